Context: an optimization exercise on an open-source flow, tuned for small area, a short achievable clock period and few clock cycles. The choices shown serve that exercise and are no tape-out recipe.
RTL that was checked went through simulation tests only; none was proved equivalent to the original.
Order is by start time. A run may have started before the one above it ended, and the first run may already hold edits.
Not every run is shown, and edits may drop behaviour that the tests do not exercise.
No functional check of the RTL was part of runs 3 to 12 and 19.
Power and IR drop assume default switching activity.

[config.mk]
export PLATFORM = sky130hd
export DESIGN_NAME = potato_cpu
export DESIGN_NICKNAME = potato_cpu
export VERILOG_FILES = /design/flow/design.v
export SDC_FILE = /design/flow/constraint.sdc
export NUM_CORES = 4
export LEC_CHECK = 0
export CAP_MARGIN = 20
export CORE_MARGIN = 2
export CORE_UTILIZATION = 40
export SLEW_MARGIN = 20
[constraint.sdc]
create_clock -name core_clock -period 5.5 [get_ports {clk}]
set_input_delay 1.1000 -clock core_clock [delete_from_list [all_inputs] [get_ports {clk}]]
set_output_delay 1.1000 -clock core_clock [all_outputs]
set_load 0.01 [all_outputs]
[design.v]
module potato_cpu(input clk, input rst_n, input [7:0] start_pc,
      input [15:0] mem_rdata,
      output [7:0] mem_addr, output mem_we, output [15:0] mem_wdata,
      output halted, output[15:0] out);
wire [15:0] ram_r_data, ir_out, sximm5, sximm8, datapath_out;
wire [7:0] pc_out, pc_in, DARout, ram_addr;
wire [2:0] opcode, r_addr, w_addr ;
wire [1:0] reg_sel, ALU_op, shift_op, wb_sel  ;
wire load_ir, w_en, en_A, en_B, en_C, sel_A, 
sel_B, en_status, Z, N, V, load_pc, load_addr, sel_addr, ram_w_en, clear_pc ;
sixteen_bit_reg InstructionReg(.clk(clk), .in(ram_r_data),
.en(load_ir), .out(ir_out));
idecoder Idecoder(.ir(ir_out), .reg_sel(reg_sel), .opcode(opcode),
 .ALU_op(ALU_op), .shift_op(shift_op), .sximm5(sximm5), .sximm8(sximm8),
  .r_addr(r_addr), .w_addr(w_addr));
datapath Datapath(.clk(clk), .mdata(ram_r_data), .pc(pc_out), .wb_sel(wb_sel),
.w_addr(w_addr), .w_en(w_en), .r_addr(r_addr), .en_A(en_A),
.en_B(en_B), .shift_op(shift_op), .sel_A(sel_A), .sel_B(sel_B),
.ALU_op(ALU_op), .en_C(en_C), .en_status(en_status), .sximm8(sximm8),
.sximm5(sximm5),.datapath_out(datapath_out), .Z_out(Z), 
.N_out(N), .V_out(V));
controller Controller(         
.clk(clk), .rst_n(rst_n), .opcode(opcode),
.ALU_op(ALU_op), .shift_op(shift_op), .Z(Z),   .N(N),   .V(V), 
.reg_sel(reg_sel), .wb_sel(wb_sel), .w_en(w_en), .en_A(en_A), 
.en_B(en_B), .en_C(en_C), .en_status(en_status), .sel_A(sel_A), .sel_B(sel_B),
.load_ir(load_ir), .load_pc(load_pc), .load_addr(load_addr), .clear_pc(clear_pc),
.sel_addr(sel_addr), .ram_w_en(ram_w_en), .halted(halted)
          );
assign  pc_in = (clear_pc)? start_pc  : pc_out + 1'd1; 
eight_bit_reg ProgramCounter(.clk(clk), .in(pc_in), .en(load_pc),
 .out(pc_out));
eight_bit_reg DataAddressRegister(.clk(clk), .in(rst_n ? datapath_out[7:0] : 8'd0), 
.en(load_addr | ~rst_n), .out(DARout));
assign  ram_addr = (sel_addr)? pc_out : DARout; 
assign mem_addr = ram_addr;
assign mem_we = ram_w_en;
assign mem_wdata = datapath_out;
assign ram_r_data = mem_rdata;
assign out = datapath_out;
endmodule
module ALU(input [15:0] val_A, input [15:0] val_B,
 input [1:0] ALU_op, output [15:0] ALU_out, output [2:0] znv);
reg [15:0] ALU_ot;
assign ALU_out = ALU_ot;
always_comb begin 
case(ALU_op)
2'b00: ALU_ot = val_A+val_B;
2'b01: ALU_ot = val_A-val_B;
2'b10: ALU_ot = val_A & val_B;
2'b11: ALU_ot =~val_B;
default ALU_ot = 16'd0;
endcase
end
reg overFlow;
assign znv[2] = (ALU_out)? 1'b0:1'b1;
assign znv[1] = (ALU_out[15])? 1'b1: 1'b0;
assign znv[0] = (overFlow);
always_comb begin 
case({val_A[15], val_B[15], ALU_op, znv[1]})
5'b1_0_01_0: overFlow = 1'b1;  
5'b0_1_01_1: overFlow = 1'b1; 
5'b1_1_00_0: overFlow = 1'b1;  
5'b0_0_00_1: overFlow = 1'b1;  
default:  overFlow = 1'b0;
endcase
end
endmodule
module controller(input clk, input rst_n, 
input [2:0] opcode, input [1:0] ALU_op, input [1:0] shift_op,
input Z, input N, input V,
output [1:0] reg_sel, output [1:0] wb_sel, output w_en,
output en_A, output en_B, output en_C, output en_status,
output sel_A, output sel_B,
output load_ir, output load_pc, output load_addr, output clear_pc,
output sel_addr, output ram_w_en, output halted);
reg [10:0] outDD;  
reg [5:0] outMM;  
assign {reg_sel, wb_sel, w_en, en_A, 
en_B, en_C, en_status, sel_A, sel_B} = outDD;
assign {load_ir, load_pc, load_addr, 
clear_pc, sel_addr, ram_w_en} = outMM;
enum reg[5:0]{
HALT = 6'd0,
FETCH1 = 6'd1,  
FETCH2 = 6'd2,  
FETCH3 = 6'd3,  
FETCH4 = 6'd26,
MOVIM = 6'd4, 
MOV1 = 6'd5, 
MOV2 = 6'd6, 
MOV3 = 6'd7, 
ANDD1 = 6'd8,
ANDD2 = 6'd9, 
ANDD3 = 6'd10,
ANDD4 = 6'd11, 
CMP1 = 6'd12, 
CMP2 = 6'd13,
CMP3 = 6'd14,
MVN1 = 6'd15,
MVN2 = 6'd16,
MVN3 = 6'd17,
CMPTAD1 = 6'd18,  
CMPTAD2 = 6'd19,   
CMPTAD3 = 6'd20,  
STR1 = 6'd21,   
STR2 = 6'd22,   
STR3 = 6'd23,  
LDR1 = 6'd24,   
LDR2 = 6'd25,   
LDR3 = 6'd27
} state;
assign halted = (state == HALT);
always_ff @(posedge clk) begin
if (~rst_n) begin
state <= FETCH1;
end else begin
casex ({state, opcode, ALU_op })
{HALT, 3'bx, 2'bx } : state <= HALT;
{FETCH4, 3'b111, 2'bx } : state <= HALT;
{FETCH1, 3'bx, 2'bx } : state <= FETCH2;
{FETCH2, 3'bx, 2'bx } : state <= FETCH3;
{FETCH3, 3'bx, 2'bx } : state <= FETCH4;
{FETCH4, 3'b110, 2'b10} : state <= MOVIM;
{FETCH4, 3'b110, 2'b00} : state <= MOV1;
{FETCH4, 3'b101, 2'bx0} : state <=ANDD1;
{FETCH4, 3'b101, 2'b01} : state <= CMP1;
{FETCH4, 3'b101, 2'b11} : state <= MVN1;
{FETCH4, 3'b011, 2'bxx} : state <= CMPTAD1;
{FETCH4, 3'b100, 2'bxx} : state <= CMPTAD1;
{CMPTAD1, 3'bxxx, 2'bxx} : state <= CMPTAD2;
{CMPTAD2, 3'bxxx, 2'bxx} : state <= CMPTAD3;
{CMPTAD3, 3'b011, 2'bxx} : state <= LDR1;
{CMPTAD3, 3'b100, 2'bxx} : state <= STR1;
{MOVIM, 3'bxxx, 2'bxx} : state <= FETCH2;
{MOV1, 3'bxxx, 2'bxx} : state <= MOV2;
{MOV2, 3'bxxx, 2'bxx} : state <= MOV3;
{MOV3, 3'bxxx, 2'bxx} : state <= FETCH2;
{ANDD1, 3'bxxx, 2'bxx} : state <= ANDD2;
{ANDD2, 3'bxxx, 2'bxx} : state <= ANDD3;
{ANDD3, 3'bxxx, 2'bxx} : state <= ANDD4;
{ANDD4, 3'bxxx, 2'bxx} : state <= FETCH2;
{CMP1, 3'bxxx, 2'bxx} : state <= CMP2;
{CMP2, 3'bxxx, 2'bxx} : state <= CMP3;
{CMP3, 3'bxxx, 2'bxx} : state <= FETCH2;
{MVN1, 3'bxxx, 2'bxx} : state <= MVN2;
{MVN2, 3'bxxx, 2'bxx} : state <= MVN3;
{MVN3, 3'bxxx, 2'bxx} : state <= FETCH2;
{STR1, 3'bxxx, 2'bxx} : state <= STR2;
{STR2, 3'bxxx, 2'bxx} : state <= STR3;
{STR3, 3'bxxx, 2'bxx} : state <= FETCH2;
{LDR1, 3'bxxx, 2'bxx} : state <= LDR2;
{LDR2, 3'bxxx, 2'bxx} : state <= LDR3;
{LDR3, 3'bxxx, 2'bxx} : state <= FETCH2;
endcase
end
end
always_comb begin
case (state)
FETCH1 : outDD = 11'b00_00_0_0_0_0_0_0_0; 
FETCH2 : outDD = 11'b00_00_0_0_0_0_0_0_0; 
FETCH3 : outDD = 11'b00_00_0_0_0_0_0_0_0; 
FETCH4 : outDD = 11'b00_00_0_0_0_0_0_0_0; 
HALT : outDD = 11'b00_00_0_0_0_0_0_0_0; 
MOVIM : outDD =  11'b10_10_1_0_0_0_0_1_1;
MOV1 : outDD =  11'b00_00_0_0_1_0_0_1_0;
MOV2 : outDD =  11'b00_00_0_0_0_1_0_1_0;
MOV3 : outDD =  11'b01_00_1_0_0_0_0_1_0;
ANDD1 : outDD =  11'b10_00_0_1_0_0_0_0_0;
ANDD2 : outDD =  11'b00_00_0_0_1_0_0_0_0;
ANDD3 : outDD =  11'b01_00_0_0_0_1_0_0_0;
ANDD4 : outDD =  11'b01_00_1_0_0_0_0_0_0;
CMP1 : outDD =  11'b10_00_0_1_0_0_0_0_0;
CMP2 : outDD =  11'b00_00_0_0_1_0_0_0_0;
CMP3 : outDD =  11'b01_00_0_0_0_0_1_0_0;
MVN1 : outDD =  11'b00_00_0_0_1_0_0_1_0;
MVN2 : outDD =  11'b00_00_0_0_0_1_0_1_0;
MVN3 : outDD =  11'b01_00_1_0_0_0_0_1_0;
CMPTAD1 : outDD =  11'b10_00_0_1_0_0_0_0_1;
CMPTAD2 : outDD =  11'b10_00_0_0_0_1_0_0_1;
CMPTAD3 : outDD =  11'b10_00_0_0_0_0_0_0_1;
STR1 : outDD =  11'b01_00_0_0_1_0_0_1_0;
STR2 : outDD =  11'b10_00_0_0_0_1_0_1_0;
STR3 : outDD =  11'b10_00_0_0_0_0_0_1_0;
LDR1 : outDD =  11'b01_11_0_0_0_0_0_1_0;
LDR2 : outDD =  11'b01_11_0_0_0_0_0_1_0;
LDR3 : outDD =  11'b01_11_1_0_0_0_0_1_0;
default : outDD = 11'b00_00_0_0_0_0_0_0_0;
endcase
end
always_comb begin
case (state)
FETCH1 : outMM = 6'b0_1_0_1_1_0; 
FETCH2 : outMM = 6'b0_0_0_0_1_0; 
FETCH3 : outMM = 6'b1_0_0_0_1_0; 
FETCH4 : outMM = 6'b0_1_0_0_1_0; 
HALT : outMM = 6'b0_0_0_0_1_0; 
MOVIM : outMM =  6'b0_0_0_0_1_0;
MOV1 : outMM =  6'b0_0_0_0_1_0;
MOV2 : outMM =  6'b0_0_0_0_1_0;
MOV3 : outMM =  6'b0_0_0_0_1_0;
ANDD1 : outMM =  6'b0_0_0_0_1_0;
ANDD2 : outMM =  6'b0_0_0_0_1_0;
ANDD3 : outMM =  6'b0_0_0_0_1_0;
ANDD4 : outMM =  6'b0_0_0_0_1_0;
CMP1 : outMM =  6'b0_0_0_0_1_0;
CMP2 : outMM =  6'b0_0_0_0_1_0;
CMP3 : outMM =  6'b0_0_0_0_1_0;
MVN1 : outMM =  6'b0_0_0_0_1_0;
MVN2 : outMM =  6'b0_0_0_0_1_0;
MVN3 : outMM =  6'b0_0_0_0_1_0;
CMPTAD1 : outMM =  6'b0_0_0_0_0_0;
CMPTAD2 : outMM =  6'b0_0_0_0_0_0;
CMPTAD3 : outMM =  6'b0_0_1_0_0_0;
STR1 : outMM =  6'b0_0_0_0_0_0;
STR2 : outMM =  6'b0_0_0_0_0_0;
STR3 : outMM =  6'b0_0_0_0_0_1;
LDR1 : outMM =  6'b0_0_0_0_0_0;
LDR2 : outMM =  6'b0_0_0_0_0_0;
LDR3 : outMM =  6'b0_0_0_0_0_0;
default : outMM = 6'b0_0_0_0_1_0;
endcase
end
endmodule
module datapath(input clk, input [15:0] mdata, input [7:0] pc, input [1:0] wb_sel,
                input [2:0] w_addr, input w_en, input [2:0] r_addr, input en_A,
                input en_B, input [1:0] shift_op, input sel_A, input sel_B,
                input [1:0] ALU_op, input en_C, input en_status,
		input [15:0] sximm8, input [15:0] sximm5,
                output [15:0] datapath_out, output Z_out, output N_out, output V_out);
  reg [15:0] r_data, w_data, val_A, val_B, ALU_out,
shift_in, shift_out, reg_A_out; 
wire [2:0] znv;
regfile regfile1 (.w_data(w_data), .w_addr(w_addr), .w_en(w_en),
.r_addr(r_addr),.clk(clk), .r_data(r_data) );
ALU ALU1(.val_A(val_A), .val_B(val_B), .ALU_op(ALU_op),
.ALU_out(ALU_out), .znv(znv));
sixteen_bit_reg regA(.clk(clk), .in(r_data), .en(en_A), .out(reg_A_out) );
sixteen_bit_reg regB(.clk(clk), .in(r_data), .en(en_B), .out(shift_in) );
sixteen_bit_reg regC(.clk(clk), .in(ALU_out), .en(en_C), .out(datapath_out) );
always_comb begin
val_A = (sel_A) ? 16'b0 : reg_A_out;
val_B = (sel_B) ? sximm5: shift_out;
end
shifter shifter1(.shift_in(shift_in), .shift_op(shift_op), .shift_out(shift_out));
always_comb begin
case (wb_sel)
2'b00: w_data = datapath_out;
2'b01: w_data = {8'b0, pc};
2'b10: w_data = sximm8;
2'b11: w_data = mdata;
endcase
end
three_bit_reg status(.clk(clk), .in(znv), .en(en_status), .out({Z_out, N_out, V_out}));
endmodule
module idecoder(input [15:0] ir, input [1:0] reg_sel,
                output [2:0] opcode, output [1:0] ALU_op, output [1:0] shift_op,
		output [15:0] sximm5, output [15:0] sximm8,
                output [2:0] r_addr, output [2:0] w_addr);
        reg [2:0] r_add, w_add;
        reg [1:0] shift;
        assign opcode = ir[15:13];
        assign ALU_op = ir[12:11];
        assign sximm5 = {ir[4],ir[4],ir[4],ir[4],ir[4],ir[4],ir[4]
        ,ir[4],ir[4],ir[4], ir[4] ,ir[4:0]} ;
        assign sximm8 = {ir[7],ir[7],ir[7],ir[7],ir[7],
        ir[7],ir[7], ir[7], ir[7:0]};
        always_comb begin
          case(opcode)
          3'b110: shift = ir[4:3];
          3'b101: shift = ir[4:3];
          default: shift = 2'b00;
          endcase
        end
        assign shift_op = shift;
        always_comb begin 
        case(reg_sel) 
        2'b00: w_add = ir[2:0];
        2'b01: w_add = ir[7:5];
        2'b10: w_add = ir[10:8];
        default: w_add =  3'b000;
        endcase
        end 
        always_comb begin 
        case(reg_sel) 
        2'b00: r_add = ir[2:0];
        2'b01: r_add = ir[7:5];
        2'b10: r_add = ir[10:8];
        default: r_add =  3'b000;
        endcase
        end 
        assign r_addr = r_add;
        assign w_addr = w_add;
endmodule
module eight_bit_reg(input clk, input [7:0] in, input en, output reg [7:0] out);
always_ff @(posedge clk) if(en) out <= in;
endmodule
module sixteen_bit_reg(input clk, input [15:0]in, input en, output reg [15:0]out);
always_ff @(posedge clk) if (en) out <= in;
endmodule
module three_bit_reg(input clk, input [2:0]in, input en, output reg [2:0] out);
always_ff @(posedge clk) if (en) out <= in;
endmodule 
module regfile(input logic clk, input logic [15:0] w_data,
 input logic [2:0] w_addr, input logic w_en,
  input logic [2:0] r_addr, output logic [15:0] r_data);
    logic [15:0] m[0:7];
    assign r_data = m[r_addr];
    always_ff @(posedge clk) if (w_en) m[w_addr] <= w_data;
endmodule
module shifter(input [15:0] shift_in, 
input [1:0] shift_op, output reg [15:0] shift_out);
always_comb begin 
    case(shift_op)
    2'b00 : shift_out = shift_in;
    2'b01 : shift_out = {shift_in[14:0], 1'b0};
    2'b10 : shift_out = {1'b0, shift_in[15:1]};
    2'b11 : shift_out ={shift_in[15], shift_in[15:1]};
    default: shift_out = shift_in;
    endcase
end
endmodule
[run.sh]
#!/bin/bash
# synth_recipe.tcl (not shown) runs the flow's synth.tcl, then flattens the netlist and writes it again
# the make line also repeats each setting of config.mk as NAME=value (left out here)
make -C /OpenROAD-flow-scripts/flow DESIGN_CONFIG=/design/flow/config.mk WORK_HOME=/design/flow/orfs CLKGATE_MAP_FILE= SYNTH_SCRIPT=/design/flow/synth_recipe.tcl finish
==> flow_summary.yaml, run 1 <==
timing:
  tightest_slew_ps: 927.7
  hold_viol_final: 0
  tns_ps: 0
  finClkSkew_ps: 24.50
  layout_min_cycle_time_ps: 5095
  rsz0062_at_grt: "false"
  fmax_mhz: 196.3
  setup_viol: 0
  max_slew_margin: 0.3792
  slew_violations: 0
  fin_crit_sh: 0.9263
grt:
  antenna_found_initial: 0
  grt_use_total: 0.1915
  grt_start_max_net_pins: 40
  grt_pass1_vias: 7955
  grt_pass1_wl_mm: 45.58
  grt.overflow.total: 0
setup_path:
  slowest_stage: "a2111oi_0"
  crit_chain: "xor2_4 -> a21oi_1 -> a221oi_1 -> buf_4 -> nor2b_1 -> a21oi_1 -> xor2_1 -> ha_1 -> a21oi_1 -> o21bai_1 -> a2111oi_0 -> o31ai_1 -> or4_1 -> a31oi_1 -> xor2_1 -> o21ai_0"
  end_kind: "register"
  cp_slowest_stage_delay_ps: 570
  arrival_ps: 5360
  cp-start-kind: "register"
  cpMostUsedCell: "a21oi_1"
  crit_type: "reg2reg"
  path_max_fanout: 14
  cp.required_ps: 5770
finish:
  nets: 1167
  syn_to_final_growth_pct: 15.44
  layout-drive-gt1-share: 0.09929
  n_antenna_cell: 0
  fin_util: 0.4703
yosys:
  synth_area_sq_mm: 0.01176
  syn_nets: 1126
  synth-seq-cells: 229
  avgSynthCellArea_sq_um: 10.93
  yosysWarnings: 9
  synthArstFlopShare: 0
  synth_cell_types: 76
  synth_edf_count: 208
  seq_area_frac_synth: 0.5671
  ys.flop_type: "edfxtp_1"
  synthCells: 1075
routing:
  first_pass_iters: 5
  vias_per_cell: 5.503
  antenna_left: 0
  drt-initial-drc-count: 664
  drc: 0
  routed_wl_mm: 29.71
  num_vias: 8321
  post_drt_wl_per_cell_microns: 19.65
clock_network:
  cts.htree.levels: 1
  cts_tree: "built"
  clk_latency_ps: 540
  cts-root-buf: "clkbuf_16"
  postCtsSetupBuffers: 0
  numClockSinks: 229
  cts.reportedPaths.clkPinSlew_ps: 60
  numCtsBuffers: 26
  cts.path.max_buffers: 3
place:
  place_congestion: 0.8784
  placement.io_buffers: 67
  dp_hpwl_mm: 20.43
floorplan:
  die_h_microns: 175.4
  std_cell_rows: 62
  core_sq_mm: 0.02886
  io_pins: 68
  initial_core_util: 0.4073
  design.die.area_sq_mm: 0.03078
  die_w_microns: 175.4
power_and_ir_drop:
  power_density_mw_per_mm2: 443.5
  p_leak_uw: 0.004877
  vdd_drop_max_mv: 0.2547
min_path:
  hp-class: "reg2reg"
flow_run:
  drv_cap: 0
outcome:
  status: "finished clean"
[cells in the mapped netlist, types with 11 or more instances]
cell / number / share of area
edfxtp_1: 208 / 0.53
nand2_1: 203 / 0.065
nand3_1: 95 / 0.040
nor2_1: 48 / 0.015
clkbuf_1: 47 / 0.015
o21ai_0: 46 / 0.020
a21oi_1: 33 / 0.014
nor2b_1: 32 / 0.017
ha_1: 24 / 0.026
dfxtp_1: 21 / 0.036
inv_1: 20 / 0.0064
nor3_1: 20 / 0.0085
xnor2_1: 18 / 0.013
buf_4: 17 / 0.011
mux2_2: 16 / 0.015
mux2i_1: 15 / 0.013
and2_1: 14 / 0.0075
xor2_1: 14 / 0.010
nand2b_1: 13 / 0.0069
a221o_1: 11 / 0.0094
[through the flow]
step,std cells,hold WS (ps),setup WS (ps),total power [uW],instance area (sq um)
3_5_place_dp,1472,638.4,431.2,4412,12770
5_1_grt,1512,664.9,15.52,6356,13570
6_report,1512,629.1,405.2,6019,13570
2_1_floorplan,1075,559.8,1071,3771,11760
4_1_cts,1512,637.2,420.5,6046,13560
3_3_place_gp,1472,632.2,506.6,4389,12770
[critical path: cells and delay by family (launching register included)]
family	cells	cell delay [ps]
AND/OR/NAND/NOR	2	730
AO/OA/AOI/OAI	9	2270
flip-flops	1	560
buffers and inverters	1	200
XOR/XNOR	3	760
adder cells (fa/ha/maj)	1	330
[cell families (layout without fill, tap and decap cells)]
family | after synthesis | after routing | synth area share
AOI/OAI and AO/OA | 176 | 176 | 0.1041
xor gates and xnor gates | 33 | 33 | 0.02618
adders and majority gates | 25 | 25 | 0.02725
buffers and inverters | 101 | 154 | 0.04023
DFF | 229 | 229 | 0.5671
muxes | 39 | 39 | 0.04343
and+or+nand+nor | 472 | 472 | 0.1917
[layout by cell type (no fill, tap or decap), drive strengths merged, types with 6 or more instances in the layout]
| cell type | Yosys | routed |
|---|---|---|
| nand2b | 13 | 13 |
| and3 | 8 | 8 |
| edfxtp | 208 | 208 |
| o21ai | 48 | 48 |
| clkinv | 0 | 7 |
| nand2 | 203 | 203 |
| nor3 | 20 | 20 |
| clkdlybuf4s50 | 0 | 67 |
| o21a | 9 | 9 |
| mux4 | 8 | 8 |
| nor2b | 32 | 32 |
| nor4 | 6 | 6 |
| a22oi | 6 | 6 |
| mux2i | 15 | 15 |
| nand3 | 95 | 95 |
| mux2 | 16 | 16 |
| a41o | 8 | 8 |
| xor2 | 15 | 15 |
| buf | 31 | 26 |
| dfxtp | 21 | 21 |
| clkbuf | 49 | 30 |
| a21oi | 33 | 33 |
| a22o | 9 | 9 |
| and2 | 16 | 16 |
| inv | 21 | 21 |
| a31oi | 7 | 7 |
| a221o | 11 | 11 |
| nor2 | 48 | 48 |
| ha | 24 | 24 |
| xnor2 | 18 | 18 |
[state kept, by name, summed over array words and instances, names as in the netlist]
register                 cells
InstructionReg.out          16
Controller.state             5
Datapath.regC.out           16
Controller.outDD            10
Datapath.regA.out           16
Controller.load_addr         1
Controller.load_pc           1
Controller.clear_pc          1
mem_we                       1
Controller.load_ir           1
Controller.sel_addr          1
DataAddressRegister.out      8
Datapath.regB.out           16
ProgramCounter.out           8
Datapath.regfile1.m        128
[area by class of cell]
type                            count  area, sq um
Timing Repair Buffer               93        865.8
Multi-Input combinational cell    745         4688
Sequential cell                   229         6666
Inverter                           21        78.83
Clock buffer                       30        665.6
Fill cell                        2672        15290
Tap cell                          384        480.5
Clock inverter                     10        125.1
[report_power, final]
group,total (uW),switching [uW],internal (uW),leakage [uW]
combinational,2010,1220,787,0.00243
clock,1620,670,953,0.000384
sequential,2390,197,2190,0.00207
[layer usage]
metal,up-vias,wire length (microns),track usage
met5,-,0,0
met1,4075,13440,0.2716
met4,0,750,0.04855
met2,212,14210,0.3151
met3,49,1311,0.02165
li1,3985,-,-
[timing repair]
item | CTS | global route
hold buffers | 0 | 0
endpoints found under the setup margin | 0 | 1
resized for setup | 0 | 2
[path summary, 6_finish.rpt]
kind	startpoint	to	slack [ps]	cells past startpoint
worst max-delay path	InstructionReg.out[13]$_DFFE_PP_	Datapath.regC.out[14]$_DFFE_PP_	410	16
worst min-delay path	Controller.load_pc$_DFF_P_	ProgramCounter.out[7]$_DFFE_PP_	630	0
worst max register to register	InstructionReg.out[13]$_DFFE_PP_	Datapath.regC.out[14]$_DFFE_PP_	410	16
worst min register to register	Controller.load_pc$_DFF_P_	ProgramCounter.out[7]$_DFFE_PP_	630	0
Testbench counts, summed over its fixed seeds: cycles 90,884.
==> run 2: changes to the inputs <==
==> design.v (replaced) <==
module potato_cpu(input clk, input rst_n, input [7:0] start_pc,
      input [15:0] mem_rdata,
      output [7:0] mem_addr, output mem_we, output [15:0] mem_wdata,
      output halted, output [15:0] out);
  reg [15:0] R [0:7];    
  reg [15:0] ir;         
  reg        iv;         
  reg        fv;         
  reg [7:0]  pc;         
  reg        rf;         
  reg        ldp;        
  reg [2:0]  ldr;        
  reg [15:0] outr;       
  wire is_halt  = ir[15] & ir[14] & ir[13];           
  wire is_ldr   = ~ir[15];                            
  wire is_str   = ir[15] & ~ir[14] & ~ir[13];         
  wire is_alu   = ir[15] & ~ir[14] & ir[13];          
  wire is_mov   = ir[15] & ir[14] & ~ir[13];          
  wire is_movim = is_mov & ir[12];
  wire is_cmp   = is_alu & ~ir[12] & ir[11];
  wire halt  = iv & is_halt;
  wire exec  = iv & ~ldp;
  wire memop = exec & (is_ldr | is_str);
  wire [15:0] a  = R[ir[10:8]];
  wire [15:0] b  = R[is_str ? ir[7:5] : ir[2:0]];
  reg  [15:0] bs;
  always @* begin
    case (ir[4:3])
      2'b00: bs = b;
      2'b01: bs = {b[14:0], 1'b0};
      2'b10: bs = {1'b0, b[15:1]};
      default: bs = {b[15], b[15:1]};
    endcase
  end
  wire [15:0] sximm5 = {{11{ir[4]}}, ir[4:0]};
  wire [15:0] sximm8 = {{8{ir[7]}}, ir[7:0]};
  wire [15:0] sum = a + (is_ldr ? sximm5 : bs);
  wire [7:0]  ea  = a[7:0] + sximm5[7:0];
  reg [15:0] res;
  always @* begin
    if (is_ldr) res = sum;
    else if (is_str) res = b;
    else if (~ir[13]) res = bs;             
    else case (ir[12:11])
      2'b00: res = sum;                     
      2'b10: res = a & bs;                  
      default: res = ~bs;                   
    endcase
  end
  wire        wr_ex = exec & ((is_alu & ~is_cmp) | is_mov);
  wire        wen   = ldp | wr_ex;
  wire [2:0]  wa    = ldp ? ldr : (is_movim ? ir[10:8] : ir[7:5]);
  wire [15:0] wd    = ldp ? mem_rdata : (is_movim ? sximm8 : res);
  always @(posedge clk) if (wen) R[wa] <= wd;
  wire out_en = exec & ((is_alu & ~is_cmp) | (is_mov & ~ir[12]) | is_ldr | is_str);
  always @(posedge clk) if (out_en) outr <= res;
  wire [7:0] fa = pc + {7'd0, ~rf};
  assign mem_addr  = ~rst_n ? start_pc : (memop ? ea : fa);
  assign mem_we    = exec & is_str;
  assign mem_wdata = b;
  wire hazard = exec & is_str & fv & (ea == pc);
  always @(posedge clk) begin
    if (~rst_n) begin
      pc  <= start_pc;
      rf  <= 1'b0;
      fv  <= 1'b1;
      iv  <= 1'b0;
      ldp <= 1'b0;
    end else begin
      if (~memop) begin
        pc <= fa;
        rf <= 1'b0;
      end else if (hazard) begin
        rf <= 1'b1;
      end
      fv  <= ~memop;
      ldp <= exec & is_ldr;
      if (~ldp & ~halt) iv <= fv & ~hazard;
    end
    ldr <= ir[7:5];
    if (~ldp & ~halt) ir <= mem_rdata;
  end
  assign halted = halt;
  assign out = outr;
endmodule
==> run 2 against run 1 <==
Net effect: still clean; die area fell by 8.0%; register-to-register slack got worse by 310 ps; via count fell by 1.5%; utilization rose by 3.1 points.
==> flow_summary.yaml, run 2 <==
setup_path:
  critPathBufInv: 3
  cpLargestDelayFamily: "compound AO/OA/AOI/OAI gates"
  cp_slowest_stage_delay_ps: 440
  crit_chain: "or3b_4 -> a21oi_4 -> buf_12 -> buf_12 -> mux2i_1 -> mux2i_4 -> mux2i_4 -> o22ai_2 -> mux2_2 -> ha_1 -> a211oi_2 -> o21bai_2 -> or4_4 -> a221o_1 -> buf_4 -> a31oi_4 -> o21ai_1 -> o2111a_1 -> a311o_1 -> a221o_2"
  arrival_ps: 5560
  path_max_fanout: 10
  end_kind: "register"
  cp.required_ps: 5660
  crit_type: "reg2reg"
  slowest_stage: "a221o_2"
  cp-start-kind: "register"
timing:
  fin_crit_sh: 0.9825
  max_slew_margin: 0.3057
  rsz0062_at_grt: "true"
  fmax_mhz: 185.1
  tns_ps: 0
  tightest_slew_ps: 1041
  finClkSkew_ps: 21.12
  layout_min_cycle_time_ps: 5404
  slew_violations: 0
  hold_viol_final: 0
  setup_viol: 0
yosys:
  ys.flop_type: "edfxtp_1"
  synth_common_cells: "168 x edfxtp_1, 85 x nand2_1, 76 x mux2i_1, 49 x nor2_1, 46 x mux4_2"
  synth.most_common_cell: "edfxtp_1"
  synth_top_area_share: 0.4675
  yosysTopAreaCell: "edfxtp_1"
  synth-seq-cells: 178
  yosysWarnings: 1
  synth_edf_count: 168
  synth_area_sq_mm: 0.01079
  syn_nets: 945
  seq_area_frac_synth: 0.4860
  synth_area_leaders: "edfxtp_1 47%, mux4_2 9.6%, mux2i_1 7.0%"
  synth_cell_types: 68
  avgSynthCellArea_sq_um: 12.14
  synthCells: 889
  synthArstFlopShare: 0
grt:
  grt_pass1_wl_mm: 48.21
  grt_start_max_net_pins: 43
  grt.overflow.total: 0
  grt_pass1_vias: 7996
  grt_use_total: 0.2266
  antenna_found_initial: 0
min_path:
  hp-class: "reg2reg"
routing:
  drt-initial-drc-count: 1057
  vias_per_cell: 5.932
  antenna_left: 0
  drc: 0
  wl_met2_mm: 15.57
  routed_wl_mm: 32.30
  wl_met1_mm: 13.92
  topRoutingLayerUsed: "met4"
  num_vias: 8198
  post_drt_wl_per_cell_microns: 23.37
  wl_met3_mm: 2.188
  first_pass_iters: 5
place:
  dp_hpwl_mm: 23.06
  placedCellCount: 1339
  place_congestion: 0.9371
  placement.io_buffers: 67
finish:
  nFillCells: 2301
  nets: 1084
  syn_to_final_growth_pct: 24.19
  layout_common_cells: "168 x edfxtp_1, 98 x buf_4, 84 x nand2_1, 67 x clkdlybuf4s50_1, 63 x mux2i_1"
  top_register: "R"
  n_antenna_cell: 0
  largest_register_ff_count: 128
  layout-drive-gt1-share: 0.2594
  fin_util: 0.5015
  stdcell_count: 1382
  top_regs: "R: 128 flops, ir: 16 flops, outr: 16 flops"
  layout_commonest_cell: "edfxtp_1"
floorplan:
  initial_core_util: 0.4038
  std_cell_rows: 60
  core_sq_mm: 0.02673
  die_w_microns: 168.3
  io_pins: 68
  design.die.area_sq_mm: 0.02831
  die_h_microns: 168.3
clock_network:
  cts_tree: "built"
  numClockSinks: 178
  hold_buffers: 0
  cts.path.max_buffers: 2
  cts.htree.levels: 4
  clk_latency_ps: 440
  cts-root-buf: "clkbuf_16"
  cts.reportedPaths.clkPinSlew_ps: 90
  numCtsBuffers: 17
power_and_ir_drop:
  p_leak_uw: 0.005010
  vdd_drop_max_mv: 0.2319
  power_density_mw_per_mm2: 366.7
flow_run:
  drv_cap: 0
outcome:
  status: "finished clean"
[run 2: changes by cell type after synthesis, moves of 17 or more]
cell      change
nor2b_1      -26
nand3_1      -86
nand2_1     -118
clkbuf_1     -17
mux4_2       +38
buf_4        -17
mux2i_1      +61
edfxtp_1     -40
[run 2: area by class of cell]
type	count	area, sq um	share of cell area
inverter	36	135.1	0.01008
timing repair buffer	173	1539	0.1148
sequential	178	5249	0.3917
tap	341	426.7	0.03184
clock inverter	15	201.4	0.01503
clock buffer	17	425.4	0.03174
multi-input combinational	622	5425	0.4048
[run 2: path summary, 6_finish.rpt]
| kind | to | slack, ps | depth (start not counted) | start |
|---|---|---|---|---|
| min reg2reg | rf$_SDFFE_PN0P_ | 480 | 1 | rf$_SDFFE_PN0P_ |
| min | rf$_SDFFE_PN0P_ | 480 | 1 | rf$_SDFFE_PN0P_ |
| max | R[7][15]$_DFFE_PP_ | 100 | 20 | ir[14]$_DFFE_PP_ |
| max reg2reg | R[7][15]$_DFFE_PP_ | 100 | 20 | ir[14]$_DFFE_PP_ |
[run 2: routing by layer]
metal / vias up / GRT usage
met1: 4072 / 0.3111
met2: 350 / 0.3806
met4: 0 / 0.05585
li1: 3722 / -
met5: - / 0
met3: 54 / 0.03244
[run 2: logic make-up after synthesis]
| logic type | after synthesis | synth area share |
|---|---|---|
| xor+xnor | 33 | 0.02678 |
| fa+ha+maj | 30 | 0.03617 |
| flops | 178 | 0.4860 |
| mux | 155 | 0.2013 |
| compound gates | 190 | 0.1217 |
| simple gates | 214 | 0.09287 |
| buf+inv | 89 | 0.03513 |
[run 2: what timing repair did]
item	CTS	global route
resized for setup	6	42
endpoints found under the setup margin	32	75
buffers inserted	1	9
hold endpoints to repair	0	0
cloned	1	0
pin swaps	2	21
[run 2: worst register-to-register path: cells and delay by family (launching register included)]
| family | cells | cell delay (ps) |
|---|---|---|
| AND/OR/NAND/NOR | 2 | 860 |
| flip-flops | 1 | 400 |
| adder cells (fa/ha/maj) | 1 | 230 |
| buffers and inverters | 3 | 460 |
| AO/OA/AOI/OAI | 10 | 2260 |
| multiplexers | 4 | 920 |
[run 2: power breakdown]
group | internal [uW] | total (uW) | switching [uW]
Combinational | 848 | 1870 | 1020
Clock | 628 | 1280 | 648
Sequential | 1720 | 1770 | 52.8
[run 2: metrics by stage]
stage / power (uW) / area [sq um] / hold slack [ps] / setup slack (ps)
2_1_floorplan: 2843 / 10800 / 342.7 / 19.92
3_3_place_gp: 3519 / 12430 / 449.5 / -23.00
3_5_place_dp: 3529 / 12430 / 458.4 / -153.5
4_1_cts: 4816 / 13130 / 479.4 / 4.868
5_1_grt: 5131 / 13400 / 504.4 / -104.5
6_report: 4914 / 13400 / 476.4 / 96.38
Testbench counts for the RTL of run 2, summed over its fixed seeds: cycles 17,718.
==> run 3: changes to the inputs <==
==> design.v (replaced) <==
module pfx_add #(parameter W = 16) (input [W-1:0] a, input [W-1:0] b, output [W-1:0] s);
  reg [W-1:0] g, p;
  integer l, i, k;
  always @* begin
    g = a & b;
    p = a ^ b;
    for (l = 1; l < W; l = l * 2)
      for (i = 0; i < W; i = i + 1)
        if (i & l) begin
          k = (i & ~(l - 1)) - 1;
          g[i] = g[i] | (p[i] & g[k]);
          p[i] = p[i] & p[k];
        end
  end
  assign s = (a ^ b) ^ {g[W-2:0], 1'b0};
endmodule
module potato_cpu(input clk, input rst_n, input [7:0] start_pc,
      input [15:0] mem_rdata,
      output [7:0] mem_addr, output mem_we, output [15:0] mem_wdata,
      output halted, output [15:0] out);
  reg [15:0] R [0:7];    
  reg [15:0] ir;         
  reg [2:0]  rb;         
  reg        iv;         
  reg        fv;         
  reg [7:0]  nf;         
  reg [7:0]  lf;         
  reg        rf;         
  reg        ldp;        
  reg [2:0]  ldr;        
  reg [7:0]  ea;         
  reg        eok;        
  reg [15:0] outr;       
  wire is_halt  = ir[15] & ir[14] & ir[13];           
  wire is_ldr   = ~ir[15];                            
  wire is_str   = ir[15] & ~ir[14] & ~ir[13];         
  wire is_mem   = ~ir[15] | (~ir[14] & ~ir[13]);
  wire is_alu   = ir[15] & ~ir[14] & ir[13];          
  wire is_mov   = ir[15] & ir[14] & ~ir[13];          
  wire is_movim = is_mov & ir[12];
  wire is_cmp   = is_alu & ~ir[12] & ir[11];
  wire halt    = iv & is_halt;
  wire ready   = iv & ~ldp;
  wire stall   = ready & is_mem & ~eok;
  wire exec    = ready & ~stall;
  wire use_ea  = exec & is_mem;
  wire load_ir = ~ldp & ~halt & ~stall;
  wire [15:0] a = R[ir[10:8]];
  wire [15:0] b = R[rb];
  reg  [15:0] bs;
  always @* begin
    case (ir[4:3] & {2{~is_mem}})
      2'b00: bs = b;
      2'b01: bs = {b[14:0], 1'b0};
      2'b10: bs = {1'b0, b[15:1]};
      default: bs = {b[15], b[15:1]};
    endcase
  end
  wire [15:0] sximm5 = {{11{ir[4]}}, ir[4:0]};
  wire [15:0] sximm8 = {{8{ir[7]}}, ir[7:0]};
  wire [15:0] sum;
  pfx_add #(16) add16(.a(a), .b(is_ldr ? sximm5 : bs), .s(sum));
  reg [15:0] res;
  always @* begin
    if (is_ldr) res = sum;
    else if (~ir[13] | is_str) res = bs;    
    else case (ir[12:11])
      2'b00: res = sum;                     
      2'b10: res = a & bs;                  
      default: res = ~bs;                   
    endcase
  end
  wire        wr_ex = exec & ((is_alu & ~is_cmp) | is_mov);
  wire        wen   = ldp | wr_ex;
  wire [2:0]  wa    = ldp ? ldr : (is_movim ? ir[10:8] : ir[7:5]);
  wire [15:0] wd    = ldp ? mem_rdata : (is_movim ? sximm8 : res);
  always @(posedge clk) if (wen) R[wa] <= wd;
  wire out_en = exec & ((is_alu & ~is_cmp) | (is_mov & ~ir[12]) | is_mem);
  always @(posedge clk) if (out_en) outr <= res;
  wire [15:0] nir = load_ir ? mem_rdata : ir;
  wire [15:0] c   = R[nir[10:8]];
  wire [7:0]  ea_n;
  pfx_add #(8) add8(.a(c[7:0]), .b({{3{nir[4]}}, nir[4:0]}), .s(ea_n));
  wire hazard  = use_ea & is_str & fv & (ea == lf);
  wire refetch = rf | (stall & fv);
  assign mem_addr  = ~rst_n ? start_pc : (use_ea ? ea : (refetch ? lf : nf));
  assign mem_we    = use_ea & is_str;
  assign mem_wdata = b;
  always @(posedge clk) begin
    if (~rst_n) begin
      nf  <= start_pc + 8'd1;
      lf  <= start_pc;
      rf  <= 1'b0;
      fv  <= 1'b1;
      iv  <= 1'b0;
      ldp <= 1'b0;
    end else begin
      if (~use_ea & ~refetch) begin
        lf <= nf;
        nf <= nf + 8'd1;
      end
      rf  <= hazard;
      fv  <= ~use_ea;
      ldp <= use_ea & is_ldr;
      if (load_ir) iv <= fv & ~hazard;
    end
    ldr <= ir[7:5];
    if (load_ir) begin
      ir <= mem_rdata;
      rb <= (mem_rdata[15:13] == 3'b100) ? mem_rdata[7:5] : mem_rdata[2:0];
    end
    ea  <= ea_n;
    eok <= ~(wen & (wa == nir[10:8]));
  end
  assign halted = halt;
  assign out = outr;
endmodule
--- a/config.mk
+++ b/config.mk
@@ -9,3 +9,4 @@
 export CORE_MARGIN = 2
-export CORE_UTILIZATION = 40
+export CORE_UTILIZATION = 55
+export SETUP_SLACK_MARGIN = 2.5
 export SLEW_MARGIN = 20
==> run 3 against run 2 <==
Net effect: still clean; utilization is 25 points higher; sequential power grew 15%; clock power barely moved; worst setup slack gained 980 ps; sequential share of layout area is 1.7 points lower; total power up 17%; count of clock-buffer cells in the layout did not move; clock skew hardly changed; hold slack worse by 72 ps; register-to-register slack gained 980 ps; critical path type unchanged; critical endpoint is now R[4][13]$_DFFE_PP_; largest cell class unchanged.
==> flow_summary.yaml, run 3 <==
power_and_ir_drop:
  power_density_mw_per_mm2: 379.5
  intPower_uw: 3798
  clockPowerShare: 0.219
  p_seq_frac: 0.352
  p_sw_uw: 1969
  swShare: 0.3414
  p_leak_uw: 0.005900
  power_frac_comb: 0.429
  vdd_drop_max_mv: 0.2916
clock_network:
  cts_tree: "built"
  cts.reportedPaths.clkPinSlew_ps: 80
  cts-root-buf: "clkbuf_16"
  hold_buffers: 0
  clk_latency_ps: 450
  cts.htree.levels: 4
  cts.path.max_buffers: 2
  numCtsBuffers: 17
  numClockSinks: 198
finish:
  layout_common_cells: "171 x edfxtp_1, 118 x buf_4, 73 x mux4_2, 68 x nand2_1, 67 x buf_6"
  layout_commonest_cell: "edfxtp_1"
  layout-drive-gt1-share: 0.4653
  syn_to_final_growth_pct: 34.97
  top_regs: "R: 128 flops, ir: 16 flops, outr: 16 flops"
  top_register: "R"
  fin_util: 0.7535
  final_area_sq_mm: 0.01520
  nets: 1107
  largest_register_ff_count: 128
  n_antenna_cell: 0
  nFillCells: 1255
yosys:
  yosysWarnings: 3
  syn_nets: 881
  synth.most_common_cell: "edfxtp_1"
  synth_area_leaders: "edfxtp_1 46%, mux4_2 13%, mux2i_1 5.0%"
  synth_top_area_share: 0.4561
  synth_cell_types: 63
  synth-seq-cells: 198
  synthCells: 827
  synth_common_cells: "171 x edfxtp_1, 77 x nand2_1, 63 x mux4_2, 56 x mux2i_1, 42 x a21oi_1"
  ys.flop_type: "edfxtp_1"
  synthArstFlopShare: 0
  synth_area_sq_mm: 0.01126
  synth_edf_count: 171
  seq_area_frac_synth: 0.5041
  yosysTopAreaCell: "edfxtp_1"
  avgSynthCellArea_sq_um: 13.61
grt:
  grt_pass1_wl_mm: 49.99
  grt_start_max_net_pins: 28
  antenna_found_initial: 1
  grt_use_total: 0.3136
  grt.overflow.total: 0
  grt_pass1_vias: 8377
setup_path:
  crit_type: "reg2reg"
  r2r_setup_slack_ps: 1080
  cp.required_ps: 5660
  cp-start-kind: "register"
  path_max_fanout: 8
  end_kind: "register"
  arrival_ps: 4580
timing:
  tightest_slew_ps: 1001
  rsz0062_at_grt: "true"
  setup_ws_ps: 1076
  hold_ws_ps: 404.8
  max_slew_margin: 0.3303
  hold_viol_final: 0
  setup_viol: 0
  fin_crit_sh: 0.8044
  slew_violations: 0
  finClkSkew_ps: 21.32
  layout_min_cycle_time_ps: 4424
  tns_ps: 0
  fmax_mhz: 226.0
floorplan:
  die_h_microns: 147.1
  core_sq_mm: 0.02017
  std_cell_rows: 52
  io_pins: 68
  die_w_microns: 147.1
  initial_core_util: 0.5583
  design.die.area_sq_mm: 0.02163
routing:
  num_vias: 8474
  post_drt_wl_per_cell_microns: 25.57
  antenna_left: 0
  first_pass_iters: 5
  vias_per_cell: 6.343
  drc: 0
  routed_wl_mm: 34.16
  drt-initial-drc-count: 981
place:
  placement.io_buffers: 67
  place_congestion: 0.9108
  placed_cell_area_sq_mm: 0.01244
  dp_slack_ps: 795.6
  dp_hpwl_mm: 21.67
outcome:
  status: "finished clean"
flow_run:
  drv_cap: 0
min_path:
  hp-class: "reg2reg"
run 3: cell types whose count changed in the layout (fill, tap and decap cells not counted), moves of 12 or more:
| cell | previous run | this run |
|---|---|---|
| a211oi_1 | 14 | 0 |
| a21oi_1 | 38 | 22 |
| a21oi_2 | 4 | 21 |
| buf_2 | 0 | 12 |
| buf_4 | 98 | 118 |
| buf_6 | 4 | 67 |
| clkdlybuf4s50_1 | 67 | 41 |
| dfxtp_1 | 9 | 21 |
| mux2i_1 | 63 | 42 |
| mux4_2 | 46 | 73 |
| nand2_1 | 84 | 68 |
| nor2_1 | 48 | 23 |
| o21ai_0 | 32 | 7 |
| o21ai_2 | 1 | 15 |
run 3: per-stage QoR:
stage                     total power [uW]  std cells
after floorplan                       3140        827
after detailed placement              3673       1146
after CTS                             5481       1305
after global placement                3623       1146
after global routing                  5961       1336
final                                 5767       1336
run 3: critical path: stages (launching register included):
cell	delay, ps
dfxtp_4	440
buf_6	170
mux4_2	530
mux2i_4	280
nor2_1	130
a221oi_2	260
a21oi_1	130
ha_1	370
o21a_1	120
o211ai_1	240
buf_4	190
a211oi_4	40
buf_4	150
o31a_1	290
nor2_2	130
xor2_1	180
o22ai_2	90
o31a_1	400
run 3: worst paths after layout:
check                   from            endpoint  depth (start not counted)
min          ir[7]$_DFFE_PP_      ldr[2]$_DFF_P_                          0
max reg2reg         register  R[4][13]$_DFFE_PP_                         17
max                 register  R[4][13]$_DFFE_PP_                         17
min reg2reg  ir[7]$_DFFE_PP_      ldr[2]$_DFF_P_                          0
run 3: area by class of cell:
class                      count  area, sq um  area share
clock inverter                15        180.2     0.01186
clock buffer                  17        425.4     0.02799
tap                          270        337.8     0.02223
multi-input combinational    536         5987      0.3940
timing repair buffer         256         2407      0.1584
inverter                      44        166.4     0.01095
sequential                   198         5693      0.3746
run 3: routing by layer:
metal	vias to the layer above	global-route usage	share of wire
li1	3626	-	-
met2	480	0.5243	0.49
met3	72	0.05466	0.088
met4	0	0.08413	0.025
met1	4296	0.4307	0.39
met5	-	0	0
run 3: power by group through the flow:
| stage | registers [uW] | clock network, uW | logic (uW) |
|---|---|---|---|
| floorplan | 2030 | 0 | 1110 |
| global placement | 2060 | 0 | 1560 |
| detailed placement | 2070 | 0 | 1600 |
| CTS | 2030 | 1270 | 2180 |
| global route | 2050 | 1320 | 2590 |
| finish | 2030 | 1260 | 2480 |
run 3: logic make-up (layout without fill, tap and decap cells):
logic type,count (synthesis),in the layout,share of synthesized area
buffers and inverters,93,332,0.03756
AND/OR/NAND/NOR,164,164,0.06667
XOR/XNOR,31,31,0.02534
AO/OA/AOI/OAI,149,149,0.08690
multiplexers,164,164,0.2437
adder cells (fa/ha/maj),28,28,0.03578
flip-flops,198,198,0.5041
run 3: what timing repair did:
item                       CTS  global route
buffers inserted           127            31
resized for setup          287            54
setup endpoints to repair  307           290
pin swaps                   63            42
==> run 4: changes to the inputs <==
--- a/config.mk
+++ b/config.mk
@@ -9,4 +9,4 @@
 export CORE_MARGIN = 2
-export CORE_UTILIZATION = 55
-export SETUP_SLACK_MARGIN = 2.5
+export CORE_UTILIZATION = 40
+export SETUP_SLACK_MARGIN = 1.5
 export SLEW_MARGIN = 20
==> run 4 against run 3 <==
Net effect: area after synthesis stayed put; utilization is 24 points lower; cell count is 2.8% higher; sequential share of layout area is 2.3 points higher; via count is 7.4% lower; critical path type unchanged; largest cell class is now flip-flops and latches; highest routed layer unchanged.
==> flow_summary.yaml, run 4 <==
outcome:
  status: "finished clean"
setup_path:
  critPathBufInv: 3
  crit_type: "reg2reg"
  cp-start-kind: "register"
  cpLargestDelayFamily: "compound AO/OA/AOI/OAI gates"
  path_max_fanout: 8
  crit_chain: "buf_12 -> buf_8 -> mux4_2 -> mux2_4 -> mux2i_1 -> a21oi_2 -> o21ba_4 -> ha_4 -> o211ai_1 -> a21o_1 -> nand2_2 -> a21o_1 -> a21oi_2 -> fa_2 -> o22ai_2 -> o31a_1 -> buf_12"
  cp.required_ps: 5710
  slowest_stage: "fa_2"
  arrival_ps: 4440
  end_kind: "register"
  cp_slowest_stage_delay_ps: 570
timing:
  rsz0062_at_grt: "true"
  setup_viol: 0
  layout_min_cycle_time_ps: 4226
  hold_viol_final: 0
  hold_ws_ps: 414.4
  max_slew_margin: 0.2615
  tns_ps: 0
  finClkSkew_ps: 17.78
  fmax_mhz: 236.6
  fin_crit_sh: 0.7685
  slew_violations: 0
  tightest_slew_ps: 1104
yosys:
  seq_area_frac_synth: 0.5041
  synth_edf_count: 171
  yosysWarnings: 3
  ys.flop_type: "edfxtp_1"
  syn_nets: 881
  avgSynthCellArea_sq_um: 13.61
  synth_cell_types: 63
  synth.most_common_cell: "edfxtp_1"
  yosysTopAreaCell: "edfxtp_1"
  synth_top_area_share: 0.4561
  synthCells: 827
  synth_common_cells: "171 x edfxtp_1, 77 x nand2_1, 63 x mux4_2, 56 x mux2i_1, 42 x a21oi_1"
  synth_area_leaders: "edfxtp_1 46%, mux4_2 13%, mux2i_1 5.0%"
  synthArstFlopShare: 0
  synth_area_sq_mm: 0.01126
  synth-seq-cells: 198
finish:
  final_area_sq_mm: 0.01429
  top_regs: "R: 128 flops, ir: 16 flops, outr: 16 flops"
  layout_common_cells: "171 x edfxtp_1, 86 x buf_4, 72 x mux4_2, 68 x nand2_1, 66 x clkdlybuf4s50_1"
  nets: 1037
  largest_register_ff_count: 128
  nFillCells: 2364
  syn_to_final_growth_pct: 26.95
  layout_commonest_cell: "edfxtp_1"
  n_antenna_cell: 0
  stdcell_count: 1374
  layout-drive-gt1-share: 0.3474
  top_register: "R"
place:
  placement.io_buffers: 67
  placedCellCount: 1266
  placed_cell_area_sq_mm: 0.01251
  dp_hpwl_mm: 21.38
  place_congestion: 0.8591
floorplan:
  initial_core_util: 0.4053
  core_sq_mm: 0.02778
  die_w_microns: 171.8
  io_pins: 68
  std_cell_rows: 61
  design.die.area_sq_mm: 0.02951
  die_h_microns: 171.8
min_path:
  hp-class: "reg2reg"
routing:
  post_drt_wl_per_cell_microns: 22.72
  vias_per_cell: 5.713
  drt-initial-drc-count: 720
  first_pass_iters: 5
  drc: 0
  num_vias: 7849
  routed_wl_mm: 31.21
  antenna_left: 0
grt:
  grt.overflow.total: 0
  grt_pass1_wl_mm: 45.20
  grt_pass1_vias: 7579
  antenna_found_initial: 0
  grt_start_max_net_pins: 44
  grt_use_total: 0.2109
clock_network:
  numClockSinks: 198
  clk_latency_ps: 450
  cts.reportedPaths.clkPinSlew_ps: 80
  cts-root-buf: "clkbuf_16"
  numCtsBuffers: 17
  cts_tree: "built"
  hold_buffers: 0
  cts.htree.levels: 4
  cts.path.max_buffers: 2
power_and_ir_drop:
  p_leak_uw: 0.005419
  vdd_drop_max_mv: 0.2251
  power_uw: 5393
  power_density_mw_per_mm2: 377.3
flow_run:
  drv_cap: 0
[run 4: cell counts after synthesis]
Identical to the previous run, type by type.
[run 4: logic make-up (layout without fill, tap and decap cells)]
family | Yosys count | count (layout) | share of synthesized area
AO/OA/AOI/OAI | 149 | 149 | 0.08690
XOR/XNOR | 31 | 31 | 0.02534
adder cells (fa/ha/maj) | 28 | 28 | 0.03578
buffers and inverters | 93 | 262 | 0.03756
flip-flops | 198 | 198 | 0.5041
multiplexers | 164 | 164 | 0.2437
AND/OR/NAND/NOR | 164 | 164 | 0.06667
[run 4: timing repair]
action / 4_1_cts / 5_1_grt
endpoints found under the setup margin: 130 / 117
pin swaps: 40 / 42
gates resized for setup: 88 / 53
gates cloned: 1 / 1
setup buffers: 49 / 25
[run 4: per-stage QoR]
step | worst slack, ps | utilization
after floorplan | 1470 | -
after global placement | 649.5 | 0.4502
after detailed placement | 617.2 | 0.4502
after CTS | 1377 | 0.5006
after global routing | 1123 | 0.5145
final | 1274 | 0.5145
[run 4: final timing paths]
| check | from | end | slack (ps) | cells past startpoint |
|---|---|---|---|---|
| max | register | R[6][8]$_DFFE_PP_ | 1270 | 17 |
| min reg2reg | ir[5]$_DFFE_PP_ | ldr[0]$_DFF_P_ | 410 | 0 |
| max reg2reg | register | R[6][8]$_DFFE_PP_ | 1270 | 17 |
| min | ir[5]$_DFFE_PP_ | ldr[0]$_DFF_P_ | 410 | 0 |
[run 4: power breakdown]
| part | internal, uW | switching, uW |
|---|---|---|
| Combinational | 1010 | 1050 |
| Sequential | 1930 | 93.5 |
| Clock | 664 | 648 |
[run 4: cell type report]
| type | instances | area, sq um | area share |
|---|---|---|---|
| Sequential cell | 198 | 5688 | 0.3979 |
| Timing Repair Buffer | 186 | 1758 | 0.1230 |
| Inverter | 44 | 166.4 | 0.01164 |
| Multi-Input combinational cell | 536 | 5579 | 0.3903 |
| Clock inverter | 15 | 203.9 | 0.01427 |
| Tap cell | 378 | 473.0 | 0.03309 |
| Clock buffer | 17 | 425.4 | 0.02976 |
[run 4: routing by layer]
layer | vias to the layer above | track usage | routed length, microns
li1 | 3491 | - | -
met1 | 4008 | 0.2815 | 13010
met4 | 0 | 0.06540 | 707
met3 | 42 | 0.02715 | 2208
met2 | 308 | 0.3597 | 15290
met5 | - | 0 | 0
==> run 5: changes to the inputs <==
--- a/design.v
+++ b/design.v
@@ -22,3 +22,4 @@
   reg [15:0] ir;         
-  reg [2:0]  rb;         
+  reg [7:0]  sa;         
+  reg [7:0]  sb;         
   reg        iv;         
@@ -47,17 +48,22 @@
   wire load_ir = ~ldp & ~halt & ~stall;
-  wire [15:0] a = R[ir[10:8]];
-  wire [15:0] b = R[rb];
-  reg  [15:0] bs;
+  reg [15:0] a, b;
+  integer j;
   always @* begin
-    case (ir[4:3] & {2{~is_mem}})
-      2'b00: bs = b;
-      2'b01: bs = {b[14:0], 1'b0};
-      2'b10: bs = {1'b0, b[15:1]};
-      default: bs = {b[15], b[15:1]};
-    endcase
+    a = 16'd0;
+    b = 16'd0;
+    for (j = 0; j < 8; j = j + 1) begin
+      a = a | ({16{sa[j]}} & R[j]);
+      b = b | ({16{sb[j]}} & R[j]);
+    end
   end
+  wire sh_n = ~ir[4] & ~ir[3] | is_mem;                  
+  wire sh_l = ~ir[4] &  ir[3] & ~is_mem;                 
+  wire sh_r =  ir[4] & ~is_mem;                          
+  wire [15:0] bs = ({16{sh_n}} & b) | ({16{sh_l}} & {b[14:0], 1'b0})
+                 | ({16{sh_r}} & {ir[3] & b[15], b[15:1]});
   wire [15:0] sximm5 = {{11{ir[4]}}, ir[4:0]};
   wire [15:0] sximm8 = {{8{ir[7]}}, ir[7:0]};
+  wire [15:0] bb = is_ldr ? sximm5 : bs;
   wire [15:0] sum;
-  pfx_add #(16) add16(.a(a), .b(is_ldr ? sximm5 : bs), .s(sum));
+  pfx_add #(16) add16(.a(a), .b(bb), .s(sum));
   reg [15:0] res;
@@ -109,3 +115,4 @@
       ir <= mem_rdata;
-      rb <= (mem_rdata[15:13] == 3'b100) ? mem_rdata[7:5] : mem_rdata[2:0];
+      sa <= 8'd1 << mem_rdata[10:8];
+      sb <= 8'd1 << ((mem_rdata[15:13] == 3'b100) ? mem_rdata[7:5] : mem_rdata[2:0]);
     end
--- a/config.mk
+++ b/config.mk
@@ -9,4 +9,4 @@
 export CORE_MARGIN = 2
-export CORE_UTILIZATION = 40
-export SETUP_SLACK_MARGIN = 1.5
+export CORE_UTILIZATION = 55
+export SETUP_SLACK_MARGIN = 1.2
 export SLEW_MARGIN = 20
==> run 5 against run 4 <==
Net effect: cell count grew 3.0%; clock power up 24%; via count is 18% higher; hold slack better by 64 ps; highest routed layer unchanged.
==> flow_summary.yaml, run 5 <==
finish:
  syn_to_final_growth_pct: 19.74
  stdcell_count: 1415
  fin_util: 0.6671
  largest_register_ff_count: 128
  n_antenna_cell: 0
  nets: 1183
  top_register: "R"
  final_area_sq_mm: 0.01346
  layout_commonest_cell: "edfxtp_1"
  layout_common_cells: "184 x edfxtp_1, 132 x nand2_1, 129 x a22oi_1, 81 x buf_4, 67 x clkdlybuf4s50_1"
  nFillCells: 1584
  multi_input_area_sq_mm: 0.004848
  ff_latch_area_sq_mm: 0.006008
  layout-drive-gt1-share: 0.1380
  top_regs: "R: 128 flops, ir: 16 flops, outr: 16 flops"
grt:
  grt_pass1_wl_mm: 52.40
  grt_start_max_net_pins: 53
  grt_use_total: 0.3209
  grt_pass1_vias: 8716
  antenna_found_initial: 0
  grt.overflow.total: 0
clock_network:
  cts_tree: "built"
  cts.path.max_buffers: 3
  hold_buffers: 0
  cts-root-buf: "clkbuf_16"
  numCtsBuffers: 23
  clk_latency_ps: 530
  numClockSinks: 208
  cts.htree.levels: 1
  cts.reportedPaths.clkPinSlew_ps: 70
place:
  placement.io_buffers: 67
  place_congestion: 0.9040
  dp_hpwl_mm: 24.02
  placed_cell_area_sq_mm: 0.01217
  placedCellCount: 1324
yosys:
  synth_edf_count: 184
  synth-seq-cells: 208
  synth_area_sq_mm: 0.01124
  synthXorXnorAreaFrac: 0.02650
  muxShareOfSynthArea: 0.03953
  synth_cell_types: 73
  yosysWarnings: 3
  avgSynthCellArea_sq_um: 10.96
  seq_area_frac_synth: 0.5345
  synth_common_cells: "184 x edfxtp_1, 134 x nand2_1, 129 x a22oi_1, 45 x o21ai_0"
  synthCells: 1025
  ys.flop_type: "edfxtp_1"
  synthSimpleGateAreaFrac: 0.1220
  synth_top_family_by_area: "compound AO/OA/AOI/OAI gates"
  syn_nets: 1079
  synth_compound_area_frac: 0.1996
  synthArstFlopShare: 0
  synth.most_common_cell: "edfxtp_1"
  synth_area_leaders: "edfxtp_1 49%, a22oi_1 8.6%, nand2_1 4.5%"
  synth_top_area_share: 0.4917
  synth_fa_ha_area_frac: 0.03585
  yosysTopAreaCell: "edfxtp_1"
routing:
  num_vias: 9276
  routed_wl_mm: 35.51
  drc: 0
  antenna_left: 0
  post_drt_wl_per_cell_microns: 25.10
  drt-initial-drc-count: 1404
  first_pass_iters: 6
  vias_per_cell: 6.555
min_path:
  hp-class: "reg2reg"
  min-delay-start: "ir[6]$_DFFE_PP_"
timing:
  tightest_slew_ps: 1034
  tns_ps: 0
  slew_violations: 0
  finClkSkew_ps: 13.76
  hold_viol_final: 0
  setup_viol: 0
  layout_min_cycle_time_ps: 4213
  max_slew_margin: 0.3033
  fin_crit_sh: 0.7660
  fmax_mhz: 237.4
  rsz0062_at_grt: "true"
setup_path:
  cp.required_ps: 5740
  critPathBufInv: 1
  cp_slowest_stage_delay_ps: 940
  crit_start: "sa[1]$_SDFFCE_PP0P_"
  crit_type: "reg2reg"
  arrival_ps: 4460
  path_max_fanout: 16
  crit_chain: "a22oi_1 -> nand4_1 -> ha_1 -> inv_1 -> fa_1 -> nand2b_1 -> a21oi_2 -> a41oi_1 -> fa_1 -> xnor2_1 -> a22oi_1 -> o221ai_1 -> o21ai_2 -> nand2_2"
  rr_startpoint: "sa[1]$_SDFFCE_PP0P_"
  end_kind: "register"
  slowest_stage: "edfxtp_1"
  cp-start-kind: "register"
  cpLargestDelayFamily: "compound AO/OA/AOI/OAI gates"
power_and_ir_drop:
  power_density_mw_per_mm2: 422.3
  p_leak_uw: 0.005169
  vdd_drop_max_mv: 0.3443
floorplan:
  std_cell_rows: 52
  die_h_microns: 146.9
  core_sq_mm: 0.02017
  design.die.area_sq_mm: 0.02159
  die_w_microns: 146.9
  initial_core_util: 0.5571
  io_pins: 68
outcome:
  status: "finished clean"
flow_run:
  drv_cap: 0
## run 5: changes by cell type after synthesis, moves of 10 or more
cell and delta:
o21ai_1 -10, a22oi_1 +127, clkbuf_1 +12, o21ai_0 +22, mux4_2 -63, mux4_1 -17, mux2_2 -21, mux2i_1 -22
a21o_1 +10, edfxtp_1 +13, nand3_1 +26, inv_1 -10, nand2_1 +57, nand4_1 +31
## run 5: worst reg2reg max path, delay by kind of cell (launching register included)
kind	cells	cell delay (ps)
AO/OA/AOI/OAI	6	1120
AND/OR/NAND/NOR	3	560
buffers and inverters	1	50
XOR/XNOR	1	150
adder cells (fa/ha/maj)	3	1090
flip-flops	1	940
## run 5: worst paths after layout
path / slack [ps] / depth (start not counted) / to
worst min register to register: 480 / 0 / ldr[1]$_DFF_P_
worst max-delay path: 1290 / 14 / R[1][9]$_DFFE_PP_
worst max register to register: 1290 / 14 / R[1][9]$_DFFE_PP_
worst min-delay path: 480 / 0 / ldr[1]$_DFF_P_
## run 5: final cells by class
| type | instances | area share |
|---|---|---|
| flip-flops and latches | 208 | 0.4465 |
| multi-input cells | 712 | 0.3603 |
| repair buffers | 151 | 0.09913 |
| clock buffers | 30 | 0.04622 |
| well taps | 270 | 0.02511 |
| clock inverters | 11 | 0.01311 |
| inverters | 33 | 0.009578 |
## run 5: repair_timing
item / CTS / global route
cloned: 0 / 1
setup endpoints to repair: 78 / 85
setup buffers: 30 / 19
pin swaps: 3 / 9
resized for setup: 11 / 16
## run 5: cells by family after synthesis
group,Yosys count
XOR/XNOR,34
AO/OA/AOI/OAI,317
AND/OR/NAND/NOR,290
buffers and inverters,106
multiplexers,42
flip-flops,208
adder cells (fa/ha/maj),28
## run 5: metrics by stage
step | power, uW | hold WS (ps) | setup slack (ps)
after floorplan | 3257 | 361.0 | 1422
after global placement | 3898 | 428.3 | 865.0
after detailed placement | 3907 | 439.0 | 847.4
after CTS | 5583 | 460.1 | 1200
after global routing | 5922 | 486.3 | 1153
final | 5682 | 478.8 | 1287
## run 5: power by group
| part | switching [uW] | leakage, uW | internal (uW) |
|---|---|---|---|
| sequential | 137 | 0.00195 | 2060 |
| combinational | 1100 | 0.00283 | 760 |
| clock | 637 | 0.000392 | 991 |
| total | 1870 | 0.00517 | 3810 |
## run 5: routing by layer
metal  track usage  vias up  routed length, microns  part of all wire
met5             0        -                       0                 0
met4        0.1168        0                    1623             0.046
met3       0.08540      142                    4247              0.12
met2        0.4915      623                   15450              0.43
met1        0.4448     4372                   14200              0.40
li1              -     4139                       -                 -
==> run 6: changes to the inputs <==
--- a/config.mk
+++ b/config.mk
@@ -10,3 +10,2 @@
 export CORE_UTILIZATION = 55
-export SETUP_SLACK_MARGIN = 1.2
 export SLEW_MARGIN = 20
==> run 6 against run 5 <==
Net effect: critical path depth increased by 2; cell area decreased by 3.6%; area after synthesis unchanged; sequential share of layout area increased by 1.6 points; register-to-register slack got worse by 620 ps; sequential power increased by 2%; cell count decreased by 3.5%; via count decreased by 2.8%; flip-flop and latch count unchanged; total power decreased by 2.2%; critical endpoint is now R[2][9]$_DFFE_PP_.
==> flow_summary.yaml, run 6 <==
outcome:
  status: "finished clean"
grt:
  grt_pass1_wl_mm: 51.79
  grt.overflow.total: 0
  grt_pass1_vias: 8518
  grt_use_total: 0.3169
  grt_start_max_net_pins: 53
  antenna_found_initial: 1
yosys:
  synth_edf_count: 184
  synth_fa_ha_area_frac: 0.03585
  synthArstFlopShare: 0
  synthXorXnorAreaFrac: 0.02650
  synth_common_cells: "184 x edfxtp_1, 134 x nand2_1, 129 x a22oi_1, 45 x o21ai_0"
  synth-seq-cells: 208
  synth_top_area_share: 0.4917
  muxShareOfSynthArea: 0.03953
  synth_cell_types: 73
  yosysWarnings: 3
  syn_nets: 1079
  synth_area_leaders: "edfxtp_1 49%, a22oi_1 8.6%, nand2_1 4.5%"
  synthCells: 1025
  synth_compound_area_frac: 0.1996
  synth_area_sq_mm: 0.01124
  synth.most_common_cell: "edfxtp_1"
  synthSimpleGateAreaFrac: 0.1220
  synth_top_family_by_area: "compound AO/OA/AOI/OAI gates"
  avgSynthCellArea_sq_um: 10.96
  seq_area_frac_synth: 0.5345
  ys.flop_type: "edfxtp_1"
  yosysTopAreaCell: "edfxtp_1"
finish:
  top_register: "R"
  nets: 1133
  multi_input_area_sq_mm: 0.004773
  syn_to_final_growth_pct: 15.47
  layout_commonest_cell: "edfxtp_1"
  ff_latch_area_sq_mm: 0.006006
  nFillCells: 1607
  top_regs: "R: 128 flops, ir: 16 flops, outr: 16 flops"
  largest_register_ff_count: 128
  layout-drive-gt1-share: 0.08493
  layout_common_cells: "184 x edfxtp_1, 134 x nand2_1, 129 x a22oi_1, 67 x clkdlybuf4s50_1, 44 x o21ai_0"
power_and_ir_drop:
  p_seq_frac: 0.402
  p_leak_uw: 0.004898
  swShare: 0.3298
  clockPowerShare: 0.293
  power_density_mw_per_mm2: 428.5
  intPower_uw: 3726
  power_frac_comb: 0.305
  p_sw_uw: 1833
  vdd_drop_max_mv: 0.3443
setup_path:
  end_kind: "register"
  cp-start-kind: "register"
  arrival_ps: 5040
  cp_slowest_stage_delay_ps: 860
  crit_type: "reg2reg"
  r2r_setup_slack_ps: 670
  cp.required_ps: 5710
  path_max_fanout: 16
  crit_chain: "a22oi_1 -> nand4_1 -> a32oi_1 -> a21oi_1 -> ha_1 -> inv_1 -> fa_1 -> nand2b_1 -> a21oi_1 -> a41oi_1 -> fa_1 -> xnor2_1 -> a22oi_1 -> o221ai_1 -> o21ai_0 -> nand2_1"
  slowest_stage: "edfxtp_1"
clock_network:
  postCtsSetupBuffers: 0
  cts-root-buf: "clkbuf_16"
  cts_tree: "built"
  numClockSinks: 208
  cts.path.max_buffers: 3
  cts-resized-gates: 0
  cts.htree.levels: 1
  numCtsBuffers: 23
  hold_buffers: 0
  clk_latency_ps: 530
  cts.reportedPaths.clkPinSlew_ps: 70
timing:
  max_slew_margin: 0.3271
  fin_crit_sh: 0.8782
  hold_viol_final: 0
  tns_ps: 0
  layout_min_cycle_time_ps: 4830
  fmax_mhz: 207.0
  setup_viol: 0
  rsz0062_at_grt: "false"
  slew_violations: 0
  setup_ws_ps: 670.1
  finClkSkew_ps: 15.34
  tightest_slew_ps: 998.7
routing:
  post_drt_wl_per_cell_microns: 25.32
  antenna_left: 0
  vias_per_cell: 6.602
  drt-initial-drc-count: 1260
  routed_wl_mm: 34.59
  num_vias: 9019
  first_pass_iters: 6
  drc: 0
min_path:
  hp-class: "reg2reg"
floorplan:
  std_cell_rows: 52
  die_h_microns: 146.9
  initial_core_util: 0.5571
  io_pins: 68
  design.die.area_sq_mm: 0.02159
  core_sq_mm: 0.02017
  die_w_microns: 146.9
place:
  dp_hpwl_mm: 24.02
  place_congestion: 0.9040
  dp_slack_ps: 847.4
  placement.io_buffers: 67
flow_run:
  drv_cap: 0
-- run 6: cell counts after synthesis --
Identical to the previous run, type by type.
-- run 6: routing by layer --
metal	GRT usage	routed length [microns]	up-vias
li1	-	-	4036
met1	0.4407	13830	4305
met2	0.4819	15210	586
met3	0.08882	4317	92
met4	0.1115	1237	0
met5	0	0	-
-- run 6: metrics by stage --
step / util / area [sq um] / hold WS [ps] / cells / total power [uW]
6_report: 0.6433 / 12970 / 473.3 / 1366 / 5559
5_1_grt: 0.6432 / 12970 / 486.1 / 1365 / 5799
4_1_cts: 0.6429 / 12970 / 460.1 / 1365 / 5527
3_5_place_dp: 0.6033 / 12170 / 439.0 / 1324 / 3907
3_3_place_gp: 0.6033 / 12170 / 428.3 / 1324 / 3898
2_1_floorplan: - / 11240 / 361.0 / 1025 / 3257
-- run 6: kinds of logic after synthesis --
| logic type | Yosys count |
|---|---|
| AOI/OAI and AO/OA | 317 |
| buffers and inverters | 106 |
| DFF | 208 |
| muxes | 42 |
| xor gates and xnor gates | 34 |
| adders and majority gates | 28 |
| and+or+nand+nor | 290 |
-- run 6: final timing paths --
check,start,to,cells after the start
setup / recovery,sb[4]$_SDFFCE_PN0P_,R[2][9]$_DFFE_PP_,16
hold / removal,ir[6]$_DFFE_PP_,ldr[1]$_DFF_P_,0
setup reg to reg,sb[4]$_SDFFCE_PN0P_,R[2][9]$_DFFE_PP_,16
hold reg to reg,ir[6]$_DFFE_PP_,ldr[1]$_DFF_P_,0
-- run 6: cell type report --
class | count | share of cell area
flip-flops and latches | 208 | 0.4629
multi-input cells | 711 | 0.3679
repair buffers | 102 | 0.07194
clock buffers | 30 | 0.04793
well taps | 270 | 0.02604
clock inverters | 11 | 0.01360
inverters | 33 | 0.009547
diodes | 1 | 0.0001929
-- run 6: power groups by stage --
| stage | combinational [uW] | clock [uW] | sequential, uW |
|---|---|---|---|
| floorplan | 1100 | 0 | 2160 |
| global placement | 1640 | 0 | 2260 |
| detailed placement | 1650 | 0 | 2250 |
| CTS | 1660 | 1640 | 2220 |
| global route | 1850 | 1710 | 2240 |
| finish | 1700 | 1630 | 2240 |
-- run 6: critical path, delay by kind of cell (launching register included) --
family	cells	cell delay (ps)
XOR/XNOR	1	150
AO/OA/AOI/OAI	8	1620
AND/OR/NAND/NOR	3	740
buffers and inverters	1	50
flip-flops	1	860
adder cells (fa/ha/maj)	3	1100
==> run 7: changes to the inputs <==
--- a/design.v
+++ b/design.v
@@ -20,6 +20,8 @@
       output halted, output [15:0] out);
-  reg [15:0] R [0:7];    
+  reg [127:0] R;         
   reg [15:0] ir;         
-  reg [7:0]  sa;         
-  reg [7:0]  sb;         
+  reg [15:0] opa;        
+  reg [15:0] opb;        
+  reg [7:0]  ea;         
+  reg        eok;        
   reg        iv;         
@@ -31,4 +33,2 @@
   reg [2:0]  ldr;        
-  reg [7:0]  ea;         
-  reg        eok;        
   reg [15:0] outr;       
@@ -48,12 +48,2 @@
   wire load_ir = ~ldp & ~halt & ~stall;
-  reg [15:0] a, b;
-  integer j;
-  always @* begin
-    a = 16'd0;
-    b = 16'd0;
-    for (j = 0; j < 8; j = j + 1) begin
-      a = a | ({16{sa[j]}} & R[j]);
-      b = b | ({16{sb[j]}} & R[j]);
-    end
-  end
   wire sh_n = ~ir[4] & ~ir[3] | is_mem;                  
@@ -61,9 +51,8 @@
   wire sh_r =  ir[4] & ~is_mem;                          
-  wire [15:0] bs = ({16{sh_n}} & b) | ({16{sh_l}} & {b[14:0], 1'b0})
-                 | ({16{sh_r}} & {ir[3] & b[15], b[15:1]});
+  wire [15:0] bs = ({16{sh_n}} & opb) | ({16{sh_l}} & {opb[14:0], 1'b0})
+                 | ({16{sh_r}} & {ir[3] & opb[15], opb[15:1]});
   wire [15:0] sximm5 = {{11{ir[4]}}, ir[4:0]};
   wire [15:0] sximm8 = {{8{ir[7]}}, ir[7:0]};
-  wire [15:0] bb = is_ldr ? sximm5 : bs;
   wire [15:0] sum;
-  pfx_add #(16) add16(.a(a), .b(bb), .s(sum));
+  pfx_add #(16) add16(.a(opa), .b(is_ldr ? sximm5 : bs), .s(sum));
   reg [15:0] res;
@@ -74,3 +63,3 @@
       2'b00: res = sum;                     
-      2'b10: res = a & bs;                  
+      2'b10: res = opa & bs;                
       default: res = ~bs;                   
@@ -78,7 +67,12 @@
   end
-  wire        wr_ex = exec & ((is_alu & ~is_cmp) | is_mov);
-  wire        wen   = ldp | wr_ex;
-  wire [2:0]  wa    = ldp ? ldr : (is_movim ? ir[10:8] : ir[7:5]);
-  wire [15:0] wd    = ldp ? mem_rdata : (is_movim ? sximm8 : res);
-  always @(posedge clk) if (wen) R[wa] <= wd;
+  wire        wr_alu = exec & ((is_alu & ~is_cmp) | (is_mov & ~ir[12]));
+  wire        wr_erl = ldp | (exec & is_movim);       
+  wire        wen    = wr_alu | wr_erl;
+  wire [2:0]  wa     = ldp ? ldr : (is_movim ? ir[10:8] : ir[7:5]);
+  wire [15:0] wde    = ldp ? mem_rdata : sximm8;
+  wire [15:0] wd     = wr_alu ? res : wde;
+  genvar gi;
+  generate for (gi = 0; gi < 8; gi = gi + 1) begin : rfw
+    always @(posedge clk) if (wen && wa == gi) R[16*gi +: 16] <= wd;
+  end endgenerate
   wire out_en = exec & ((is_alu & ~is_cmp) | (is_mov & ~ir[12]) | is_mem);
@@ -86,5 +80,24 @@
   wire [15:0] nir = load_ir ? mem_rdata : ir;
-  wire [15:0] c   = R[nir[10:8]];
+  wire [2:0]  nra = nir[10:8];
+  wire [2:0]  nrb = (nir[15:13] == 3'b100) ? nir[7:5] : nir[2:0];
+  reg  [15:0] ra, rb;
+  always @* begin
+    case (nra)
+      3'd0: ra = R[15:0];     3'd1: ra = R[31:16];
+      3'd2: ra = R[47:32];    3'd3: ra = R[63:48];
+      3'd4: ra = R[79:64];    3'd5: ra = R[95:80];
+      3'd6: ra = R[111:96];   default: ra = R[127:112];
+    endcase
+    case (nrb)
+      3'd0: rb = R[15:0];     3'd1: rb = R[31:16];
+      3'd2: rb = R[47:32];    3'd3: rb = R[63:48];
+      3'd4: rb = R[79:64];    3'd5: rb = R[95:80];
+      3'd6: rb = R[111:96];   default: rb = R[127:112];
+    endcase
+  end
+  wire        fwa = wen & (wa == nra);
+  wire        fwb = wen & (wa == nrb);
+  wire [7:0]  eab = (wr_erl & (wa == nra)) ? wde[7:0] : ra[7:0];
   wire [7:0]  ea_n;
-  pfx_add #(8) add8(.a(c[7:0]), .b({{3{nir[4]}}, nir[4:0]}), .s(ea_n));
+  pfx_add #(8) add8(.a(eab), .b({{3{nir[4]}}, nir[4:0]}), .s(ea_n));
   wire hazard  = use_ea & is_str & fv & (ea == lf);
@@ -93,3 +106,3 @@
   assign mem_we    = use_ea & is_str;
-  assign mem_wdata = b;
+  assign mem_wdata = opb;
   always @(posedge clk) begin
@@ -113,9 +126,7 @@
     ldr <= ir[7:5];
-    if (load_ir) begin
-      ir <= mem_rdata;
-      sa <= 8'd1 << mem_rdata[10:8];
-      sb <= 8'd1 << ((mem_rdata[15:13] == 3'b100) ? mem_rdata[7:5] : mem_rdata[2:0]);
-    end
+    if (load_ir) ir <= mem_rdata;
+    opa <= fwa ? wd : ra;
+    opb <= fwb ? wd : rb;
     ea  <= ea_n;
-    eok <= ~(wen & (wa == nir[10:8]));
+    eok <= ~(wr_alu & (wa == nra));
   end
==> run 7 against run 6 <==
Net effect: still clean; global-route usage fell by 2.0 points; first-iteration DRC count fell by 19%; cell count rose by 11%; area after synthesis rose by 7.0%; clock skew rose by 15 ps; cell area rose by 7.5%; wire length rose by 1.2%; total power rose by 0.30%; combinational power barely moved.
==> flow_summary.yaml, run 7 <==
power_and_ir_drop:
  p_leak_uw: 0.005312
  vdd_drop_max_mv: 0.2658
  power_density_mw_per_mm2: 399.8
floorplan:
  initial_core_util: 0.5559
  die_w_microns: 151.8
  std_cell_rows: 54
  io_pins: 68
  core_sq_mm: 0.02162
  die_h_microns: 151.8
  design.die.area_sq_mm: 0.02305
yosys:
  muxShareOfSynthArea: 0.09681
  synth-seq-cells: 224
  synth_area_sq_mm: 0.01202
  synthArstFlopShare: 0
  synthXorXnorAreaFrac: 0.02478
  synth_cell_types: 68
  synth_top_area_share: 0.4047
  synth_fa_ha_area_frac: 0.03352
  synth_area_leaders: "edfxtp_1 40%, dfxtp_1 10%, mux2i_1 5.2%"
  avgSynthCellArea_sq_um: 10.48
  ys.flop_type: "edfxtp_1"
  synth_compound_area_frac: 0.1913
  synth_edf_count: 162
  synthCells: 1147
  yosysWarnings: 3
  synth.most_common_cell: "edfxtp_1"
  yosysTopAreaCell: "edfxtp_1"
  syn_nets: 1201
  synth_top_family_by_area: "compound AO/OA/AOI/OAI gates"
  synthSimpleGateAreaFrac: 0.1080
  synth_common_cells: "162 x edfxtp_1, 141 x nand2_1, 82 x o21ai_0, 78 x nor2_1, 71 x a21oi_1"
  seq_area_frac_synth: 0.5080
place:
  place_congestion: 0.9141
  placement.io_buffers: 67
  dp_hpwl_mm: 25.03
  placed_cell_area_sq_mm: 0.01314
setup_path:
  reg2reg_depth: 12
  cp-start-kind: "register"
  arrival_ps: 5090
  crit_type: "reg2reg"
  r2r_setup_slack_ps: 620
  r2r-end: "R[63]$_DFFE_PP_"
  path_max_fanout: 10
  rr_startpoint: "ir[14]$_DFF_P_"
  end_kind: "register"
  cp.required_ps: 5710
min_path:
  hold_path_end: "ldr[1]$_DFF_P_"
  min-delay-start: "ir[6]$_DFF_P_"
  hp-class: "reg2reg"
  whs_path_depth: 0
finish:
  top_register: "R"
  n_antenna_cell: 0
  layout_common_cells: "162 x edfxtp_1, 141 x nand2_1, 81 x o21ai_0, 78 x nor2_1, 71 x a21oi_1"
  layout-drive-gt1-share: 0.1078
  nets: 1272
  final_area_sq_mm: 0.01395
  syn_to_final_growth_pct: 16.04
  largest_register_ff_count: 128
  layout_commonest_cell: "edfxtp_1"
routing:
  post_drt_wl_per_cell_microns: 23.12
  topRoutingLayerUsed: "met4"
  first_pass_iters: 7
  drt-initial-drc-count: 1015
  wl_met1_mm: 15.14
  wl_met2_mm: 16.03
  num_vias: 9447
  antenna_left: 0
  drc: 0
  vias_per_cell: 6.240
  routed_wl_mm: 35.00
  wl_met3_mm: 2.558
clock_network:
  cts-resized-gates: 0
  clk_latency_ps: 540
  cts-root-buf: "clkbuf_16"
  cts.path.max_buffers: 3
  postCtsSetupBuffers: 0
  numCtsBuffers: 24
  cts.reportedPaths.clkPinSlew_ps: 60
  cts.htree.levels: 1
  numClockSinks: 224
  cts_tree: "built"
  hold_buffers: 0
timing:
  setup_viol: 0
  fmax_mhz: 205.0
  tns_ps: 0
  hold_viol_final: 0
  fin_crit_sh: 0.8868
  slew_violations: 0
  tightest_slew_ps: 1129
  finClkSkew_ps: 30.70
  layout_min_cycle_time_ps: 4878
  max_slew_margin: 0.2459
  rsz0062_at_grt: "false"
grt:
  grt.overflow.total: 0
  antenna_found_initial: 0
  grt_pass1_vias: 9016
  grt_start_max_net_pins: 36
  grt_pass1_wl_mm: 53.31
  grt_use_total: 0.2973
outcome:
  status: "finished clean"
flow_run:
  drv_cap: 0
run 7: worst max path at each step:
stage                         startpoint          endpoint
after global placement     mem_rdata[10]     ea[7]$_DFF_P_
after global routing      ir[14]$_DFF_P_   R[63]$_DFFE_PP_
final                     ir[14]$_DFF_P_   R[63]$_DFFE_PP_
after detailed placement   mem_rdata[10]     ea[7]$_DFF_P_
after floorplan           ir[15]$_DFF_P_  R[105]$_DFFE_PP_
after CTS                 ir[15]$_DFF_P_     ea[7]$_DFF_P_
run 7: area by class of cell:
cell class                 count  area [sq um]
sequential                   224          6106
clock inverter                12         148.9
multi-input combinational    811          5492
fill                        1776          7674
clock buffer                  30         654.4
tap                          280         350.3
inverter                      40         150.1
timing repair buffer         117          1046
run 7: metrics by stage:
step | worst slack (ps) | total power (uW) | util | hold WS [ps] | std cells
floorplan | 1071 | 3315 | - | 367.9 | 1147
global placement | 466.9 | 3929 | 0.6079 | 405.6 | 1472
detailed placement | 368.1 | 3946 | 0.6079 | 411.1 | 1472
CTS | 706.5 | 5575 | 0.6451 | 393.0 | 1514
global route | 176.6 | 5832 | 0.6451 | 411.3 | 1514
finish | 622.5 | 5576 | 0.6451 | 400.4 | 1514
run 7: kinds of logic (layout without fill, tap and decap cells):
| family | after synthesis | count (layout) |
|---|---|---|
| compound gates | 351 | 351 |
| simple gates | 296 | 296 |
| flops | 224 | 224 |
| buf+inv | 112 | 199 |
| mux | 102 | 102 |
| xor+xnor | 34 | 34 |
| fa+ha+maj | 28 | 28 |
run 7: report_power, final:
group          switching [uW]  internal (uW)  leakage [uW]
Clock                     649            983      0.000387
Combinational             991            717       0.00291
Sequential                162           2070       0.00202
Total                    1800           3770       0.00531
run 7: worst max-delay path: stages, from the launching register on:
cell       delay (ps)
dfxtp_1           400
o211ai_1          770
a2bb2oi_1         180
o21ai_0           140
o21ai_0           340
ha_1              240
a211oi_1           50
o21ai_0           600
o311a_1           300
o21ai_0           180
a2111oi_0         460
o32ai_1           170
a21oi_1           730
run 7: routing by layer:
layer  up-vias  global-route usage
met2       433              0.4725
li1       4423                   -
met3        79             0.04107
met5         -                   0
met1      4512              0.4210
met4         0              0.1077
==> run 8: changes to the inputs <==
--- a/config.mk
+++ b/config.mk
@@ -10,2 +10,3 @@
 export CORE_UTILIZATION = 55
+export SETUP_SLACK_MARGIN = 1.0
 export SLEW_MARGIN = 20
==> run 8 against run 7 <==
Net effect: die area unchanged; non-clock buffer count grew 19; cell count up 1.3%; wire length grew 1.1%; largest cell class unchanged; area after synthesis did not move; synthesized cell count unchanged; utilization rose by 1.3 points; hold slack worse by 3.6 ps; register-to-register slack better by 500 ps; global-route usage about the same; fmax is 11% higher; sequential share of layout area shrank 0.80 points.
==> flow_summary.yaml, run 8 <==
yosys:
  synth_cell_types: 68
  synthSimpleGateAreaFrac: 0.1080
  ys.flop_type: "edfxtp_1"
  synth_compound_area_frac: 0.1913
  synth_fa_ha_area_frac: 0.03352
  syn_nets: 1201
  synth.most_common_cell: "edfxtp_1"
  seq_area_frac_synth: 0.5080
  synthCells: 1147
  synth_common_cells: "162 x edfxtp_1, 141 x nand2_1, 82 x o21ai_0, 78 x nor2_1, 71 x a21oi_1"
  synth_edf_count: 162
  synth_area_leaders: "edfxtp_1 40%, dfxtp_1 10%, mux2i_1 5.2%"
  muxShareOfSynthArea: 0.09681
  synth_top_family_by_area: "compound AO/OA/AOI/OAI gates"
  synth_area_sq_mm: 0.01202
  avgSynthCellArea_sq_um: 10.48
  synth-seq-cells: 224
  synthArstFlopShare: 0
  synthXorXnorAreaFrac: 0.02478
  yosysTopAreaCell: "edfxtp_1"
  yosysWarnings: 3
  synth_top_area_share: 0.4047
timing:
  slew_violations: 0
  max_slew_margin: 0.2410
  fin_crit_sh: 0.7962
  layout_min_cycle_time_ps: 4379
  hold_viol_final: 0
  setup_ws_ps: 1121
  finClkSkew_ps: 31.19
  fmax_mhz: 228.4
  tns_ps: 0
  tightest_slew_ps: 1136
  rsz0062_at_grt: "true"
  setup_viol: 0
place:
  place_congestion: 0.9141
  dp_hpwl_mm: 25.03
  placement.io_buffers: 67
  dp_slack_ps: 368.1
power_and_ir_drop:
  power_frac_comb: 0.314
  p_leak_uw: 0.005435
  clockPowerShare: 0.290
  intPower_uw: 3815
  swShare: 0.3237
  p_seq_frac: 0.396
  vdd_drop_max_mv: 0.2673
  power_density_mw_per_mm2: 396.6
  p_sw_uw: 1826
floorplan:
  design.die.area_sq_mm: 0.02305
  io_pins: 68
  core_sq_mm: 0.02162
  initial_core_util: 0.5559
  std_cell_rows: 54
  die_h_microns: 151.8
  die_w_microns: 151.8
grt:
  groute.layer.met2.usage: 0.4725
  antenna_found_initial: 0
  grt_pass1_wl_mm: 53.34
  grt_start_max_net_pins: 36
  met3_usage: 0.04079
  grt.overflow.total: 0
  grt.busiest_layer: "met2"
  grt_pass1_vias: 9021
  gr-usage-met1: 0.4214
  grt_use_total: 0.2974
finish:
  largest_register_ff_count: 128
  layout_common_cells: "162 x edfxtp_1, 141 x nand2_1, 78 x nor2_1, 76 x o21ai_0, 68 x a21oi_1"
  nets: 1291
  n_antenna_cell: 0
  layout_commonest_cell: "edfxtp_1"
  layout-drive-gt1-share: 0.1333
  syn_to_final_growth_pct: 18.34
  top_register: "R"
  nFillCells: 1745
clock_network:
  cts_tree: "built"
  numClockSinks: 224
  clk_latency_ps: 540
  cts-root-buf: "clkbuf_16"
  numCtsBuffers: 24
  cts.reportedPaths.clkPinSlew_ps: 70
  cts.path.max_buffers: 3
  cts.htree.levels: 1
setup_path:
  cp.required_ps: 5950
  end_kind: "register"
  path_max_fanout: 11
  arrival_ps: 4830
  crit_type: "reg2reg"
  cp-start-kind: "register"
routing:
  post_drt_wl_per_cell_microns: 23.09
  routed_wl_mm: 35.40
  num_vias: 9603
  vias_per_cell: 6.264
  antenna_left: 0
  first_pass_iters: 5
  drt-initial-drc-count: 983
  drc: 0
min_path:
  hp-class: "reg2reg"
flow_run:
  drv_cap: 0
outcome:
  status: "finished clean"
-- run 8: cell counts after synthesis --
No cell type changed its count.
-- run 8: cell type report --
type	count	area, sq um	area share
inverter	40	150.1	0.01056
sequential	224	6113	0.4298
timing repair buffer	136	1259	0.08849
clock buffer	30	654.4	0.04601
tap	280	350.3	0.02463
multi-input combinational	811	5548	0.3900
clock inverter	12	148.9	0.01047
-- run 8: power groups by stage --
stage / clock network [uW] / logic [uW] / registers [uW]
after CTS: 1650 / 1690 / 2230
final: 1640 / 1770 / 2240
after floorplan: 0 / 1080 / 2230
after global routing: 1720 / 1920 / 2250
after detailed placement: 0 / 1680 / 2270
after global placement: 0 / 1660 / 2270
-- run 8: critical path: stages, from the launching register on --
cell	delay, ps
dfxtp_4	380
and4_1	220
a311o_2	440
buf_12	180
mux2i_4	220
inv_1	230
o21ai_0	170
o221ai_1	150
o22a_1	220
mux2_2	280
ha_1	220
fa_2	400
a21o_1	160
a21o_1	180
a21o_1	190
a21oi_2	150
nor2b_1	60
nor2_1	130
xor2_1	190
xnor2_1	140
-- run 8: through the flow --
step / area, sq um / std cells / power [uW] / hold slack, ps / util
after floorplan: 12020 / 1147 / 3315 / 367.9 / -
after global placement: 13140 / 1472 / 3929 / 405.6 / 0.6079
after detailed placement: 13140 / 1472 / 3946 / 411.1 / 0.6079
after CTS: 13980 / 1516 / 5581 / 393.0 / 0.6464
after global routing: 14220 / 1533 / 5898 / 411.1 / 0.6579
final: 14220 / 1533 / 5641 / 396.8 / 0.6579
-- run 8: cells by family (layout without fill, tap and decap cells) --
group / Yosys count / in the layout
AOI/OAI and AO/OA: 351 / 351
and+or+nand+nor: 296 / 296
DFF: 224 / 224
xor gates and xnor gates: 34 / 34
muxes: 102 / 102
adders and majority gates: 28 / 28
buffers and inverters: 112 / 218
-- run 8: final timing paths --
kind / cells after the start / from / slack, ps / endpoint
max: 19 / ir[14]$_DFF_P_ / 1120 / ea[7]$_DFF_P_
min: 0 / ir[6]$_DFF_P_ / 400 / ldr[1]$_DFF_P_
max reg2reg: 19 / ir[14]$_DFF_P_ / 1120 / ea[7]$_DFF_P_
min reg2reg: 0 / ir[6]$_DFF_P_ / 400 / ldr[1]$_DFF_P_
-- run 8: per-layer routing --
layer  wire length [microns]  vias up
li1                        -     4475
met1                   15110     4601
met2                   16240      443
met3                    2775       84
met4                    1271        0
met5                       0        -
-- run 8: what timing repair did --
item	CTS	global route
buffers inserted	2	16
pin swaps	1	6
setup endpoints to repair	24	67
endpoints found under the hold margin	0	0
hold buffers	0	0
gates cloned	0	1
resized for setup	6	28
==> run 9: changes to the inputs <==
--- a/design.v
+++ b/design.v
@@ -22,2 +22,3 @@
   reg [15:0] ir;         
+  reg        im;         
   reg [15:0] opa;        
@@ -37,3 +38,2 @@
   wire is_str   = ir[15] & ~ir[14] & ~ir[13];         
-  wire is_mem   = ~ir[15] | (~ir[14] & ~ir[13]);
   wire is_alu   = ir[15] & ~ir[14] & ir[13];          
@@ -42,27 +42,16 @@
   wire is_cmp   = is_alu & ~ir[12] & ir[11];
+  wire is_add   = is_alu & ~ir[12] & ~ir[11];
+  wire is_and   = is_alu & ir[12] & ~ir[11];
+  wire is_mvn   = is_alu & ir[12] & ir[11];
   wire halt    = iv & is_halt;
   wire ready   = iv & ~ldp;
-  wire stall   = ready & is_mem & ~eok;
+  wire stall   = ready & im & ~eok;
   wire exec    = ready & ~stall;
-  wire use_ea  = exec & is_mem;
+  wire use_ea  = ready & im & eok;
   wire load_ir = ~ldp & ~halt & ~stall;
-  wire sh_n = ~ir[4] & ~ir[3] | is_mem;                  
-  wire sh_l = ~ir[4] &  ir[3] & ~is_mem;                 
-  wire sh_r =  ir[4] & ~is_mem;                          
-  wire [15:0] bs = ({16{sh_n}} & opb) | ({16{sh_l}} & {opb[14:0], 1'b0})
-                 | ({16{sh_r}} & {ir[3] & opb[15], opb[15:1]});
-  wire [15:0] sximm5 = {{11{ir[4]}}, ir[4:0]};
-  wire [15:0] sximm8 = {{8{ir[7]}}, ir[7:0]};
   wire [15:0] sum;
-  pfx_add #(16) add16(.a(opa), .b(is_ldr ? sximm5 : bs), .s(sum));
-  reg [15:0] res;
-  always @* begin
-    if (is_ldr) res = sum;
-    else if (~ir[13] | is_str) res = bs;    
-    else case (ir[12:11])
-      2'b00: res = sum;                     
-      2'b10: res = opa & bs;                
-      default: res = ~bs;                   
-    endcase
-  end
+  pfx_add #(16) add16(.a(opa), .b(opb), .s(sum));
+  wire [15:0] lres = is_and ? (opa & opb) : (is_mvn ? ~opb : opb);
+  wire        rsum = is_add | is_ldr;                 
+  wire [15:0] res  = rsum ? sum : lres;
   wire        wr_alu = exec & ((is_alu & ~is_cmp) | (is_mov & ~ir[12]));
@@ -71,4 +60,6 @@
   wire [2:0]  wa     = ldp ? ldr : (is_movim ? ir[10:8] : ir[7:5]);
-  wire [15:0] wde    = ldp ? mem_rdata : sximm8;
-  wire [15:0] wd     = wr_alu ? res : wde;
+  wire [15:0] wde    = ldp ? mem_rdata : {{8{ir[7]}}, ir[7:0]};
+  wire        wsum   = wr_alu & is_add;               
+  wire [15:0] wdo    = wr_alu ? lres : wde;           
+  wire [15:0] wd     = wsum ? sum : wdo;
   genvar gi;
@@ -77,7 +68,10 @@
   end endgenerate
-  wire out_en = exec & ((is_alu & ~is_cmp) | (is_mov & ~ir[12]) | is_mem);
+  wire out_en = exec & ((is_alu & ~is_cmp) | (is_mov & ~ir[12]) | im);
   always @(posedge clk) if (out_en) outr <= res;
-  wire [15:0] nir = load_ir ? mem_rdata : ir;
-  wire [2:0]  nra = nir[10:8];
-  wire [2:0]  nrb = (nir[15:13] == 3'b100) ? nir[7:5] : nir[2:0];
+  wire [15:0] d   = mem_rdata;
+  wire        d_ldr = ~d[15];
+  wire        d_str = d[15] & ~d[14] & ~d[13];
+  wire        d_sh  = d[15] & (d[14] ^ d[13]);        
+  wire [2:0]  nra = d[10:8];
+  wire [2:0]  nrb = d_str ? d[7:5] : d[2:0];
   reg  [15:0] ra, rb;
@@ -97,7 +91,28 @@
   end
-  wire        fwa = wen & (wa == nra);
-  wire        fwb = wen & (wa == nrb);
+  wire fwa = wen & (wa == nra);
+  wire fwb = wen & (wa == nrb);
+  wire [2:0]  irb  = is_str ? ir[7:5] : ir[2:0];
+  wire        kla  = ldp & (ldr == ir[10:8]);
+  wire        klb  = ldp & (ldr == irb) & ~is_ldr;
+  wire [1:0]  amt  = load_ir ? (d[4:3] & {2{d_sh}}) : (ir[4:3] & {2{is_mov | is_alu}});
+  wire        s_n  = amt == 2'b00;
+  wire        s_l  = amt == 2'b01;
+  wire        s_r  = amt[1];
+  wire        s_a  = amt[0];
+  function [15:0] shf(input [15:0] x, input n, input l, input r, input ar);
+    shf = ({16{n}} & x) | ({16{l}} & {x[14:0], 1'b0}) | ({16{r}} & {ar & x[15], x[15:1]});
+  endfunction
+  wire        bsum = load_ir & fwb & wsum & ~d_ldr;   
+  wire [15:0] bx   = load_ir ? (fwb ? wdo : rb) : d;
+  wire [15:0] opb_o = (load_ir & d_ldr) ? {{11{d[4]}}, d[4:0]} :
+                      (load_ir | klb) ? shf(bx, s_n, s_l, s_r, s_a) : opb;
+  wire [15:0] opb_n = bsum ? shf(sum, s_n, s_l, s_r, s_a) : opb_o;
+  wire        asum = load_ir & fwa & wsum;
+  wire [15:0] ka   = kla ? d : opa;
+  wire [15:0] opa_o = load_ir ? (fwa ? wdo : ra) : ka;
+  wire [15:0] opa_n = asum ? sum : opa_o;
   wire [7:0]  eab = (wr_erl & (wa == nra)) ? wde[7:0] : ra[7:0];
-  wire [7:0]  ea_n;
-  pfx_add #(8) add8(.a(eab), .b({{3{nir[4]}}, nir[4:0]}), .s(ea_n));
+  wire [7:0]  ea_l, ea_k;
+  pfx_add #(8) add8l(.a(eab), .b({{3{d[4]}}, d[4:0]}), .s(ea_l));
+  pfx_add #(8) add8k(.a(ka[7:0]), .b({{3{ir[4]}}, ir[4:0]}), .s(ea_k));
   wire hazard  = use_ea & is_str & fv & (ea == lf);
@@ -126,7 +141,10 @@
     ldr <= ir[7:5];
-    if (load_ir) ir <= mem_rdata;
-    opa <= fwa ? wd : ra;
-    opb <= fwb ? wd : rb;
-    ea  <= ea_n;
-    eok <= ~(wr_alu & (wa == nra));
+    if (load_ir) begin
+      ir <= d;
+      im <= d_ldr | d_str;
+    end
+    opa <= opa_n;
+    opb <= opb_n;
+    ea  <= load_ir ? ea_l : ea_k;
+    eok <= ~(load_ir & wr_alu & (wa == nra));
   end
--- a/config.mk
+++ b/config.mk
@@ -10,3 +10,3 @@
 export CORE_UTILIZATION = 55
-export SETUP_SLACK_MARGIN = 1.0
+export SETUP_SLACK_MARGIN = 2.2
 export SLEW_MARGIN = 20
==> run 9 against run 8 <==
Net effect: count of clock-buffer cells in the layout shrank 4; hold slack improved by 4.4 ps; flip-flop and latch count grew 1; sequential share of layout area is 7.3 points lower; utilization up 4.7 points; critical path type unchanged.
==> flow_summary.yaml, run 9 <==
floorplan:
  io_pins: 68
  design.die.area_sq_mm: 0.02755
  die_h_microns: 166.0
  initial_core_util: 0.5570
  core_sq_mm: 0.02591
  std_cell_rows: 59
  die_w_microns: 166.0
grt:
  grt_use_total: 0.3564
  antenna_found_initial: 0
  grt_pass1_vias: 12240
  grt.overflow.total: 0
  grt_start_max_net_pins: 67
  grt_pass1_wl_mm: 75.55
setup_path:
  cp-start-kind: "register"
  reg2reg_depth: 21
  cp.required_ps: 5910
  path_max_fanout: 5
  arrival_ps: 4280
  crit_type: "reg2reg"
  end_kind: "register"
  r2r_setup_slack_ps: 1620
yosys:
  avgSynthCellArea_sq_um: 10.11
  synth_top_area_share: 0.4182
  synth-seq-cells: 225
  synthCells: 1427
  seq_area_frac_synth: 0.4515
  synth.most_common_cell: "edfxtp_1"
  synth_area_leaders: "edfxtp_1 42%, mux2i_1 5.1%, nand2_1 4.0%"
  synth_area_sq_mm: 0.01443
  synth_edf_count: 201
  synthArstFlopShare: 0
  yosysWarnings: 3
  synth_cell_types: 80
  syn_nets: 1492
  synth_common_cells: "201 x edfxtp_1, 152 x nand2_1, 109 x nor2_1, 90 x o21ai_0, 89 x a21oi_1"
  ys.flop_type: "edfxtp_1"
  yosysTopAreaCell: "edfxtp_1"
timing:
  fin_crit_sh: 0.7050
  max_slew_margin: 0.2710
  layout_min_cycle_time_ps: 3877
  finClkSkew_ps: 18.04
  rsz0062_at_grt: "true"
  tns_ps: 0
  fmax_mhz: 257.9
  hold_viol_final: 0
  slew_violations: 0
  tightest_slew_ps: 1082
  hold_ws_ps: 401.2
  setup_viol: 0
routing:
  drt-initial-drc-count: 2018
  drc: 0
  post_drt_wl_per_cell_microns: 26.89
  antenna_left: 0
  first_pass_iters: 6
  vias_per_cell: 6.802
  num_vias: 13060
  routed_wl_mm: 51.62
place:
  placedCellCount: 1777
  placement.io_buffers: 67
  dp_hpwl_mm: 35.16
  place_congestion: 1.005
finish:
  layout_commonest_cell: "edfxtp_1"
  largest_register_ff_count: 128
  nFillCells: 1909
  stdcell_count: 1920
  layout_common_cells: "201 x edfxtp_1, 147 x nand2_1, 114 x buf_4, 104 x nor2_1, 78 x a21oi_1"
  n_antenna_cell: 0
  syn_to_final_growth_pct: 26.62
  layout-drive-gt1-share: 0.2549
  top_register: "R"
  nets: 1636
power_and_ir_drop:
  vdd_drop_max_mv: 0.2858
  intPower_uw: 3918
  swShare: 0.3418
  p_leak_uw: 0.006806
  power_density_mw_per_mm2: 325.7
  clockPowerShare: 0.283
  p_sw_uw: 2034
  power_frac_comb: 0.349
  p_seq_frac: 0.369
clock_network:
  cts.reportedPaths.clkPinSlew_ps: 60
  numCtsBuffers: 25
  cts.path.max_buffers: 3
  cts-root-buf: "clkbuf_16"
  clk_latency_ps: 530
  cts_tree: "built"
  numClockSinks: 225
  cts.htree.levels: 1
min_path:
  whs_path_depth: 0
  hp-class: "reg2reg"
outcome:
  status: "finished clean"
flow_run:
  drv_cap: 0
[run 9: cell type report]
type,count,area (sq um),area share
Multi-Input combinational cell,1070,8307,0.4545
Sequential cell,225,6521,0.3568
Clock buffer,26,629.4,0.03444
Timing Repair Buffer,222,2116,0.1158
Inverter,27,105.1,0.005751
Tap cell,335,419.2,0.02294
Clock inverter,15,177.7,0.009722
[run 9: final timing paths]
kind,to,start
setup / recovery,ea[7]$_DFF_P_,ir[13]$_DFFE_PP_
hold / removal,ldr[2]$_DFF_P_,ir[7]$_DFFE_PP_
hold reg to reg,ldr[2]$_DFF_P_,ir[7]$_DFFE_PP_
setup reg to reg,ea[7]$_DFF_P_,ir[13]$_DFFE_PP_
[run 9: stage by stage]
step | power (uW) | cell area, sq um | setup WS (ps) | util
floorplan | 3333 | 14770 | 1649 | -
detailed placement | 3940 | 15680 | 753.7 | 0.6053
global placement | 3921 | 15680 | 796.1 | 0.6053
CTS | 5739 | 17490 | 1740 | 0.6751
global route | 6178 | 18280 | 1542 | 0.7053
finish | 5953 | 18280 | 1623 | 0.7053
[run 9: repair_timing]
item,CTS,global route
hold buffers,0,0
cloned,6,4
endpoints found under the setup margin,139,117
buffers inserted,50,41
gates resized for setup,158,94
pin swaps,32,57
[run 9: cells by family after synthesis]
group / share of synthesized area
compound gates: 0.2029
simple gates: 0.1393
flops: 0.4515
buf+inv: 0.03832
mux: 0.1011
xor+xnor: 0.02792
fa+ha+maj: 0.03901
[run 9: layer usage]
metal | routed length [microns] | share of wire | vias up | track usage
li1 | - | - | 5743 | -
met1 | 20280 | 0.39 | 6311 | 0.4893
met2 | 23450 | 0.45 | 838 | 0.5584
met3 | 5158 | 0.10 | 168 | 0.06363
met4 | 2735 | 0.053 | 0 | 0.1577
met5 | 0 | 0 | - | 0
[run 9: power by group through the flow]
stage               clock (uW)  sequential [uW]  combinational (uW)
CTS                       1690             2190                1860
global route              1760             2210                2210
global placement             0             2230                1690
finish                    1680             2190                2080
detailed placement           0             2230                1710
floorplan                    0             2220                1120
[run 9: critical path: stages (launching register included)]
cell and delay (ps):
edfxtp_1 420, and4b_4 400, buf_4 140, mux2i_4 240, nand2_1 130, xor2_2 200, nor4_4 240, buf_6 180
nor2_4 50, a21oi_2 140, ha_2 200, inv_2 40, fa_2 330, inv_2 80, a21o_1 120, a21o_1 140
a21o_1 130, a21oi_2 60, o21bai_1 180, xnor2_1 150, xnor2_1 140, o21ai_1 70
==> run 10: changes to the inputs <==
--- a/config.mk
+++ b/config.mk
@@ -10,3 +10,3 @@
 export CORE_UTILIZATION = 55
-export SETUP_SLACK_MARGIN = 2.2
+export SETUP_SLACK_MARGIN = 1.5
 export SLEW_MARGIN = 20
==> run 10 against run 9 <==
Net effect: still clean; non-clock buffer count shrank 82; die area is the same; clock power shrank 7%; total power shrank 6.6%; register-to-register slack lost 50 ps; cell area shrank 8.4%; via count shrank 4.3%; area after synthesis is the same; first-iteration DRC count shrank 24%; critical endpoint is now opb[3]$_DFFE_PP_; highest routed layer unchanged.
==> flow_summary.yaml, run 10 <==
clock_network:
  numCtsBuffers: 25
  cts_tree: "built"
  cts.path.max_buffers: 3
  hold_buffers: 0
  cts.reportedPaths.clkPinSlew_ps: 70
  cts.htree.levels: 1
  numClockSinks: 225
  clk_latency_ps: 560
  cts-root-buf: "clkbuf_16"
setup_path:
  reg2reg_depth: 17
  cp_slowest_stage_delay_ps: 470
  end_kind: "register"
  cp-start-kind: "input port"
  rr_startpoint: "ir[13]$_DFFE_PP_"
  path_max_fanout: 12
  r2r-end: "ea[7]$_DFF_P_"
  endpoint: "opb[3]$_DFFE_PP_"
  cpMostUsedCell: "mux2_4"
  crit_type: "in2reg"
  slowest_stage: "clkdlybuf4s50_1"
  arrival_ps: 4300
  crit_chain: "clkdlybuf4s50_1 -> or3b_4 -> buf_12 -> mux2_4 -> a222oi_1 -> a31oi_2 -> mux2_4 -> mux4_2 -> a211oi_2 -> o22ai_1"
  r2r_setup_slack_ps: 1570
  cp.required_ps: 5800
  crit_start: "mem_rdata[15]"
routing:
  post_drt_wl_per_cell_microns: 26.33
  topRoutingLayerUsed: "met4"
  drt-initial-drc-count: 1531
  first_pass_iters: 6
  wl_met1_mm: 19.33
  vias_per_cell: 6.794
  num_vias: 12500
  wl_met3_mm: 4.829
  drc: 0
  routed_wl_mm: 48.46
  wl_met2_mm: 21.91
  antenna_left: 0
timing:
  setup_viol: 0
  max_slew_margin: 0.2429
  slew_violations: 0
  fmax_mhz: 249.9
  layout_min_cycle_time_ps: 4001
  tightest_slew_ps: 1124
  hold_viol_final: 0
  tns_ps: 0
  rsz0062_at_grt: "true"
  finClkSkew_ps: 31.78
  fin_crit_sh: 0.7275
place:
  placement.io_buffers: 67
  dp_hpwl_mm: 34.01
  place_congestion: 0.9578
finish:
  fin_util: 0.6458
  layout_commonest_cell: "edfxtp_1"
  nets: 1552
  layout-drive-gt1-share: 0.1488
  largest_register_ff_count: 128
  top_register: "R"
  layout_common_cells: "201 x edfxtp_1, 151 x nand2_1, 109 x nor2_1, 87 x a21oi_1, 84 x o21ai_0"
  n_antenna_cell: 0
  syn_to_final_growth_pct: 15.94
floorplan:
  design.die.area_sq_mm: 0.02755
  io_pins: 68
  die_w_microns: 166.0
  initial_core_util: 0.5570
  std_cell_rows: 59
  core_sq_mm: 0.02591
  die_h_microns: 166.0
yosys:
  synth_common_cells: "201 x edfxtp_1, 152 x nand2_1, 109 x nor2_1, 90 x o21ai_0, 89 x a21oi_1"
  ys.flop_type: "edfxtp_1"
  synth_cell_types: 80
  synthArstFlopShare: 0
  avgSynthCellArea_sq_um: 10.11
  syn_nets: 1492
  synth_area_sq_mm: 0.01443
  yosysWarnings: 3
  yosysTopAreaCell: "edfxtp_1"
  synthCells: 1427
  synth-seq-cells: 225
  synth_area_leaders: "edfxtp_1 42%, mux2i_1 5.1%, nand2_1 4.0%"
  seq_area_frac_synth: 0.4515
  synth_top_area_share: 0.4182
  synth.most_common_cell: "edfxtp_1"
  synth_edf_count: 201
grt:
  grt_use_total: 0.3429
  grt_pass1_wl_mm: 72.62
  grt.overflow.total: 0
  grt_pass1_vias: 11860
  antenna_found_initial: 0
  grt_start_max_net_pins: 43
flow_run:
  drv_cap: 0
outcome:
  status: "finished clean"
power_and_ir_drop:
  vdd_drop_max_mv: 0.3059
  p_leak_uw: 0.006130
  power_density_mw_per_mm2: 332.3
min_path:
  hp-class: "reg2reg"
==> run 10: cell count changes in the layout (fill, tap and decap cells not counted), moves of 6 or more <==
cell / delta
buf_6: -21
o21ai_1: -6
buf_2: -7
a21oi_1: +9
buf_4: -51
a21oi_2: -8
o21ai_0: +11
clkdlybuf4s50_1: +15
mux2i_1: +9
xnor2_1: +6
==> run 10: cell families (layout without fill, tap and decap cells) <==
group                    after synthesis  after routing  share of synthesized area
AO/OA/AOI/OAI                        435            435                     0.2029
XOR/XNOR                              46             46                    0.02792
adder cells (fa/ha/maj)               39             39                    0.03901
buffers and inverters                134            212                    0.03832
flip-flops                           225            225                     0.4515
multiplexers                         123            123                     0.1011
AND/OR/NAND/NOR                      425            425                     0.1393
==> run 10: layout make-up <==
class / count / area [sq um]
well taps: 335 / 419.2
inverters: 27 / 101.3
multi-input cells: 1068 / 7636
clock buffers: 26 / 629.4
repair buffers: 140 / 1309
flip-flops and latches: 225 / 6520
clock inverters: 19 / 118.9
fillers: 2074 / 9178
==> run 10: routing by layer <==
| layer | track usage | up-vias |
|---|---|---|
| li1 | - | 5554 |
| met1 | 0.4652 | 6032 |
| met2 | 0.5376 | 771 |
| met3 | 0.06363 | 144 |
| met4 | 0.1595 | 0 |
| met5 | 0 | - |
==> run 10: worst min path at each step <==
stage	start	cells after the start	end
global route	ir[7]$_DFFE_PP_	0	ldr[2]$_DFF_P_
floorplan	ir[7]$_DFFE_PP_	0	ldr[2]$_DFF_P_
CTS	ir[7]$_DFFE_PP_	0	ldr[2]$_DFF_P_
detailed placement	ir[7]$_DFFE_PP_	0	ldr[2]$_DFF_P_
finish	ir[7]$_DFFE_PP_	0	ldr[2]$_DFF_P_
global placement	ir[7]$_DFFE_PP_	0	ldr[2]$_DFF_P_
==> run 10: metrics by stage <==
step / hold slack [ps] / instance area, sq um / power, uW / worst slack (ps) / instances
3_5_place_dp: 385.6 / 15510 / 3923 / 744.3 / 1776
5_1_grt: 421.3 / 16730 / 5794 / 1432 / 1840
3_3_place_gp: 389.6 / 15510 / 3905 / 772.9 / 1776
2_1_floorplan: 361.9 / 14470 / 3300 / 1501 / 1427
6_report: 411.0 / 16730 / 5561 / 1499 / 1840
4_1_cts: 403.4 / 16370 / 5476 / 1438 / 1828
==> run 10: where the power goes <==
part	leakage (uW)	internal (uW)	switching, uW	total (uW)
Sequential	0.00211	2080	117	2200
Clock	0.000361	838	729	1570
Combinational	0.00366	696	1100	1800
Total	0.00613	3610	1950	5560
==> run 10: repair_timing <==
item,4_1_cts,5_1_grt
pin swaps,1,10
endpoints found under the setup margin,20,42
resized for setup,19,54
setup buffers,7,9
cloned,0,2
==> run 10: critical path, delay by kind of cell <==
kind | cells | cell delay, ps
buffers and inverters | 2 | 640
multiplexers | 3 | 1170
AO/OA/AOI/OAI | 4 | 950
AND/OR/NAND/NOR | 1 | 420
==> run 11: changes to the inputs <==
==> design.v: back to that of run 5 <==
==> flow/run.sh (new file) <==
#!/bin/bash
# Own layout flow: the standard ORFS flow, with the I/O port buffers made
# from plain buffers (sky130_fd_sc_hd__buf_2) instead of delay cells, and the
# resizer free to change a cell's footprint. Everything else is standard.
set -euo pipefail
cd "$(dirname "$0")/.."
bash standard.sh MATCH_CELL_FOOTPRINT=0 "BUFFER_PORTS_ARGS=-buffer_cell sky130_fd_sc_hd__buf_2" finish > flow_make.log 2>&1
==> standard.sh (new file) <==
#!/bin/bash
# synth_recipe.tcl (not shown) runs the flow's synth.tcl, then flattens the netlist and writes it again
# the make line also repeats each setting of config.mk as NAME=value (left out here)
make -C /OpenROAD-flow-scripts/flow DESIGN_CONFIG=/design/flow/config.mk WORK_HOME=/design/flow/orfs CLKGATE_MAP_FILE= SYNTH_SCRIPT=/design/flow/synth_recipe.tcl "${@:-finish}"
--- a/config.mk
+++ b/config.mk
@@ -10,3 +10,3 @@
 export CORE_UTILIZATION = 55
-export SETUP_SLACK_MARGIN = 1.5
+export SETUP_SLACK_MARGIN = 1.2
 export SLEW_MARGIN = 20
removed: run.sh
==> run 11 against run 10 <==
Net effect: highest routed layer unchanged; clock power shrank 3%; clock skew shrank 16 ps; fmax shrank 6.0%; critical path type is now reg2reg; cell area shrank 21%; area after synthesis shrank 22%; combinational power is essentially flat; non-clock buffer count grew 17; first-iteration DRC count shrank 27%; hold slack gained 5.8 ps; synthesized cell count shrank 28%; total power shrank 0.12%.
==> flow_summary.yaml, run 11 <==
outcome:
  status: "finished clean"
place:
  place_congestion: 0.9129
  placement.io_buffers: 67
  dp_hpwl_mm: 24.72
  dp_slack_ps: 803.9
  placed_cell_area_sq_mm: 0.01185
finish:
  nets: 1189
  largest_register_ff_count: 128
  fin_util: 0.6534
  top_register: "R"
  layout_commonest_cell: "edfxtp_1"
  syn_to_final_growth_pct: 17.28
  layout-drive-gt1-share: 0.2009
  layout_common_cells: "184 x edfxtp_1, 132 x nand2_1, 128 x a22oi_1, 85 x buf_4, 67 x buf_2"
  n_antenna_cell: 0
  top_regs: "R: 128 flops, ir: 16 flops, outr: 16 flops"
  final_area_sq_mm: 0.01318
yosys:
  ys.flop_type: "edfxtp_1"
  synth_edf_count: 184
  synth_top_area_share: 0.4917
  synth_area_sq_mm: 0.01124
  synth.most_common_cell: "edfxtp_1"
  avgSynthCellArea_sq_um: 10.96
  yosysWarnings: 3
  yosysTopAreaCell: "edfxtp_1"
  syn_nets: 1079
  seq_area_frac_synth: 0.5345
  synth_cell_types: 73
  synth-seq-cells: 208
  synth_area_leaders: "edfxtp_1 49%, a22oi_1 8.6%, nand2_1 4.5%"
  synthArstFlopShare: 0
  synthCells: 1025
  synth_common_cells: "184 x edfxtp_1, 134 x nand2_1, 129 x a22oi_1, 45 x o21ai_0"
setup_path:
  cp.required_ps: 5740
  end_kind: "register"
  crit_type: "reg2reg"
  cp-start-kind: "register"
  arrival_ps: 4500
  path_max_fanout: 8
routing:
  drt-initial-drc-count: 1123
  routed_wl_mm: 36.66
  vias_per_cell: 6.613
  antenna_left: 0
  first_pass_iters: 6
  drc: 0
  post_drt_wl_per_cell_microns: 25.82
  num_vias: 9391
power_and_ir_drop:
  p_sw_uw: 1881
  swShare: 0.3387
  vdd_drop_max_mv: 0.3474
  p_leak_uw: 0.005177
  p_seq_frac: 0.395
  clockPowerShare: 0.276
  power_frac_comb: 0.329
  intPower_uw: 3673
  power_density_mw_per_mm2: 421.5
grt:
  grt_pass1_wl_mm: 52.95
  antenna_found_initial: 0
  grt_start_max_net_pins: 53
  grt.overflow.total: 0
  grt_pass1_vias: 8626
  grt_use_total: 0.3278
timing:
  setup_ws_ps: 1242
  setup_viol: 0
  slew_violations: 0
  tightest_slew_ps: 980.1
  fin_crit_sh: 0.7741
  tns_ps: 0
  max_slew_margin: 0.3452
  fmax_mhz: 234.9
  rsz0062_at_grt: "true"
  hold_viol_final: 0
  layout_min_cycle_time_ps: 4258
  finClkSkew_ps: 15.86
floorplan:
  die_h_microns: 146.9
  std_cell_rows: 52
  initial_core_util: 0.5571
  core_sq_mm: 0.02017
  die_w_microns: 146.9
  design.die.area_sq_mm: 0.02159
  io_pins: 68
clock_network:
  hold_buffers: 0
  cts.reportedPaths.clkPinSlew_ps: 60
  numClockSinks: 208
  cts.htree.levels: 1
  cts-root-buf: "clkbuf_16"
  cts.path.max_buffers: 3
  numCtsBuffers: 23
  cts_tree: "built"
  clk_latency_ps: 530
flow_run:
  drv_cap: 0
min_path:
  hp-class: "reg2reg"
[run 11: changes by cell type in the layout (fill, tap and decap cells not counted), sizes merged, moves of 45 or more]
| cell | change |
|---|---|
| o21ai | -45 |
| a22oi | +109 |
| nor2 | -73 |
| clkdlybuf4s50 | -60 |
| a21oi | -52 |
| buf | +82 |
[run 11: cell families (layout without fill, tap and decap cells)]
group	count (synthesis)	count (layout)	share of synthesized area
AO/OA/AOI/OAI	317	318	0.1996
AND/OR/NAND/NOR	290	290	0.1220
flip-flops	208	208	0.5345
buffers and inverters	106	230	0.04198
multiplexers	42	42	0.03953
XOR/XNOR	34	34	0.02650
adder cells (fa/ha/maj)	28	28	0.03585
[run 11: per-layer routing]
metal | routed length [microns] | vias up | GRT usage | part of all wire
met5 | 0 | - | 0 | 0
met1 | 14960 | 4452 | 0.4694 | 0.41
li1 | - | 4153 | - | -
met2 | 16200 | 649 | 0.5063 | 0.44
met4 | 1503 | 0 | 0.1154 | 0.041
met3 | 4002 | 137 | 0.06180 | 0.11
[run 11: worst max-delay path, stage by stage (launching register included)]
cell and delay [ps]:
edfxtp_1 540, buf_4 230, a22oi_1 230, nand4_1 160, buf_4 200, a21oi_1 200, nor2_1 70, a21o_1 200
ha_1 270, o21ai_1 140, a21oi_2 160, a41oi_1 170, fa_1 460, xnor2_1 150, a22oi_1 170, o221ai_1 200
o21ai_2 240, nand2_2 150
[run 11: repair_timing]
item / CTS / global route
pin swaps: 0 / 10
hold endpoints to repair: 0 / 0
gates resized for setup: 7 / 30
buffers inserted: 23 / 29
gates cloned: 0 / 2
endpoints found under the setup margin: 33 / 92
[run 11: worst paths after layout]
path,startpoint,to,slack [ps],cells past startpoint
worst min register to register,ir[5]$_DFFE_PP_,ldr[0]$_DFF_P_,420,0
worst max register to register,sb[3]$_SDFFCE_PP0P_,R[4][9]$_DFFE_PP_,1240,17
worst min-delay path,ir[5]$_DFFE_PP_,ldr[0]$_DFF_P_,420,0
worst max-delay path,sb[3]$_SDFFCE_PP0P_,R[4][9]$_DFFE_PP_,1240,17
[run 11: through the flow]
step / instances / power (uW) / hold slack, ps
global route: 1420 / 5778 / 425.6
finish: 1420 / 5554 / 416.7
global placement: 1326 / 3821 / 401.7
floorplan: 1025 / 3257 / 361.0
detailed placement: 1326 / 3833 / 406.4
CTS: 1389 / 5394 / 412.6
[run 11: power by group through the flow]
stage / logic (uW) / clock network [uW] / registers (uW)
after detailed placement: 1590 / 0 / 2250
after global placement: 1580 / 0 / 2250
after global routing: 1970 / 1600 / 2210
after CTS: 1670 / 1540 / 2190
after floorplan: 1100 / 0 / 2160
final: 1830 / 1530 / 2200
[run 11: cell type report]
cell class              instances  area [sq um]
fillers                      1605          6990
clock inverters                10         140.1
inverters                      33         131.4
well taps                     270         337.8
repair buffers                157          1061
multi-input cells             712          4900
flip-flops and latches        208          6007
clock buffers                  30         601.8
==> run 12: changes to the inputs <==
==> design.v: back to that of run 9 <==
--- a/config.mk
+++ b/config.mk
@@ -10,3 +10,3 @@
 export CORE_UTILIZATION = 55
-export SETUP_SLACK_MARGIN = 1.2
+export SETUP_SLACK_MARGIN = 1.5
 export SLEW_MARGIN = 20
==> run 12 against run 11 <==
Net effect: critical endpoint is now opb[9]$_DFFE_PP_; global-route usage increased by 1.3 points; flip-flop and latch count increased by 17; sequential share of layout area down 5.3 points; non-clock buffer count decreased by 32; synthesized cell count is 39% higher; still clean on timing, DRC and antenna; critical path type is now in2reg.
==> flow_summary.yaml, run 12 <==
grt:
  grt_start_max_net_pins: 44
  grt.overflow.total: 0
  antenna_found_initial: 1
  grt_pass1_vias: 11520
  grt_use_total: 0.3404
  grt_pass1_wl_mm: 72.39
setup_path:
  rr_startpoint: "ir[13]$_DFFE_PP_"
  cp_slowest_stage_delay_ps: 580
  crit_chain: "buf_2 -> buf_4 -> nor3b_2 -> mux2_2 -> a221oi_1 -> nor3_1 -> nor3_1 -> mux2_2 -> mux2i_1 -> o21ai_0 -> a32oi_1"
  slowest_stage: "nor3b_2"
  cpLargestDelayFamily: "simple AND/OR/NAND/NOR gates"
  crit_type: "in2reg"
  critPathBufInv: 2
  r2r-end: "ea[7]$_DFF_P_"
  path_max_fanout: 18
  arrival_ps: 4190
  r2r_setup_slack_ps: 1560
  crit_start: "mem_rdata[15]"
  reg2reg_depth: 20
  cp-start-kind: "input port"
  end_kind: "register"
  cp.required_ps: 5740
min_path:
  min-delay-start: "ir[6]$_DFFE_PP_"
  hold_path_end: "ldr[1]$_DFF_P_"
  hp-class: "reg2reg"
  whs_path_depth: 0
yosys:
  yosysTopAreaCell: "edfxtp_1"
  syn_nets: 1492
  synth_common_cells: "201 x edfxtp_1, 152 x nand2_1, 109 x nor2_1, 90 x o21ai_0, 89 x a21oi_1"
  yosysWarnings: 3
  ys.flop_type: "edfxtp_1"
  synthArstFlopShare: 0
  synthCells: 1427
  synth_top_area_share: 0.4182
  synth_area_leaders: "edfxtp_1 42%, mux2i_1 5.1%, nand2_1 4.0%"
  synth_edf_count: 201
  synth_area_sq_mm: 0.01443
  seq_area_frac_synth: 0.4515
  synth-seq-cells: 225
  synth_cell_types: 80
  avgSynthCellArea_sq_um: 10.11
  synth.most_common_cell: "edfxtp_1"
power_and_ir_drop:
  p_seq_frac: 0.392
  power_density_mw_per_mm2: 344.9
  intPower_uw: 3684
  p_sw_uw: 1903
  p_leak_uw: 0.006027
  clockPowerShare: 0.302
  power_frac_comb: 0.305
  swShare: 0.3405
  vdd_drop_max_mv: 0.3235
finish:
  layout_commonest_cell: "edfxtp_1"
  n_antenna_cell: 0
  top_register: "R"
  largest_register_ff_count: 128
  layout_common_cells: "201 x edfxtp_1, 152 x nand2_1, 109 x nor2_1, 88 x a21oi_1, 87 x o21ai_0"
  fin_util: 0.6252
  nets: 1537
  syn_to_final_growth_pct: 12.24
  layout-drive-gt1-share: 0.1752
routing:
  drc: 0
  vias_per_cell: 6.757
  num_vias: 12330
  first_pass_iters: 6
  post_drt_wl_per_cell_microns: 26.29
  drt-initial-drc-count: 1911
  antenna_left: 0
  routed_wl_mm: 47.98
clock_network:
  cts-root-buf: "clkbuf_16"
  numClockSinks: 225
  numCtsBuffers: 25
  cts.path.max_buffers: 3
  cts.htree.levels: 1
  cts.reportedPaths.clkPinSlew_ps: 60
  clk_latency_ps: 540
  cts_tree: "built"
  hold_buffers: 0
floorplan:
  initial_core_util: 0.5570
  std_cell_rows: 59
  die_w_microns: 166.0
  design.die.area_sq_mm: 0.02755
  core_sq_mm: 0.02591
  die_h_microns: 166.0
  io_pins: 68
timing:
  max_slew_margin: 0.2330
  tns_ps: 0
  fmax_mhz: 253.2
  rsz0062_at_grt: "true"
  tightest_slew_ps: 1138
  finClkSkew_ps: 29.10
  setup_viol: 0
  hold_viol_final: 0
  fin_crit_sh: 0.7182
  slew_violations: 0
  layout_min_cycle_time_ps: 3950
place:
  placement.io_buffers: 67
  dp_hpwl_mm: 33.86
  place_congestion: 0.9802
outcome:
  status: "finished clean"
flow_run:
  drv_cap: 0
## run 12: changes by cell type after synthesis, sizes merged, moves of 16 or more
cell	delta
mux2i	+40
nand2	+18
mux2	+28
edfxtp	+17
a22oi	-109
nand4	-25
o21ai	+45
a211oi	+28
nor2	+73
o211ai	+16
a21oi	+52
clkbuf	+30
a221oi	+23
nor2b	+19
## run 12: worst max path at each step
stage          slack, ps           endpoint  cells after the start
6_report            1550   opb[9]$_DFFE_PP_                     11
5_1_grt             1350      ea[7]$_DFF_P_                     20
4_1_cts             1510      ea[7]$_DFF_P_                     21
3_5_place_dp         470  opb[13]$_DFFE_PP_                     12
3_3_place_gp         500  opb[13]$_DFFE_PP_                     12
2_1_floorplan       1500      ea[7]$_DFF_P_                     19
## run 12: cell type report
class	count	area [sq um]
clock buffer	27	633.1
timing repair buffer	125	787.0
multi-input combinational	1068	7546
sequential	225	6518
clock inverter	18	192.7
tap	335	419.2
inverter	27	103.9
fill	2120	9712
## run 12: kinds of logic after synthesis
group / after synthesis / synth area share
XOR/XNOR: 46 / 0.02792
buffers and inverters: 134 / 0.03832
AND/OR/NAND/NOR: 425 / 0.1393
AO/OA/AOI/OAI: 435 / 0.2029
adder cells (fa/ha/maj): 39 / 0.03901
flip-flops: 225 / 0.4515
multiplexers: 123 / 0.1011
## run 12: metal layers
| metal | share of wire | global-route usage | vias up |
|---|---|---|---|
| met1 | 0.42 | 0.4881 | 5955 |
| met5 | 0 | 0 | - |
| met3 | 0.088 | 0.04171 | 114 |
| met2 | 0.46 | 0.5443 | 724 |
| li1 | - | - | 5539 |
| met4 | 0.032 | 0.1070 | 0 |
## run 12: through the flow
stage          hold WS (ps)  std cells  instance area (sq um)  setup WS (ps)  total power, uW
2_1_floorplan         361.9       1427                  14460           1502             3299
3_3_place_gp          393.9       1767                  15120          497.0             3836
3_5_place_dp          387.2       1767                  15120          472.0             3846
4_1_cts               405.9       1819                  16020           1507             5541
5_1_grt               433.8       1825                  16200           1347             5841
6_report              412.8       1825                  16200           1550             5587
## run 12: timing repair
action | CTS | global route
pin swaps | 1 | 3
setup buffers | 7 | 4
resized for setup | 7 | 31
endpoints found under the setup margin | 14 | 30
## run 12: power groups by stage
stage	clock network, uW	registers (uW)	logic, uW
6_report	1690	2190	1710
5_1_grt	1780	2210	1850
4_1_cts	1710	2190	1640
3_5_place_dp	0	2230	1620
3_3_place_gp	0	2230	1610
2_1_floorplan	0	2220	1080
==> run 13: changes to the inputs <==
==> design.v (replaced) <==
module pfx_add #(parameter W = 16) (input [W-1:0] a, input [W-1:0] b, output [W-1:0] s);
  reg [W-1:0] g, p;
  integer l, i, k;
  always @* begin
    g = a & b;
    p = a ^ b;
    for (l = 1; l < W; l = l * 2)
      for (i = 0; i < W; i = i + 1)
        if (i & l) begin
          k = (i & ~(l - 1)) - 1;
          g[i] = g[i] | (p[i] & g[k]);
          p[i] = p[i] & p[k];
        end
  end
  assign s = (a ^ b) ^ {g[W-2:0], 1'b0};
endmodule
module potato_cpu(input clk, input rst_n, input [7:0] start_pc,
      input [15:0] mem_rdata,
      output [7:0] mem_addr, output mem_we, output [15:0] mem_wdata,
      output halted, output [15:0] out);
  reg [127:0] R;         
  reg [15:0] ir;         
  reg        iv;         
  reg        fv;         
  reg [7:0]  nf;         
  reg [7:0]  lf;         
  reg        rf;         
  reg        ldp;        
  reg [2:0]  ldr;        
  reg [7:0]  ea;         
  reg        eok;        
  reg [15:0] outr;       
  reg [7:0]  sa;         
  reg [7:0]  sb;         
  reg        s_n, s_l, s_r, s_a;    
  reg        f_mem;      
  reg        f_ldr;      
  reg        f_halt;     
  reg        f_add;      
  reg        f_sum;      
  wire is_alu   = ir[15] & ~ir[14] & ir[13];          
  wire is_mov   = ir[15] & ir[14] & ~ir[13];          
  wire is_movim = is_mov & ir[12];
  wire is_cmp   = is_alu & ~ir[12] & ir[11];
  wire is_and   = is_alu & ir[12] & ~ir[11];
  wire is_mvn   = is_alu & ir[12] & ir[11];
  wire halt    = iv & f_halt;
  wire ready   = iv & ~ldp;
  wire stall   = ready & f_mem & ~eok;
  wire exec    = ready & ~stall;
  wire use_ea  = ready & f_mem & eok;
  wire load_ir = ~ldp & ~halt & ~stall;
  reg [15:0] a, b;
  integer j;
  always @* begin
    a = 16'd0;
    b = 16'd0;
    for (j = 0; j < 8; j = j + 1) begin
      a = a | ({16{sa[j]}} & R[16*j +: 16]);
      b = b | ({16{sb[j]}} & R[16*j +: 16]);
    end
  end
  wire [15:0] bb = ({16{s_n}} & b) | ({16{s_l}} & {b[14:0], 1'b0})
                 | ({16{s_r}} & {s_a & b[15], b[15:1]})
                 | ({16{f_ldr}} & {{11{ir[4]}}, ir[4:0]});
  wire [15:0] sum;
  pfx_add #(16) add16(.a(a), .b(bb), .s(sum));
  wire [15:0] lres = is_and ? (a & bb) : (is_mvn ? ~bb : bb);    
  wire [15:0] res  = f_sum ? sum : lres;
  wire        wr_ex = exec & ((is_alu & ~is_cmp) | is_mov);
  wire        wen   = ldp | wr_ex;
  wire [2:0]  wa    = ldp ? ldr : (is_movim ? ir[10:8] : ir[7:5]);
  wire [15:0] wde   = ldp ? mem_rdata : {{8{ir[7]}}, ir[7:0]};
  wire        wsum  = ~ldp & f_add;
  wire [15:0] wd    = wsum ? sum : ((ldp | is_movim) ? wde : lres);
  genvar gi;
  generate for (gi = 0; gi < 8; gi = gi + 1) begin : rfw
    always @(posedge clk) if (wen && wa == gi) R[16*gi +: 16] <= wd;
  end endgenerate
  wire out_en = exec & ((is_alu & ~is_cmp) | (is_mov & ~ir[12]) | f_mem);
  always @(posedge clk) if (out_en) outr <= res;
  wire [15:0] nir = load_ir ? mem_rdata : ir;
  wire        n_ldr = ~nir[15];
  wire        n_str = nir[15] & ~nir[14] & ~nir[13];
  wire        n_sh  = nir[15] & (nir[14] ^ nir[13]);   
  wire [2:0]  n_rb  = n_str ? nir[7:5] : nir[2:0];
  wire [15:0] c;
  assign c = R[16*nir[10:8] +: 16];
  wire        wr_erl = ldp | (exec & is_movim);      
  wire [7:0]  eab = (wr_erl & (wa == nir[10:8])) ? wde[7:0] : c[7:0];
  wire [7:0]  ea_n;
  pfx_add #(8) add8(.a(eab), .b({{3{nir[4]}}, nir[4:0]}), .s(ea_n));
  wire hazard  = use_ea & ~f_ldr & fv & (ea == lf);
  wire refetch = rf | (stall & fv);
  assign mem_addr  = ~rst_n ? start_pc : (use_ea ? ea : (refetch ? lf : nf));
  assign mem_we    = use_ea & ~f_ldr;
  assign mem_wdata = b;
  always @(posedge clk) begin
    if (~rst_n) begin
      nf  <= start_pc + 8'd1;
      lf  <= start_pc;
      rf  <= 1'b0;
      fv  <= 1'b1;
      iv  <= 1'b0;
      ldp <= 1'b0;
    end else begin
      if (~use_ea & ~refetch) begin
        lf <= nf;
        nf <= nf + 8'd1;
      end
      rf  <= hazard;
      fv  <= ~use_ea;
      ldp <= use_ea & f_ldr;
      if (load_ir) iv <= fv & ~hazard;
    end
    ldr <= ir[7:5];
    if (load_ir) ir <= mem_rdata;
    sa     <= 8'd1 << nir[10:8];
    sb     <= 8'd1 << n_rb;
    s_n    <= ~n_ldr & ~(n_sh & (nir[4] | nir[3]));
    s_l    <= n_sh & ~nir[4] & nir[3];
    s_r    <= n_sh & nir[4];
    s_a    <= nir[3];
    f_mem  <= n_ldr | n_str;
    f_ldr  <= n_ldr;
    f_halt <= nir[15] & nir[14] & nir[13];
    f_add  <= nir[15] & ~nir[14] & nir[13] & ~nir[12] & ~nir[11];
    f_sum  <= n_ldr | (nir[15] & ~nir[14] & nir[13] & ~nir[12] & ~nir[11]);
    ea     <= ea_n;
    eok    <= ~(wen & ~wr_erl & (wa == nir[10:8]));
  end
  assign halted = halt;
  assign out = outr;
endmodule
--- a/config.mk
+++ b/config.mk
@@ -10,3 +10,3 @@
 export CORE_UTILIZATION = 55
-export SETUP_SLACK_MARGIN = 1.5
+export SETUP_SLACK_MARGIN = 2.0
 export SLEW_MARGIN = 20
==> run 13 against run 12 <==
Net effect: fmax rose by 2.4%; combinational power is 9% lower; register-to-register slack better by 80 ps; clock power down 9%; clock skew down 11 ps; cell count is 22% lower; synthesized cell count down 27%; worst setup slack better by 93 ps; critical path depth up 4; global-route usage increased by 0.40 points; via count down 21%.
==> flow_summary.yaml, run 13 <==
outcome:
  status: "finished clean"
yosys:
  seq_area_frac_synth: 0.5212
  synth_top_area_share: 0.4226
  synth_common_cells: "160 x edfxtp_1, 135 x a22oi_1, 97 x nand2_1, 62 x clkbuf_1, 56 x dfxtp_1"
  synthCells: 1048
  syn_nets: 1104
  synth_cell_types: 68
  avgSynthCellArea_sq_um: 10.85
  synth_area_sq_mm: 0.01137
  synth_area_leaders: "edfxtp_1 42%, dfxtp_1 9.9%, a22oi_1 8.9%"
  synthArstFlopShare: 0
  synth_edf_count: 160
  ys.flop_type: "edfxtp_1"
  synth.most_common_cell: "edfxtp_1"
  yosysTopAreaCell: "edfxtp_1"
  yosysWarnings: 3
  synth-seq-cells: 216
finish:
  layout-drive-gt1-share: 0.2506
  layout_common_cells: "160 x edfxtp_1, 128 x a22oi_1, 95 x nand2_1, 67 x buf_2, 58 x buf_4"
  stdcell_count: 1427
  layout_commonest_cell: "edfxtp_1"
  multi_input_area_sq_mm: 0.005473
  nets: 1195
  ff_latch_area_sq_mm: 0.005972
  top_regs: "R: 128 flops, ir: 16 flops, outr: 16 flops"
  top_register: "R"
  fin_util: 0.6718
  nFillCells: 1553
  syn_to_final_growth_pct: 19.56
  largest_register_ff_count: 128
  n_antenna_cell: 0
setup_path:
  cpMostUsedCell: "fa_2"
  cpLargestDelayFamily: "compound AO/OA/AOI/OAI gates"
  cp-start-kind: "register"
  path_max_fanout: 16
  slowest_stage: "dfxtp_4"
  end_kind: "register"
  cp.required_ps: 5760
  cp_slowest_stage_delay_ps: 450
  critPathBufInv: 1
  arrival_ps: 4120
  crit_chain: "a22oi_2 -> nand4_1 -> a222oi_1 -> inv_1 -> ha_2 -> fa_2 -> a211oi_2 -> o21bai_1 -> a21oi_2 -> nor2b_1 -> o21ai_1 -> nand2b_1 -> fa_2 -> xor2_2 -> o21a_4"
  crit_type: "reg2reg"
routing:
  antenna_left: 0
  drt-initial-drc-count: 1354
  vias_per_cell: 6.797
  post_drt_wl_per_cell_microns: 26.76
  first_pass_iters: 7
  routed_wl_mm: 38.19
  num_vias: 9699
  drc: 0
grt:
  antenna_found_initial: 1
  grt.busiest_layer: "met2"
  grt_pass1_vias: 8947
  groute.layer.met2.usage: 0.5037
  gr-usage-met1: 0.5001
  grt_pass1_wl_mm: 56.10
  grt.overflow.total: 0
  grt_start_max_net_pins: 40
  grt_use_total: 0.3444
  met3_usage: 0.08117
clock_network:
  cts.htree.levels: 1
  cts_tree: "built"
  cts-root-buf: "clkbuf_16"
  numCtsBuffers: 24
  clk_latency_ps: 530
  cts.reportedPaths.clkPinSlew_ps: 60
  numClockSinks: 216
  cts.path.max_buffers: 3
  hold_buffers: 0
timing:
  layout_min_cycle_time_ps: 3858
  slew_violations: 0
  rsz0062_at_grt: "true"
  max_slew_margin: 0.3343
  hold_viol_final: 0
  fin_crit_sh: 0.7014
  finClkSkew_ps: 17.71
  fmax_mhz: 259.2
  setup_viol: 0
  tns_ps: 0
  tightest_slew_ps: 997.2
floorplan:
  die_h_microns: 147.8
  core_sq_mm: 0.02023
  io_pins: 68
  die_w_microns: 147.8
  std_cell_rows: 52
  initial_core_util: 0.5619
  design.die.area_sq_mm: 0.02184
power_and_ir_drop:
  power_density_mw_per_mm2: 385.7
  vdd_drop_max_mv: 0.3569
  p_leak_uw: 0.005254
place:
  place_congestion: 0.9528
  dp_hpwl_mm: 25.56
  placedCellCount: 1332
  placement.io_buffers: 67
min_path:
  hp-class: "reg2reg"
flow_run:
  drv_cap: 0
[run 13: cell count changes after synthesis, moves of 21 or more]
cell	previous run	this run
mux2_2	31	6
nand2_1	152	97
a221oi_1	22	1
mux2i_1	73	35
edfxtp_1	201	160
nor2_1	109	41
a22oi_1	20	135
nand3_1	33	12
dfxtp_1	24	56
o21ai_0	90	43
nand4_1	9	42
a21oi_1	89	49
[run 13: repair_timing]
| item | 4_1_cts | 5_1_grt |
|---|---|---|
| endpoints found under the setup margin | 123 | 117 |
| pin swaps | 17 | 30 |
| gates cloned | 0 | 0 |
| buffers inserted | 36 | 15 |
| gates resized for setup | 69 | 48 |
[run 13: final cells by class]
class / count / share of cell area
inverter: 34 / 0.01031
timing repair buffer: 136 / 0.06775
clock buffer: 30 / 0.04740
multi-input combinational: 727 / 0.4026
clock inverter: 14 / 0.007732
sequential: 216 / 0.4393
tap: 270 / 0.02485
[run 13: cell families after synthesis]
group,count (synthesis),share of synthesized area
AOI/OAI and AO/OA,356,0.2172
xor gates and xnor gates,33,0.02542
adders and majority gates,30,0.03764
buffers and inverters,105,0.03708
DFF,216,0.5212
muxes,46,0.04589
and+or+nand+nor,262,0.1155
[run 13: path summary, 6_finish.rpt]
check                   startpoint         endpoint  slack, ps  depth (start not counted)
hold reg to reg      ir[5]$_DFF_P_   ldr[0]$_DFF_P_        390                          0
setup / recovery  sb[7]$_SDFF_PN0_  R[41]$_DFFE_PP_       1640                         15
hold / removal       ir[5]$_DFF_P_   ldr[0]$_DFF_P_        390                          0
setup reg to reg  sb[7]$_SDFF_PN0_  R[41]$_DFFE_PP_       1640                         15
[run 13: worst reg2reg max path: stages (launching register included)]
cell and delay [ps]:
dfxtp_4 450, a22oi_2 180, nand4_1 270, a222oi_1 460, inv_1 90, ha_2 200
fa_2 360, a211oi_2 270, o21bai_1 110, a21oi_2 160, nor2b_1 80, o21ai_1 120
nand2b_1 90, fa_2 360, xor2_2 160, o21a_4 250
[run 13: routing by layer]
metal  vias up  routed length, microns
li1       4254                       -
met1      4588                   15330
met2       682                   16210
met3       173                    4816
met4         2                    1819
met5         -                      12
[run 13: report_power, final]
group	switching [uW]	leakage (uW)	internal, uW
Sequential	168	0.00195	1980
Clock	655	0.000373	881
Combinational	923	0.00293	634
Total	1750	0.00525	3500
[run 13: metrics by stage]
stage                     total power (uW)  hold WS (ps)  setup WS, ps  area (sq um)
after floorplan                       3008         362.1          1783         11580
after global placement                3446         377.5          1081         11990
after detailed placement              3449         381.1         994.9         12000
after CTS                             5059         389.0          1764         13240
after global routing                  5442         412.2          1534         13590
final                                 5243         387.6          1642         13590
Testbench counts for the RTL of run 13, summed over its fixed seeds: cycles 17,907.
==> run 14: changes to the inputs <==
--- a/config.mk
+++ b/config.mk
@@ -10,3 +10,5 @@
 export CORE_UTILIZATION = 55
-export SETUP_SLACK_MARGIN = 2.0
+export CTS_BUF_LIST = sky130_fd_sc_hd__clkbuf_8
+export CTS_CLUSTER_SIZE = 30
+export SETUP_SLACK_MARGIN = 1.5
 export SLEW_MARGIN = 20
==> run 14 against run 13 <==
Net effect: still clean on timing, DRC and antenna; hold slack got worse by 12 ps; cell area decreased by 3.4%; clock skew increased by 18 ps; combinational power decreased by 9.6%; wire length increased by 0.60%; critical path type unchanged; largest cell class unchanged.
==> flow_summary.yaml, run 14 <==
yosys:
  synthCells: 1048
  yosysWarnings: 3
  yosysTopAreaCell: "edfxtp_1"
  synth.most_common_cell: "edfxtp_1"
  ys.flop_type: "edfxtp_1"
  synthArstFlopShare: 0
  seq_area_frac_synth: 0.5212
  synth_cell_types: 68
  synth_edf_count: 160
  synth_common_cells: "160 x edfxtp_1, 135 x a22oi_1, 97 x nand2_1, 62 x clkbuf_1, 56 x dfxtp_1"
  syn_nets: 1104
  avgSynthCellArea_sq_um: 10.85
  synth_top_area_share: 0.4226
  synth_area_sq_mm: 0.01137
  synth_area_leaders: "edfxtp_1 42%, dfxtp_1 9.9%, a22oi_1 8.9%"
  synth-seq-cells: 216
min_path:
  hp-class: "reg2reg"
  min-delay-start: "ir[6]$_DFF_P_"
  whs_path_depth: 0
floorplan:
  std_cell_rows: 52
  die_h_microns: 147.8
  core_sq_mm: 0.02023
  initial_core_util: 0.5619
  die_w_microns: 147.8
  design.die.area_sq_mm: 0.02184
  io_pins: 68
timing:
  hold_ws_ps: 375.5
  rsz0062_at_grt: "true"
  setup_viol: 0
  tns_ps: 0
  slew_violations: 0
  hold_viol_final: 0
  finClkSkew_ps: 35.33
  fin_crit_sh: 0.7164
  layout_min_cycle_time_ps: 3940
  tightest_slew_ps: 1025
  max_slew_margin: 0.3108
  fmax_mhz: 253.8
grt:
  grt_use_total: 0.3501
  antenna_found_initial: 1
  grt_pass1_wl_mm: 56.80
  grt_pass1_vias: 9225
  grt.overflow.total: 0
  grt_start_max_net_pins: 42
finish:
  largest_register_ff_count: 128
  layout_commonest_cell: "edfxtp_1"
  syn_to_final_growth_pct: 15.47
  fin_util: 0.6488
  layout-drive-gt1-share: 0.1940
  nFillCells: 1638
  ff_latch_area_sq_mm: 0.005957
  nets: 1191
  layout_common_cells: "160 x edfxtp_1, 135 x a22oi_1, 97 x nand2_1, 67 x buf_2"
  multi_input_area_sq_mm: 0.005140
  top_register: "R"
  top_regs: "R: 128 flops, ir: 16 flops, outr: 16 flops"
clock_network:
  cts-root-buf: "clkbuf_8"
  cts_tree: "built"
  cts.reportedPaths.clkPinSlew_ps: 60
  cts.path.max_buffers: 3
  hold_buffers: 0
  clk_latency_ps: 560
  numClockSinks: 216
  numCtsBuffers: 39
  cts.htree.levels: 2
power_and_ir_drop:
  power_uw: 5124
  p_leak_uw: 0.005151
  power_frac_comb: 0.276
  swShare: 0.3319
  p_sw_uw: 1701
  p_seq_frac: 0.418
  clockPowerShare: 0.306
  vdd_drop_max_mv: 0.2865
  power_density_mw_per_mm2: 390.3
  intPower_uw: 3423
place:
  placement.io_buffers: 67
  place_congestion: 1.019
  dp_hpwl_mm: 25.87
routing:
  post_drt_wl_per_cell_microns: 26.76
  vias_per_cell: 6.752
  num_vias: 9696
  drt-initial-drc-count: 1236
  antenna_left: 0
  drc: 0
  routed_wl_mm: 38.42
  first_pass_iters: 7
setup_path:
  reg2reg_depth: 19
  end_kind: "register"
  slowest_stage: "dfxtp_1"
  cp-start-kind: "register"
  path_max_fanout: 15
  crit_chain: "nor2_1 -> a21o_4 -> mux2i_4 -> buf_4 -> inv_1 -> o221ai_1 -> a31oi_1 -> nor3_1 -> a21oi_1 -> ha_1 -> inv_1 -> fa_1 -> inv_1 -> a21o_1 -> a21o_1 -> a21o_1 -> a31o_2 -> xnor2_1 -> xnor2_1"
  crit_type: "reg2reg"
  rr_startpoint: "ldp$_SDFF_PN0_"
  arrival_ps: 4360
  cp_slowest_stage_delay_ps: 330
  crit_start: "ldp$_SDFF_PN0_"
  cp.required_ps: 5920
flow_run:
  drv_cap: 0
outcome:
  status: "finished clean"
[run 14: cell families (layout without fill, tap and decap cells)]
logic type      count (synthesis)  in the layout  share of synthesized area
compound gates                356            356                     0.2172
flops                         216            216                     0.5212
xor+xnor                       33             33                    0.02542
other cells                     0              1                          0
mux                            46             46                    0.04589
buf+inv                       105            222                    0.03708
simple gates                  262            262                     0.1155
fa+ha+maj                      30             30                    0.03764
[run 14: area by class of cell]
type	instances	share of cell area
Antenna cell	1	0.0001906
Clock buffer	45	0.04717
Clock inverter	26	0.01544
Inverter	34	0.009911
Multi-Input combinational cell	727	0.3915
Sequential cell	216	0.4537
Tap cell	270	0.02573
Timing Repair Buffer	117	0.05632
[run 14: per-layer routing]
layer	global-route usage	wire length, microns	vias to the layer above
met5	0	0	-
met3	0.09383	4580	129
li1	-	-	4247
met4	0.1606	1776	0
met2	0.5156	16700	669
met1	0.4871	15370	4651
[run 14: metrics by stage]
| stage | cell area [sq um] | instances | worst slack [ps] |
|---|---|---|---|
| 2_1_floorplan | 11390 | 1048 | 1504 |
| 3_3_place_gp | 11960 | 1338 | 1098 |
| 3_5_place_dp | 11960 | 1338 | 1013 |
| 4_1_cts | 12950 | 1425 | 1506 |
| 5_1_grt | 13130 | 1435 | 1385 |
| 6_report | 13130 | 1436 | 1560 |
[run 14: worst max-delay path, delay by kind of cell, from the launching register on]
| kind | cells | cell delay, ps |
|---|---|---|
| compound gates | 8 | 1430 |
| buf+inv | 4 | 630 |
| simple gates | 2 | 560 |
| fa+ha+maj | 2 | 370 |
| flops | 1 | 330 |
| xor+xnor | 2 | 260 |
| mux | 1 | 230 |
[run 14: timing repair]
item | in CTS | in global routing
resized for setup | 23 | 19
buffers inserted | 16 | 10
setup endpoints to repair | 54 | 46
cloned | 0 | 0
pin swaps | 4 | 11
[run 14: final timing paths]
check | slack [ps] | to
min reg2reg | 380 | ldr[1]$_DFF_P_
min | 380 | ldr[1]$_DFF_P_
max reg2reg | 1560 | ea[7]$_DFF_P_
max | 1560 | ea[7]$_DFF_P_
[run 14: power groups by stage]
stage	clock (uW)	sequential, uW	combinational, uW
finish	1570	2140	1410
global route	1680	2150	1520
CTS	1580	2140	1330
detailed placement	0	2170	1270
global placement	0	2170	1270
floorplan	0	2080	897
==> run 15: changes to the inputs <==
--- a/config.mk
+++ b/config.mk
@@ -9,5 +9,5 @@
 export CORE_MARGIN = 2
-export CORE_UTILIZATION = 55
-export CTS_BUF_LIST = sky130_fd_sc_hd__clkbuf_8
-export CTS_CLUSTER_SIZE = 30
+export CORE_UTILIZATION = 65
+export CTS_BUF_LIST = sky130_fd_sc_hd__clkbuf_4 sky130_fd_sc_hd__clkbuf_8
+export CTS_CLUSTER_SIZE = 20
 export SETUP_SLACK_MARGIN = 1.5
==> run 15 against run 14 <==
Net effect: still clean on timing, DRC and antenna; synthesized cell count did not move; worst setup slack worse by 56 ps; cell area down 0.43%; clock skew fell by 4.4 ps; count of clock-buffer cells in the layout increased by 6; area after synthesis is the same; via count is 3.9% higher; critical path depth is the same; largest cell class unchanged.
==> flow_summary.yaml, run 15 <==
routing:
  num_vias: 10070
  drc: 0
  drt-initial-drc-count: 1482
  antenna_left: 0
  vias_per_cell: 7.219
  routed_wl_mm: 37.84
  post_drt_wl_per_cell_microns: 27.12
  first_pass_iters: 9
setup_path:
  rr_startpoint: "R[16]$_DFFE_PP_"
  end_kind: "register"
  r2r_setup_slack_ps: 1500
  arrival_ps: 4220
  path_max_fanout: 8
  crit_type: "reg2reg"
  cp.required_ps: 5720
  cp-start-kind: "register"
  crit_start: "R[16]$_DFFE_PP_"
clock_network:
  cts-root-buf: "clkbuf_8"
  cts_tree: "built"
  cts.path.max_buffers: 3
  cts.htree.levels: 2
  numClockSinks: 216
  hold_buffers: 0
  clk_latency_ps: 550
  cts.reportedPaths.clkPinSlew_ps: 70
  numCtsBuffers: 36
yosys:
  synthCells: 1048
  syn_nets: 1104
  synth.most_common_cell: "edfxtp_1"
  seq_area_frac_synth: 0.5212
  yosysWarnings: 3
  synth-seq-cells: 216
  synth_area_leaders: "edfxtp_1 42%, dfxtp_1 9.9%, a22oi_1 8.9%"
  synth_edf_count: 160
  synthArstFlopShare: 0
  synth_top_area_share: 0.4226
  synth_cell_types: 68
  avgSynthCellArea_sq_um: 10.85
  ys.flop_type: "edfxtp_1"
  synth_area_sq_mm: 0.01137
  synth_common_cells: "160 x edfxtp_1, 135 x a22oi_1, 97 x nand2_1, 62 x clkbuf_1, 56 x dfxtp_1"
  yosysTopAreaCell: "edfxtp_1"
grt:
  grt_pass1_wl_mm: 54.60
  grt.overflow.total: 0
  antenna_found_initial: 0
  grt_use_total: 0.3996
  grt_start_max_net_pins: 43
  grt_pass1_vias: 9376
finish:
  layout_commonest_cell: "edfxtp_1"
  top_register: "R"
  nets: 1198
  fin_util: 0.7611
  layout-drive-gt1-share: 0.2111
  nFillCells: 1211
  n_antenna_cell: 0
  layout_common_cells: "160 x edfxtp_1, 134 x a22oi_1, 97 x nand2_1, 67 x buf_2, 57 x buf_4"
  syn_to_final_growth_pct: 14.98
  top_regs: "R: 128 flops, ir: 16 flops, outr: 16 flops"
  largest_register_ff_count: 128
timing:
  tightest_slew_ps: 1042
  tns_ps: 0
  max_slew_margin: 0.3042
  fin_crit_sh: 0.7265
  rsz0062_at_grt: "true"
  layout_min_cycle_time_ps: 3996
  slew_violations: 0
  finClkSkew_ps: 30.94
  fmax_mhz: 250.3
  setup_viol: 0
  hold_viol_final: 0
floorplan:
  design.die.area_sq_mm: 0.01857
  initial_core_util: 0.6619
  io_pins: 68
  die_w_microns: 136.3
  die_h_microns: 136.3
  std_cell_rows: 48
  core_sq_mm: 0.01718
power_and_ir_drop:
  p_leak_uw: 0.005131
  intPower_uw: 3292
  p_seq_frac: 0.428
  p_sw_uw: 1705
  power_density_mw_per_mm2: 382.2
  power_frac_comb: 0.290
  vdd_drop_max_mv: 0.3393
  clockPowerShare: 0.282
  swShare: 0.3411
place:
  place_congestion: 1.052
  dp_hpwl_mm: 24.85
  placement.io_buffers: 67
flow_run:
  drv_cap: 0
outcome:
  status: "finished clean"
min_path:
  hp-class: "reg2reg"
  min-delay-start: "ir[6]$_DFF_P_"
run 15: cell count changes in the layout (fill, tap and decap cells not counted), moves of 2 or more:
| cell | before | now |
|---|---|---|
| xnor2_2 | 0 | 2 |
| clkbuf_8 | 45 | 40 |
| bufinv_16 | 3 | 0 |
| dfxtp_1 | 47 | 45 |
| o21ai_0 | 41 | 38 |
| o21ai_1 | 5 | 7 |
| dfxtp_2 | 1 | 3 |
| clkbuf_4 | 0 | 11 |
| xnor2_1 | 21 | 19 |
| nor2_2 | 0 | 2 |
| inv_1 | 43 | 32 |
| buf_4 | 47 | 57 |
run 15: metal layers:
layer,global-route usage,share of wire,up-vias
li1,-,-,4268
met1,0.5286,0.36,4756
met2,0.5935,0.42,832
met3,0.1245,0.15,215
met4,0.2078,0.066,0
met5,0,0,-
run 15: critical path, stage by stage (launching register included):
cell	delay [ps]
edfxtp_1	440
a22oi_1	270
nand4_1	240
a222oi_1	420
buf_4	180
buf_4	100
buf_4	90
buf_4	90
buf_4	90
buf_4	90
buf_4	90
buf_4	90
buf_4	100
buf_4	90
buf_4	100
buf_4	100
nand2_1	50
a22oi_1	220
mux2i_1	140
a21oi_1	660
run 15: through the flow:
stage / power, uW / area, sq um / hold slack (ps) / cells / setup slack [ps]
after floorplan: 2976 / 11390 / 362.1 / 1048 / 1504
after global placement: 3405 / 11880 / 384.7 / 1290 / 1070
after detailed placement: 3427 / 11880 / 386.4 / 1290 / 1011
after CTS: 4849 / 12750 / 374.3 / 1371 / 1536
after global routing: 5164 / 13070 / 390.1 / 1395 / 1361
final: 4997 / 13070 / 378.0 / 1395 / 1504
run 15: timing repair:
action                     CTS  global route
cloned                       0             1
pin swaps                    3            16
hold endpoints to repair     0             0
buffers inserted            15            23
resized for setup           23            31
setup endpoints to repair   61            62
run 15: power groups by stage:
| stage | clock (uW) | combinational (uW) | sequential (uW) |
|---|---|---|---|
| 2_1_floorplan | 0 | 897 | 2080 |
| 3_3_place_gp | 0 | 1240 | 2160 |
| 3_5_place_dp | 0 | 1260 | 2160 |
| 4_1_cts | 1410 | 1310 | 2130 |
| 5_1_grt | 1480 | 1540 | 2150 |
| 6_report | 1410 | 1450 | 2140 |
run 15: logic make-up (layout without fill, tap and decap cells):
group,count (synthesis),after routing,synth area share
DFF,216,216,0.5212
and+or+nand+nor,262,262,0.1155
buffers and inverters,105,226,0.03708
AOI/OAI and AO/OA,356,357,0.2172
adders and majority gates,30,30,0.03764
xor gates and xnor gates,33,33,0.02542
muxes,46,46,0.04589
run 15: final cells by class:
type | count | area (sq um) | area share
clock buffers | 51 | 633.1 | 0.04843
multi-input cells | 728 | 5185 | 0.3966
flip-flops and latches | 216 | 5959 | 0.4559
well taps | 225 | 281.5 | 0.02154
repair buffers | 126 | 794.5 | 0.06078
clock inverters | 15 | 88.84 | 0.006796
inverters | 34 | 130.1 | 0.009954
run 15: worst paths after layout:
kind	to	cells past startpoint
setup / recovery	R[96]$_DFFE_PP_	19
hold / removal	ldr[1]$_DFF_P_	0
setup reg to reg	R[96]$_DFFE_PP_	19
hold reg to reg	ldr[1]$_DFF_P_	0
==> run 16: changes to the inputs <==
--- a/config.mk
+++ b/config.mk
@@ -9,6 +9,4 @@
 export CORE_MARGIN = 2
-export CORE_UTILIZATION = 65
-export CTS_BUF_LIST = sky130_fd_sc_hd__clkbuf_4 sky130_fd_sc_hd__clkbuf_8
-export CTS_CLUSTER_SIZE = 20
-export SETUP_SLACK_MARGIN = 1.5
+export CORE_UTILIZATION = 55
+export SETUP_SLACK_MARGIN = 1.2
 export SLEW_MARGIN = 20
==> run 16 against run 15 <==
Net effect: wire length down 0.74%; utilization down 12 points; area after synthesis unchanged; synthesized cell count unchanged; highest routed layer is now met5; clock power up 16%.
==> flow_summary.yaml, run 16 <==
routing:
  antenna_left: 0
  routed_wl_mm: 37.56
  first_pass_iters: 9
  vias_per_cell: 6.918
  drc: 0
  drt-initial-drc-count: 1631
  post_drt_wl_per_cell_microns: 27.04
  num_vias: 9609
timing:
  finClkSkew_ps: 14.44
  layout_min_cycle_time_ps: 4138
  tns_ps: 0
  fmax_mhz: 241.7
  hold_viol_final: 0
  tightest_slew_ps: 952.3
  rsz0062_at_grt: "false"
  setup_viol: 0
  max_slew_margin: 0.3597
  slew_violations: 0
  fin_crit_sh: 0.7524
setup_path:
  cp.required_ps: 5750
  reg2reg_depth: 15
  crit_start: "R[65]$_DFFE_PP_"
  critPathBufInv: 1
  rr_startpoint: "R[65]$_DFFE_PP_"
  end_kind: "register"
  slowest_stage: "edfxtp_1"
  crit_type: "reg2reg"
  cp_slowest_stage_delay_ps: 430
  crit_chain: "a22oi_1 -> nand4_1 -> a222oi_1 -> inv_1 -> ha_1 -> fa_2 -> a211oi_2 -> o21bai_1 -> a21oi_2 -> nor2b_1 -> o21ai_0 -> nand2b_1 -> fa_1 -> xor2_1 -> o21a_2"
  r2r_setup_slack_ps: 1360
  cp-start-kind: "register"
  cpLargestDelayFamily: "compound AO/OA/AOI/OAI gates"
  path_max_fanout: 8
  r2r-end: "R[73]$_DFFE_PP_"
  arrival_ps: 4390
clock_network:
  numClockSinks: 216
  cts_tree: "built"
  cts.reportedPaths.clkPinSlew_ps: 70
  cts.htree.levels: 1
  numCtsBuffers: 23
  cts-root-buf: "clkbuf_16"
  clk_latency_ps: 530
  cts.path.max_buffers: 3
finish:
  nets: 1158
  syn_to_final_growth_pct: 13.46
  final_area_sq_mm: 0.01290
  top_regs: "R: 128 flops, ir: 16 flops, outr: 16 flops"
  largest_register_ff_count: 128
  n_antenna_cell: 0
  layout-drive-gt1-share: 0.1626
  nFillCells: 1638
  layout_commonest_cell: "edfxtp_1"
  top_register: "R"
  layout_common_cells: "160 x edfxtp_1, 135 x a22oi_1, 97 x nand2_1, 67 x buf_2, 48 x dfxtp_1"
outcome:
  status: "finished clean"
min_path:
  hold_path_end: "ldr[1]$_DFF_P_"
  whs_path_depth: 0
  hp-class: "reg2reg"
  min-delay-start: "ir[6]$_DFF_P_"
floorplan:
  design.die.area_sq_mm: 0.02184
  std_cell_rows: 52
  initial_core_util: 0.5619
  die_w_microns: 147.8
  io_pins: 68
  die_h_microns: 147.8
  core_sq_mm: 0.02023
yosys:
  yosysTopAreaCell: "edfxtp_1"
  synth_common_cells: "160 x edfxtp_1, 135 x a22oi_1, 97 x nand2_1, 62 x clkbuf_1, 56 x dfxtp_1"
  yosysWarnings: 3
  synthArstFlopShare: 0
  avgSynthCellArea_sq_um: 10.85
  synth_area_leaders: "edfxtp_1 42%, dfxtp_1 9.9%, a22oi_1 8.9%"
  synth_top_area_share: 0.4226
  syn_nets: 1104
  synthCells: 1048
  synth_cell_types: 68
  ys.flop_type: "edfxtp_1"
  synth-seq-cells: 216
  synth.most_common_cell: "edfxtp_1"
  seq_area_frac_synth: 0.5212
  synth_edf_count: 160
  synth_area_sq_mm: 0.01137
grt:
  grt_start_max_net_pins: 43
  antenna_found_initial: 1
  grt_pass1_wl_mm: 55.78
  grt.overflow.total: 0
  grt_pass1_vias: 9012
  grt_use_total: 0.3394
power_and_ir_drop:
  p_leak_uw: 0.004986
  vdd_drop_max_mv: 0.3012
  power_density_mw_per_mm2: 396.2
place:
  place_congestion: 1.012
  placement.io_buffers: 67
  placed_cell_area_sq_mm: 0.01198
  dp_hpwl_mm: 26.45
flow_run:
  drv_cap: 0
==> run 16: cell counts after synthesis <==
Identical to the previous run, type by type.
==> run 16: worst max-delay path by stage <==
stage,end,slack [ps],cells past startpoint
finish,R[73]$_DFFE_PP_,1360,15
global route,R[73]$_DFFE_PP_,1180,15
CTS,R[73]$_DFFE_PP_,1270,15
detailed placement,ea[7]$_DFF_P_,940,18
global placement,ea[7]$_DFF_P_,970,18
floorplan,R[105]$_DFFE_PP_,1320,17
==> run 16: logic make-up (layout without fill, tap and decap cells) <==
logic type | count (synthesis) | after routing | share of synthesized area
AO/OA/AOI/OAI | 356 | 356 | 0.2172
XOR/XNOR | 33 | 33 | 0.02542
adder cells (fa/ha/maj) | 30 | 30 | 0.03764
buffers and inverters | 105 | 176 | 0.03708
flip-flops | 216 | 216 | 0.5212
multiplexers | 46 | 46 | 0.04589
AND/OR/NAND/NOR | 262 | 262 | 0.1155
==> run 16: worst reg2reg max path, delay by kind of cell (launching register included) <==
kind            cells  cell delay, ps
flops               1             430
fa+ha+maj           3            1110
compound gates      7            1690
buf+inv             1             100
simple gates        3             360
xor+xnor            1             180
==> run 16: cell type report <==
| class | instances | area, sq um | share of cell area |
|---|---|---|---|
| Clock buffer | 30 | 643.1 | 0.04985 |
| Timing Repair Buffer | 100 | 583.1 | 0.04520 |
| Tap cell | 270 | 337.8 | 0.02619 |
| Inverter | 34 | 130.1 | 0.01009 |
| Clock inverter | 12 | 156.4 | 0.01212 |
| Sequential cell | 216 | 5953 | 0.4615 |
| Multi-Input combinational cell | 727 | 5096 | 0.3951 |
==> run 16: what timing repair did <==
item | CTS | global route
buffers inserted | 1 | 4
setup endpoints to repair | 35 | 38
resized for setup | 11 | 20
hold buffers | 0 | 0
pin swaps | 1 | 5
==> run 16: where the power goes <==
| group | internal [uW] | total [uW] | leakage, uW | switching [uW] |
|---|---|---|---|---|
| clock network | 973 | 1630 | 0.000386 | 657 |
| logic | 504 | 1350 | 0.00265 | 847 |
| registers | 1980 | 2130 | 0.00195 | 151 |
| total | 3460 | 5110 | 0.00499 | 1650 |
==> run 16: layer usage <==
| metal | GRT usage | part of all wire |
|---|---|---|
| met1 | 0.4791 | 0.39 |
| met2 | 0.5188 | 0.44 |
| met5 | 0 | 0.00045 |
| met3 | 0.07809 | 0.12 |
| met4 | 0.1197 | 0.043 |
==> run 16: through the flow <==
stage	hold WS (ps)	cells	total power (uW)	utilization	worst slack [ps]
2_1_floorplan	362.1	1048	2970	-	1325
3_3_place_gp	390.5	1342	3436	0.5920	974.4
3_5_place_dp	383.7	1342	3442	0.5923	936.3
4_1_cts	392.9	1385	5063	0.6334	1265
5_1_grt	401.0	1389	5302	0.6375	1177
6_report	391.4	1389	5111	0.6375	1362
==> run 17: changes to the inputs <==
--- a/config.mk
+++ b/config.mk
@@ -7,2 +7,3 @@
 export LEC_CHECK = 0
+export ABC_AREA = 1
 export CAP_MARGIN = 20
@@ -10,3 +11,3 @@
 export CORE_UTILIZATION = 55
-export SETUP_SLACK_MARGIN = 1.2
+export SETUP_SLACK_MARGIN = 1.5
 export SLEW_MARGIN = 20
==> run 17 against run 16 <==
Net effect: still clean on timing, DRC and antenna; die area rose by 6.8%; area after synthesis rose by 7.0%; cell area is 6.8% higher; via count is 18% higher; register-to-register slack improved by 350 ps; critical path depth shrank 1; worst setup slack improved by 350 ps; fmax rose by 9.2%; first-iteration DRC count shrank 6.0%; hold slack got worse by 16 ps; sequential power increased by 9.4%.
==> flow_summary.yaml, run 17 <==
outcome:
  status: "finished clean"
finish:
  top_register: "R"
  nets: 1644
  layout_common_cells: "515 x nand2_1, 160 x edfxtp_1, 142 x nor2_1, 140 x inv_1, 97 x nand3_1"
  n_antenna_cell: 0
  syn_to_final_growth_pct: 13.31
  largest_register_ff_count: 128
  fin_util: 0.6334
  layout-drive-gt1-share: 0.1344
  top_regs: "R: 128 flops, ir: 16 flops, outr: 16 flops"
  nFillCells: 1949
  stdcell_count: 1887
  layout_commonest_cell: "nand2_1"
grt:
  grt.overflow.total: 0
  grt_start_max_net_pins: 32
  grt_pass1_vias: 10220
  grt_use_total: 0.3416
  antenna_found_initial: 0
  grt_pass1_wl_mm: 61.30
yosys:
  synth_edf_count: 160
  synth.most_common_cell: "nand2_1"
  yosysWarnings: 3
  synth_area_sq_mm: 0.01216
  ys.flop_type: "edfxtp_1"
  yosysTopAreaCell: "edfxtp_1"
  synth-seq-cells: 216
  synth_cell_types: 54
  avgSynthCellArea_sq_um: 8.022
  seq_area_frac_synth: 0.4872
  synthCells: 1516
  synth_common_cells: "517 x nand2_1, 160 x edfxtp_1, 143 x inv_1, 143 x nor2_1, 100 x nand3_1"
  synthArstFlopShare: 0
  synth_area_leaders: "edfxtp_1 40%, nand2_1 16%, dfxtp_1 9.2%"
  synth_top_area_share: 0.3951
  syn_nets: 1572
routing:
  antenna_left: 0
  vias_per_cell: 5.986
  post_drt_wl_per_cell_microns: 21.68
  wl_met1_mm: 16.73
  topRoutingLayerUsed: "met4"
  num_vias: 11300
  wl_met3_mm: 4.727
  wl_met2_mm: 17.82
  first_pass_iters: 8
  routed_wl_mm: 40.91
  drc: 0
  drt-initial-drc-count: 1533
power_and_ir_drop:
  power_density_mw_per_mm2: 449.3
  swShare: 0.3906
  p_sw_uw: 2419
  p_leak_uw: 0.006177
  power_frac_comb: 0.361
  p_seq_frac: 0.376
  clockPowerShare: 0.262
  intPower_uw: 3774
  vdd_drop_max_mv: 0.3332
timing:
  tns_ps: 0
  finClkSkew_ps: 23.65
  max_slew_margin: 0.3279
  fin_crit_sh: 0.6891
  setup_viol: 0
  hold_ws_ps: 375.3
  layout_min_cycle_time_ps: 3790
  fmax_mhz: 263.9
  hold_viol_final: 0
  rsz0062_at_grt: "false"
  slew_violations: 0
  setup_ws_ps: 1710
  tightest_slew_ps: 999.6
floorplan:
  initial_core_util: 0.5590
  die_h_microns: 152.7
  std_cell_rows: 54
  design.die.area_sq_mm: 0.02332
  io_pins: 68
  core_sq_mm: 0.02176
  die_w_microns: 152.7
clock_network:
  numCtsBuffers: 25
  cts_tree: "built"
  cts.path.max_buffers: 3
  clk_latency_ps: 550
  cts-root-buf: "clkbuf_16"
  cts.htree.levels: 1
  hold_buffers: 0
  cts.reportedPaths.clkPinSlew_ps: 60
  numClockSinks: 216
setup_path:
  crit_chain: "inv_1 -> buf_4 -> o21ai_0 -> a221oi_1 -> nand2_1 -> ha_1 -> fa_1 -> nand3_1 -> nand2_1 -> nand4_1 -> nand3_4 -> fa_1 -> nor2_1 -> a21oi_2"
  endpoint: "R[104]$_DFFE_PP_"
  crit_type: "reg2reg"
  slowest_stage: "fa_1"
  cp_slowest_stage_delay_ps: 590
  r2r_setup_slack_ps: 1710
  path_max_fanout: 10
  cp-start-kind: "register"
  cp.required_ps: 5800
  r2r-end: "R[104]$_DFFE_PP_"
  end_kind: "register"
  reg2reg_depth: 14
  rr_startpoint: "sa[1]$_SDFF_PP0_"
  crit_start: "sa[1]$_SDFF_PP0_"
  arrival_ps: 4090
flow_run:
  drv_cap: 0
place:
  placedCellCount: 1822
  dp_hpwl_mm: 28.72
  placement.io_buffers: 67
  place_congestion: 0.9914
  dp_slack_ps: 833.7
min_path:
  hp-class: "reg2reg"
==> run 17: worst max-delay path, delay by kind of cell (launching register included) <==
kind	cells	cell delay (ps)
flops	1	490
fa+ha+maj	3	1290
compound gates	3	670
buf+inv	2	350
simple gates	6	750
==> run 17: how the worst min path moves through the flow <==
stage / from / to / slack, ps / cells after the start
2_1_floorplan: ir[7]$_DFF_P_ / ldr[2]$_DFF_P_ / 350 / 0
3_3_place_gp: ir[7]$_DFF_P_ / ldr[2]$_DFF_P_ / 370 / 0
3_5_place_dp: ir[7]$_DFF_P_ / ldr[2]$_DFF_P_ / 370 / 0
4_1_cts: ir[7]$_DFF_P_ / ldr[2]$_DFF_P_ / 380 / 0
5_1_grt: ir[7]$_DFF_P_ / ldr[2]$_DFF_P_ / 380 / 0
6_report: ir[7]$_DFF_P_ / ldr[2]$_DFF_P_ / 380 / 0
==> run 17: area by class of cell <==
cell class / count / area, sq um / share of cell area
clock buffers: 39 / 729.5 / 0.05293
repair buffers: 100 / 590.6 / 0.04285
clock inverters: 7 / 77.57 / 0.005629
multi-input cells: 1091 / 5512 / 0.3999
flip-flops and latches: 216 / 5937 / 0.4308
well taps: 280 / 350.3 / 0.02542
inverters: 154 / 584.3 / 0.04240
==> run 17: cells by family after synthesis <==
kind of cell / after synthesis / synth area share
xor gates and xnor gates: 17 / 0.01224
and+or+nand+nor: 839 / 0.2948
AOI/OAI and AO/OA: 204 / 0.1004
buffers and inverters: 210 / 0.07016
DFF: 216 / 0.4872
adders and majority gates: 30 / 0.03519
==> run 17: power groups by stage <==
stage / Sequential (uW) / Clock (uW) / Combinational (uW)
3_5_place_dp: 2350 / 0 / 2100
3_3_place_gp: 2350 / 0 / 2080
2_1_floorplan: 2230 / 0 / 1470
4_1_cts: 2320 / 1640 / 2130
6_report: 2330 / 1620 / 2240
5_1_grt: 2340 / 1710 / 2470
==> run 17: routing by layer <==
metal | up-vias | global-route usage
met2 | 697 | 0.5283
met3 | 135 | 0.05774
met4 | 0 | 0.1063
li1 | 5183 | -
met1 | 5281 | 0.4953
met5 | - | 0
==> run 17: per-stage QoR <==
stage	power [uW]	instance area [sq um]
2_1_floorplan	3704	12160
3_3_place_gp	4430	12680
3_5_place_dp	4455	12690
4_1_cts	6094	13540
5_1_grt	6522	13780
6_report	6192	13780
==> run 17: what timing repair did <==
item | in CTS | in global routing
resized for setup | 11 | 23
setup endpoints to repair | 78 | 69
setup buffers | 0 | 18
pin swaps | 0 | 5
cloned | 0 | 1
==> run 18: changes to the inputs <==
--- a/config.mk
+++ b/config.mk
@@ -7,3 +7,2 @@
 export LEC_CHECK = 0
-export ABC_AREA = 1
 export CAP_MARGIN = 20
==> run 18 against run 17 <==
Net effect: combinational power is 38% lower; critical path type unchanged; fmax is 3.6% lower; sequential share of layout area is 2.4 points higher; critical endpoint is now ea[7]$_DFF_P_; first-iteration DRC count is 15% lower; critical path depth is 5 higher; still clean on timing, DRC and antenna; global-route usage is 0.44 points higher.
==> flow_summary.yaml, run 18 <==
setup_path:
  rr_startpoint: "ldp$_SDFF_PN0_"
  arrival_ps: 4340
  end_kind: "register"
  cp-start-kind: "register"
  crit_start: "ldp$_SDFF_PN0_"
  cp.required_ps: 5910
  crit_type: "reg2reg"
  path_max_fanout: 15
timing:
  tns_ps: 0
  max_slew_margin: 0.3403
  finClkSkew_ps: 34.65
  layout_min_cycle_time_ps: 3933
  rsz0062_at_grt: "true"
  fin_crit_sh: 0.7150
  hold_viol_final: 0
  fmax_mhz: 254.3
  tightest_slew_ps: 988.1
  slew_violations: 0
  setup_viol: 0
power_and_ir_drop:
  power_uw: 5214
  intPower_uw: 3548
  vdd_drop_max_mv: 0.2518
  power_frac_comb: 0.267
  swShare: 0.3194
  clockPowerShare: 0.323
  power_density_mw_per_mm2: 398.4
  p_leak_uw: 0.005074
  p_seq_frac: 0.410
  p_sw_uw: 1665
grt:
  grt_pass1_vias: 9155
  grt_pass1_wl_mm: 56.60
  antenna_found_initial: 1
  grt_start_max_net_pins: 42
  grt.overflow.total: 0
  grt_use_total: 0.3460
min_path:
  hp-class: "reg2reg"
  min-delay-start: "ir[6]$_DFF_P_"
finish:
  top_regs: "R: 128 flops, ir: 16 flops, outr: 16 flops"
  syn_to_final_growth_pct: 15.09
  final_area_sq_mm: 0.01309
  top_register: "R"
  layout-drive-gt1-share: 0.1808
  layout_common_cells: "160 x edfxtp_1, 134 x a22oi_1, 97 x nand2_1, 67 x buf_2, 47 x dfxtp_1"
  layout_commonest_cell: "edfxtp_1"
  nets: 1172
  largest_register_ff_count: 128
  ff_latch_area_sq_mm: 0.005957
  multi_input_area_sq_mm: 0.005127
  nFillCells: 1634
  n_antenna_cell: 0
clock_network:
  cts_tree: "built"
  cts.path.max_buffers: 3
  cts-root-buf: "clkbuf_16"
  numCtsBuffers: 24
  hold_buffers: 0
  cts.htree.levels: 1
  clk_latency_ps: 550
  cts.reportedPaths.clkPinSlew_ps: 60
  numClockSinks: 216
floorplan:
  die_h_microns: 147.8
  io_pins: 68
  std_cell_rows: 52
  design.die.area_sq_mm: 0.02184
  initial_core_util: 0.5619
  core_sq_mm: 0.02023
  die_w_microns: 147.8
routing:
  drc: 0
  antenna_left: 0
  drt-initial-drc-count: 1302
  first_pass_iters: 6
  routed_wl_mm: 38.09
  vias_per_cell: 6.874
  post_drt_wl_per_cell_microns: 27.13
  num_vias: 9651
yosys:
  yosysTopAreaCell: "edfxtp_1"
  synth_area_leaders: "edfxtp_1 42%, dfxtp_1 9.9%, a22oi_1 8.9%"
  synthArstFlopShare: 0
  synth_edf_count: 160
  synth.most_common_cell: "edfxtp_1"
  synth_cell_types: 68
  synth_common_cells: "160 x edfxtp_1, 135 x a22oi_1, 97 x nand2_1, 62 x clkbuf_1, 56 x dfxtp_1"
  synth-seq-cells: 216
  synth_area_sq_mm: 0.01137
  synth_top_area_share: 0.4226
  synthCells: 1048
  avgSynthCellArea_sq_um: 10.85
  seq_area_frac_synth: 0.5212
  yosysWarnings: 3
  syn_nets: 1104
  ys.flop_type: "edfxtp_1"
place:
  place_congestion: 1.019
  placement.io_buffers: 67
  placed_cell_area_sq_mm: 0.01196
  dp_hpwl_mm: 25.87
outcome:
  status: "finished clean"
flow_run:
  drv_cap: 0
run 18: cell types whose count changed after synthesis, sizes merged, moves of 20 or more:
cell / delta
a221oi: -20
clkbuf: +26
a21o: +26
mux2i: +37
nand2: -439
inv: -119
o21ai: -48
nand3: -88
nor2: -107
a22oi: +135
run 18: final timing paths:
kind	end	slack, ps	cells after the start
max	ea[7]$_DFF_P_	1570	19
min	ldr[1]$_DFF_P_	370	0
max reg2reg	ea[7]$_DFF_P_	1570	19
min reg2reg	ldr[1]$_DFF_P_	370	0
run 18: layout make-up:
type / count / share of cell area
Clock buffer: 37 / 0.05422
Tap cell: 270 / 0.02582
Clock inverter: 7 / 0.01061
Sequential cell: 216 / 0.4553
Multi-Input combinational cell: 727 / 0.3919
Timing Repair Buffer: 113 / 0.05230
Inverter: 34 / 0.009945
run 18: repair_timing:
item,CTS,global route
resized for setup,22,19
pin swaps,4,11
setup endpoints to repair,54,46
setup buffers,15,7
run 18: metal layers:
| metal | part of all wire | global-route usage |
|---|---|---|
| met5 | 0 | 0 |
| met4 | 0.049 | 0.1476 |
| met3 | 0.12 | 0.06667 |
| met2 | 0.43 | 0.5205 |
| met1 | 0.40 | 0.4938 |
run 18: logic make-up after synthesis:
group	after synthesis	synth area share
flops	216	0.5212
mux	46	0.04589
compound gates	356	0.2172
fa+ha+maj	30	0.03764
buf+inv	105	0.03708
xor+xnor	33	0.02542
simple gates	262	0.1155
run 18: through the flow:
| stage | hold slack, ps | setup slack, ps | util | cells |
|---|---|---|---|---|
| after floorplan | 362.1 | 1504 | - | 1048 |
| after global placement | 385.9 | 1098 | 0.5909 | 1338 |
| after detailed placement | 386.6 | 1013 | 0.5911 | 1338 |
| after CTS | 377.6 | 1486 | 0.6412 | 1397 |
| after global routing | 398.3 | 1405 | 0.6467 | 1404 |
| final | 372.8 | 1567 | 0.6467 | 1404 |
run 18: critical path, stage by stage, from the launching register on:
cell and delay (ps):
dfxtp_1 330, nor2_1 280, a21o_4 280, mux2i_4 240
buf_4 240, inv_1 240, o221ai_1 140, a31oi_1 90
nor3_1 260, a21oi_1 70, ha_1 200, inv_1 70
fa_1 170, inv_1 70, a21o_1 190, a21o_1 210
a21o_1 200, a31o_2 250, xnor2_1 130, xnor2_1 130
run 18: power groups by stage:
stage	sequential (uW)	clock [uW]	combinational, uW
3_3_place_gp	2170	0	1270
6_report	2140	1680	1390
2_1_floorplan	2080	0	897
4_1_cts	2140	1690	1320
3_5_place_dp	2170	0	1270
5_1_grt	2150	1770	1500
==> run 19: changes to the inputs <==
--- a/design.v
+++ b/design.v
@@ -25,3 +25,2 @@
   reg [7:0]  nf;         
-  reg [7:0]  lf;         
   reg        rf;         
@@ -39,3 +38,2 @@
   reg        f_add;      
-  reg        f_sum;      
   wire is_alu   = ir[15] & ~ir[14] & ir[13];          
@@ -68,3 +66,3 @@
   wire [15:0] lres = is_and ? (a & bb) : (is_mvn ? ~bb : bb);    
-  wire [15:0] res  = f_sum ? sum : lres;
+  wire [15:0] res  = (f_ldr | f_add) ? sum : lres;
   wire        wr_ex = exec & ((is_alu & ~is_cmp) | is_mov);
@@ -92,2 +90,3 @@
   pfx_add #(8) add8(.a(eab), .b({{3{nir[4]}}, nir[4:0]}), .s(ea_n));
+  wire [7:0] lf = nf - 8'd1;                         
   wire hazard  = use_ea & ~f_ldr & fv & (ea == lf);
@@ -100,3 +99,2 @@
       nf  <= start_pc + 8'd1;
-      lf  <= start_pc;
       rf  <= 1'b0;
@@ -106,6 +104,3 @@
     end else begin
-      if (~use_ea & ~refetch) begin
-        lf <= nf;
-        nf <= nf + 8'd1;
-      end
+      if (~use_ea & ~refetch) nf <= nf + 8'd1;
       rf  <= hazard;
@@ -127,3 +122,2 @@
     f_add  <= nir[15] & ~nir[14] & nir[13] & ~nir[12] & ~nir[11];
-    f_sum  <= n_ldr | (nir[15] & ~nir[14] & nir[13] & ~nir[12] & ~nir[11]);
     ea     <= ea_n;
==> run 19 against run 18 <==
Net effect: cell count increased by 4.1%; area after synthesis decreased by 0.56%; largest cell class unchanged; clock skew decreased by 20 ps; total power increased by 2.9%; via count increased by 5.3%; global-route usage increased by 1.3 points; cell area increased by 2.6%; critical path type unchanged; first-iteration DRC count increased by 6.1%; count of clock-buffer cells in the layout decreased by 6.
==> flow_summary.yaml, run 19 <==
grt:
  grt_pass1_wl_mm: 58.31
  grt_use_total: 0.3589
  grt.overflow.total: 0
  grt_start_max_net_pins: 30
  antenna_found_initial: 1
  grt_pass1_vias: 9365
timing:
  setup_ws_ps: 1500
  finClkSkew_ps: 14.29
  tns_ps: 0
  layout_min_cycle_time_ps: 4000
  tightest_slew_ps: 1087
  max_slew_margin: 0.2698
  hold_viol_final: 0
  fin_crit_sh: 0.7273
  slew_violations: 0
  hold_ws_ps: 456.9
  fmax_mhz: 250.0
  setup_viol: 0
  rsz0062_at_grt: "true"
yosys:
  syn_nets: 1133
  synth_edf_count: 152
  synthCells: 1076
  seq_area_frac_synth: 0.5011
  synth_area_leaders: "edfxtp_1 40%, dfxtp_1 9.7%, a22oi_1 8.2%"
  synthArstFlopShare: 0
  synth_common_cells: "152 x edfxtp_1, 123 x a22oi_1, 95 x nand2_1, 67 x nor2_1, 63 x clkbuf_1"
  avgSynthCellArea_sq_um: 10.51
  synth.most_common_cell: "edfxtp_1"
  synth-seq-cells: 207
  synth_area_sq_mm: 0.01131
  yosysWarnings: 3
  synth_top_area_share: 0.4037
  ys.flop_type: "edfxtp_1"
  synth_cell_types: 72
  yosysTopAreaCell: "edfxtp_1"
power_and_ir_drop:
  p_sw_uw: 1838
  clockPowerShare: 0.291
  power_density_mw_per_mm2: 399.8
  swShare: 0.3426
  power_frac_comb: 0.322
  p_leak_uw: 0.005085
  p_seq_frac: 0.387
  intPower_uw: 3527
  vdd_drop_max_mv: 0.3155
finish:
  layout_commonest_cell: "edfxtp_1"
  nets: 1232
  fin_util: 0.6633
  nFillCells: 1613
  n_antenna_cell: 0
  ff_latch_area_sq_mm: 0.005683
  top_register: "R"
  syn_to_final_growth_pct: 18.71
  multi_input_area_sq_mm: 0.005517
  largest_register_ff_count: 128
  top_regs: "R: 128 flops, ir: 16 flops, outr: 16 flops"
  stdcell_count: 1461
  layout-drive-gt1-share: 0.2183
  layout_common_cells: "152 x edfxtp_1, 110 x a22oi_1, 95 x nand2_1, 71 x buf_4, 67 x buf_2"
outcome:
  status: "finished clean"
setup_path:
  cpLargestDelayFamily: "compound AO/OA/AOI/OAI gates"
  path_max_fanout: 15
  critPathBufInv: 3
  reg2reg_depth: 15
  endpoint: "R[30]$_DFFE_PP_"
  path_depth: 15
  cp_slowest_stage_delay_ps: 440
  cp-start-kind: "register"
  r2r_setup_slack_ps: 1500
  rr_startpoint: "sb[0]$_SDFF_PP0_"
  crit_start: "sb[0]$_SDFF_PP0_"
  arrival_ps: 4240
  slowest_stage: "fa_2"
  r2r-end: "R[30]$_DFFE_PP_"
  end_kind: "register"
  crit_chain: "buf_6 -> a22oi_1 -> nand4_1 -> a222oi_1 -> inv_1 -> ha_2 -> fa_2 -> a211oi_4 -> o21ai_2 -> a31oi_4 -> buf_6 -> o31ai_4 -> a21oi_2 -> xnor2_1 -> o221a_2"
  cpMostUsedCell: "buf_6"
  cp.required_ps: 5740
  crit_type: "reg2reg"
min_path:
  hp-class: "reg2reg"
  min-delay-start: "ir[6]$_DFF_P_"
  whs_path_depth: 0
clock_network:
  cts.htree.levels: 1
  cts.path.max_buffers: 3
  cts.reportedPaths.clkPinSlew_ps: 70
  hold_buffers: 0
  cts_tree: "built"
  numClockSinks: 207
  cts-root-buf: "clkbuf_16"
  numCtsBuffers: 22
  clk_latency_ps: 530
routing:
  post_drt_wl_per_cell_microns: 27.55
  num_vias: 10160
  drt-initial-drc-count: 1382
  first_pass_iters: 6
  routed_wl_mm: 40.26
  antenna_left: 0
  drc: 0
  vias_per_cell: 6.953
place:
  dp_slack_ps: 1004
  place_congestion: 1.003
  dp_hpwl_mm: 27.17
  placedCellCount: 1369
  placement.io_buffers: 67
floorplan:
  initial_core_util: 0.5587
  design.die.area_sq_mm: 0.02172
  io_pins: 68
  die_w_microns: 147.4
  die_h_microns: 147.4
  std_cell_rows: 52
  core_sq_mm: 0.02023
flow_run:
  drv_cap: 0
## run 19: cell count changes after synthesis, moves of 7 or more
cell | before | now
inv_1 | 32 | 40
xnor2_1 | 21 | 31
nor2_1 | 41 | 67
edfxtp_1 | 160 | 152
a22oi_1 | 135 | 123
nand4_1 | 42 | 33
a21o_1 | 29 | 20
a22o_1 | 3 | 13
a2111o_1 | 0 | 7
a21oi_1 | 49 | 41
## run 19: how the worst min path moves through the flow
stage                           to
floorplan           ldr[1]$_DFF_P_
global placement    ldr[1]$_DFF_P_
detailed placement  ldr[1]$_DFF_P_
CTS                 ldr[1]$_DFF_P_
global route        ldr[1]$_DFF_P_
finish              ldr[1]$_DFF_P_
## run 19: cell families (layout without fill, tap and decap cells)
| kind of cell | after synthesis | count (layout) | share of synthesized area |
|---|---|---|---|
| AO/OA/AOI/OAI | 378 | 379 | 0.2404 |
| XOR/XNOR | 43 | 43 | 0.03398 |
| adder cells (fa/ha/maj) | 31 | 31 | 0.03896 |
| buffers and inverters | 113 | 227 | 0.03873 |
| flip-flops | 207 | 207 | 0.5011 |
| multiplexers | 33 | 33 | 0.02988 |
| AND/OR/NAND/NOR | 271 | 271 | 0.1170 |
## run 19: layout make-up
type                    instances  area share
clock buffers                  31     0.04894
repair buffers                145     0.07085
inverters                      42     0.01203
well taps                     270     0.02517
multi-input cells             757      0.4110
flip-flops and latches        207      0.4234
clock inverters                 9    0.008576
## run 19: power groups by stage
| stage | sequential [uW] | combinational (uW) | clock [uW] |
|---|---|---|---|
| floorplan | 2020 | 1050 | 0 |
| global placement | 2110 | 1460 | 0 |
| detailed placement | 2110 | 1470 | 0 |
| CTS | 2070 | 1550 | 1560 |
| global route | 2080 | 1850 | 1630 |
| finish | 2070 | 1730 | 1560 |
## run 19: per-layer routing
layer | global-route usage | part of all wire | up-vias
li1 | - | - | 4386
met5 | 0 | 0.00032 | -
met3 | 0.07191 | 0.12 | 190
met4 | 0.1563 | 0.057 | 2
met2 | 0.5481 | 0.43 | 699
met1 | 0.5023 | 0.39 | 4882
## run 19: per-stage QoR
| stage | power (uW) | instance area [sq um] |
|---|---|---|
| 3_3_place_gp | 3569 | 11930 |
| 2_1_floorplan | 3065 | 11340 |
| 5_1_grt | 5559 | 13420 |
| 3_5_place_dp | 3577 | 11930 |
| 4_1_cts | 5184 | 12970 |
| 6_report | 5365 | 13420 |
## run 19: worst reg2reg max path, delay by kind of cell, from the launching register on
kind	cells	cell delay [ps]
AOI/OAI and AO/OA	8	1870
xor gates and xnor gates	1	120
adders and majority gates	2	670
buffers and inverters	3	470
DFF	1	350
and+or+nand+nor	1	230
## run 19: timing repair
item,in CTS,in global routing
buffers inserted,24,27
gates resized for setup,22,54
pin swaps,11,26
cloned,0,1
setup endpoints to repair,90,72
==> run 20: changes to the inputs <==
--- a/design.v
+++ b/design.v
@@ -25,2 +25,3 @@
   reg [7:0]  nf;         
+  reg [7:0]  lf;         
   reg        rf;         
@@ -38,2 +39,3 @@
   reg        f_add;      
+  reg        f_sum;      
   wire is_alu   = ir[15] & ~ir[14] & ir[13];          
@@ -66,3 +68,3 @@
   wire [15:0] lres = is_and ? (a & bb) : (is_mvn ? ~bb : bb);    
-  wire [15:0] res  = (f_ldr | f_add) ? sum : lres;
+  wire [15:0] res  = f_sum ? sum : lres;
   wire        wr_ex = exec & ((is_alu & ~is_cmp) | is_mov);
@@ -90,3 +92,2 @@
   pfx_add #(8) add8(.a(eab), .b({{3{nir[4]}}, nir[4:0]}), .s(ea_n));
-  wire [7:0] lf = nf - 8'd1;                         
   wire hazard  = use_ea & ~f_ldr & fv & (ea == lf);
@@ -99,2 +100,3 @@
       nf  <= start_pc + 8'd1;
+      lf  <= start_pc;
       rf  <= 1'b0;
@@ -104,3 +106,6 @@
     end else begin
-      if (~use_ea & ~refetch) nf <= nf + 8'd1;
+      if (~use_ea & ~refetch) begin
+        lf <= nf;
+        nf <= nf + 8'd1;
+      end
       rf  <= hazard;
@@ -122,2 +127,3 @@
     f_add  <= nir[15] & ~nir[14] & nir[13] & ~nir[12] & ~nir[11];
+    f_sum  <= n_ldr | (nir[15] & ~nir[14] & nir[13] & ~nir[12] & ~nir[11]);
     ea     <= ea_n;
--- a/config.mk
+++ b/config.mk
@@ -7,2 +7,3 @@
 export LEC_CHECK = 0
+export ABC_AREA = 1
 export CAP_MARGIN = 20
@@ -10,3 +11,3 @@
 export CORE_UTILIZATION = 55
-export SETUP_SLACK_MARGIN = 1.5
+export SETUP_SLACK_MARGIN = 1.0
 export SLEW_MARGIN = 20
==> run 20 against run 19 <==
Net effect: sequential power is 13% higher; count of clock-buffer cells in the layout is 8 higher; worst setup slack worse by 190 ps; synthesized cell count is 41% higher; first-iteration DRC count is 6.7% higher; wire length is 0.83% higher; cell area is 0.95% higher; total power is 15% higher; area after synthesis is 7.6% higher; critical path type unchanged.
==> flow_summary.yaml, run 20 <==
outcome:
  status: "finished clean"
timing:
  fmax_mhz: 238.7
  layout_min_cycle_time_ps: 4190
  tightest_slew_ps: 1050
  rsz0062_at_grt: "true"
  setup_viol: 0
  max_slew_margin: 0.2989
  hold_viol_final: 0
  finClkSkew_ps: 21.33
  fin_crit_sh: 0.7618
  hold_ws_ps: 373.8
  tns_ps: 0
  slew_violations: 0
yosys:
  synth_cell_types: 54
  yosysWarnings: 3
  synth.most_common_cell: "nand2_1"
  synth_top_family_by_area: "simple AND/OR/NAND/NOR gates"
  synth_area_leaders: "edfxtp_1 40%, nand2_1 16%, dfxtp_1 9.2%"
  synthCells: 1516
  synth_common_cells: "517 x nand2_1, 160 x edfxtp_1, 143 x inv_1, 143 x nor2_1, 100 x nand3_1"
  avgSynthCellArea_sq_um: 8.022
  synth_fa_ha_area_frac: 0.03519
  synth_area_sq_mm: 0.01216
  syn_nets: 1572
  synthXorXnorAreaFrac: 0.01224
  yosysTopAreaCell: "edfxtp_1"
  synth-seq-cells: 216
  synthSimpleGateAreaFrac: 0.2948
  ys.flop_type: "edfxtp_1"
  seq_area_frac_synth: 0.4872
  synth_top_area_share: 0.3951
  muxShareOfSynthArea: 0
  synthArstFlopShare: 0
  synth_edf_count: 160
  synth_compound_area_frac: 0.1004
routing:
  num_vias: 11160
  drc: 0
  vias_per_cell: 5.974
  post_drt_wl_per_cell_microns: 21.73
  first_pass_iters: 6
  routed_wl_mm: 40.59
  antenna_left: 0
  drt-initial-drc-count: 1474
clock_network:
  cts.reportedPaths.clkPinSlew_ps: 60
  cts-root-buf: "clkbuf_16"
  clk_latency_ps: 550
  hold_buffers: 0
  cts.htree.levels: 1
  cts.path.max_buffers: 3
  cts_tree: "built"
  numClockSinks: 216
  numCtsBuffers: 25
grt:
  grt_use_total: 0.3411
  grt_start_max_net_pins: 32
  antenna_found_initial: 0
  grt_pass1_wl_mm: 61.19
  grt_pass1_vias: 10210
  grt.overflow.total: 0
floorplan:
  initial_core_util: 0.5590
  die_w_microns: 152.7
  std_cell_rows: 54
  design.die.area_sq_mm: 0.02332
  io_pins: 68
  die_h_microns: 152.7
  core_sq_mm: 0.02176
finish:
  multi_input_area_sq_mm: 0.005426
  largest_register_ff_count: 128
  syn_to_final_growth_pct: 11.41
  n_antenna_cell: 0
  final_area_sq_mm: 0.01355
  stdcell_count: 1868
  top_register: "R"
  nets: 1625
  top_regs: "R: 128 flops, ir: 16 flops, outr: 16 flops"
  layout_common_cells: "516 x nand2_1, 160 x edfxtp_1, 143 x inv_1, 143 x nor2_1, 100 x nand3_1"
  layout-drive-gt1-share: 0.1146
  fin_util: 0.6228
  ff_latch_area_sq_mm: 0.005929
  layout_commonest_cell: "nand2_1"
  nFillCells: 1977
setup_path:
  cp.required_ps: 5930
  path_max_fanout: 31
  cp-start-kind: "register"
  crit_type: "reg2reg"
  arrival_ps: 4620
  r2r_setup_slack_ps: 1310
  end_kind: "register"
  r2r-end: "ea[7]$_DFF_P_"
  rr_startpoint: "ldp$_SDFF_PN0_"
  cp_slowest_stage_delay_ps: 570
  slowest_stage: "dfxtp_4"
  reg2reg_depth: 25
min_path:
  min-delay-start: "ir[7]$_DFF_P_"
  whs_path_depth: 0
  hp-class: "reg2reg"
  hold_path_end: "ldr[2]$_DFF_P_"
power_and_ir_drop:
  p_seq_frac: 0.379
  intPower_uw: 3746
  clockPowerShare: 0.264
  swShare: 0.3904
  p_leak_uw: 0.006057
  power_density_mw_per_mm2: 453.5
  vdd_drop_max_mv: 0.3333
  power_frac_comb: 0.356
  p_sw_uw: 2399
place:
  placement.io_buffers: 67
  place_congestion: 0.9914
  dp_hpwl_mm: 28.72
  placedCellCount: 1822
  placed_cell_area_sq_mm: 0.01269
flow_run:
  drv_cap: 0
[run 20: changes by cell type in the layout (fill, tap and decap cells not counted), moves of 18 or more]
cell      before  now
a221oi_1       1   21
a22oi_1      110    0
a31oi_1       19    1
buf_4         71   14
inv_1         38  143
mux2i_1       28    0
nand2_1       95  516
nand3_1        7  100
nor2_1        63  143
o21ai_0       41   79
xnor2_1       28    6
[run 20: layout make-up]
type,count,share of cell area
clock inverter,7,0.005725
multi-input combinational,1090,0.4005
timing repair buffer,82,0.03334
tap,280,0.02586
sequential,216,0.4376
inverter,154,0.04313
clock buffer,39,0.05384
[run 20: logic make-up after synthesis]
group / Yosys count
AND/OR/NAND/NOR: 839
flip-flops: 216
buffers and inverters: 210
AO/OA/AOI/OAI: 204
adder cells (fa/ha/maj): 30
XOR/XNOR: 17
[run 20: power groups by stage]
stage | combinational (uW) | sequential, uW | clock [uW]
3_3_place_gp | 2080 | 2350 | 0
5_1_grt | 2420 | 2340 | 1710
3_5_place_dp | 2100 | 2350 | 0
4_1_cts | 2120 | 2320 | 1640
2_1_floorplan | 1470 | 2230 | 0
6_report | 2190 | 2330 | 1620
[run 20: worst max path at each step]
stage | startpoint | endpoint | slack [ps] | cells after the start
3_3_place_gp | ldp$_SDFF_PN0_ | ea[7]$_DFF_P_ | 950 | 26
3_5_place_dp | ldp$_SDFF_PN0_ | ea[7]$_DFF_P_ | 830 | 25
4_1_cts | ldp$_SDFF_PN0_ | ea[7]$_DFF_P_ | 1180 | 26
2_1_floorplan | mem_rdata[8] | ea[7]$_DFF_P_ | 1930 | 25
5_1_grt | ldp$_SDFF_PN0_ | ea[7]$_DFF_P_ | 970 | 25
6_report | ldp$_SDFF_PN0_ | ea[7]$_DFF_P_ | 1310 | 25
[run 20: routing by layer]
layer / vias up / GRT usage / wire (microns)
li1: 5140 / - / -
met4: 0 / 0.1076 / 1399
met2: 696 / 0.5270 / 17930
met1: 5213 / 0.4942 / 16790
met5: - / 0 / 0
met3: 110 / 0.05774 / 4476
[run 20: critical path, delay by kind of cell (launching register included)]
family	cells	cell delay [ps]
simple gates	14	1930
xor+xnor	1	190
flops	1	570
buf+inv	6	570
fa+ha+maj	2	550
compound gates	2	260
[run 20: per-stage QoR]
stage	total power (uW)	setup WS (ps)
CTS	6081	1184
global route	6471	967.3
finish	6145	1310
global placement	4430	951.2
detailed placement	4455	833.7
floorplan	3704	1927
[run 20: repair_timing]
item                       CTS  global route
gates resized for setup      1            11
setup buffers                0             0
setup endpoints to repair    2            67
Testbench counts for the RTL of run 20, summed over its fixed seeds: cycles 17,907.
==> run 21: changes to the inputs <==
--- a/config.mk
+++ b/config.mk
@@ -7,3 +7,2 @@
 export LEC_CHECK = 0
-export ABC_AREA = 1
 export CAP_MARGIN = 20
@@ -11,3 +10,3 @@
 export CORE_UTILIZATION = 55
-export SETUP_SLACK_MARGIN = 1.0
+export SETUP_SLACK_MARGIN = 1.7
 export SLEW_MARGIN = 20
==> run 21 against run 20 <==
Net effect: clock power increased by 4%; total power decreased by 14%; fmax up 5.2%; clock skew shrank 5.0 ps; largest cell class unchanged; global-route usage is 0.59 points higher; still clean; area after synthesis is 6.5% lower; via count shrank 12%; first-iteration DRC count increased by 2.2%; combinational power decreased by 34%; sequential power fell by 8.6%; critical path type unchanged; cell count down 23%.
==> flow_summary.yaml, run 21 <==
outcome:
  status: "finished clean"
flow_run:
  drv_cap: 0
floorplan:
  die_h_microns: 147.8
  die_w_microns: 147.8
  design.die.area_sq_mm: 0.02184
  io_pins: 68
  initial_core_util: 0.5619
  std_cell_rows: 52
  core_sq_mm: 0.02023
yosys:
  synth_area_sq_mm: 0.01137
  synth-seq-cells: 216
  synth_edf_count: 160
  seq_area_frac_synth: 0.5212
  syn_nets: 1104
  synth_area_leaders: "edfxtp_1 42%, dfxtp_1 9.9%, a22oi_1 8.9%"
  synthCells: 1048
  synth_cell_types: 68
  ys.flop_type: "edfxtp_1"
  synthArstFlopShare: 0
  avgSynthCellArea_sq_um: 10.85
  yosysTopAreaCell: "edfxtp_1"
  synth_common_cells: "160 x edfxtp_1, 135 x a22oi_1, 97 x nand2_1, 62 x clkbuf_1, 56 x dfxtp_1"
  synth_top_area_share: 0.4226
  synth.most_common_cell: "edfxtp_1"
  yosysWarnings: 3
setup_path:
  crit_chain: "a22oi_1 -> nand4_1 -> a222oi_1 -> inv_1 -> ha_2 -> fa_2 -> a211oi_2 -> o21bai_1 -> a21oi_2 -> nor2b_1 -> o21ai_1 -> nand2b_1 -> fa_2 -> xor2_1 -> o21a_2"
  r2r_setup_slack_ps: 1520
  end_kind: "register"
  rr_startpoint: "R[96]$_DFFE_PP_"
  path_max_fanout: 8
  reg2reg_depth: 15
  r2r-end: "R[25]$_DFFE_PP_"
  cp.required_ps: 5750
  crit_type: "reg2reg"
  cp_slowest_stage_delay_ps: 470
  critPathBufInv: 1
  cpLargestDelayFamily: "compound AO/OA/AOI/OAI gates"
  cp-start-kind: "register"
  arrival_ps: 4230
  cpMostUsedCell: "fa_2"
  slowest_stage: "edfxtp_1"
power_and_ir_drop:
  power_density_mw_per_mm2: 392.6
  vdd_drop_max_mv: 0.3147
  p_leak_uw: 0.005244
min_path:
  whs_path_depth: 0
  min-delay-start: "ir[5]$_DFF_P_"
  hp-class: "reg2reg"
  hold_path_end: "ldr[0]$_DFF_P_"
place:
  dp_hpwl_mm: 26.06
  placed_cell_area_sq_mm: 0.01196
  placement.io_buffers: 67
  dp_slack_ps: 1225
  place_congestion: 0.9301
routing:
  antenna_left: 0
  vias_per_cell: 6.856
  num_vias: 9811
  post_drt_wl_per_cell_microns: 27.18
  wl_met3_mm: 4.834
  topRoutingLayerUsed: "met4"
  first_pass_iters: 6
  wl_met1_mm: 15.01
  routed_wl_mm: 38.90
  drc: 0
  wl_met2_mm: 16.96
  drt-initial-drc-count: 1507
timing:
  hold_ws_ps: 393.7
  tightest_slew_ps: 1218
  slew_violations: 0
  setup_ws_ps: 1518
  layout_min_cycle_time_ps: 3982
  max_slew_margin: 0.1809
  rsz0062_at_grt: "true"
  setup_viol: 0
  fin_crit_sh: 0.7240
  fmax_mhz: 251.1
  hold_viol_final: 0
  tns_ps: 0
  finClkSkew_ps: 16.30
finish:
  top_regs: "R: 128 flops, ir: 16 flops, outr: 16 flops"
  largest_register_ff_count: 128
  fin_util: 0.6631
  layout-drive-gt1-share: 0.2145
  final_area_sq_mm: 0.01342
  n_antenna_cell: 0
  top_register: "R"
  layout_common_cells: "160 x edfxtp_1, 134 x a22oi_1, 97 x nand2_1, 67 x buf_2, 66 x buf_4"
  nFillCells: 1593
  nets: 1199
  layout_commonest_cell: "edfxtp_1"
  syn_to_final_growth_pct: 18.00
grt:
  grt_pass1_vias: 9119
  grt_use_total: 0.3470
  grt.overflow.total: 0
  antenna_found_initial: 0
  grt_pass1_wl_mm: 56.55
  grt_start_max_net_pins: 27
clock_network:
  clk_latency_ps: 530
  numClockSinks: 216
  cts.path.max_buffers: 3
  cts.htree.levels: 1
  hold_buffers: 0
  cts_tree: "built"
  cts.reportedPaths.clkPinSlew_ps: 60
  numCtsBuffers: 24
  cts-root-buf: "clkbuf_16"
run 21: repair_timing:
action                     CTS  global route
buffers inserted            21            28
resized for setup           33            38
setup endpoints to repair   89            71
pin swaps                    4            12
run 21: power by group:
group | switching (uW) | total, uW | internal (uW)
Sequential | 152 | 2130 | 1980
Combinational | 882 | 1440 | 562
Clock | 664 | 1690 | 1030
Total | 1700 | 5270 | 3570
run 21: kinds of logic (layout without fill, tap and decap cells):
| logic type | count (synthesis) | after routing | synth area share |
|---|---|---|---|
| buffers and inverters | 105 | 218 | 0.03708 |
| multiplexers | 46 | 46 | 0.04589 |
| AO/OA/AOI/OAI | 356 | 356 | 0.2172 |
| AND/OR/NAND/NOR | 262 | 262 | 0.1155 |
| flip-flops | 216 | 216 | 0.5212 |
| adder cells (fa/ha/maj) | 30 | 30 | 0.03764 |
| XOR/XNOR | 33 | 33 | 0.02542 |
run 21: worst register-to-register path, delay by kind of cell (launching register included):
family | cells | cell delay [ps]
DFF | 1 | 470
adders and majority gates | 3 | 910
and+or+nand+nor | 3 | 430
AOI/OAI and AO/OA | 7 | 1600
xor gates and xnor gates | 1 | 190
buffers and inverters | 1 | 90
run 21: worst max path at each step:
stage	startpoint	slack, ps	cells past startpoint	end
3_3_place_gp	mem_rdata[10]	1270	16	ea[7]$_DFF_P_
2_1_floorplan	mem_rdata[8]	1700	16	ea[7]$_DFF_P_
6_report	R[96]$_DFFE_PP_	1520	15	R[25]$_DFFE_PP_
3_5_place_dp	mem_rdata[8]	1230	17	ea[7]$_DFF_P_
4_1_cts	ldp$_SDFF_PN0_	1610	19	ea[7]$_DFF_P_
5_1_grt	R[96]$_DFFE_PP_	1320	15	R[25]$_DFFE_PP_
run 21: area by class of cell:
cell class / count / area, sq um / area share
Sequential cell: 216 / 5958 / 0.4441
Multi-Input combinational cell: 727 / 5202 / 0.3878
Timing Repair Buffer: 140 / 944.7 / 0.07041
Clock buffer: 31 / 646.9 / 0.04821
Tap cell: 270 / 337.8 / 0.02518
Clock inverter: 13 / 190.2 / 0.01418
Inverter: 34 / 136.4 / 0.01017
run 21: per-layer routing:
| metal | track usage | vias up |
|---|---|---|
| li1 | - | 4264 |
| met1 | 0.4747 | 4698 |
| met2 | 0.5309 | 690 |
| met3 | 0.08395 | 159 |
| met4 | 0.1500 | 0 |
| met5 | 0 | - |
run 21: stage by stage:
stage	std cells	total power [uW]
final	1431	5268
after global routing	1431	5466
after CTS	1403	5162
after detailed placement	1338	3440
after global placement	1338	3440
after floorplan	1048	2987
==> run 22: changes to the inputs <==
--- a/config.mk
+++ b/config.mk
@@ -10,3 +10,4 @@
 export CORE_UTILIZATION = 55
-export SETUP_SLACK_MARGIN = 1.7
+export PLACE_DENSITY = 0.75
+export SETUP_SLACK_MARGIN = 1.5
 export SLEW_MARGIN = 20
==> run 22 against run 21 <==
Net effect: combinational power shrank 3%; die area unchanged; area after synthesis is the same; fmax down 1.3%; utilization decreased by 1.3 points; sequential share of layout area up 0.88 points; clock skew down 0.85 ps; hold slack about the same; cell count decreased by 1.0%; count of clock-buffer cells in the layout increased by 1; sequential power hardly changed; critical path type unchanged; largest power group unchanged; highest routed layer unchanged.
==> flow_summary.yaml, run 22 <==
yosys:
  synth_edf_count: 160
  avgSynthCellArea_sq_um: 10.85
  yosysTopAreaCell: "edfxtp_1"
  synth_top_family_by_area: "compound AO/OA/AOI/OAI gates"
  yosysWarnings: 3
  synth-seq-cells: 216
  synth_area_sq_mm: 0.01137
  synth_area_leaders: "edfxtp_1 42%, dfxtp_1 9.9%, a22oi_1 8.9%"
  syn_nets: 1104
  ys.flop_type: "edfxtp_1"
  synthXorXnorAreaFrac: 0.02542
  synthArstFlopShare: 0
  synth_cell_types: 68
  muxShareOfSynthArea: 0.04589
  synth_compound_area_frac: 0.2172
  synthSimpleGateAreaFrac: 0.1155
  synth_top_area_share: 0.4226
  synth_common_cells: "160 x edfxtp_1, 135 x a22oi_1, 97 x nand2_1, 62 x clkbuf_1, 56 x dfxtp_1"
  seq_area_frac_synth: 0.5212
  synthCells: 1048
  synth_fa_ha_area_frac: 0.03764
  synth.most_common_cell: "edfxtp_1"
floorplan:
  design.die.area_sq_mm: 0.02184
  die_w_microns: 147.8
  die_h_microns: 147.8
  initial_core_util: 0.5619
  std_cell_rows: 52
  core_sq_mm: 0.02023
  io_pins: 68
routing:
  vias_per_cell: 7.006
  drt-initial-drc-count: 1635
  post_drt_wl_per_cell_microns: 26.40
  num_vias: 9921
  antenna_left: 0
  first_pass_iters: 9
  drc: 0
  routed_wl_mm: 37.38
grt:
  grt_use_total: 0.3366
  grt_start_max_net_pins: 43
  antenna_found_initial: 2
  grt.overflow.total: 0
  grt_pass1_vias: 9415
  grt_pass1_wl_mm: 55.82
clock_network:
  numClockSinks: 216
  cts.reportedPaths.clkPinSlew_ps: 60
  cts_tree: "built"
  cts.htree.levels: 1
  clk_latency_ps: 540
  cts.path.max_buffers: 3
  cts-root-buf: "clkbuf_16"
  hold_buffers: 0
  numCtsBuffers: 24
setup_path:
  crit_type: "reg2reg"
  path_max_fanout: 16
  cpLargestDelayFamily: "compound AO/OA/AOI/OAI gates"
  cp.required_ps: 5760
  critPathBufInv: 0
  cp_slowest_stage_delay_ps: 430
  crit_chain: "a22oi_1 -> nand4_1 -> a22oi_1 -> nand3_1 -> ha_1 -> o21ai_0 -> o21bai_1 -> a21oi_2 -> nor2b_1 -> o21ai_1 -> nand2b_1 -> fa_2 -> xor2_1 -> o21a_2"
  arrival_ps: 4300
  end_kind: "register"
  cp-start-kind: "register"
  cpMostUsedCell: "a22oi_1"
  slowest_stage: "dfxtp_4"
place:
  placement.io_buffers: 67
  place_congestion: 1.018
  dp_hpwl_mm: 25.16
  placedCellCount: 1334
finish:
  syn_to_final_growth_pct: 15.73
  top_register: "R"
  layout_common_cells: "160 x edfxtp_1, 130 x a22oi_1, 97 x nand2_1, 67 x buf_2, 51 x buf_4"
  stdcell_count: 1416
  top_regs: "R: 128 flops, ir: 16 flops, outr: 16 flops"
  largest_register_ff_count: 128
  layout-drive-gt1-share: 0.1921
  nets: 1183
  layout_commonest_cell: "edfxtp_1"
power_and_ir_drop:
  p_leak_uw: 0.005117
  power_density_mw_per_mm2: 388.8
  vdd_drop_max_mv: 0.2751
timing:
  tns_ps: 0
  setup_viol: 0
  rsz0062_at_grt: "false"
  fin_crit_sh: 0.7338
  max_slew_margin: 0.3042
  layout_min_cycle_time_ps: 4036
  tightest_slew_ps: 1042
  finClkSkew_ps: 15.45
  fmax_mhz: 247.8
  hold_viol_final: 0
  slew_violations: 0
min_path:
  hp-class: "reg2reg"
outcome:
  status: "finished clean"
flow_run:
  drv_cap: 0
[run 22: worst paths after layout]
path | start | to | slack (ps) | cells after the start
max | sb[6]$_SDFF_PN0_ | R[25]$_DFFE_PP_ | 1460 | 14
min | ir[7]$_DFF_P_ | ldr[2]$_DFF_P_ | 390 | 0
max reg2reg | sb[6]$_SDFF_PN0_ | R[25]$_DFFE_PP_ | 1460 | 14
min reg2reg | ir[7]$_DFF_P_ | ldr[2]$_DFF_P_ | 390 | 0
[run 22: final cells by class]
class | count | area (sq um)
repair buffers | 124 | 807.0
diodes | 1 | 2.502
clock buffers | 32 | 650.6
fillers | 1603 | 7077
clock inverters | 12 | 125.1
well taps | 270 | 337.8
flip-flops and latches | 216 | 5959
multi-input cells | 727 | 5144
inverters | 34 | 131.4
[run 22: cells by family after synthesis]
family | count (synthesis)
compound gates | 356
simple gates | 262
flops | 216
buf+inv | 105
mux | 46
xor+xnor | 33
fa+ha+maj | 30
[run 22: routing by layer]
layer  GRT usage  up-vias  wire (microns)
met5           0        -               0
met4      0.1587        0            2082
met3     0.07747      179            5441
met2      0.5019      845           16010
met1      0.4692     4665           13850
li1            -     4232               -
[run 22: timing repair]
action                     in CTS  in global routing
setup endpoints to repair      54                 54
pin swaps                       3                 13
buffers inserted               14                 23
resized for setup              20                 29
hold endpoints to repair        0                  0
[run 22: per-stage QoR]
stage	total power, uW	area, sq um	setup slack [ps]	hold WS (ps)	util
after floorplan	2976	11390	1504	362.1	-
after global placement	3388	11920	1224	379.8	0.5893
after detailed placement	3414	11920	1125	384.7	0.5893
after CTS	5013	12850	1504	392.9	0.6353
after global routing	5305	13160	1430	407.3	0.6503
final	5115	13160	1464	393.4	0.6503
[run 22: power breakdown]
| part | leakage [uW] | switching (uW) | internal (uW) |
|---|---|---|---|
| Combinational | 0.00278 | 852 | 545 |
| Clock | 0.000388 | 645 | 928 |
| Sequential | 0.00195 | 163 | 1980 |
==> run 23: changes to the inputs <==
--- a/config.mk
+++ b/config.mk
@@ -10,3 +10,5 @@
 export CORE_UTILIZATION = 55
-export PLACE_DENSITY = 0.75
+export CTS_BUF_LIST = sky130_fd_sc_hd__clkbuf_16
+export CTS_CLUSTER_DIAMETER = 200
+export CTS_CLUSTER_SIZE = 24
 export SETUP_SLACK_MARGIN = 1.5
==> run 23 against run 22 <==
Net effect: total power decreased by 12%; clock power decreased by about 40%; non-clock buffer count decreased by 5; largest power group unchanged; count of clock-buffer cells in the layout decreased by 19; synthesized cell count unchanged; clock skew decreased by 0.60 ps; first-iteration DRC count decreased by 19%; utilization decreased by 2.5 points; hold slack improved by 8.0 ps; largest cell class unchanged; critical path depth increased by 2; highest routed layer is now met5; register-to-register slack improved by 90 ps.
==> flow_summary.yaml, run 23 <==
routing:
  vias_per_cell: 6.944
  drt-initial-drc-count: 1328
  antenna_left: 0
  post_drt_wl_per_cell_microns: 27.58
  num_vias: 9624
  first_pass_iters: 6
  drc: 0
  routed_wl_mm: 38.23
floorplan:
  core_sq_mm: 0.02023
  die_w_microns: 147.8
  io_pins: 68
  initial_core_util: 0.5619
  design.die.area_sq_mm: 0.02184
  std_cell_rows: 52
  die_h_microns: 147.8
setup_path:
  endpoint: "ea[7]$_DFF_P_"
  rr_startpoint: "ldp$_SDFF_PN0_"
  reg2reg_depth: 16
  r2r-end: "ea[7]$_DFF_P_"
  arrival_ps: 4330
  cp-start-kind: "register"
  crit_type: "reg2reg"
  crit_start: "ldp$_SDFF_PN0_"
  r2r_setup_slack_ps: 1550
  path_max_fanout: 10
  end_kind: "register"
  cp.required_ps: 5880
timing:
  fin_crit_sh: 0.7174
  hold_ws_ps: 401.5
  max_slew_margin: 0.2999
  hold_viol_final: 0
  slew_violations: 0
  finClkSkew_ps: 14.85
  setup_viol: 0
  tightest_slew_ps: 1049
  tns_ps: 0
  fmax_mhz: 253.4
  rsz0062_at_grt: "true"
  layout_min_cycle_time_ps: 3946
flow_run:
  drv_cap: 0
yosys:
  yosysTopAreaCell: "edfxtp_1"
  synth_area_sq_mm: 0.01137
  syn_nets: 1104
  muxShareOfSynthArea: 0.04589
  synth.most_common_cell: "edfxtp_1"
  yosysWarnings: 3
  avgSynthCellArea_sq_um: 10.85
  ys.flop_type: "edfxtp_1"
  synthCells: 1048
  synth-seq-cells: 216
  synthXorXnorAreaFrac: 0.02542
  synth_edf_count: 160
  synth_compound_area_frac: 0.2172
  synth_cell_types: 68
  synth_fa_ha_area_frac: 0.03764
  synth_common_cells: "160 x edfxtp_1, 135 x a22oi_1, 97 x nand2_1, 62 x clkbuf_1, 56 x dfxtp_1"
  synthArstFlopShare: 0
  synth_top_area_share: 0.4226
  seq_area_frac_synth: 0.5212
  synthSimpleGateAreaFrac: 0.1155
  synth_top_family_by_area: "compound AO/OA/AOI/OAI gates"
  synth_area_leaders: "edfxtp_1 42%, dfxtp_1 9.9%, a22oi_1 8.9%"
grt:
  groute.layer.met2.usage: 0.5174
  grt_pass1_wl_mm: 56.26
  antenna_found_initial: 2
  grt_use_total: 0.3450
  grt_start_max_net_pins: 42
  grt_pass1_vias: 9067
  grt.overflow.total: 0
  grt.busiest_layer: "met2"
  met3_usage: 0.06821
  gr-usage-met1: 0.4878
clock_network:
  hold_buffers: 0
  clk_latency_ps: 490
  cts.path.max_buffers: 3
  cts_tree: "built"
  cts.reportedPaths.clkPinSlew_ps: 100
  numClockSinks: 216
  cts-root-buf: "clkbuf_16"
  cts.htree.levels: 1
  numCtsBuffers: 12
place:
  placement.io_buffers: 67
  place_congestion: 1.019
  placed_cell_area_sq_mm: 0.01196
  dp_hpwl_mm: 25.87
finish:
  final_area_sq_mm: 0.01266
  n_antenna_cell: 0
  layout_commonest_cell: "edfxtp_1"
  top_regs: "R: 128 flops, ir: 16 flops, outr: 16 flops"
  layout_common_cells: "160 x edfxtp_1, 133 x a22oi_1, 97 x nand2_1, 67 x buf_2, 51 x buf_4"
  layout-drive-gt1-share: 0.1694
  nFillCells: 1695
  top_register: "R"
  fin_util: 0.6255
  syn_to_final_growth_pct: 11.32
  largest_register_ff_count: 128
  nets: 1166
power_and_ir_drop:
  power_density_mw_per_mm2: 355.2
  power_uw: 4496
  p_seq_frac: 0.475
  swShare: 0.3429
  vdd_drop_max_mv: 0.2846
  clockPowerShare: 0.210
  p_leak_uw: 0.004893
  power_frac_comb: 0.314
  p_sw_uw: 1541
  intPower_uw: 2954
outcome:
  status: "finished clean"
min_path:
  min-delay-start: "ir[6]$_DFF_P_"
  hp-class: "reg2reg"
[run 23: cell counts after synthesis]
No cell type changed its count.
[run 23: worst max-delay path, cell delays in order, from the launching register on]
cell and delay, ps:
dfxtp_1 350, nor2_1 280, a21o_4 280, mux2i_2 430, buf_4 250, clkinv_1 280, mux4_2 380, nand2_1 100
a22o_1 150, fa_1 170, inv_1 70, a21o_1 190, a21o_1 210, a21o_1 200, a31o_2 250, xnor2_1 130
xnor2_1 130
[run 23: what timing repair did]
item                                    4_1_cts  5_1_grt
endpoints found under the setup margin       54       46
buffers inserted                             17       11
gates resized for setup                      24       21
pin swaps                                     4       14
hold endpoints to repair                      0        0
[run 23: logic make-up after synthesis]
family,Yosys count
adders and majority gates,30
AOI/OAI and AO/OA,356
xor gates and xnor gates,33
and+or+nand+nor,262
DFF,216
buffers and inverters,105
muxes,46
[run 23: final cells by class]
type	count	area [sq um]	area share
Tap cell	270	337.8	0.02669
Clock inverter	7	26.28	0.002076
Timing Repair Buffer	119	729.5	0.05763
Clock buffer	13	325.3	0.02570
Inverter	34	130.1	0.01028
Sequential cell	216	5957	0.4706
Multi-Input combinational cell	727	5151	0.4070
[run 23: how the worst min path moves through the flow]
stage                           endpoint  slack, ps  cells after the start
after global routing      ldr[0]$_DFF_P_        420                      0
after CTS                 ldr[0]$_DFF_P_        410                      0
final                     ldr[1]$_DFF_P_        400                      0
after global placement    ldr[1]$_DFF_P_        390                      0
after floorplan           ldr[0]$_DFF_P_        360                      0
after detailed placement  ldr[0]$_DFF_P_        390                      0
[run 23: power groups by stage]
stage / clock (uW) / combinational (uW) / sequential, uW
3_3_place_gp: 0 / 1270 / 2170
6_report: 946 / 1410 / 2140
4_1_cts: 961 / 1330 / 2130
3_5_place_dp: 0 / 1270 / 2170
5_1_grt: 1020 / 1520 / 2150
2_1_floorplan: 0 / 897 / 2080
[run 23: routing by layer]
layer / up-vias / wire length (microns)
li1: 4184 / -
met1: 4639 / 15250
met2: 647 / 16580
met3: 152 / 4367
met4: 2 / 2023
met5: - / 13
[run 23: per-stage QoR]
stage               setup slack (ps)  instances
floorplan                       1504       1048
global placement                1098       1338
detailed placement              1013       1338
CTS                             1508       1375
global route                    1395       1386
finish                          1554       1386
==> run 24: changes to the inputs <==
--- a/config.mk
+++ b/config.mk
@@ -10,5 +10,5 @@
 export CORE_UTILIZATION = 55
-export CTS_BUF_LIST = sky130_fd_sc_hd__clkbuf_16
+export CTS_BUF_LIST = sky130_fd_sc_hd__clkbuf_8
 export CTS_CLUSTER_DIAMETER = 200
-export CTS_CLUSTER_SIZE = 24
+export CTS_CLUSTER_SIZE = 16
 export SETUP_SLACK_MARGIN = 1.5
==> run 24 against run 23 <==
Net effect: hold slack improved by 8.2 ps; sequential share of layout area about the same; highest routed layer is now met4; cell area about the same; global-route usage about the same; largest cell class unchanged; sequential power about the same.
==> flow_summary.yaml, run 24 <==
power_and_ir_drop:
  swShare: 0.3554
  power_density_mw_per_mm2: 346.2
  intPower_uw: 2827
  power_frac_comb: 0.325
  p_sw_uw: 1558
  clockPowerShare: 0.188
  power_uw: 4385
  vdd_drop_max_mv: 0.2620
  p_seq_frac: 0.487
  p_leak_uw: 0.004908
timing:
  rsz0062_at_grt: "false"
  hold_viol_final: 0
  fmax_mhz: 258.9
  tns_ps: 0
  setup_viol: 0
  slew_violations: 0
  hold_ws_ps: 409.7
  tightest_slew_ps: 1009
  finClkSkew_ps: 41.89
  max_slew_margin: 0.3263
  fin_crit_sh: 0.7022
  layout_min_cycle_time_ps: 3862
finish:
  nFillCells: 1702
  n_antenna_cell: 0
  syn_to_final_growth_pct: 11.39
  top_register: "R"
  largest_register_ff_count: 128
  layout-drive-gt1-share: 0.1814
  layout_commonest_cell: "edfxtp_1"
  layout_common_cells: "160 x edfxtp_1, 134 x a22oi_1, 97 x nand2_1, 67 x buf_2, 54 x buf_4"
  nets: 1176
  top_regs: "R: 128 flops, ir: 16 flops, outr: 16 flops"
floorplan:
  die_h_microns: 147.8
  std_cell_rows: 52
  die_w_microns: 147.8
  io_pins: 68
  initial_core_util: 0.5619
  design.die.area_sq_mm: 0.02184
  core_sq_mm: 0.02023
grt:
  antenna_found_initial: 1
  grt.busiest_layer: "met2"
  met3_usage: 0.06790
  grt_pass1_wl_mm: 56.37
  grt_use_total: 0.3447
  grt.overflow.total: 0
  grt_pass1_vias: 9049
  gr-usage-met1: 0.4956
  grt_start_max_net_pins: 42
  groute.layer.met2.usage: 0.5142
routing:
  routed_wl_mm: 38.28
  drt-initial-drc-count: 1273
  vias_per_cell: 6.896
  antenna_left: 0
  drc: 0
  first_pass_iters: 8
  post_drt_wl_per_cell_microns: 27.34
  num_vias: 9654
setup_path:
  cpLargestDelayFamily: "buffers and inverters"
  rr_startpoint: "sb[2]$_SDFF_PP0_"
  crit_chain: "a22oi_1 -> nand4_1 -> a222oi_1 -> buf_4 -> buf_4 -> buf_4 -> buf_4 -> buf_4 -> buf_4 -> buf_4 -> buf_4 -> buf_4 -> buf_4 -> buf_4 -> buf_4 -> a22oi_1 -> mux2i_1 -> a21oi_1"
  crit_start: "sb[2]$_SDFF_PP0_"
  cp.required_ps: 5710
  cpMostUsedCell: "buf_4"
  cp_slowest_stage_delay_ps: 690
  crit_type: "reg2reg"
  arrival_ps: 4070
  cp-start-kind: "register"
  path_max_fanout: 16
  end_kind: "register"
  critPathBufInv: 12
  slowest_stage: "a21oi_1"
yosys:
  synth_edf_count: 160
  synth_cell_types: 68
  yosysWarnings: 3
  yosysTopAreaCell: "edfxtp_1"
  synthCells: 1048
  synth_common_cells: "160 x edfxtp_1, 135 x a22oi_1, 97 x nand2_1, 62 x clkbuf_1, 56 x dfxtp_1"
  synth_top_area_share: 0.4226
  ys.flop_type: "edfxtp_1"
  synth_fa_ha_area_frac: 0.03764
  synth_top_family_by_area: "compound AO/OA/AOI/OAI gates"
  muxShareOfSynthArea: 0.04589
  synth.most_common_cell: "edfxtp_1"
  synthSimpleGateAreaFrac: 0.1155
  syn_nets: 1104
  synthXorXnorAreaFrac: 0.02542
  seq_area_frac_synth: 0.5212
  avgSynthCellArea_sq_um: 10.85
  synth_area_sq_mm: 0.01137
  synthArstFlopShare: 0
  synth_area_leaders: "edfxtp_1 42%, dfxtp_1 9.9%, a22oi_1 8.9%"
  synth_compound_area_frac: 0.2172
  synth-seq-cells: 216
clock_network:
  numCtsBuffers: 17
  numClockSinks: 216
  cts.reportedPaths.clkPinSlew_ps: 120
  cts.path.max_buffers: 3
  cts-root-buf: "clkbuf_8"
  cts.htree.levels: 1
  cts_tree: "built"
  clk_latency_ps: 540
  hold_buffers: 0
min_path:
  hp-class: "reg2reg"
  min-delay-start: "ir[7]$_DFF_P_"
flow_run:
  drv_cap: 0
place:
  placement.io_buffers: 67
  dp_hpwl_mm: 25.87
  place_congestion: 1.019
outcome:
  status: "finished clean"
run 24: cell counts after synthesis:
No cell type changed its count.
run 24: timing repair:
item                       in CTS  in global routing
pin swaps                       4                 15
resized for setup              23                 30
setup endpoints to repair      54                 46
setup buffers                  16                 17
run 24: power groups by stage:
stage | registers (uW) | logic [uW] | clock network (uW)
after floorplan | 2080 | 897 | 0
after global placement | 2170 | 1270 | 0
after detailed placement | 2170 | 1270 | 0
after CTS | 2130 | 1330 | 833
after global routing | 2150 | 1530 | 903
final | 2140 | 1420 | 825
run 24: worst paths after layout:
check                                      end  slack [ps]  depth (start not counted)
worst min register to register  ldr[2]$_DFF_P_         410                          0
worst max-delay path            R[0]$_DFFE_PP_        1640                         18
worst max register to register  R[0]$_DFFE_PP_        1640                         18
worst min-delay path            ldr[2]$_DFF_P_         410                          0
run 24: routing by layer:
metal / wire length, microns / vias up
met5: 0 / -
met2: 16610 / 667
met1: 15380 / 4638
li1: - / 4204
met4: 1834 / 0
met3: 4448 / 145
run 24: logic make-up (layout without fill, tap and decap cells):
kind of cell	after synthesis	count (layout)
simple gates	262	262
xor+xnor	33	33
compound gates	356	356
mux	46	46
flops	216	216
buf+inv	105	187
fa+ha+maj	30	30
run 24: final cells by class:
type,count,area [sq um],area share
clock buffers,17,234.0,0.01847
clock inverters,12,50.05,0.003952
inverters,34,133.9,0.01057
multi-input cells,727,5164,0.4077
flip-flops and latches,216,5962,0.4708
well taps,270,337.8,0.02667
repair buffers,124,783.3,0.06185
run 24: stage by stage:
stage	cell area, sq um	util	setup slack, ps	instances
after global routing	12660	0.6259	1476	1400
final	12660	0.6259	1638	1400
after floorplan	11390	-	1504	1048
after CTS	12420	0.6138	1521	1383
after detailed placement	11960	0.5911	1013	1338
after global placement	11960	0.5909	1098	1338
==> run 25: changes to the inputs <==
--- a/config.mk
+++ b/config.mk
@@ -10,6 +10,6 @@
 export CORE_UTILIZATION = 55
-export CTS_BUF_LIST = sky130_fd_sc_hd__clkbuf_8
+export CTS_BUF_LIST = sky130_fd_sc_hd__clkbuf_16
 export CTS_CLUSTER_DIAMETER = 200
-export CTS_CLUSTER_SIZE = 16
-export SETUP_SLACK_MARGIN = 1.5
+export CTS_CLUSTER_SIZE = 24
+export SETUP_SLACK_MARGIN = 1.7
 export SLEW_MARGIN = 20
==> run 25 against run 24 <==
Net effect: count of clock-buffer cells in the layout fell by 4; largest cell class unchanged; area after synthesis unchanged; cell area grew 2.8%.
==> flow_summary.yaml, run 25 <==
setup_path:
  end_kind: "register"
  rr_startpoint: "R[96]$_DFFE_PP_"
  cp-start-kind: "register"
  crit_type: "reg2reg"
  path_max_fanout: 8
  reg2reg_depth: 15
  r2r-end: "R[105]$_DFFE_PP_"
  cp.required_ps: 5730
  arrival_ps: 4270
  r2r_setup_slack_ps: 1460
power_and_ir_drop:
  intPower_uw: 2991
  p_sw_uw: 1560
  p_leak_uw: 0.005054
  clockPowerShare: 0.208
  p_seq_frac: 0.467
  power_frac_comb: 0.326
  swShare: 0.3428
  vdd_drop_max_mv: 0.3292
  power_density_mw_per_mm2: 349.5
yosys:
  synth.most_common_cell: "edfxtp_1"
  syn_nets: 1104
  ys.flop_type: "edfxtp_1"
  synth_top_area_share: 0.4226
  synth_edf_count: 160
  synth_common_cells: "160 x edfxtp_1, 135 x a22oi_1, 97 x nand2_1, 62 x clkbuf_1, 56 x dfxtp_1"
  avgSynthCellArea_sq_um: 10.85
  yosysTopAreaCell: "edfxtp_1"
  seq_area_frac_synth: 0.5212
  synth_area_sq_mm: 0.01137
  yosysWarnings: 3
  synthCells: 1048
  synth_area_leaders: "edfxtp_1 42%, dfxtp_1 9.9%, a22oi_1 8.9%"
  synthArstFlopShare: 0
  synth-seq-cells: 216
  synth_cell_types: 68
finish:
  syn_to_final_growth_pct: 14.53
  fin_util: 0.6435
  layout_common_cells: "160 x edfxtp_1, 134 x a22oi_1, 97 x nand2_1, 71 x buf_4, 67 x buf_2"
  nFillCells: 1639
  top_register: "R"
  layout-drive-gt1-share: 0.2095
  layout_commonest_cell: "edfxtp_1"
  largest_register_ff_count: 128
  n_antenna_cell: 0
  top_regs: "R: 128 flops, ir: 16 flops, outr: 16 flops"
  nets: 1192
timing:
  layout_min_cycle_time_ps: 4038
  slew_violations: 0
  rsz0062_at_grt: "true"
  tightest_slew_ps: 1226
  setup_viol: 0
  hold_ws_ps: 403.2
  finClkSkew_ps: 17.11
  max_slew_margin: 0.1760
  fin_crit_sh: 0.7343
  fmax_mhz: 247.6
  hold_viol_final: 0
  tns_ps: 0
min_path:
  min-delay-start: "ir[6]$_DFF_P_"
  whs_path_depth: 0
  hold_path_end: "ldr[1]$_DFF_P_"
  hp-class: "reg2reg"
clock_network:
  numClockSinks: 216
  cts.htree.levels: 1
  numCtsBuffers: 12
  cts.reportedPaths.clkPinSlew_ps: 100
  cts-root-buf: "clkbuf_16"
  cts_tree: "built"
  hold_buffers: 0
  cts.path.max_buffers: 3
  clk_latency_ps: 490
grt:
  grt.overflow.total: 0
  grt_pass1_wl_mm: 55.38
  grt_start_max_net_pins: 27
  antenna_found_initial: 1
  grt_pass1_vias: 8839
  grt_use_total: 0.3399
floorplan:
  design.die.area_sq_mm: 0.02184
  core_sq_mm: 0.02023
  io_pins: 68
  die_w_microns: 147.8
  std_cell_rows: 52
  initial_core_util: 0.5619
  die_h_microns: 147.8
routing:
  drt-initial-drc-count: 1583
  drc: 0
  antenna_left: 0
  num_vias: 9764
  vias_per_cell: 6.920
  routed_wl_mm: 38.26
  first_pass_iters: 7
  post_drt_wl_per_cell_microns: 27.11
place:
  placement.io_buffers: 67
  dp_hpwl_mm: 26.06
  place_congestion: 0.9301
flow_run:
  drv_cap: 0
outcome:
  status: "finished clean"
==> run 25: cell types whose count changed in the layout (fill, tap and decap cells not counted), moves of 3 or more <==
cell and delta:
buf_4 +17, clkbuf_16 +13, clkbuf_8 -17, inv_1 -7, o21ai_0 -4, o21ai_2 +3
==> run 25: through the flow <==
stage	worst slack [ps]	instances	area (sq um)	power [uW]
floorplan	1704	1048	11460	2987
global placement	1272	1338	11960	3440
detailed placement	1225	1338	11960	3440
CTS	1680	1375	12560	4409
global route	1315	1411	13020	4732
finish	1462	1411	13020	4551
==> run 25: power by group through the flow <==
stage / Sequential, uW / Clock (uW) / Combinational [uW]
after CTS: 2120 / 946 / 1340
after global placement: 2160 / 0 / 1280
after detailed placement: 2160 / 0 / 1280
after floorplan: 2080 / 0 / 907
after global routing: 2130 / 1010 / 1590
final: 2120 / 946 / 1480
==> run 25: worst max path at each step <==
stage / startpoint / endpoint / cells past startpoint
final: R[96]$_DFFE_PP_ / R[105]$_DFFE_PP_ / 15
after global routing: R[16]$_DFFE_PP_ / R[105]$_DFFE_PP_ / 15
after CTS: sb[5]$_SDFF_PN0_ / R[105]$_DFFE_PP_ / 15
after detailed placement: mem_rdata[8] / ea[7]$_DFF_P_ / 17
after global placement: mem_rdata[10] / ea[7]$_DFF_P_ / 16
after floorplan: mem_rdata[8] / ea[7]$_DFF_P_ / 16
==> run 25: cell type report <==
cell class,instances,area [sq um],share of cell area
Clock buffer,13,325.3,0.02498
Clock inverter,6,22.52,0.001730
Inverter,34,136.4,0.01047
Multi-Input combinational cell,727,5258,0.4038
Sequential cell,216,5964,0.4581
Tap cell,270,337.8,0.02594
Timing Repair Buffer,145,977.2,0.07505
==> run 25: per-layer routing <==
metal	wire length, microns	part of all wire	global-route usage	vias up
li1	-	-	-	4230
met1	15240	0.40	0.4763	4666
met2	16620	0.43	0.5216	697
met3	4521	0.12	0.07778	169
met4	1859	0.049	0.1245	2
met5	13	0.00034	0	-
==> run 25: worst max-delay path, cell delays in order, from the launching register on <==
cell and delay, ps:
edfxtp_1 470, a22oi_1 260, nand4_1 270, a222oi_1 500, inv_1 100, ha_2 210
fa_2 370, a211oi_2 240, o21bai_1 110, a21oi_2 160, nor2b_1 70, o21ai_1 140
nand2b_1 90, fa_2 360, xor2_2 200, o21a_4 240
==> run 25: kinds of logic after synthesis <==
logic type,synth area share
xor gates and xnor gates,0.02542
adders and majority gates,0.03764
AOI/OAI and AO/OA,0.2172
and+or+nand+nor,0.1155
DFF,0.5212
buffers and inverters,0.03708
muxes,0.04589
==> run 25: timing repair <==
item,4_1_cts,5_1_grt
setup buffers,18,36
resized for setup,41,45
pin swaps,4,15
endpoints found under the setup margin,88,95
==> run 26: changes to the inputs <==
--- a/config.mk
+++ b/config.mk
@@ -9,3 +9,3 @@
 export CORE_MARGIN = 2
-export CORE_UTILIZATION = 55
+export CORE_UTILIZATION = 45
 export CTS_BUF_LIST = sky130_fd_sc_hd__clkbuf_16
@@ -13,3 +13,3 @@
 export CTS_CLUSTER_SIZE = 24
-export SETUP_SLACK_MARGIN = 1.7
+export SETUP_SLACK_MARGIN = 1.5
 export SLEW_MARGIN = 20
==> run 26 against run 25 <==
Net effect: clock power grew 1%; sequential power is essentially flat; wire length grew 0.81%; hold slack lost 5.2 ps; critical path depth is the same; register-to-register slack gained 220 ps; critical endpoint is now R[89]$_DFFE_PP_.
==> flow_summary.yaml, run 26 <==
floorplan:
  die_h_microns: 163.0
  core_sq_mm: 0.02496
  io_pins: 68
  std_cell_rows: 58
  design.die.area_sq_mm: 0.02655
  die_w_microns: 163.0
  initial_core_util: 0.4554
min_path:
  min-delay-start: "ir[7]$_DFF_P_"
  whs_path_depth: 0
  hold_path_end: "ldr[2]$_DFF_P_"
  hp-class: "reg2reg"
place:
  placedCellCount: 1396
  placement.io_buffers: 67
  dp_hpwl_mm: 26.20
  place_congestion: 0.9729
setup_path:
  crit_start: "R[80]$_DFFE_PP_"
  r2r_setup_slack_ps: 1680
  cp-start-kind: "register"
  rr_startpoint: "R[80]$_DFFE_PP_"
  crit_type: "reg2reg"
  path_max_fanout: 8
  reg2reg_depth: 15
  end_kind: "register"
  r2r-end: "R[89]$_DFFE_PP_"
  arrival_ps: 4060
  cp.required_ps: 5740
routing:
  antenna_left: 0
  first_pass_iters: 8
  post_drt_wl_per_cell_microns: 26.36
  routed_wl_mm: 38.56
  drc: 0
  num_vias: 9687
  drt-initial-drc-count: 1418
  vias_per_cell: 6.621
grt:
  grt_start_max_net_pins: 28
  grt.overflow.total: 0
  grt_use_total: 0.2813
  grt_pass1_vias: 8868
  antenna_found_initial: 0
  grt_pass1_wl_mm: 55.86
finish:
  nFillCells: 2160
  layout_commonest_cell: "edfxtp_1"
  largest_register_ff_count: 128
  layout-drive-gt1-share: 0.1915
  top_regs: "R: 128 flops, ir: 16 flops, outr: 16 flops"
  n_antenna_cell: 0
  nets: 1184
  syn_to_final_growth_pct: 14.10
  stdcell_count: 1463
  layout_common_cells: "160 x edfxtp_1, 126 x a22oi_1, 97 x nand2_1, 67 x buf_2, 64 x buf_4"
  top_register: "R"
timing:
  hold_viol_final: 0
  fin_crit_sh: 0.6939
  slew_violations: 0
  max_slew_margin: 0.2765
  tightest_slew_ps: 1076
  setup_viol: 0
  rsz0062_at_grt: "false"
  fmax_mhz: 262.0
  layout_min_cycle_time_ps: 3817
  finClkSkew_ps: 27.08
  tns_ps: 0
  hold_ws_ps: 398.1
clock_network:
  cts.reportedPaths.clkPinSlew_ps: 100
  numClockSinks: 216
  cts_tree: "built"
  cts.htree.levels: 1
  hold_buffers: 0
  clk_latency_ps: 500
  cts-root-buf: "clkbuf_16"
  cts.path.max_buffers: 3
  numCtsBuffers: 12
yosys:
  ys.flop_type: "edfxtp_1"
  synth_area_leaders: "edfxtp_1 42%, dfxtp_1 9.9%, a22oi_1 8.9%"
  syn_nets: 1104
  synth-seq-cells: 216
  synth_common_cells: "160 x edfxtp_1, 135 x a22oi_1, 97 x nand2_1, 62 x clkbuf_1, 56 x dfxtp_1"
  synth_area_sq_mm: 0.01137
  yosysWarnings: 3
  yosysTopAreaCell: "edfxtp_1"
  synth_cell_types: 68
  avgSynthCellArea_sq_um: 10.85
  synth.most_common_cell: "edfxtp_1"
  synth_top_area_share: 0.4226
  synthArstFlopShare: 0
  seq_area_frac_synth: 0.5212
  synth_edf_count: 160
  synthCells: 1048
power_and_ir_drop:
  vdd_drop_max_mv: 0.2832
  power_density_mw_per_mm2: 349.5
  p_leak_uw: 0.004994
  power_uw: 4533
flow_run:
  drv_cap: 0
outcome:
  status: "finished clean"
==> run 26: cell counts after synthesis <==
No cell type changed its count.
==> run 26: where the power goes <==
group / switching [uW] / total [uW] / leakage [uW] / internal (uW)
combinational: 869 / 1440 / 0.00285 / 573
clock: 527 / 957 / 0.000192 / 430
sequential: 157 / 2130 / 0.00195 / 1980
==> run 26: cells by family (layout without fill, tap and decap cells) <==
logic type	after synthesis	count (layout)	share of synthesized area
xor gates and xnor gates	33	33	0.02542
muxes	46	46	0.04589
adders and majority gates	30	30	0.03764
and+or+nand+nor	262	262	0.1155
buffers and inverters	105	190	0.03708
AOI/OAI and AO/OA	356	356	0.2172
DFF	216	216	0.5212
==> run 26: stage by stage <==
step                cell area, sq um  utilization  worst slack (ps)
floorplan                      11390            -              1504
CTS                            12550       0.5029              1507
detailed placement             12010       0.4813              1115
global placement               12010       0.4813              1188
global route                   12970       0.5196              1501
finish                         12970       0.5196              1683
==> run 26: how the worst max path moves through the flow <==
| stage | endpoint | depth (start not counted) |
|---|---|---|
| 6_report | R[89]$_DFFE_PP_ | 15 |
| 2_1_floorplan | R[105]$_DFFE_PP_ | 17 |
| 5_1_grt | ea[7]$_DFF_P_ | 17 |
| 3_5_place_dp | R[46]$_DFFE_PP_ | 13 |
| 4_1_cts | R[73]$_DFFE_PP_ | 15 |
| 3_3_place_gp | R[94]$_DFFE_PP_ | 13 |
==> run 26: routing by layer <==
layer  vias to the layer above  part of all wire  GRT usage
li1                       4211                 -          -
met1                      4658              0.40     0.4020
met2                       678              0.44     0.4368
met3                       140              0.11    0.04584
met4                         0             0.042    0.09332
met5                         -                 0          0
==> run 26: final cells by class <==
class	instances	area, sq um	share of cell area
clock buffers	13	325.3	0.02508
repair buffers	137	918.4	0.07079
well taps	330	412.9	0.03183
clock inverters	6	22.52	0.001736
flip-flops and latches	216	5961	0.4595
multi-input cells	727	5201	0.4009
inverters	34	131.4	0.01013
==> run 26: worst max-delay path, stage by stage (launching register included) <==
cell and delay, ps:
edfxtp_1 460, a22oi_2 230, nand4_1 170, buf_4 190, a22o_1 180, nand3b_1 240, fa_2 460, a211oi_4 280
o21bai_1 110, a21oi_2 170, nor2b_1 70, o21ai_1 130, nand2b_1 100, fa_2 380, xor2_2 160, o21a_4 230
==> run 26: timing repair <==
| action | in CTS | in global routing |
|---|---|---|
| buffers inserted | 19 | 29 |
| pin swaps | 3 | 20 |
| setup endpoints to repair | 54 | 62 |
| resized for setup | 21 | 39 |
| endpoints found under the hold margin | 0 | 0 |
==> run 27: changes to the inputs <==
==> flow/run.sh (replaced) <==
#!/bin/bash
# Own layout flow: the standard ORFS flow, with the I/O port buffers made
# from plain buffers (sky130_fd_sc_hd__buf_1) instead of delay cells, and the
# resizer free to change a cell's footprint. Everything else is standard.
set -euo pipefail
cd "$(dirname "$0")/.."
bash standard.sh MATCH_CELL_FOOTPRINT=0 "BUFFER_PORTS_ARGS=-buffer_cell sky130_fd_sc_hd__buf_1" finish > flow_make.log 2>&1
--- a/config.mk
+++ b/config.mk
@@ -9,6 +9,6 @@
 export CORE_MARGIN = 2
-export CORE_UTILIZATION = 45
-export CTS_BUF_LIST = sky130_fd_sc_hd__clkbuf_16
+export CORE_UTILIZATION = 55
+export CTS_BUF_LIST = sky130_fd_sc_hd__clkbuf_8
 export CTS_CLUSTER_DIAMETER = 200
-export CTS_CLUSTER_SIZE = 24
+export CTS_CLUSTER_SIZE = 14
 export SETUP_SLACK_MARGIN = 1.5
==> run 27 against run 26 <==
Net effect: largest cell class unchanged; clock power down 11%; still clean; via count down 1.8%; flip-flop and latch count stayed put; hold slack gained 18 ps; sequential power about the same; sequential share of layout area increased by 1.4 points; total power down 3.8%.
==> flow_summary.yaml, run 27 <==
power_and_ir_drop:
  intPower_uw: 2821
  vdd_drop_max_mv: 0.2659
  clockPowerShare: 0.196
  p_sw_uw: 1539
  power_density_mw_per_mm2: 346.0
  p_leak_uw: 0.004740
  swShare: 0.3529
  power_frac_comb: 0.316
  p_seq_frac: 0.487
setup_path:
  reg2reg_depth: 16
  endpoint: "outr[9]$_DFFE_PP_"
  slowest_stage: "edfxtp_1"
  cp-start-kind: "register"
  crit_start: "R[33]$_DFFE_PP_"
  crit_type: "reg2reg"
  arrival_ps: 4200
  path_max_fanout: 3
  cpMostUsedCell: "o21ai_0"
  r2r-end: "outr[9]$_DFFE_PP_"
  crit_chain: "a22oi_2 -> nand4_1 -> a222oi_1 -> inv_1 -> ha_2 -> fa_2 -> a211oi_2 -> o21bai_1 -> a21oi_2 -> nor2b_1 -> o21ai_0 -> nand2b_1 -> fa_1 -> xor2_1 -> nand2_1 -> o21ai_0"
  r2r_setup_slack_ps: 1530
  rr_startpoint: "R[33]$_DFFE_PP_"
  cp_slowest_stage_delay_ps: 450
  cp.required_ps: 5730
  end_kind: "register"
yosys:
  synth_cell_types: 68
  ys.flop_type: "edfxtp_1"
  synth_common_cells: "160 x edfxtp_1, 135 x a22oi_1, 97 x nand2_1, 62 x clkbuf_1, 56 x dfxtp_1"
  synth_edf_count: 160
  avgSynthCellArea_sq_um: 10.85
  synth_area_sq_mm: 0.01137
  synth.most_common_cell: "edfxtp_1"
  syn_nets: 1104
  synthCells: 1048
  synth-seq-cells: 216
  synth_top_area_share: 0.4226
  yosysTopAreaCell: "edfxtp_1"
  seq_area_frac_synth: 0.5212
  synthArstFlopShare: 0
  yosysWarnings: 3
  synth_area_leaders: "edfxtp_1 42%, dfxtp_1 9.9%, a22oi_1 8.9%"
routing:
  first_pass_iters: 6
  vias_per_cell: 6.782
  num_vias: 9515
  post_drt_wl_per_cell_microns: 26.92
  drc: 0
  antenna_left: 0
  drt-initial-drc-count: 1383
  routed_wl_mm: 37.77
clock_network:
  numCtsBuffers: 19
  hold_buffers: 0
  clk_latency_ps: 540
  cts.reportedPaths.clkPinSlew_ps: 90
  cts-root-buf: "clkbuf_8"
  cts.path.max_buffers: 3
  numClockSinks: 216
  cts_tree: "built"
  cts.htree.levels: 1
finish:
  fin_util: 0.6228
  nets: 1177
  multi_input_area_sq_mm: 0.005142
  top_register: "R"
  nFillCells: 1721
  n_antenna_cell: 0
  layout_common_cells: "160 x edfxtp_1, 133 x a22oi_1, 97 x nand2_1, 67 x buf_1, 53 x buf_4"
  largest_register_ff_count: 128
  ff_latch_area_sq_mm: 0.005966
  syn_to_final_growth_pct: 10.84
  stdcell_count: 1403
  layout_commonest_cell: "edfxtp_1"
  layout-drive-gt1-share: 0.1200
  top_regs: "R: 128 flops, ir: 16 flops, outr: 16 flops"
grt:
  grt_use_total: 0.3438
  grt.overflow.total: 0
  grt_start_max_net_pins: 43
  antenna_found_initial: 1
  grt_pass1_wl_mm: 56.28
  grt_pass1_vias: 9047
floorplan:
  core_sq_mm: 0.02023
  std_cell_rows: 52
  design.die.area_sq_mm: 0.02184
  initial_core_util: 0.5619
  die_h_microns: 147.8
  die_w_microns: 147.8
  io_pins: 68
timing:
  tns_ps: 0
  layout_min_cycle_time_ps: 3969
  finClkSkew_ps: 35.04
  tightest_slew_ps: 1032
  fmax_mhz: 252.0
  max_slew_margin: 0.3064
  setup_viol: 0
  fin_crit_sh: 0.7216
  slew_violations: 0
  hold_viol_final: 0
  rsz0062_at_grt: "true"
place:
  place_congestion: 0.9761
  dp_hpwl_mm: 26.23
  placement.io_buffers: 67
  placedCellCount: 1340
min_path:
  hp-class: "reg2reg"
flow_run:
  drv_cap: 0
outcome:
  status: "finished clean"
run 27: worst min path at each step:
stage / from / to / slack [ps] / cells past startpoint
floorplan: ir[5]$_DFF_P_ / ldr[0]$_DFF_P_ / 360 / 0
global placement: ir[6]$_DFF_P_ / ldr[1]$_DFF_P_ / 390 / 0
finish: ir[5]$_DFF_P_ / ldr[0]$_DFF_P_ / 420 / 0
detailed placement: ir[6]$_DFF_P_ / ldr[1]$_DFF_P_ / 390 / 0
global route: ir[5]$_DFF_P_ / ldr[0]$_DFF_P_ / 420 / 0
CTS: ir[6]$_DFF_P_ / ldr[1]$_DFF_P_ / 410 / 0
run 27: final cells by class:
class / instances / share of cell area
clock buffers: 19 / 0.02075
clock inverters: 14 / 0.004567
inverters: 34 / 0.01082
multi-input cells: 727 / 0.4081
flip-flops and latches: 216 / 0.4734
well taps: 270 / 0.02681
repair buffers: 123 / 0.05560
run 27: critical path, delay by kind of cell, from the launching register on:
kind | cells | cell delay, ps
AND/OR/NAND/NOR | 4 | 430
adder cells (fa/ha/maj) | 3 | 1010
flip-flops | 1 | 450
buffers and inverters | 1 | 90
XOR/XNOR | 1 | 180
AO/OA/AOI/OAI | 7 | 1530
run 27: layer usage:
metal	vias up	GRT usage	part of all wire
met3	119	0.06728	0.11
met1	4565	0.4949	0.41
met5	-	0	0.00034
met2	617	0.5247	0.44
met4	2	0.1188	0.036
li1	4212	-	-
run 27: cells by family (layout without fill, tap and decap cells):
group | after synthesis | after routing | share of synthesized area
buffers and inverters | 105 | 190 | 0.03708
xor gates and xnor gates | 33 | 33 | 0.02542
muxes | 46 | 46 | 0.04589
AOI/OAI and AO/OA | 356 | 356 | 0.2172
adders and majority gates | 30 | 30 | 0.03764
and+or+nand+nor | 262 | 262 | 0.1155
DFF | 216 | 216 | 0.5212
run 27: what timing repair did:
action,4_1_cts,5_1_grt
pin swaps,2,10
setup buffers,18,12
cloned,0,0
endpoints found under the setup margin,46,61
resized for setup,26,27
run 27: power groups by stage:
stage / clock [uW] / sequential, uW / combinational (uW)
after floorplan: 0 / 2080 / 897
after global placement: 0 / 2160 / 1260
after detailed placement: 0 / 2160 / 1260
after CTS: 871 / 2120 / 1320
after global routing: 933 / 2140 / 1490
final: 856 / 2130 / 1380
run 27: stage by stage:
stage | power [uW] | setup slack (ps) | hold WS [ps] | area [sq um]
2_1_floorplan | 2976 | 1504 | 362.1 | 11390
3_3_place_gp | 3422 | 1025 | 391.3 | 11890
3_5_place_dp | 3426 | 945.2 | 387.0 | 11890
4_1_cts | 4305 | 1507 | 414.4 | 12400
5_1_grt | 4562 | 1283 | 423.3 | 12600
6_report | 4360 | 1531 | 415.7 | 12600
==> run 28: changes to the inputs <==
==> flow/run.sh (replaced) <==
#!/bin/bash
# Own layout flow: the standard ORFS flow, with the I/O port buffers made
# from plain buffers (sky130_fd_sc_hd__buf_2) instead of delay cells, and the
# resizer free to change a cell's footprint. Everything else is standard.
set -euo pipefail
cd "$(dirname "$0")/.."
bash standard.sh MATCH_CELL_FOOTPRINT=0 "BUFFER_PORTS_ARGS=-buffer_cell sky130_fd_sc_hd__buf_2" finish > flow_make.log 2>&1
--- a/config.mk
+++ b/config.mk
@@ -9,7 +9,7 @@
 export CORE_MARGIN = 2
-export CORE_UTILIZATION = 55
-export CTS_BUF_LIST = sky130_fd_sc_hd__clkbuf_8
+export CORE_UTILIZATION = 50
+export CTS_BUF_LIST = sky130_fd_sc_hd__clkbuf_16
 export CTS_CLUSTER_DIAMETER = 200
-export CTS_CLUSTER_SIZE = 14
-export SETUP_SLACK_MARGIN = 1.5
+export CTS_CLUSTER_SIZE = 24
+export SETUP_SLACK_MARGIN = 1.4
 export SLEW_MARGIN = 20
==> run 28 against run 27 <==
Net effect: synthesized cell count is the same; highest routed layer is now met4; still clean; largest cell class unchanged; critical endpoint is now R[14]$_DFFE_PP_; sequential share of layout area shrank 0.51 points; critical path depth shrank 1; hold slack lost 24 ps; cell count grew 0.57%.
==> flow_summary.yaml, run 28 <==
setup_path:
  cp.required_ps: 5720
  reg2reg_depth: 15
  end_kind: "register"
  path_max_fanout: 8
  arrival_ps: 4230
  cp-start-kind: "register"
  crit_type: "reg2reg"
clock_network:
  numClockSinks: 216
  cts_tree: "built"
  clk_latency_ps: 490
  cts-root-buf: "clkbuf_16"
  cts.path.max_buffers: 3
  numCtsBuffers: 12
  cts.reportedPaths.clkPinSlew_ps: 100
  cts.htree.levels: 1
yosys:
  ys.flop_type: "edfxtp_1"
  synth_common_cells: "160 x edfxtp_1, 135 x a22oi_1, 97 x nand2_1, 62 x clkbuf_1, 56 x dfxtp_1"
  synthArstFlopShare: 0
  synth_edf_count: 160
  yosysTopAreaCell: "edfxtp_1"
  synth_area_leaders: "edfxtp_1 42%, dfxtp_1 9.9%, a22oi_1 8.9%"
  synth.most_common_cell: "edfxtp_1"
  synth_top_area_share: 0.4226
  synthCells: 1048
  synth_cell_types: 68
  yosysWarnings: 3
  seq_area_frac_synth: 0.5212
  synth-seq-cells: 216
  synth_area_sq_mm: 0.01137
  avgSynthCellArea_sq_um: 10.85
  syn_nets: 1104
finish:
  layout_common_cells: "160 x edfxtp_1, 131 x a22oi_1, 97 x nand2_1, 67 x buf_2, 60 x buf_4"
  nets: 1175
  top_register: "R"
  largest_register_ff_count: 128
  top_regs: "R: 128 flops, ir: 16 flops, outr: 16 flops"
  fin_util: 0.5653
  syn_to_final_growth_pct: 11.89
  nFillCells: 1911
  layout_commonest_cell: "edfxtp_1"
  layout-drive-gt1-share: 0.1717
routing:
  post_drt_wl_per_cell_microns: 27.42
  num_vias: 9558
  antenna_left: 0
  first_pass_iters: 6
  vias_per_cell: 6.774
  routed_wl_mm: 38.69
  drt-initial-drc-count: 1395
  drc: 0
power_and_ir_drop:
  power_frac_comb: 0.318
  swShare: 0.3422
  intPower_uw: 2956
  p_seq_frac: 0.470
  power_density_mw_per_mm2: 353.3
  clockPowerShare: 0.212
  p_leak_uw: 0.004934
  vdd_drop_max_mv: 0.2995
  p_sw_uw: 1538
place:
  placement.io_buffers: 67
  place_congestion: 0.9369
  dp_hpwl_mm: 26.61
timing:
  setup_viol: 0
  fmax_mhz: 249.3
  rsz0062_at_grt: "true"
  slew_violations: 0
  hold_viol_final: 0
  tns_ps: 0
  fin_crit_sh: 0.7292
  finClkSkew_ps: 16.23
  tightest_slew_ps: 1005
  layout_min_cycle_time_ps: 4011
  max_slew_margin: 0.3301
grt:
  antenna_found_initial: 1
  grt_pass1_vias: 8916
  grt_start_max_net_pins: 43
  grt_use_total: 0.3167
  grt.overflow.total: 0
  grt_pass1_wl_mm: 56.70
floorplan:
  core_sq_mm: 0.02250
  std_cell_rows: 55
  die_h_microns: 154.8
  design.die.area_sq_mm: 0.02396
  initial_core_util: 0.5053
  die_w_microns: 154.8
  io_pins: 68
min_path:
  whs_path_depth: 0
  hp-class: "reg2reg"
flow_run:
  drv_cap: 0
outcome:
  status: "finished clean"
## run 28: cell counts after synthesis
No cell type changed its count.
## run 28: power groups by stage
stage / Sequential, uW / Clock [uW] / Combinational (uW)
6_report: 2110 / 953 / 1430
5_1_grt: 2120 / 1020 / 1540
4_1_cts: 2110 / 966 / 1330
3_5_place_dp: 2150 / 0 / 1290
3_3_place_gp: 2150 / 0 / 1290
2_1_floorplan: 2080 / 0 / 895
## run 28: final timing paths
kind                   startpoint              end  slack, ps
setup / recovery  R[32]$_DFFE_PP_  R[14]$_DFFE_PP_       1490
hold / removal      ir[5]$_DFF_P_   ldr[0]$_DFF_P_        390
setup reg to reg  R[32]$_DFFE_PP_  R[14]$_DFFE_PP_       1490
hold reg to reg     ir[5]$_DFF_P_   ldr[0]$_DFF_P_        390
## run 28: per-layer routing
layer / wire length [microns] / share of wire / GRT usage / vias up
met1: 15950 / 0.41 / 0.4422 / 4631
met5: 0 / 0 / 0 / -
met3: 4047 / 0.10 / 0.06108 / 104
met2: 17350 / 0.45 / 0.5023 / 621
met4: 1345 / 0.035 / 0.1001 / 0
li1: - / - / - / 4202
## run 28: through the flow
step	hold WS [ps]	instance area, sq um	power (uW)	cells	worst slack (ps)
6_report	391.7	12720	4494	1411	1489
3_5_place_dp	381.7	12000	3443	1357	1059
2_1_floorplan	362.1	11380	2974	1048	1402
4_1_cts	395.1	12480	4408	1388	1401
5_1_grt	410.4	12720	4681	1409	1335
3_3_place_gp	385.5	12000	3440	1357	1153
## run 28: layout make-up
type,count,area (sq um),area share
inverter,34,130.1,0.01023
clock buffer,13,325.3,0.02557
antenna,2,5.005,0.0003934
sequential,216,5957,0.4683
tap,285,356.6,0.02803
timing repair buffer,128,805.8,0.06334
multi-input combinational,727,5119,0.4024
clock inverter,6,22.52,0.001770
## run 28: cell families (layout without fill, tap and decap cells)
| kind of cell | after synthesis | after routing | share of synthesized area |
|---|---|---|---|
| other | 0 | 2 | 0 |
| adders and majority gates | 30 | 30 | 0.03764 |
| muxes | 46 | 46 | 0.04589 |
| AOI/OAI and AO/OA | 356 | 356 | 0.2172 |
| xor gates and xnor gates | 33 | 33 | 0.02542 |
| DFF | 216 | 216 | 0.5212 |
| and+or+nand+nor | 262 | 262 | 0.1155 |
| buffers and inverters | 105 | 181 | 0.03708 |
## run 28: critical path: stages (launching register included)
cell and delay (ps):
edfxtp_1 450, a22oi_2 210, nand4_1 240, a222oi_1 420, inv_1 90, ha_2 210
fa_2 370, a211oi_2 280, buf_4 150, buf_4 90, o21a_1 140, o21a_1 190
nor2b_1 110, a22o_1 200, nor2_1 160, a2bb2oi_2 440
## run 28: repair_timing
item | CTS | global route
hold buffers | 0 | 0
gates cloned | 0 | 0
resized for setup | 19 | 22
buffers inserted | 12 | 21
pin swaps | 2 | 11
setup endpoints to repair | 43 | 38
==> run 29: changes to the inputs <==
--- a/config.mk
+++ b/config.mk
@@ -13,3 +13,3 @@
 export CTS_CLUSTER_SIZE = 24
-export SETUP_SLACK_MARGIN = 1.4
+export SETUP_SLACK_MARGIN = 1.5
 export SLEW_MARGIN = 20
==> run 29 against run 28 <==
Net effect: hold slack about the same; total power down 0.86%; clock power about the same; area after synthesis unchanged; die area unchanged; sequential share of layout area up 0.61 points; critical path type unchanged; largest power group unchanged.
==> flow_summary.yaml, run 29 <==
routing:
  vias_per_cell: 6.752
  antenna_left: 0
  drt-initial-drc-count: 1256
  routed_wl_mm: 37.50
  num_vias: 9379
  post_drt_wl_per_cell_microns: 27.00
  drc: 0
  first_pass_iters: 6
power_and_ir_drop:
  p_leak_uw: 0.004827
  power_density_mw_per_mm2: 354.4
  p_sw_uw: 1526
  vdd_drop_max_mv: 0.2181
  power_frac_comb: 0.307
  clockPowerShare: 0.213
  intPower_uw: 2930
  p_seq_frac: 0.479
  swShare: 0.3424
  power_uw: 4455
yosys:
  syn_nets: 1104
  yosysWarnings: 3
  synth_edf_count: 160
  synthArstFlopShare: 0
  synthCells: 1048
  synth_cell_types: 68
  synth_area_leaders: "edfxtp_1 42%, dfxtp_1 9.9%, a22oi_1 8.9%"
  seq_area_frac_synth: 0.5212
  yosysTopAreaCell: "edfxtp_1"
  synth_common_cells: "160 x edfxtp_1, 135 x a22oi_1, 97 x nand2_1, 62 x clkbuf_1, 56 x dfxtp_1"
  ys.flop_type: "edfxtp_1"
  synth.most_common_cell: "edfxtp_1"
  avgSynthCellArea_sq_um: 10.85
  synth_area_sq_mm: 0.01137
  synth-seq-cells: 216
  synth_top_area_share: 0.4226
timing:
  fmax_mhz: 256.3
  hold_viol_final: 0
  setup_viol: 0
  max_slew_margin: 0.3753
  fin_crit_sh: 0.7094
  tns_ps: 0
  tightest_slew_ps: 929.1
  layout_min_cycle_time_ps: 3902
  slew_violations: 0
  finClkSkew_ps: 22.61
  rsz0062_at_grt: "true"
clock_network:
  numClockSinks: 216
  clk_latency_ps: 490
  cts.path.max_buffers: 3
  cts_tree: "built"
  cts-root-buf: "clkbuf_16"
  numCtsBuffers: 12
  cts.reportedPaths.clkPinSlew_ps: 100
  cts.htree.levels: 1
setup_path:
  crit_type: "reg2reg"
  arrival_ps: 4120
  rr_startpoint: "sb[1]$_SDFF_PP0_"
  cpLargestDelayFamily: "compound AO/OA/AOI/OAI gates"
  end_kind: "register"
  cp-start-kind: "register"
  critPathBufInv: 1
  reg2reg_depth: 15
  crit_chain: "a22oi_1 -> nand4_1 -> buf_4 -> a22o_1 -> nand3b_1 -> fa_2 -> a211oi_2 -> o21bai_1 -> a21oi_2 -> nor2b_1 -> o21ai_1 -> nand2b_1 -> fa_2 -> xor2_1 -> o21a_2"
  cpMostUsedCell: "fa_2"
  cp.required_ps: 5720
  r2r_setup_slack_ps: 1600
  path_max_fanout: 16
  cp_slowest_stage_delay_ps: 450
  r2r-end: "R[57]$_DFFE_PP_"
  slowest_stage: "dfxtp_4"
finish:
  n_antenna_cell: 0
  layout-drive-gt1-share: 0.1639
  top_register: "R"
  largest_register_ff_count: 128
  nets: 1154
  layout_common_cells: "160 x edfxtp_1, 132 x a22oi_1, 97 x nand2_1, 67 x buf_2, 46 x a21oi_1"
  top_regs: "R: 128 flops, ir: 16 flops, outr: 16 flops"
  nFillCells: 1935
  fin_util: 0.5586
  layout_commonest_cell: "edfxtp_1"
  syn_to_final_growth_pct: 10.56
place:
  place_congestion: 0.9257
  placement.io_buffers: 67
  dp_hpwl_mm: 25.95
min_path:
  hold_path_end: "ldr[1]$_DFF_P_"
  whs_path_depth: 0
  min-delay-start: "ir[6]$_DFF_P_"
  hp-class: "reg2reg"
grt:
  grt.busiest_layer: "met2"
  antenna_found_initial: 0
  grt_start_max_net_pins: 43
  grt_pass1_vias: 8718
  groute.layer.met2.usage: 0.4770
  grt.overflow.total: 0
  met3_usage: 0.05380
  gr-usage-met1: 0.4432
  grt_pass1_wl_mm: 55.49
  grt_use_total: 0.3081
flow_run:
  drv_cap: 0
floorplan:
  die_h_microns: 154.8
  std_cell_rows: 55
  io_pins: 68
  design.die.area_sq_mm: 0.02396
  die_w_microns: 154.8
  initial_core_util: 0.5053
  core_sq_mm: 0.02250
outcome:
  status: "finished clean"
[run 29: metrics by stage]
step | hold slack [ps] | instances | worst slack (ps) | area (sq um)
after floorplan | 362.1 | 1048 | 1504 | 11390
after global placement | 388.7 | 1352 | 1145 | 11970
after detailed placement | 378.5 | 1352 | 992.1 | 11970
after CTS | 396.3 | 1376 | 1506 | 12400
after global routing | 412.7 | 1389 | 1432 | 12570
final | 392.0 | 1389 | 1598 | 12570
[run 29: worst max path at each step]
| stage | cells after the start | from | end | slack, ps |
|---|---|---|---|---|
| after floorplan | 17 | sb[1]$_SDFF_PP0_ | R[105]$_DFFE_PP_ | 1500 |
| after global placement | 17 | mem_rdata[8] | ea[7]$_DFF_P_ | 1140 |
| after detailed placement | 17 | mem_rdata[8] | ea[7]$_DFF_P_ | 990 |
| after CTS | 14 | sb[6]$_SDFF_PN0_ | R[57]$_DFFE_PP_ | 1510 |
| after global routing | 15 | sb[1]$_SDFF_PP0_ | R[9]$_DFFE_PP_ | 1430 |
| final | 15 | sb[1]$_SDFF_PP0_ | R[57]$_DFFE_PP_ | 1600 |
[run 29: layout make-up]
class                   instances  area (sq um)  share of cell area
inverters                      34         130.1             0.01035
well taps                     285         356.6             0.02837
clock buffers                  13         325.3             0.02588
multi-input cells             727          5130              0.4081
flip-flops and latches        216          5963              0.4744
repair buffers                107         639.4             0.05086
clock inverters                 7         26.28            0.002090
[run 29: worst register-to-register path: stages (launching register included)]
cell and delay, ps:
dfxtp_4 450, a22oi_1 220, nand4_1 210, buf_4 210
a22o_1 180, nand3b_1 240, fa_2 430, a211oi_2 290
o21bai_1 120, a21oi_2 180, nor2b_1 80, o21ai_1 130
nand2b_1 110, fa_2 380, xor2_1 180, o21a_2 250
[run 29: timing repair]
action | in CTS | in global routing
resized for setup | 22 | 25
pin swaps | 2 | 16
buffers inserted | 4 | 13
setup endpoints to repair | 46 | 46
hold buffers | 0 | 0
[run 29: cells by family after synthesis]
| kind of cell | Yosys count | share of synthesized area |
|---|---|---|
| adder cells (fa/ha/maj) | 30 | 0.03764 |
| XOR/XNOR | 33 | 0.02542 |
| flip-flops | 216 | 0.5212 |
| multiplexers | 46 | 0.04589 |
| buffers and inverters | 105 | 0.03708 |
| AO/OA/AOI/OAI | 356 | 0.2172 |
| AND/OR/NAND/NOR | 262 | 0.1155 |
[run 29: power groups by stage]
stage               registers, uW  clock network [uW]  logic (uW)
detailed placement           2160                   0        1280
global route                 2150                1020        1480
finish                       2140                 950        1370
global placement             2160                   0        1270
CTS                          2130                 962        1310
floorplan                    2080                   0         897
[run 29: routing by layer]
metal / wire length [microns] / part of all wire
met1: 15660 / 0.42
met2: 16680 / 0.44
met3: 3834 / 0.10
met4: 1331 / 0.035
met5: 0 / 0
==> run 30: changes to the inputs <==
--- a/config.mk
+++ b/config.mk
@@ -10,5 +10,5 @@
 export CORE_UTILIZATION = 50
-export CTS_BUF_LIST = sky130_fd_sc_hd__clkbuf_16
+export CTS_BUF_LIST = sky130_fd_sc_hd__clkbuf_8
 export CTS_CLUSTER_DIAMETER = 200
-export CTS_CLUSTER_SIZE = 24
+export CTS_CLUSTER_SIZE = 14
 export SETUP_SLACK_MARGIN = 1.5
==> run 30 against run 29 <==
Net effect: worst setup slack better by 31 ps; global-route usage is 0.23 points higher; non-clock buffer count is 2 lower; sequential power hardly changed; cell count is 0.79% higher; largest power group unchanged; flip-flop and latch count stayed put; still clean.
==> flow_summary.yaml, run 30 <==
power_and_ir_drop:
  power_uw: 4373
  p_leak_uw: 0.004829
  vdd_drop_max_mv: 0.1887
  power_density_mw_per_mm2: 349.3
yosys:
  ys.flop_type: "edfxtp_1"
  synth_edf_count: 160
  seq_area_frac_synth: 0.5212
  synthCells: 1048
  synthArstFlopShare: 0
  avgSynthCellArea_sq_um: 10.85
  yosysTopAreaCell: "edfxtp_1"
  synth-seq-cells: 216
  synth_area_sq_mm: 0.01137
  synth.most_common_cell: "edfxtp_1"
  synth_cell_types: 68
  synth_area_leaders: "edfxtp_1 42%, dfxtp_1 9.9%, a22oi_1 8.9%"
  synth_common_cells: "160 x edfxtp_1, 135 x a22oi_1, 97 x nand2_1, 62 x clkbuf_1, 56 x dfxtp_1"
  synth_top_area_share: 0.4226
  yosysWarnings: 3
  syn_nets: 1104
finish:
  top_register: "R"
  largest_register_ff_count: 128
  multi_input_area_sq_mm: 0.005125
  layout-drive-gt1-share: 0.1659
  nFillCells: 1957
  nets: 1159
  top_regs: "R: 128 flops, ir: 16 flops, outr: 16 flops"
  layout_common_cells: "160 x edfxtp_1, 133 x a22oi_1, 97 x nand2_1, 67 x buf_2, 46 x a21oi_1"
  n_antenna_cell: 0
  ff_latch_area_sq_mm: 0.005963
  syn_to_final_growth_pct: 10.10
  layout_commonest_cell: "edfxtp_1"
timing:
  tns_ps: 0
  rsz0062_at_grt: "true"
  fin_crit_sh: 0.7038
  hold_viol_final: 0
  fmax_mhz: 258.3
  max_slew_margin: 0.3746
  finClkSkew_ps: 27.50
  setup_viol: 0
  layout_min_cycle_time_ps: 3871
  slew_violations: 0
  tightest_slew_ps: 936.9
  setup_ws_ps: 1629
clock_network:
  cts.reportedPaths.clkPinSlew_ps: 100
  cts.htree.levels: 1
  cts_tree: "built"
  numCtsBuffers: 19
  numClockSinks: 216
  clk_latency_ps: 550
  cts-root-buf: "clkbuf_8"
  cts.path.max_buffers: 3
grt:
  antenna_found_initial: 0
  grt_pass1_wl_mm: 55.79
  grt_start_max_net_pins: 43
  grt.overflow.total: 0
  grt_pass1_vias: 8749
  grt_use_total: 0.3104
floorplan:
  core_sq_mm: 0.02250
  std_cell_rows: 55
  design.die.area_sq_mm: 0.02396
  die_w_microns: 154.8
  io_pins: 68
  die_h_microns: 154.8
  initial_core_util: 0.5053
routing:
  drt-initial-drc-count: 1195
  post_drt_wl_per_cell_microns: 26.96
  first_pass_iters: 7
  routed_wl_mm: 37.74
  num_vias: 9443
  drc: 0
  antenna_left: 0
  vias_per_cell: 6.745
setup_path:
  end_kind: "register"
  crit_type: "reg2reg"
  cp-start-kind: "register"
  arrival_ps: 4150
  path_max_fanout: 16
  reg2reg_depth: 15
  cp.required_ps: 5780
min_path:
  whs_path_depth: 0
  hp-class: "reg2reg"
place:
  dp_slack_ps: 992.1
  placement.io_buffers: 67
  place_congestion: 0.9257
  dp_hpwl_mm: 25.95
flow_run:
  drv_cap: 0
outcome:
  status: "finished clean"
-- run 30: cells by family after synthesis --
family | after synthesis | share of synthesized area
flip-flops | 216 | 0.5212
XOR/XNOR | 33 | 0.02542
adder cells (fa/ha/maj) | 30 | 0.03764
multiplexers | 46 | 0.04589
AO/OA/AOI/OAI | 356 | 0.2172
AND/OR/NAND/NOR | 262 | 0.1155
buffers and inverters | 105 | 0.03708
-- run 30: power by group --
part,switching [uW],internal (uW)
Sequential,156,1980
Combinational,849,516
Clock,546,327
Total,1550,2820
-- run 30: metrics by stage --
| step | hold WS (ps) | utilization | instances | instance area, sq um |
|---|---|---|---|---|
| 6_report | 394.4 | 0.5563 | 1400 | 12520 |
| 5_1_grt | 412.2 | 0.5563 | 1400 | 12520 |
| 4_1_cts | 395.9 | 0.5502 | 1390 | 12380 |
| 3_5_place_dp | 378.5 | 0.5318 | 1352 | 11970 |
| 3_3_place_gp | 388.7 | 0.5318 | 1352 | 11970 |
| 2_1_floorplan | 362.1 | - | 1048 | 11390 |
-- run 30: worst max-delay path, cell delays in order, from the launching register on --
cell and delay [ps]:
dfxtp_4 450, a22oi_1 220, nand4_1 190, buf_4 200
a22o_1 180, nand3b_1 240, fa_2 430, a211oi_2 280
o21bai_1 120, a21oi_2 180, nor2b_1 80, o21ai_1 130
nand2b_1 110, fa_2 380, xor2_1 180, o21a_2 250
-- run 30: path summary, 6_finish.rpt --
| path | startpoint | to | slack, ps |
|---|---|---|---|
| worst min register to register | ir[6]$_DFF_P_ | ldr[1]$_DFF_P_ | 390 |
| worst max-delay path | sb[1]$_SDFF_PP0_ | R[41]$_DFFE_PP_ | 1630 |
| worst max register to register | sb[1]$_SDFF_PP0_ | R[41]$_DFFE_PP_ | 1630 |
| worst min-delay path | ir[6]$_DFF_P_ | ldr[1]$_DFF_P_ | 390 |
-- run 30: layout make-up --
cell class,instances,area share
timing repair buffer,105,0.04987
clock buffer,19,0.02089
multi-input combinational,727,0.4094
clock inverter,14,0.004598
sequential,216,0.4764
tap,285,0.02849
inverter,34,0.01039
-- run 30: what timing repair did --
item	in CTS	in global routing
resized for setup	22	24
pin swaps	3	14
hold endpoints to repair	0	0
hold buffers	0	0
setup endpoints to repair	46	46
buffers inserted	5	10
-- run 30: per-layer routing --
layer  global-route usage  up-vias  wire (microns)  share of wire
li1                     -     4168               -              -
met1               0.4491     4543           15700           0.42
met2               0.4766      623           16590           0.44
met3              0.05688      109            4035           0.11
met4              0.09832        0            1419          0.038
met5                    0        -               0              0
==> run 31: changes to the inputs <==
--- a/config.mk
+++ b/config.mk
@@ -9,3 +9,3 @@
 export CORE_MARGIN = 2
-export CORE_UTILIZATION = 50
+export CORE_UTILIZATION = 45
 export CTS_BUF_LIST = sky130_fd_sc_hd__clkbuf_8
==> run 31 against run 30 <==
Net effect: still clean on timing, DRC and antenna; count of clock-buffer cells in the layout unchanged; utilization shrank 4.3 points; hold slack is essentially flat; area after synthesis did not move; global-route usage down 2.9 points; critical path type unchanged; largest cell class unchanged; largest power group unchanged; highest routed layer unchanged.
==> flow_summary.yaml, run 31 <==
yosys:
  syn_nets: 1104
  synth_area_leaders: "edfxtp_1 42%, dfxtp_1 9.9%, a22oi_1 8.9%"
  synthArstFlopShare: 0
  synth_top_area_share: 0.4226
  seq_area_frac_synth: 0.5212
  synth_common_cells: "160 x edfxtp_1, 135 x a22oi_1, 97 x nand2_1, 62 x clkbuf_1, 56 x dfxtp_1"
  synth-seq-cells: 216
  yosysWarnings: 3
  synth_area_sq_mm: 0.01137
  avgSynthCellArea_sq_um: 10.85
  yosysTopAreaCell: "edfxtp_1"
  synthCells: 1048
  synth_edf_count: 160
  synth_cell_types: 68
  ys.flop_type: "edfxtp_1"
  synth.most_common_cell: "edfxtp_1"
flow_run:
  drv_cap: 0
routing:
  antenna_left: 0
  post_drt_wl_per_cell_microns: 26.13
  num_vias: 9591
  first_pass_iters: 6
  drc: 0
  vias_per_cell: 6.520
  drt-initial-drc-count: 1360
  routed_wl_mm: 38.44
grt:
  grt_pass1_wl_mm: 55.93
  grt.overflow.total: 0
  antenna_found_initial: 0
  grt_pass1_vias: 8895
  grt_start_max_net_pins: 28
  grt_use_total: 0.2814
timing:
  fin_crit_sh: 0.7168
  fmax_mhz: 253.6
  setup_ws_ps: 1558
  layout_min_cycle_time_ps: 3942
  tightest_slew_ps: 1055
  setup_viol: 0
  slew_violations: 0
  finClkSkew_ps: 54.12
  rsz0062_at_grt: "true"
  tns_ps: 0
  max_slew_margin: 0.2909
  hold_viol_final: 0
setup_path:
  arrival_ps: 4240
  cp_slowest_stage_delay_ps: 460
  crit_type: "reg2reg"
  end_kind: "register"
  slowest_stage: "fa_2"
  cp.required_ps: 5800
  cp-start-kind: "register"
  path_max_fanout: 8
  crit_chain: "a22oi_1 -> nand4_1 -> buf_4 -> a22o_1 -> nand3b_1 -> fa_2 -> a211oi_4 -> o21bai_1 -> a21oi_2 -> nor2b_1 -> o21ai_1 -> nand2b_1 -> fa_1 -> xor2_1 -> o21a_2"
floorplan:
  initial_core_util: 0.4554
  die_h_microns: 163.0
  design.die.area_sq_mm: 0.02655
  core_sq_mm: 0.02496
  die_w_microns: 163.0
  std_cell_rows: 58
  io_pins: 68
min_path:
  hp-class: "reg2reg"
finish:
  layout_common_cells: "160 x edfxtp_1, 129 x a22oi_1, 97 x nand2_1, 67 x buf_2, 59 x buf_4"
  nets: 1184
  layout_commonest_cell: "edfxtp_1"
  n_antenna_cell: 0
  layout-drive-gt1-share: 0.1858
  top_register: "R"
  top_regs: "R: 128 flops, ir: 16 flops, outr: 16 flops"
  largest_register_ff_count: 128
  fin_util: 0.5137
  syn_to_final_growth_pct: 12.80
  stdcell_count: 1471
clock_network:
  cts-root-buf: "clkbuf_8"
  cts.path.max_buffers: 3
  clk_latency_ps: 570
  numCtsBuffers: 19
  numClockSinks: 216
  cts.reportedPaths.clkPinSlew_ps: 110
  cts.htree.levels: 1
  cts_tree: "built"
outcome:
  status: "finished clean"
power_and_ir_drop:
  vdd_drop_max_mv: 0.1953
  p_leak_uw: 0.004963
  power_density_mw_per_mm2: 344.8
place:
  placement.io_buffers: 67
  placedCellCount: 1396
  dp_slack_ps: 1115
  place_congestion: 0.9729
  dp_hpwl_mm: 26.20
[run 31: changes by cell type in the layout (fill, tap and decap cells not counted), moves of 2 or more]
cell and change:
a22oi_1 -4, dfxtp_1 +3, dfxtp_2 -3, clkinvlp_4 +2
buf_4 +22, buf_12 +2, a22oi_2 +4
[run 31: final cells by class]
class	count	area, sq um
sequential	216	5959
tap	330	412.9
multi-input combinational	727	5154
clock buffer	19	261.5
fill	2201	12140
clock inverter	15	65.06
timing repair buffer	130	840.8
inverter	34	131.4
[run 31: worst paths after layout]
path / start / to / slack [ps] / cells past startpoint
hold reg to reg: ir[5]$_DFF_P_ / ldr[0]$_DFF_P_ / 390 / 0
setup / recovery: R[32]$_DFFE_PP_ / R[121]$_DFFE_PP_ / 1560 / 15
setup reg to reg: R[32]$_DFFE_PP_ / R[121]$_DFFE_PP_ / 1560 / 15
hold / removal: ir[5]$_DFF_P_ / ldr[0]$_DFF_P_ / 390 / 0
[run 31: worst max-delay path, delay by kind of cell (launching register included)]
kind | cells | cell delay, ps
AND/OR/NAND/NOR | 4 | 610
XOR/XNOR | 1 | 180
flip-flops | 1 | 450
adder cells (fa/ha/maj) | 2 | 890
AO/OA/AOI/OAI | 7 | 1350
buffers and inverters | 1 | 190
[run 31: timing repair]
| item | 4_1_cts | 5_1_grt |
|---|---|---|
| hold buffers | 0 | 0 |
| setup endpoints to repair | 54 | 62 |
| gates resized for setup | 22 | 28 |
| pin swaps | 3 | 12 |
| setup buffers | 18 | 23 |
[run 31: per-stage QoR]
stage | hold slack [ps] | instance area, sq um | power [uW]
2_1_floorplan | 362.1 | 11390 | 2976
3_3_place_gp | 378.1 | 12010 | 3417
3_5_place_dp | 381.5 | 12010 | 3427
4_1_cts | 397.0 | 12530 | 4338
5_1_grt | 408.8 | 12820 | 4621
6_report | 394.4 | 12820 | 4422
[run 31: logic make-up (layout without fill, tap and decap cells)]
| kind of cell | after synthesis | in the layout | share of synthesized area |
|---|---|---|---|
| simple gates | 262 | 262 | 0.1155 |
| xor+xnor | 33 | 33 | 0.02542 |
| flops | 216 | 216 | 0.5212 |
| fa+ha+maj | 30 | 30 | 0.03764 |
| compound gates | 356 | 356 | 0.2172 |
| mux | 46 | 46 | 0.04589 |
| buf+inv | 105 | 198 | 0.03708 |
[run 31: metal layers]
layer	share of wire	vias to the layer above	track usage
met5	0	-	0
met1	0.41	4644	0.4037
met4	0.037	0	0.09654
met2	0.44	620	0.4316
met3	0.11	100	0.04864
li1	-	4227	-
[run 31: report_power, final]
part / internal (uW) / switching, uW
combinational: 557 / 856
clock: 328 / 546
sequential: 1980 / 157
==> run 32: changes to the inputs <==
--- a/config.mk
+++ b/config.mk
@@ -9,3 +9,3 @@
 export CORE_MARGIN = 2
-export CORE_UTILIZATION = 45
+export CORE_UTILIZATION = 50
 export CTS_BUF_LIST = sky130_fd_sc_hd__clkbuf_8
@@ -13,3 +13,3 @@
 export CTS_CLUSTER_SIZE = 14
-export SETUP_SLACK_MARGIN = 1.5
+export SETUP_SLACK_MARGIN = 1.6
 export SLEW_MARGIN = 20
==> run 32 against run 31 <==
Net effect: count of clock-buffer cells in the layout unchanged; hold slack improved by 8.5 ps; synthesized cell count unchanged; global-route usage increased by 4.1 points; total power increased by 1.2%; utilization increased by 5.7 points; critical path depth decreased by 1; critical path type unchanged; critical endpoint is now R[9]$_DFFE_PP_.
==> flow_summary.yaml, run 32 <==
clock_network:
  cts_tree: "built"
  numCtsBuffers: 19
  clk_latency_ps: 580
  hold_buffers: 0
  cts.htree.levels: 1
  cts.reportedPaths.clkPinSlew_ps: 90
  numClockSinks: 216
  cts-root-buf: "clkbuf_8"
  cts.path.max_buffers: 3
finish:
  layout_common_cells: "160 x edfxtp_1, 132 x a22oi_1, 97 x nand2_1, 67 x buf_2, 58 x buf_4"
  top_register: "R"
  layout_commonest_cell: "edfxtp_1"
  n_antenna_cell: 0
  syn_to_final_growth_pct: 12.89
  nets: 1184
  largest_register_ff_count: 128
  layout-drive-gt1-share: 0.1911
  top_regs: "R: 128 flops, ir: 16 flops, outr: 16 flops"
routing:
  first_pass_iters: 7
  drt-initial-drc-count: 1396
  antenna_left: 0
  routed_wl_mm: 39.48
  vias_per_cell: 6.781
  num_vias: 9670
  post_drt_wl_per_cell_microns: 27.69
  drc: 0
floorplan:
  design.die.area_sq_mm: 0.02396
  core_sq_mm: 0.02250
  std_cell_rows: 55
  die_w_microns: 154.8
  io_pins: 68
  initial_core_util: 0.5053
  die_h_microns: 154.8
timing:
  max_slew_margin: 0.2392
  slew_violations: 0
  setup_viol: 0
  tns_ps: 0
  rsz0062_at_grt: "true"
  fin_crit_sh: 0.7062
  hold_viol_final: 0
  layout_min_cycle_time_ps: 3884
  finClkSkew_ps: 38.38
  tightest_slew_ps: 1137
  fmax_mhz: 257.4
grt:
  grt_pass1_wl_mm: 57.50
  grt_pass1_vias: 9003
  grt_start_max_net_pins: 32
  antenna_found_initial: 0
  grt_use_total: 0.3226
  grt.overflow.total: 0
min_path:
  whs_path_depth: 0
  hp-class: "reg2reg"
setup_path:
  arrival_ps: 4200
  crit_start: "R[36]$_DFFE_PP_"
  cpMostUsedCell: "a22oi_1"
  crit_chain: "a22oi_1 -> nand4_1 -> a22oi_1 -> nand3_1 -> ha_1 -> o21ai_0 -> o21bai_1 -> a21oi_2 -> nor2b_1 -> o21ai_1 -> nand2b_1 -> fa_2 -> xor2_2 -> o21a_4"
  r2r_setup_slack_ps: 1620
  reg2reg_depth: 14
  endpoint: "R[9]$_DFFE_PP_"
  cp-start-kind: "register"
  cp_slowest_stage_delay_ps: 470
  rr_startpoint: "R[36]$_DFFE_PP_"
  slowest_stage: "edfxtp_1"
  crit_type: "reg2reg"
  r2r-end: "R[9]$_DFFE_PP_"
  path_max_fanout: 8
  end_kind: "register"
  cp.required_ps: 5820
yosys:
  ys.flop_type: "edfxtp_1"
  seq_area_frac_synth: 0.5212
  synth_area_sq_mm: 0.01137
  syn_nets: 1104
  synth_top_area_share: 0.4226
  synth_edf_count: 160
  synth_cell_types: 68
  avgSynthCellArea_sq_um: 10.85
  synthArstFlopShare: 0
  synth-seq-cells: 216
  synth_common_cells: "160 x edfxtp_1, 135 x a22oi_1, 97 x nand2_1, 62 x clkbuf_1, 56 x dfxtp_1"
  synthCells: 1048
  yosysWarnings: 3
  yosysTopAreaCell: "edfxtp_1"
  synth.most_common_cell: "edfxtp_1"
  synth_area_leaders: "edfxtp_1 42%, dfxtp_1 9.9%, a22oi_1 8.9%"
power_and_ir_drop:
  power_uw: 4477
  vdd_drop_max_mv: 0.2396
  power_density_mw_per_mm2: 348.9
  p_leak_uw: 0.004981
flow_run:
  drv_cap: 0
place:
  place_congestion: 1.012
  placement.io_buffers: 67
  dp_hpwl_mm: 26.73
outcome:
  status: "finished clean"
## run 32: where the power goes
group / leakage [uW] / internal [uW] / switching (uW)
Clock: 0.000211 / 328 / 571
Combinational: 0.00282 / 563 / 870
Sequential: 0.00195 / 1980 / 166
## run 32: cell families after synthesis
logic type | after synthesis | share of synthesized area
AOI/OAI and AO/OA | 356 | 0.2172
and+or+nand+nor | 262 | 0.1155
DFF | 216 | 0.5212
buffers and inverters | 105 | 0.03708
muxes | 46 | 0.04589
xor gates and xnor gates | 33 | 0.02542
adders and majority gates | 30 | 0.03764
## run 32: through the flow
step	instance area, sq um	util	worst slack [ps]	std cells	hold WS (ps)
final	12830	0.5704	1616	1426	402.9
after global routing	12830	0.5704	1454	1426	418.0
after CTS	12460	0.5539	1555	1397	399.8
after detailed placement	11960	0.5317	904.8	1351	385.8
after global placement	11960	0.5317	1018	1351	386.6
after floorplan	11430	-	1636	1048	362.1
## run 32: worst min-delay path by stage
stage / from / endpoint / slack [ps]
final: ir[6]$_DFF_P_ / ldr[1]$_DFF_P_ / 400
after detailed placement: ir[6]$_DFF_P_ / ldr[1]$_DFF_P_ / 390
after global placement: ir[6]$_DFF_P_ / ldr[1]$_DFF_P_ / 390
after global routing: ir[6]$_DFF_P_ / ldr[1]$_DFF_P_ / 420
after floorplan: ir[5]$_DFF_P_ / ldr[0]$_DFF_P_ / 360
after CTS: ir[6]$_DFF_P_ / ldr[1]$_DFF_P_ / 400
## run 32: critical path, delay by kind of cell (launching register included)
kind / cells / cell delay, ps
adders and majority gates: 2 / 760
AOI/OAI and AO/OA: 7 / 1570
xor gates and xnor gates: 1 / 170
DFF: 1 / 470
and+or+nand+nor: 4 / 700
## run 32: repair_timing
item / 4_1_cts / 5_1_grt
endpoints found under the setup margin: 74 / 65
cloned: 0 / 0
gates resized for setup: 32 / 35
setup buffers: 12 / 29
pin swaps: 4 / 20
## run 32: per-layer routing
layer  part of all wire  global-route usage  vias to the layer above
met2               0.44              0.5047                      656
met5                  0                   0                        -
met4              0.040              0.1098                        0
met1               0.41              0.4476                     4654
li1                   -                   -                     4229
met3               0.11             0.07033                      131
## run 32: final cells by class
class | count | area [sq um]
Fill cell | 1948 | 9668
Sequential cell | 216 | 5966
Multi-Input combinational cell | 727 | 5216
Timing Repair Buffer | 130 | 835.8
Tap cell | 285 | 356.6
Clock buffer | 19 | 261.5
Inverter | 34 | 133.9
Clock inverter | 15 | 65.06

-- port drivers added, routing unchanged --
How much do the figures lean on ideal ports? The routed layouts below were timed once more, with nothing changed but the port constraints.
Step 1: set_driving_cell puts a clkbuf_16 on clk and a buf_2 on each other input, an assumption about the parent block.
Step 2 moves the port delays by t, midway between the first and last clock arrival at a register: inputs arrive t later, outputs are due t later. That takes back most of the time a late clock gives input paths.
Slacks: no drivers / after step 1 / after step 2; pairs: no drivers / after step 1.
| run | t, ns | slack for setup (ns) | worst hold slack (ns) | latest minus earliest clock arrival (ns) | pins driven straight from the clock port |
|---|---|---|---|---|---|
| run 1 | 0.579 | 0.405 / 0.405 / 0.405 | 0.629 / 0.629 / 0.629 | 0.025 / 0.026 | 1 |
| run 2 | 0.482 | 0.096 / 0.096 / 0.096 | 0.476 / 0.476 / 0.476 | 0.021 / 0.021 | 1 |
| run 3 | 0.492 | 1.076 / 1.076 / 1.076 | 0.405 / 0.405 / 0.405 | 0.021 / 0.022 | 1 |
| run 4 | 0.492 | 1.274 / 1.274 / 1.173 | 0.414 / 0.414 / 0.414 | 0.018 / 0.018 | 1 |
| run 5 | 0.569 | 1.287 / 1.287 / 1.073 | 0.479 / 0.479 / 0.479 | 0.014 / 0.014 | 1 |
| run 6 | 0.570 | 0.670 / 0.670 / 0.670 | 0.473 / 0.473 / 0.473 | 0.015 / 0.016 | 1 |
| run 7 | 0.569 | 0.622 / 0.622 / 0.304 | 0.400 / 0.400 / 0.400 | 0.031 / 0.031 | 1 |
| run 8 | 0.571 | 1.121 / 1.121 / 0.637 | 0.397 / 0.397 / 0.397 | 0.032 / 0.031 | 1 |
| run 9 | 0.573 | 1.623 / 1.623 / 1.150 | 0.401 / 0.401 / 0.401 | 0.019 / 0.019 | 1 |
| run 10 | 0.592 | 1.499 / 1.525 / 0.933 | 0.411 / 0.411 / 0.411 | 0.032 / 0.032 | 1 |
| run 11 | 0.567 | 1.242 / 1.242 / 1.242 | 0.417 / 0.417 / 0.417 | 0.016 / 0.016 | 1 |
| run 12 | 0.576 | 1.550 / 1.554 / 1.001 | 0.413 / 0.413 / 0.413 | 0.029 / 0.030 | 1 |
| run 13 | 0.577 | 1.642 / 1.642 / 1.467 | 0.388 / 0.388 / 0.388 | 0.018 / 0.017 | 1 |
| run 14 | 0.589 | 1.560 / 1.560 / 1.179 | 0.376 / 0.376 / 0.376 | 0.036 / 0.036 | 1 |
| run 15 | 0.581 | 1.504 / 1.504 / 1.176 | 0.378 / 0.378 / 0.378 | 0.031 / 0.031 | 1 |
| run 16 | 0.572 | 1.362 / 1.362 / 1.044 | 0.391 / 0.391 / 0.391 | 0.015 / 0.014 | 1 |
| run 17 | 0.587 | 1.710 / 1.710 / 1.329 | 0.375 / 0.375 / 0.375 | 0.024 / 0.024 | 1 |
| run 18 | 0.579 | 1.567 / 1.567 / 1.178 | 0.373 / 0.373 / 0.373 | 0.035 / 0.034 | 1 |
| run 19 | 0.567 | 1.500 / 1.500 / 1.266 | 0.457 / 0.457 / 0.457 | 0.014 / 0.015 | 1 |
| run 20 | 0.585 | 1.310 / 1.310 / 1.080 | 0.374 / 0.374 / 0.374 | 0.021 / 0.021 | 1 |
| run 21 | 0.571 | 1.518 / 1.518 / 1.295 | 0.394 / 0.394 / 0.394 | 0.016 / 0.017 | 1 |
| run 22 | 0.578 | 1.464 / 1.464 / 1.321 | 0.393 / 0.393 / 0.393 | 0.016 / 0.016 | 1 |
| run 23 | 0.534 | 1.554 / 1.554 / 1.198 | 0.401 / 0.401 / 0.401 | 0.015 / 0.015 | 1 |
| run 24 | 0.567 | 1.638 / 1.638 / 1.286 | 0.410 / 0.410 / 0.410 | 0.042 / 0.042 | 1 |
| run 25 | 0.524 | 1.462 / 1.462 / 1.439 | 0.403 / 0.403 / 0.403 | 0.017 / 0.017 | 1 |
| run 26 | 0.534 | 1.683 / 1.683 / 1.231 | 0.398 / 0.398 / 0.398 | 0.028 / 0.027 | 1 |
| run 27 | 0.560 | 1.531 / 1.531 / 1.204 | 0.416 / 0.416 / 0.416 | 0.035 / 0.035 | 1 |
| run 28 | 0.531 | 1.489 / 1.489 / 1.274 | 0.392 / 0.392 / 0.392 | 0.016 / 0.016 | 1 |
| run 29 | 0.528 | 1.598 / 1.598 / 1.220 | 0.392 / 0.392 / 0.392 | 0.023 / 0.022 | 1 |
| run 30 | 0.581 | 1.629 / 1.629 / 1.246 | 0.394 / 0.394 / 0.394 | 0.028 / 0.027 | 1 |
| run 31 | 0.589 | 1.558 / 1.558 / 1.257 | 0.394 / 0.394 / 0.394 | 0.054 / 0.055 | 1 |
| run 32 | 0.605 | 1.616 / 1.616 / 1.177 | 0.403 / 0.403 / 0.403 | 0.039 / 0.038 | 1 |
After both steps every run listed still meets setup and hold. For run 10, which loses most, drivers alone change the setup slack by +0.026 ns; drivers and shift together by -0.566 ns.
